Source: an optimization exercise on an open RTL-to-GDS flow (aim: small area). Production flows keep margins and buffers that such runs may drop. At most, simulation tests tie the RTL to the original design; equivalence was not proved. Order is by start time. A run may have started before the one above it ended, and the first run may already hold edits. Some runs may be left out. An edit can pass the tests and still lose a function that they never use. The RTL of runs 1, 6, 7, 13, 24 to 26, 28, 31 and 40 was laid out without a check of its function.

### flow/run.sh
#!/bin/bash
# synth_recipe.tcl (not shown) runs the flow's synth.tcl, then flattens the netlist and writes it again
# the make line also repeats each setting of config.mk as NAME=value (left out here)
make -C /OpenROAD-flow-scripts/flow DESIGN_CONFIG=/design/flow/config.mk WORK_HOME=/design/flow/orfs CLKGATE_MAP_FILE= SYNTH_SCRIPT=/design/flow/synth_recipe.tcl finish
### flow/constraint.sdc
create_clock -name core_clock -period 15.0 [get_ports {clk}]
set_input_delay 3.0000 -clock core_clock [delete_from_list [all_inputs] [get_ports {clk}]]
set_output_delay 3.0000 -clock core_clock [all_outputs]
set_load 0.01 [all_outputs]
### flow/design.v
module uniformRV32 ( RST, CLK, Y );
  input   CLK;
  input   RST;
  parameter [31:0] SEED = 32'h0F0F0F0F;
  output reg [31:0]  Y;
  reg  [31:0] next;
  always@* begin
    next[31] = Y[30];
    next[30] = Y[29];
    next[29] = Y[28];
    next[28] = Y[27];
    next[27] = Y[26];
    next[26] = Y[25];
    next[25] = Y[24];
    next[24] = Y[23];
    next[23] = Y[22];
    next[22] = Y[21];
    next[21] = Y[20];
    next[20] = Y[19];
    next[19] = Y[18];
    next[18] = Y[17];
    next[17] = Y[16];
    next[16] = Y[15];
    next[15] = Y[14];
    next[14] = Y[13];
    next[13] = Y[12];
    next[12] = Y[11];
    next[11] = Y[10];
    next[10] = Y[9];
    next[9] = Y[8];
    next[8] = Y[7];
    next[7] = Y[6];
    next[6] = Y[5];
    next[5] = Y[4];
    next[4] = Y[3];
    next[3] = Y[2];
    next[2] = Y[1];
    next[1] = Y[0];
    next[0] = Y[31]^Y[21]^Y[1]^Y[0];
  end
  always@(posedge CLK or posedge RST) begin
    if (RST) begin
      Y <= SEED;
    end else begin
      Y <= next;
    end
  end
endmodule
module gaussian_noise_40db (Y, clk, Y_hat, noise, reset);
input	[31:0]	Y;	
input clk, reset;
output reg [31:0]  	Y_hat, noise;
wire [31:0] noise1,noise2, noise3,noise4,noise5, noise6;
localparam [31:0] seed = 32'h0F0F0F0F;
uniformRV32 #(.SEED(seed)) uniformRV32_1( .RST (reset), .CLK (clk), .Y (noise1));
uniformRV32 #(.SEED(seed+15)) uniformRV32_2( .RST (reset), .CLK (clk), .Y (noise2));
uniformRV32 #(.SEED(seed+8)) uniformRV32_3( .RST (reset), .CLK (clk), .Y (noise3));
uniformRV32 #(.SEED(seed+12)) uniformRV32_4( .RST (reset), .CLK (clk), .Y (noise4));
uniformRV32 #(.SEED(seed+50)) uniformRV32_5( .RST (reset), .CLK (clk), .Y (noise5));
uniformRV32 #(.SEED(seed+47)) uniformRV32_6( .RST (reset), .CLK (clk), .Y (noise6));
always@(*)	 begin
	 noise = (noise1+noise2+noise3+noise4+noise5+noise6);
	 Y_hat = {{10'h00000000}, {noise[31:10]}}+Y;  
end
endmodule
module gaussian_noise_30db (Y, clk, Y_hat, noise, reset);
input	[31:0]	Y;	
input clk, reset;
output reg [31:0]  	Y_hat, noise;
wire [31:0] noise1,noise2, noise3,noise4,noise5, noise6;
localparam [31:0] seed = 32'h0FEFBF0F;
uniformRV32 #(.SEED(seed)) uniformRV32_1( .RST (reset), .CLK (clk), .Y (noise1));
uniformRV32 #(.SEED(seed+15)) uniformRV32_2( .RST (reset), .CLK (clk), .Y (noise2));
uniformRV32 #(.SEED(seed+8)) uniformRV32_3( .RST (reset), .CLK (clk), .Y (noise3));
uniformRV32 #(.SEED(seed+12)) uniformRV32_4( .RST (reset), .CLK (clk), .Y (noise4));
uniformRV32 #(.SEED(seed+50)) uniformRV32_5( .RST (reset), .CLK (clk), .Y (noise5));
uniformRV32 #(.SEED(seed+47)) uniformRV32_6( .RST (reset), .CLK (clk), .Y (noise6));
always@(*)	 begin
	 noise = (noise1+noise2+noise3+noise4+noise5+noise6);
	 Y_hat = {{8'b00000000}, {noise[31:8]}}+Y;  
end
endmodule
module gaussian_noise_20db (Y, clk, Y_hat, noise, reset);
input	[31:0]	Y;	
input clk, reset;
output reg [31:0]  	Y_hat, noise;
wire [31:0] noise1,noise2, noise3,noise4,noise5, noise6;
localparam [31:0] seed = 32'h0AEFBA0F;
uniformRV32 #(.SEED(seed)) uniformRV32_1( .RST (reset), .CLK (clk), .Y (noise1));
uniformRV32 #(.SEED(seed+15)) uniformRV32_2( .RST (reset), .CLK (clk), .Y (noise2));
uniformRV32 #(.SEED(seed+8)) uniformRV32_3( .RST (reset), .CLK (clk), .Y (noise3));
uniformRV32 #(.SEED(seed+12)) uniformRV32_4( .RST (reset), .CLK (clk), .Y (noise4));
uniformRV32 #(.SEED(seed+50)) uniformRV32_5( .RST (reset), .CLK (clk), .Y (noise5));
uniformRV32 #(.SEED(seed+47)) uniformRV32_6( .RST (reset), .CLK (clk), .Y (noise6));
always@(*)	 begin
	 noise = (noise1+noise2+noise3+noise4+noise5+noise6);
	 Y_hat = {{6'h00000000}, {noise[31:6]}}+Y;  
end
endmodule
module gaussian_noise_10db (Y, clk, Y_hat, noise, reset);
input	[31:0]	Y;	
input clk, reset;
output reg [31:0]  	Y_hat, noise;
wire [31:0] noise1,noise2, noise3,noise4,noise5, noise6;
localparam [31:0] seed = 32'h0AEF6A04;
uniformRV32 #(.SEED(seed)) uniformRV32_1( .RST (reset), .CLK (clk), .Y (noise1));
uniformRV32 #(.SEED(seed+15)) uniformRV32_2( .RST (reset), .CLK (clk), .Y (noise2));
uniformRV32 #(.SEED(seed+8)) uniformRV32_3( .RST (reset), .CLK (clk), .Y (noise3));
uniformRV32 #(.SEED(seed+12)) uniformRV32_4( .RST (reset), .CLK (clk), .Y (noise4));
uniformRV32 #(.SEED(seed+50)) uniformRV32_5( .RST (reset), .CLK (clk), .Y (noise5));
uniformRV32 #(.SEED(seed+47)) uniformRV32_6( .RST (reset), .CLK (clk), .Y (noise6));
always@(*)	 begin
	 noise = (noise1+noise2+noise3+noise4+noise5+noise6);
	 Y_hat = {{4'h00000000}, {noise[31:4]}}+Y;  
end
endmodule
module gaussian_noise_0db (Y, clk, Y_hat, noise, reset);
input	[31:0]	Y;	
input clk, reset;
output reg [31:0]  	Y_hat, noise;
wire [31:0] noise1,noise2, noise3,noise4,noise5, noise6;
localparam [31:0] seed = 32'h0A2F6204;
uniformRV32 #(.SEED(seed)) uniformRV32_1( .RST (reset), .CLK (clk), .Y (noise1));
uniformRV32 #(.SEED(seed+15)) uniformRV32_2( .RST (reset), .CLK (clk), .Y (noise2));
uniformRV32 #(.SEED(seed+8)) uniformRV32_3( .RST (reset), .CLK (clk), .Y (noise3));
uniformRV32 #(.SEED(seed+12)) uniformRV32_4( .RST (reset), .CLK (clk), .Y (noise4));
uniformRV32 #(.SEED(seed+50)) uniformRV32_5( .RST (reset), .CLK (clk), .Y (noise5));
uniformRV32 #(.SEED(seed+47)) uniformRV32_6( .RST (reset), .CLK (clk), .Y (noise6));
always@(*)	 begin
	 noise = (noise1+noise2+noise3+noise4+noise5+noise6);
	 Y_hat = {{2'h00000000}, {noise[31:2]}}+Y;  
end
endmodule
module gaussian_noise_m10db (Y, clk, Y_hat, noise, reset);
input	[31:0]	Y;	
input clk, reset;
output reg [31:0]  	Y_hat, noise;
wire [31:0] noise1,noise2, noise3,noise4,noise5, noise6;
localparam [31:0] seed = 32'h112C6204;
uniformRV32 #(.SEED(seed)) uniformRV32_1( .RST (reset), .CLK (clk), .Y (noise1));
uniformRV32 #(.SEED(seed+15)) uniformRV32_2( .RST (reset), .CLK (clk), .Y (noise2));
uniformRV32 #(.SEED(seed+8)) uniformRV32_3( .RST (reset), .CLK (clk), .Y (noise3));
uniformRV32 #(.SEED(seed+12)) uniformRV32_4( .RST (reset), .CLK (clk), .Y (noise4));
uniformRV32 #(.SEED(seed+50)) uniformRV32_5( .RST (reset), .CLK (clk), .Y (noise5));
uniformRV32 #(.SEED(seed+47)) uniformRV32_6( .RST (reset), .CLK (clk), .Y (noise6));
always@(*)	 begin
	 noise = (noise1+noise2+noise3+noise4+noise5+noise6);
	 Y_hat = noise+Y;  
end
endmodule
module gaussian_noise (Y, select, clk, Y_hat, noise_debug, reset, state);
input [31:0] Y ;
input [2:0] select;
input reset;
input clk;
output reg [31:0] Y_hat, noise_debug;
output reg [2:0] state;
wire reset_0;
wire [31:0] Y_hat_40, Y_hat_30, Y_hat_20, Y_hat_10, Y_hat_0, Y_hat_m10;
wire [31:0] noise_debug_40, noise_debug_30, noise_debug_20, noise_debug_10, noise_debug_0, noise_debug_m10;
assign reset_0 = reset;
gaussian_noise_40db gaussian_noise_40db_1(.Y (Y), .clk (clk), .Y_hat (Y_hat_40), .noise (noise_debug_40), .reset(reset_0));
gaussian_noise_30db gaussian_noise_30db_1(.Y (Y), .clk (clk), .Y_hat (Y_hat_30), .noise (noise_debug_30), .reset(reset_0));
gaussian_noise_20db gaussian_noise_20db_1(.Y (Y), .clk (clk), .Y_hat (Y_hat_20), .noise (noise_debug_20), .reset(reset_0));
gaussian_noise_10db gaussian_noise_10db_1(.Y (Y), .clk (clk), .Y_hat (Y_hat_10), .noise (noise_debug_10), .reset(reset_0));
gaussian_noise_0db gaussian_noise_0db_1(.Y (Y), .clk (clk), .Y_hat (Y_hat_0), .noise (noise_debug_0), .reset(reset_0));
gaussian_noise_m10db gaussian_noise_m10db_1(.Y (Y), .clk (clk), .Y_hat (Y_hat_m10), .noise (noise_debug_m10), .reset(reset_0));
always@(*)	 begin
if(select == 3'b000) begin 
	Y_hat=Y_hat_40;
	noise_debug = noise_debug_40;
	state=select;	
end
else if(select == 3'b001) begin 
	Y_hat=Y_hat_30;
	noise_debug = noise_debug_30; 
	state=select;	
end
else if(select == 3'b010) begin 
	Y_hat=Y_hat_20;
	noise_debug = noise_debug_20; 
	state=select;	
end
else if(select == 3'b011) begin 
	Y_hat=Y_hat_10;
	noise_debug = noise_debug_10; 
	state=select;	
end
else if(select == 3'b100) begin 
	Y_hat=Y_hat_0;
	noise_debug = noise_debug_0; 
	state=select;	
end
else if(select == 3'b101) begin 
	Y_hat=Y_hat_m10;
	noise_debug = noise_debug_m10; 
	state=select;	
end
else begin 
	Y_hat=Y;
	noise_debug = 32'h00000000; 
	state=select;	
end
end
endmodule
### flow/config.mk
export PLATFORM = sky130hd
export DESIGN_NAME = gaussian_noise
export DESIGN_NICKNAME = gaussian_noise
export VERILOG_FILES = /design/flow/design.v
export SDC_FILE = /design/flow/constraint.sdc
export NUM_CORES = 4
export LEC_CHECK = 0
export CAP_MARGIN = 20
export CORE_MARGIN = 2
export CORE_UTILIZATION = 40
export SLEW_MARGIN = 20
==> metrics.cfg, run 1 <==
[die]
initial_core_util_pct = 40.3
die-height_um = 423
dieWidth_um = 423
rows = 153
core_um2 = 174000
io_pins = 104
die-area_um2 = 179000

[cts]
ctsHoldBuffers = 0
cts_tree = yes
cts_resized = 0
post_cts_buffers = 0
clock_latency_ps = 790
cts_buffers = 131
htreeDepth = 4
root_buffer = clkbuf_16
clk_path_buf_depth = 3
clk_pin_slew_ps = 60
clock-sinks = 1152

[cells_and_area]
mostFrequentLayoutCells = inv_1 (1,359), fa_1 (744), dfrtp_1 (588)
post-route-cell-area_um2 = 78500
syn_to_final_growth_pct = 11.9
post_route_cells_drive_above_1_share_pct = 13.7
layout_commonest_cell = inv_1
stdcell_count = 8743
fin_nets = 7426

[timing]
post-route-min-period_ps = 12690
skew_ps = 36.6
tightest_slew_ps = 1220
setup_viol = 0
min_period_over_period_pct = 84.6
slew_viol_final = 0
finalSetupTns_ps = 0
maxSlewHeadroom_pct = 18.2
fmax_mhz = 78.8
rsz0062_at_grt = no
hold_viol_final = 0
holdWs_ps = 350

[place]
io_buffers = 103
dpl_cell_area_um2 = 74000
dp.cells = 8491
hpwl_um = 150000
gp_congestion = 1.01

[worst_setup_path]
cp_max_fo = 4
r2r-end = gaussian_noise_0db_1.uniformRV32_2.Y[0]
startpoint_type = register
end_kind = primary output
cpPeakStageDelay_ps = 810
reg2reg_from = gaussian_noise_0db_1.uniformRV32_2.Y[21]
ff2ff_setup_slack_ps = 13950
required_ps = 12000
r2r_cells = 2
crit_slowest_cell = o21ai_0
cp.arrival_ps = 9690
crit_type = reg -> out

[routing]
drt-wirelength-per-cell_um = 21.6
postRouteAntennaNets = 0
vias = 44200
vias_per_cell = 5.05
drc = 0
wl_um = 189000
first_iter_violations = 3550
dr.pass1.iters = 6

[logic_synthesis]
async_reset_ff_share_pct = 100
synthCells = 6115
yosysSeqAreaShare_pct = 42.1
syn_area_um2 = 70100
synth_seq_cells = 1152
syn-num-nets = 7242
synth.distinct_cells = 99
synth_flop_cell = dfrtp_1
avgSynthCellArea_um2 = 11.5
synth_edf_count = 0
yosysWarningCount = 43

[grt]
grt_antenna_before_repair = 25
grt_start_max_net_pins = 184
track_usage_pct = 21.8
grt_pass1_wl_um = 294000
overflow = 0
grt_pass1_vias = 47300

[hold_path]
hold_end = gaussian_noise_20db_1.uniformRV32_6.Y[8]
min-delay-start = gaussian_noise_20db_1.uniformRV32_6.Y[7]
worstHoldPathType = reg -> reg
hold-path-cell-count = 0

[run]
cap_viol_max_count = 0

[outcome]
status = finished clean

## worst max-delay path, delay by kind of cell, from the launching register on
family                   cells  cell delay, ps
buffers and inverters        6             970
adder cells (fa/ha/maj)      6            2330
XOR/XNOR                     2             540
AO/OA/AOI/OAI               15            3590
AND/OR/NAND/NOR              4             900
flip-flops                   1             550
## layer usage
metal  part of all wire, %  track usage [%]  vias up  wire length (um)
met5                 0.014                0        -                27
met4                   6.0             11.7        4             11300
met3                   5.1             3.28      406              9710
met2                    46             33.8     1268             86700
met1                    43             29.6    22600             81300
li1                      -                -    19900                 -
## synthesized netlist by cell type, types with 15 or more instances
cell	number	share of area, %
inv_1	1362	7.3
fa_1	744	21
dfrtp_1	588	21
dfstp_2	564	21
ha_1	346	6.2
xnor2_1	306	3.8
a21oi_1	301	2.1
nand2_1	233	1.2
nor2_1	226	1.2
o21ai_0	209	1.5
xor2_1	154	1.9
a21o_1	148	1.6
nand3_1	69	0.49
clkbuf_1	64	0.34
a211oi_1	54	0.58
o21a_1	52	0.56
a31oi_1	51	0.45
nand2b_1	51	0.45
nor3_1	50	0.36
o211ai_1	47	0.50
o21bai_1	41	0.44
and3_1	32	0.29
nor2b_1	26	0.23
o22ai_1	24	0.21
mux2i_1	23	0.33
nand4_1	23	0.21
a211o_1	18	0.22
mux4_2	17	0.55
o31ai_1	17	0.18
a221oi_1	16	0.20
or3_1	16	0.14
a22oi_1	15	0.16
and2_1	15	0.13
## final cells by class
cell class	instances	area [um2]
Clock inverter	48	589
Antenna cell	8	20.0
Tap cell	2325	2910
Inverter	1363	5120
Timing Repair Buffer	132	1310
Fill cell	16000	95500
Clock buffer	196	3830
Sequential cell	1152	29500
Multi-Input combinational cell	3519	35200
## worst max-delay path by stage
stage               cells after the start                                      from  slack (ps)                                 endpoint
floorplan                               1                                     reset       -3440  gaussian_noise_0db_1.uniformRV32_1.Y[0]
global placement                       28  gaussian_noise_10db_1.uniformRV32_3.Y[2]        3460                                Y_hat[30]
detailed placement                     33  gaussian_noise_40db_1.uniformRV32_3.Y[1]        3330                                Y_hat[30]
CTS                                    33  gaussian_noise_40db_1.uniformRV32_3.Y[1]        2430                                Y_hat[30]
global route                           33  gaussian_noise_40db_1.uniformRV32_3.Y[1]        1880                                Y_hat[30]
finish                                 33  gaussian_noise_40db_1.uniformRV32_3.Y[1]        2310                                Y_hat[30]
## logic make-up (layout without fill, tap and decap cells)
family                   Yosys count  in the layout  synth area share, %
buffers and inverters           1444           1739                 7.75
flip-flops                      1152           1152                 42.1
AO/OA/AOI/OAI                   1142           1142                 10.8
adder cells (fa/ha/maj)         1091           1091                 27.4
AND/OR/NAND/NOR                  778            778                 5.17
XOR/XNOR                         460            460                 5.74
multiplexers                      48             48                 1.00
other                              0              8                    0
## through the flow
stage	setup WS [ps]	utilization [%]
2_1_floorplan	-3440	-
5_1_grt	1880	45.1
4_1_cts	2430	45.1
3_5_place_dp	3330	42.6
6_report	2310	45.1
3_3_place_gp	3460	42.6
Power of run 1 is not shown: the default activity estimate is doubtful for this run.
==> run 2: changes to the inputs <==
==> flow/design.v (replaced) <==
module gaussian_noise (Y, select, clk, Y_hat, noise_debug, reset, state);
input [31:0] Y;
input [2:0] select;
input reset;
input clk;
output [31:0] Y_hat, noise_debug;
output [2:0] state;
reg [31:0] g0;
reg [31:0] g1;
reg [31:0] g2;
reg [31:0] g3;
reg [31:0] g4;
reg [31:0] g5;
reg [37:0] ch;
always @(posedge clk or posedge reset) begin
  if (reset) begin
    g0 <= 32'h0f0f0f0f;
    g1 <= 32'h0fefbf0f;
    g2 <= 32'h0aefba0f;
    g3 <= 32'h0aef6a04;
    g4 <= 32'h0a2f6204;
    g5 <= 32'h112c6204;
    ch <= 38'h6d;
  end else begin
    g0 <= {g0[30:0], g0[31]^g0[21]^g0[1]^g0[0]};
    g1 <= {g1[30:0], g1[31]^g1[21]^g1[1]^g1[0]};
    g2 <= {g2[30:0], g2[31]^g2[21]^g2[1]^g2[0]};
    g3 <= {g3[30:0], g3[31]^g3[21]^g3[1]^g3[0]};
    g4 <= {g4[30:0], g4[31]^g4[21]^g4[1]^g4[0]};
    g5 <= {g5[30:0], g5[31]^g5[21]^g5[1]^g5[0]};
    ch <= {ch[36:0], ch[31]^ch[21]^ch[1]^ch[0]};
  end
end
wire valid = (select[2:1] != 2'b11);
wire setb = (select >= 3'd3);
reg [31:0] gs;
always @(*) begin
  case (select)
    3'd0: gs = g0;
    3'd1: gs = g1;
    3'd2: gs = g2;
    3'd3: gs = g3;
    3'd4: gs = g4;
    3'd5: gs = g5;
    default: gs = 32'd0;
  endcase
end
wire [31:0] v0, v1, v2;
genvar m;
generate for (m = 0; m < 32; m = m + 1) begin : col
  wire d00 = ch[m+6] ^ ch[m+4] ^ ch[m+3] ^ ch[m+2];
  wire d01 = ch[m+5] ^ ch[m+2];
  wire d02 = ch[m+6] ^ ch[m+5] ^ ch[m+3] ^ ch[m+2];
  wire d03 = ch[m+5] ^ ch[m+3] ^ ch[m+2] ^ ch[m+1] ^ ch[m+0];
  wire d04 = ch[m+6] ^ ch[m+4] ^ ch[m+1];
  wire [2:0] c0 = {2'b0,d00} + {2'b0,d01} + {2'b0,d02} + {2'b0,d03} + {2'b0,d04};
  wire d10 = ch[m+6] ^ ch[m+3] ^ ch[m+2];
  wire d11 = ch[m+5] ^ ch[m+4] ^ ch[m+3];
  wire d12 = ch[m+6] ^ ch[m+5] ^ ch[m+3] ^ ch[m+2];
  wire d13 = ch[m+6] ^ ch[m+5] ^ ch[m+4] ^ ch[m+1];
  wire d14 = ch[m+6] ^ ch[m+1];
  wire [2:0] c1 = {2'b0,d10} + {2'b0,d11} + {2'b0,d12} + {2'b0,d13} + {2'b0,d14};
  wire [2:0] c = valid ? (setb ? c1 : c0) : 3'd0;
  wire [2:0] v = gs[m] ? 3'd6 - c : c;
  assign v0[m] = v[0];
  assign v1[m] = v[1];
  assign v2[m] = v[2];
end endgenerate
wire [31:0] n = v0 + {v1[30:0], 1'b0} + {v2[29:0], 2'b0};
reg [31:0] ns;
always @(*) begin
  case (select)
    3'd0: ns = n >> 10;
    3'd1: ns = n >> 8;
    3'd2: ns = n >> 6;
    3'd3: ns = n >> 4;
    3'd4: ns = n >> 2;
    3'd5: ns = n >> 0;
    default: ns = n;
  endcase
end
assign noise_debug = n;
assign Y_hat = Y + ns;
assign state = select;
endmodule
==> metrics.cfg, run 2 <==
[grt]
track_usage_pct = 21.7  ; -0.073 points
grt_pass1_vias = 17000  ; -64%
grt_start_max_net_pins = 96  ; -48%
grt_pass1_wl_um = 96200  ; -67%
overflow = 0  ; unchanged
grt_antenna_before_repair = 1  ; -96%

[worst_setup_path]
cp_max_fo = 68  ; +64
startpoint_type = input pin
cpPeakStageDelay_ps = 550  ; -260 ps
required_ps = 12000  ; about the same
end_kind = primary output
cp.arrival_ps = 11420  ; +1730 ps
crit_slowest_cell = clkdlybuf4s50_1
cpMostUsedCell = a21oi_1
crit_type = in -> out

[timing]
setup_viol = 0  ; unchanged
maxSlewHeadroom_pct = 31.1  ; +13 points
tightest_slew_ps = 1030  ; -192 ps
finalWorstSetupSlack_ps = 576  ; -1740 ps
finalSetupTns_ps = 0  ; unchanged
skew_ps = 29.3  ; -7.39 ps
rsz0062_at_grt = no
fmax_mhz = 69.3  ; -12%
slew_viol_final = 0  ; unchanged
hold_viol_final = 0  ; unchanged
min_period_over_period_pct = 96.2  ; +12 points
post-route-min-period_ps = 14420  ; +1740 ps

[logic_synthesis]
synthTopCellsByArea = dfrtp_1 (16%), fa_1 (15%), xnor2_1 (12%)
yosysTopAreaCellShare_pct = 15.8  ; -5.4 points
synth_flop_cell = dfrtp_1
synthCells = 2269  ; -63%
synth_seq_cells = 230  ; -80%
avgSynthCellArea_um2 = 9.41  ; -18%
synth_edf_count = 0  ; unchanged
synth_top_area_cell = dfrtp_1
synth.distinct_cells = 83  ; -16%
netlist_top_cells_count = xnor2_1 (294), nand2_1 (218), inv_1 (210), a21oi_1 (177), fa_1 (155)
syn-num-nets = 2612  ; -64%
yosysWarningCount = 1  ; -98%
yosysSeqAreaShare_pct = 27.5  ; -15 points
yosysMostFrequentCell = xnor2_1
async_reset_ff_share_pct = 100  ; unchanged
syn_area_um2 = 21400  ; -70%

[place]
hpwl_um = 47700  ; -68%
gp_congestion = 0.928  ; -7.8%
dp_slack_ps = 438  ; -2900 ps
io_buffers = 103  ; unchanged

[cells_and_area]
largest_register_ffs = 38
post_route_cells_drive_above_1_share_pct = 11.0  ; -2.7 points
largest_register = ch
diodes = 0  ; -8
syn_to_final_growth_pct = 12.8
layout_commonest_cell = xnor2_1
fin_nets = 2669  ; -64%
mostFrequentLayoutCells = xnor2_1 (294), nand2_1 (217), inv_1 (209)

[outcome]
status = finished clean

[run]
cap_viol_max_count = 0  ; unchanged

[die]
dieWidth_um = 235  ; -44%
die-area_um2 = 55300  ; -69%
io_pins = 104  ; unchanged
rows = 84  ; -45%
core_um2 = 52700  ; -70%
initial_core_util_pct = 40.6  ; +0.26 points
die-height_um = 235  ; -44%

[cts]
htreeDepth = 1  ; -3
clk_pin_slew_ps = 60  ; about the same
ctsHoldBuffers = 0  ; unchanged
root_buffer = clkbuf_16
cts_tree = yes
clock-sinks = 230  ; -80%
clk_path_buf_depth = 3  ; unchanged
clock_latency_ps = 550  ; -240 ps
cts_buffers = 25  ; -81%

[routing]
wl_um = 60000  ; -68%
drt-wirelength-per-cell_um = 19.8  ; -8.5%
first_iter_violations = 1191  ; -66%
drc = 0  ; unchanged
dr.pass1.iters = 5  ; -1
postRouteAntennaNets = 0  ; unchanged
vias_per_cell = 5.44  ; +7.6%
vias = 16500  ; -63%

[hold_path]
worstHoldPathType = reg -> reg

[run 2: cell types whose count changed in the layout (fill, tap and decap cells not counted), moves of 109 or more]
cell / previous run / this run
inv_1: 1359 / 209
fa_1: 744 / 155
dfstp_2: 564 / 95
dfrtp_1: 588 / 135
ha_1: 346 / 151
o21ai_0: 209 / 53
a21oi_1: 301 / 176
a21o_1: 148 / 25
clkbuf_16: 134 / 25
[run 2: per-layer routing]
metal  track usage (%)  wire (um)
met5                 0         13
met4              4.32       1110
met3              2.53       3470
met2              36.9      28900
met1              30.0      26500
[run 2: worst paths after layout]
check / endpoint / cells past startpoint / slack, ps / start
max: Y_hat[31] / 35 / 580 / select[2]
min: g1[13] / 0 / 340 / g1[12]
max reg2reg: ch[0] / 2 / 13250 / ch[31]
min reg2reg: g1[13] / 0 / 340 / g1[12]
max in group asynchronous: ch[18] / 4 / 9910 / reset
min in group asynchronous: ch[4] / 2 / 2960 / reset
[run 2: worst max-delay path: cells and delay by family]
family | cells | cell delay, ps
buffers and inverters | 7 | 1730
xor gates and xnor gates | 3 | 830
adders and majority gates | 4 | 1530
AOI/OAI and AO/OA | 17 | 3360
and+or+nand+nor | 4 | 900
[run 2: area by class of cell]
type / count / area, um2
multi-input combinational: 1707 / 14300
tap: 688 / 861
clock buffer: 33 / 686
timing repair buffer: 151 / 1420
clock inverter: 13 / 188
inverter: 211 / 800
fill: 4981 / 28600
sequential: 230 / 5870
[run 2: metrics by stage]
stage	cells	utilization (%)	instance area [um2]	hold slack (ps)
finish	3033	45.8	24100	337
global route	3033	45.8	24100	333
CTS	3030	45.7	24000	330
detailed placement	2984	44.0	23200	356
global placement	2984	44.0	23200	356
floorplan	2269	-	21400	352
[run 2: kinds of logic after synthesis]
family,after synthesis,synth area share [%]
compound gates,505,15.9
xor+xnor,430,17.8
fa+ha+maj,306,23.4
simple gates,463,9.25
mux,3,0.141
buf+inv,332,6.00
flops,230,27.5
[run 2: repair_timing]
action / 4_1_cts / 5_1_grt
gates resized for setup: 0 / 5
setup endpoints to repair: 0 / 4
buffers inserted: 0 / 3
Power of run 2 is not shown: the default activity estimate is doubtful for this run.
==> run 3: changes to the inputs <==
--- a/flow/design.v
+++ b/flow/design.v
@@ -13,3 +13,16 @@
 reg [31:0] g5;
-reg [37:0] ch;
+reg [31:0] ch;   
+reg [31:1] ca0, ca1, ca2, cb0, cb1, cb2;   
+wire h00 = ch[6] ^ ch[4] ^ ch[3] ^ ch[2];
+wire h01 = ch[5] ^ ch[2];
+wire h02 = ch[6] ^ ch[5] ^ ch[3] ^ ch[2];
+wire h03 = ch[5] ^ ch[3] ^ ch[2] ^ ch[1] ^ ch[0];
+wire h04 = ch[6] ^ ch[4] ^ ch[1];
+wire [2:0] n0 = {2'b0,h00} + {2'b0,h01} + {2'b0,h02} + {2'b0,h03} + {2'b0,h04};
+wire h10 = ch[6] ^ ch[3] ^ ch[2];
+wire h11 = ch[5] ^ ch[4] ^ ch[3];
+wire h12 = ch[6] ^ ch[5] ^ ch[3] ^ ch[2];
+wire h13 = ch[6] ^ ch[5] ^ ch[4] ^ ch[1];
+wire h14 = ch[6] ^ ch[1];
+wire [2:0] n1 = {2'b0,h10} + {2'b0,h11} + {2'b0,h12} + {2'b0,h13} + {2'b0,h14};
 always @(posedge clk or posedge reset) begin
@@ -22,3 +35,9 @@
     g5 <= 32'h112c6204;
-    ch <= 38'h6d;
+    ch <= 32'h0000006d;
+    ca0 <= 31'h00000031;
+    ca1 <= 31'h00000006;
+    ca2 <= 31'h00000008;
+    cb0 <= 31'h00000007;
+    cb1 <= 31'h00000013;
+    cb2 <= 31'h00000008;
   end else begin
@@ -30,5 +49,13 @@
     g5 <= {g5[30:0], g5[31]^g5[21]^g5[1]^g5[0]};
-    ch <= {ch[36:0], ch[31]^ch[21]^ch[1]^ch[0]};
+    ch <= {ch[30:0], ch[31]^ch[21]^ch[1]^ch[0]};
+    ca0 <= {ca0[30:1], n0[0]};
+    ca1 <= {ca1[30:1], n0[1]};
+    ca2 <= {ca2[30:1], n0[2]};
+    cb0 <= {cb0[30:1], n1[0]};
+    cb1 <= {cb1[30:1], n1[1]};
+    cb2 <= {cb2[30:1], n1[2]};
   end
 end
+wire [31:0] a0 = {ca0, n0[0]}, a1 = {ca1, n0[1]}, a2 = {ca2, n0[2]};
+wire [31:0] b0 = {cb0, n1[0]}, b1 = {cb1, n1[1]}, b2 = {cb2, n1[2]};
 wire valid = (select[2:1] != 2'b11);
@@ -50,15 +77,3 @@
 generate for (m = 0; m < 32; m = m + 1) begin : col
-  wire d00 = ch[m+6] ^ ch[m+4] ^ ch[m+3] ^ ch[m+2];
-  wire d01 = ch[m+5] ^ ch[m+2];
-  wire d02 = ch[m+6] ^ ch[m+5] ^ ch[m+3] ^ ch[m+2];
-  wire d03 = ch[m+5] ^ ch[m+3] ^ ch[m+2] ^ ch[m+1] ^ ch[m+0];
-  wire d04 = ch[m+6] ^ ch[m+4] ^ ch[m+1];
-  wire [2:0] c0 = {2'b0,d00} + {2'b0,d01} + {2'b0,d02} + {2'b0,d03} + {2'b0,d04};
-  wire d10 = ch[m+6] ^ ch[m+3] ^ ch[m+2];
-  wire d11 = ch[m+5] ^ ch[m+4] ^ ch[m+3];
-  wire d12 = ch[m+6] ^ ch[m+5] ^ ch[m+3] ^ ch[m+2];
-  wire d13 = ch[m+6] ^ ch[m+5] ^ ch[m+4] ^ ch[m+1];
-  wire d14 = ch[m+6] ^ ch[m+1];
-  wire [2:0] c1 = {2'b0,d10} + {2'b0,d11} + {2'b0,d12} + {2'b0,d13} + {2'b0,d14};
-  wire [2:0] c = valid ? (setb ? c1 : c0) : 3'd0;
+  wire [2:0] c = valid ? (setb ? {b2[m], b1[m], b0[m]} : {a2[m], a1[m], a0[m]}) : 3'd0;
   wire [2:0] v = gs[m] ? 3'd6 - c : c;
==> metrics.cfg, run 3 <==
[place]
io_buffers = 103  ; unchanged
dp.cells = 2461  ; -18%
hpwl_um = 37800  ; -21%
gp_congestion = 0.914  ; -1.5%
dpl_cell_area_um2 = 21200  ; -8.6%

[timing]
slew_viol_final = 0  ; unchanged
skew_ps = 18.6  ; -10.7 ps
finalSetupTns_ps = 0  ; unchanged
hold_viol_final = 0  ; unchanged
tightest_slew_ps = 1040  ; +14.2 ps
setup_viol = 0  ; unchanged
holdWs_ps = 346  ; +9.56 ps
maxSlewHeadroom_pct = 30.2  ; -0.95 points
min_period_over_period_pct = 97.2  ; +1.1 points
post-route-min-period_ps = 14580  ; +161 ps
fmax_mhz = 68.6  ; -1.1%
rsz0062_at_grt = no

[worst_setup_path]
startpoint_type = input pin
crit_cells = 30  ; -14%
cpLargestDelayFamily = compound AO/OA/AOI/OAI gates
cp.arrival_ps = 11580  ; +160 ps
cp_max_fo = 26  ; -62%
required_ps = 12000  ; about the same
cpMostUsedCell = nor2_1
cp_num_buf_inv = 2  ; -5
cpPeakStageDelay_ps = 750  ; +200 ps
r2r_cells = 7  ; +5
crit_type = in -> out
end_kind = primary output
crit_slowest_cell = o31ai_1

[cells_and_area]
stdcell_count = 2538  ; -16%
syn_to_final_growth_pct = 17.2
fillers = 4373  ; -12%
fin_nets = 2055  ; -23%
layout_commonest_cell = dfrtp_1
post_route_cells_drive_above_1_share_pct = 13.8  ; +2.7 points
post-route-cell-area_um2 = 22600  ; -6.2%
mostFrequentLayoutCells = dfrtp_1 (296), nand2_1 (289), a21oi_1 (168)

[run]
cap_viol_max_count = 0  ; unchanged

[logic_synthesis]
yosysWarningCount = 1  ; unchanged
synthCells = 1778  ; -22%
synth_seq_cells = 404  ; +76%
synth.distinct_cells = 87  ; +4.8%
synth_flop_cell = dfrtp_1
syn_area_um2 = 19300  ; -9.7%
synthTopCellsByArea = dfrtp_1 (38%), dfstp_2 (15%), ha_1 (6.0%)
avgSynthCellArea_um2 = 10.8  ; +15%
syn-num-nets = 1943  ; -26%
yosysTopAreaCellShare_pct = 38.4  ; +23 points
async_reset_ff_share_pct = 100  ; unchanged
synth_top_area_cell = dfrtp_1
synth_edf_count = 0  ; unchanged
yosysSeqAreaShare_pct = 53.1  ; +26 points
yosysMostFrequentCell = dfrtp_1
netlist_top_cells_count = dfrtp_1 (296), nand2_1 (289), a21oi_1 (168), dfstp_2 (108), nor2_1 (96)

[die]
rows = 80  ; -4.8%
dieWidth_um = 224  ; -4.9%
die-height_um = 224  ; -4.9%
core_um2 = 47600  ; -9.5%
io_pins = 104  ; unchanged
initial_core_util_pct = 40.5  ; -0.099 points
die-area_um2 = 50000  ; -9.6%

[routing]
vias_per_cell = 5.50  ; +1.2%
postRouteAntennaNets = 0  ; unchanged
wl_um = 51200  ; -15%
drc = 0  ; unchanged
vias = 14000  ; -15%
dr.pass1.iters = 6  ; +1
first_iter_violations = 1370  ; +15%
drt-wirelength-per-cell_um = 20.2  ; +2.1%

[cts]
clock_latency_ps = 570  ; +20 ps
clk_path_buf_depth = 3  ; unchanged
ctsHoldBuffers = 0  ; unchanged
root_buffer = clkbuf_16
post_cts_buffers = 0  ; unchanged
cts_tree = yes
htreeDepth = 2  ; +1
cts_buffers = 41  ; +64%
clk_pin_slew_ps = 60  ; about the same
cts_resized = 0  ; unchanged
clock-sinks = 404  ; +76%

[grt]
grt_antenna_before_repair = 1  ; unchanged
grt_pass1_vias = 14000  ; -17%
track_usage_pct = 20.7  ; -1.1 points
grt_start_max_net_pins = 194  ; +100%
overflow = 0  ; unchanged
grt_pass1_wl_um = 79600  ; -17%

[outcome]
status = finished clean

[hold_path]
hold-path-cell-count = 0  ; unchanged
worstHoldPathType = reg -> reg

-- run 3: changes by cell type in the layout (fill, tap and decap cells not counted), sizes merged, moves of 19 or more --
| cell | change |
|---|---|
| xnor2 | -236 |
| inv | -187 |
| dfrtp | +161 |
| fa | -120 |
| xor2 | -80 |
| nand2 | +74 |
| ha | -58 |
| nor2 | -53 |
| o21ai | +36 |
| clkbuf | +32 |
| a22oi | -20 |
| or2 | -20 |
| mux2i | +19 |
-- run 3: layer usage --
metal | vias up | global-route usage, % | part of all wire (%) | routed length, um
met1 | 6950 | 28.1 | 44 | 22700
li1 | 6504 | - | - | -
met3 | 77 | 3.52 | 5.9 | 3020
met4 | 0 | 7.20 | 3.1 | 1570
met5 | - | 0 | 0 | 0
met2 | 435 | 33.6 | 47 | 24000
-- run 3: cells by family (layout without fill, tap and decap cells) --
family	Yosys count	after routing	synth area share [%]
compound gates	508	508	17.1
simple gates	481	481	10.7
flops	404	404	53.1
fa+ha+maj	128	128	9.67
xor+xnor	115	115	5.46
buf+inv	115	259	2.38
mux	27	27	1.49
other cells	0	1	0
-- run 3: metrics by stage --
| stage | util, % | setup WS [ps] |
|---|---|---|
| 3_3_place_gp | 44.5 | 614 |
| 5_1_grt | 47.4 | 85.5 |
| 6_report | 47.4 | 415 |
| 3_5_place_dp | 44.5 | 655 |
| 2_1_floorplan | - | 941 |
| 4_1_cts | 47.4 | 629 |
-- run 3: path summary, 6_finish.rpt --
path                            slack (ps)        end      start
worst max-delay path                   420  Y_hat[17]  select[1]
worst min register to register         350     ch[26]     ch[25]
worst min-delay path                   350     ch[26]     ch[25]
worst max register to register       12360     ca1[0]      ch[6]
max in group asynchronous            10350     g5[27]      reset
min in group asynchronous             3040    ca2[25]      reset
-- run 3: cell type report --
type | count | area, um2 | share of cell area (%)
inverters | 27 | 109 | 0.482
well taps | 615 | 769 | 3.40
flip-flops and latches | 404 | 10200 | 45.3
clock inverters | 9 | 159 | 0.703
multi-input cells | 1259 | 8600 | 38.1
clock buffers | 66 | 1230 | 5.44
diodes | 1 | 2.50 | 0.0111
repair buffers | 157 | 1490 | 6.57
Power of run 3 is not shown: the default activity estimate is doubtful for this run.
==> run 4: changes to the inputs <==
--- a/flow/config.mk
+++ b/flow/config.mk
@@ -7,5 +7,6 @@
 export LEC_CHECK = 0
-export CAP_MARGIN = 20
+export CAP_MARGIN = 5
 export CORE_MARGIN = 2
 export CORE_UTILIZATION = 40
-export SLEW_MARGIN = 20
+export CTS_BUF_LIST = sky130_fd_sc_hd__clkbuf_4
+export SLEW_MARGIN = 5
==> metrics.cfg, run 4 <==
[cells_and_area]
post_route_cells_drive_above_1_share_pct = 17.9  ; +4.2 points
fin_nets = 2114  ; +2.9%
layout_commonest_cell = dfrtp_1
mostFrequentLayoutCells = dfrtp_1 (296), nand2_1 (289), a21oi_1 (168)
syn_to_final_growth_pct = 16.9

[worst_setup_path]
startpoint_type = input pin
cpPeakStageDelay_ps = 730  ; -20 ps
crit_type = in -> out
cp_max_fo = 26  ; unchanged
cp.arrival_ps = 11570  ; about the same
required_ps = 12000  ; about the same
crit_slowest_cell = a222oi_1
cpMostUsedCell = nor2_1
end_kind = primary output

[routing]
drt-met1-wl_um = 22800  ; +0.78%
wl_um = 51500  ; +0.56%
wl_met3_um = 2830  ; -6.2%
first_iter_violations = 1197  ; -13%
dr.pass1.iters = 7  ; +1
vias = 14300  ; +2.6%
drt-wirelength-per-cell_um = 19.5  ; -3.6%
drc = 0  ; unchanged
top_layer = met4
postRouteAntennaNets = 0  ; unchanged
met2_wirelength_um = 24600  ; +2.6%
vias_per_cell = 5.41  ; -1.6%

[grt]
overflow = 0  ; unchanged
track_usage_pct = 20.9  ; +0.27 points
grt_start_max_net_pins = 194  ; unchanged
grt_pass1_wl_um = 80700  ; +1.3%
grt_pass1_vias = 14600  ; +3.7%
grt_antenna_before_repair = 2  ; +1

[cts]
post_cts_buffers = 0  ; unchanged
cts_buffers = 101  ; +150%
clk_path_buf_depth = 3  ; unchanged
clk_pin_slew_ps = 60  ; about the same
clock_latency_ps = 850  ; +280 ps
clock-sinks = 404  ; unchanged
root_buffer = clkbuf_4
htreeDepth = 3  ; +1
cts_resized = 0  ; unchanged
cts_tree = yes
ctsHoldBuffers = 0  ; unchanged

[logic_synthesis]
synthSimpleGateAreaFrac_pct = 10.7  ; unchanged
netlist_top_cells_count = dfrtp_1 (296), nand2_1 (289), a21oi_1 (168), dfstp_2 (108), nor2_1 (96)
synthCells = 1778  ; unchanged
yosysMostFrequentCell = dfrtp_1
synth_edf_count = 0  ; unchanged
synthTopCellsByArea = dfrtp_1 (38%), dfstp_2 (15%), ha_1 (6.0%)
avgSynthCellArea_um2 = 10.8  ; unchanged
synth_mux_area_share_pct = 1.49  ; unchanged
yosysTopAreaCellShare_pct = 38.4  ; unchanged
syn-num-nets = 1943  ; unchanged
synth_seq_cells = 404  ; unchanged
yosysSeqAreaShare_pct = 53.1  ; unchanged
syn_area_um2 = 19300  ; unchanged
synthAdderAreaFrac_pct = 9.67  ; unchanged
synth_compound_area_share_pct = 17.1  ; unchanged
synth_top_family_by_area = compound AO/OA/AOI/OAI gates
async_reset_ff_share_pct = 100  ; unchanged
synth_top_area_cell = dfrtp_1
synth.distinct_cells = 87  ; unchanged
yosysWarningCount = 1  ; unchanged
synth_flop_cell = dfrtp_1
synthXorXnorAreaFrac_pct = 5.46  ; unchanged

[outcome]
status = finished clean

[die]
die-area_um2 = 50000  ; unchanged
dieWidth_um = 224  ; unchanged
core_um2 = 47600  ; unchanged
rows = 80  ; unchanged
die-height_um = 224  ; unchanged
initial_core_util_pct = 40.5  ; unchanged
io_pins = 104  ; unchanged

[timing]
min_period_over_period_pct = 97.1  ; about the same
post-route-min-period_ps = 14570  ; -14.6 ps
finalSetupTns_ps = 0  ; unchanged
tightest_slew_ps = 1100  ; +61.7 ps
setup_viol = 0  ; unchanged
fmax_mhz = 68.6  ; about the same
finalWorstSetupSlack_ps = 430  ; +14.6 ps
rsz0062_at_grt = no
holdWs_ps = 336  ; -9.94 ps
hold_viol_final = 0  ; unchanged
maxSlewHeadroom_pct = 26.5  ; -3.6 points
slew_viol_final = 0  ; unchanged
skew_ps = 38.6  ; +20.0 ps

[place]
dp_slack_ps = 655  ; unchanged
hpwl_um = 37800  ; unchanged
io_buffers = 103  ; unchanged
gp_congestion = 0.914  ; unchanged

[hold_path]
worstHoldPathType = reg -> reg

[run]
cap_viol_max_count = 0  ; unchanged

-- run 4: cell counts after synthesis --
Identical to the previous run, type by type.
-- run 4: kinds of logic after synthesis --
| kind of cell | after synthesis |
|---|---|
| multiplexers | 27 |
| XOR/XNOR | 115 |
| flip-flops | 404 |
| AO/OA/AOI/OAI | 508 |
| adder cells (fa/ha/maj) | 128 |
| AND/OR/NAND/NOR | 481 |
| buffers and inverters | 115 |
-- run 4: layout make-up --
cell class / count / area [um2]
multi-input combinational: 1259 / 8600
fill: 4449 / 25100
inverter: 27 / 109
antenna: 4 / 10.0
clock inverter: 34 / 233
timing repair buffer: 156 / 1450
sequential: 404 / 10200
tap: 615 / 769
clock buffer: 148 / 1110
-- run 4: path summary, 6_finish.rpt --
kind	startpoint	to	slack [ps]	cells past startpoint
max	select[1]	Y_hat[17]	430	30
min	ch[29]	ch[30]	340	0
max reg2reg	ch[6]	ca1[0]	12370	7
min reg2reg	ch[29]	ch[30]	340	0
max in group asynchronous	reset	g0[29]	10600	3
min in group asynchronous	reset	cb2[23]	2780	2
-- run 4: layer usage --
metal | vias to the layer above | track usage [%]
li1 | 6710 | -
met1 | 7101 | 28.0
met2 | 452 | 34.2
met3 | 66 | 4.37
met4 | 0 | 6.82
met5 | - | 0
-- run 4: stage by stage --
| step | utilization, % | cells | cell area (um2) |
|---|---|---|---|
| after detailed placement | 44.5 | 2461 | 21200 |
| after global placement | 44.5 | 2461 | 21200 |
| after floorplan | - | 1778 | 19300 |
| after global routing | 47.3 | 2647 | 22500 |
| after CTS | 47.3 | 2643 | 22500 |
| final | 47.3 | 2647 | 22500 |
-- run 4: worst max-delay path: cells and delay by family --
kind,cells,cell delay (ps)
compound gates,13,3960
xor+xnor,3,670
simple gates,7,1120
fa+ha+maj,5,1750
buf+inv,2,1020
Power of run 4 is not shown: the default activity estimate is doubtful for this run.
==> run 5: changes to the inputs <==
--- a/flow/config.mk
+++ b/flow/config.mk
@@ -7,6 +7,6 @@
 export LEC_CHECK = 0
-export CAP_MARGIN = 5
+export CAP_MARGIN = 20
 export CORE_MARGIN = 2
 export CORE_UTILIZATION = 40
-export CTS_BUF_LIST = sky130_fd_sc_hd__clkbuf_4
-export SLEW_MARGIN = 5
+export CTS_BUF_LIST = sky130_fd_sc_hd__clkbuf_8
+export SLEW_MARGIN = 20
==> metrics.cfg, run 5 <==
[grt]
grt_antenna_before_repair = 2  ; unchanged
grt_start_max_net_pins = 194  ; unchanged
overflow = 0  ; unchanged
track_usage_pct = 20.8  ; -0.12 points
grt_pass1_vias = 14200  ; -2.3%
grt_pass1_wl_um = 80100  ; -0.72%

[cts]
root_buffer = clkbuf_8
ctsHoldBuffers = 0  ; unchanged
clk_pin_slew_ps = 50  ; about the same
post_cts_buffers = 0  ; unchanged
cts_tree = yes
clk_path_buf_depth = 3  ; unchanged
cts_resized = 0  ; unchanged
clock-sinks = 404  ; unchanged
cts_buffers = 67  ; -34%
clock_latency_ps = 630  ; -220 ps
htreeDepth = 3  ; unchanged

[logic_synthesis]
synth_top_area_cell = dfrtp_1
synthCells = 1778  ; unchanged
yosysSeqAreaShare_pct = 53.1  ; unchanged
async_reset_ff_share_pct = 100  ; unchanged
synth.distinct_cells = 87  ; unchanged
synth_flop_cell = dfrtp_1
synthTopCellsByArea = dfrtp_1 (38%), dfstp_2 (15%), ha_1 (6.0%)
syn-num-nets = 1943  ; unchanged
avgSynthCellArea_um2 = 10.8  ; unchanged
yosysWarningCount = 1  ; unchanged
syn_area_um2 = 19300  ; unchanged
netlist_top_cells_count = dfrtp_1 (296), nand2_1 (289), a21oi_1 (168), dfstp_2 (108), nor2_1 (96)
yosysMostFrequentCell = dfrtp_1
synth_edf_count = 0  ; unchanged
yosysTopAreaCellShare_pct = 38.4  ; unchanged
synth_seq_cells = 404  ; unchanged

[timing]
tightest_slew_ps = 1030  ; -67.3 ps
setup_viol = 0  ; unchanged
min_period_over_period_pct = 96.8  ; -0.31 points
hold_viol_final = 0  ; unchanged
post-route-min-period_ps = 14520  ; -46.7 ps
skew_ps = 23.7  ; -14.9 ps
finalSetupTns_ps = 0  ; unchanged
fmax_mhz = 68.9  ; +0.32%
rsz0062_at_grt = no
maxSlewHeadroom_pct = 30.5  ; +4.0 points
slew_viol_final = 0  ; unchanged

[outcome]
status = finished clean

[die]
dieWidth_um = 224  ; unchanged
die-area_um2 = 50000  ; unchanged
die-height_um = 224  ; unchanged
rows = 80  ; unchanged
initial_core_util_pct = 40.5  ; unchanged
io_pins = 104  ; unchanged
core_um2 = 47600  ; unchanged

[cells_and_area]
mostFrequentLayoutCells = dfrtp_1 (296), nand2_1 (289), a21oi_1 (168)
layout_commonest_cell = dfrtp_1
fin_nets = 2081  ; -1.6%
fillers = 4397  ; -1.2%
post_route_cells_drive_above_1_share_pct = 15.4  ; -2.5 points
syn_to_final_growth_pct = 17.3

[routing]
postRouteAntennaNets = 0  ; unchanged
drt-met1-wl_um = 22900  ; +0.47%
wl_um = 51300  ; -0.37%
vias = 14000  ; -2.0%
met2_wirelength_um = 24300  ; -1.2%
wl_met3_um = 2800  ; -0.88%
drc = 0  ; unchanged
vias_per_cell = 5.43  ; +0.35%
top_layer = met4
dr.pass1.iters = 7  ; unchanged
drt-wirelength-per-cell_um = 19.9  ; +2.1%
first_iter_violations = 1295  ; +8.2%

[run]
cap_viol_max_count = 0  ; unchanged

[worst_setup_path]
required_ps = 12000  ; about the same
startpoint_type = input pin
cpMostUsedCell = a21oi_1
cpLargestDelayFamily = compound AO/OA/AOI/OAI gates
cpPeakStageDelay_ps = 770  ; +40 ps
cp_max_fo = 40  ; +54%
cp_num_buf_inv = 2  ; unchanged
cp.arrival_ps = 11520  ; -50 ps
crit_type = in -> out
crit_slowest_cell = and2_2
end_kind = primary output

[place]
gp_congestion = 0.914  ; unchanged
io_buffers = 103  ; unchanged
hpwl_um = 37800  ; unchanged

[hold_path]
worstHoldPathType = reg -> reg

[run 5: cell types whose count changed in the layout (fill, tap and decap cells not counted), moves of 2 or more]
| cell | previous run | this run |
|---|---|---|
| clkbuf_4 | 148 | 0 |
| clkbuf_8 | 0 | 84 |
| clkinv_1 | 22 | 1 |
| inv_1 | 24 | 45 |
| clkinvlp_4 | 0 | 3 |
| diode_2 | 4 | 2 |
[run 5: area by class of cell]
class                           instances  area (um2)  area share [%]
Multi-Input combinational cell       1259        8600            38.0
Clock buffer                           84        1160            5.11
Timing Repair Buffer                  157        1490            6.56
Antenna cell                            2        5.00          0.0221
Inverter                               27         109           0.481
Clock inverter                         36         251            1.11
Sequential cell                       404       10200            45.3
Tap cell                              615         769            3.40
[run 5: worst paths after layout]
path	from	end	slack (ps)	cells after the start
max	select[1]	Y_hat[17]	480	28
max in group asynchronous	reset	g1[28]	10440	4
min in group asynchronous	reset	ca2[25]	2990	2
min	ch[25]	ch[26]	350	0
min reg2reg	ch[25]	ch[26]	350	0
max reg2reg	ch[6]	ca1[0]	12360	7
[run 5: per-stage QoR]
stage	instance area (um2)	instances	worst slack, ps	utilization (%)	hold slack [ps]
6_report	22600	2584	476	47.5	345
5_1_grt	22600	2583	105	47.5	356
4_1_cts	22600	2581	631	47.4	347
3_5_place_dp	21200	2461	655	44.5	336
3_3_place_gp	21200	2461	614	44.5	337
2_1_floorplan	19300	1778	941	-	331
[run 5: cells by family after synthesis]
family / Yosys count / synth area share (%)
buf+inv: 115 / 2.38
mux: 27 / 1.49
flops: 404 / 53.1
xor+xnor: 115 / 5.46
simple gates: 481 / 10.7
compound gates: 508 / 17.1
fa+ha+maj: 128 / 9.67
[run 5: worst reg2reg max path, stage by stage, from the launching register on]
cell and delay, ps:
dfstp_2 560, xor2_1 80, xnor2_1 360, xor2_1 160, fa_1 560, inv_1 60
fa_1 420, ha_1 320
[run 5: layer usage]
metal / vias up / global-route usage (%)
met2: 419 / 34.1
met4: 0 / 6.54
met1: 6969 / 28.0
met3: 70 / 4.01
li1: 6579 / -
met5: - / 0
Power of run 5 is not shown: the default activity estimate is doubtful for this run.
==> run 6: changes to the inputs <==
--- a/flow/design.v
+++ b/flow/design.v
@@ -60,25 +60,9 @@
 wire [31:0] b0 = {cb0, n1[0]}, b1 = {cb1, n1[1]}, b2 = {cb2, n1[2]};
-wire valid = (select[2:1] != 2'b11);
-wire setb = (select >= 3'd3);
-reg [31:0] gs;
-always @(*) begin
-  case (select)
-    3'd0: gs = g0;
-    3'd1: gs = g1;
-    3'd2: gs = g2;
-    3'd3: gs = g3;
-    3'd4: gs = g4;
-    3'd5: gs = g5;
-    default: gs = 32'd0;
-  endcase
-end
-wire [31:0] v0, v1, v2;
-genvar m;
-generate for (m = 0; m < 32; m = m + 1) begin : col
-  wire [2:0] c = valid ? (setb ? {b2[m], b1[m], b0[m]} : {a2[m], a1[m], a0[m]}) : 3'd0;
-  wire [2:0] v = gs[m] ? 3'd6 - c : c;
-  assign v0[m] = v[0];
-  assign v1[m] = v[1];
-  assign v2[m] = v[2];
-end endgenerate
+wire valid = ~(select[2] & select[1]);   
+wire setb = select[2] | (select[1] & select[0]);   
+wire [31:0] gs = select[2] ? (select[0] ? g5 : g4) : (select[1] ? (select[0] ? g3 : g2) : (select[0] ? g1 : g0));
+wire [31:0] c0 = setb ? b0 : a0, c1 = setb ? b1 : a1, c2 = setb ? b2 : a2;
+wire [31:0] v0 = c0;
+wire [31:0] v1 = c1 ^ (gs & ~c0);
+wire [31:0] v2 = c2 ^ (gs & ~(c1 & c0));
 wire [31:0] n = v0 + {v1[30:0], 1'b0} + {v2[29:0], 2'b0};
@@ -93,7 +77,7 @@
     3'd5: ns = n >> 0;
-    default: ns = n;
+    default: ns = 32'd0;
   endcase
 end
-assign noise_debug = n;
 assign Y_hat = Y + ns;
+assign noise_debug = valid ? n : 32'd0;
 assign state = select;
--- a/flow/config.mk
+++ b/flow/config.mk
@@ -10,3 +10,5 @@
 export CORE_UTILIZATION = 40
-export CTS_BUF_LIST = sky130_fd_sc_hd__clkbuf_8
+export CTS_BUF_LIST = sky130_fd_sc_hd__clkbuf_16
+export CTS_CLUSTER_DIAMETER = 100
+export CTS_CLUSTER_SIZE = 24
 export SLEW_MARGIN = 20
==> metrics.cfg, run 6 <==
[logic_synthesis]
synth_top_area_cell = dfrtp_1
synthCells = 1553  ; -13%
syn-num-nets = 1688  ; -13%
synth_flop_cell = dfrtp_1
syn_area_um2 = 19300  ; about the same
netlist_top_cells_count = dfrtp_1 (296), mux2i_1 (134), nand2_1 (109), dfstp_2 (108), xor2_1 (88)
synthAdderAreaFrac_pct = 7.73  ; -1.9 points
synthTopCellsByArea = dfrtp_1 (38%), dfstp_2 (15%), mux2i_1 (7.0%)
yosysSeqAreaShare_pct = 53.2  ; about the same
synth.distinct_cells = 92  ; +5.7%
synthXorXnorAreaFrac_pct = 6.80  ; +1.3 points
synth_edf_count = 0  ; unchanged
yosysMostFrequentCell = dfrtp_1
async_reset_ff_share_pct = 100  ; unchanged
synth_compound_area_share_pct = 10.4  ; -6.7 points
yosysWarningCount = 1  ; unchanged
synthSimpleGateAreaFrac_pct = 7.54  ; -3.2 points
synth_top_family_by_area = multiplexers
synth_mux_area_share_pct = 11.4  ; +9.9 points
yosysTopAreaCellShare_pct = 38.4  ; about the same
synth_seq_cells = 404  ; unchanged
avgSynthCellArea_um2 = 12.4  ; +14%

[routing]
vias = 11800  ; -16%
drt-wirelength-per-cell_um = 18.1  ; -9.0%
first_iter_violations = 677  ; -48%
drc = 0  ; unchanged
postRouteAntennaNets = 0  ; unchanged
dr.pass1.iters = 5  ; -2
vias_per_cell = 5.21  ; -4.1%
wl_um = 41100  ; -20%

[timing]
hold_viol_final = 0  ; unchanged
rsz0062_at_grt = no
skew_ps = 24.3  ; +0.527 ps
tightest_slew_ps = 958  ; -76.8 ps
maxSlewHeadroom_pct = 36.1  ; +5.6 points
post-route-min-period_ps = 14460  ; -60.9 ps
finalSetupTns_ps = 0  ; unchanged
setup_viol = 0  ; unchanged
slew_viol_final = 0  ; unchanged
min_period_over_period_pct = 96.4  ; -0.41 points
fmax_mhz = 69.1  ; +0.42%

[cells_and_area]
fin_nets = 1780  ; -14%
mostFrequentLayoutCells = dfrtp_1 (296), mux2i_1 (134), nand2_1 (109)
syn_to_final_growth_pct = 12.2
post_route_cells_drive_above_1_share_pct = 14.5  ; -0.87 points
stdcell_count = 2273  ; -12%
diodes = 0  ; -2
layout_commonest_cell = dfrtp_1

[hold_path]
worstHoldPathType = reg -> reg

[grt]
overflow = 0  ; unchanged
track_usage_pct = 16.5  ; -4.3 points
grt_util_met1_pct = 24.9  ; -3.1 points
grt_pass1_wl_um = 66700  ; -17%
grt_antenna_before_repair = 0  ; -2
grt_busiest_layer = met2
grt_start_max_net_pins = 159  ; -18%
grt_pass1_vias = 12200  ; -14%
use_met2_pct = 25.5  ; -8.6 points
met3_usage_pct = 1.91  ; -2.1 points

[worst_setup_path]
end_kind = primary output
startpoint_type = input pin
cp_max_fo = 27  ; -33%
crit_slowest_cell = clkdlybuf4s50_1
cp.arrival_ps = 11460  ; -60 ps
cpMostUsedCell = o21ai_0
cpPeakStageDelay_ps = 760  ; about the same
crit_type = in -> out
required_ps = 12000  ; about the same

[cts]
clock-sinks = 404  ; unchanged
clk_pin_slew_ps = 90  ; +40 ps
clock_latency_ps = 540  ; -90 ps
ctsHoldBuffers = 0  ; unchanged
htreeDepth = 1  ; -2
root_buffer = clkbuf_16
cts_buffers = 21  ; -69%
cts_tree = yes
clk_path_buf_depth = 3  ; unchanged

[die]
die-area_um2 = 50000  ; about the same
rows = 80  ; unchanged
die-height_um = 223  ; about the same
core_um2 = 47600  ; unchanged
dieWidth_um = 223  ; about the same
initial_core_util_pct = 40.4  ; about the same
io_pins = 104  ; unchanged

[place]
dp.cells = 2231  ; -9.3%
hpwl_um = 30300  ; -20%
io_buffers = 103  ; unchanged
gp_congestion = 0.889  ; -2.7%

[run]
cap_viol_max_count = 0  ; unchanged

[outcome]
status = finished clean

==> run 6: changes by cell type in the layout (fill, tap and decap cells not counted), sizes merged, moves of 26 or more <==
cell    before  now
a21oi      169   61
a22oi       62    2
buf         57   31
clkbuf      84   21
ha          93   63
mux2i       22  134
mux4         1   33
nand2      292  109
xor2        52   88
==> run 6: final cells by class <==
class / count / area, um2
clock buffers: 21 / 526
inverters: 60 / 233
clock inverters: 15 / 80.1
repair buffers: 132 / 1290
well taps: 615 / 769
fillers: 4231 / 26000
multi-input cells: 1026 / 8480
flip-flops and latches: 404 / 10200
==> run 6: metal layers <==
metal / routed length [um] / vias to the layer above
li1: - / 5654
met1: 20600 / 5887
met2: 18100 / 254
met3: 1570 / 50
met4: 812 / 0
met5: 0 / -
==> run 6: cells by family after synthesis <==
| family | after synthesis |
|---|---|
| AND/OR/NAND/NOR | 301 |
| buffers and inverters | 123 |
| XOR/XNOR | 148 |
| flip-flops | 404 |
| multiplexers | 177 |
| AO/OA/AOI/OAI | 302 |
| adder cells (fa/ha/maj) | 98 |
==> run 6: worst paths after layout <==
path | start | endpoint | slack (ps) | cells after the start
max | select[2] | Y_hat[20] | 540 | 33
min | ch[15] | ch[16] | 350 | 0
max reg2reg | ch[3] | cb1[0] | 12310 | 8
min reg2reg | ch[15] | ch[16] | 350 | 0
max in group asynchronous | reset | ch[28] | 9890 | 4
min in group asynchronous | reset | g1[28] | 2960 | 2
==> run 6: timing repair <==
item                                   4_1_cts  5_1_grt
buffers inserted                             0        6
gates resized for setup                      0        2
setup endpoints to repair                    0        4
endpoints found under the hold margin        0        0
==> run 6: through the flow <==
step | setup WS, ps | area, um2 | hold slack, ps | utilization (%)
2_1_floorplan | 941 | 19300 | 331 | -
3_3_place_gp | 422 | 20900 | 336 | 44.0
3_5_place_dp | 248 | 20900 | 337 | 44.0
4_1_cts | 241 | 21500 | 359 | 45.2
5_1_grt | 33.2 | 21600 | 365 | 45.4
6_report | 537 | 21600 | 355 | 45.4
==> run 6: worst max-delay path, delay by kind of cell <==
| family | cells | cell delay (ps) |
|---|---|---|
| AOI/OAI and AO/OA | 13 | 2580 |
| xor gates and xnor gates | 2 | 450 |
| adders and majority gates | 5 | 1870 |
| buffers and inverters | 6 | 1950 |
| muxes | 1 | 300 |
| and+or+nand+nor | 6 | 1310 |
Power of run 6 is not shown: the default activity estimate is doubtful for this run.
==> run 7: changes to the inputs <==
==> flow/flow/run.sh (new file) <==
#!/bin/bash
# Standard ORFS layout, with the port buffers inserted as the smallest buffer cell.
# Each tool's full log is kept by ORFS under orfs/logs/; make's own output goes to flow_make.log.
set -euo pipefail
bash standard.sh BUFFER_PORTS_ARGS="-buffer_cell sky130_fd_sc_hd__buf_1" finish > flow_make.log 2>&1
==> flow/standard.sh (new file) <==
#!/bin/bash
# synth_recipe.tcl (not shown) runs the flow's synth.tcl, then flattens the netlist and writes it again
# the make line also repeats each setting of config.mk as NAME=value (left out here)
make -C /OpenROAD-flow-scripts/flow DESIGN_CONFIG=/design/flow/config.mk WORK_HOME=/design/flow/orfs CLKGATE_MAP_FILE= SYNTH_SCRIPT=/design/flow/synth_recipe.tcl "${@:-finish}"
removed: flow/run.sh
==> metrics.cfg, run 7 <==
[outcome]
status = finished clean

[cells_and_area]
syn_to_final_growth_pct = 8.64
post_route_cells_drive_above_1_share_pct = 13.9  ; -0.63 points
multi_input_area_um2 = 8470  ; about the same
diodes = 0  ; unchanged
layout_commonest_cell = dfrtp_1
fin_nets = 1766  ; -0.79%
fillers = 4327  ; +2.3%
mostFrequentLayoutCells = dfrtp_1 (296), mux2i_1 (134), nand2_1 (109)
regArea_um2 = 10200  ; unchanged

[worst_setup_path]
end_kind = primary output
cp.arrival_ps = 10990  ; -470 ps
startpoint_type = input pin
crit_type = in -> out
cp_max_fo = 67  ; +150%
r2r_cells = 7  ; -1
ff2ff_setup_slack_ps = 12250  ; -60 ps
cpMostUsedCell = o21ai_0
required_ps = 12000  ; about the same
reg2reg_from = ch[6]
crit_end = Y_hat[20]
r2r-end = cb1[0]
startpoint = select[0]
crit_slowest_cell = or4b_2
cpPeakStageDelay_ps = 640  ; -120 ps

[logic_synthesis]
synth.distinct_cells = 92  ; unchanged
avgSynthCellArea_um2 = 12.4  ; unchanged
yosysMostFrequentCell = dfrtp_1
yosysWarningCount = 1  ; unchanged
synth_flop_cell = dfrtp_1
syn_area_um2 = 19300  ; unchanged
synthCells = 1553  ; unchanged
synthTopCellsByArea = dfrtp_1 (38%), dfstp_2 (15%), mux2i_1 (7.0%)
syn-num-nets = 1688  ; unchanged
async_reset_ff_share_pct = 100  ; unchanged
netlist_top_cells_count = dfrtp_1 (296), mux2i_1 (134), nand2_1 (109), dfstp_2 (108), xor2_1 (88)
yosysTopAreaCellShare_pct = 38.4  ; unchanged
synth_edf_count = 0  ; unchanged
synth_top_area_cell = dfrtp_1
synth_seq_cells = 404  ; unchanged
yosysSeqAreaShare_pct = 53.2  ; unchanged

[timing]
slew_viol_final = 0  ; unchanged
finalSetupTns_ps = 0  ; unchanged
setup_viol = 0  ; unchanged
min_period_over_period_pct = 93.3  ; -3.1 points
post-route-min-period_ps = 13990  ; -471 ps
rsz0062_at_grt = no
maxSlewHeadroom_pct = 35.8  ; -0.32 points
tightest_slew_ps = 938  ; -19.4 ps
hold_viol_final = 0  ; unchanged
fmax_mhz = 71.5  ; +3.4%
skew_ps = 18.2  ; -6.03 ps
holdWs_ps = 351  ; -4.05 ps

[die]
initial_core_util_pct = 40.4  ; unchanged
dieWidth_um = 223  ; unchanged
io_pins = 104  ; unchanged
rows = 80  ; unchanged
die-height_um = 223  ; unchanged
core_um2 = 47600  ; unchanged
die-area_um2 = 50000  ; unchanged

[run]
cap_viol_max_count = 0  ; unchanged

[routing]
vias_per_cell = 5.21  ; about the same
postRouteAntennaNets = 0  ; unchanged
wl_um = 40600  ; -1.3%
drc = 0  ; unchanged
dr.pass1.iters = 5  ; unchanged
drt-wirelength-per-cell_um = 17.9  ; -0.82%
first_iter_violations = 687  ; +1.5%
vias = 11800  ; -0.41%

[grt]
overflow = 0  ; unchanged
grt_start_max_net_pins = 159  ; unchanged
track_usage_pct = 16.3  ; -0.27 points
grt_antenna_before_repair = 0  ; unchanged
grt_pass1_vias = 12000  ; -1.1%
grt_pass1_wl_um = 65800  ; -1.4%

[cts]
root_buffer = clkbuf_16
clock-sinks = 404  ; unchanged
cts_tree = yes
clock_latency_ps = 550  ; about the same
ctsHoldBuffers = 0  ; unchanged
clk_pin_slew_ps = 90  ; about the same
clk_path_buf_depth = 3  ; unchanged
cts_resized = 0  ; unchanged
htreeDepth = 1  ; unchanged
post_cts_buffers = 0  ; unchanged
cts_buffers = 22  ; +4.8%

[hold_path]
worstHoldPathType = reg -> reg

[place]
hpwl_um = 30000  ; -0.80%
io_buffers = 103  ; unchanged
gp_congestion = 0.904  ; +1.7%

-- run 7: worst min path at each step --
| stage | cells past startpoint | end | start |
|---|---|---|---|
| after floorplan | 0 | ch[10] | ch[9] |
| after global placement | 0 | ch[8] | ch[7] |
| after detailed placement | 0 | ch[31] | ch[30] |
| after CTS | 0 | ch[28] | ch[27] |
| after global routing | 0 | ch[29] | ch[28] |
| final | 0 | g0[17] | g0[16] |
-- run 7: area by class of cell --
cell class / instances / area share (%)
sequential: 404 / 48.9
multi-input combinational: 1026 / 40.5
tap: 615 / 3.68
clock buffer: 23 / 2.75
timing repair buffer: 117 / 2.50
inverter: 60 / 1.11
clock inverter: 17 / 0.568
-- run 7: worst max-delay path, delay by kind of cell --
family                     cells  cell delay, ps
and+or+nand+nor                6            1170
xor gates and xnor gates       2             560
muxes                          1             340
AOI/OAI and AO/OA             13            3030
adders and majority gates      5            1840
buffers and inverters          5            1000
-- run 7: kinds of logic after synthesis --
family,after synthesis,synth area share (%)
DFF,404,53.2
AOI/OAI and AO/OA,302,10.4
and+or+nand+nor,301,7.54
muxes,177,11.4
xor gates and xnor gates,148,6.80
buffers and inverters,123,2.95
adders and majority gates,98,7.73
-- run 7: per-layer routing --
metal  global-route usage (%)  vias to the layer above  part of all wire (%)
li1                         -                     5624                     -
met4                     3.83                        0                   1.8
met5                        0                        -                     0
met1                     23.9                     5873                    48
met3                     1.84                       46                   4.3
met2                     25.9                      253                    46
-- run 7: through the flow --
stage               setup slack (ps)  utilization [%]  cells  area (um2)
CTS                             1040             43.9   2262       20900
global route                     532             43.9   2262       20900
global placement                1110             42.5   2222       20200
detailed placement              1060             42.5   2222       20200
floorplan                        941                -   1553       19300
finish                          1010             43.9   2262       20900
Power of run 7 is not shown: the default activity estimate is doubtful for this run.
==> run 8: changes to the inputs <==
--- a/flow/design.v
+++ b/flow/design.v
@@ -67,3 +67,170 @@
 wire [31:0] v2 = c2 ^ (gs & ~(c1 & c0));
-wire [31:0] n = v0 + {v1[30:0], 1'b0} + {v2[29:0], 2'b0};
+wire [31:0] ra = v0, rb = {v1[30:0], 1'b0}, rc = {v2[29:0], 2'b0};
+wire [31:0] cs = ra ^ rb ^ rc;
+wire [31:0] cc = (ra & rb) | (ra & rc) | (rb & rc);
+wire [31:0] n_p = cs ^ {cc[30:0], 1'b0};
+wire [31:0] n_g = cs & {cc[30:0], 1'b0};
+wire n_G1 = n_g[0] | (n_p[0] & 1'b0);
+wire n_P1 = n_p[0] & 1'b0;
+wire n_G2 = n_g[2] | (n_p[2] & n_g[1]);
+wire n_P2 = n_p[2] & n_p[1];
+wire n_G3 = n_g[4] | (n_p[4] & n_g[3]);
+wire n_P3 = n_p[4] & n_p[3];
+wire n_G4 = n_g[6] | (n_p[6] & n_g[5]);
+wire n_P4 = n_p[6] & n_p[5];
+wire n_G5 = n_g[8] | (n_p[8] & n_g[7]);
+wire n_P5 = n_p[8] & n_p[7];
+wire n_G6 = n_g[10] | (n_p[10] & n_g[9]);
+wire n_P6 = n_p[10] & n_p[9];
+wire n_G7 = n_g[12] | (n_p[12] & n_g[11]);
+wire n_P7 = n_p[12] & n_p[11];
+wire n_G8 = n_g[14] | (n_p[14] & n_g[13]);
+wire n_P8 = n_p[14] & n_p[13];
+wire n_G9 = n_g[16] | (n_p[16] & n_g[15]);
+wire n_P9 = n_p[16] & n_p[15];
+wire n_G10 = n_g[18] | (n_p[18] & n_g[17]);
+wire n_P10 = n_p[18] & n_p[17];
+wire n_G11 = n_g[20] | (n_p[20] & n_g[19]);
+wire n_P11 = n_p[20] & n_p[19];
+wire n_G12 = n_g[22] | (n_p[22] & n_g[21]);
+wire n_P12 = n_p[22] & n_p[21];
+wire n_G13 = n_g[24] | (n_p[24] & n_g[23]);
+wire n_P13 = n_p[24] & n_p[23];
+wire n_G14 = n_g[26] | (n_p[26] & n_g[25]);
+wire n_P14 = n_p[26] & n_p[25];
+wire n_G15 = n_g[28] | (n_p[28] & n_g[27]);
+wire n_P15 = n_p[28] & n_p[27];
+wire n_G16 = n_g[30] | (n_p[30] & n_g[29]);
+wire n_P16 = n_p[30] & n_p[29];
+wire n_G17 = n_g[1] | (n_p[1] & n_G1);
+wire n_P17 = n_p[1] & n_P1;
+wire n_G18 = n_G2 | (n_P2 & n_G1);
+wire n_P18 = n_P2 & n_P1;
+wire n_G19 = n_g[5] | (n_p[5] & n_G3);
+wire n_P19 = n_p[5] & n_P3;
+wire n_G20 = n_G4 | (n_P4 & n_G3);
+wire n_P20 = n_P4 & n_P3;
+wire n_G21 = n_g[9] | (n_p[9] & n_G5);
+wire n_P21 = n_p[9] & n_P5;
+wire n_G22 = n_G6 | (n_P6 & n_G5);
+wire n_P22 = n_P6 & n_P5;
+wire n_G23 = n_g[13] | (n_p[13] & n_G7);
+wire n_P23 = n_p[13] & n_P7;
+wire n_G24 = n_G8 | (n_P8 & n_G7);
+wire n_P24 = n_P8 & n_P7;
+wire n_G25 = n_g[17] | (n_p[17] & n_G9);
+wire n_P25 = n_p[17] & n_P9;
+wire n_G26 = n_G10 | (n_P10 & n_G9);
+wire n_P26 = n_P10 & n_P9;
+wire n_G27 = n_g[21] | (n_p[21] & n_G11);
+wire n_P27 = n_p[21] & n_P11;
+wire n_G28 = n_G12 | (n_P12 & n_G11);
+wire n_P28 = n_P12 & n_P11;
+wire n_G29 = n_g[25] | (n_p[25] & n_G13);
+wire n_P29 = n_p[25] & n_P13;
+wire n_G30 = n_G14 | (n_P14 & n_G13);
+wire n_P30 = n_P14 & n_P13;
+wire n_G31 = n_g[29] | (n_p[29] & n_G15);
+wire n_P31 = n_p[29] & n_P15;
+wire n_G32 = n_G16 | (n_P16 & n_G15);
+wire n_P32 = n_P16 & n_P15;
+wire n_G33 = n_g[3] | (n_p[3] & n_G18);
+wire n_P33 = n_p[3] & n_P18;
+wire n_G34 = n_G3 | (n_P3 & n_G18);
+wire n_P34 = n_P3 & n_P18;
+wire n_G35 = n_G19 | (n_P19 & n_G18);
+wire n_P35 = n_P19 & n_P18;
+wire n_G36 = n_G20 | (n_P20 & n_G18);
+wire n_P36 = n_P20 & n_P18;
+wire n_G37 = n_g[11] | (n_p[11] & n_G22);
+wire n_P37 = n_p[11] & n_P22;
+wire n_G38 = n_G7 | (n_P7 & n_G22);
+wire n_P38 = n_P7 & n_P22;
+wire n_G39 = n_G23 | (n_P23 & n_G22);
+wire n_P39 = n_P23 & n_P22;
+wire n_G40 = n_G24 | (n_P24 & n_G22);
+wire n_P40 = n_P24 & n_P22;
+wire n_G41 = n_g[19] | (n_p[19] & n_G26);
+wire n_P41 = n_p[19] & n_P26;
+wire n_G42 = n_G11 | (n_P11 & n_G26);
+wire n_P42 = n_P11 & n_P26;
+wire n_G43 = n_G27 | (n_P27 & n_G26);
+wire n_P43 = n_P27 & n_P26;
+wire n_G44 = n_G28 | (n_P28 & n_G26);
+wire n_P44 = n_P28 & n_P26;
+wire n_G45 = n_g[27] | (n_p[27] & n_G30);
+wire n_P45 = n_p[27] & n_P30;
+wire n_G46 = n_G15 | (n_P15 & n_G30);
+wire n_P46 = n_P15 & n_P30;
+wire n_G47 = n_G31 | (n_P31 & n_G30);
+wire n_P47 = n_P31 & n_P30;
+wire n_G48 = n_G32 | (n_P32 & n_G30);
+wire n_P48 = n_P32 & n_P30;
+wire n_G49 = n_g[7] | (n_p[7] & n_G36);
+wire n_P49 = n_p[7] & n_P36;
+wire n_G50 = n_G5 | (n_P5 & n_G36);
+wire n_P50 = n_P5 & n_P36;
+wire n_G51 = n_G21 | (n_P21 & n_G36);
+wire n_P51 = n_P21 & n_P36;
+wire n_G52 = n_G22 | (n_P22 & n_G36);
+wire n_P52 = n_P22 & n_P36;
+wire n_G53 = n_G37 | (n_P37 & n_G36);
+wire n_P53 = n_P37 & n_P36;
+wire n_G54 = n_G38 | (n_P38 & n_G36);
+wire n_P54 = n_P38 & n_P36;
+wire n_G55 = n_G39 | (n_P39 & n_G36);
+wire n_P55 = n_P39 & n_P36;
+wire n_G56 = n_G40 | (n_P40 & n_G36);
+wire n_P56 = n_P40 & n_P36;
+wire n_G57 = n_g[23] | (n_p[23] & n_G44);
+wire n_P57 = n_p[23] & n_P44;
+wire n_G58 = n_G13 | (n_P13 & n_G44);
+wire n_P58 = n_P13 & n_P44;
+wire n_G59 = n_G29 | (n_P29 & n_G44);
+wire n_P59 = n_P29 & n_P44;
+wire n_G60 = n_G30 | (n_P30 & n_G44);
+wire n_P60 = n_P30 & n_P44;
+wire n_G61 = n_G45 | (n_P45 & n_G44);
+wire n_P61 = n_P45 & n_P44;
+wire n_G62 = n_G46 | (n_P46 & n_G44);
+wire n_P62 = n_P46 & n_P44;
+wire n_G63 = n_G47 | (n_P47 & n_G44);
+wire n_P63 = n_P47 & n_P44;
+wire n_G64 = n_G48 | (n_P48 & n_G44);
+wire n_P64 = n_P48 & n_P44;
+wire n_G65 = n_g[15] | (n_p[15] & n_G56);
+wire n_P65 = n_p[15] & n_P56;
+wire n_G66 = n_G9 | (n_P9 & n_G56);
+wire n_P66 = n_P9 & n_P56;
+wire n_G67 = n_G25 | (n_P25 & n_G56);
+wire n_P67 = n_P25 & n_P56;
+wire n_G68 = n_G26 | (n_P26 & n_G56);
+wire n_P68 = n_P26 & n_P56;
+wire n_G69 = n_G41 | (n_P41 & n_G56);
+wire n_P69 = n_P41 & n_P56;
+wire n_G70 = n_G42 | (n_P42 & n_G56);
+wire n_P70 = n_P42 & n_P56;
+wire n_G71 = n_G43 | (n_P43 & n_G56);
+wire n_P71 = n_P43 & n_P56;
+wire n_G72 = n_G44 | (n_P44 & n_G56);
+wire n_P72 = n_P44 & n_P56;
+wire n_G73 = n_G57 | (n_P57 & n_G56);
+wire n_P73 = n_P57 & n_P56;
+wire n_G74 = n_G58 | (n_P58 & n_G56);
+wire n_P74 = n_P58 & n_P56;
+wire n_G75 = n_G59 | (n_P59 & n_G56);
+wire n_P75 = n_P59 & n_P56;
+wire n_G76 = n_G60 | (n_P60 & n_G56);
+wire n_P76 = n_P60 & n_P56;
+wire n_G77 = n_G61 | (n_P61 & n_G56);
+wire n_P77 = n_P61 & n_P56;
+wire n_G78 = n_G62 | (n_P62 & n_G56);
+wire n_P78 = n_P62 & n_P56;
+wire n_G79 = n_G63 | (n_P63 & n_G56);
+wire n_P79 = n_P63 & n_P56;
+wire n_G80 = n_G64 | (n_P64 & n_G56);
+wire n_P80 = n_P64 & n_P56;
+wire n_G81 = n_g[31] | (n_p[31] & n_G80);
+wire n_P81 = n_p[31] & n_P80;
+wire [31:0] n = n_p ^ {n_G80, n_G79, n_G78, n_G77, n_G76, n_G75, n_G74, n_G73, n_G72, n_G71, n_G70, n_G69, n_G68, n_G67, n_G66, n_G65, n_G56, n_G55, n_G54, n_G53, n_G52, n_G51, n_G50, n_G49, n_G36, n_G35, n_G34, n_G33, n_G18, n_G17, n_G1, 1'b0};
 reg [31:0] ns;
@@ -80,3 +247,168 @@
 end
-assign Y_hat = Y + ns;
+wire [31:0] yh_p = Y ^ ns;
+wire [31:0] yh_g = Y & ns;
+wire yh_G1 = yh_g[0] | (yh_p[0] & 1'b0);
+wire yh_P1 = yh_p[0] & 1'b0;
+wire yh_G2 = yh_g[2] | (yh_p[2] & yh_g[1]);
+wire yh_P2 = yh_p[2] & yh_p[1];
+wire yh_G3 = yh_g[4] | (yh_p[4] & yh_g[3]);
+wire yh_P3 = yh_p[4] & yh_p[3];
+wire yh_G4 = yh_g[6] | (yh_p[6] & yh_g[5]);
+wire yh_P4 = yh_p[6] & yh_p[5];
+wire yh_G5 = yh_g[8] | (yh_p[8] & yh_g[7]);
+wire yh_P5 = yh_p[8] & yh_p[7];
+wire yh_G6 = yh_g[10] | (yh_p[10] & yh_g[9]);
+wire yh_P6 = yh_p[10] & yh_p[9];
+wire yh_G7 = yh_g[12] | (yh_p[12] & yh_g[11]);
+wire yh_P7 = yh_p[12] & yh_p[11];
+wire yh_G8 = yh_g[14] | (yh_p[14] & yh_g[13]);
+wire yh_P8 = yh_p[14] & yh_p[13];
+wire yh_G9 = yh_g[16] | (yh_p[16] & yh_g[15]);
+wire yh_P9 = yh_p[16] & yh_p[15];
+wire yh_G10 = yh_g[18] | (yh_p[18] & yh_g[17]);
+wire yh_P10 = yh_p[18] & yh_p[17];
+wire yh_G11 = yh_g[20] | (yh_p[20] & yh_g[19]);
+wire yh_P11 = yh_p[20] & yh_p[19];
+wire yh_G12 = yh_g[22] | (yh_p[22] & yh_g[21]);
+wire yh_P12 = yh_p[22] & yh_p[21];
+wire yh_G13 = yh_g[24] | (yh_p[24] & yh_g[23]);
+wire yh_P13 = yh_p[24] & yh_p[23];
+wire yh_G14 = yh_g[26] | (yh_p[26] & yh_g[25]);
+wire yh_P14 = yh_p[26] & yh_p[25];
+wire yh_G15 = yh_g[28] | (yh_p[28] & yh_g[27]);
+wire yh_P15 = yh_p[28] & yh_p[27];
+wire yh_G16 = yh_g[30] | (yh_p[30] & yh_g[29]);
+wire yh_P16 = yh_p[30] & yh_p[29];
+wire yh_G17 = yh_g[1] | (yh_p[1] & yh_G1);
+wire yh_P17 = yh_p[1] & yh_P1;
+wire yh_G18 = yh_G2 | (yh_P2 & yh_G1);
+wire yh_P18 = yh_P2 & yh_P1;
+wire yh_G19 = yh_g[5] | (yh_p[5] & yh_G3);
+wire yh_P19 = yh_p[5] & yh_P3;
+wire yh_G20 = yh_G4 | (yh_P4 & yh_G3);
+wire yh_P20 = yh_P4 & yh_P3;
+wire yh_G21 = yh_g[9] | (yh_p[9] & yh_G5);
+wire yh_P21 = yh_p[9] & yh_P5;
+wire yh_G22 = yh_G6 | (yh_P6 & yh_G5);
+wire yh_P22 = yh_P6 & yh_P5;
+wire yh_G23 = yh_g[13] | (yh_p[13] & yh_G7);
+wire yh_P23 = yh_p[13] & yh_P7;
+wire yh_G24 = yh_G8 | (yh_P8 & yh_G7);
+wire yh_P24 = yh_P8 & yh_P7;
+wire yh_G25 = yh_g[17] | (yh_p[17] & yh_G9);
+wire yh_P25 = yh_p[17] & yh_P9;
+wire yh_G26 = yh_G10 | (yh_P10 & yh_G9);
+wire yh_P26 = yh_P10 & yh_P9;
+wire yh_G27 = yh_g[21] | (yh_p[21] & yh_G11);
+wire yh_P27 = yh_p[21] & yh_P11;
+wire yh_G28 = yh_G12 | (yh_P12 & yh_G11);
+wire yh_P28 = yh_P12 & yh_P11;
+wire yh_G29 = yh_g[25] | (yh_p[25] & yh_G13);
+wire yh_P29 = yh_p[25] & yh_P13;
+wire yh_G30 = yh_G14 | (yh_P14 & yh_G13);
+wire yh_P30 = yh_P14 & yh_P13;
+wire yh_G31 = yh_g[29] | (yh_p[29] & yh_G15);
+wire yh_P31 = yh_p[29] & yh_P15;
+wire yh_G32 = yh_G16 | (yh_P16 & yh_G15);
+wire yh_P32 = yh_P16 & yh_P15;
+wire yh_G33 = yh_g[3] | (yh_p[3] & yh_G18);
+wire yh_P33 = yh_p[3] & yh_P18;
+wire yh_G34 = yh_G3 | (yh_P3 & yh_G18);
+wire yh_P34 = yh_P3 & yh_P18;
+wire yh_G35 = yh_G19 | (yh_P19 & yh_G18);
+wire yh_P35 = yh_P19 & yh_P18;
+wire yh_G36 = yh_G20 | (yh_P20 & yh_G18);
+wire yh_P36 = yh_P20 & yh_P18;
+wire yh_G37 = yh_g[11] | (yh_p[11] & yh_G22);
+wire yh_P37 = yh_p[11] & yh_P22;
+wire yh_G38 = yh_G7 | (yh_P7 & yh_G22);
+wire yh_P38 = yh_P7 & yh_P22;
+wire yh_G39 = yh_G23 | (yh_P23 & yh_G22);
+wire yh_P39 = yh_P23 & yh_P22;
+wire yh_G40 = yh_G24 | (yh_P24 & yh_G22);
+wire yh_P40 = yh_P24 & yh_P22;
+wire yh_G41 = yh_g[19] | (yh_p[19] & yh_G26);
+wire yh_P41 = yh_p[19] & yh_P26;
+wire yh_G42 = yh_G11 | (yh_P11 & yh_G26);
+wire yh_P42 = yh_P11 & yh_P26;
+wire yh_G43 = yh_G27 | (yh_P27 & yh_G26);
+wire yh_P43 = yh_P27 & yh_P26;
+wire yh_G44 = yh_G28 | (yh_P28 & yh_G26);
+wire yh_P44 = yh_P28 & yh_P26;
+wire yh_G45 = yh_g[27] | (yh_p[27] & yh_G30);
+wire yh_P45 = yh_p[27] & yh_P30;
+wire yh_G46 = yh_G15 | (yh_P15 & yh_G30);
+wire yh_P46 = yh_P15 & yh_P30;
+wire yh_G47 = yh_G31 | (yh_P31 & yh_G30);
+wire yh_P47 = yh_P31 & yh_P30;
+wire yh_G48 = yh_G32 | (yh_P32 & yh_G30);
+wire yh_P48 = yh_P32 & yh_P30;
+wire yh_G49 = yh_g[7] | (yh_p[7] & yh_G36);
+wire yh_P49 = yh_p[7] & yh_P36;
+wire yh_G50 = yh_G5 | (yh_P5 & yh_G36);
+wire yh_P50 = yh_P5 & yh_P36;
+wire yh_G51 = yh_G21 | (yh_P21 & yh_G36);
+wire yh_P51 = yh_P21 & yh_P36;
+wire yh_G52 = yh_G22 | (yh_P22 & yh_G36);
+wire yh_P52 = yh_P22 & yh_P36;
+wire yh_G53 = yh_G37 | (yh_P37 & yh_G36);
+wire yh_P53 = yh_P37 & yh_P36;
+wire yh_G54 = yh_G38 | (yh_P38 & yh_G36);
+wire yh_P54 = yh_P38 & yh_P36;
+wire yh_G55 = yh_G39 | (yh_P39 & yh_G36);
+wire yh_P55 = yh_P39 & yh_P36;
+wire yh_G56 = yh_G40 | (yh_P40 & yh_G36);
+wire yh_P56 = yh_P40 & yh_P36;
+wire yh_G57 = yh_g[23] | (yh_p[23] & yh_G44);
+wire yh_P57 = yh_p[23] & yh_P44;
+wire yh_G58 = yh_G13 | (yh_P13 & yh_G44);
+wire yh_P58 = yh_P13 & yh_P44;
+wire yh_G59 = yh_G29 | (yh_P29 & yh_G44);
+wire yh_P59 = yh_P29 & yh_P44;
+wire yh_G60 = yh_G30 | (yh_P30 & yh_G44);
+wire yh_P60 = yh_P30 & yh_P44;
+wire yh_G61 = yh_G45 | (yh_P45 & yh_G44);
+wire yh_P61 = yh_P45 & yh_P44;
+wire yh_G62 = yh_G46 | (yh_P46 & yh_G44);
+wire yh_P62 = yh_P46 & yh_P44;
+wire yh_G63 = yh_G47 | (yh_P47 & yh_G44);
+wire yh_P63 = yh_P47 & yh_P44;
+wire yh_G64 = yh_G48 | (yh_P48 & yh_G44);
+wire yh_P64 = yh_P48 & yh_P44;
+wire yh_G65 = yh_g[15] | (yh_p[15] & yh_G56);
+wire yh_P65 = yh_p[15] & yh_P56;
+wire yh_G66 = yh_G9 | (yh_P9 & yh_G56);
+wire yh_P66 = yh_P9 & yh_P56;
+wire yh_G67 = yh_G25 | (yh_P25 & yh_G56);
+wire yh_P67 = yh_P25 & yh_P56;
+wire yh_G68 = yh_G26 | (yh_P26 & yh_G56);
+wire yh_P68 = yh_P26 & yh_P56;
+wire yh_G69 = yh_G41 | (yh_P41 & yh_G56);
+wire yh_P69 = yh_P41 & yh_P56;
+wire yh_G70 = yh_G42 | (yh_P42 & yh_G56);
+wire yh_P70 = yh_P42 & yh_P56;
+wire yh_G71 = yh_G43 | (yh_P43 & yh_G56);
+wire yh_P71 = yh_P43 & yh_P56;
+wire yh_G72 = yh_G44 | (yh_P44 & yh_G56);
+wire yh_P72 = yh_P44 & yh_P56;
+wire yh_G73 = yh_G57 | (yh_P57 & yh_G56);
+wire yh_P73 = yh_P57 & yh_P56;
+wire yh_G74 = yh_G58 | (yh_P58 & yh_G56);
+wire yh_P74 = yh_P58 & yh_P56;
+wire yh_G75 = yh_G59 | (yh_P59 & yh_G56);
+wire yh_P75 = yh_P59 & yh_P56;
+wire yh_G76 = yh_G60 | (yh_P60 & yh_G56);
+wire yh_P76 = yh_P60 & yh_P56;
+wire yh_G77 = yh_G61 | (yh_P61 & yh_G56);
+wire yh_P77 = yh_P61 & yh_P56;
+wire yh_G78 = yh_G62 | (yh_P62 & yh_G56);
+wire yh_P78 = yh_P62 & yh_P56;
+wire yh_G79 = yh_G63 | (yh_P63 & yh_G56);
+wire yh_P79 = yh_P63 & yh_P56;
+wire yh_G80 = yh_G64 | (yh_P64 & yh_G56);
+wire yh_P80 = yh_P64 & yh_P56;
+wire yh_G81 = yh_g[31] | (yh_p[31] & yh_G80);
+wire yh_P81 = yh_p[31] & yh_P80;
+wire [31:0] yh = yh_p ^ {yh_G80, yh_G79, yh_G78, yh_G77, yh_G76, yh_G75, yh_G74, yh_G73, yh_G72, yh_G71, yh_G70, yh_G69, yh_G68, yh_G67, yh_G66, yh_G65, yh_G56, yh_G55, yh_G54, yh_G53, yh_G52, yh_G51, yh_G50, yh_G49, yh_G36, yh_G35, yh_G34, yh_G33, yh_G18, yh_G17, yh_G1, 1'b0};
+assign Y_hat = yh;
 assign noise_debug = valid ? n : 32'd0;
==> flow/run.sh (new file) <==
#!/bin/bash
# synth_recipe.tcl (not shown) runs the flow's synth.tcl, then flattens the netlist and writes it again
# the make line also repeats each setting of config.mk as NAME=value (left out here)
make -C /OpenROAD-flow-scripts/flow DESIGN_CONFIG=/design/flow/config.mk WORK_HOME=/design/flow/orfs CLKGATE_MAP_FILE= SYNTH_SCRIPT=/design/flow/synth_recipe.tcl finish
removed: flow/flow/run.sh
removed: flow/standard.sh
==> metrics.cfg, run 8 <==
[logic_synthesis]
synth_seq_cells = 404  ; unchanged
yosysSeqAreaShare_pct = 56.1  ; +2.9 points
synth_flop_cell = dfrtp_1
async_reset_ff_share_pct = 100  ; unchanged
yosysMostFrequentCell = dfrtp_1
synthCells = 1381  ; -11%
syn_area_um2 = 18300  ; -5.2%
yosysTopAreaCellShare_pct = 40.5  ; +2.1 points
yosysWarningCount = 1  ; unchanged
syn-num-nets = 1521  ; -9.9%
netlist_top_cells_count = dfrtp_1 (296), mux2i_1 (111), dfstp_2 (108), nor2_1 (96), xor2_1 (83)
synth.distinct_cells = 68  ; -26%
avgSynthCellArea_um2 = 13.2  ; +6.7%
synth_edf_count = 0  ; unchanged
synthTopCellsByArea = dfrtp_1 (41%), dfstp_2 (16%), mux2i_1 (6.1%)
synth_top_area_cell = dfrtp_1

[die]
die-height_um = 218  ; -2.6%
core_um2 = 45300  ; -5.0%
io_pins = 104  ; unchanged
dieWidth_um = 218  ; -2.6%
initial_core_util_pct = 40.4  ; -0.087 points
die-area_um2 = 47400  ; -5.1%
rows = 78  ; -2.5%

[routing]
vias = 10500  ; -11%
wl_um = 38600  ; -4.8%
dr.pass1.iters = 5  ; unchanged
first_iter_violations = 446  ; -35%
vias_per_cell = 5.04  ; -3.3%
drt-wirelength-per-cell_um = 18.5  ; +3.3%
postRouteAntennaNets = 0  ; unchanged
drc = 0  ; unchanged

[timing]
min_period_over_period_pct = 95.7  ; +2.4 points
finalSetupTns_ps = 0  ; unchanged
setup_viol = 0  ; unchanged
fmax_mhz = 69.7  ; -2.5%
hold_viol_final = 0  ; unchanged
post-route-min-period_ps = 14350  ; +357 ps
slew_viol_final = 0  ; unchanged
maxSlewHeadroom_pct = 36.4  ; +0.54 points
finalWorstSetupSlack_ps = 652  ; -357 ps
skew_ps = 17.3  ; -0.918 ps
tightest_slew_ps = 954  ; +16.1 ps
rsz0062_at_grt = no

[cells_and_area]
mostFrequentLayoutCells = dfrtp_1 (296), mux2i_1 (111), dfstp_2 (108)
multi_input_area_um2 = 7630  ; -9.9%
fin_nets = 1611  ; -8.8%
fillers = 4068  ; -6.0%
diodes = 0  ; unchanged
syn_to_final_growth_pct = 12.6
layout_commonest_cell = dfrtp_1
regArea_um2 = 10200  ; unchanged
post_route_cells_drive_above_1_share_pct = 17.6  ; +3.7 points

[cts]
htreeDepth = 1  ; unchanged
cts_resized = 0  ; unchanged
cts_buffers = 20  ; -9.1%
clock-sinks = 404  ; unchanged
root_buffer = clkbuf_16
ctsHoldBuffers = 0  ; unchanged
clk_path_buf_depth = 3  ; unchanged
clock_latency_ps = 540  ; about the same
clk_pin_slew_ps = 90  ; about the same
post_cts_buffers = 0  ; unchanged
cts_tree = yes

[grt]
grt_antenna_before_repair = 0  ; unchanged
grt_pass1_wl_um = 62000  ; -5.7%
grt_start_max_net_pins = 123  ; -23%
grt_pass1_vias = 11300  ; -6.2%
overflow = 0  ; unchanged
track_usage_pct = 16.6  ; +0.31 points

[hold_path]
worstHoldPathType = reg -> reg
hold-path-cell-count = 0  ; unchanged

[worst_setup_path]
crit_slowest_cell = clkdlybuf4s50_1
ff2ff_setup_slack_ps = 12280  ; +30 ps
cp_num_buf_inv = 3  ; -2
cpLargestDelayFamily = compound AO/OA/AOI/OAI gates
crit_type = in -> out
startpoint = select[1]
startpoint_type = input pin
required_ps = 12000  ; about the same
end_kind = primary output
crit_end = Y_hat[31]
cp_max_fo = 40  ; -40%
crit_cells = 30  ; -6.3%
r2r-end = cb0[1]
reg2reg_from = ch[3]
r2r_cells = 5  ; -2
cpPeakStageDelay_ps = 550  ; -90 ps
cp.arrival_ps = 11350  ; +360 ps
cpMostUsedCell = a21oi_1

[place]
io_buffers = 103  ; unchanged
hpwl_um = 28600  ; -4.9%
dp_slack_ps = 659  ; -398 ps
gp_congestion = 0.852  ; -5.8%

[run]
cap_viol_max_count = 0  ; unchanged

[outcome]
status = finished clean

[run 8: changes by cell type in the layout (fill, tap and decap cells not counted), moves of 23 or more]
cell,change
buf_1,-100
clkdlybuf4s50_1,+100
mux2_2,+49
mux2i_1,-23
nand2_1,-54
nor2_1,+24
[run 8: worst min-delay path by stage]
stage,start,end,slack [ps]
global placement,ch[28],ch[29],330
CTS,ch[28],ch[29],360
global route,ch[25],ch[26],360
floorplan,ch[9],ch[10],330
finish,ch[17],ch[18],350
detailed placement,ch[7],ch[8],330
[run 8: cell type report]
cell class                      instances  share of cell area [%]
Tap cell                              600                    3.65
Clock buffer                           21                    2.55
Timing Repair Buffer                  118                    5.63
Inverter                               55                    1.04
Sequential cell                       404                    49.8
Clock inverter                         15                   0.280
Multi-Input combinational cell        872                    37.1
[run 8: through the flow]
| step | instance area (um2) | hold WS, ps | std cells | utilization [%] |
|---|---|---|---|---|
| floorplan | 18300 | 331 | 1381 | - |
| global placement | 20000 | 335 | 2049 | 44.2 |
| detailed placement | 20000 | 335 | 2049 | 44.2 |
| CTS | 20600 | 356 | 2085 | 45.5 |
| global route | 20600 | 365 | 2085 | 45.5 |
| finish | 20600 | 354 | 2085 | 45.5 |
[run 8: metal layers]
metal / global-route usage [%] / wire length, um
met2: 27.9 / 18200
met5: 0 / 0
met1: 22.3 / 17600
met3: 2.41 / 1750
met4: 5.08 / 1030
[run 8: kinds of logic after synthesis]
logic type,synth area share (%)
AOI/OAI and AO/OA,7.48
xor gates and xnor gates,6.88
adders and majority gates,8.69
buffers and inverters,2.24
DFF,56.1
muxes,13.4
and+or+nand+nor,5.24
[run 8: worst register-to-register path: cells and delay by family, from the launching register on]
kind | cells | cell delay (ps)
fa+ha+maj | 2 | 1270
xor+xnor | 3 | 730
flops | 1 | 570
Power of run 8 is not shown: the default activity estimate is doubtful for this run.
==> run 9: changes to the inputs <==
==> flow/flow/run.sh (new file) <==
#!/bin/bash
# Standard ORFS layout, with the port buffers inserted as the smallest buffer cell.
# Each tool's full log is kept by ORFS under orfs/logs/; make's own output goes to flow_make.log.
set -euo pipefail
bash standard.sh BUFFER_PORTS_ARGS="-buffer_cell sky130_fd_sc_hd__buf_1" finish > flow_make.log 2>&1
==> flow/standard.sh (new file) <==
#!/bin/bash
# synth_recipe.tcl (not shown) runs the flow's synth.tcl, then flattens the netlist and writes it again
# the make line also repeats each setting of config.mk as NAME=value (left out here)
make -C /OpenROAD-flow-scripts/flow DESIGN_CONFIG=/design/flow/config.mk WORK_HOME=/design/flow/orfs CLKGATE_MAP_FILE= SYNTH_SCRIPT=/design/flow/synth_recipe.tcl "${@:-finish}"
removed: flow/run.sh
==> metrics.cfg, run 9 <==
[outcome]
status = finished clean

[cts]
root_buffer = clkbuf_16
htreeDepth = 1  ; unchanged
clock_latency_ps = 540  ; about the same
clk_pin_slew_ps = 90  ; about the same
cts_buffers = 20  ; unchanged
post_cts_buffers = 0  ; unchanged
cts_tree = yes
clk_path_buf_depth = 3  ; unchanged
cts_resized = 0  ; unchanged
ctsHoldBuffers = 0  ; unchanged
clock-sinks = 404  ; unchanged

[timing]
post-route-min-period_ps = 14230  ; -119 ps
setup_viol = 0  ; unchanged
tightest_slew_ps = 955  ; +0.343 ps
hold_viol_final = 0  ; unchanged
rsz0062_at_grt = no
maxSlewHeadroom_pct = 36.3  ; about the same
fmax_mhz = 70.3  ; +0.84%
skew_ps = 18.3  ; +0.983 ps
slew_viol_final = 0  ; unchanged
min_period_over_period_pct = 94.9  ; -0.79 points
finalSetupTns_ps = 0  ; unchanged

[cells_and_area]
syn_to_final_growth_pct = 9.17
fillers = 4138  ; +1.7%
post_route_cells_drive_above_1_share_pct = 17.6  ; -0.067 points
mostFrequentLayoutCells = dfrtp_1 (296), mux2i_1 (111), dfstp_2 (108)
fin_nets = 1611  ; unchanged
layout_commonest_cell = dfrtp_1

[hold_path]
hold-path-cell-count = 0  ; unchanged
min-delay-start = ch[29]
worstHoldPathType = reg -> reg
hold_end = ch[30]

[place]
hpwl_um = 27900  ; -2.3%
gp_congestion = 0.930  ; +9.2%
io_buffers = 103  ; unchanged

[logic_synthesis]
synthSimpleGateAreaFrac_pct = 5.24  ; unchanged
synth_edf_count = 0  ; unchanged
syn_area_um2 = 18300  ; unchanged
synthXorXnorAreaFrac_pct = 6.88  ; unchanged
yosysWarningCount = 1  ; unchanged
syn-num-nets = 1521  ; unchanged
synthTopCellsByArea = dfrtp_1 (41%), dfstp_2 (16%), mux2i_1 (6.1%)
synth_top_area_cell = dfrtp_1
synth_compound_area_share_pct = 7.48  ; unchanged
avgSynthCellArea_um2 = 13.2  ; unchanged
netlist_top_cells_count = dfrtp_1 (296), mux2i_1 (111), dfstp_2 (108), nor2_1 (96), xor2_1 (83)
yosysSeqAreaShare_pct = 56.1  ; unchanged
synth_flop_cell = dfrtp_1
synth_seq_cells = 404  ; unchanged
synth_top_family_by_area = multiplexers
async_reset_ff_share_pct = 100  ; unchanged
yosysTopAreaCellShare_pct = 40.5  ; unchanged
synth_mux_area_share_pct = 13.4  ; unchanged
synthCells = 1381  ; unchanged
yosysMostFrequentCell = dfrtp_1
synthAdderAreaFrac_pct = 8.69  ; unchanged
synth.distinct_cells = 68  ; unchanged

[worst_setup_path]
reg2reg_from = ch[3]
crit_slowest_cell = buf_4
r2r-end = ca1[0]
required_ps = 12000  ; about the same
r2r_cells = 7  ; +2
cpPeakStageDelay_ps = 500  ; -50 ps
cp.arrival_ps = 11230  ; -120 ps
ff2ff_setup_slack_ps = 12350  ; +70 ps
crit_type = in -> out
cpMostUsedCell = xnor2_1
cp_max_fo = 27  ; -33%
end_kind = primary output
startpoint_type = input pin

[routing]
drc = 0  ; unchanged
vias_per_cell = 5.08  ; +0.78%
vias = 10600  ; +0.83%
wl_um = 37600  ; -2.5%
drt-wirelength-per-cell_um = 18.0  ; -2.5%
first_iter_violations = 632  ; +42%
dr.pass1.iters = 7  ; +2
postRouteAntennaNets = 0  ; unchanged

[grt]
grt_antenna_before_repair = 0  ; unchanged
grt_start_max_net_pins = 187  ; +52%
overflow = 0  ; unchanged
grt_pass1_wl_um = 60600  ; -2.2%
track_usage_pct = 16.2  ; -0.40 points
grt_pass1_vias = 11000  ; -2.2%

[die]
io_pins = 104  ; unchanged
rows = 78  ; unchanged
die-area_um2 = 47400  ; unchanged
core_um2 = 45300  ; unchanged
die-height_um = 218  ; unchanged
dieWidth_um = 218  ; unchanged
initial_core_util_pct = 40.4  ; unchanged

[run]
cap_viol_max_count = 0  ; unchanged

-- run 9: cell counts after synthesis --
No cell type changed its count.
-- run 9: cell families after synthesis --
kind of cell / count (synthesis)
adders and majority gates: 103
muxes: 200
and+or+nand+nor: 216
DFF: 404
xor gates and xnor gates: 141
AOI/OAI and AO/OA: 212
buffers and inverters: 105
-- run 9: final cells by class --
type | count | area, um2 | share of cell area (%)
Antenna cell | 1 | 2.50 | 0.0125
Sequential cell | 404 | 10200 | 51.3
Inverter | 55 | 214 | 1.07
Timing Repair Buffer | 118 | 520 | 2.61
Multi-Input combinational cell | 872 | 7640 | 38.3
Tap cell | 600 | 751 | 3.76
Clock inverter | 15 | 56.3 | 0.282
Clock buffer | 21 | 526 | 2.63
-- run 9: worst max-delay path: cells and delay by family --
| family | cells | cell delay, ps |
|---|---|---|
| compound gates | 13 | 3660 |
| fa+ha+maj | 4 | 1630 |
| buf+inv | 3 | 940 |
| simple gates | 4 | 890 |
| xor+xnor | 4 | 810 |
| mux | 2 | 280 |
-- run 9: worst max path at each step --
stage                    from         to
floorplan               reset    ca0[10]
global placement    select[1]  Y_hat[31]
detailed placement  select[1]  Y_hat[31]
CTS                 select[1]  Y_hat[31]
global route        select[1]  Y_hat[31]
finish              select[1]  Y_hat[31]
-- run 9: layer usage --
layer  up-vias  wire, um  track usage, %
li1       4942         -               -
met1      5394     17600            23.2
met2       215     17400            25.8
met3        51      1820            2.43
met4         0       802            4.44
met5         -         0               0
-- run 9: per-stage QoR --
stage                     hold WS, ps  instances  utilization [%]  cell area (um2)  worst slack, ps
final                             350       2086             44.1            20000              770
after global placement            333       2049             42.8            19400             1010
after global routing              363       2085             44.1            19900              158
after floorplan                   331       1381                -            18300              941
after detailed placement          336       2049             42.8            19400              807
after CTS                         354       2085             44.1            19900              768
Power of run 9 is not shown: the default activity estimate is doubtful for this run.
==> run 10: changes to the inputs <==
--- a/flow/config.mk
+++ b/flow/config.mk
@@ -9,6 +9,6 @@
 export CORE_MARGIN = 2
-export CORE_UTILIZATION = 40
+export CORE_UTILIZATION = 55
 export CTS_BUF_LIST = sky130_fd_sc_hd__clkbuf_16
-export CTS_CLUSTER_DIAMETER = 100
-export CTS_CLUSTER_SIZE = 24
+export CTS_CLUSTER_DIAMETER = 80
+export CTS_CLUSTER_SIZE = 30
 export SLEW_MARGIN = 20
==> metrics.cfg, run 10 <==
[outcome]
status = finished clean

[cts]
clock_latency_ps = 550  ; about the same
htreeDepth = 1  ; unchanged
post_cts_buffers = 0  ; unchanged
clk_path_buf_depth = 3  ; unchanged
root_buffer = clkbuf_16
cts_tree = yes
cts_buffers = 20  ; unchanged
cts_resized = 0  ; unchanged
clock-sinks = 404  ; unchanged
ctsHoldBuffers = 0  ; unchanged
clk_pin_slew_ps = 110  ; +20 ps

[timing]
slew_viol_final = 0  ; unchanged
fmax_mhz = 70.7  ; +0.62%
skew_ps = 28.5  ; +10.2 ps
maxSlewHeadroom_pct = 33.6  ; -2.7 points
setup_viol = 0  ; unchanged
hold_viol_final = 0  ; unchanged
post-route-min-period_ps = 14140  ; -87.6 ps
tightest_slew_ps = 988  ; +33.4 ps
rsz0062_at_grt = no
finalSetupTns_ps = 0  ; unchanged
holdWs_ps = 347  ; -2.88 ps
finalWorstSetupSlack_ps = 858  ; +87.6 ps
min_period_over_period_pct = 94.3  ; -0.58 points

[cells_and_area]
post_route_cells_drive_above_1_share_pct = 18.3  ; +0.72 points
post-route-cell-area_um2 = 19900  ; -0.21%
diodes = 0  ; -1
syn_to_final_growth_pct = 8.94
mostFrequentLayoutCells = dfrtp_1 (296), mux2i_1 (111), dfstp_2 (108)
layout_commonest_cell = dfrtp_1
fin_nets = 1613  ; +0.12%

[logic_synthesis]
avgSynthCellArea_um2 = 13.2  ; unchanged
async_reset_ff_share_pct = 100  ; unchanged
synth.distinct_cells = 68  ; unchanged
synth_edf_count = 0  ; unchanged
synth_flop_cell = dfrtp_1
yosysTopAreaCellShare_pct = 40.5  ; unchanged
yosysWarningCount = 1  ; unchanged
syn-num-nets = 1521  ; unchanged
synth_seq_cells = 404  ; unchanged
synthCells = 1381  ; unchanged
synthTopCellsByArea = dfrtp_1 (41%), dfstp_2 (16%), mux2i_1 (6.1%)
syn_area_um2 = 18300  ; unchanged
netlist_top_cells_count = dfrtp_1 (296), mux2i_1 (111), dfstp_2 (108), nor2_1 (96), xor2_1 (83)
yosysMostFrequentCell = dfrtp_1
synth_top_area_cell = dfrtp_1
yosysSeqAreaShare_pct = 56.1  ; unchanged

[worst_setup_path]
startpoint_type = input pin
cpPeakStageDelay_ps = 670  ; +170 ps
r2r_cells = 7  ; unchanged
crit_type = in -> out
end_kind = primary output
cp_max_fo = 35  ; +30%
cp_num_buf_inv = 4  ; +1
crit_cells = 31  ; +3.3%
cpMostUsedCell = a21oi_1
crit_slowest_cell = a21oi_4
cpLargestDelayFamily = compound AO/OA/AOI/OAI gates
required_ps = 12000  ; about the same
cp.arrival_ps = 11140  ; -90 ps

[die]
core_um2 = 32600  ; -28%
io_pins = 104  ; unchanged
die-height_um = 186  ; -14%
dieWidth_um = 186  ; -14%
die-area_um2 = 34700  ; -27%
initial_core_util_pct = 56.0  ; +16 points
rows = 66  ; -15%

[grt]
overflow = 0  ; unchanged
track_usage_pct = 21.7  ; +5.5 points
grt_antenna_before_repair = 0  ; unchanged
use_met2_pct = 34.5  ; +8.7 points
grt_busiest_layer = met2
met3_usage_pct = 3.27  ; +0.84 points
grt_pass1_vias = 10700  ; -3.4%
grt_pass1_wl_um = 58200  ; -4.1%
grt_util_met1_pct = 31.9  ; +8.7 points
grt_start_max_net_pins = 211  ; +13%

[routing]
first_iter_violations = 531  ; -16%
drt-wirelength-per-cell_um = 18.9  ; +4.9%
vias = 10400  ; -1.9%
vias_per_cell = 5.39  ; +6.1%
wl_um = 36500  ; -3.0%
dr.pass1.iters = 5  ; -2
drc = 0  ; unchanged
postRouteAntennaNets = 0  ; unchanged

[hold_path]
hold-path-cell-count = 0  ; unchanged
worstHoldPathType = reg -> reg

[place]
io_buffers = 103  ; unchanged
hpwl_um = 26700  ; -4.5%
dp_slack_ps = 848  ; +41.1 ps
gp_congestion = 0.850  ; -8.6%
dpl_cell_area_um2 = 19200  ; -0.94%

[run]
cap_viol_max_count = 0  ; unchanged

==> run 10: cell types whose count changed in the layout (fill, tap and decap cells not counted), sizes merged <==
cell / before / now
clkinv: 2 / 5
inv: 68 / 65
buf: 115 / 117
diode: 1 / 0
==> run 10: worst paths after layout <==
| check | start | end | slack [ps] |
|---|---|---|---|
| max | select[1] | Y_hat[31] | 860 |
| min | cb2[14] | cb2[15] | 350 |
| max reg2reg | ch[2] | ca1[0] | 12340 |
| min reg2reg | cb2[14] | cb2[15] | 350 |
| max in group asynchronous | reset | ca2[14] | 10210 |
| min in group asynchronous | reset | ch[12] | 2590 |
==> run 10: logic make-up (layout without fill, tap and decap cells) <==
kind of cell	Yosys count	after routing	share of synthesized area, %
AOI/OAI and AO/OA	212	212	7.48
xor gates and xnor gates	141	141	6.88
adders and majority gates	103	103	8.69
buffers and inverters	105	211	2.24
DFF	404	404	56.1
muxes	200	200	13.4
and+or+nand+nor	216	216	5.24
==> run 10: area by class of cell <==
type / instances / area [um2]
inverter: 55 / 214
sequential: 404 / 10200
multi-input combinational: 872 / 7630
timing repair buffer: 120 / 572
tap: 442 / 553
clock inverter: 15 / 169
clock buffer: 21 / 526
fill: 2566 / 12700
==> run 10: layer usage <==
metal	up-vias	routed length [um]
li1	4960	-
met1	5187	17400
met2	198	16800
met3	56	1570
met4	0	762
met5	-	0
==> run 10: metrics by stage <==
| step | utilization, % | std cells |
|---|---|---|
| 5_1_grt | 61.0 | 1929 |
| 3_3_place_gp | 58.8 | 1892 |
| 3_5_place_dp | 58.8 | 1892 |
| 2_1_floorplan | - | 1381 |
| 6_report | 61.0 | 1929 |
| 4_1_cts | 60.9 | 1928 |
Power of run 10 is not shown: the default activity estimate is doubtful for this run.
==> run 11: changes to the inputs <==
--- a/flow/design.v
+++ b/flow/design.v
@@ -7,10 +7,10 @@
 output [2:0] state;
-reg [31:0] g0;
-reg [31:0] g1;
-reg [31:0] g2;
-reg [31:0] g3;
-reg [31:0] g4;
-reg [31:0] g5;
-reg [31:0] ch;   
-reg [31:1] ca0, ca1, ca2, cb0, cb1, cb2;   
+reg [31:0] g0;   
+reg [31:0] g1;   
+reg [31:0] g2;   
+reg [31:0] g3;   
+reg [31:0] g4;   
+reg [31:0] g5;   
+reg [37:0] ch;   
+reg [31:1] ca1, ca2, cb1, cb2;   
 wire h00 = ch[6] ^ ch[4] ^ ch[3] ^ ch[2];
@@ -35,7 +35,5 @@
     g5 <= 32'h112c6204;
-    ch <= 32'h0000006d;
-    ca0 <= 31'h00000031;
+    ch <= 38'h6d;
     ca1 <= 31'h00000006;
     ca2 <= 31'h00000008;
-    cb0 <= 31'h00000007;
     cb1 <= 31'h00000013;
@@ -49,7 +47,5 @@
     g5 <= {g5[30:0], g5[31]^g5[21]^g5[1]^g5[0]};
-    ch <= {ch[30:0], ch[31]^ch[21]^ch[1]^ch[0]};
-    ca0 <= {ca0[30:1], n0[0]};
+    ch <= {ch[36:0], ch[31]^ch[21]^ch[1]^ch[0]};
     ca1 <= {ca1[30:1], n0[1]};
     ca2 <= {ca2[30:1], n0[2]};
-    cb0 <= {cb0[30:1], n1[0]};
     cb1 <= {cb1[30:1], n1[1]};
@@ -58,4 +54,14 @@
 end
-wire [31:0] a0 = {ca0, n0[0]}, a1 = {ca1, n0[1]}, a2 = {ca2, n0[2]};
-wire [31:0] b0 = {cb0, n1[0]}, b1 = {cb1, n1[1]}, b2 = {cb2, n1[2]};
+wire [31:0] a1 = {ca1, n0[1]}, a2 = {ca2, n0[2]};
+wire [31:0] b1 = {cb1, n1[1]}, b2 = {cb2, n1[2]};
+wire [31:0] a0;
+genvar ia;
+generate for (ia = 0; ia < 32; ia = ia + 1) begin : para
+  assign a0[ia] = ch[ia+6] ^ ch[ia+5] ^ ch[ia+3] ^ ch[ia+0];
+end endgenerate
+wire [31:0] b0;
+genvar ib;
+generate for (ib = 0; ib < 32; ib = ib + 1) begin : parb
+  assign b0[ib] = ch[ib+5] ^ ch[ib+3];
+end endgenerate
 wire valid = ~(select[2] & select[1]);   
==> flow/flow/run.sh (replaced) <==
#!/bin/bash
# Standard ORFS layout with two changes:
#  - synthesis maps with flow/abc_map.script (ORFS's speed script without ABC's own
#    buffering and sizing; OpenROAD repairs and sizes later); everything else in the
#    synthesis, including register mapping and naming, is the standard script;
#  - the port buffers are the smallest buffer cell.
# ORFS keeps each tool's full log under orfs/logs/; make's own output is in flow_make.log.
set -euo pipefail
here=$(pwd)
{
  echo "proc abc {args} { set i [lsearch \$args -script]; if {\$i >= 0} { lset args [expr {\$i+1}] $here/flow/abc_map.script }; yosys abc {*}\$args }"
  cat synth_recipe.tcl
} > my_synth.tcl
bash standard.sh SYNTH_SCRIPT=$here/my_synth.tcl BUFFER_PORTS_ARGS="-buffer_cell sky130_fd_sc_hd__buf_1" finish > flow_make.log 2>&1
==> flow/flow/abc_map.script (new file) <==
&get -n
&st
&dch
&nf
&st
&syn2
&if -g -K 6
&synch2
&nf
&st
&syn2
&if -g -K 6
&synch2
&nf
&st
&syn2
&if -g -K 6
&synch2
&nf
&st
&syn2
&if -g -K 6
&synch2
&nf
&st
&syn2
&if -g -K 6
&synch2
&nf
&put
topo
--- a/flow/config.mk
+++ b/flow/config.mk
@@ -9,6 +9,6 @@
 export CORE_MARGIN = 2
-export CORE_UTILIZATION = 55
+export CORE_UTILIZATION = 40
 export CTS_BUF_LIST = sky130_fd_sc_hd__clkbuf_16
-export CTS_CLUSTER_DIAMETER = 80
-export CTS_CLUSTER_SIZE = 30
+export CTS_CLUSTER_DIAMETER = 100
+export CTS_CLUSTER_SIZE = 24
 export SLEW_MARGIN = 20
==> metrics.cfg, run 11 <==
[timing]
slew_viol_final = 0  ; unchanged
finalSetupTns_ps = 0  ; unchanged
skew_ps = 28.4  ; -0.107 ps
maxSlewHeadroom_pct = 46.3  ; +13 points
hold_viol_final = 0  ; unchanged
post-route-min-period_ps = 14180  ; +36.1 ps
rsz0062_at_grt = no
setup_viol = 0  ; unchanged
min_period_over_period_pct = 94.5  ; +0.24 points
tightest_slew_ps = 806  ; -182 ps
fmax_mhz = 70.5  ; -0.25%

[run]
cap_viol_max_count = 0  ; unchanged

[logic_synthesis]
syn-num-nets = 1516  ; -0.33%
synthCells = 1376  ; -0.36%
synth_seq_cells = 348  ; -14%
yosysWarningCount = 1  ; unchanged
synth_flop_cell = dfrtp_1
netlist_top_cells_count = dfrtp_1 (246), xnor2_1 (173), dfstp_2 (102), nand2_1 (91)
synth_top_area_cell = dfrtp_1
async_reset_ff_share_pct = 100  ; unchanged
syn_area_um2 = 17300  ; -5.3%
synth_top_family_by_area = multiplexers
yosysSeqAreaShare_pct = 51.1  ; -5.0 points
synthSimpleGateAreaFrac_pct = 5.92  ; +0.69 points
yosysTopAreaCellShare_pct = 35.6  ; -5.0 points
synthAdderAreaFrac_pct = 9.10  ; +0.40 points
synthTopCellsByArea = dfrtp_1 (36%), dfstp_2 (15%), xnor2_1 (8.8%)
yosysMostFrequentCell = dfrtp_1
synth_edf_count = 0  ; unchanged
synth_compound_area_share_pct = 7.41  ; -0.071 points
synthXorXnorAreaFrac_pct = 12.2  ; +5.3 points
synth.distinct_cells = 50  ; -26%
avgSynthCellArea_um2 = 12.6  ; -5.0%
synth_mux_area_share_pct = 12.6  ; -0.82 points

[cts]
clk_path_buf_depth = 3  ; unchanged
root_buffer = clkbuf_16
cts_buffers = 19  ; -5.0%
clock-sinks = 348  ; -14%
clk_pin_slew_ps = 90  ; -20 ps
cts_tree = yes
ctsHoldBuffers = 0  ; unchanged
post_cts_buffers = 0  ; unchanged
cts_resized = 0  ; unchanged
clock_latency_ps = 530  ; -20 ps
htreeDepth = 1  ; unchanged

[cells_and_area]
mostFrequentLayoutCells = dfrtp_1 (246), xnor2_1 (173), dfstp_2 (102)
post_route_cells_drive_above_1_share_pct = 12.0  ; -6.3 points
syn_to_final_growth_pct = 10.9
diodes = 0  ; unchanged
largest_register = ch
layout_commonest_cell = dfrtp_1
fin_nets = 1658  ; +2.8%
largest_register_ffs = 38

[grt]
grt_antenna_before_repair = 0  ; unchanged
grt_pass1_vias = 11100  ; +4.4%
grt_start_max_net_pins = 112  ; -47%
grt_util_met1_pct = 24.7  ; -7.2 points
grt_pass1_wl_um = 61200  ; +5.2%
overflow = 0  ; unchanged
grt_busiest_layer = met2
track_usage_pct = 17.4  ; -4.4 points
use_met2_pct = 28.2  ; -6.4 points
met3_usage_pct = 2.13  ; -1.1 points

[die]
die-height_um = 212  ; +14%
initial_core_util_pct = 40.3  ; -16 points
dieWidth_um = 212  ; +14%
die-area_um2 = 44900  ; +29%
rows = 76  ; +15%
io_pins = 104  ; unchanged
core_um2 = 42900  ; +31%

[worst_setup_path]
cp_num_buf_inv = 5  ; +1
required_ps = 12000  ; about the same
crit_slowest_cell = a21oi_4
cpPeakStageDelay_ps = 600  ; -70 ps
end_kind = primary output
startpoint_type = input pin
crit_type = in -> out
cp_max_fo = 28  ; -20%
cpLargestDelayFamily = compound AO/OA/AOI/OAI gates
cp.arrival_ps = 11180  ; +40 ps

[routing]
first_iter_violations = 542  ; +2.1%
dr.pass1.iters = 5  ; unchanged
drt-wirelength-per-cell_um = 18.0  ; -4.9%
vias_per_cell = 5.03  ; -6.7%
postRouteAntennaNets = 0  ; unchanged
wl_um = 38100  ; +4.3%
drc = 0  ; unchanged
vias = 10600  ; +2.3%

[place]
gp_congestion = 0.799  ; -6.0%
io_buffers = 103  ; unchanged
hpwl_um = 28800  ; +8.0%

[outcome]
status = finished clean

[hold_path]
worstHoldPathType = reg -> reg

[run 11: worst register-to-register path: stages (launching register included)]
cell	delay, ps
dfstp_2	670
xor2_1	110
xnor2_1	400
xor2_1	150
fa_1	520
clkinv_1	60
ha_1	260
a21o_1	160
ha_1	310
[run 11: layout make-up]
| class | instances | area [um2] |
|---|---|---|
| Tap cell | 585 | 732 |
| Sequential cell | 348 | 8840 |
| Fill cell | 3938 | 23700 |
| Clock inverter | 15 | 91.3 |
| Timing Repair Buffer | 124 | 586 |
| Inverter | 74 | 285 |
| Multi-Input combinational cell | 951 | 8180 |
| Clock buffer | 19 | 475 |
[run 11: through the flow]
stage          worst slack (ps)  instance area [um2]  hold WS, ps  instances  utilization, %
6_report                    822                19200          347       2116            44.7
5_1_grt                     129                19200          344       2116            44.7
3_5_place_dp                801                18600          353       2082            43.4
4_1_cts                     786                19200          348       2116            44.7
3_3_place_gp                942                18600          351       2082            43.4
2_1_floorplan              1250                17300          347       1376               -
[run 11: worst paths after layout]
check	cells after the start	end	slack [ps]	startpoint
hold / removal	0	g2[23]	350	g2[22]
setup / recovery	28	Y_hat[31]	820	select[1]
min in group asynchronous	2	g4[3]	2650	reset
max in group asynchronous	3	g5[20]	11040	reset
hold reg to reg	0	g2[23]	350	g2[22]
setup reg to reg	8	ca1[0]	12260	ch[6]
[run 11: metal layers]
metal / part of all wire [%] / up-vias
met2: 46 / 205
met1: 48 / 5361
li1: - / 5031
met5: 0 / -
met4: 2.6 / 0
met3: 3.6 / 46
[run 11: cells by family (layout without fill, tap and decap cells)]
family          Yosys count  after routing
simple gates            235            235
flops                   348            348
buf+inv                  77            232
xor+xnor                239            239
fa+ha+maj               103            103
compound gates          203            203
mux                     171            171
Power of run 11 is not shown: the default activity estimate is doubtful for this run.
==> run 12: changes to the inputs <==
==> flow/flow/run.sh (replaced) <==
#!/bin/bash
# Standard ORFS layout, with the port buffers inserted as the smallest buffer cell.
# Each tool's full log is kept by ORFS under orfs/logs/; make's own output goes to flow_make.log.
set -euo pipefail
bash standard.sh BUFFER_PORTS_ARGS="-buffer_cell sky130_fd_sc_hd__buf_1" finish > flow_make.log 2>&1
removed: flow/flow/abc_map.script
==> metrics.cfg, run 12 <==
[grt]
grt_pass1_vias = 11000  ; -0.84%
track_usage_pct = 16.5  ; -0.91 points
overflow = 0  ; unchanged
grt_start_max_net_pins = 114  ; +1.8%
grt_pass1_wl_um = 58900  ; -3.8%
grt_antenna_before_repair = 1  ; +1

[cts]
root_buffer = clkbuf_16
cts_resized = 0  ; unchanged
ctsHoldBuffers = 0  ; unchanged
clk_pin_slew_ps = 90  ; about the same
clock-sinks = 348  ; unchanged
clock_latency_ps = 510  ; -20 ps
clk_path_buf_depth = 3  ; unchanged
cts_buffers = 18  ; -1
cts_tree = yes
htreeDepth = 1  ; unchanged
post_cts_buffers = 0  ; unchanged

[routing]
first_iter_violations = 623  ; +15%
drt-wirelength-per-cell_um = 17.4  ; -3.5%
dr.pass1.iters = 5  ; unchanged
postRouteAntennaNets = 0  ; unchanged
vias = 10500  ; -1.4%
vias_per_cell = 4.98  ; -0.93%
wl_um = 36600  ; -3.9%
drc = 0  ; unchanged

[logic_synthesis]
yosysTopAreaCellShare_pct = 35.0  ; -0.59 points
synth_flop_cell = dfrtp_1
yosysWarningCount = 1  ; unchanged
yosysSeqAreaShare_pct = 50.2  ; -0.85 points
synth_edf_count = 0  ; unchanged
syn-num-nets = 1564  ; +3.2%
avgSynthCellArea_um2 = 12.4  ; -1.7%
synthTopCellsByArea = dfrtp_1 (35%), dfstp_2 (15%), xnor2_1 (8.5%)
syn_area_um2 = 17600  ; +1.7%
async_reset_ff_share_pct = 100  ; unchanged
yosysMostFrequentCell = dfrtp_1
netlist_top_cells_count = dfrtp_1 (246), xnor2_1 (170), dfstp_2 (102), nand2_1 (91)
synthCells = 1424  ; +3.5%
synth_seq_cells = 348  ; unchanged
synth.distinct_cells = 61  ; +22%
synth_top_area_cell = dfrtp_1

[timing]
hold_viol_final = 0  ; unchanged
skew_ps = 9.67  ; -18.7 ps
fmax_mhz = 72.7  ; +3.0%
finalSetupTns_ps = 0  ; unchanged
rsz0062_at_grt = no
slew_viol_final = 0  ; unchanged
tightest_slew_ps = 964  ; +159 ps
setup_viol = 0  ; unchanged
post-route-min-period_ps = 13760  ; -417 ps
maxSlewHeadroom_pct = 35.7  ; -11 points
min_period_over_period_pct = 91.7  ; -2.8 points

[place]
dpl_cell_area_um2 = 18600  ; +0.20%
hpwl_um = 27900  ; -3.1%
gp_congestion = 0.825  ; +3.2%
io_buffers = 103  ; unchanged

[die]
core_um2 = 43300  ; +0.89%
initial_core_util_pct = 40.7  ; +0.32 points
io_pins = 104  ; unchanged
die-area_um2 = 45700  ; +1.7%
die-height_um = 214  ; +0.82%
dieWidth_um = 214  ; +0.82%
rows = 76  ; unchanged

[cells_and_area]
diodes = 0  ; unchanged
largest_register_ffs = 38  ; unchanged
post-route-cell-area_um2 = 19200  ; about the same
multi_input_area_um2 = 8280  ; +1.2%
post_route_cells_drive_above_1_share_pct = 16.9  ; +4.9 points
layout_commonest_cell = dfrtp_1
mostFrequentLayoutCells = dfrtp_1 (246), xnor2_1 (170), dfstp_2 (102)
regArea_um2 = 8840  ; unchanged
fillers = 3994  ; +1.4%
fin_nets = 1650  ; -0.48%
syn_to_final_growth_pct = 9.06
largest_register = ch

[worst_setup_path]
startpoint = select[2]
startpoint_type = input pin
end_kind = primary output
cpMostUsedCell = a21o_1
crit_type = in -> out
crit_slowest_cell = fa_1
cp.arrival_ps = 10760  ; -420 ps
cpPeakStageDelay_ps = 560  ; -40 ps
reg2reg_from = ch[5]
cp_max_fo = 62  ; +120%
required_ps = 12000  ; about the same

[outcome]
status = finished clean

[hold_path]
worstHoldPathType = reg -> reg
min-delay-start = g0[24]

[run]
cap_viol_max_count = 0  ; unchanged

==> run 12: area by class of cell <==
class | count | share of cell area [%]
Sequential cell | 348 | 46.0
Multi-Input combinational cell | 951 | 43.2
Tap cell | 585 | 3.81
Timing Repair Buffer | 117 | 2.69
Clock buffer | 19 | 2.48
Inverter | 74 | 1.49
Clock inverter | 13 | 0.320
==> run 12: logic make-up after synthesis <==
family | after synthesis | share of synthesized area (%)
mux | 171 | 12.4
simple gates | 235 | 5.83
compound gates | 203 | 7.73
fa+ha+maj | 103 | 8.95
xor+xnor | 239 | 12.1
buf+inv | 125 | 2.79
flops | 348 | 50.2
==> run 12: metal layers <==
layer / GRT usage, % / up-vias / part of all wire (%)
met5: 0 / - / 0
met4: 2.42 / 0 / 1.2
met3: 2.18 / 26 / 3.5
met2: 29.4 / 168 / 51
met1: 21.8 / 5280 / 44
li1: - / 5025 / -
==> run 12: path summary, 6_finish.rpt <==
path	end	slack, ps	depth (start not counted)
worst max-delay path	Y_hat[31]	1240	29
worst min-delay path	g0[25]	360	0
worst max register to register	ca1[0]	12390	8
worst min register to register	g0[25]	360	0
max in group asynchronous	ca1[27]	10020	4
min in group asynchronous	g2[7]	2650	2
==> run 12: worst max-delay path: cells and delay by family <==
kind                       cells  cell delay [ps]
muxes                          2              260
adders and majority gates      3             1220
and+or+nand+nor                3              550
xor gates and xnor gates       4             1480
AOI/OAI and AO/OA             13             3140
buffers and inverters          4             1030
==> run 12: per-stage QoR <==
step,hold slack (ps),utilization [%],cells,worst slack (ps)
finish,363,44.3,2107,1240
global route,369,44.3,2107,634
CTS,366,44.3,2107,1270
detailed placement,355,43.1,2075,1290
global placement,352,43.1,2075,1420
floorplan,349,-,1424,2470
Power of run 12 is not shown: the default activity estimate is doubtful for this run.
==> run 13: changes to the inputs <==
--- a/flow/design.v
+++ b/flow/design.v
@@ -110,133 +110,87 @@
 wire n_P16 = n_p[30] & n_p[29];
-wire n_G17 = n_g[1] | (n_p[1] & n_G1);
-wire n_P17 = n_p[1] & n_P1;
-wire n_G18 = n_G2 | (n_P2 & n_G1);
-wire n_P18 = n_P2 & n_P1;
-wire n_G19 = n_g[5] | (n_p[5] & n_G3);
-wire n_P19 = n_p[5] & n_P3;
-wire n_G20 = n_G4 | (n_P4 & n_G3);
-wire n_P20 = n_P4 & n_P3;
-wire n_G21 = n_g[9] | (n_p[9] & n_G5);
-wire n_P21 = n_p[9] & n_P5;
-wire n_G22 = n_G6 | (n_P6 & n_G5);
-wire n_P22 = n_P6 & n_P5;
-wire n_G23 = n_g[13] | (n_p[13] & n_G7);
-wire n_P23 = n_p[13] & n_P7;
-wire n_G24 = n_G8 | (n_P8 & n_G7);
-wire n_P24 = n_P8 & n_P7;
-wire n_G25 = n_g[17] | (n_p[17] & n_G9);
-wire n_P25 = n_p[17] & n_P9;
-wire n_G26 = n_G10 | (n_P10 & n_G9);
-wire n_P26 = n_P10 & n_P9;
-wire n_G27 = n_g[21] | (n_p[21] & n_G11);
-wire n_P27 = n_p[21] & n_P11;
-wire n_G28 = n_G12 | (n_P12 & n_G11);
-wire n_P28 = n_P12 & n_P11;
-wire n_G29 = n_g[25] | (n_p[25] & n_G13);
-wire n_P29 = n_p[25] & n_P13;
-wire n_G30 = n_G14 | (n_P14 & n_G13);
-wire n_P30 = n_P14 & n_P13;
-wire n_G31 = n_g[29] | (n_p[29] & n_G15);
-wire n_P31 = n_p[29] & n_P15;
-wire n_G32 = n_G16 | (n_P16 & n_G15);
-wire n_P32 = n_P16 & n_P15;
-wire n_G33 = n_g[3] | (n_p[3] & n_G18);
-wire n_P33 = n_p[3] & n_P18;
-wire n_G34 = n_G3 | (n_P3 & n_G18);
-wire n_P34 = n_P3 & n_P18;
-wire n_G35 = n_G19 | (n_P19 & n_G18);
-wire n_P35 = n_P19 & n_P18;
-wire n_G36 = n_G20 | (n_P20 & n_G18);
-wire n_P36 = n_P20 & n_P18;
-wire n_G37 = n_g[11] | (n_p[11] & n_G22);
-wire n_P37 = n_p[11] & n_P22;
-wire n_G38 = n_G7 | (n_P7 & n_G22);
-wire n_P38 = n_P7 & n_P22;
-wire n_G39 = n_G23 | (n_P23 & n_G22);
-wire n_P39 = n_P23 & n_P22;
-wire n_G40 = n_G24 | (n_P24 & n_G22);
-wire n_P40 = n_P24 & n_P22;
-wire n_G41 = n_g[19] | (n_p[19] & n_G26);
-wire n_P41 = n_p[19] & n_P26;
-wire n_G42 = n_G11 | (n_P11 & n_G26);
-wire n_P42 = n_P11 & n_P26;
-wire n_G43 = n_G27 | (n_P27 & n_G26);
-wire n_P43 = n_P27 & n_P26;
-wire n_G44 = n_G28 | (n_P28 & n_G26);
-wire n_P44 = n_P28 & n_P26;
-wire n_G45 = n_g[27] | (n_p[27] & n_G30);
-wire n_P45 = n_p[27] & n_P30;
-wire n_G46 = n_G15 | (n_P15 & n_G30);
-wire n_P46 = n_P15 & n_P30;
-wire n_G47 = n_G31 | (n_P31 & n_G30);
-wire n_P47 = n_P31 & n_P30;
-wire n_G48 = n_G32 | (n_P32 & n_G30);
-wire n_P48 = n_P32 & n_P30;
-wire n_G49 = n_g[7] | (n_p[7] & n_G36);
-wire n_P49 = n_p[7] & n_P36;
-wire n_G50 = n_G5 | (n_P5 & n_G36);
-wire n_P50 = n_P5 & n_P36;
-wire n_G51 = n_G21 | (n_P21 & n_G36);
-wire n_P51 = n_P21 & n_P36;
-wire n_G52 = n_G22 | (n_P22 & n_G36);
-wire n_P52 = n_P22 & n_P36;
-wire n_G53 = n_G37 | (n_P37 & n_G36);
-wire n_P53 = n_P37 & n_P36;
-wire n_G54 = n_G38 | (n_P38 & n_G36);
-wire n_P54 = n_P38 & n_P36;
-wire n_G55 = n_G39 | (n_P39 & n_G36);
-wire n_P55 = n_P39 & n_P36;
-wire n_G56 = n_G40 | (n_P40 & n_G36);
-wire n_P56 = n_P40 & n_P36;
-wire n_G57 = n_g[23] | (n_p[23] & n_G44);
-wire n_P57 = n_p[23] & n_P44;
-wire n_G58 = n_G13 | (n_P13 & n_G44);
-wire n_P58 = n_P13 & n_P44;
-wire n_G59 = n_G29 | (n_P29 & n_G44);
-wire n_P59 = n_P29 & n_P44;
-wire n_G60 = n_G30 | (n_P30 & n_G44);
-wire n_P60 = n_P30 & n_P44;
-wire n_G61 = n_G45 | (n_P45 & n_G44);
-wire n_P61 = n_P45 & n_P44;
-wire n_G62 = n_G46 | (n_P46 & n_G44);
-wire n_P62 = n_P46 & n_P44;
-wire n_G63 = n_G47 | (n_P47 & n_G44);
-wire n_P63 = n_P47 & n_P44;
-wire n_G64 = n_G48 | (n_P48 & n_G44);
-wire n_P64 = n_P48 & n_P44;
-wire n_G65 = n_g[15] | (n_p[15] & n_G56);
-wire n_P65 = n_p[15] & n_P56;
-wire n_G66 = n_G9 | (n_P9 & n_G56);
-wire n_P66 = n_P9 & n_P56;
-wire n_G67 = n_G25 | (n_P25 & n_G56);
-wire n_P67 = n_P25 & n_P56;
-wire n_G68 = n_G26 | (n_P26 & n_G56);
-wire n_P68 = n_P26 & n_P56;
-wire n_G69 = n_G41 | (n_P41 & n_G56);
-wire n_P69 = n_P41 & n_P56;
-wire n_G70 = n_G42 | (n_P42 & n_G56);
-wire n_P70 = n_P42 & n_P56;
-wire n_G71 = n_G43 | (n_P43 & n_G56);
-wire n_P71 = n_P43 & n_P56;
-wire n_G72 = n_G44 | (n_P44 & n_G56);
-wire n_P72 = n_P44 & n_P56;
-wire n_G73 = n_G57 | (n_P57 & n_G56);
-wire n_P73 = n_P57 & n_P56;
-wire n_G74 = n_G58 | (n_P58 & n_G56);
-wire n_P74 = n_P58 & n_P56;
-wire n_G75 = n_G59 | (n_P59 & n_G56);
-wire n_P75 = n_P59 & n_P56;
-wire n_G76 = n_G60 | (n_P60 & n_G56);
-wire n_P76 = n_P60 & n_P56;
-wire n_G77 = n_G61 | (n_P61 & n_G56);
-wire n_P77 = n_P61 & n_P56;
-wire n_G78 = n_G62 | (n_P62 & n_G56);
-wire n_P78 = n_P62 & n_P56;
-wire n_G79 = n_G63 | (n_P63 & n_G56);
-wire n_P79 = n_P63 & n_P56;
-wire n_G80 = n_G64 | (n_P64 & n_G56);
-wire n_P80 = n_P64 & n_P56;
-wire n_G81 = n_g[31] | (n_p[31] & n_G80);
-wire n_P81 = n_p[31] & n_P80;
-wire [31:0] n = n_p ^ {n_G80, n_G79, n_G78, n_G77, n_G76, n_G75, n_G74, n_G73, n_G72, n_G71, n_G70, n_G69, n_G68, n_G67, n_G66, n_G65, n_G56, n_G55, n_G54, n_G53, n_G52, n_G51, n_G50, n_G49, n_G36, n_G35, n_G34, n_G33, n_G18, n_G17, n_G1, 1'b0};
+wire n_G17 = n_G2 | (n_P2 & n_G1);
+wire n_P17 = n_P2 & n_P1;
+wire n_G18 = n_G4 | (n_P4 & n_G3);
+wire n_P18 = n_P4 & n_P3;
+wire n_G19 = n_G6 | (n_P6 & n_G5);
+wire n_P19 = n_P6 & n_P5;
+wire n_G20 = n_G8 | (n_P8 & n_G7);
+wire n_P20 = n_P8 & n_P7;
+wire n_G21 = n_G10 | (n_P10 & n_G9);
+wire n_P21 = n_P10 & n_P9;
+wire n_G22 = n_G12 | (n_P12 & n_G11);
+wire n_P22 = n_P12 & n_P11;
+wire n_G23 = n_G14 | (n_P14 & n_G13);
+wire n_P23 = n_P14 & n_P13;
+wire n_G24 = n_G16 | (n_P16 & n_G15);
+wire n_P24 = n_P16 & n_P15;
+wire n_G25 = n_G18 | (n_P18 & n_G17);
+wire n_P25 = n_P18 & n_P17;
+wire n_G26 = n_G20 | (n_P20 & n_G19);
+wire n_P26 = n_P20 & n_P19;
+wire n_G27 = n_G22 | (n_P22 & n_G21);
+wire n_P27 = n_P22 & n_P21;
+wire n_G28 = n_G24 | (n_P24 & n_G23);
+wire n_P28 = n_P24 & n_P23;
+wire n_G29 = n_G26 | (n_P26 & n_G25);
+wire n_P29 = n_P26 & n_P25;
+wire n_G30 = n_G28 | (n_P28 & n_G27);
+wire n_P30 = n_P28 & n_P27;
+wire n_G31 = n_G30 | (n_P30 & n_G29);
+wire n_P31 = n_P30 & n_P29;
+wire n_G32 = n_G27 | (n_P27 & n_G29);
+wire n_P32 = n_P27 & n_P29;
+wire n_G33 = n_G19 | (n_P19 & n_G25);
+wire n_P33 = n_P19 & n_P25;
+wire n_G34 = n_G21 | (n_P21 & n_G29);
+wire n_P34 = n_P21 & n_P29;
+wire n_G35 = n_G23 | (n_P23 & n_G32);
+wire n_P35 = n_P23 & n_P32;
+wire n_G36 = n_G3 | (n_P3 & n_G17);
+wire n_P36 = n_P3 & n_P17;
+wire n_G37 = n_G5 | (n_P5 & n_G25);
+wire n_P37 = n_P5 & n_P25;
+wire n_G38 = n_G7 | (n_P7 & n_G33);
+wire n_P38 = n_P7 & n_P33;
+wire n_G39 = n_G9 | (n_P9 & n_G29);
+wire n_P39 = n_P9 & n_P29;
+wire n_G40 = n_G11 | (n_P11 & n_G34);
+wire n_P40 = n_P11 & n_P34;
+wire n_G41 = n_G13 | (n_P13 & n_G32);
+wire n_P41 = n_P13 & n_P32;
+wire n_G42 = n_G15 | (n_P15 & n_G35);
+wire n_P42 = n_P15 & n_P35;
+wire n_G43 = n_g[1] | (n_p[1] & n_G1);
+wire n_P43 = n_p[1] & n_P1;
+wire n_G44 = n_g[3] | (n_p[3] & n_G17);
+wire n_P44 = n_p[3] & n_P17;
+wire n_G45 = n_g[5] | (n_p[5] & n_G36);
+wire n_P45 = n_p[5] & n_P36;
+wire n_G46 = n_g[7] | (n_p[7] & n_G25);
+wire n_P46 = n_p[7] & n_P25;
+wire n_G47 = n_g[9] | (n_p[9] & n_G37);
+wire n_P47 = n_p[9] & n_P37;
+wire n_G48 = n_g[11] | (n_p[11] & n_G33);
+wire n_P48 = n_p[11] & n_P33;
+wire n_G49 = n_g[13] | (n_p[13] & n_G38);
+wire n_P49 = n_p[13] & n_P38;
+wire n_G50 = n_g[15] | (n_p[15] & n_G29);
+wire n_P50 = n_p[15] & n_P29;
+wire n_G51 = n_g[17] | (n_p[17] & n_G39);
+wire n_P51 = n_p[17] & n_P39;
+wire n_G52 = n_g[19] | (n_p[19] & n_G34);
+wire n_P52 = n_p[19] & n_P34;
+wire n_G53 = n_g[21] | (n_p[21] & n_G40);
+wire n_P53 = n_p[21] & n_P40;
+wire n_G54 = n_g[23] | (n_p[23] & n_G32);
+wire n_P54 = n_p[23] & n_P32;
+wire n_G55 = n_g[25] | (n_p[25] & n_G41);
+wire n_P55 = n_p[25] & n_P41;
+wire n_G56 = n_g[27] | (n_p[27] & n_G35);
+wire n_P56 = n_p[27] & n_P35;
+wire n_G57 = n_g[29] | (n_p[29] & n_G42);
+wire n_P57 = n_p[29] & n_P42;
+wire n_G58 = n_g[31] | (n_p[31] & n_G31);
+wire n_P58 = n_p[31] & n_P31;
+wire [31:0] n = n_p ^ {n_G31, n_G57, n_G42, n_G56, n_G35, n_G55, n_G41, n_G54, n_G32, n_G53, n_G40, n_G52, n_G34, n_G51, n_G39, n_G50, n_G29, n_G49, n_G38, n_G48, n_G33, n_G47, n_G37, n_G46, n_G25, n_G45, n_G36, n_G44, n_G17, n_G43, n_G1, 1'b0};
 reg [31:0] ns;
==> metrics.cfg, run 13 <==
[outcome]
status = finished clean

[die]
die-height_um = 213  ; -0.51%
dieWidth_um = 213  ; -0.51%
io_pins = 104  ; unchanged
initial_core_util_pct = 40.5  ; -0.16 points
rows = 76  ; unchanged
die-area_um2 = 45200  ; -1.0%
core_um2 = 43000  ; -0.66%

[worst_setup_path]
end_kind = primary output
cpLargestDelayFamily = compound AO/OA/AOI/OAI gates
crit_slowest_cell = fa_1
crit_type = in -> out
startpoint_type = input pin
cpMostUsedCell = a21o_1
required_ps = 12000  ; about the same
cp_num_buf_inv = 5  ; +1
cp_max_fo = 26  ; -58%
cp.arrival_ps = 11200  ; +440 ps
cpPeakStageDelay_ps = 560  ; about the same

[cts]
post_cts_buffers = 0  ; unchanged
clk_pin_slew_ps = 90  ; about the same
clock-sinks = 348  ; unchanged
ctsHoldBuffers = 0  ; unchanged
root_buffer = clkbuf_16
clock_latency_ps = 530  ; +20 ps
cts_tree = yes
cts_resized = 0  ; unchanged
htreeDepth = 1  ; unchanged
cts_buffers = 18  ; unchanged
clk_path_buf_depth = 3  ; unchanged

[grt]
grt_start_max_net_pins = 201  ; +76%
overflow = 0  ; unchanged
grt_pass1_wl_um = 59100  ; +0.43%
grt_pass1_vias = 11100  ; +0.41%
grt_antenna_before_repair = 0  ; -1
track_usage_pct = 16.5  ; +0.039 points

[cells_and_area]
largest_register = ch
largest_register_ffs = 38  ; unchanged
layout_commonest_cell = dfrtp_1
mostFrequentLayoutCells = dfrtp_1 (246), xnor2_1 (160), dfstp_2 (102)
diodes = 0  ; unchanged
post_route_cells_drive_above_1_share_pct = 12.3  ; -4.5 points
fin_nets = 1654  ; +0.24%
syn_to_final_growth_pct = 9.37
fillers = 4042  ; +1.2%

[logic_synthesis]
synthTopCellsByArea = dfrtp_1 (35%), dfstp_2 (15%), xnor2_1 (8.0%)
netlist_top_cells_count = dfrtp_1 (246), xnor2_1 (160), dfstp_2 (102), nor2_1 (96), mux2i_1 (95)
avgSynthCellArea_um2 = 12.3  ; -0.63%
async_reset_ff_share_pct = 100  ; unchanged
synth.distinct_cells = 56  ; -8.2%
yosysSeqAreaShare_pct = 50.8  ; +0.53 points
syn-num-nets = 1569  ; +0.32%
yosysTopAreaCellShare_pct = 35.4  ; +0.37 points
yosysMostFrequentCell = dfrtp_1
synth_flop_cell = dfrtp_1
synthCells = 1418  ; -0.42%
synth_top_area_cell = dfrtp_1
yosysWarningCount = 1  ; unchanged
synth_seq_cells = 348  ; unchanged
syn_area_um2 = 17400  ; -1.0%
synth_edf_count = 0  ; unchanged

[routing]
drt-wirelength-per-cell_um = 17.3  ; -0.53%
dr.pass1.iters = 5  ; unchanged
drc = 0  ; unchanged
first_iter_violations = 669  ; +7.4%
postRouteAntennaNets = 0  ; unchanged
vias_per_cell = 5.07  ; +1.8%
vias = 10700  ; +1.5%
wl_um = 36300  ; -0.86%

[timing]
tightest_slew_ps = 1010  ; +41.5 ps
slew_viol_final = 0  ; unchanged
fmax_mhz = 70.4  ; -3.1%
finalSetupTns_ps = 0  ; unchanged
skew_ps = 20.5  ; +10.8 ps
maxSlewHeadroom_pct = 32.4  ; -3.3 points
hold_viol_final = 0  ; unchanged
post-route-min-period_ps = 14200  ; +435 ps
setup_viol = 0  ; unchanged
rsz0062_at_grt = no
min_period_over_period_pct = 94.6  ; +2.9 points

[hold_path]
worstHoldPathType = reg -> reg

[place]
gp_congestion = 0.872  ; +5.7%
hpwl_um = 27200  ; -2.3%
io_buffers = 103  ; unchanged

[run]
cap_viol_max_count = 0  ; unchanged

## run 13: cell types whose count changed after synthesis, sizes merged, moves of 13 or more
| cell | before | now |
|---|---|---|
| mux2 | 63 | 1 |
| mux2i | 77 | 95 |
| o21ai | 58 | 44 |
| a21oi | 48 | 63 |
| nor2 | 77 | 96 |
| nor3 | 19 | 3 |
| o22ai | 10 | 26 |
| xnor2 | 173 | 160 |
## run 13: area by class of cell
class	count	area (um2)	share of cell area [%]
well taps	585	732	3.84
clock inverters	13	61.3	0.322
clock buffers	19	475	2.50
inverters	76	293	1.54
flip-flops and latches	348	8840	46.4
multi-input cells	940	8070	42.4
repair buffers	119	578	3.04
## run 13: cell families after synthesis
group | after synthesis | share of synthesized area, %
buffers and inverters | 130 | 2.96
AND/OR/NAND/NOR | 232 | 5.71
adder cells (fa/ha/maj) | 114 | 10.3
AO/OA/AOI/OAI | 234 | 8.94
flip-flops | 348 | 50.8
XOR/XNOR | 233 | 11.8
multiplexers | 127 | 9.54
## run 13: per-stage QoR
stage                     std cells  cell area, um2  utilization (%)  setup slack (ps)  hold slack (ps)
after floorplan                1418           17400                -              1720              349
after global placement         2066           18500             42.9               886              351
after detailed placement       2066           18500             42.9               862              355
after CTS                      2098           19000             44.2               827              366
after global routing           2100           19000             44.3               229              371
final                          2100           19000             44.3               804              364
## run 13: per-layer routing
layer / global-route usage, % / vias to the layer above / routed length (um)
met5: 0 / - / 0
met2: 27.5 / 182 / 17900
li1: - / 5035 / -
met1: 23.4 / 5391 / 16600
met3: 1.88 / 44 / 1120
met4: 3.21 / 0 / 700
## run 13: worst paths after layout
| kind | startpoint | endpoint | slack (ps) | depth (start not counted) |
|---|---|---|---|---|
| worst max-delay path | select[1] | Y_hat[31] | 800 | 32 |
| worst min-delay path | g5[13] | g5[14] | 360 | 0 |
| worst max register to register | ch[5] | ca1[0] | 12130 | 8 |
| worst min register to register | g5[13] | g5[14] | 360 | 0 |
| max in group asynchronous | reset | cb2[23] | 10670 | 5 |
| min in group asynchronous | reset | g3[6] | 2540 | 2 |
Power of run 13 is not shown: the default activity estimate is doubtful for this run.
==> run 14: changes to the inputs <==
--- a/flow/design.v
+++ b/flow/design.v
@@ -195,14 +195,4 @@
 wire [31:0] n = n_p ^ {n_G31, n_G57, n_G42, n_G56, n_G35, n_G55, n_G41, n_G54, n_G32, n_G53, n_G40, n_G52, n_G34, n_G51, n_G39, n_G50, n_G29, n_G49, n_G38, n_G48, n_G33, n_G47, n_G37, n_G46, n_G25, n_G45, n_G36, n_G44, n_G17, n_G43, n_G1, 1'b0};
-reg [31:0] ns;
-always @(*) begin
-  case (select)
-    3'd0: ns = n >> 10;
-    3'd1: ns = n >> 8;
-    3'd2: ns = n >> 6;
-    3'd3: ns = n >> 4;
-    3'd4: ns = n >> 2;
-    3'd5: ns = n >> 0;
-    default: ns = 32'd0;
-  endcase
-end
+wire [31:0] ng = valid ? n : 32'd0;   
+wire [31:0] ns = select[2] ? (select[0] ? ng : ng >> 2) : (select[1] ? (select[0] ? ng >> 4 : ng >> 6) : (select[0] ? ng >> 8 : ng >> 10));
 wire [31:0] yh_p = Y ^ ns;
@@ -373,3 +363,3 @@
 assign Y_hat = yh;
-assign noise_debug = valid ? n : 32'd0;
+assign noise_debug = ng;
 assign state = select;
==> metrics.cfg, run 14 <==
[outcome]
status = finished clean

[cells_and_area]
syn_to_final_growth_pct = 9.23
largest_register_ffs = 38  ; unchanged
fillers = 4034  ; -0.20%
mostFrequentLayoutCells = dfrtp_1 (246), xnor2_1 (170), nand2_1 (119)
post_route_cells_drive_above_1_share_pct = 12.4  ; about the same
largest_register = ch
layout_commonest_cell = dfrtp_1
fin_nets = 1661  ; +0.42%
diodes = 0  ; unchanged

[logic_synthesis]
synth_seq_cells = 348  ; unchanged
synth.distinct_cells = 46  ; -18%
synthAdderAreaFrac_pct = 10.3  ; +0.022 points
yosysMostFrequentCell = dfrtp_1
syn-num-nets = 1574  ; +0.32%
synth_top_family_by_area = XOR/XNOR gates
yosysTopAreaCellShare_pct = 35.4  ; +0.074 points
synth_flop_cell = dfrtp_1
synth_edf_count = 0  ; unchanged
yosysWarningCount = 1  ; unchanged
synthTopCellsByArea = dfrtp_1 (35%), dfstp_2 (15%), xnor2_1 (8.6%)
synth_compound_area_share_pct = 7.02  ; -1.9 points
avgSynthCellArea_um2 = 12.2  ; -0.56%
synthCells = 1423  ; +0.35%
synth_mux_area_share_pct = 11.2  ; +1.7 points
synthSimpleGateAreaFrac_pct = 5.94  ; +0.24 points
netlist_top_cells_count = dfrtp_1 (246), xnor2_1 (170), nand2_1 (119), mux2i_1 (113), dfstp_2 (102)
synth_top_area_cell = dfrtp_1
async_reset_ff_share_pct = 100  ; unchanged
yosysSeqAreaShare_pct = 50.9  ; +0.11 points
synthXorXnorAreaFrac_pct = 11.7  ; -0.076 points
syn_area_um2 = 17400  ; -0.21%

[die]
die-area_um2 = 45100  ; -0.21%
core_um2 = 43000  ; unchanged
die-height_um = 212  ; -0.10%
io_pins = 104  ; unchanged
rows = 76  ; unchanged
dieWidth_um = 212  ; -0.10%
initial_core_util_pct = 40.4  ; -0.084 points

[grt]
grt_start_max_net_pins = 122  ; -39%
track_usage_pct = 15.9  ; -0.63 points
grt_antenna_before_repair = 0  ; unchanged
overflow = 0  ; unchanged
grt_pass1_wl_um = 57200  ; -3.3%
grt_pass1_vias = 10500  ; -5.0%

[hold_path]
worstHoldPathType = reg -> reg
min-delay-start = g0[24]
hold_end = g0[25]
hold-path-cell-count = 0  ; unchanged

[worst_setup_path]
crit_type = in -> out
cp_max_fo = 20  ; -23%
cpPeakStageDelay_ps = 570  ; about the same
cp.arrival_ps = 11320  ; +120 ps
reg2reg_from = ch[6]
cpMostUsedCell = a21oi_1
crit_slowest_cell = fa_1
end_kind = primary output
startpoint_type = input pin
ff2ff_setup_slack_ps = 12170  ; +40 ps
r2r_cells = 8  ; unchanged
required_ps = 12000  ; about the same
r2r-end = cb1[0]

[timing]
min_period_over_period_pct = 95.5  ; +0.82 points
tightest_slew_ps = 961  ; -44.4 ps
hold_viol_final = 0  ; unchanged
setup_viol = 0  ; unchanged
rsz0062_at_grt = no
finalSetupTns_ps = 0  ; unchanged
fmax_mhz = 69.8  ; -0.86%
skew_ps = 19.3  ; -1.20 ps
post-route-min-period_ps = 14320  ; +124 ps
slew_viol_final = 0  ; unchanged
maxSlewHeadroom_pct = 35.9  ; +3.5 points

[cts]
clk_pin_slew_ps = 90  ; about the same
clock-sinks = 348  ; unchanged
clk_path_buf_depth = 3  ; unchanged
clock_latency_ps = 510  ; -20 ps
root_buffer = clkbuf_16
ctsHoldBuffers = 0  ; unchanged
cts_tree = yes
cts_buffers = 18  ; unchanged
htreeDepth = 1  ; unchanged

[routing]
first_iter_violations = 640  ; -4.3%
dr.pass1.iters = 4  ; -1
postRouteAntennaNets = 0  ; unchanged
vias = 10300  ; -3.5%
drc = 0  ; unchanged
vias_per_cell = 4.88  ; -3.8%
wl_um = 35400  ; -2.4%
drt-wirelength-per-cell_um = 16.8  ; -2.7%

[place]
hpwl_um = 26700  ; -2.1%
io_buffers = 103  ; unchanged
gp_congestion = 0.847  ; -2.9%

[run]
cap_viol_max_count = 0  ; unchanged

## run 14: changes by cell type in the layout (fill, tap and decap cells not counted), sizes merged, moves of 10 or more
cell,delta
and2,+16
mux2i,+18
nand2,+29
nor2,-35
nor3,+18
o21ai,+33
o221ai,-14
o22ai,-26
xnor2,+10
xor2,-12
## run 14: critical path: cells and delay by family
family | cells | cell delay, ps
compound gates | 17 | 3930
buf+inv | 4 | 860
xor+xnor | 3 | 580
fa+ha+maj | 4 | 1640
simple gates | 5 | 640
mux | 2 | 640
## run 14: cell type report
cell class	instances	area (um2)	area share [%]
Clock buffer	19	475	2.51
Clock inverter	13	61.3	0.323
Inverter	74	285	1.50
Multi-Input combinational cell	947	8040	42.4
Sequential cell	348	8840	46.6
Tap cell	585	732	3.86
Timing Repair Buffer	121	543	2.86
## run 14: repair_timing
item	in CTS	in global routing
setup buffers	0	3
resized for setup	0	0
endpoints found under the setup margin	0	1
## run 14: layer usage
metal / up-vias / wire length [um] / track usage, %
li1: 4948 / - / -
met1: 5126 / 17800 / 24.3
met3: 28 / 1450 / 1.43
met2: 177 / 15800 / 24.9
met5: - / 0 / 0
met4: 0 / 444 / 2.65
## run 14: how the worst max path moves through the flow
| stage | start | to | slack [ps] | depth (start not counted) |
|---|---|---|---|---|
| after detailed placement | select[0] | Y_hat[31] | 660 | 37 |
| after global placement | select[0] | Y_hat[31] | 820 | 37 |
| final | select[0] | Y_hat[31] | 680 | 35 |
| after floorplan | select[0] | Y_hat[31] | 1390 | 36 |
| after CTS | select[0] | Y_hat[31] | 600 | 37 |
| after global routing | select[0] | Y_hat[31] | 50 | 35 |
## run 14: cells by family (layout without fill, tap and decap cells)
group / Yosys count / after routing
XOR/XNOR: 231 / 231
multiplexers: 154 / 154
buffers and inverters: 128 / 227
flip-flops: 348 / 348
adder cells (fa/ha/maj): 114 / 114
AO/OA/AOI/OAI: 207 / 207
AND/OR/NAND/NOR: 241 / 241
## run 14: stage by stage
stage,std cells,util (%),setup WS (ps),hold slack [ps],area [um2]
2_1_floorplan,1423,-,1390,349,17400
3_3_place_gp,2072,42.9,818,355,18400
3_5_place_dp,2072,42.9,660,355,18400
4_1_cts,2104,44.1,603,340,19000
5_1_grt,2107,44.2,52.3,342,19000
6_report,2107,44.2,681,342,19000
Power of run 14 is not shown: the default activity estimate is doubtful for this run.
==> run 15: changes to the inputs <==
--- a/flow/config.mk
+++ b/flow/config.mk
@@ -12,3 +12,3 @@
 export CTS_CLUSTER_DIAMETER = 100
-export CTS_CLUSTER_SIZE = 24
+export CTS_CLUSTER_SIZE = 30
 export SLEW_MARGIN = 20
==> metrics.cfg, run 15 <==
[logic_synthesis]
synth.distinct_cells = 46  ; unchanged
synthTopCellsByArea = dfrtp_1 (35%), dfstp_2 (15%), xnor2_1 (8.6%)
synthAdderAreaFrac_pct = 10.3  ; unchanged
synth_edf_count = 0  ; unchanged
synthXorXnorAreaFrac_pct = 11.7  ; unchanged
netlist_top_cells_count = dfrtp_1 (246), xnor2_1 (170), nand2_1 (119), mux2i_1 (113), dfstp_2 (102)
synthSimpleGateAreaFrac_pct = 5.94  ; unchanged
synth_seq_cells = 348  ; unchanged
synthCells = 1423  ; unchanged
synth_flop_cell = dfrtp_1
yosysWarningCount = 1  ; unchanged
yosysMostFrequentCell = dfrtp_1
syn_area_um2 = 17400  ; unchanged
yosysSeqAreaShare_pct = 50.9  ; unchanged
synth_top_family_by_area = XOR/XNOR gates
synth_mux_area_share_pct = 11.2  ; unchanged
syn-num-nets = 1574  ; unchanged
yosysTopAreaCellShare_pct = 35.4  ; unchanged
avgSynthCellArea_um2 = 12.2  ; unchanged
async_reset_ff_share_pct = 100  ; unchanged
synth_compound_area_share_pct = 7.02  ; unchanged
synth_top_area_cell = dfrtp_1

[place]
hpwl_um = 26700  ; unchanged
io_buffers = 103  ; unchanged
dp.cells = 2072  ; unchanged
gp_congestion = 0.847  ; unchanged

[timing]
finalSetupTns_ps = 0  ; unchanged
post-route-min-period_ps = 14280  ; -34.5 ps
min_period_over_period_pct = 95.2  ; -0.23 points
setup_viol = 0  ; unchanged
skew_ps = 19.1  ; -0.148 ps
tightest_slew_ps = 963  ; +1.68 ps
hold_viol_final = 0  ; unchanged
rsz0062_at_grt = no
slew_viol_final = 0  ; unchanged
maxSlewHeadroom_pct = 35.8  ; -0.11 points
fmax_mhz = 70.0  ; +0.24%

[worst_setup_path]
cp_num_buf_inv = 6  ; +2
cpPeakStageDelay_ps = 540  ; -30 ps
cpMostUsedCell = a21oi_1
r2r-end = cb1[0]
reg2reg_from = ch[6]
cp.arrival_ps = 11280  ; -40 ps
r2r_cells = 8  ; unchanged
startpoint_type = input pin
required_ps = 12000  ; about the same
ff2ff_setup_slack_ps = 12170  ; about the same
crit_slowest_cell = fa_1
end_kind = primary output
cpLargestDelayFamily = compound AO/OA/AOI/OAI gates
crit_type = in -> out
cp_max_fo = 56  ; +180%

[cts]
cts_tree = yes
clk_path_buf_depth = 3  ; unchanged
clk_pin_slew_ps = 110  ; +20 ps
ctsHoldBuffers = 0  ; unchanged
clock-sinks = 348  ; unchanged
clock_latency_ps = 520  ; about the same
root_buffer = clkbuf_16
htreeDepth = 1  ; unchanged
cts_buffers = 15  ; -3

[cells_and_area]
fillers = 4035  ; +0.025%
regArea_um2 = 8840  ; unchanged
fin_nets = 1658  ; -0.18%
diodes = 0  ; unchanged
largest_register = ch
stdcell_count = 2101  ; -0.28%
layout_commonest_cell = dfrtp_1
syn_to_final_growth_pct = 8.61
multi_input_area_um2 = 8040  ; unchanged
finalCoreUtilization_pct = 43.9  ; -0.25 points
largest_register_ffs = 38  ; unchanged
post_route_cells_drive_above_1_share_pct = 12.3  ; -0.083 points
mostFrequentLayoutCells = dfrtp_1 (246), xnor2_1 (170), nand2_1 (119)

[die]
io_pins = 104  ; unchanged
die-height_um = 212  ; unchanged
initial_core_util_pct = 40.4  ; unchanged
die-area_um2 = 45100  ; unchanged
dieWidth_um = 212  ; unchanged
core_um2 = 43000  ; unchanged
rows = 76  ; unchanged

[grt]
track_usage_pct = 15.8  ; -0.073 points
grt_pass1_vias = 10500  ; -0.42%
overflow = 0  ; unchanged
grt_pass1_wl_um = 56800  ; -0.54%
grt_start_max_net_pins = 122  ; unchanged
grt_antenna_before_repair = 0  ; unchanged

[routing]
dr.pass1.iters = 6  ; +2
drt-wirelength-per-cell_um = 16.8  ; -0.26%
drc = 0  ; unchanged
vias = 10300  ; -0.11%
vias_per_cell = 4.89  ; +0.18%
first_iter_violations = 604  ; -5.6%
wl_um = 35200  ; -0.55%
postRouteAntennaNets = 0  ; unchanged

[hold_path]
hold_end = g3[17]
worstHoldPathType = reg -> reg
hold-path-cell-count = 0  ; unchanged
min-delay-start = g3[16]

[run]
cap_viol_max_count = 0  ; unchanged

[outcome]
status = finished clean

[run 15: cell counts after synthesis]
No cell type changed its count.
[run 15: cell type report]
cell class / instances / share of cell area [%]
Clock inverter: 11 / 0.292
Tap cell: 585 / 3.88
Multi-Input combinational cell: 947 / 42.6
Sequential cell: 348 / 46.8
Inverter: 74 / 1.51
Timing Repair Buffer: 121 / 2.88
Clock buffer: 15 / 1.99
[run 15: through the flow]
step	hold slack (ps)	area [um2]	setup slack, ps
finish	362	18900	715
global route	369	18900	50.4
CTS	367	18800	653
detailed placement	355	18400	660
global placement	355	18400	818
floorplan	349	17400	1390
[run 15: kinds of logic after synthesis]
| kind of cell | Yosys count |
|---|---|
| AO/OA/AOI/OAI | 207 |
| XOR/XNOR | 231 |
| adder cells (fa/ha/maj) | 114 |
| buffers and inverters | 128 |
| flip-flops | 348 |
| multiplexers | 154 |
| AND/OR/NAND/NOR | 241 |
[run 15: worst max-delay path by stage]
stage / from / endpoint / slack [ps] / cells after the start
after floorplan: select[0] / Y_hat[31] / 1390 / 36
final: select[0] / Y_hat[31] / 720 / 36
after detailed placement: select[0] / Y_hat[31] / 660 / 37
after global routing: select[0] / Y_hat[31] / 50 / 35
after global placement: select[0] / Y_hat[31] / 820 / 37
after CTS: select[0] / Y_hat[31] / 650 / 37
[run 15: repair_timing]
item | 4_1_cts | 5_1_grt
setup buffers | 0 | 3
endpoints found under the setup margin | 0 | 1
hold endpoints to repair | 0 | 0
gates resized for setup | 0 | 0
[run 15: metal layers]
metal | vias to the layer above | routed length [um] | GRT usage (%)
met2 | 182 | 15700 | 24.9
met1 | 5110 | 17400 | 24.0
met5 | - | 0 | 0
met4 | 0 | 501 | 2.89
met3 | 30 | 1660 | 1.30
li1 | 4946 | - | -
[run 15: worst register-to-register path, stage by stage (launching register included)]
cell     delay, ps
dfstp_2        660
xor2_1         390
xor2_1         270
xnor2_1        130
fa_1           540
inv_1           50
ha_1           270
a21o_1         160
ha_1           300
Power of run 15 is not shown: the default activity estimate is doubtful for this run.
==> run 16: changes to the inputs <==
--- a/flow/config.mk
+++ b/flow/config.mk
@@ -10,5 +10,5 @@
 export CORE_UTILIZATION = 40
-export CTS_BUF_LIST = sky130_fd_sc_hd__clkbuf_16
-export CTS_CLUSTER_DIAMETER = 100
-export CTS_CLUSTER_SIZE = 30
+export CTS_BUF_LIST = sky130_fd_sc_hd__clkbuf_8
+export CTS_CLUSTER_DIAMETER = 60
+export CTS_CLUSTER_SIZE = 16
 export SLEW_MARGIN = 20
==> metrics.cfg, run 16 <==
[worst_setup_path]
end_kind = primary output
startpoint = select[0]
crit_slowest_cell = fa_1
required_ps = 12000  ; about the same
crit_type = in -> out
startpoint_type = input pin
cpMostUsedCell = a21oi_1
cp_max_fo = 56  ; unchanged
cpPeakStageDelay_ps = 540  ; about the same
cp.arrival_ps = 11270  ; about the same
reg2reg_from = ch[6]

[die]
die-area_um2 = 45100  ; unchanged
dieWidth_um = 212  ; unchanged
core_um2 = 43000  ; unchanged
rows = 76  ; unchanged
initial_core_util_pct = 40.4  ; unchanged
io_pins = 104  ; unchanged
die-height_um = 212  ; unchanged

[routing]
postRouteAntennaNets = 0  ; unchanged
first_iter_violations = 639  ; +5.8%
vias_per_cell = 4.85  ; -0.77%
wl_um = 35600  ; +0.93%
dr.pass1.iters = 4  ; -2
drc = 0  ; unchanged
vias = 10300  ; +0.36%
drt-wirelength-per-cell_um = 16.7  ; -0.21%

[cells_and_area]
syn_to_final_growth_pct = 8.92
fillers = 4055  ; +0.50%
post-route-cell-area_um2 = 18900  ; +0.29%
largest_register_ffs = 38  ; unchanged
fin_nets = 1670  ; +0.72%
finalCoreUtilization_pct = 44.0  ; +0.13 points
post_route_cells_drive_above_1_share_pct = 13.0  ; +0.72 points
largest_register = ch
mostFrequentLayoutCells = dfrtp_1 (246), xnor2_1 (170), nand2_1 (119)
layout_commonest_cell = dfrtp_1
diodes = 0  ; unchanged

[hold_path]
worstHoldPathType = reg -> reg
min-delay-start = g0[24]

[place]
io_buffers = 103  ; unchanged
dpl_cell_area_um2 = 18400  ; unchanged
gp_congestion = 0.847  ; unchanged
hpwl_um = 26700  ; unchanged

[cts]
clk_pin_slew_ps = 110  ; about the same
post_cts_buffers = 0  ; unchanged
cts_tree = yes
cts_buffers = 27  ; +12
clk_path_buf_depth = 3  ; unchanged
htreeDepth = 1  ; unchanged
ctsHoldBuffers = 0  ; unchanged
root_buffer = clkbuf_8
clock-sinks = 348  ; unchanged
clock_latency_ps = 600  ; +80 ps
cts_resized = 0  ; unchanged

[timing]
slew_viol_final = 0  ; unchanged
skew_ps = 22.2  ; +3.11 ps
maxSlewHeadroom_pct = 34.9  ; -0.86 points
setup_viol = 0  ; unchanged
rsz0062_at_grt = no
holdWs_ps = 342  ; -20.6 ps
fmax_mhz = 70.1  ; about the same
post-route-min-period_ps = 14270  ; -9.99 ps
min_period_over_period_pct = 95.2  ; about the same
hold_viol_final = 0  ; unchanged
finalSetupTns_ps = 0  ; unchanged
tightest_slew_ps = 976  ; +12.9 ps

[logic_synthesis]
async_reset_ff_share_pct = 100  ; unchanged
synth_flop_cell = dfrtp_1
yosysSeqAreaShare_pct = 50.9  ; unchanged
synth_edf_count = 0  ; unchanged
synth_top_area_cell = dfrtp_1
avgSynthCellArea_um2 = 12.2  ; unchanged
synth.distinct_cells = 46  ; unchanged
syn_area_um2 = 17400  ; unchanged
yosysTopAreaCellShare_pct = 35.4  ; unchanged
synthCells = 1423  ; unchanged
syn-num-nets = 1574  ; unchanged
synthTopCellsByArea = dfrtp_1 (35%), dfstp_2 (15%), xnor2_1 (8.6%)
synth_seq_cells = 348  ; unchanged
yosysMostFrequentCell = dfrtp_1
netlist_top_cells_count = dfrtp_1 (246), xnor2_1 (170), nand2_1 (119), mux2i_1 (113), dfstp_2 (102)
yosysWarningCount = 1  ; unchanged

[run]
cap_viol_max_count = 0  ; unchanged

[grt]
track_usage_pct = 16.0  ; +0.19 points
grt_antenna_before_repair = 0  ; unchanged
overflow = 0  ; unchanged
grt_start_max_net_pins = 122  ; unchanged
grt_pass1_vias = 10600  ; +1.1%
grt_pass1_wl_um = 57500  ; +1.1%

[outcome]
status = finished clean

-- run 16: cell types whose count changed in the layout (fill, tap and decap cells not counted), sizes merged --
cell,change
clkinvlp,+1
clkbuf,+12
inv,+12
clkinv,-1
-- run 16: worst paths after layout --
path | endpoint | slack [ps] | cells after the start
min in group asynchronous | g3[26] | 2550 | 2
min reg2reg | g0[25] | 340 | 0
max reg2reg | cb1[0] | 12170 | 8
min | g0[25] | 340 | 0
max in group asynchronous | ca1[7] | 10920 | 3
max | Y_hat[31] | 730 | 36
-- run 16: area by class of cell --
cell class              count  area (um2)  share of cell area, %
clock buffers              27         372                   1.96
clock inverters            23         113                  0.595
inverters                  74         285                   1.51
multi-input cells         947        8040                   42.5
flip-flops and latches    348        8840                   46.7
well taps                 585         732                   3.87
repair buffers            121         543                   2.87
-- run 16: critical path: cells and delay by family --
kind                       cells  cell delay [ps]
AOI/OAI and AO/OA             15             3320
muxes                          1              340
xor gates and xnor gates       4              930
and+or+nand+nor                6              740
adders and majority gates      4             1660
buffers and inverters          6             1210
-- run 16: through the flow --
| step | setup WS [ps] | cells |
|---|---|---|
| 6_report | 725 | 2125 |
| 5_1_grt | 50.4 | 2125 |
| 4_1_cts | 653 | 2122 |
| 3_5_place_dp | 660 | 2072 |
| 3_3_place_gp | 818 | 2072 |
| 2_1_floorplan | 1390 | 1423 |
-- run 16: metal layers --
layer  GRT usage, %  wire length [um]  up-vias
met2           24.9             15600      192
li1               -                 -     4971
met4           3.38               573        0
met1           24.2             17700     5101
met3           1.65              1630       41
met5              0                 0        -
-- run 16: logic make-up (layout without fill, tap and decap cells) --
group                      after synthesis  after routing  synth area share (%)
muxes                                  154            154                  11.2
AOI/OAI and AO/OA                      207            207                  7.02
adders and majority gates              114            114                  10.3
buffers and inverters                  128            245                  2.91
xor gates and xnor gates               231            231                  11.7
and+or+nand+nor                        241            241                  5.94
DFF                                    348            348                  50.9
Power of run 16 is not shown: the default activity estimate is doubtful for this run.
==> run 17: changes to the inputs <==
--- a/flow/config.mk
+++ b/flow/config.mk
@@ -7,3 +7,3 @@
 export LEC_CHECK = 0
-export CAP_MARGIN = 20
+export CAP_MARGIN = 5
 export CORE_MARGIN = 2
@@ -13,2 +13,2 @@
 export CTS_CLUSTER_SIZE = 16
-export SLEW_MARGIN = 20
+export SLEW_MARGIN = 5
==> metrics.cfg, run 17 <==
[logic_synthesis]
syn_area_um2 = 17400  ; unchanged
synth_edf_count = 0  ; unchanged
synth.distinct_cells = 46  ; unchanged
yosysMostFrequentCell = dfrtp_1
synthTopCellsByArea = dfrtp_1 (35%), dfstp_2 (15%), xnor2_1 (8.6%)
async_reset_ff_share_pct = 100  ; unchanged
netlist_top_cells_count = dfrtp_1 (246), xnor2_1 (170), nand2_1 (119), mux2i_1 (113), dfstp_2 (102)
syn-num-nets = 1574  ; unchanged
yosysTopAreaCellShare_pct = 35.4  ; unchanged
yosysSeqAreaShare_pct = 50.9  ; unchanged
yosysWarningCount = 1  ; unchanged
synth_flop_cell = dfrtp_1
synth_seq_cells = 348  ; unchanged
synth_top_area_cell = dfrtp_1
avgSynthCellArea_um2 = 12.2  ; unchanged
synthCells = 1423  ; unchanged

[place]
dp.cells = 2072  ; unchanged
dpl_cell_area_um2 = 18400  ; unchanged
hpwl_um = 26700  ; unchanged
dp_slack_ps = 660  ; unchanged
io_buffers = 103  ; unchanged
gp_congestion = 0.847  ; unchanged

[cells_and_area]
fillers = 4055  ; unchanged
stdcell_count = 2125  ; unchanged
syn_to_final_growth_pct = 8.92  ; unchanged
post-route-cell-area_um2 = 18900  ; unchanged
largest_register = ch
mostFrequentLayoutCells = dfrtp_1 (246), xnor2_1 (170), nand2_1 (119)
layout_commonest_cell = dfrtp_1
fin_nets = 1670  ; unchanged
post_route_cells_drive_above_1_share_pct = 13.0  ; unchanged
diodes = 0  ; unchanged
largest_register_ffs = 38  ; unchanged
multi_input_area_um2 = 8040  ; unchanged
regArea_um2 = 8840  ; unchanged

[routing]
dr.pass1.iters = 4  ; unchanged
top_layer = met4
vias_per_cell = 4.85  ; unchanged
drc = 0  ; unchanged
drt-wirelength-per-cell_um = 16.7  ; unchanged
postRouteAntennaNets = 0  ; unchanged
wl_um = 35600  ; unchanged
met2_wirelength_um = 15600  ; unchanged
wl_met3_um = 1630  ; unchanged
drt-met1-wl_um = 17700  ; unchanged
vias = 10300  ; unchanged
first_iter_violations = 639  ; unchanged

[worst_setup_path]
crit_cells = 36  ; unchanged
cp_max_fo = 56  ; unchanged
crit_type = in -> out
startpoint_type = input pin
crit_slowest_cell = fa_1
cpPeakStageDelay_ps = 540  ; about the same
r2r_cells = 8  ; unchanged
reg2reg_from = ch[6]
required_ps = 12000  ; about the same
r2r-end = cb1[0]
cpMostUsedCell = a21oi_1
cp.arrival_ps = 11270  ; about the same
cp_num_buf_inv = 6  ; unchanged
ff2ff_setup_slack_ps = 12170  ; about the same
cpLargestDelayFamily = compound AO/OA/AOI/OAI gates
end_kind = primary output

[timing]
skew_ps = 22.2  ; unchanged
min_period_over_period_pct = 95.2  ; unchanged
slew_viol_final = 0  ; unchanged
finalWorstSetupSlack_ps = 725  ; unchanged
tightest_slew_ps = 976  ; unchanged
setup_viol = 0  ; unchanged
finalSetupTns_ps = 0  ; unchanged
post-route-min-period_ps = 14270  ; unchanged
rsz0062_at_grt = no
fmax_mhz = 70.1  ; unchanged
maxSlewHeadroom_pct = 34.9  ; unchanged
hold_viol_final = 0  ; unchanged

[die]
rows = 76  ; unchanged
dieWidth_um = 212  ; unchanged
die-area_um2 = 45100  ; unchanged
initial_core_util_pct = 40.4  ; unchanged
core_um2 = 43000  ; unchanged
die-height_um = 212  ; unchanged
io_pins = 104  ; unchanged

[cts]
cts_tree = yes
clk_pin_slew_ps = 110  ; about the same
htreeDepth = 1  ; unchanged
clock_latency_ps = 600  ; about the same
root_buffer = clkbuf_8
ctsHoldBuffers = 0  ; unchanged
clock-sinks = 348  ; unchanged
clk_path_buf_depth = 3  ; unchanged
cts_buffers = 27  ; unchanged

[run]
cap_viol_max_count = 0  ; unchanged

[grt]
grt_antenna_before_repair = 0  ; unchanged
grt_start_max_net_pins = 122  ; unchanged
overflow = 0  ; unchanged
grt_pass1_wl_um = 57500  ; unchanged
grt_pass1_vias = 10600  ; unchanged
track_usage_pct = 16.0  ; unchanged

[hold_path]
hold-path-cell-count = 0  ; unchanged
min-delay-start = g0[24]
worstHoldPathType = reg -> reg
hold_end = g0[25]

[outcome]
status = finished clean

## run 17: cell counts in the layout (fill, tap and decap cells not counted)
Identical to the previous run, type by type.
## run 17: worst max path at each step
stage / start / to
CTS: select[0] / Y_hat[31]
global route: select[0] / Y_hat[31]
detailed placement: select[0] / Y_hat[31]
floorplan: select[0] / Y_hat[31]
global placement: select[0] / Y_hat[31]
finish: select[0] / Y_hat[31]
## run 17: per-stage QoR
step / utilization, % / hold WS, ps
floorplan: - / 349
global placement: 42.9 / 355
detailed placement: 42.9 / 355
CTS: 44.0 / 343
global route: 44.0 / 344
finish: 44.0 / 342
## run 17: what timing repair did
item / CTS / global route
buffers inserted: 0 / 3
resized for setup: 0 / 0
setup endpoints to repair: 0 / 1
hold endpoints to repair: 0 / 0
## run 17: kinds of logic after synthesis
kind of cell | synth area share (%)
compound gates | 7.02
xor+xnor | 11.7
fa+ha+maj | 10.3
buf+inv | 2.91
flops | 50.9
mux | 11.2
simple gates | 5.94
## run 17: final cells by class
class / count / share of cell area (%)
flip-flops and latches: 348 / 46.7
repair buffers: 121 / 2.87
well taps: 585 / 3.87
multi-input cells: 947 / 42.5
clock inverters: 23 / 0.595
clock buffers: 27 / 1.96
inverters: 74 / 1.51
## run 17: routing by layer
metal / vias up / global-route usage (%)
li1: 4971 / -
met1: 5101 / 24.2
met2: 192 / 24.9
met3: 41 / 1.65
met4: 0 / 3.38
met5: - / 0
Power of run 17 is not shown: the default activity estimate is doubtful for this run.
==> run 18: changes to the inputs <==
--- a/flow/config.mk
+++ b/flow/config.mk
@@ -7,5 +7,5 @@
 export LEC_CHECK = 0
-export CAP_MARGIN = 5
+export CAP_MARGIN = 20
 export CORE_MARGIN = 2
-export CORE_UTILIZATION = 40
+export CORE_UTILIZATION = 50
 export CTS_BUF_LIST = sky130_fd_sc_hd__clkbuf_8
@@ -13,2 +13,2 @@
 export CTS_CLUSTER_SIZE = 16
-export SLEW_MARGIN = 5
+export SLEW_MARGIN = 20
==> metrics.cfg, run 18 <==
[logic_synthesis]
synthTopCellsByArea = dfrtp_1 (35%), dfstp_2 (15%), xnor2_1 (8.6%)
yosysTopAreaCellShare_pct = 35.4  ; unchanged
synthXorXnorAreaFrac_pct = 11.7  ; unchanged
synth_top_family_by_area = XOR/XNOR gates
synth.distinct_cells = 46  ; unchanged
synth_seq_cells = 348  ; unchanged
synthCells = 1423  ; unchanged
avgSynthCellArea_um2 = 12.2  ; unchanged
netlist_top_cells_count = dfrtp_1 (246), xnor2_1 (170), nand2_1 (119), mux2i_1 (113), dfstp_2 (102)
synth_mux_area_share_pct = 11.2  ; unchanged
synth_compound_area_share_pct = 7.02  ; unchanged
synth_edf_count = 0  ; unchanged
syn_area_um2 = 17400  ; unchanged
synthAdderAreaFrac_pct = 10.3  ; unchanged
yosysSeqAreaShare_pct = 50.9  ; unchanged
yosysMostFrequentCell = dfrtp_1
synth_top_area_cell = dfrtp_1
yosysWarningCount = 1  ; unchanged
synth_flop_cell = dfrtp_1
async_reset_ff_share_pct = 100  ; unchanged
syn-num-nets = 1574  ; unchanged
synthSimpleGateAreaFrac_pct = 5.94  ; unchanged

[worst_setup_path]
r2r_cells = 8  ; unchanged
crit_type = in -> out
crit_slowest_cell = mux4_2
end_kind = primary output
cp.arrival_ps = 11220  ; -50 ps
startpoint_type = input pin
crit_cells = 34  ; -5.6%
cp_max_fo = 21  ; -63%
required_ps = 12000  ; about the same
cpPeakStageDelay_ps = 570  ; +30 ps
cp_num_buf_inv = 3  ; -3
cpMostUsedCell = a21oi_1
cpLargestDelayFamily = compound AO/OA/AOI/OAI gates

[timing]
fmax_mhz = 70.3  ; +0.37%
skew_ps = 32.3  ; +10.1 ps
finalSetupTns_ps = 0  ; unchanged
maxSlewHeadroom_pct = 34.2  ; -0.73 points
min_period_over_period_pct = 94.8  ; -0.35 points
hold_viol_final = 0  ; unchanged
post-route-min-period_ps = 14220  ; -53.0 ps
tightest_slew_ps = 987  ; +10.9 ps
rsz0062_at_grt = no
slew_viol_final = 0  ; unchanged
setup_viol = 0  ; unchanged

[cells_and_area]
largest_register = ch
layout_commonest_cell = dfrtp_1
syn_to_final_growth_pct = 8.29
largest_register_ffs = 38  ; unchanged
stdcell_count = 1993  ; -6.2%
mostFrequentLayoutCells = dfrtp_1 (246), xnor2_1 (170), nand2_1 (119)
diodes = 0  ; unchanged
fin_nets = 1668  ; -0.12%
post_route_cells_drive_above_1_share_pct = 13.1  ; +0.15 points
fillers = 2986  ; -26%

[place]
dp.cells = 1937  ; -6.5%
hpwl_um = 26400  ; -1.1%
io_buffers = 103  ; unchanged
gp_congestion = 0.895  ; +5.7%

[die]
core_um2 = 34400  ; -20%
die-height_um = 190  ; -10%
initial_core_util_pct = 50.5  ; +10 points
rows = 68  ; -11%
io_pins = 104  ; unchanged
dieWidth_um = 190  ; -10%
die-area_um2 = 36300  ; -20%

[routing]
drt-met1-wl_um = 17700  ; -0.50%
vias = 10300  ; +0.049%
vias_per_cell = 5.17  ; +6.7%
wl_um = 35400  ; -0.53%
dr.pass1.iters = 4  ; unchanged
met2_wirelength_um = 15100  ; -3.4%
top_layer = met4
wl_met3_um = 1990  ; +22%
drt-wirelength-per-cell_um = 17.7  ; +6.1%
first_iter_violations = 431  ; -33%
postRouteAntennaNets = 0  ; unchanged
drc = 0  ; unchanged

[cts]
cts_tree = yes
clock-sinks = 348  ; unchanged
cts_buffers = 27  ; unchanged
clk_path_buf_depth = 3  ; unchanged
clock_latency_ps = 600  ; about the same
htreeDepth = 1  ; unchanged
clk_pin_slew_ps = 100  ; about the same
root_buffer = clkbuf_8
ctsHoldBuffers = 0  ; unchanged

[grt]
overflow = 0  ; unchanged
grt_pass1_wl_um = 57300  ; -0.31%
grt_pass1_vias = 10500  ; -0.75%
grt_antenna_before_repair = 0  ; unchanged
grt_start_max_net_pins = 178  ; +46%
track_usage_pct = 20.1  ; +4.1 points

[hold_path]
worstHoldPathType = reg -> reg
hold-path-cell-count = 0  ; unchanged

[outcome]
status = finished clean

[run]
cap_viol_max_count = 0  ; unchanged

==> run 18: changes by cell type in the layout (fill, tap and decap cells not counted), sizes merged <==
cell	before	now
clkinv	0	1
clkbuf	30	32
buf	118	116
bufinv	0	1
inv	96	91
clkinvlp	1	2
==> run 18: layer usage <==
metal | up-vias | GRT usage, %
met3 | 44 | 2.58
li1 | 4946 | -
met4 | 0 | 3.94
met2 | 192 | 29.6
met1 | 5128 | 31.9
met5 | - | 0
==> run 18: kinds of logic after synthesis <==
logic type | after synthesis
AO/OA/AOI/OAI | 207
XOR/XNOR | 231
flip-flops | 348
buffers and inverters | 128
multiplexers | 154
AND/OR/NAND/NOR | 241
adder cells (fa/ha/maj) | 114
==> run 18: cell type report <==
type / instances / area, um2 / area share [%]
Inverter: 74 / 285 / 1.52
Clock buffer: 29 / 399 / 2.12
Tap cell: 455 / 569 / 3.03
Sequential cell: 348 / 8840 / 47.0
Multi-Input combinational cell: 947 / 8050 / 42.8
Timing Repair Buffer: 119 / 553 / 2.94
Clock inverter: 21 / 126 / 0.672
==> run 18: metrics by stage <==
step                      hold WS [ps]  cell area (um2)  util [%]  setup WS (ps)
final                              354            18800      54.7            778
after global routing               354            18800      54.7           44.7
after CTS                          357            18800      54.6            625
after detailed placement           356            18200      53.1            666
after global placement             354            18200      53.1            832
after floorplan                    349            17400         -           1390
==> run 18: path summary, 6_finish.rpt <==
check / startpoint / endpoint / slack [ps]
min in group asynchronous: reset / g3[24] / 2510
hold reg to reg: g0[26] / g0[27] / 350
hold / removal: g0[26] / g0[27] / 350
setup / recovery: select[0] / Y_hat[31] / 780
setup reg to reg: ch[6] / cb1[0] / 12220
max in group asynchronous: reset / cb2[20] / 10460
==> run 18: timing repair <==
item                       CTS  global route
buffers inserted             0             6
gates resized for setup      0             0
setup endpoints to repair    0             2
Power of run 18 is not shown: the default activity estimate is doubtful for this run.
==> run 19: changes to the inputs <==
--- a/flow/config.mk
+++ b/flow/config.mk
@@ -9,6 +9,6 @@
 export CORE_MARGIN = 2
-export CORE_UTILIZATION = 50
+export CORE_UTILIZATION = 40
 export CTS_BUF_LIST = sky130_fd_sc_hd__clkbuf_8
-export CTS_CLUSTER_DIAMETER = 60
-export CTS_CLUSTER_SIZE = 16
+export CTS_CLUSTER_DIAMETER = 50
+export CTS_CLUSTER_SIZE = 14
 export SLEW_MARGIN = 20
==> metrics.cfg, run 19 <==
[worst_setup_path]
r2r_cells = 8  ; unchanged
startpoint = select[0]
required_ps = 12000  ; about the same
cp_num_buf_inv = 6  ; +3
cpPeakStageDelay_ps = 540  ; -30 ps
reg2reg_from = ch[6]
crit_type = in -> out
crit_cells = 36  ; +5.9%
cpMostUsedCell = a21oi_1
cp.arrival_ps = 11300  ; +80 ps
startpoint_type = input pin
r2r-end = cb1[0]
end_kind = primary output
crit_end = Y_hat[31]
cp_max_fo = 56  ; +170%
cpLargestDelayFamily = compound AO/OA/AOI/OAI gates
crit_slowest_cell = fa_1
ff2ff_setup_slack_ps = 12170  ; -50 ps

[logic_synthesis]
yosysWarningCount = 1  ; unchanged
syn-num-nets = 1574  ; unchanged
synthCells = 1423  ; unchanged
synth.distinct_cells = 46  ; unchanged
yosysTopAreaCellShare_pct = 35.4  ; unchanged
async_reset_ff_share_pct = 100  ; unchanged
netlist_top_cells_count = dfrtp_1 (246), xnor2_1 (170), nand2_1 (119), mux2i_1 (113), dfstp_2 (102)
yosysMostFrequentCell = dfrtp_1
yosysSeqAreaShare_pct = 50.9  ; unchanged
synth_seq_cells = 348  ; unchanged
synth_top_area_cell = dfrtp_1
synth_flop_cell = dfrtp_1
syn_area_um2 = 17400  ; unchanged
avgSynthCellArea_um2 = 12.2  ; unchanged
synthTopCellsByArea = dfrtp_1 (35%), dfstp_2 (15%), xnor2_1 (8.6%)
synth_edf_count = 0  ; unchanged

[cts]
htreeDepth = 1  ; unchanged
clock_latency_ps = 620  ; +20 ps
cts_resized = 0  ; unchanged
clk_pin_slew_ps = 90  ; about the same
clock-sinks = 348  ; unchanged
root_buffer = clkbuf_8
clk_path_buf_depth = 3  ; unchanged
cts_buffers = 30  ; +11%
cts_tree = yes

[place]
io_buffers = 103  ; unchanged
dp_slack_ps = 660  ; -6.04 ps
gp_congestion = 0.847  ; -5.4%
dpl_cell_area_um2 = 18400  ; +0.96%
hpwl_um = 26700  ; +1.1%

[grt]
overflow = 0  ; unchanged
track_usage_pct = 16.0  ; -4.1 points
grt_pass1_vias = 10700  ; +1.6%
grt_antenna_before_repair = 0  ; unchanged
grt_start_max_net_pins = 122  ; -31%
grt_pass1_wl_um = 57400  ; +0.17%

[die]
die-area_um2 = 45100  ; +24%
initial_core_util_pct = 40.4  ; -10 points
die-height_um = 212  ; +12%
dieWidth_um = 212  ; +12%
rows = 76  ; +12%
io_pins = 104  ; unchanged
core_um2 = 43000  ; +25%

[timing]
slew_viol_final = 0  ; unchanged
fmax_mhz = 69.9  ; -0.58%
finalWorstSetupSlack_ps = 696  ; -82.5 ps
finalSetupTns_ps = 0  ; unchanged
hold_viol_final = 0  ; unchanged
setup_viol = 0  ; unchanged
tightest_slew_ps = 961  ; -25.6 ps
rsz0062_at_grt = no
maxSlewHeadroom_pct = 35.9  ; +1.7 points
skew_ps = 13.5  ; -18.8 ps
min_period_over_period_pct = 95.4  ; +0.55 points
post-route-min-period_ps = 14300  ; +82.5 ps

[cells_and_area]
multi_input_area_um2 = 8040  ; about the same
regArea_um2 = 8840  ; unchanged
fillers = 4018  ; +35%
diodes = 0  ; unchanged
finalCoreUtilization_pct = 44.2  ; -11 points
fin_nets = 1673  ; +0.30%
mostFrequentLayoutCells = dfrtp_1 (246), xnor2_1 (170), nand2_1 (119)
syn_to_final_growth_pct = 9.33
post-route-cell-area_um2 = 19000  ; +0.96%
layout_commonest_cell = dfrtp_1
post_route_cells_drive_above_1_share_pct = 13.3  ; +0.20 points
largest_register_ffs = 38  ; unchanged
largest_register = ch

[routing]
drt-wirelength-per-cell_um = 16.7  ; -5.9%
vias_per_cell = 4.87  ; -5.9%
wl_um = 35600  ; +0.59%
dr.pass1.iters = 5  ; +1
first_iter_violations = 571  ; +32%
postRouteAntennaNets = 0  ; unchanged
vias = 10400  ; +0.60%
drc = 0  ; unchanged

[outcome]
status = finished clean

[hold_path]
worstHoldPathType = reg -> reg

[run]
cap_viol_max_count = 0  ; unchanged

run 19: timing repair:
action                     CTS  global route
setup endpoints to repair    0             1
hold buffers                 0             0
setup buffers                0             3
run 19: worst min path at each step:
| stage | from | to | slack, ps | cells after the start |
|---|---|---|---|---|
| 2_1_floorplan | g2[28] | g2[29] | 350 | 0 |
| 3_3_place_gp | g1[8] | g1[9] | 350 | 0 |
| 3_5_place_dp | g2[16] | g2[17] | 350 | 0 |
| 4_1_cts | g0[10] | g0[11] | 360 | 0 |
| 5_1_grt | g0[10] | g0[11] | 360 | 0 |
| 6_report | g0[10] | g0[11] | 360 | 0 |
run 19: routing by layer:
| layer | GRT usage (%) | part of all wire, % | wire length [um] |
|---|---|---|---|
| met1 | 24.1 | 50 | 17900 |
| met2 | 24.7 | 43 | 15500 |
| met3 | 1.65 | 3.9 | 1400 |
| met4 | 4.20 | 2.1 | 761 |
| met5 | 0 | 0 | 0 |
run 19: area by class of cell:
| class | count | area share [%] |
|---|---|---|
| Inverter | 74 | 1.50 |
| Clock buffer | 33 | 2.39 |
| Multi-Input combinational cell | 947 | 42.3 |
| Tap cell | 585 | 3.85 |
| Timing Repair Buffer | 121 | 2.86 |
| Sequential cell | 348 | 46.5 |
| Clock inverter | 22 | 0.534 |
run 19: cell families after synthesis:
logic type      share of synthesized area [%]
compound gates                           7.02
xor+xnor                                 11.7
fa+ha+maj                                10.3
buf+inv                                  2.91
flops                                    50.9
mux                                      11.2
simple gates                             5.94
run 19: through the flow:
step / hold WS, ps / instances
after floorplan: 349 / 1423
after CTS: 357 / 2127
final: 360 / 2130
after global placement: 355 / 2072
after detailed placement: 355 / 2072
after global routing: 363 / 2130
Power of run 19 is not shown: the default activity estimate is doubtful for this run.
==> run 20: changes to the inputs <==
--- a/flow/config.mk
+++ b/flow/config.mk
@@ -10,5 +10,5 @@
 export CORE_UTILIZATION = 40
-export CTS_BUF_LIST = sky130_fd_sc_hd__clkbuf_8
-export CTS_CLUSTER_DIAMETER = 50
-export CTS_CLUSTER_SIZE = 14
+export CTS_BUF_LIST = sky130_fd_sc_hd__clkbuf_16
+export CTS_CLUSTER_DIAMETER = 100
+export CTS_CLUSTER_SIZE = 28
 export SLEW_MARGIN = 20
==> metrics.cfg, run 20 <==
[worst_setup_path]
cp_num_buf_inv = 4  ; -2
cp_max_fo = 20  ; -64%
cpPeakStageDelay_ps = 530  ; about the same
cpLargestDelayFamily = compound AO/OA/AOI/OAI gates
crit_type = in -> out
startpoint_type = input pin
end_kind = primary output
cp.arrival_ps = 11270  ; -30 ps
cpMostUsedCell = a21oi_1
required_ps = 12000  ; about the same
crit_slowest_cell = fa_1

[routing]
postRouteAntennaNets = 0  ; unchanged
drc = 0  ; unchanged
vias_per_cell = 4.87  ; about the same
dr.pass1.iters = 6  ; +1
vias = 10200  ; -1.3%
drt-wirelength-per-cell_um = 16.8  ; +0.65%
first_iter_violations = 614  ; +7.5%
wl_um = 35400  ; -0.62%

[die]
initial_core_util_pct = 40.4  ; unchanged
die-area_um2 = 45100  ; unchanged
die-height_um = 212  ; unchanged
dieWidth_um = 212  ; unchanged
rows = 76  ; unchanged
io_pins = 104  ; unchanged
core_um2 = 43000  ; unchanged

[logic_synthesis]
yosysSeqAreaShare_pct = 50.9  ; unchanged
synth_top_area_cell = dfrtp_1
syn_area_um2 = 17400  ; unchanged
yosysMostFrequentCell = dfrtp_1
synthCells = 1423  ; unchanged
synth_edf_count = 0  ; unchanged
synth_seq_cells = 348  ; unchanged
async_reset_ff_share_pct = 100  ; unchanged
netlist_top_cells_count = dfrtp_1 (246), xnor2_1 (170), nand2_1 (119), mux2i_1 (113), dfstp_2 (102)
syn-num-nets = 1574  ; unchanged
synth.distinct_cells = 46  ; unchanged
yosysWarningCount = 1  ; unchanged
yosysTopAreaCellShare_pct = 35.4  ; unchanged
synthTopCellsByArea = dfrtp_1 (35%), dfstp_2 (15%), xnor2_1 (8.6%)
synth_flop_cell = dfrtp_1
avgSynthCellArea_um2 = 12.2  ; unchanged

[place]
gp_congestion = 0.847  ; unchanged
hpwl_um = 26700  ; unchanged
io_buffers = 103  ; unchanged

[run]
cap_viol_max_count = 0  ; unchanged

[cells_and_area]
largest_register_ffs = 38  ; unchanged
fin_nets = 1659  ; -0.84%
post_route_cells_drive_above_1_share_pct = 12.3  ; -1.1 points
largest_register = ch
mostFrequentLayoutCells = dfrtp_1 (246), xnor2_1 (170), nand2_1 (119)
syn_to_final_growth_pct = 8.89
diodes = 0  ; unchanged
layout_commonest_cell = dfrtp_1

[timing]
skew_ps = 18.3  ; +4.78 ps
fmax_mhz = 70.1  ; +0.22%
hold_viol_final = 0  ; unchanged
finalSetupTns_ps = 0  ; unchanged
tightest_slew_ps = 965  ; +3.44 ps
setup_viol = 0  ; unchanged
maxSlewHeadroom_pct = 35.7  ; -0.23 points
min_period_over_period_pct = 95.1  ; -0.21 points
post-route-min-period_ps = 14270  ; -32.0 ps
slew_viol_final = 0  ; unchanged
rsz0062_at_grt = no

[cts]
clk_pin_slew_ps = 100  ; about the same
cts_tree = yes
cts_buffers = 16  ; -47%
htreeDepth = 1  ; unchanged
root_buffer = clkbuf_16
clock-sinks = 348  ; unchanged
cts_resized = 0  ; unchanged
clock_latency_ps = 520  ; -100 ps
clk_path_buf_depth = 3  ; unchanged

[grt]
grt_pass1_vias = 10500  ; -1.4%
track_usage_pct = 15.9  ; -0.082 points
overflow = 0  ; unchanged
grt_start_max_net_pins = 122  ; unchanged
grt_antenna_before_repair = 0  ; unchanged
grt_pass1_wl_um = 57000  ; -0.63%

[outcome]
status = finished clean

[hold_path]
worstHoldPathType = reg -> reg

-- run 20: worst register-to-register path: stages (launching register included) --
cell and delay [ps]:
dfstp_2 650, xor2_1 390, xor2_1 270, xnor2_1 130
fa_1 540, inv_1 50, ha_1 270, a21o_1 160
ha_1 300
-- run 20: worst paths after layout --
| path | startpoint | to | slack [ps] | cells past startpoint |
|---|---|---|---|---|
| worst max-delay path | select[0] | Y_hat[31] | 730 | 35 |
| worst min-delay path | g1[24] | g1[25] | 350 | 0 |
| worst max register to register | ch[6] | cb1[0] | 12170 | 8 |
| worst min register to register | g1[24] | g1[25] | 350 | 0 |
| max in group asynchronous | reset | ca2[5] | 10870 | 3 |
| min in group asynchronous | reset | g2[26] | 2650 | 2 |
-- run 20: cells by family after synthesis --
kind of cell / after synthesis / share of synthesized area (%)
xor+xnor: 231 / 11.7
compound gates: 207 / 7.02
mux: 154 / 11.2
flops: 348 / 50.9
buf+inv: 128 / 2.91
fa+ha+maj: 114 / 10.3
simple gates: 241 / 5.94
-- run 20: through the flow --
stage | setup slack (ps) | instance area (um2) | cells | utilization [%] | hold WS [ps]
after global routing | 46.8 | 18900 | 2103 | 44.0 | 348
after global placement | 818 | 18400 | 2072 | 42.9 | 355
after detailed placement | 660 | 18400 | 2072 | 42.9 | 355
after floorplan | 1390 | 17400 | 1423 | - | 349
after CTS | 653 | 18900 | 2100 | 44.0 | 352
final | 728 | 18900 | 2103 | 44.0 | 350
-- run 20: layout make-up --
cell class	instances	area [um2]
repair buffers	121	543
fillers	4019	24100
clock inverters	11	53.8
well taps	585	732
inverters	74	285
clock buffers	17	425
multi-input cells	947	8040
flip-flops and latches	348	8840
-- run 20: routing by layer --
metal  up-vias  GRT usage, %  wire length (um)
met5         -             0                 0
met4         0          3.52               574
met3        33          1.42              1320
met2       174          24.9             15500
met1      5096          24.1             17900
li1       4936             -                 -
-- run 20: repair_timing --
item / in CTS / in global routing
endpoints found under the setup margin: 0 / 1
endpoints found under the hold margin: 0 / 0
hold buffers: 0 / 0
buffers inserted: 0 / 3
Power of run 20 is not shown: the default activity estimate is doubtful for this run.
==> run 21: changes to the inputs <==
--- a/flow/config.mk
+++ b/flow/config.mk
@@ -9,6 +9,6 @@
 export CORE_MARGIN = 2
-export CORE_UTILIZATION = 40
-export CTS_BUF_LIST = sky130_fd_sc_hd__clkbuf_16
-export CTS_CLUSTER_DIAMETER = 100
-export CTS_CLUSTER_SIZE = 28
+export CORE_UTILIZATION = 30
+export CTS_BUF_LIST = sky130_fd_sc_hd__clkbuf_8
+export CTS_CLUSTER_DIAMETER = 60
+export CTS_CLUSTER_SIZE = 16
 export SLEW_MARGIN = 20
==> metrics.cfg, run 21 <==
[worst_setup_path]
reg2reg_from = ch[6]
cpMostUsedCell = a21oi_1
cpPeakStageDelay_ps = 560  ; +30 ps
crit_type = in -> out
cp.arrival_ps = 11280  ; about the same
cp_max_fo = 23  ; +15%
startpoint = select[0]
crit_slowest_cell = mux4_2
startpoint_type = input pin
required_ps = 12000  ; about the same
end_kind = primary output

[logic_synthesis]
avgSynthCellArea_um2 = 12.2  ; unchanged
synth_compound_area_share_pct = 7.02  ; unchanged
synth_edf_count = 0  ; unchanged
yosysMostFrequentCell = dfrtp_1
synth_mux_area_share_pct = 11.2  ; unchanged
synthXorXnorAreaFrac_pct = 11.7  ; unchanged
synthCells = 1423  ; unchanged
yosysTopAreaCellShare_pct = 35.4  ; unchanged
async_reset_ff_share_pct = 100  ; unchanged
synth.distinct_cells = 46  ; unchanged
syn_area_um2 = 17400  ; unchanged
synthAdderAreaFrac_pct = 10.3  ; unchanged
synth_top_family_by_area = XOR/XNOR gates
synthSimpleGateAreaFrac_pct = 5.94  ; unchanged
syn-num-nets = 1574  ; unchanged
yosysSeqAreaShare_pct = 50.9  ; unchanged
netlist_top_cells_count = dfrtp_1 (246), xnor2_1 (170), nand2_1 (119), mux2i_1 (113), dfstp_2 (102)
synth_flop_cell = dfrtp_1
synth_seq_cells = 348  ; unchanged
synthTopCellsByArea = dfrtp_1 (35%), dfstp_2 (15%), xnor2_1 (8.6%)
yosysWarningCount = 1  ; unchanged
synth_top_area_cell = dfrtp_1

[cells_and_area]
layout_commonest_cell = dfrtp_1
fin_nets = 1667  ; +0.48%
mostFrequentLayoutCells = dfrtp_1 (246), xnor2_1 (170), nand2_1 (119)
syn_to_final_growth_pct = 10.5
post_route_cells_drive_above_1_share_pct = 13.0  ; +0.77 points
largest_register_ffs = 38  ; unchanged
largest_register = ch

[timing]
fmax_mhz = 70.0  ; about the same
slew_viol_final = 0  ; unchanged
skew_ps = 18.0  ; -0.301 ps
maxSlewHeadroom_pct = 29.3  ; -6.4 points
finalSetupTns_ps = 0  ; unchanged
min_period_over_period_pct = 95.2  ; about the same
hold_viol_final = 0  ; unchanged
tightest_slew_ps = 1060  ; +95.4 ps
rsz0062_at_grt = no
setup_viol = 0  ; unchanged
post-route-min-period_ps = 14280  ; +11.4 ps

[die]
die-height_um = 245  ; +15%
io_pins = 104  ; unchanged
initial_core_util_pct = 30.2  ; -10 points
dieWidth_um = 245  ; +15%
core_um2 = 57500  ; +34%
die-area_um2 = 59900  ; +33%
rows = 88  ; +16%

[routing]
drt-wirelength-per-cell_um = 16.3  ; -3.2%
wl_um = 37500  ; +5.9%
first_iter_violations = 513  ; -16%
drc = 0  ; unchanged
dr.pass1.iters = 5  ; -1
vias_per_cell = 4.56  ; -6.4%
vias = 10500  ; +2.5%
postRouteAntennaNets = 0  ; unchanged

[run]
cap_viol_max_count = 0  ; unchanged

[grt]
grt_pass1_wl_um = 60900  ; +6.8%
overflow = 0  ; unchanged
grt_start_max_net_pins = 169  ; +39%
grt_antenna_before_repair = 1  ; +1
track_usage_pct = 12.5  ; -3.4 points
grt_pass1_vias = 11100  ; +5.4%

[place]
io_buffers = 103  ; unchanged
gp_congestion = 0.857  ; +1.2%
hpwl_um = 28200  ; +5.7%

[cts]
htreeDepth = 1  ; unchanged
cts_resized = 0  ; unchanged
clock_latency_ps = 590  ; +70 ps
cts_buffers = 27  ; +11
ctsHoldBuffers = 0  ; unchanged
clk_pin_slew_ps = 100  ; about the same
post_cts_buffers = 0  ; unchanged
root_buffer = clkbuf_8
clk_path_buf_depth = 3  ; unchanged
cts_tree = yes
clock-sinks = 348  ; unchanged

[outcome]
status = finished clean

[hold_path]
min-delay-start = g1[24]
worstHoldPathType = reg -> reg

[run 21: area by class of cell]
type	count	area (um2)
Antenna cell	1	2.50
Multi-Input combinational cell	947	8040
Sequential cell	348	8840
Inverter	74	285
Clock buffer	31	427
Clock inverter	18	111
Timing Repair Buffer	118	533
Tap cell	765	957
Fill cell	5726	38300
[run 21: metal layers]
layer  part of all wire, %  GRT usage, %
met1                    50          18.5
met2                    45          19.9
met3                   4.2          1.31
met4                   1.5          2.65
met5                     0             0
[run 21: critical path, delay by kind of cell]
family,cells,cell delay [ps]
mux,2,900
xor+xnor,3,590
fa+ha+maj,4,1710
buf+inv,6,1450
simple gates,7,580
compound gates,16,3030
[run 21: cells by family after synthesis]
logic type,count (synthesis)
flip-flops,348
AND/OR/NAND/NOR,241
XOR/XNOR,231
AO/OA/AOI/OAI,207
multiplexers,154
buffers and inverters,128
adder cells (fa/ha/maj),114
[run 21: final timing paths]
path	to	slack [ps]	cells past startpoint
max	Y_hat[31]	720	38
min	g1[25]	350	0
max in group asynchronous	g2[14]	10270	4
max reg2reg	cb1[0]	12190	8
min in group asynchronous	g2[29]	2560	2
min reg2reg	g1[25]	350	0
[run 21: stage by stage]
step	area [um2]	setup WS, ps	hold slack, ps	std cells	utilization (%)
floorplan	17400	1390	349	1423	-
global placement	18700	872	354	2252	32.5
detailed placement	18700	709	355	2252	32.5
CTS	19200	694	351	2301	33.4
global route	19200	25.7	356	2302	33.4
finish	19200	716	351	2302	33.4
Power of run 21 is not shown: the default activity estimate is doubtful for this run.
==> run 22: changes to the inputs <==
--- a/flow/config.mk
+++ b/flow/config.mk
@@ -9,6 +9,6 @@
 export CORE_MARGIN = 2
-export CORE_UTILIZATION = 30
-export CTS_BUF_LIST = sky130_fd_sc_hd__clkbuf_8
-export CTS_CLUSTER_DIAMETER = 60
-export CTS_CLUSTER_SIZE = 16
+export CORE_UTILIZATION = 40
+export CTS_BUF_LIST = sky130_fd_sc_hd__clkbuf_8 sky130_fd_sc_hd__clkbuf_16
+export CTS_CLUSTER_DIAMETER = 80
+export CTS_CLUSTER_SIZE = 20
 export SLEW_MARGIN = 20
==> metrics.cfg, run 22 <==
[timing]
skew_ps = 11.9  ; -6.03 ps
finalSetupTns_ps = 0  ; unchanged
slew_viol_final = 0  ; unchanged
rsz0062_at_grt = no
maxSlewHeadroom_pct = 36.0  ; +6.7 points
finalWorstSetupSlack_ps = 689  ; -26.9 ps
tightest_slew_ps = 960  ; -100 ps
min_period_over_period_pct = 95.4  ; +0.18 points
hold_viol_final = 0  ; unchanged
fmax_mhz = 69.9  ; -0.19%
setup_viol = 0  ; unchanged
post-route-min-period_ps = 14310  ; +26.9 ps

[place]
hpwl_um = 26700  ; -5.4%
dpl_cell_area_um2 = 18400  ; -1.3%
io_buffers = 103  ; unchanged
dp.cells = 2072  ; -8.0%
dp_slack_ps = 660  ; -48.8 ps
gp_congestion = 0.847  ; -1.2%

[cells_and_area]
largest_register = ch
layout_commonest_cell = dfrtp_1
fillers = 4011  ; -30%
largest_register_ffs = 38  ; unchanged
post_route_cells_drive_above_1_share_pct = 12.6  ; -0.45 points
syn_to_final_growth_pct = 9.66
stdcell_count = 2112  ; -8.3%
post-route-cell-area_um2 = 19100  ; -0.75%
mostFrequentLayoutCells = dfrtp_1 (246), xnor2_1 (170), nand2_1 (119)
diodes = 0  ; -1
fin_nets = 1664  ; -0.18%

[logic_synthesis]
synth_seq_cells = 348  ; unchanged
synthCells = 1423  ; unchanged
avgSynthCellArea_um2 = 12.2  ; unchanged
netlist_top_cells_count = dfrtp_1 (246), xnor2_1 (170), nand2_1 (119), mux2i_1 (113), dfstp_2 (102)
synth_flop_cell = dfrtp_1
yosysSeqAreaShare_pct = 50.9  ; unchanged
syn_area_um2 = 17400  ; unchanged
synth.distinct_cells = 46  ; unchanged
syn-num-nets = 1574  ; unchanged
yosysTopAreaCellShare_pct = 35.4  ; unchanged
synth_edf_count = 0  ; unchanged
synthTopCellsByArea = dfrtp_1 (35%), dfstp_2 (15%), xnor2_1 (8.6%)
synth_top_area_cell = dfrtp_1
yosysWarningCount = 1  ; unchanged
async_reset_ff_share_pct = 100  ; unchanged
yosysMostFrequentCell = dfrtp_1

[die]
dieWidth_um = 212  ; -13%
core_um2 = 43000  ; -25%
die-area_um2 = 45100  ; -25%
io_pins = 104  ; unchanged
die-height_um = 212  ; -13%
initial_core_util_pct = 40.4  ; +10 points
rows = 76  ; -14%

[run]
cap_viol_max_count = 0  ; unchanged

[worst_setup_path]
end_kind = primary output
required_ps = 12000  ; about the same
crit_slowest_cell = fa_1
cp.arrival_ps = 11310  ; +30 ps
startpoint = select[0]
startpoint_type = input pin
cp_max_fo = 20  ; -13%
crit_type = in -> out
reg2reg_from = ch[6]
cpPeakStageDelay_ps = 560  ; about the same
cpMostUsedCell = a21oi_1

[routing]
drt-wirelength-per-cell_um = 16.8  ; +3.2%
vias_per_cell = 4.85  ; +6.4%
drc = 0  ; unchanged
postRouteAntennaNets = 0  ; unchanged
dr.pass1.iters = 5  ; unchanged
first_iter_violations = 635  ; +24%
vias = 10200  ; -2.4%
wl_um = 35500  ; -5.3%

[cts]
clk_pin_slew_ps = 80  ; -20 ps
post_cts_buffers = 0  ; unchanged
clock_latency_ps = 520  ; -70 ps
cts_buffers = 21  ; -22%
cts_tree = yes
htreeDepth = 1  ; unchanged
cts_resized = 0  ; unchanged
clock-sinks = 348  ; unchanged
ctsHoldBuffers = 0  ; unchanged
root_buffer = clkbuf_16
clk_path_buf_depth = 3  ; unchanged

[outcome]
status = finished clean

[grt]
grt_pass1_vias = 10600  ; -4.3%
track_usage_pct = 15.9  ; +3.4 points
grt_start_max_net_pins = 122  ; -28%
grt_pass1_wl_um = 57500  ; -5.6%
overflow = 0  ; unchanged
grt_antenna_before_repair = 0  ; -1

[hold_path]
worstHoldPathType = reg -> reg
min-delay-start = g0[24]

## run 22: path summary, 6_finish.rpt
kind / endpoint / slack (ps) / cells after the start
setup / recovery: Y_hat[31] / 690 / 35
hold / removal: g0[25] / 350 / 0
setup reg to reg: cb1[0] / 12170 / 8
hold reg to reg: g0[25] / 350 / 0
max in group asynchronous: ca2[5] / 10850 / 3
min in group asynchronous: g3[26] / 2660 / 2
## run 22: metal layers
metal | track usage (%) | share of wire (%) | vias to the layer above | wire length [um]
met4 | 2.72 | 1.3 | 0 | 461
met2 | 25.2 | 44 | 171 | 15700
met5 | 0 | 0 | - | 0
li1 | - | - | 4950 | -
met3 | 1.55 | 4.0 | 37 | 1410
met1 | 24.1 | 50 | 5088 | 17900
## run 22: area by class of cell
cell class	count	area, um2	share of cell area [%]
sequential	348	8840	46.4
multi-input combinational	947	8040	42.2
tap	585	732	3.84
clock buffer	22	551	2.89
timing repair buffer	121	543	2.85
inverter	74	285	1.50
clock inverter	15	61.3	0.322
## run 22: worst max-delay path, delay by kind of cell
kind	cells	cell delay [ps]
muxes	2	640
xor gates and xnor gates	3	580
adders and majority gates	4	1630
buffers and inverters	4	870
and+or+nand+nor	5	640
AOI/OAI and AO/OA	17	3930
## run 22: kinds of logic (layout without fill, tap and decap cells)
kind of cell,count (synthesis),after routing,share of synthesized area [%]
AOI/OAI and AO/OA,207,207,7.02
xor gates and xnor gates,231,231,11.7
adders and majority gates,114,114,10.3
buffers and inverters,128,232,2.91
DFF,348,348,50.9
muxes,154,154,11.2
and+or+nand+nor,241,241,5.94
## run 22: per-stage QoR
step	hold slack [ps]	util (%)
2_1_floorplan	349	-
3_3_place_gp	355	42.9
3_5_place_dp	355	42.9
4_1_cts	355	44.3
5_1_grt	360	44.3
6_report	355	44.3
Power of run 22 is not shown: the default activity estimate is doubtful for this run.
==> run 23: changes to the inputs <==
--- a/flow/config.mk
+++ b/flow/config.mk
@@ -10,5 +10,6 @@
 export CORE_UTILIZATION = 40
-export CTS_BUF_LIST = sky130_fd_sc_hd__clkbuf_8 sky130_fd_sc_hd__clkbuf_16
-export CTS_CLUSTER_DIAMETER = 80
-export CTS_CLUSTER_SIZE = 20
+export CTS_BUF_LIST = sky130_fd_sc_hd__clkbuf_8
+export CTS_CLUSTER_DIAMETER = 60
+export CTS_CLUSTER_SIZE = 16
+export GPL_TIMING_DRIVEN = 0
 export SLEW_MARGIN = 20
==> metrics.cfg, run 23 <==
[timing]
tightest_slew_ps = 815  ; -145 ps
setup_viol = 0  ; unchanged
skew_ps = 36.3  ; +24.4 ps
fmax_mhz = 69.4  ; -0.62%
slew_viol_final = 0  ; unchanged
post-route-min-period_ps = 14400  ; +89.5 ps
min_period_over_period_pct = 96.0  ; +0.60 points
hold_viol_final = 0  ; unchanged
maxSlewHeadroom_pct = 45.7  ; +9.7 points
rsz0062_at_grt = no

[logic_synthesis]
synth_edf_count = 0  ; unchanged
synthCells = 1423  ; unchanged
yosysWarningCount = 1  ; unchanged
synth_seq_cells = 348  ; unchanged
synth.distinct_cells = 46  ; unchanged
yosysMostFrequentCell = dfrtp_1
synth_top_area_cell = dfrtp_1
yosysTopAreaCellShare_pct = 35.4  ; unchanged
synthTopCellsByArea = dfrtp_1 (35%), dfstp_2 (15%), xnor2_1 (8.6%)
yosysSeqAreaShare_pct = 50.9  ; unchanged
synth_flop_cell = dfrtp_1
syn-num-nets = 1574  ; unchanged
netlist_top_cells_count = dfrtp_1 (246), xnor2_1 (170), nand2_1 (119), mux2i_1 (113), dfstp_2 (102)
syn_area_um2 = 17400  ; unchanged
avgSynthCellArea_um2 = 12.2  ; unchanged
async_reset_ff_share_pct = 100  ; unchanged

[grt]
overflow = 0  ; unchanged
grt_antenna_before_repair = 0  ; unchanged
track_usage_pct = 17.4  ; +1.5 points
grt_util_met1_pct = 25.2  ; +1.1 points
met3_usage_pct = 1.79  ; +0.24 points
grt_busiest_layer = met2
use_met2_pct = 28.0  ; +2.7 points
grt_pass1_vias = 11200  ; +5.2%
grt_pass1_wl_um = 61700  ; +7.4%
grt_start_max_net_pins = 112  ; -8.2%

[routing]
dr.pass1.iters = 5  ; unchanged
vias_per_cell = 4.91  ; +1.1%
drt-wirelength-per-cell_um = 17.6  ; +5.0%
vias = 10600  ; +3.5%
wl_um = 38100  ; +7.4%
drc = 0  ; unchanged
first_iter_violations = 508  ; -20%
postRouteAntennaNets = 0  ; unchanged

[cells_and_area]
layout_commonest_cell = dfrtp_1
post_route_cells_drive_above_1_share_pct = 13.3  ; +0.75 points
largest_register = ch
mostFrequentLayoutCells = dfrtp_1 (246), xnor2_1 (169), nand2_1 (119)
post-route-cell-area_um2 = 19200  ; +0.69%
largest_register_ffs = 38  ; unchanged
syn_to_final_growth_pct = 10.4
fin_nets = 1706  ; +2.5%

[run]
cap_viol_max_count = 0  ; unchanged

[worst_setup_path]
required_ps = 12000  ; about the same
r2r-end = cb1[0]
cpPeakStageDelay_ps = 740  ; +180 ps
r2r_cells = 9  ; +1
cp_max_fo = 10  ; -50%
ff2ff_setup_slack_ps = 11880  ; -290 ps
crit_slowest_cell = clkdlybuf4s15_1
cp.arrival_ps = 11400  ; +90 ps
end_kind = primary output
crit_type = in -> out
startpoint_type = input pin
reg2reg_from = ch[6]

[cts]
htreeDepth = 1  ; unchanged
root_buffer = clkbuf_8
post_cts_buffers = 0  ; unchanged
ctsHoldBuffers = 0  ; unchanged
cts_buffers = 28  ; +33%
clock-sinks = 348  ; unchanged
clk_path_buf_depth = 3  ; unchanged
clk_pin_slew_ps = 110  ; +30 ps
clock_latency_ps = 610  ; +90 ps
cts_tree = yes

[hold_path]
min-delay-start = g0[10]
hold_end = g0[11]
worstHoldPathType = reg -> reg
hold-path-cell-count = 0  ; unchanged

[outcome]
status = finished clean

[die]
dieWidth_um = 212  ; unchanged
rows = 76  ; unchanged
io_pins = 104  ; unchanged
die-area_um2 = 45100  ; unchanged
core_um2 = 43000  ; unchanged
die-height_um = 212  ; unchanged
initial_core_util_pct = 40.4  ; unchanged

[place]
dpl_cell_area_um2 = 18600  ; +0.84%
io_buffers = 100  ; -2.9%
gp_congestion = 0.879  ; +3.8%
hpwl_um = 29800  ; +12%

==> run 23: cell count changes in the layout (fill, tap and decap cells not counted), moves of 7 or more <==
cell	previous run	this run
buf_1	100	111
buf_4	17	6
clkbuf_1	0	21
clkbuf_16	22	0
clkbuf_2	1	8
clkbuf_8	0	29
==> run 23: area by class of cell <==
type                            count  area, um2
Antenna cell                        1       2.50
Buffer                             53        256
Clock buffer                       29        399
Clock inverter                     22        166
Fill cell                        4063      23800
Inverter                           74        285
Multi-Input combinational cell    947       8050
Sequential cell                   348       8840
Tap cell                          585        732
Timing Repair Buffer              103        458
==> run 23: metal layers <==
metal	wire, um	share of wire (%)	vias up
li1	-	-	5051
met1	18500	49	5260
met2	17200	45	237
met3	1440	3.8	59
met4	939	2.5	0
met5	0	0	-
==> run 23: worst max path at each step <==
| stage | cells past startpoint | slack [ps] | end | startpoint |
|---|---|---|---|---|
| 2_1_floorplan | 36 | 1390 | Y_hat[31] | select[0] |
| 6_report | 34 | 600 | Y_hat[31] | select[2] |
| 3_3_place_gp | 37 | -640 | Y_hat[31] | select[2] |
| 3_5_place_dp | 37 | -720 | Y_hat[31] | select[2] |
| 5_1_grt | 36 | 3 | Y_hat[31] | select[2] |
| 4_1_cts | 37 | 8 | Y_hat[31] | select[0] |
==> run 23: cells by family after synthesis <==
group           share of synthesized area, %
buf+inv                                 2.91
flops                                   50.9
mux                                     11.2
xor+xnor                                11.7
compound gates                          7.02
simple gates                            5.94
fa+ha+maj                               10.3
==> run 23: what timing repair did <==
item | CTS | global route
endpoints found under the setup margin | 11 | 8
cloned | 0 | 0
resized for setup | 10 | 26
pin swaps | 0 | 0
==> run 23: through the flow <==
stage	utilization (%)	TNS, ps	hold WS (ps)	instances	setup slack, ps
6_report	44.6	0	348	2162	600
5_1_grt	44.6	0	356	2161	2.84
4_1_cts	44.6	0	349	2161	8.05
3_5_place_dp	43.2	-4210	355	2111	-723
3_3_place_gp	43.0	-139690	354	2108	-638
2_1_floorplan	-	0	349	1423	1390
==> run 23: worst max-delay path: cells and delay by family <==
| kind | cells | cell delay, ps |
|---|---|---|
| adders and majority gates | 4 | 1610 |
| muxes | 1 | 310 |
| AOI/OAI and AO/OA | 17 | 3860 |
| and+or+nand+nor | 5 | 650 |
| buffers and inverters | 4 | 1350 |
| xor gates and xnor gates | 3 | 610 |
Power of run 23 is not shown: the default activity estimate is doubtful for this run.
==> run 24: changes to the inputs <==
--- a/flow/design.v
+++ b/flow/design.v
@@ -68,3 +68,4 @@
 wire setb = select[2] | (select[1] & select[0]);   
-wire [31:0] gs = select[2] ? (select[0] ? g5 : g4) : (select[1] ? (select[0] ? g3 : g2) : (select[0] ? g1 : g0));
+wire [5:0] sel1h = {select == 3'd5, select == 3'd4, select == 3'd3, select == 3'd2, select == 3'd1, select == 3'd0};
+wire [31:0] gs = ({32{sel1h[0]}} & g0) | ({32{sel1h[1]}} & g1) | ({32{sel1h[2]}} & g2) | ({32{sel1h[3]}} & g3) | ({32{sel1h[4]}} & g4) | ({32{sel1h[5]}} & g5);
 wire [31:0] c0 = setb ? b0 : a0, c1 = setb ? b1 : a1, c2 = setb ? b2 : a2;
--- a/flow/config.mk
+++ b/flow/config.mk
@@ -13,3 +13,2 @@
 export CTS_CLUSTER_SIZE = 16
-export GPL_TIMING_DRIVEN = 0
 export SLEW_MARGIN = 20
==> metrics.cfg, run 24 <==
[worst_setup_path]
reg2reg_from = ch[2]
end_kind = primary output
cpPeakStageDelay_ps = 690  ; -50 ps
startpoint = select[2]
startpoint_type = input pin
crit_type = in -> out
cpMostUsedCell = o21ai_0
cp.arrival_ps = 11210  ; -190 ps
cpLargestDelayFamily = compound AO/OA/AOI/OAI gates
required_ps = 12000  ; about the same
cp_max_fo = 10  ; unchanged
cp_num_buf_inv = 4  ; unchanged
crit_slowest_cell = and3_1

[cts]
clk_pin_slew_ps = 100  ; about the same
root_buffer = clkbuf_8
cts_tree = yes
clock-sinks = 348  ; unchanged
clock_latency_ps = 600  ; about the same
clk_path_buf_depth = 3  ; unchanged
post_cts_buffers = 0  ; unchanged
cts_buffers = 27  ; -3.6%
htreeDepth = 1  ; unchanged
cts_resized = 0  ; -10
ctsHoldBuffers = 0  ; unchanged

[die]
die-height_um = 210  ; -1.0%
core_um2 = 41900  ; -2.4%
rows = 75  ; -1.3%
initial_core_util_pct = 40.6  ; +0.14 points
io_pins = 104  ; unchanged
die-area_um2 = 44200  ; -2.0%
dieWidth_um = 210  ; -1.0%

[logic_synthesis]
synthTopCellsByArea = dfrtp_1 (36%), dfstp_2 (16%), xnor2_1 (8.8%)
yosysSeqAreaShare_pct = 51.9  ; +1.1 points
synthCells = 1442  ; +1.3%
synth_top_area_cell = dfrtp_1
yosysWarningCount = 1  ; unchanged
synth_flop_cell = dfrtp_1
avgSynthCellArea_um2 = 11.8  ; -3.4%
yosysTopAreaCellShare_pct = 36.2  ; +0.75 points
synth_seq_cells = 348  ; unchanged
async_reset_ff_share_pct = 100  ; unchanged
syn-num-nets = 1593  ; +1.2%
synth.distinct_cells = 54  ; +17%
syn_area_um2 = 17000  ; -2.1%
synth_edf_count = 0  ; unchanged
yosysMostFrequentCell = dfrtp_1
netlist_top_cells_count = dfrtp_1 (246), xnor2_1 (170), dfstp_2 (102), a22oi_1 (89)

[routing]
vias_per_cell = 5.13  ; +4.5%
first_iter_violations = 721  ; +42%
postRouteAntennaNets = 0  ; unchanged
drc = 0  ; unchanged
wl_um = 38200  ; +0.21%
vias = 10800  ; +1.5%
drt-wirelength-per-cell_um = 18.2  ; +3.2%
dr.pass1.iters = 8  ; +3

[timing]
fmax_mhz = 70.4  ; +1.4%
min_period_over_period_pct = 94.7  ; -1.3 points
setup_viol = 0  ; unchanged
slew_viol_final = 0  ; unchanged
skew_ps = 19.4  ; -16.9 ps
post-route-min-period_ps = 14210  ; -195 ps
finalSetupTns_ps = 0  ; unchanged
tightest_slew_ps = 968  ; +153 ps
hold_viol_final = 0  ; unchanged
maxSlewHeadroom_pct = 35.5  ; -10 points
rsz0062_at_grt = no

[grt]
grt_pass1_vias = 11600  ; +3.5%
grt_start_max_net_pins = 210  ; +88%
grt_antenna_before_repair = 0  ; unchanged
grt_pass1_wl_um = 62200  ; +0.72%
track_usage_pct = 17.9  ; +0.45 points
overflow = 0  ; unchanged

[cells_and_area]
syn_to_final_growth_pct = 9.47
mostFrequentLayoutCells = dfrtp_1 (246), xnor2_1 (170), dfstp_2 (102)
post-route-cell-area_um2 = 18600  ; -2.9%
largest_register_ffs = 38  ; unchanged
layout_commonest_cell = dfrtp_1
fin_nets = 1690  ; -0.94%
diodes = 0  ; -1
post_route_cells_drive_above_1_share_pct = 11.9  ; -1.5 points
largest_register = ch

[place]
gp_congestion = 0.879  ; about the same
io_buffers = 103  ; +3.0%
dpl_cell_area_um2 = 18100  ; -2.6%
hpwl_um = 29400  ; -1.4%

[run]
cap_viol_max_count = 0  ; unchanged

[outcome]
status = finished clean

[hold_path]
min-delay-start = g1[9]
worstHoldPathType = reg -> reg

==> run 24: changes by cell type in the layout (fill, tap and decap cells not counted), sizes merged, moves of 13 or more <==
cell and delta:
inv +13, mux2i -34, mux4 -31, nand3 +29, nand2 -35, clkbuf -30, a22oi +89, o21ai -25
==> run 24: layout make-up <==
class | count | area, um2
clock inverter | 23 | 141
timing repair buffer | 127 | 628
sequential | 348 | 8840
inverter | 85 | 327
clock buffer | 27 | 372
fill | 3944 | 23300
multi-input combinational | 950 | 7650
tap | 539 | 674
==> run 24: kinds of logic after synthesis <==
family                   share of synthesized area [%]
multiplexers                                      5.11
adder cells (fa/ha/maj)                           10.5
AO/OA/AOI/OAI                                     10.7
flip-flops                                        51.9
AND/OR/NAND/NOR                                   6.25
XOR/XNOR                                          12.2
buffers and inverters                             3.30
==> run 24: path summary, 6_finish.rpt <==
| path | to | slack, ps | cells after the start |
|---|---|---|---|
| worst max-delay path | Y_hat[31] | 790 | 34 |
| worst min-delay path | g1[10] | 360 | 0 |
| worst max register to register | cb1[0] | 12360 | 8 |
| worst min register to register | g1[10] | 360 | 0 |
| max in group asynchronous | cb2[25] | 10850 | 4 |
| min in group asynchronous | g4[5] | 2620 | 2 |
==> run 24: per-layer routing <==
metal  track usage (%)  wire, um
met2              31.1     19100
met4              4.38       921
met1              23.5     16600
met5                 0         0
met3              2.68      1580
==> run 24: per-stage QoR <==
stage | hold slack [ps] | cells | utilization, % | worst slack (ps)
2_1_floorplan | 347 | 1442 | - | 1950
3_3_place_gp | 354 | 2048 | 43.1 | 976
3_5_place_dp | 357 | 2048 | 43.1 | 848
4_1_cts | 355 | 2098 | 44.3 | 808
5_1_grt | 363 | 2099 | 44.4 | 187
6_report | 362 | 2099 | 44.4 | 795
Power of run 24 is not shown: the default activity estimate is doubtful for this run.
==> run 25: changes to the inputs <==
--- a/flow/config.mk
+++ b/flow/config.mk
@@ -10,5 +10,5 @@
 export CORE_UTILIZATION = 40
-export CTS_BUF_LIST = sky130_fd_sc_hd__clkbuf_8
-export CTS_CLUSTER_DIAMETER = 60
-export CTS_CLUSTER_SIZE = 16
+export CTS_BUF_LIST = sky130_fd_sc_hd__clkbuf_16
+export CTS_CLUSTER_DIAMETER = 100
+export CTS_CLUSTER_SIZE = 30
 export SLEW_MARGIN = 20
==> metrics.cfg, run 25 <==
[timing]
min_period_over_period_pct = 94.7  ; about the same
hold_viol_final = 0  ; unchanged
fmax_mhz = 70.4  ; about the same
post-route-min-period_ps = 14210  ; +4.33 ps
rsz0062_at_grt = no
maxSlewHeadroom_pct = 35.6  ; +0.15 points
finalSetupTns_ps = 0  ; unchanged
tightest_slew_ps = 965  ; -2.32 ps
slew_viol_final = 0  ; unchanged
skew_ps = 21.9  ; +2.50 ps
setup_viol = 0  ; unchanged

[cts]
root_buffer = clkbuf_16
clk_pin_slew_ps = 110  ; about the same
post_cts_buffers = 0  ; unchanged
cts_resized = 0  ; unchanged
cts_buffers = 15  ; -44%
clock-sinks = 348  ; unchanged
ctsHoldBuffers = 0  ; unchanged
htreeDepth = 1  ; unchanged
cts_tree = yes
clk_path_buf_depth = 3  ; unchanged
clock_latency_ps = 510  ; -90 ps

[grt]
grt_antenna_before_repair = 0  ; unchanged
grt_start_max_net_pins = 210  ; unchanged
grt_pass1_wl_um = 61600  ; -0.94%
grt_pass1_vias = 11400  ; -1.6%
track_usage_pct = 17.7  ; -0.21 points
overflow = 0  ; unchanged

[logic_synthesis]
synth_flop_cell = dfrtp_1
yosysSeqAreaShare_pct = 51.9  ; unchanged
yosysTopAreaCellShare_pct = 36.2  ; unchanged
synthTopCellsByArea = dfrtp_1 (36%), dfstp_2 (16%), xnor2_1 (8.8%)
synth_compound_area_share_pct = 10.7  ; unchanged
yosysMostFrequentCell = dfrtp_1
synth.distinct_cells = 54  ; unchanged
synthSimpleGateAreaFrac_pct = 6.25  ; unchanged
synth_top_area_cell = dfrtp_1
async_reset_ff_share_pct = 100  ; unchanged
synthXorXnorAreaFrac_pct = 12.2  ; unchanged
synth_top_family_by_area = XOR/XNOR gates
netlist_top_cells_count = dfrtp_1 (246), xnor2_1 (170), dfstp_2 (102), a22oi_1 (89)
avgSynthCellArea_um2 = 11.8  ; unchanged
synth_mux_area_share_pct = 5.11  ; unchanged
synth_seq_cells = 348  ; unchanged
yosysWarningCount = 1  ; unchanged
synthAdderAreaFrac_pct = 10.5  ; unchanged
syn-num-nets = 1593  ; unchanged
synthCells = 1442  ; unchanged
syn_area_um2 = 17000  ; unchanged
synth_edf_count = 0  ; unchanged

[routing]
dr.pass1.iters = 5  ; -3
drt-wirelength-per-cell_um = 18.3  ; +0.57%
vias_per_cell = 5.16  ; +0.65%
drc = 0  ; unchanged
postRouteAntennaNets = 0  ; unchanged
first_iter_violations = 676  ; -6.2%
wl_um = 37900  ; -0.63%
vias = 10700  ; -0.55%

[worst_setup_path]
cp.arrival_ps = 11210  ; about the same
cpPeakStageDelay_ps = 520  ; -170 ps
ff2ff_setup_slack_ps = 12350  ; about the same
end_kind = primary output
cpMostUsedCell = o21ai_0
startpoint_type = input pin
cp_max_fo = 19  ; +9
crit_type = in -> out
required_ps = 12000  ; about the same
crit_slowest_cell = a21oi_4

[die]
die-height_um = 210  ; unchanged
core_um2 = 41900  ; unchanged
io_pins = 104  ; unchanged
die-area_um2 = 44200  ; unchanged
initial_core_util_pct = 40.6  ; unchanged
rows = 75  ; unchanged
dieWidth_um = 210  ; unchanged

[cells_and_area]
finalCoreUtilization_pct = 44.2  ; -0.21 points
fin_nets = 1678  ; -0.71%
mostFrequentLayoutCells = dfrtp_1 (246), xnor2_1 (170), dfstp_2 (102)
layout_commonest_cell = dfrtp_1
diodes = 0  ; unchanged
post_route_cells_drive_above_1_share_pct = 10.9  ; -0.98 points
largest_register = ch
largest_register_ffs = 38  ; unchanged
syn_to_final_growth_pct = 8.96

[outcome]
status = finished clean

[run]
cap_viol_max_count = 0  ; unchanged

[place]
hpwl_um = 29400  ; unchanged
io_buffers = 103  ; unchanged
gp_congestion = 0.879  ; unchanged

[hold_path]
worstHoldPathType = reg -> reg

## run 25: worst max-delay path: cells and delay by family
family                   cells  cell delay [ps]
XOR/XNOR                     4             1240
buffers and inverters        4              710
multiplexers                 1              300
AND/OR/NAND/NOR              3              320
AO/OA/AOI/OAI               18             4050
adder cells (fa/ha/maj)      4             1520
## run 25: kinds of logic (layout without fill, tap and decap cells)
group,Yosys count,after routing
xor+xnor,233,233
simple gates,237,237
flops,348,348
compound gates,280,280
buf+inv,144,237
mux,86,86
fa+ha+maj,114,114
## run 25: final timing paths
| check | startpoint | end | cells past startpoint |
|---|---|---|---|
| max in group asynchronous | reset | ch[37] | 4 |
| hold reg to reg | g0[24] | g0[25] | 0 |
| setup reg to reg | ch[2] | cb1[0] | 8 |
| min in group asynchronous | reset | g0[7] | 2 |
| hold / removal | g0[24] | g0[25] | 0 |
| setup / recovery | select[1] | Y_hat[31] | 34 |
## run 25: final cells by class
| cell class | count | area (um2) |
|---|---|---|
| inverter | 85 | 327 |
| sequential | 348 | 8840 |
| timing repair buffer | 127 | 628 |
| clock buffer | 15 | 375 |
| fill | 3931 | 23400 |
| multi-input combinational | 950 | 7650 |
| tap | 539 | 674 |
| clock inverter | 10 | 50.0 |
## run 25: metrics by stage
stage	worst slack, ps	hold slack (ps)	instance area (um2)	instances
detailed placement	848	357	18100	2048
CTS	806	372	18500	2073
finish	791	371	18500	2074
global route	191	377	18500	2074
floorplan	1950	347	17000	1442
global placement	976	354	18100	2048
## run 25: layer usage
| metal | vias to the layer above | global-route usage [%] | wire length [um] |
|---|---|---|---|
| li1 | 5073 | - | - |
| met1 | 5432 | 23.4 | 16800 |
| met2 | 155 | 31.3 | 19200 |
| met3 | 44 | 2.13 | 1190 |
| met4 | 0 | 3.62 | 755 |
| met5 | - | 0 | 0 |
Power of run 25 is not shown: the default activity estimate is doubtful for this run.
==> run 26: changes to the inputs <==
--- a/flow/config.mk
+++ b/flow/config.mk
@@ -12,3 +12,3 @@
 export CTS_CLUSTER_DIAMETER = 100
-export CTS_CLUSTER_SIZE = 30
+export CTS_CLUSTER_SIZE = 26
 export SLEW_MARGIN = 20
==> metrics.cfg, run 26 <==
[cells_and_area]
regArea_um2 = 8840  ; unchanged
largest_register_ffs = 38  ; unchanged
largest_register = ch
finalCoreUtilization_pct = 44.3  ; +0.14 points
diodes = 0  ; unchanged
fin_nets = 1680  ; +0.12%
stdcell_count = 2078  ; +0.19%
multi_input_area_um2 = 7650  ; unchanged
syn_to_final_growth_pct = 9.30
fillers = 3918  ; -0.33%
layout_commonest_cell = dfrtp_1
post_route_cells_drive_above_1_share_pct = 11.0  ; +0.17 points
mostFrequentLayoutCells = dfrtp_1 (246), xnor2_1 (170), dfstp_2 (102)

[logic_synthesis]
yosysMostFrequentCell = dfrtp_1
synth_top_family_by_area = XOR/XNOR gates
synth_flop_cell = dfrtp_1
yosysTopAreaCellShare_pct = 36.2  ; unchanged
yosysWarningCount = 1  ; unchanged
synth_compound_area_share_pct = 10.7  ; unchanged
synthSimpleGateAreaFrac_pct = 6.25  ; unchanged
syn_area_um2 = 17000  ; unchanged
synth_mux_area_share_pct = 5.11  ; unchanged
yosysSeqAreaShare_pct = 51.9  ; unchanged
avgSynthCellArea_um2 = 11.8  ; unchanged
async_reset_ff_share_pct = 100  ; unchanged
synth_seq_cells = 348  ; unchanged
synthAdderAreaFrac_pct = 10.5  ; unchanged
synthCells = 1442  ; unchanged
syn-num-nets = 1593  ; unchanged
synth_edf_count = 0  ; unchanged
synthTopCellsByArea = dfrtp_1 (36%), dfstp_2 (16%), xnor2_1 (8.8%)
netlist_top_cells_count = dfrtp_1 (246), xnor2_1 (170), dfstp_2 (102), a22oi_1 (89)
synth.distinct_cells = 54  ; unchanged
synthXorXnorAreaFrac_pct = 12.2  ; unchanged
synth_top_area_cell = dfrtp_1

[outcome]
status = finished clean

[timing]
maxSlewHeadroom_pct = 35.6  ; about the same
post-route-min-period_ps = 14210  ; +2.89 ps
min_period_over_period_pct = 94.7  ; about the same
skew_ps = 16.5  ; -5.44 ps
setup_viol = 0  ; unchanged
rsz0062_at_grt = no
holdWs_ps = 359  ; -11.1 ps
slew_viol_final = 0  ; unchanged
hold_viol_final = 0  ; unchanged
tightest_slew_ps = 965  ; -0.0798 ps
finalSetupTns_ps = 0  ; unchanged
fmax_mhz = 70.4  ; about the same

[die]
dieWidth_um = 210  ; unchanged
core_um2 = 41900  ; unchanged
rows = 75  ; unchanged
initial_core_util_pct = 40.6  ; unchanged
die-height_um = 210  ; unchanged
die-area_um2 = 44200  ; unchanged
io_pins = 104  ; unchanged

[cts]
cts_resized = 0  ; unchanged
cts_tree = yes
clk_path_buf_depth = 3  ; unchanged
clk_pin_slew_ps = 100  ; about the same
clock_latency_ps = 500  ; about the same
cts_buffers = 17  ; +2
ctsHoldBuffers = 0  ; unchanged
root_buffer = clkbuf_16
clock-sinks = 348  ; unchanged
post_cts_buffers = 0  ; unchanged
htreeDepth = 1  ; unchanged

[place]
io_buffers = 103  ; unchanged
dp.cells = 2048  ; unchanged
hpwl_um = 29400  ; unchanged
gp_congestion = 0.879  ; unchanged

[worst_setup_path]
end_kind = primary output
crit_slowest_cell = a21oi_4
cpPeakStageDelay_ps = 520  ; about the same
cp.arrival_ps = 11210  ; about the same
cpMostUsedCell = o21ai_0
startpoint_type = input pin
required_ps = 12000  ; about the same
cp_max_fo = 19  ; unchanged
crit_type = in -> out

[routing]
first_iter_violations = 647  ; -4.3%
vias_per_cell = 5.19  ; +0.52%
wl_um = 37900  ; about the same
drt-wirelength-per-cell_um = 18.2  ; -0.26%
postRouteAntennaNets = 0  ; unchanged
dr.pass1.iters = 5  ; unchanged
drc = 0  ; unchanged
vias = 10800  ; +0.71%

[grt]
grt_pass1_vias = 11500  ; +0.60%
track_usage_pct = 17.8  ; +0.070 points
overflow = 0  ; unchanged
grt_start_max_net_pins = 210  ; unchanged
grt_antenna_before_repair = 0  ; unchanged
grt_pass1_wl_um = 61800  ; +0.32%

[hold_path]
worstHoldPathType = reg -> reg

[run]
cap_viol_max_count = 0  ; unchanged

-- run 26: cell count changes in the layout (fill, tap and decap cells not counted) --
cell       previous run  this run
inv_1                92        93
clkinv_2              0         1
clkbuf_16            15        17
-- run 26: worst max-delay path, delay by kind of cell --
kind                       cells  cell delay, ps
AOI/OAI and AO/OA             18            4050
xor gates and xnor gates       4            1240
adders and majority gates      4            1520
buffers and inverters          4             710
muxes                          1             300
and+or+nand+nor                3             320
-- run 26: routing by layer --
metal  GRT usage, %  wire (um)  share of wire [%]  vias to the layer above
met5              0          0                  0                        -
met4           3.60        780                2.1                        0
met3           2.28       1400                3.7                       50
met2           31.4      19100                 50                      189
met1           23.4      16600                 44                     5456
li1               -          -                  -                     5085
-- run 26: path summary, 6_finish.rpt --
kind	from	endpoint	slack [ps]	cells after the start
setup reg to reg	ch[3]	cb1[0]	12350	8
setup / recovery	select[1]	Y_hat[31]	790	34
max in group asynchronous	reset	ca2[22]	10730	4
hold / removal	g0[16]	g0[17]	360	0
hold reg to reg	g0[16]	g0[17]	360	0
min in group asynchronous	reset	g3[5]	2710	2
-- run 26: cell families (layout without fill, tap and decap cells) --
kind of cell / count (synthesis) / in the layout
adder cells (fa/ha/maj): 114 / 114
XOR/XNOR: 233 / 233
AO/OA/AOI/OAI: 280 / 280
AND/OR/NAND/NOR: 237 / 237
multiplexers: 86 / 86
buffers and inverters: 144 / 241
flip-flops: 348 / 348
-- run 26: layout make-up --
cell class	count	area share [%]
sequential	348	47.5
multi-input combinational	950	41.1
tap	539	3.63
timing repair buffer	127	3.38
inverter	85	1.76
clock inverter	12	0.316
clock buffer	17	2.29
-- run 26: through the flow --
stage,area [um2],worst slack (ps)
2_1_floorplan,17000,1950
4_1_cts,18600,808
6_report,18600,788
5_1_grt,18600,193
3_3_place_gp,18100,976
3_5_place_dp,18100,848
Power of run 26 is not shown: the default activity estimate is doubtful for this run.
==> run 27: changes to the inputs <==
--- a/flow/design.v
+++ b/flow/design.v
@@ -70,3 +70,4 @@
 wire [31:0] gs = ({32{sel1h[0]}} & g0) | ({32{sel1h[1]}} & g1) | ({32{sel1h[2]}} & g2) | ({32{sel1h[3]}} & g3) | ({32{sel1h[4]}} & g4) | ({32{sel1h[5]}} & g5);
-wire [31:0] c0 = setb ? b0 : a0, c1 = setb ? b1 : a1, c2 = setb ? b2 : a2;
+wire [31:0] c0 = setb ? b0 : a0;
+wire [31:0] c1 = setb ? b1 : a1, c2 = setb ? b2 : a2;
 wire [31:0] v0 = c0;
--- a/flow/config.mk
+++ b/flow/config.mk
@@ -10,5 +10,5 @@
 export CORE_UTILIZATION = 40
-export CTS_BUF_LIST = sky130_fd_sc_hd__clkbuf_16
-export CTS_CLUSTER_DIAMETER = 100
-export CTS_CLUSTER_SIZE = 26
+export CTS_BUF_LIST = sky130_fd_sc_hd__clkbuf_8
+export CTS_CLUSTER_DIAMETER = 60
+export CTS_CLUSTER_SIZE = 16
 export SLEW_MARGIN = 20
==> metrics.cfg, run 27 <==
[routing]
postRouteAntennaNets = 0  ; unchanged
drt-wirelength-per-cell_um = 18.2  ; -0.30%
drc = 0  ; unchanged
wl_um = 38200  ; +0.71%
vias_per_cell = 5.13  ; -1.2%
first_iter_violations = 721  ; +11%
dr.pass1.iters = 8  ; +3
vias = 10800  ; -0.16%

[place]
hpwl_um = 29400  ; unchanged
dp_slack_ps = 848  ; unchanged
gp_congestion = 0.879  ; unchanged
io_buffers = 103  ; unchanged
dp.cells = 2048  ; unchanged

[worst_setup_path]
cp_max_fo = 10  ; -9
r2r_cells = 8  ; unchanged
cpPeakStageDelay_ps = 690  ; +170 ps
cpMostUsedCell = o21ai_0
required_ps = 12000  ; about the same
crit_type = in -> out
end_kind = primary output
cp.arrival_ps = 11210  ; about the same
startpoint_type = input pin
crit_slowest_cell = and3_1

[cells_and_area]
mostFrequentLayoutCells = dfrtp_1 (246), xnor2_1 (170), dfstp_2 (102)
stdcell_count = 2099  ; +1.0%
fillers = 3944  ; +0.66%
layout_commonest_cell = dfrtp_1
largest_register_ffs = 38  ; unchanged
fin_nets = 1690  ; +0.60%
largest_register = ch
diodes = 0  ; unchanged
syn_to_final_growth_pct = 9.47
post_route_cells_drive_above_1_share_pct = 11.9  ; +0.81 points

[logic_synthesis]
async_reset_ff_share_pct = 100  ; unchanged
synthCells = 1442  ; unchanged
synth.distinct_cells = 54  ; unchanged
yosysWarningCount = 1  ; unchanged
syn-num-nets = 1593  ; unchanged
avgSynthCellArea_um2 = 11.8  ; unchanged
synth_flop_cell = dfrtp_1
yosysSeqAreaShare_pct = 51.9  ; unchanged
synthTopCellsByArea = dfrtp_1 (36%), dfstp_2 (16%), xnor2_1 (8.8%)
synth_seq_cells = 348  ; unchanged
netlist_top_cells_count = dfrtp_1 (246), xnor2_1 (170), dfstp_2 (102), a22oi_1 (89)
synth_top_area_cell = dfrtp_1
synth_edf_count = 0  ; unchanged
yosysTopAreaCellShare_pct = 36.2  ; unchanged
yosysMostFrequentCell = dfrtp_1
syn_area_um2 = 17000  ; unchanged

[cts]
clk_pin_slew_ps = 100  ; about the same
clk_path_buf_depth = 3  ; unchanged
root_buffer = clkbuf_8
cts_resized = 0  ; unchanged
clock-sinks = 348  ; unchanged
clock_latency_ps = 600  ; +100 ps
htreeDepth = 1  ; unchanged
cts_tree = yes
post_cts_buffers = 0  ; unchanged
cts_buffers = 27  ; +10
ctsHoldBuffers = 0  ; unchanged

[die]
initial_core_util_pct = 40.6  ; unchanged
rows = 75  ; unchanged
dieWidth_um = 210  ; unchanged
core_um2 = 41900  ; unchanged
io_pins = 104  ; unchanged
die-area_um2 = 44200  ; unchanged
die-height_um = 210  ; unchanged

[run]
cap_viol_max_count = 0  ; unchanged

[hold_path]
hold-path-cell-count = 0  ; unchanged
worstHoldPathType = reg -> reg

[grt]
grt_pass1_vias = 11600  ; +0.98%
grt_start_max_net_pins = 210  ; unchanged
track_usage_pct = 17.9  ; +0.14 points
grt_antenna_before_repair = 0  ; unchanged
overflow = 0  ; unchanged
grt_pass1_wl_um = 62200  ; +0.63%

[timing]
setup_viol = 0  ; unchanged
min_period_over_period_pct = 94.7  ; about the same
tightest_slew_ps = 968  ; +2.40 ps
maxSlewHeadroom_pct = 35.5  ; -0.16 points
finalWorstSetupSlack_ps = 795  ; +7.22 ps
rsz0062_at_grt = no
holdWs_ps = 362  ; +2.04 ps
fmax_mhz = 70.4  ; about the same
post-route-min-period_ps = 14210  ; -7.22 ps
slew_viol_final = 0  ; unchanged
skew_ps = 19.4  ; +2.94 ps
finalSetupTns_ps = 0  ; unchanged
hold_viol_final = 0  ; unchanged

[outcome]
status = finished clean

==> run 27: cell counts after synthesis <==
No cell type changed its count.
==> run 27: worst max-delay path: cells and delay by family <==
kind / cells / cell delay, ps
xor gates and xnor gates: 3 / 780
AOI/OAI and AO/OA: 18 / 3530
adders and majority gates: 4 / 1680
buffers and inverters: 4 / 730
muxes: 1 / 300
and+or+nand+nor: 4 / 1140
==> run 27: final timing paths <==
check / slack, ps / end / start
worst max-delay path: 790 / Y_hat[31] / select[2]
worst min-delay path: 360 / g1[10] / g1[9]
worst max register to register: 12360 / cb1[0] / ch[2]
worst min register to register: 360 / g1[10] / g1[9]
max in group asynchronous: 10850 / cb2[25] / reset
min in group asynchronous: 2620 / g4[5] / reset
==> run 27: metal layers <==
metal / wire (um) / GRT usage, % / share of wire, %
met1: 16600 / 23.5 / 43
met3: 1580 / 2.68 / 4.1
met2: 19100 / 31.1 / 50
met4: 921 / 4.38 / 2.4
met5: 0 / 0 / 0
==> run 27: logic make-up after synthesis <==
family	count (synthesis)	synth area share [%]
DFF	348	51.9
AOI/OAI and AO/OA	280	10.7
and+or+nand+nor	237	6.25
xor gates and xnor gates	233	12.2
buffers and inverters	144	3.30
adders and majority gates	114	10.5
muxes	86	5.11
==> run 27: per-stage QoR <==
stage | cell area [um2] | utilization [%]
after global routing | 18600 | 44.4
after floorplan | 17000 | -
after detailed placement | 18100 | 43.1
final | 18600 | 44.4
after global placement | 18100 | 43.1
after CTS | 18600 | 44.3
==> run 27: final cells by class <==
type,count,area [um2],area share [%]
timing repair buffer,127,628,3.37
sequential,348,8840,47.4
clock buffer,27,372,2.00
tap,539,674,3.62
clock inverter,23,141,0.759
inverter,85,327,1.75
multi-input combinational,950,7650,41.1
Power of run 27 is not shown: the default activity estimate is doubtful for this run.
==> run 28: changes to the inputs <==
--- a/flow/design.v
+++ b/flow/design.v
@@ -70,4 +70,3 @@
 wire [31:0] gs = ({32{sel1h[0]}} & g0) | ({32{sel1h[1]}} & g1) | ({32{sel1h[2]}} & g2) | ({32{sel1h[3]}} & g3) | ({32{sel1h[4]}} & g4) | ({32{sel1h[5]}} & g5);
-wire [31:0] c0 = setb ? b0 : a0;
-wire [31:0] c1 = setb ? b1 : a1, c2 = setb ? b2 : a2;
+wire [31:0] c0 = setb ? b0 : a0, c1 = setb ? b1 : a1, c2 = setb ? b2 : a2;
 wire [31:0] v0 = c0;
--- a/flow/config.mk
+++ b/flow/config.mk
@@ -10,5 +10,5 @@
 export CORE_UTILIZATION = 40
-export CTS_BUF_LIST = sky130_fd_sc_hd__clkbuf_8
-export CTS_CLUSTER_DIAMETER = 60
-export CTS_CLUSTER_SIZE = 16
+export CTS_BUF_LIST = sky130_fd_sc_hd__clkbuf_16
+export CTS_CLUSTER_DIAMETER = 80
+export CTS_CLUSTER_SIZE = 28
 export SLEW_MARGIN = 20
==> metrics.cfg, run 28 <==
[logic_synthesis]
async_reset_ff_share_pct = 100  ; unchanged
synth_edf_count = 0  ; unchanged
yosysTopAreaCellShare_pct = 36.2  ; unchanged
avgSynthCellArea_um2 = 11.8  ; unchanged
syn-num-nets = 1593  ; unchanged
yosysSeqAreaShare_pct = 51.9  ; unchanged
yosysWarningCount = 1  ; unchanged
synth_seq_cells = 348  ; unchanged
syn_area_um2 = 17000  ; unchanged
synth_flop_cell = dfrtp_1
synth.distinct_cells = 54  ; unchanged
netlist_top_cells_count = dfrtp_1 (246), xnor2_1 (170), dfstp_2 (102), a22oi_1 (89)
synth_top_area_cell = dfrtp_1
synthTopCellsByArea = dfrtp_1 (36%), dfstp_2 (16%), xnor2_1 (8.8%)
synthCells = 1442  ; unchanged
yosysMostFrequentCell = dfrtp_1

[die]
io_pins = 104  ; unchanged
core_um2 = 41900  ; unchanged
die-height_um = 210  ; unchanged
initial_core_util_pct = 40.6  ; unchanged
die-area_um2 = 44200  ; unchanged
rows = 75  ; unchanged
dieWidth_um = 210  ; unchanged

[worst_setup_path]
r2r-end = cb1[0]
startpoint = select[1]
cp_num_buf_inv = 4  ; unchanged
crit_slowest_cell = a21oi_4
cpMostUsedCell = o21ai_0
cp.arrival_ps = 11250  ; +40 ps
reg2reg_from = ch[3]
r2r_cells = 8  ; unchanged
cpLargestDelayFamily = compound AO/OA/AOI/OAI gates
required_ps = 12000  ; about the same
crit_end = Y_hat[31]
crit_cells = 34  ; unchanged
crit_type = in -> out
ff2ff_setup_slack_ps = 12350  ; about the same
cp_max_fo = 19  ; +9
end_kind = primary output
startpoint_type = input pin
cpPeakStageDelay_ps = 520  ; -170 ps

[grt]
overflow = 0  ; unchanged
use_met2_pct = 31.2  ; +0.091 points
grt_busiest_layer = met2
grt_start_max_net_pins = 210  ; unchanged
grt_antenna_before_repair = 0  ; unchanged
met3_usage_pct = 2.32  ; -0.36 points
grt_pass1_wl_um = 61900  ; -0.38%
grt_pass1_vias = 11500  ; -0.99%
track_usage_pct = 17.8  ; -0.11 points
grt_util_met1_pct = 23.5  ; -0.034 points

[timing]
rsz0062_at_grt = no
tightest_slew_ps = 984  ; +16.6 ps
setup_viol = 0  ; unchanged
hold_viol_final = 0  ; unchanged
finalSetupTns_ps = 0  ; unchanged
skew_ps = 18.0  ; -1.46 ps
slew_viol_final = 0  ; unchanged
min_period_over_period_pct = 95.0  ; +0.29 points
fmax_mhz = 70.2  ; -0.30%
maxSlewHeadroom_pct = 34.4  ; -1.1 points
post-route-min-period_ps = 14250  ; +42.8 ps

[cells_and_area]
diodes = 0  ; unchanged
fillers = 3919  ; -0.63%
layout_commonest_cell = dfrtp_1
stdcell_count = 2078  ; -1.0%
fin_nets = 1680  ; -0.59%
post_route_cells_drive_above_1_share_pct = 11.2  ; -0.62 points
syn_to_final_growth_pct = 9.53  ; about the same
regArea_um2 = 8840  ; unchanged
mostFrequentLayoutCells = dfrtp_1 (246), xnor2_1 (170), dfstp_2 (102)
finalCoreUtilization_pct = 44.4  ; about the same
largest_register = ch
multi_input_area_um2 = 7650  ; unchanged
largest_register_ffs = 38  ; unchanged

[place]
gp_congestion = 0.879  ; unchanged
io_buffers = 103  ; unchanged
hpwl_um = 29400  ; unchanged
dp.cells = 2048  ; unchanged

[run]
cap_viol_max_count = 0  ; unchanged

[cts]
htreeDepth = 1  ; unchanged
clk_path_buf_depth = 3  ; unchanged
cts_buffers = 17  ; -37%
clock_latency_ps = 510  ; -90 ps
cts_resized = 0  ; unchanged
root_buffer = clkbuf_16
post_cts_buffers = 0  ; unchanged
clock-sinks = 348  ; unchanged
clk_pin_slew_ps = 100  ; about the same
cts_tree = yes
ctsHoldBuffers = 0  ; unchanged

[routing]
drc = 0  ; unchanged
vias_per_cell = 5.17  ; +0.84%
postRouteAntennaNets = 0  ; unchanged
dr.pass1.iters = 5  ; -3
drt-wirelength-per-cell_um = 18.3  ; +0.51%
wl_um = 38000  ; -0.50%
first_iter_violations = 724  ; +0.42%
vias = 10700  ; -0.17%

[hold_path]
hold-path-cell-count = 0  ; unchanged
worstHoldPathType = reg -> reg

[outcome]
status = finished clean

[run 28: cell counts after synthesis]
Identical to the previous run, type by type.
[run 28: metrics by stage]
| step | setup slack, ps | hold WS, ps | cell area (um2) |
|---|---|---|---|
| 2_1_floorplan | 1950 | 347 | 17000 |
| 3_3_place_gp | 976 | 354 | 18100 |
| 3_5_place_dp | 848 | 357 | 18100 |
| 4_1_cts | 808 | 361 | 18600 |
| 5_1_grt | 193 | 360 | 18600 |
| 6_report | 752 | 360 | 18600 |
[run 28: cells by family after synthesis]
| kind of cell | after synthesis | synth area share (%) |
|---|---|---|
| mux | 86 | 5.11 |
| compound gates | 280 | 10.7 |
| simple gates | 237 | 6.25 |
| xor+xnor | 233 | 12.2 |
| fa+ha+maj | 114 | 10.5 |
| buf+inv | 144 | 3.30 |
| flops | 348 | 51.9 |
[run 28: area by class of cell]
type / count / share of cell area [%]
flip-flops and latches: 348 / 47.4
well taps: 539 / 3.62
inverters: 85 / 1.75
clock buffers: 18 / 2.42
clock inverters: 11 / 0.389
multi-input cells: 950 / 41.0
repair buffers: 127 / 3.37
[run 28: worst min path at each step]
stage               endpoint  slack, ps  startpoint
floorplan             g3[31]        350      g3[30]
global placement     cb2[15]        350     cb2[14]
detailed placement    g1[12]        360      g1[11]
CTS                    g5[9]        360       g5[8]
global route           g5[9]        360       g5[8]
finish                g0[11]        360      g0[10]
[run 28: routing by layer]
metal	wire length (um)	part of all wire (%)
met1	16700	44
met2	19100	50
met3	1240	3.3
met4	867	2.3
met5	0	0
[run 28: worst reg2reg max path, cell delays in order (launching register included)]
cell and delay, ps:
dfstp_2 590, xnor2_1 240, xor2_1 300, xor2_1 250, fa_1 440, inv_1 60, ha_1 220, a21o_1 160
ha_1 310
Power of run 28 is not shown: the default activity estimate is doubtful for this run.
==> run 29: changes to the inputs <==
==> flow/design.v (replaced) <==
module gaussian_noise (Y, select, clk, Y_hat, noise_debug, reset, state);
input [31:0] Y;
input [2:0] select;
input reset;
input clk;
output [31:0] Y_hat, noise_debug;
output [2:0] state;
reg [31:0] ch;   
reg [31:0] n0;   
reg [31:0] n1;   
reg [31:0] n2;   
reg [31:0] n3;   
reg [31:0] n4;   
reg [31:0] n5;   
wire chfb = ch[31] ^ ch[21] ^ ch[1] ^ ch[0];
wire [6:0] cw = {ch[5:0], chfb};   
wire h00 = cw[6] ^ cw[4] ^ cw[3] ^ cw[2];
wire h01 = cw[5] ^ cw[2];
wire h02 = cw[6] ^ cw[5] ^ cw[3] ^ cw[2];
wire h03 = cw[5] ^ cw[3] ^ cw[2] ^ cw[1] ^ cw[0];
wire h04 = cw[6] ^ cw[4] ^ cw[1];
wire [2:0] c0 = {2'b0,h00} + {2'b0,h01} + {2'b0,h02} + {2'b0,h03} + {2'b0,h04};   
wire h10 = cw[6] ^ cw[3] ^ cw[2];
wire h11 = cw[5] ^ cw[4] ^ cw[3];
wire h12 = cw[6] ^ cw[5] ^ cw[3] ^ cw[2];
wire h13 = cw[6] ^ cw[5] ^ cw[4] ^ cw[1];
wire h14 = cw[6] ^ cw[1];
wire [2:0] c1 = {2'b0,h10} + {2'b0,h11} + {2'b0,h12} + {2'b0,h13} + {2'b0,h14};   
wire b0 = ^(ch & 32'h3c333334);   
wire [2:0] w0 = b0 ? 3'd6 - c0 : c0;   
wire [31:0] u0;   
wire [31:3] k0;   
assign u0[0] = w0[0];
assign u0[1] = n0[0] ^ w0[1];
assign u0[2] = n0[1] ^ w0[2] ^ (n0[0] & w0[1]);
assign k0[3] = (n0[1] & w0[2]) | ((n0[1] ^ w0[2]) & n0[0] & w0[1]);
genvar i0;
generate for (i0 = 3; i0 < 32; i0 = i0 + 1) begin : inc0
  assign u0[i0] = n0[i0-1] ^ k0[i0];
  if (i0 < 31) begin : cy
    assign k0[i0+1] = n0[i0-1] & k0[i0];
  end
end endgenerate
wire b1 = ^(ch & 32'h3f722374);   
wire [2:0] w1 = b1 ? 3'd6 - c0 : c0;   
wire [31:0] u1;   
wire [31:3] k1;   
assign u1[0] = w1[0];
assign u1[1] = n1[0] ^ w1[1];
assign u1[2] = n1[1] ^ w1[2] ^ (n1[0] & w1[1]);
assign k1[3] = (n1[1] & w1[2]) | ((n1[1] ^ w1[2]) & n1[0] & w1[1]);
genvar i1;
generate for (i1 = 3; i1 < 32; i1 = i1 + 1) begin : inc1
  assign u1[i1] = n1[i1-1] ^ k1[i1];
  if (i1 < 31) begin : cy
    assign k1[i1+1] = n1[i1-1] & k1[i1];
  end
end endgenerate
wire b2 = ^(ch & 32'h17780b74);   
wire [2:0] w2 = b2 ? 3'd6 - c0 : c0;   
wire [31:0] u2;   
wire [31:3] k2;   
assign u2[0] = w2[0];
assign u2[1] = n2[0] ^ w2[1];
assign u2[2] = n2[1] ^ w2[2] ^ (n2[0] & w2[1]);
assign k2[3] = (n2[1] & w2[2]) | ((n2[1] ^ w2[2]) & n2[0] & w2[1]);
genvar i2;
generate for (i2 = 3; i2 < 32; i2 = i2 + 1) begin : inc2
  assign u2[i2] = n2[i2-1] ^ k2[i2];
  if (i2 < 31) begin : cy
    assign k2[i2+1] = n2[i2-1] & k2[i2];
  end
end endgenerate
wire b3 = ^(ch & 32'h15b8bb78);   
wire [2:0] w3 = b3 ? 3'd6 - c1 : c1;   
wire [31:0] u3;   
wire [31:3] k3;   
assign u3[0] = w3[0];
assign u3[1] = n3[0] ^ w3[1];
assign u3[2] = n3[1] ^ w3[2] ^ (n3[0] & w3[1]);
assign k3[3] = (n3[1] & w3[2]) | ((n3[1] ^ w3[2]) & n3[0] & w3[1]);
genvar i3;
generate for (i3 = 3; i3 < 32; i3 = i3 + 1) begin : inc3
  assign u3[i3] = n3[i3-1] ^ k3[i3];
  if (i3 < 31) begin : cy
    assign k3[i3+1] = n3[i3-1] & k3[i3];
  end
end endgenerate
wire b4 = ^(ch & 32'h11b97b78);   
wire [2:0] w4 = b4 ? 3'd6 - c1 : c1;   
wire [31:0] u4;   
wire [31:3] k4;   
assign u4[0] = w4[0];
assign u4[1] = n4[0] ^ w4[1];
assign u4[2] = n4[1] ^ w4[2] ^ (n4[0] & w4[1]);
assign k4[3] = (n4[1] & w4[2]) | ((n4[1] ^ w4[2]) & n4[0] & w4[1]);
genvar i4;
generate for (i4 = 3; i4 < 32; i4 = i4 + 1) begin : inc4
  assign u4[i4] = n4[i4-1] ^ k4[i4];
  if (i4 < 31) begin : cy
    assign k4[i4+1] = n4[i4-1] & k4[i4];
  end
end endgenerate
wire b5 = ^(ch & 32'h11894178);   
wire [2:0] w5 = b5 ? 3'd6 - c1 : c1;   
wire [31:0] u5;   
wire [31:3] k5;   
assign u5[0] = w5[0];
assign u5[1] = n5[0] ^ w5[1];
assign u5[2] = n5[1] ^ w5[2] ^ (n5[0] & w5[1]);
assign k5[3] = (n5[1] & w5[2]) | ((n5[1] ^ w5[2]) & n5[0] & w5[1]);
genvar i5;
generate for (i5 = 3; i5 < 32; i5 = i5 + 1) begin : inc5
  assign u5[i5] = n5[i5-1] ^ k5[i5];
  if (i5 < 31) begin : cy
    assign k5[i5+1] = n5[i5-1] & k5[i5];
  end
end endgenerate
always @(posedge clk or posedge reset) begin
  if (reset) begin
    ch <= 32'h0000006d;
    n0 <= 32'h5a5a5ade;
    n1 <= 32'h5f9e7ade;
    n2 <= 32'h419e5cde;
    n3 <= 32'h419c7c9c;
    n4 <= 32'h3d1c4c9c;
    n5 <= 32'h670a4c9c;
  end else begin
    ch <= {ch[30:0], chfb};
    n0 <= u0;
    n1 <= u1;
    n2 <= u2;
    n3 <= u3;
    n4 <= u4;
    n5 <= u5;
  end
end
wire [5:0] sel1h = {select == 3'd5, select == 3'd4, select == 3'd3, select == 3'd2, select == 3'd1, select == 3'd0};
wire [31:0] ng = ({32{sel1h[0]}} & n0) | ({32{sel1h[1]}} & n1) | ({32{sel1h[2]}} & n2) | ({32{sel1h[3]}} & n3) | ({32{sel1h[4]}} & n4) | ({32{sel1h[5]}} & n5);
wire [31:0] ns = select[2] ? (select[0] ? ng : ng >> 2) : (select[1] ? (select[0] ? ng >> 4 : ng >> 6) : (select[0] ? ng >> 8 : ng >> 10));
wire [31:0] yh_p = Y ^ ns;
wire [31:0] yh_g = Y & ns;
wire yh_G1 = yh_g[0] | (yh_p[0] & 1'b0);
wire yh_P1 = yh_p[0] & 1'b0;
wire yh_G2 = yh_g[2] | (yh_p[2] & yh_g[1]);
wire yh_P2 = yh_p[2] & yh_p[1];
wire yh_G3 = yh_g[4] | (yh_p[4] & yh_g[3]);
wire yh_P3 = yh_p[4] & yh_p[3];
wire yh_G4 = yh_g[6] | (yh_p[6] & yh_g[5]);
wire yh_P4 = yh_p[6] & yh_p[5];
wire yh_G5 = yh_g[8] | (yh_p[8] & yh_g[7]);
wire yh_P5 = yh_p[8] & yh_p[7];
wire yh_G6 = yh_g[10] | (yh_p[10] & yh_g[9]);
wire yh_P6 = yh_p[10] & yh_p[9];
wire yh_G7 = yh_g[12] | (yh_p[12] & yh_g[11]);
wire yh_P7 = yh_p[12] & yh_p[11];
wire yh_G8 = yh_g[14] | (yh_p[14] & yh_g[13]);
wire yh_P8 = yh_p[14] & yh_p[13];
wire yh_G9 = yh_g[16] | (yh_p[16] & yh_g[15]);
wire yh_P9 = yh_p[16] & yh_p[15];
wire yh_G10 = yh_g[18] | (yh_p[18] & yh_g[17]);
wire yh_P10 = yh_p[18] & yh_p[17];
wire yh_G11 = yh_g[20] | (yh_p[20] & yh_g[19]);
wire yh_P11 = yh_p[20] & yh_p[19];
wire yh_G12 = yh_g[22] | (yh_p[22] & yh_g[21]);
wire yh_P12 = yh_p[22] & yh_p[21];
wire yh_G13 = yh_g[24] | (yh_p[24] & yh_g[23]);
wire yh_P13 = yh_p[24] & yh_p[23];
wire yh_G14 = yh_g[26] | (yh_p[26] & yh_g[25]);
wire yh_P14 = yh_p[26] & yh_p[25];
wire yh_G15 = yh_g[28] | (yh_p[28] & yh_g[27]);
wire yh_P15 = yh_p[28] & yh_p[27];
wire yh_G16 = yh_g[30] | (yh_p[30] & yh_g[29]);
wire yh_P16 = yh_p[30] & yh_p[29];
wire yh_G17 = yh_G2 | (yh_P2 & yh_G1);
wire yh_P17 = yh_P2 & yh_P1;
wire yh_G18 = yh_G4 | (yh_P4 & yh_G3);
wire yh_P18 = yh_P4 & yh_P3;
wire yh_G19 = yh_G6 | (yh_P6 & yh_G5);
wire yh_P19 = yh_P6 & yh_P5;
wire yh_G20 = yh_G8 | (yh_P8 & yh_G7);
wire yh_P20 = yh_P8 & yh_P7;
wire yh_G21 = yh_G10 | (yh_P10 & yh_G9);
wire yh_P21 = yh_P10 & yh_P9;
wire yh_G22 = yh_G12 | (yh_P12 & yh_G11);
wire yh_P22 = yh_P12 & yh_P11;
wire yh_G23 = yh_G14 | (yh_P14 & yh_G13);
wire yh_P23 = yh_P14 & yh_P13;
wire yh_G24 = yh_G16 | (yh_P16 & yh_G15);
wire yh_P24 = yh_P16 & yh_P15;
wire yh_G25 = yh_G18 | (yh_P18 & yh_G17);
wire yh_P25 = yh_P18 & yh_P17;
wire yh_G26 = yh_G20 | (yh_P20 & yh_G19);
wire yh_P26 = yh_P20 & yh_P19;
wire yh_G27 = yh_G22 | (yh_P22 & yh_G21);
wire yh_P27 = yh_P22 & yh_P21;
wire yh_G28 = yh_G24 | (yh_P24 & yh_G23);
wire yh_P28 = yh_P24 & yh_P23;
wire yh_G29 = yh_G26 | (yh_P26 & yh_G25);
wire yh_P29 = yh_P26 & yh_P25;
wire yh_G30 = yh_G28 | (yh_P28 & yh_G27);
wire yh_P30 = yh_P28 & yh_P27;
wire yh_G31 = yh_G30 | (yh_P30 & yh_G29);
wire yh_P31 = yh_P30 & yh_P29;
wire yh_G32 = yh_G27 | (yh_P27 & yh_G29);
wire yh_P32 = yh_P27 & yh_P29;
wire yh_G33 = yh_G19 | (yh_P19 & yh_G25);
wire yh_P33 = yh_P19 & yh_P25;
wire yh_G34 = yh_G21 | (yh_P21 & yh_G29);
wire yh_P34 = yh_P21 & yh_P29;
wire yh_G35 = yh_G23 | (yh_P23 & yh_G32);
wire yh_P35 = yh_P23 & yh_P32;
wire yh_G36 = yh_G3 | (yh_P3 & yh_G17);
wire yh_P36 = yh_P3 & yh_P17;
wire yh_G37 = yh_G5 | (yh_P5 & yh_G25);
wire yh_P37 = yh_P5 & yh_P25;
wire yh_G38 = yh_G7 | (yh_P7 & yh_G33);
wire yh_P38 = yh_P7 & yh_P33;
wire yh_G39 = yh_G9 | (yh_P9 & yh_G29);
wire yh_P39 = yh_P9 & yh_P29;
wire yh_G40 = yh_G11 | (yh_P11 & yh_G34);
wire yh_P40 = yh_P11 & yh_P34;
wire yh_G41 = yh_G13 | (yh_P13 & yh_G32);
wire yh_P41 = yh_P13 & yh_P32;
wire yh_G42 = yh_G15 | (yh_P15 & yh_G35);
wire yh_P42 = yh_P15 & yh_P35;
wire yh_G43 = yh_g[1] | (yh_p[1] & yh_G1);
wire yh_P43 = yh_p[1] & yh_P1;
wire yh_G44 = yh_g[3] | (yh_p[3] & yh_G17);
wire yh_P44 = yh_p[3] & yh_P17;
wire yh_G45 = yh_g[5] | (yh_p[5] & yh_G36);
wire yh_P45 = yh_p[5] & yh_P36;
wire yh_G46 = yh_g[7] | (yh_p[7] & yh_G25);
wire yh_P46 = yh_p[7] & yh_P25;
wire yh_G47 = yh_g[9] | (yh_p[9] & yh_G37);
wire yh_P47 = yh_p[9] & yh_P37;
wire yh_G48 = yh_g[11] | (yh_p[11] & yh_G33);
wire yh_P48 = yh_p[11] & yh_P33;
wire yh_G49 = yh_g[13] | (yh_p[13] & yh_G38);
wire yh_P49 = yh_p[13] & yh_P38;
wire yh_G50 = yh_g[15] | (yh_p[15] & yh_G29);
wire yh_P50 = yh_p[15] & yh_P29;
wire yh_G51 = yh_g[17] | (yh_p[17] & yh_G39);
wire yh_P51 = yh_p[17] & yh_P39;
wire yh_G52 = yh_g[19] | (yh_p[19] & yh_G34);
wire yh_P52 = yh_p[19] & yh_P34;
wire yh_G53 = yh_g[21] | (yh_p[21] & yh_G40);
wire yh_P53 = yh_p[21] & yh_P40;
wire yh_G54 = yh_g[23] | (yh_p[23] & yh_G32);
wire yh_P54 = yh_p[23] & yh_P32;
wire yh_G55 = yh_g[25] | (yh_p[25] & yh_G41);
wire yh_P55 = yh_p[25] & yh_P41;
wire yh_G56 = yh_g[27] | (yh_p[27] & yh_G35);
wire yh_P56 = yh_p[27] & yh_P35;
wire yh_G57 = yh_g[29] | (yh_p[29] & yh_G42);
wire yh_P57 = yh_p[29] & yh_P42;
wire yh_G58 = yh_g[31] | (yh_p[31] & yh_G31);
wire yh_P58 = yh_p[31] & yh_P31;
wire [31:0] yh = yh_p ^ {yh_G31, yh_G57, yh_G42, yh_G56, yh_G35, yh_G55, yh_G41, yh_G54, yh_G32, yh_G53, yh_G40, yh_G52, yh_G34, yh_G51, yh_G39, yh_G50, yh_G29, yh_G49, yh_G38, yh_G48, yh_G33, yh_G47, yh_G37, yh_G46, yh_G25, yh_G45, yh_G36, yh_G44, yh_G17, yh_G43, yh_G1, 1'b0};
assign Y_hat = yh;
assign noise_debug = ng;
assign state = select;
endmodule
--- a/flow/config.mk
+++ b/flow/config.mk
@@ -11,4 +11,4 @@
 export CTS_BUF_LIST = sky130_fd_sc_hd__clkbuf_16
-export CTS_CLUSTER_DIAMETER = 80
-export CTS_CLUSTER_SIZE = 28
+export CTS_CLUSTER_DIAMETER = 100
+export CTS_CLUSTER_SIZE = 30
 export SLEW_MARGIN = 20
==> metrics.cfg, run 29 <==
[outcome]
status = finished clean

[worst_setup_path]
cp.arrival_ps = 9680  ; -1570 ps
crit_type = in -> out
r2r_cells = 40  ; +32
startpoint_type = input pin
cp_num_buf_inv = 3  ; -1
cpPeakStageDelay_ps = 1070  ; +550 ps
cp_max_fo = 29  ; +10
cpMostUsedCell = o21ai_0
ff2ff_setup_slack_ps = 5930  ; -6420 ps
cpLargestDelayFamily = compound AO/OA/AOI/OAI gates
reg2reg_from = ch[5]
r2r-end = n3[31]
required_ps = 12000  ; about the same
cp_cell_sequence = clkbuf_4 > clkinv_1 > nor2_1 > a21oi_1 > o21ai_0 > o21ai_0 > mux2_2 > o21ai_0 > ha_1 > a21o_1 > a21o_1 > o311ai_0 > a21oi_1 > o41a_1 > fa_1 > xor2_1 > buf_1
end_kind = primary output
crit_slowest_cell = nor2_1

[cells_and_area]
post_route_cells_drive_above_1_share_pct = 16.3  ; +5.1 points
fin_nets = 1397  ; -17%
layout_commonest_cell = ha_1
diodes = 0  ; unchanged
syn_to_final_growth_pct = 8.99
biggestRegsByFlops = ch (32), n2 (32), n3 (32)
mostFrequentLayoutCells = ha_1 (213), dfrtp_1 (114), dfstp_2 (106)

[grt]
overflow = 0  ; unchanged
grt_pass1_wl_um = 46000  ; -26%
grt_pass1_vias = 8571  ; -25%
grt_start_max_net_pins = 99  ; -53%
track_usage_pct = 17.7  ; -0.042 points
grt_antenna_before_repair = 0  ; unchanged

[die]
dieWidth_um = 183  ; -13%
io_pins = 104  ; unchanged
rows = 65  ; -13%
die-area_um2 = 33400  ; -25%
initial_core_util_pct = 40.6  ; about the same
die-height_um = 183  ; -13%
core_um2 = 31500  ; -25%

[logic_synthesis]
synth_top_family_by_area = adder cells
netlist_top_cells_count = ha_1 (213), dfrtp_1 (114), dfstp_2 (106), nor2_1 (78), inv_1 (70)
syn_area_um2 = 12800  ; -25%
synthTopCellsByArea = dfrtp_1 (22%), dfstp_2 (22%), ha_1 (21%)
synthAdderAreaFrac_pct = 24.2  ; +14 points
synth.distinct_cells = 53  ; -1.9%
yosysMostFrequentCell = ha_1
syn-num-nets = 1311  ; -18%
synthCells = 1040  ; -28%
synth_seq_cells = 220  ; -37%
avgSynthCellArea_um2 = 12.3  ; +4.0%
synth_mux_area_share_pct = 9.35  ; +4.2 points
yosysWarningCount = 1  ; unchanged
synthXorXnorAreaFrac_pct = 6.02  ; -6.1 points
synth_compound_area_share_pct = 7.81  ; -2.9 points
synth_top_area_cell = dfrtp_1
yosysSeqAreaShare_pct = 44.2  ; -7.8 points
synth_edf_count = 0  ; unchanged
synth_flop_cell = dfrtp_1
async_reset_ff_share_pct = 100  ; unchanged
yosysTopAreaCellShare_pct = 22.4  ; -14 points
synthSimpleGateAreaFrac_pct = 4.69  ; -1.6 points

[routing]
dr.pass1.iters = 5  ; unchanged
drt-wirelength-per-cell_um = 18.8  ; +2.8%
postRouteAntennaNets = 0  ; unchanged
wl_um = 28800  ; -24%
first_iter_violations = 370  ; -49%
drc = 0  ; unchanged
vias_per_cell = 5.22  ; +1.0%
vias = 8012  ; -25%

[timing]
slew_viol_final = 0  ; unchanged
maxSlewHeadroom_pct = 23.7  ; -11 points
fmax_mhz = 78.9  ; +12%
tightest_slew_ps = 1140  ; +155 ps
rsz0062_at_grt = no
setup_viol = 0  ; unchanged
min_period_over_period_pct = 84.5  ; -10 points
skew_ps = 30.5  ; +12.5 ps
finalSetupTns_ps = 0  ; unchanged
post-route-min-period_ps = 12680  ; -1570 ps
hold_viol_final = 0  ; unchanged

[cts]
post_cts_buffers = 0  ; unchanged
ctsHoldBuffers = 0  ; unchanged
clk_path_buf_depth = 3  ; unchanged
cts_tree = yes
clock_latency_ps = 490  ; -20 ps
cts_resized = 0  ; unchanged
clk_pin_slew_ps = 110  ; about the same
root_buffer = clkbuf_16
htreeDepth = 1  ; unchanged
clock-sinks = 220  ; -37%
cts_buffers = 12  ; -5

[hold_path]
min-delay-start = ch[10]
hold_end = ch[11]
worstHoldPathType = reg -> reg
hold-path-cell-count = 0  ; unchanged

[place]
io_buffers = 103  ; unchanged
hpwl_um = 22200  ; -24%
gp_congestion = 0.866  ; -1.4%

[run]
cap_viol_max_count = 0  ; unchanged

[run 29: changes by cell type after synthesis, sizes merged, moves of 26 or more]
cell	previous run	this run
ha	65	213
dfrtp	246	114
xnor2	170	53
a22oi	89	12
nand2	84	31
xor2	61	30
fa	49	21
mux2i	79	51
nand3	33	6
a21oi	71	45
[run 29: cell type report]
type / count / area [um2]
Clock buffer: 13 / 325
Clock inverter: 7 / 72.6
Fill cell: 2966 / 17600
Inverter: 71 / 274
Multi-Input combinational cell: 710 / 6640
Sequential cell: 220 / 5640
Tap cell: 402 / 503
Timing Repair Buffer: 111 / 455
[run 29: logic make-up (layout without fill, tap and decap cells)]
family,after synthesis,after routing
AO/OA/AOI/OAI,158,158
XOR/XNOR,83,83
adder cells (fa/ha/maj),234,234
buffers and inverters,110,202
flip-flops,220,220
multiplexers,94,94
AND/OR/NAND/NOR,141,141
[run 29: worst max-delay path by stage]
stage                    from   endpoint  slack, ps  cells past startpoint
finish              select[0]  Y_hat[30]       2320                     17
global route        select[0]  Y_hat[30]       1880                     17
CTS                 select[0]  Y_hat[30]       2320                     17
detailed placement  select[0]  Y_hat[30]       2340                     17
global placement    select[0]  Y_hat[30]       2330                     17
floorplan           select[0]  Y_hat[22]       5010                     19
[run 29: per-layer routing]
layer  track usage [%]  wire (um)  part of all wire [%]
met5                 0          0                     0
met4              4.71        784                   2.7
met3              3.01       1280                   4.4
met2              32.9      15000                    52
met1              21.2      11800                    41
[run 29: stage by stage]
step / hold WS [ps] / instances / cell area (um2) / utilization (%) / worst slack (ps)
2_1_floorplan: 331 / 1040 / 12800 / - / 5010
3_3_place_gp: 331 / 1514 / 13500 / 42.9 / 2330
3_5_place_dp: 337 / 1514 / 13500 / 42.9 / 2340
4_1_cts: 364 / 1534 / 13900 / 44.2 / 2320
5_1_grt: 371 / 1534 / 13900 / 44.2 / 1880
6_report: 360 / 1534 / 13900 / 44.2 / 2320
Power of run 29 is not shown: the default activity estimate is doubtful for this run.
==> run 30: changes to the inputs <==
--- a/flow/config.mk
+++ b/flow/config.mk
@@ -10,5 +10,5 @@
 export CORE_UTILIZATION = 40
-export CTS_BUF_LIST = sky130_fd_sc_hd__clkbuf_16
-export CTS_CLUSTER_DIAMETER = 100
-export CTS_CLUSTER_SIZE = 30
+export CTS_BUF_LIST = sky130_fd_sc_hd__clkbuf_8
+export CTS_CLUSTER_DIAMETER = 60
+export CTS_CLUSTER_SIZE = 16
 export SLEW_MARGIN = 20
==> metrics.cfg, run 30 <==
[worst_setup_path]
crit_end = Y_hat[30]
cpPeakStageDelay_ps = 1040  ; -30 ps
cp_cell_sequence = clkbuf_4 > clkinv_1 > nor2_1 > a21oi_1 > o21ai_0 > o21ai_0 > mux2_2 > o21ai_0 > ha_1 > a21o_1 > a21o_1 > o311ai_0 > a21oi_1 > o41a_1 > fa_1 > xor2_1 > buf_1
ff2ff_setup_slack_ps = 5940  ; about the same
startpoint_type = input pin
required_ps = 12000  ; about the same
end_kind = primary output
crit_slowest_cell = nor2_1
startpoint = select[0]
cp_max_fo = 29  ; unchanged
cp_num_buf_inv = 3  ; unchanged
cpLargestDelayFamily = compound AO/OA/AOI/OAI gates
crit_cells = 17  ; unchanged
reg2reg_from = ch[5]
crit_type = in -> out
cpMostUsedCell = o21ai_0
r2r-end = n4[31]
cp.arrival_ps = 9670  ; about the same
r2r_cells = 40  ; unchanged

[timing]
min_period_over_period_pct = 84.4  ; about the same
rsz0062_at_grt = no
fmax_mhz = 79.0  ; about the same
slew_viol_final = 0  ; unchanged
tightest_slew_ps = 1140  ; -0.773 ps
skew_ps = 27.8  ; -2.62 ps
setup_viol = 0  ; unchanged
hold_viol_final = 0  ; unchanged
finalSetupTns_ps = 0  ; unchanged
maxSlewHeadroom_pct = 23.8  ; +0.052 points
holdWs_ps = 357  ; -3.47 ps
post-route-min-period_ps = 12670  ; -12.6 ps

[routing]
vias = 7999  ; -0.16%
wl_um = 28900  ; +0.23%
dr.pass1.iters = 5  ; unchanged
vias_per_cell = 5.16  ; -1.3%
drc = 0  ; unchanged
first_iter_violations = 320  ; -14%
postRouteAntennaNets = 0  ; unchanged
drt-wirelength-per-cell_um = 18.6  ; -0.87%

[cts]
cts_tree = yes
clock-sinks = 220  ; unchanged
clk_pin_slew_ps = 100  ; about the same
clock_latency_ps = 540  ; +50 ps
clk_path_buf_depth = 3  ; unchanged
cts_resized = 0  ; unchanged
ctsHoldBuffers = 0  ; unchanged
htreeDepth = 1  ; unchanged
post_cts_buffers = 0  ; unchanged
cts_buffers = 21  ; +9
root_buffer = clkbuf_8

[die]
die-area_um2 = 33400  ; unchanged
die-height_um = 183  ; unchanged
rows = 65  ; unchanged
initial_core_util_pct = 40.6  ; unchanged
io_pins = 104  ; unchanged
dieWidth_um = 183  ; unchanged
core_um2 = 31500  ; unchanged

[grt]
grt_pass1_wl_um = 46400  ; +0.72%
grt_antenna_before_repair = 0  ; unchanged
track_usage_pct = 17.9  ; +0.11 points
grt_start_max_net_pins = 99  ; unchanged
overflow = 0  ; unchanged
grt_pass1_vias = 8662  ; +1.1%

[logic_synthesis]
yosysWarningCount = 1  ; unchanged
synth_edf_count = 0  ; unchanged
syn_area_um2 = 12800  ; unchanged
yosysSeqAreaShare_pct = 44.2  ; unchanged
synth.distinct_cells = 53  ; unchanged
synthTopCellsByArea = dfrtp_1 (22%), dfstp_2 (22%), ha_1 (21%)
async_reset_ff_share_pct = 100  ; unchanged
synth_flop_cell = dfrtp_1
synth_seq_cells = 220  ; unchanged
synth_top_area_cell = dfrtp_1
synthCells = 1040  ; unchanged
syn-num-nets = 1311  ; unchanged
avgSynthCellArea_um2 = 12.3  ; unchanged
yosysTopAreaCellShare_pct = 22.4  ; unchanged
yosysMostFrequentCell = ha_1
netlist_top_cells_count = ha_1 (213), dfrtp_1 (114), dfstp_2 (106), nor2_1 (78), inv_1 (70)

[cells_and_area]
fillers = 2968  ; +0.067%
layout_commonest_cell = ha_1
regArea_um2 = 5640  ; unchanged
syn_to_final_growth_pct = 9.35
multi_input_area_um2 = 6640  ; unchanged
diodes = 0  ; unchanged
fin_nets = 1406  ; +0.64%
mostFrequentLayoutCells = ha_1 (213), dfrtp_1 (114), dfstp_2 (106)
biggestRegsByFlops = ch (32), n2 (32), n3 (32)
post_route_cells_drive_above_1_share_pct = 17.5  ; +1.2 points

[run]
cap_viol_max_count = 0  ; unchanged

[place]
io_buffers = 103  ; unchanged
hpwl_um = 22200  ; unchanged
gp_congestion = 0.866  ; unchanged

[hold_path]
worstHoldPathType = reg -> reg

[outcome]
status = finished clean

## run 30: final cells by class
class | instances | share of cell area (%)
Clock inverter | 14 | 0.914
Timing Repair Buffer | 111 | 3.26
Clock buffer | 23 | 2.27
Multi-Input combinational cell | 710 | 47.6
Sequential cell | 220 | 40.4
Inverter | 71 | 1.96
Tap cell | 402 | 3.60
## run 30: worst min-delay path by stage
stage	endpoint	cells after the start	startpoint	slack (ps)
after floorplan	ch[11]	0	ch[10]	330
after global placement	ch[8]	0	ch[7]	330
after detailed placement	ch[31]	0	ch[30]	340
after CTS	ch[11]	0	ch[10]	360
after global routing	ch[19]	0	ch[18]	370
final	ch[11]	0	ch[10]	360
## run 30: cell families after synthesis
kind of cell	after synthesis	synth area share, %
adders and majority gates	234	24.2
DFF	220	44.2
AOI/OAI and AO/OA	158	7.81
and+or+nand+nor	141	4.69
buffers and inverters	110	3.78
muxes	94	9.35
xor gates and xnor gates	83	6.02
## run 30: worst register-to-register path, delay by kind of cell, from the launching register on
| kind | cells | cell delay (ps) |
|---|---|---|
| DFF | 1 | 620 |
| buffers and inverters | 2 | 120 |
| muxes | 1 | 290 |
| AOI/OAI and AO/OA | 1 | 240 |
| adders and majority gates | 32 | 6970 |
| xor gates and xnor gates | 4 | 760 |
## run 30: per-layer routing
layer / GRT usage [%] / part of all wire (%)
met1: 21.5 / 41
met2: 32.5 / 52
met4: 5.29 / 2.9
met5: 0 / 0
met3: 3.17 / 4.0
## run 30: stage by stage
stage | utilization (%) | cell area, um2 | worst slack, ps | cells
after floorplan | - | 12800 | 5010 | 1040
after global placement | 42.9 | 13500 | 2330 | 1514
after detailed placement | 42.9 | 13500 | 2340 | 1514
after CTS | 44.3 | 14000 | 2320 | 1551
after global routing | 44.3 | 14000 | 1880 | 1551
final | 44.3 | 14000 | 2330 | 1551
Power of run 30 is not shown: the default activity estimate is doubtful for this run.
==> run 31: changes to the inputs <==
--- a/flow/design.v
+++ b/flow/design.v
@@ -139,3 +139,3 @@
 wire [31:0] ng = ({32{sel1h[0]}} & n0) | ({32{sel1h[1]}} & n1) | ({32{sel1h[2]}} & n2) | ({32{sel1h[3]}} & n3) | ({32{sel1h[4]}} & n4) | ({32{sel1h[5]}} & n5);
-wire [31:0] ns = select[2] ? (select[0] ? ng : ng >> 2) : (select[1] ? (select[0] ? ng >> 4 : ng >> 6) : (select[0] ? ng >> 8 : ng >> 10));
+wire [31:0] ns = ({32{sel1h[0]}} & (n0 >> 10)) | ({32{sel1h[1]}} & (n1 >> 8)) | ({32{sel1h[2]}} & (n2 >> 6)) | ({32{sel1h[3]}} & (n3 >> 4)) | ({32{sel1h[4]}} & (n4 >> 2)) | ({32{sel1h[5]}} & (n5 >> 0));
 wire [31:0] yh_p = Y ^ ns;
@@ -174,87 +174,133 @@
 wire yh_P16 = yh_p[30] & yh_p[29];
-wire yh_G17 = yh_G2 | (yh_P2 & yh_G1);
-wire yh_P17 = yh_P2 & yh_P1;
-wire yh_G18 = yh_G4 | (yh_P4 & yh_G3);
-wire yh_P18 = yh_P4 & yh_P3;
-wire yh_G19 = yh_G6 | (yh_P6 & yh_G5);
-wire yh_P19 = yh_P6 & yh_P5;
-wire yh_G20 = yh_G8 | (yh_P8 & yh_G7);
-wire yh_P20 = yh_P8 & yh_P7;
-wire yh_G21 = yh_G10 | (yh_P10 & yh_G9);
-wire yh_P21 = yh_P10 & yh_P9;
-wire yh_G22 = yh_G12 | (yh_P12 & yh_G11);
-wire yh_P22 = yh_P12 & yh_P11;
-wire yh_G23 = yh_G14 | (yh_P14 & yh_G13);
-wire yh_P23 = yh_P14 & yh_P13;
-wire yh_G24 = yh_G16 | (yh_P16 & yh_G15);
-wire yh_P24 = yh_P16 & yh_P15;
-wire yh_G25 = yh_G18 | (yh_P18 & yh_G17);
-wire yh_P25 = yh_P18 & yh_P17;
-wire yh_G26 = yh_G20 | (yh_P20 & yh_G19);
-wire yh_P26 = yh_P20 & yh_P19;
-wire yh_G27 = yh_G22 | (yh_P22 & yh_G21);
-wire yh_P27 = yh_P22 & yh_P21;
-wire yh_G28 = yh_G24 | (yh_P24 & yh_G23);
-wire yh_P28 = yh_P24 & yh_P23;
-wire yh_G29 = yh_G26 | (yh_P26 & yh_G25);
-wire yh_P29 = yh_P26 & yh_P25;
-wire yh_G30 = yh_G28 | (yh_P28 & yh_G27);
-wire yh_P30 = yh_P28 & yh_P27;
-wire yh_G31 = yh_G30 | (yh_P30 & yh_G29);
-wire yh_P31 = yh_P30 & yh_P29;
-wire yh_G32 = yh_G27 | (yh_P27 & yh_G29);
-wire yh_P32 = yh_P27 & yh_P29;
-wire yh_G33 = yh_G19 | (yh_P19 & yh_G25);
-wire yh_P33 = yh_P19 & yh_P25;
-wire yh_G34 = yh_G21 | (yh_P21 & yh_G29);
-wire yh_P34 = yh_P21 & yh_P29;
-wire yh_G35 = yh_G23 | (yh_P23 & yh_G32);
-wire yh_P35 = yh_P23 & yh_P32;
-wire yh_G36 = yh_G3 | (yh_P3 & yh_G17);
-wire yh_P36 = yh_P3 & yh_P17;
-wire yh_G37 = yh_G5 | (yh_P5 & yh_G25);
-wire yh_P37 = yh_P5 & yh_P25;
-wire yh_G38 = yh_G7 | (yh_P7 & yh_G33);
-wire yh_P38 = yh_P7 & yh_P33;
-wire yh_G39 = yh_G9 | (yh_P9 & yh_G29);
-wire yh_P39 = yh_P9 & yh_P29;
-wire yh_G40 = yh_G11 | (yh_P11 & yh_G34);
-wire yh_P40 = yh_P11 & yh_P34;
-wire yh_G41 = yh_G13 | (yh_P13 & yh_G32);
-wire yh_P41 = yh_P13 & yh_P32;
-wire yh_G42 = yh_G15 | (yh_P15 & yh_G35);
-wire yh_P42 = yh_P15 & yh_P35;
-wire yh_G43 = yh_g[1] | (yh_p[1] & yh_G1);
-wire yh_P43 = yh_p[1] & yh_P1;
-wire yh_G44 = yh_g[3] | (yh_p[3] & yh_G17);
-wire yh_P44 = yh_p[3] & yh_P17;
-wire yh_G45 = yh_g[5] | (yh_p[5] & yh_G36);
-wire yh_P45 = yh_p[5] & yh_P36;
-wire yh_G46 = yh_g[7] | (yh_p[7] & yh_G25);
-wire yh_P46 = yh_p[7] & yh_P25;
-wire yh_G47 = yh_g[9] | (yh_p[9] & yh_G37);
-wire yh_P47 = yh_p[9] & yh_P37;
-wire yh_G48 = yh_g[11] | (yh_p[11] & yh_G33);
-wire yh_P48 = yh_p[11] & yh_P33;
-wire yh_G49 = yh_g[13] | (yh_p[13] & yh_G38);
-wire yh_P49 = yh_p[13] & yh_P38;
-wire yh_G50 = yh_g[15] | (yh_p[15] & yh_G29);
-wire yh_P50 = yh_p[15] & yh_P29;
-wire yh_G51 = yh_g[17] | (yh_p[17] & yh_G39);
-wire yh_P51 = yh_p[17] & yh_P39;
-wire yh_G52 = yh_g[19] | (yh_p[19] & yh_G34);
-wire yh_P52 = yh_p[19] & yh_P34;
-wire yh_G53 = yh_g[21] | (yh_p[21] & yh_G40);
-wire yh_P53 = yh_p[21] & yh_P40;
-wire yh_G54 = yh_g[23] | (yh_p[23] & yh_G32);
-wire yh_P54 = yh_p[23] & yh_P32;
-wire yh_G55 = yh_g[25] | (yh_p[25] & yh_G41);
-wire yh_P55 = yh_p[25] & yh_P41;
-wire yh_G56 = yh_g[27] | (yh_p[27] & yh_G35);
-wire yh_P56 = yh_p[27] & yh_P35;
-wire yh_G57 = yh_g[29] | (yh_p[29] & yh_G42);
-wire yh_P57 = yh_p[29] & yh_P42;
-wire yh_G58 = yh_g[31] | (yh_p[31] & yh_G31);
-wire yh_P58 = yh_p[31] & yh_P31;
-wire [31:0] yh = yh_p ^ {yh_G31, yh_G57, yh_G42, yh_G56, yh_G35, yh_G55, yh_G41, yh_G54, yh_G32, yh_G53, yh_G40, yh_G52, yh_G34, yh_G51, yh_G39, yh_G50, yh_G29, yh_G49, yh_G38, yh_G48, yh_G33, yh_G47, yh_G37, yh_G46, yh_G25, yh_G45, yh_G36, yh_G44, yh_G17, yh_G43, yh_G1, 1'b0};
+wire yh_G17 = yh_g[1] | (yh_p[1] & yh_G1);
+wire yh_P17 = yh_p[1] & yh_P1;
+wire yh_G18 = yh_G2 | (yh_P2 & yh_G1);
+wire yh_P18 = yh_P2 & yh_P1;
+wire yh_G19 = yh_g[5] | (yh_p[5] & yh_G3);
+wire yh_P19 = yh_p[5] & yh_P3;
+wire yh_G20 = yh_G4 | (yh_P4 & yh_G3);
+wire yh_P20 = yh_P4 & yh_P3;
+wire yh_G21 = yh_g[9] | (yh_p[9] & yh_G5);
+wire yh_P21 = yh_p[9] & yh_P5;
+wire yh_G22 = yh_G6 | (yh_P6 & yh_G5);
+wire yh_P22 = yh_P6 & yh_P5;
+wire yh_G23 = yh_g[13] | (yh_p[13] & yh_G7);
+wire yh_P23 = yh_p[13] & yh_P7;
+wire yh_G24 = yh_G8 | (yh_P8 & yh_G7);
+wire yh_P24 = yh_P8 & yh_P7;
+wire yh_G25 = yh_g[17] | (yh_p[17] & yh_G9);
+wire yh_P25 = yh_p[17] & yh_P9;
+wire yh_G26 = yh_G10 | (yh_P10 & yh_G9);
+wire yh_P26 = yh_P10 & yh_P9;
+wire yh_G27 = yh_g[21] | (yh_p[21] & yh_G11);
+wire yh_P27 = yh_p[21] & yh_P11;
+wire yh_G28 = yh_G12 | (yh_P12 & yh_G11);
+wire yh_P28 = yh_P12 & yh_P11;
+wire yh_G29 = yh_g[25] | (yh_p[25] & yh_G13);
+wire yh_P29 = yh_p[25] & yh_P13;
+wire yh_G30 = yh_G14 | (yh_P14 & yh_G13);
+wire yh_P30 = yh_P14 & yh_P13;
+wire yh_G31 = yh_g[29] | (yh_p[29] & yh_G15);
+wire yh_P31 = yh_p[29] & yh_P15;
+wire yh_G32 = yh_G16 | (yh_P16 & yh_G15);
+wire yh_P32 = yh_P16 & yh_P15;
+wire yh_G33 = yh_g[3] | (yh_p[3] & yh_G18);
+wire yh_P33 = yh_p[3] & yh_P18;
+wire yh_G34 = yh_G3 | (yh_P3 & yh_G18);
+wire yh_P34 = yh_P3 & yh_P18;
+wire yh_G35 = yh_G19 | (yh_P19 & yh_G18);
+wire yh_P35 = yh_P19 & yh_P18;
+wire yh_G36 = yh_G20 | (yh_P20 & yh_G18);
+wire yh_P36 = yh_P20 & yh_P18;
+wire yh_G37 = yh_g[11] | (yh_p[11] & yh_G22);
+wire yh_P37 = yh_p[11] & yh_P22;
+wire yh_G38 = yh_G7 | (yh_P7 & yh_G22);
+wire yh_P38 = yh_P7 & yh_P22;
+wire yh_G39 = yh_G23 | (yh_P23 & yh_G22);
+wire yh_P39 = yh_P23 & yh_P22;
+wire yh_G40 = yh_G24 | (yh_P24 & yh_G22);
+wire yh_P40 = yh_P24 & yh_P22;
+wire yh_G41 = yh_g[19] | (yh_p[19] & yh_G26);
+wire yh_P41 = yh_p[19] & yh_P26;
+wire yh_G42 = yh_G11 | (yh_P11 & yh_G26);
+wire yh_P42 = yh_P11 & yh_P26;
+wire yh_G43 = yh_G27 | (yh_P27 & yh_G26);
+wire yh_P43 = yh_P27 & yh_P26;
+wire yh_G44 = yh_G28 | (yh_P28 & yh_G26);
+wire yh_P44 = yh_P28 & yh_P26;
+wire yh_G45 = yh_g[27] | (yh_p[27] & yh_G30);
+wire yh_P45 = yh_p[27] & yh_P30;
+wire yh_G46 = yh_G15 | (yh_P15 & yh_G30);
+wire yh_P46 = yh_P15 & yh_P30;
+wire yh_G47 = yh_G31 | (yh_P31 & yh_G30);
+wire yh_P47 = yh_P31 & yh_P30;
+wire yh_G48 = yh_G32 | (yh_P32 & yh_G30);
+wire yh_P48 = yh_P32 & yh_P30;
+wire yh_G49 = yh_g[7] | (yh_p[7] & yh_G36);
+wire yh_P49 = yh_p[7] & yh_P36;
+wire yh_G50 = yh_G5 | (yh_P5 & yh_G36);
+wire yh_P50 = yh_P5 & yh_P36;
+wire yh_G51 = yh_G21 | (yh_P21 & yh_G36);
+wire yh_P51 = yh_P21 & yh_P36;
+wire yh_G52 = yh_G22 | (yh_P22 & yh_G36);
+wire yh_P52 = yh_P22 & yh_P36;
+wire yh_G53 = yh_G37 | (yh_P37 & yh_G36);
+wire yh_P53 = yh_P37 & yh_P36;
+wire yh_G54 = yh_G38 | (yh_P38 & yh_G36);
+wire yh_P54 = yh_P38 & yh_P36;
+wire yh_G55 = yh_G39 | (yh_P39 & yh_G36);
+wire yh_P55 = yh_P39 & yh_P36;
+wire yh_G56 = yh_G40 | (yh_P40 & yh_G36);
+wire yh_P56 = yh_P40 & yh_P36;
+wire yh_G57 = yh_g[23] | (yh_p[23] & yh_G44);
+wire yh_P57 = yh_p[23] & yh_P44;
+wire yh_G58 = yh_G13 | (yh_P13 & yh_G44);
+wire yh_P58 = yh_P13 & yh_P44;
+wire yh_G59 = yh_G29 | (yh_P29 & yh_G44);
+wire yh_P59 = yh_P29 & yh_P44;
+wire yh_G60 = yh_G30 | (yh_P30 & yh_G44);
+wire yh_P60 = yh_P30 & yh_P44;
+wire yh_G61 = yh_G45 | (yh_P45 & yh_G44);
+wire yh_P61 = yh_P45 & yh_P44;
+wire yh_G62 = yh_G46 | (yh_P46 & yh_G44);
+wire yh_P62 = yh_P46 & yh_P44;
+wire yh_G63 = yh_G47 | (yh_P47 & yh_G44);
+wire yh_P63 = yh_P47 & yh_P44;
+wire yh_G64 = yh_G48 | (yh_P48 & yh_G44);
+wire yh_P64 = yh_P48 & yh_P44;
+wire yh_G65 = yh_g[15] | (yh_p[15] & yh_G56);
+wire yh_P65 = yh_p[15] & yh_P56;
+wire yh_G66 = yh_G9 | (yh_P9 & yh_G56);
+wire yh_P66 = yh_P9 & yh_P56;
+wire yh_G67 = yh_G25 | (yh_P25 & yh_G56);
+wire yh_P67 = yh_P25 & yh_P56;
+wire yh_G68 = yh_G26 | (yh_P26 & yh_G56);
+wire yh_P68 = yh_P26 & yh_P56;
+wire yh_G69 = yh_G41 | (yh_P41 & yh_G56);
+wire yh_P69 = yh_P41 & yh_P56;
+wire yh_G70 = yh_G42 | (yh_P42 & yh_G56);
+wire yh_P70 = yh_P42 & yh_P56;
+wire yh_G71 = yh_G43 | (yh_P43 & yh_G56);
+wire yh_P71 = yh_P43 & yh_P56;
+wire yh_G72 = yh_G44 | (yh_P44 & yh_G56);
+wire yh_P72 = yh_P44 & yh_P56;
+wire yh_G73 = yh_G57 | (yh_P57 & yh_G56);
+wire yh_P73 = yh_P57 & yh_P56;
+wire yh_G74 = yh_G58 | (yh_P58 & yh_G56);
+wire yh_P74 = yh_P58 & yh_P56;
+wire yh_G75 = yh_G59 | (yh_P59 & yh_G56);
+wire yh_P75 = yh_P59 & yh_P56;
+wire yh_G76 = yh_G60 | (yh_P60 & yh_G56);
+wire yh_P76 = yh_P60 & yh_P56;
+wire yh_G77 = yh_G61 | (yh_P61 & yh_G56);
+wire yh_P77 = yh_P61 & yh_P56;
+wire yh_G78 = yh_G62 | (yh_P62 & yh_G56);
+wire yh_P78 = yh_P62 & yh_P56;
+wire yh_G79 = yh_G63 | (yh_P63 & yh_G56);
+wire yh_P79 = yh_P63 & yh_P56;
+wire yh_G80 = yh_G64 | (yh_P64 & yh_G56);
+wire yh_P80 = yh_P64 & yh_P56;
+wire yh_G81 = yh_g[31] | (yh_p[31] & yh_G80);
+wire yh_P81 = yh_p[31] & yh_P80;
+wire [31:0] yh = yh_p ^ {yh_G80, yh_G79, yh_G78, yh_G77, yh_G76, yh_G75, yh_G74, yh_G73, yh_G72, yh_G71, yh_G70, yh_G69, yh_G68, yh_G67, yh_G66, yh_G65, yh_G56, yh_G55, yh_G54, yh_G53, yh_G52, yh_G51, yh_G50, yh_G49, yh_G36, yh_G35, yh_G34, yh_G33, yh_G18, yh_G17, yh_G1, 1'b0};
 assign Y_hat = yh;
==> metrics.cfg, run 31 <==
[logic_synthesis]
synthXorXnorAreaFrac_pct = 6.81  ; +0.79 points
synthAdderAreaFrac_pct = 24.0  ; -0.20 points
yosysTopAreaCellShare_pct = 23.9  ; +1.5 points
yosysMostFrequentCell = ha_1
synth.distinct_cells = 44  ; -17%
synth_edf_count = 0  ; unchanged
yosysSeqAreaShare_pct = 47.2  ; +3.0 points
syn_area_um2 = 11900  ; -6.4%
avgSynthCellArea_um2 = 12.5  ; +1.6%
synth_compound_area_share_pct = 12.2  ; +4.4 points
yosysWarningCount = 1  ; unchanged
synth_top_area_cell = dfrtp_1
synthCells = 958  ; -7.9%
synthTopCellsByArea = dfrtp_1 (24%), dfstp_2 (23%), ha_1 (22%)
syn-num-nets = 1218  ; -7.1%
synth_seq_cells = 220  ; unchanged
synthSimpleGateAreaFrac_pct = 5.81  ; +1.1 points
netlist_top_cells_count = ha_1 (213), a22oi_1 (130), dfrtp_1 (114), dfstp_2 (106), nand2_1 (52)
async_reset_ff_share_pct = 100  ; unchanged
synth_mux_area_share_pct = 1.93  ; -7.4 points
synth_top_family_by_area = adder cells
synth_flop_cell = dfrtp_1

[worst_setup_path]
r2r_cells = 40  ; unchanged
end_kind = primary output
cp_max_fo = 49  ; +69%
startpoint = select[0]
startpoint_type = input pin
ff2ff_setup_slack_ps = 5880  ; -60 ps
crit_end = Y_hat[27]
reg2reg_from = ch[5]
crit_type = in -> out
required_ps = 12000  ; about the same
cp.arrival_ps = 7560  ; -2110 ps
r2r-end = n3[31]

[cells_and_area]
layout_commonest_cell = ha_1
mostFrequentLayoutCells = ha_1 (213), a22oi_1 (130), dfrtp_1 (114)
syn_to_final_growth_pct = 10.5
post_route_cells_drive_above_1_share_pct = 16.3  ; -1.2 points
fin_nets = 1312  ; -6.7%
fillers = 2828  ; -4.7%
multi_input_area_um2 = 6100  ; -8.2%
diodes = 0  ; unchanged
biggestRegsByFlops = ch (32), n2 (32), n3 (32)
regArea_um2 = 5640  ; unchanged

[place]
hpwl_um = 20800  ; -6.3%
io_buffers = 103  ; unchanged
gp_congestion = 0.814  ; -6.0%

[grt]
met3_usage_pct = 2.56  ; -0.62 points
overflow = 0  ; unchanged
grt_util_met1_pct = 25.7  ; +4.2 points
use_met2_pct = 29.0  ; -3.5 points
grt_busiest_layer = met2
grt_pass1_vias = 8340  ; -3.7%
grt_antenna_before_repair = 0  ; unchanged
track_usage_pct = 18.1  ; +0.24 points
grt_pass1_wl_um = 44600  ; -3.8%
grt_start_max_net_pins = 140  ; +41%

[timing]
hold_viol_final = 0  ; unchanged
fmax_mhz = 94.7  ; +20%
rsz0062_at_grt = no
slew_viol_final = 0  ; unchanged
skew_ps = 27.4  ; -0.483 ps
maxSlewHeadroom_pct = 35.2  ; +11 points
min_period_over_period_pct = 70.4  ; -14 points
finalSetupTns_ps = 0  ; unchanged
post-route-min-period_ps = 10560  ; -2110 ps
tightest_slew_ps = 972  ; -167 ps
setup_viol = 0  ; unchanged

[cts]
clock-sinks = 220  ; unchanged
clk_path_buf_depth = 3  ; unchanged
cts_resized = 0  ; unchanged
post_cts_buffers = 0  ; unchanged
cts_buffers = 20  ; -4.8%
clk_pin_slew_ps = 100  ; about the same
cts_tree = yes
clock_latency_ps = 540  ; about the same
root_buffer = clkbuf_8
ctsHoldBuffers = 0  ; unchanged
htreeDepth = 1  ; unchanged

[routing]
postRouteAntennaNets = 0  ; unchanged
first_iter_violations = 561  ; +75%
vias = 8041  ; +0.53%
wl_um = 27600  ; -4.6%
vias_per_cell = 5.52  ; +7.1%
drc = 0  ; unchanged
dr.pass1.iters = 6  ; +1
drt-wirelength-per-cell_um = 18.9  ; +1.7%

[outcome]
status = finished clean

[die]
core_um2 = 29600  ; -6.1%
io_pins = 104  ; unchanged
rows = 63  ; -3.1%
initial_core_util_pct = 40.4  ; -0.13 points
dieWidth_um = 177  ; -3.2%
die-area_um2 = 31300  ; -6.2%
die-height_um = 177  ; -3.2%

[hold_path]
worstHoldPathType = reg -> reg

[run]
cap_viol_max_count = 0  ; unchanged

## run 31: cell types whose count changed after synthesis, moves of 21 or more
cell | before | now
a21oi_1 | 45 | 19
inv_1 | 70 | 25
nand4_1 | 3 | 28
mux2i_1 | 51 | 5
nand3_1 | 6 | 34
nand2_1 | 31 | 52
a22oi_1 | 12 | 130
nor2_1 | 78 | 18
## run 31: cell type report
| cell class | count | area share [%] |
|---|---|---|
| clock buffer | 25 | 2.61 |
| clock inverter | 11 | 0.701 |
| inverter | 25 | 0.768 |
| multi-input combinational | 675 | 46.2 |
| sequential | 220 | 42.7 |
| tap | 390 | 3.70 |
| timing repair buffer | 110 | 3.35 |
## run 31: cells by family (layout without fill, tap and decap cells)
logic type / Yosys count / in the layout
and+or+nand+nor: 146 / 146
DFF: 220 / 220
xor gates and xnor gates: 86 / 86
muxes: 19 / 19
adders and majority gates: 223 / 223
AOI/OAI and AO/OA: 201 / 201
buffers and inverters: 63 / 171
## run 31: metal layers
metal	vias up	part of all wire (%)
met4	0	2.3
met3	47	5.7
li1	3745	-
met1	3993	46
met2	256	46
met5	-	0
## run 31: critical path, stage by stage
cell and delay, ps:
buf_1 580, inv_1 230, nor3_2 200, buf_4 490
a22oi_1 140, nand4_1 180, ha_1 210, o211ai_1 120
o211ai_1 420, nand4_1 340, a211oi_1 560, o21ai_0 260
o21ai_0 320, a21oi_1 130, xnor2_1 150, buf_1 160
## run 31: how the worst min path moves through the flow
stage | from | end | cells past startpoint
floorplan | ch[10] | ch[11] | 0
global placement | ch[7] | ch[8] | 0
detailed placement | ch[18] | ch[19] | 0
CTS | ch[18] | ch[19] | 0
global route | ch[30] | ch[31] | 0
finish | ch[7] | ch[8] | 0
## run 31: per-stage QoR
stage	utilization, %	cell area (um2)	setup slack, ps	instances	hold WS, ps
2_1_floorplan	-	11900	5750	958	331
3_3_place_gp	43.2	12800	4610	1420	334
3_5_place_dp	43.2	12800	4540	1420	336
4_1_cts	44.7	13200	4550	1456	361
5_1_grt	44.7	13200	4160	1456	373
6_report	44.7	13200	4440	1456	359
Power of run 31 is not shown: the default activity estimate is doubtful for this run.
==> run 32: changes to the inputs <==
--- a/flow/design.v
+++ b/flow/design.v
@@ -14,17 +14,47 @@
 reg [31:0] n5;   
-wire chfb = ch[31] ^ ch[21] ^ ch[1] ^ ch[0];
-wire [6:0] cw = {ch[5:0], chfb};   
-wire h00 = cw[6] ^ cw[4] ^ cw[3] ^ cw[2];
-wire h01 = cw[5] ^ cw[2];
-wire h02 = cw[6] ^ cw[5] ^ cw[3] ^ cw[2];
-wire h03 = cw[5] ^ cw[3] ^ cw[2] ^ cw[1] ^ cw[0];
-wire h04 = cw[6] ^ cw[4] ^ cw[1];
+wire x0 = ch[4] ^ ch[5];
+wire x1 = ch[28] ^ ch[8];
+wire x2 = x0 ^ x1;
+wire x3 = ch[20] ^ ch[21];
+wire x4 = ch[24] ^ ch[6];
+wire x5 = ch[9] ^ x2;
+wire x6 = x3 ^ x5;
+wire x7 = ch[13] ^ x6;
+wire x8 = ch[19] ^ x4;
+wire x9 = ch[1] ^ ch[2];
+wire x10 = ch[11] ^ x8;
+wire x11 = ch[12] ^ x7;
+wire x12 = ch[23] ^ ch[3];
+wire x13 = ch[26] ^ ch[2];
+wire x14 = ch[0] ^ ch[3];
+wire x15 = ch[14] ^ ch[16];
+wire x16 = ch[17] ^ ch[27];
+wire x17 = ch[21] ^ ch[31];
+wire x18 = ch[22] ^ ch[25];
+wire x19 = ch[29] ^ x13;
+wire x20 = ch[2] ^ ch[4];
+wire x21 = ch[5] ^ x9;
+wire x22 = x0 ^ x9;
+wire x23 = x10 ^ x11;
+wire x24 = x12 ^ x15;
+wire x25 = x16 ^ x19;
+wire chfb = ch[0] ^ ch[1] ^ x17;
+wire h00 = ch[3] ^ x21;
+wire h01 = ch[1] ^ ch[4];
+wire h02 = x22;
+wire h03 = x17 ^ x20;
+wire h04 = ch[5] ^ x14;
+wire h10 = x21;
+wire h11 = ch[3] ^ x20;
+wire h12 = x22;
+wire h13 = x0 ^ x14;
+wire h14 = ch[0] ^ ch[5];
+wire b0 = ch[16] ^ x11 ^ x25;
+wire b1 = x18 ^ x25 ^ x4 ^ x7;
+wire b2 = x10 ^ x13 ^ x18 ^ x6;
+wire b3 = ch[15] ^ ch[26] ^ x12 ^ x23;
+wire b4 = x23 ^ x24;
+wire b5 = x2 ^ x24 ^ x8;
 wire [2:0] c0 = {2'b0,h00} + {2'b0,h01} + {2'b0,h02} + {2'b0,h03} + {2'b0,h04};   
-wire h10 = cw[6] ^ cw[3] ^ cw[2];
-wire h11 = cw[5] ^ cw[4] ^ cw[3];
-wire h12 = cw[6] ^ cw[5] ^ cw[3] ^ cw[2];
-wire h13 = cw[6] ^ cw[5] ^ cw[4] ^ cw[1];
-wire h14 = cw[6] ^ cw[1];
 wire [2:0] c1 = {2'b0,h10} + {2'b0,h11} + {2'b0,h12} + {2'b0,h13} + {2'b0,h14};   
-wire b0 = ^(ch & 32'h3c333334);   
 wire [2:0] w0 = b0 ? 3'd6 - c0 : c0;   
@@ -43,3 +73,2 @@
 end endgenerate
-wire b1 = ^(ch & 32'h3f722374);   
 wire [2:0] w1 = b1 ? 3'd6 - c0 : c0;   
@@ -58,3 +87,2 @@
 end endgenerate
-wire b2 = ^(ch & 32'h17780b74);   
 wire [2:0] w2 = b2 ? 3'd6 - c0 : c0;   
@@ -73,3 +101,2 @@
 end endgenerate
-wire b3 = ^(ch & 32'h15b8bb78);   
 wire [2:0] w3 = b3 ? 3'd6 - c1 : c1;   
@@ -88,3 +115,2 @@
 end endgenerate
-wire b4 = ^(ch & 32'h11b97b78);   
 wire [2:0] w4 = b4 ? 3'd6 - c1 : c1;   
@@ -103,3 +129,2 @@
 end endgenerate
-wire b5 = ^(ch & 32'h11894178);   
 wire [2:0] w5 = b5 ? 3'd6 - c1 : c1;   
==> metrics.cfg, run 32 <==
[outcome]
status = finished clean

[worst_setup_path]
crit_end = Y_hat[30]
cp_cell_sequence = buf_1 > nand2b_1 > nor2_4 > buf_4 > nand2_1 > nand4_1 > ha_1 > a211oi_1 > o211ai_1 > nand4_1 > nand2_1 > a21oi_1 > o21ai_0 > a21o_1 > a21oi_1 > xnor2_1 > buf_1
startpoint_type = input pin
reg2reg_from = ch[4]
startpoint = select[2]
crit_slowest_cell = buf_4
ff2ff_setup_slack_ps = 5990  ; +110 ps
r2r_cells = 39  ; -2.5%
cpPeakStageDelay_ps = 510  ; -70 ps
cp_max_fo = 53  ; +8.2%
cpLargestDelayFamily = compound AO/OA/AOI/OAI gates
required_ps = 12000  ; about the same
end_kind = primary output
crit_cells = 17  ; +1
r2r-end = n1[31]
crit_type = in -> out
cp.arrival_ps = 7260  ; -300 ps
cp_num_buf_inv = 3  ; -1

[grt]
grt_antenna_before_repair = 0  ; unchanged
overflow = 0  ; unchanged
grt_pass1_vias = 8103  ; -2.8%
grt_start_max_net_pins = 92  ; -34%
grt_util_met1_pct = 25.0  ; -0.71 points
track_usage_pct = 17.6  ; -0.48 points
met3_usage_pct = 2.26  ; -0.29 points
grt_pass1_wl_um = 43200  ; -3.2%
use_met2_pct = 28.4  ; -0.62 points
grt_busiest_layer = met2

[timing]
rsz0062_at_grt = no
fmax_mhz = 97.5  ; +2.9%
finalSetupTns_ps = 0  ; unchanged
tightest_slew_ps = 1010  ; +33.2 ps
min_period_over_period_pct = 68.4  ; -2.0 points
slew_viol_final = 0  ; unchanged
skew_ps = 34.5  ; +7.14 ps
post-route-min-period_ps = 10260  ; -300 ps
setup_viol = 0  ; unchanged
hold_viol_final = 0  ; unchanged
maxSlewHeadroom_pct = 33.0  ; -2.2 points

[cells_and_area]
layout_commonest_cell = ha_1
syn_to_final_growth_pct = 10.8
fillers = 2752  ; -2.7%
biggestRegsByFlops = ch (32), n2 (32), n5 (32)
diodes = 0  ; unchanged
fin_nets = 1299  ; -0.99%
mostFrequentLayoutCells = ha_1 (213), a22oi_1 (127), dfrtp_1 (114)
stdcell_count = 1443  ; -0.89%
post_route_cells_drive_above_1_share_pct = 16.5  ; +0.20 points
finalCoreUtilization_pct = 44.7  ; about the same

[logic_synthesis]
yosysTopAreaCellShare_pct = 24.1  ; +0.18 points
netlist_top_cells_count = ha_1 (213), a22oi_1 (127), dfrtp_1 (114), dfstp_2 (106), nand2_1 (52)
synth_edf_count = 0  ; unchanged
yosysMostFrequentCell = ha_1
synth_top_area_cell = dfrtp_1
synth_seq_cells = 220  ; unchanged
avgSynthCellArea_um2 = 12.6  ; +0.92%
synthTopCellsByArea = dfrtp_1 (24%), dfstp_2 (23%), ha_1 (22%)
yosysWarningCount = 1  ; unchanged
synth_flop_cell = dfrtp_1
syn_area_um2 = 11900  ; -0.76%
synth.distinct_cells = 49  ; +11%
async_reset_ff_share_pct = 100  ; unchanged
yosysSeqAreaShare_pct = 47.5  ; +0.36 points
syn-num-nets = 1202  ; -1.3%
synthCells = 942  ; -1.7%

[cts]
clk_path_buf_depth = 3  ; unchanged
post_cts_buffers = 0  ; unchanged
clock_latency_ps = 540  ; about the same
cts_tree = yes
ctsHoldBuffers = 0  ; unchanged
root_buffer = clkbuf_8
clk_pin_slew_ps = 100  ; about the same
htreeDepth = 1  ; unchanged
clock-sinks = 220  ; unchanged
cts_buffers = 21  ; +5.0%
cts_resized = 0  ; unchanged

[place]
io_buffers = 103  ; unchanged
hpwl_um = 20100  ; -3.4%
gp_congestion = 0.869  ; +6.8%
dp.cells = 1406  ; -0.99%

[routing]
vias_per_cell = 5.44  ; -1.5%
drt-wirelength-per-cell_um = 18.5  ; -2.2%
dr.pass1.iters = 6  ; unchanged
vias = 7851  ; -2.4%
drc = 0  ; unchanged
wl_um = 26800  ; -3.0%
first_iter_violations = 537  ; -4.3%
postRouteAntennaNets = 0  ; unchanged

[die]
rows = 63  ; unchanged
initial_core_util_pct = 40.3  ; -0.094 points
dieWidth_um = 176  ; -0.37%
die-height_um = 176  ; -0.37%
io_pins = 104  ; unchanged
die-area_um2 = 31000  ; -0.75%
core_um2 = 29400  ; -0.53%

[hold_path]
worstHoldPathType = reg -> reg

[run]
cap_viol_max_count = 0  ; unchanged

-- run 32: cell types whose count changed after synthesis, sizes merged, moves of 3 or more --
cell,before,now
inv,25,14
mux2,14,8
and3,4,0
o211ai,5,2
mux2i,5,8
and4,1,4
xor2,35,38
a22oi,130,127
-- run 32: through the flow --
step	instance area [um2]	hold slack, ps	setup WS, ps
after CTS	13100	357	4670
after floorplan	11900	331	5790
after global routing	13100	377	4350
final	13100	357	4740
after detailed placement	12700	340	4680
after global placement	12700	334	4780
-- run 32: worst min-delay path by stage --
stage               startpoint  endpoint  slack [ps]  cells after the start
floorplan               ch[10]    ch[11]         330                      0
detailed placement      ch[18]    ch[19]         340                      0
CTS                     ch[10]    ch[11]         360                      0
finish                  ch[10]    ch[11]         360                      0
global placement        ch[18]    ch[19]         330                      0
global route            ch[18]    ch[19]         380                      0
-- run 32: metal layers --
layer | wire, um | vias up
li1 | - | 3687
met1 | 12400 | 3890
met2 | 12200 | 228
met3 | 1400 | 46
met4 | 782 | 0
met5 | 0 | -
-- run 32: area by class of cell --
class	count	area, um2	area share (%)
Timing Repair Buffer	112	454	3.46
Clock inverter	14	144	1.10
Sequential cell	220	5640	42.9
Tap cell	390	488	3.72
Multi-Input combinational cell	670	6030	45.9
Clock buffer	23	317	2.41
Inverter	14	60.1	0.457
-- run 32: cells by family after synthesis --
family,after synthesis,share of synthesized area [%]
fa+ha+maj,223,24.2
compound gates,192,11.7
mux,16,1.44
buf+inv,52,1.90
simple gates,151,6.28
flops,220,47.5
xor+xnor,88,7.01
Power of run 32 is not shown: the default activity estimate is doubtful for this run.
==> run 33: changes to the inputs <==
--- a/flow/config.mk
+++ b/flow/config.mk
@@ -10,5 +10,5 @@
 export CORE_UTILIZATION = 40
-export CTS_BUF_LIST = sky130_fd_sc_hd__clkbuf_8
-export CTS_CLUSTER_DIAMETER = 60
-export CTS_CLUSTER_SIZE = 16
+export CTS_BUF_LIST = sky130_fd_sc_hd__clkbuf_16
+export CTS_CLUSTER_DIAMETER = 100
+export CTS_CLUSTER_SIZE = 30
 export SLEW_MARGIN = 20
==> metrics.cfg, run 33 <==
[logic_synthesis]
syn-num-nets = 1202  ; unchanged
synthCells = 942  ; unchanged
yosysSeqAreaShare_pct = 47.5  ; unchanged
netlist_top_cells_count = ha_1 (213), a22oi_1 (127), dfrtp_1 (114), dfstp_2 (106), nand2_1 (52)
yosysWarningCount = 1  ; unchanged
synth_flop_cell = dfrtp_1
syn_area_um2 = 11900  ; unchanged
synth_edf_count = 0  ; unchanged
synth.distinct_cells = 49  ; unchanged
yosysMostFrequentCell = ha_1
synth_top_area_cell = dfrtp_1
synthTopCellsByArea = dfrtp_1 (24%), dfstp_2 (23%), ha_1 (22%)
yosysTopAreaCellShare_pct = 24.1  ; unchanged
async_reset_ff_share_pct = 100  ; unchanged
avgSynthCellArea_um2 = 12.6  ; unchanged
synth_seq_cells = 220  ; unchanged

[timing]
min_period_over_period_pct = 68.2  ; -0.17 points
finalSetupTns_ps = 0  ; unchanged
post-route-min-period_ps = 10230  ; -25.3 ps
skew_ps = 15.0  ; -19.5 ps
finalWorstSetupSlack_ps = 4770  ; +25.3 ps
hold_viol_final = 0  ; unchanged
setup_viol = 0  ; unchanged
tightest_slew_ps = 1000  ; -2.57 ps
holdWs_ps = 352  ; -5.03 ps
fmax_mhz = 97.8  ; +0.25%
slew_viol_final = 0  ; unchanged
rsz0062_at_grt = no
maxSlewHeadroom_pct = 33.2  ; +0.17 points

[cts]
cts_buffers = 11  ; -48%
ctsHoldBuffers = 0  ; unchanged
post_cts_buffers = 0  ; unchanged
root_buffer = clkbuf_16
cts_tree = yes
clk_path_buf_depth = 3  ; unchanged
clock_latency_ps = 480  ; -60 ps
cts_resized = 0  ; unchanged
htreeDepth = 1  ; unchanged
clk_pin_slew_ps = 110  ; about the same
clock-sinks = 220  ; unchanged

[run]
cap_viol_max_count = 0  ; unchanged

[place]
io_buffers = 103  ; unchanged
dp.cells = 1406  ; unchanged
dp_slack_ps = 4680  ; unchanged
gp_congestion = 0.869  ; unchanged
hpwl_um = 20100  ; unchanged

[cells_and_area]
stdcell_count = 1423  ; -1.4%
post_route_cells_drive_above_1_share_pct = 15.0  ; -1.5 points
syn_to_final_growth_pct = 9.71
diodes = 0  ; unchanged
mostFrequentLayoutCells = ha_1 (213), a22oi_1 (127), dfrtp_1 (114)
fin_nets = 1289  ; -0.77%
layout_commonest_cell = ha_1
biggestRegsByFlops = ch (32), n2 (32), n5 (32)

[grt]
grt_pass1_wl_um = 42900  ; -0.65%
grt_start_max_net_pins = 92  ; unchanged
grt_pass1_vias = 8022  ; -1.0%
overflow = 0  ; unchanged
grt_antenna_before_repair = 0  ; unchanged
track_usage_pct = 17.5  ; -0.084 points

[die]
io_pins = 104  ; unchanged
dieWidth_um = 176  ; unchanged
initial_core_util_pct = 40.3  ; unchanged
die-area_um2 = 31000  ; unchanged
core_um2 = 29400  ; unchanged
rows = 63  ; unchanged
die-height_um = 176  ; unchanged

[worst_setup_path]
cpLargestDelayFamily = compound AO/OA/AOI/OAI gates
ff2ff_setup_slack_ps = 6020  ; +30 ps
required_ps = 12000  ; about the same
crit_slowest_cell = buf_4
cp_num_buf_inv = 3  ; unchanged
r2r_cells = 39  ; unchanged
cpPeakStageDelay_ps = 500  ; about the same
startpoint_type = input pin
startpoint = select[2]
crit_type = in -> out
cp.arrival_ps = 7230  ; -30 ps
r2r-end = n1[31]
reg2reg_from = ch[4]
cp_max_fo = 53  ; unchanged
cp_cell_sequence = buf_1 > nand2b_1 > nor2_4 > buf_4 > nand2_1 > nand4_1 > ha_1 > a211oi_1 > o211ai_1 > nand4_1 > nand2_1 > a21oi_1 > o21ai_0 > a21o_1 > a21oi_1 > xnor2_1 > buf_1
end_kind = primary output

[routing]
first_iter_violations = 629  ; +17%
dr.pass1.iters = 6  ; unchanged
wl_um = 26700  ; -0.17%
drc = 0  ; unchanged
postRouteAntennaNets = 0  ; unchanged
vias_per_cell = 5.50  ; +1.1%
vias = 7831  ; -0.25%
drt-wirelength-per-cell_um = 18.8  ; +1.2%

[hold_path]
hold-path-cell-count = 0  ; unchanged
min-delay-start = ch[10]
worstHoldPathType = reg -> reg
hold_end = ch[11]

[outcome]
status = finished clean

-- run 33: cell counts after synthesis --
No cell type changed its count.
-- run 33: per-stage QoR --
step	area, um2	utilization (%)
finish	13000	44.2
global route	13000	44.2
CTS	13000	44.2
detailed placement	12700	43.1
global placement	12700	43.1
floorplan	11900	-
-- run 33: worst max path at each step --
stage / to / slack, ps / cells after the start
6_report: Y_hat[30] / 4770 / 17
5_1_grt: Y_hat[27] / 4360 / 17
4_1_cts: Y_hat[30] / 4670 / 17
3_5_place_dp: Y_hat[30] / 4680 / 17
3_3_place_gp: Y_hat[30] / 4780 / 17
2_1_floorplan: Y_hat[16] / 5790 / 15
-- run 33: kinds of logic after synthesis --
family	share of synthesized area [%]
AOI/OAI and AO/OA	11.7
xor gates and xnor gates	7.01
adders and majority gates	24.2
buffers and inverters	1.90
DFF	47.5
muxes	1.44
and+or+nand+nor	6.28
-- run 33: area by class of cell --
cell class | count | area (um2)
Clock buffer | 11 | 275
Clock inverter | 6 | 61.3
Fill cell | 2758 | 16400
Inverter | 14 | 60.1
Multi-Input combinational cell | 670 | 6030
Sequential cell | 220 | 5640
Tap cell | 390 | 488
Timing Repair Buffer | 112 | 454
-- run 33: worst reg2reg max path: cells and delay by family (launching register included) --
kind	cells	cell delay, ps
buf+inv	2	110
mux	1	280
xor+xnor	3	720
compound gates	1	230
fa+ha+maj	32	7030
flops	1	530
-- run 33: routing by layer --
| layer | part of all wire [%] | global-route usage, % | vias up | routed length [um] |
|---|---|---|---|---|
| li1 | - | - | 3661 | - |
| met1 | 46 | 24.9 | 3882 | 12200 |
| met2 | 46 | 28.4 | 249 | 12300 |
| met3 | 5.9 | 2.09 | 39 | 1580 |
| met4 | 2.5 | 4.86 | 0 | 666 |
| met5 | 0 | 0 | - | 0 |
Power of run 33 is not shown: the default activity estimate is doubtful for this run.
==> run 34: changes to the inputs <==
--- a/flow/config.mk
+++ b/flow/config.mk
@@ -10,5 +10,5 @@
 export CORE_UTILIZATION = 40
-export CTS_BUF_LIST = sky130_fd_sc_hd__clkbuf_16
-export CTS_CLUSTER_DIAMETER = 100
-export CTS_CLUSTER_SIZE = 30
+export CTS_BUF_LIST = sky130_fd_sc_hd__clkbuf_4
+export CTS_CLUSTER_DIAMETER = 40
+export CTS_CLUSTER_SIZE = 10
 export SLEW_MARGIN = 20
==> metrics.cfg, run 34 <==
[logic_synthesis]
avgSynthCellArea_um2 = 12.6  ; unchanged
yosysWarningCount = 1  ; unchanged
async_reset_ff_share_pct = 100  ; unchanged
synthCells = 942  ; unchanged
yosysTopAreaCellShare_pct = 24.1  ; unchanged
synth_flop_cell = dfrtp_1
synth_seq_cells = 220  ; unchanged
netlist_top_cells_count = ha_1 (213), a22oi_1 (127), dfrtp_1 (114), dfstp_2 (106), nand2_1 (52)
syn-num-nets = 1202  ; unchanged
synth.distinct_cells = 49  ; unchanged
synthTopCellsByArea = dfrtp_1 (24%), dfstp_2 (23%), ha_1 (22%)
yosysSeqAreaShare_pct = 47.5  ; unchanged
yosysMostFrequentCell = ha_1
syn_area_um2 = 11900  ; unchanged
synth_top_area_cell = dfrtp_1
synth_edf_count = 0  ; unchanged

[worst_setup_path]
cp_cell_sequence = buf_1 > nand2b_1 > nor2_4 > buf_4 > nand2_1 > nand4_1 > ha_1 > a211oi_1 > o211ai_1 > nand4_1 > nand2_1 > a21oi_1 > o21ai_0 > a21o_1 > a21oi_1 > xnor2_1 > buf_1
cp_max_fo = 53  ; unchanged
cpPeakStageDelay_ps = 500  ; about the same
crit_type = in -> out
crit_slowest_cell = buf_4
cp.arrival_ps = 7250  ; +20 ps
r2r_cells = 39  ; unchanged
required_ps = 12000  ; about the same
startpoint_type = input pin
end_kind = primary output

[grt]
track_usage_pct = 18.1  ; +0.55 points
use_met2_pct = 28.6  ; +0.20 points
overflow = 0  ; unchanged
grt_util_met1_pct = 25.0  ; +0.12 points
grt_busiest_layer = met2
grt_antenna_before_repair = 1  ; +1
met3_usage_pct = 2.89  ; +0.80 points
grt_pass1_vias = 8302  ; +3.5%
grt_pass1_wl_um = 43900  ; +2.2%
grt_start_max_net_pins = 92  ; unchanged

[place]
hpwl_um = 20100  ; unchanged
gp_congestion = 0.869  ; unchanged
io_buffers = 103  ; unchanged

[cells_and_area]
fillers = 2761  ; +0.11%
mostFrequentLayoutCells = ha_1 (213), a22oi_1 (127), dfrtp_1 (114)
biggestRegsByFlops = ch (32), n2 (32), n5 (32)
post_route_cells_drive_above_1_share_pct = 18.6  ; +3.6 points
multi_input_area_um2 = 6030  ; unchanged
fin_nets = 1313  ; +1.9%
syn_to_final_growth_pct = 10.5
layout_commonest_cell = ha_1
regArea_um2 = 5640  ; unchanged

[routing]
postRouteAntennaNets = 0  ; unchanged
dr.pass1.iters = 5  ; -1
first_iter_violations = 552  ; -12%
wl_um = 27200  ; +1.9%
drt-wirelength-per-cell_um = 18.5  ; -1.4%
vias = 8004  ; +2.2%
drc = 0  ; unchanged
vias_per_cell = 5.44  ; -1.1%

[die]
die-area_um2 = 31000  ; unchanged
initial_core_util_pct = 40.3  ; unchanged
die-height_um = 176  ; unchanged
rows = 63  ; unchanged
io_pins = 104  ; unchanged
dieWidth_um = 176  ; unchanged
core_um2 = 29400  ; unchanged

[timing]
rsz0062_at_grt = no
post-route-min-period_ps = 10250  ; +21.0 ps
hold_viol_final = 0  ; unchanged
min_period_over_period_pct = 68.3  ; +0.14 points
skew_ps = 64.8  ; +49.8 ps
tightest_slew_ps = 997  ; -5.66 ps
setup_viol = 0  ; unchanged
slew_viol_final = 0  ; unchanged
maxSlewHeadroom_pct = 33.5  ; +0.38 points
fmax_mhz = 97.6  ; -0.20%
finalSetupTns_ps = 0  ; unchanged

[cts]
cts_resized = 0  ; unchanged
clk_pin_slew_ps = 90  ; -20 ps
post_cts_buffers = 0  ; unchanged
clock_latency_ps = 670  ; +190 ps
root_buffer = clkbuf_4
htreeDepth = 2  ; +1
clock-sinks = 220  ; unchanged
ctsHoldBuffers = 0  ; unchanged
cts_tree = yes
clk_path_buf_depth = 3  ; unchanged
cts_buffers = 35  ; +24

[run]
cap_viol_max_count = 0  ; unchanged

[hold_path]
worstHoldPathType = reg -> reg
hold-path-cell-count = 0  ; unchanged

[outcome]
status = finished clean

[run 34: cell counts after synthesis]
No cell type changed its count.
[run 34: kinds of logic (layout without fill, tap and decap cells)]
group | after synthesis | in the layout | share of synthesized area (%)
mux | 16 | 16 | 1.44
other cells | 0 | 1 | 0
compound gates | 192 | 192 | 11.7
xor+xnor | 88 | 88 | 7.01
flops | 220 | 220 | 47.5
buf+inv | 52 | 190 | 1.90
fa+ha+maj | 223 | 223 | 24.2
simple gates | 151 | 151 | 6.28
[run 34: layout make-up]
type	count	share of cell area, %
sequential	220	43.0
clock buffer	40	2.29
multi-input combinational	670	46.0
inverter	14	0.458
antenna	1	0.0191
tap	390	3.72
clock inverter	24	0.993
timing repair buffer	112	3.47
[run 34: worst paths after layout]
path,from,endpoint,slack [ps]
max,select[2],Y_hat[30],4750
min,ch[30],ch[31],360
max reg2reg,ch[4],n1[31],5980
min reg2reg,ch[30],ch[31],360
max in group asynchronous,reset,n5[18],10460
min in group asynchronous,reset,ch[10],2460
[run 34: critical path: cells and delay by family]
kind                     cells  cell delay [ps]
AO/OA/AOI/OAI                6             1470
AND/OR/NAND/NOR              6             1190
adder cells (fa/ha/maj)      1              280
XOR/XNOR                     1              140
buffers and inverters        3             1150
[run 34: per-layer routing]
| layer | routed length, um | share of wire [%] |
|---|---|---|
| met1 | 12400 | 46 |
| met2 | 12500 | 46 |
| met3 | 1440 | 5.3 |
| met4 | 926 | 3.4 |
| met5 | 0 | 0 |
[run 34: stage by stage]
stage | instance area (um2) | cells | hold slack [ps] | setup WS, ps | util, %
after global routing | 13100 | 1471 | 391 | 4350 | 44.6
after detailed placement | 12700 | 1406 | 340 | 4680 | 43.1
after global placement | 12700 | 1406 | 334 | 4780 | 43.1
final | 13100 | 1471 | 358 | 4750 | 44.6
after floorplan | 11900 | 942 | 331 | 5790 | -
after CTS | 13100 | 1470 | 363 | 4670 | 44.6
Power of run 34 is not shown: the default activity estimate is doubtful for this run.
==> run 35: changes to the inputs <==
--- a/flow/config.mk
+++ b/flow/config.mk
@@ -10,5 +10,5 @@
 export CORE_UTILIZATION = 40
-export CTS_BUF_LIST = sky130_fd_sc_hd__clkbuf_4
-export CTS_CLUSTER_DIAMETER = 40
-export CTS_CLUSTER_SIZE = 10
+export CTS_BUF_LIST = sky130_fd_sc_hd__clkbuf_8
+export CTS_CLUSTER_DIAMETER = 60
+export CTS_CLUSTER_SIZE = 18
 export SLEW_MARGIN = 20
==> metrics.cfg, run 35 <==
[outcome]
status = finished clean

[worst_setup_path]
startpoint_type = input pin
end_kind = primary output
required_ps = 12000  ; about the same
ff2ff_setup_slack_ps = 5980  ; about the same
cp_max_fo = 53  ; unchanged
cp_cell_sequence = buf_1 > nand2b_1 > nor2_4 > buf_4 > nand2_1 > nand4_1 > ha_1 > a211oi_1 > o211ai_1 > nand4_1 > nand2_1 > a21oi_1 > o21ai_0 > a21o_1 > a21oi_1 > xnor2_1 > buf_1
cp.arrival_ps = 7270  ; +20 ps
cp_num_buf_inv = 3  ; unchanged
cpLargestDelayFamily = compound AO/OA/AOI/OAI gates
reg2reg_from = ch[4]
crit_slowest_cell = buf_4
crit_type = in -> out
cpPeakStageDelay_ps = 510  ; about the same
r2r-end = n1[31]
r2r_cells = 39  ; unchanged

[timing]
finalSetupTns_ps = 0  ; unchanged
fmax_mhz = 97.4  ; -0.15%
setup_viol = 0  ; unchanged
rsz0062_at_grt = no
tightest_slew_ps = 1010  ; +12.8 ps
min_period_over_period_pct = 68.4  ; +0.10 points
slew_viol_final = 0  ; unchanged
maxSlewHeadroom_pct = 32.7  ; -0.86 points
skew_ps = 46.7  ; -18.1 ps
holdWs_ps = 358  ; +0.333 ps
post-route-min-period_ps = 10270  ; +15.1 ps
hold_viol_final = 0  ; unchanged

[cts]
clk_path_buf_depth = 3  ; unchanged
cts_buffers = 21  ; -40%
root_buffer = clkbuf_8
cts_resized = 0  ; unchanged
cts_tree = yes
clk_pin_slew_ps = 100  ; about the same
post_cts_buffers = 0  ; unchanged
clock_latency_ps = 550  ; -120 ps
ctsHoldBuffers = 0  ; unchanged
htreeDepth = 1  ; -1
clock-sinks = 220  ; unchanged

[die]
die-area_um2 = 31000  ; unchanged
io_pins = 104  ; unchanged
die-height_um = 176  ; unchanged
rows = 63  ; unchanged
initial_core_util_pct = 40.3  ; unchanged
core_um2 = 29400  ; unchanged
dieWidth_um = 176  ; unchanged

[routing]
first_iter_violations = 561  ; +1.6%
drc = 0  ; unchanged
wl_um = 27000  ; -0.89%
vias = 7837  ; -2.1%
postRouteAntennaNets = 0  ; unchanged
dr.pass1.iters = 6  ; +1
vias_per_cell = 5.43  ; -0.19%
drt-wirelength-per-cell_um = 18.7  ; +1.0%

[logic_synthesis]
syn_area_um2 = 11900  ; unchanged
synth_flop_cell = dfrtp_1
synth_seq_cells = 220  ; unchanged
yosysSeqAreaShare_pct = 47.5  ; unchanged
yosysWarningCount = 1  ; unchanged
synthCells = 942  ; unchanged
synth.distinct_cells = 49  ; unchanged
async_reset_ff_share_pct = 100  ; unchanged
yosysTopAreaCellShare_pct = 24.1  ; unchanged
synthTopCellsByArea = dfrtp_1 (24%), dfstp_2 (23%), ha_1 (22%)
netlist_top_cells_count = ha_1 (213), a22oi_1 (127), dfrtp_1 (114), dfstp_2 (106), nand2_1 (52)
yosysMostFrequentCell = ha_1
synth_top_area_cell = dfrtp_1
avgSynthCellArea_um2 = 12.6  ; unchanged
syn-num-nets = 1202  ; unchanged
synth_edf_count = 0  ; unchanged

[hold_path]
worstHoldPathType = reg -> reg
min-delay-start = ch[10]
hold-path-cell-count = 0  ; unchanged
hold_end = ch[11]

[cells_and_area]
diodes = 0  ; -1
fin_nets = 1299  ; -1.1%
mostFrequentLayoutCells = ha_1 (213), a22oi_1 (127), dfrtp_1 (114)
fillers = 2742  ; -0.69%
layout_commonest_cell = ha_1
biggestRegsByFlops = ch (32), n2 (32), n5 (32)
post_route_cells_drive_above_1_share_pct = 16.9  ; -1.7 points
syn_to_final_growth_pct = 11.3

[grt]
grt_start_max_net_pins = 92  ; unchanged
grt_pass1_vias = 8123  ; -2.2%
track_usage_pct = 17.7  ; -0.35 points
grt_antenna_before_repair = 0  ; -1
overflow = 0  ; unchanged
grt_pass1_wl_um = 43400  ; -1.0%

[place]
gp_congestion = 0.869  ; unchanged
io_buffers = 103  ; unchanged
hpwl_um = 20100  ; unchanged

[run]
cap_viol_max_count = 0  ; unchanged

## run 35: cell families (layout without fill, tap and decap cells)
group / after synthesis / in the layout / synth area share, %
XOR/XNOR: 88 / 88 / 7.01
flip-flops: 220 / 220 / 47.5
buffers and inverters: 52 / 163 / 1.90
AND/OR/NAND/NOR: 151 / 151 / 6.28
adder cells (fa/ha/maj): 223 / 223 / 24.2
multiplexers: 16 / 16 / 1.44
AO/OA/AOI/OAI: 192 / 192 / 11.7
## run 35: area by class of cell
cell class / count / area, um2 / area share (%)
well taps: 390 / 488 / 3.70
clock buffers: 24 / 330 / 2.50
inverters: 14 / 60.1 / 0.455
repair buffers: 112 / 454 / 3.44
multi-input cells: 670 / 6030 / 45.7
flip-flops and latches: 220 / 5640 / 42.7
clock inverters: 13 / 194 / 1.47
## run 35: layer usage
layer,up-vias,routed length (um),global-route usage (%)
met5,-,0,0
met4,0,667,4.79
met3,44,1410,2.39
met2,206,12400,28.7
met1,3903,12500,25.0
li1,3684,-,-
## run 35: worst max path at each step
stage | startpoint | endpoint | slack [ps] | depth (start not counted)
finish | select[2] | Y_hat[30] | 4730 | 17
global route | select[2] | Y_hat[27] | 4350 | 17
CTS | select[2] | Y_hat[30] | 4670 | 17
detailed placement | select[2] | Y_hat[30] | 4680 | 17
global placement | select[2] | Y_hat[30] | 4780 | 17
floorplan | select[1] | Y_hat[16] | 5790 | 15
## run 35: per-stage QoR
stage                     instance area (um2)  setup slack (ps)  instances  utilization [%]
after global placement                  12700              4780       1406             43.1
after global routing                    13200              4350       1443             44.9
after CTS                               13200              4670       1443             44.9
after floorplan                         11900              5790        942                -
after detailed placement                12700              4680       1406             43.1
final                                   13200              4730       1443             44.9
Power of run 35 is not shown: the default activity estimate is doubtful for this run.
==> run 36: changes to the inputs <==
--- a/flow/config.mk
+++ b/flow/config.mk
@@ -10,5 +10,5 @@
 export CORE_UTILIZATION = 40
-export CTS_BUF_LIST = sky130_fd_sc_hd__clkbuf_8
-export CTS_CLUSTER_DIAMETER = 60
-export CTS_CLUSTER_SIZE = 18
+export CTS_BUF_LIST = sky130_fd_sc_hd__clkbuf_16
+export CTS_CLUSTER_DIAMETER = 100
+export CTS_CLUSTER_SIZE = 24
 export SLEW_MARGIN = 20
==> metrics.cfg, run 36 <==
[routing]
postRouteAntennaNets = 0  ; unchanged
vias_per_cell = 5.48  ; +0.84%
first_iter_violations = 621  ; +11%
dr.pass1.iters = 5  ; -1
drc = 0  ; unchanged
vias = 7815  ; -0.28%
drt-wirelength-per-cell_um = 18.9  ; +0.87%
wl_um = 26900  ; -0.25%

[cts]
cts_buffers = 13  ; -38%
clock_latency_ps = 480  ; -70 ps
post_cts_buffers = 0  ; unchanged
cts_tree = yes
htreeDepth = 1  ; unchanged
clock-sinks = 220  ; unchanged
ctsHoldBuffers = 0  ; unchanged
cts_resized = 0  ; unchanged
clk_path_buf_depth = 3  ; unchanged
root_buffer = clkbuf_16
clk_pin_slew_ps = 100  ; about the same

[timing]
setup_viol = 0  ; unchanged
skew_ps = 20.1  ; -26.6 ps
post-route-min-period_ps = 10270  ; +5.38 ps
tightest_slew_ps = 1000  ; -9.52 ps
slew_viol_final = 0  ; unchanged
hold_viol_final = 0  ; unchanged
maxSlewHeadroom_pct = 33.3  ; +0.63 points
rsz0062_at_grt = no
fmax_mhz = 97.4  ; about the same
finalSetupTns_ps = 0  ; unchanged
min_period_over_period_pct = 68.5  ; about the same

[logic_synthesis]
synth_seq_cells = 220  ; unchanged
synthCells = 942  ; unchanged
synth_top_area_cell = dfrtp_1
synth_flop_cell = dfrtp_1
synthTopCellsByArea = dfrtp_1 (24%), dfstp_2 (23%), ha_1 (22%)
netlist_top_cells_count = ha_1 (213), a22oi_1 (127), dfrtp_1 (114), dfstp_2 (106), nand2_1 (52)
synth.distinct_cells = 49  ; unchanged
avgSynthCellArea_um2 = 12.6  ; unchanged
async_reset_ff_share_pct = 100  ; unchanged
syn-num-nets = 1202  ; unchanged
yosysTopAreaCellShare_pct = 24.1  ; unchanged
syn_area_um2 = 11900  ; unchanged
synth_edf_count = 0  ; unchanged
yosysSeqAreaShare_pct = 47.5  ; unchanged
yosysWarningCount = 1  ; unchanged
yosysMostFrequentCell = ha_1

[die]
rows = 63  ; unchanged
io_pins = 104  ; unchanged
die-area_um2 = 31000  ; unchanged
core_um2 = 29400  ; unchanged
die-height_um = 176  ; unchanged
initial_core_util_pct = 40.3  ; unchanged
dieWidth_um = 176  ; unchanged

[grt]
grt_pass1_wl_um = 43300  ; -0.35%
grt_start_max_net_pins = 92  ; unchanged
grt_antenna_before_repair = 0  ; unchanged
overflow = 0  ; unchanged
track_usage_pct = 17.7  ; -0.041 points
grt_pass1_vias = 8074  ; -0.60%

[hold_path]
worstHoldPathType = reg -> reg

[worst_setup_path]
cp.arrival_ps = 7270  ; about the same
end_kind = primary output
crit_type = in -> out
startpoint_type = input pin
required_ps = 12000  ; about the same
cp_max_fo = 53  ; unchanged

[cells_and_area]
layout_commonest_cell = ha_1
syn_to_final_growth_pct = 10.0
mostFrequentLayoutCells = ha_1 (213), a22oi_1 (127), dfrtp_1 (114)
fillers = 2758  ; +0.58%
fin_nets = 1291  ; -0.62%
post_route_cells_drive_above_1_share_pct = 15.1  ; -1.8 points
diodes = 0  ; unchanged
biggestRegsByFlops = ch (32), n2 (32), n5 (32)

[place]
hpwl_um = 20100  ; unchanged
gp_congestion = 0.869  ; unchanged
io_buffers = 103  ; unchanged

[outcome]
status = finished clean

[run]
cap_viol_max_count = 0  ; unchanged

## run 36: cell types whose count changed in the layout (fill, tap and decap cells not counted)
cell        previous run  this run
inv_1                 13        18
inv_8                  4         1
bufinv_16              3         0
clkbuf_8              24         0
clkinvlp_4             2         0
clkbuf_16              0        13
clkinv_4               2         1
clkinv_8               2         1
## run 36: final timing paths
kind / slack [ps] / from / endpoint / depth (start not counted)
min in group asynchronous: 2630 / reset / ch[11] / 2
hold reg to reg: 340 / ch[10] / ch[11] / 0
setup / recovery: 4730 / select[2] / Y_hat[30] / 17
max in group asynchronous: 10310 / reset / n5[8] / 4
setup reg to reg: 6000 / ch[4] / n1[31] / 39
hold / removal: 340 / ch[10] / ch[11] / 0
## run 36: final cells by class
type	instances	area, um2	area share [%]
Clock buffer	13	325	2.49
Clock inverter	8	48.8	0.374
Inverter	14	60.1	0.460
Multi-Input combinational cell	670	6030	46.2
Sequential cell	220	5640	43.2
Tap cell	390	488	3.74
Timing Repair Buffer	112	454	3.48
## run 36: per-layer routing
layer	global-route usage (%)	part of all wire [%]	up-vias
li1	-	-	3662
met1	25.0	47	3917
met2	28.9	46	197
met3	2.17	4.9	39
met4	4.68	2.3	0
met5	0	0	-
## run 36: logic make-up (layout without fill, tap and decap cells)
family                     Yosys count  in the layout  synth area share (%)
AOI/OAI and AO/OA                  192            192                  11.7
buffers and inverters               52            147                  1.90
xor gates and xnor gates            88             88                  7.01
and+or+nand+nor                    151            151                  6.28
muxes                               16             16                  1.44
adders and majority gates          223            223                  24.2
DFF                                220            220                  47.5
## run 36: through the flow
step / utilization, % / std cells / hold slack (ps) / setup WS [ps] / cell area [um2]
after global routing: 44.4 / 1427 / 370 / 4360 / 13000
after detailed placement: 43.1 / 1406 / 340 / 4680 / 12700
after floorplan: - / 942 / 331 / 5790 / 11900
after global placement: 43.1 / 1406 / 334 / 4780 / 12700
after CTS: 44.4 / 1427 / 348 / 4670 / 13000
final: 44.4 / 1427 / 339 / 4730 / 13000
## run 36: worst max-delay path, stage by stage
cell and delay [ps]:
buf_1 480, nand2b_1 330, nor2_4 140, buf_4 500
nand2_1 180, nand4_1 240, ha_1 290, a211oi_1 300
o211ai_1 180, nand4_1 120, nand2_1 170, a21oi_1 360
o21ai_0 240, a21o_1 240, a21oi_1 170, xnor2_1 140
buf_1 170
Power of run 36 is not shown: the default activity estimate is doubtful for this run.
==> run 37: changes to the inputs <==
==> flow/flow/run.sh (replaced) <==
#!/bin/bash
# Standard ORFS layout with two changes:
#  - synthesis maps with flow/abc_map.script (an area-oriented ABC mapping);
#    everything else in the
#    synthesis, including register mapping and naming, is the standard script;
#  - the port buffers are the smallest buffer cell.
# ORFS keeps each tool's full log under orfs/logs/; make's own output is in flow_make.log.
set -euo pipefail
here=$(pwd)
{
  echo "proc abc {args} { set i [lsearch \$args -script]; if {\$i >= 0} { lset args [expr {\$i+1}] $here/flow/abc_map.script }; yosys abc {*}\$args }"
  cat synth_recipe.tcl
} > my_synth.tcl
bash standard.sh SYNTH_SCRIPT=$here/my_synth.tcl BUFFER_PORTS_ARGS="-buffer_cell sky130_fd_sc_hd__buf_1" finish > flow_make.log 2>&1
==> flow/flow/abc_map.script (new file) <==
strash
dch
map -a
topo
==> metrics.cfg, run 37 <==
[cells_and_area]
post_route_cells_drive_above_1_share_pct = 12.0  ; -3.1 points
post-route-cell-area_um2 = 13100  ; about the same
regArea_um2 = 5640  ; unchanged
fillers = 2808  ; +1.8%
mostFrequentLayoutCells = ha_1 (213), clkinv_1 (130), nand2_1 (120)
biggestRegsByFlops = ch (32), n2 (32), n5 (32)
diodes = 0  ; unchanged
layout_commonest_cell = ha_1
syn_to_final_growth_pct = 11.1
stdcell_count = 1592  ; +12%
multi_input_area_um2 = 5630  ; -6.7%
fin_nets = 1462  ; +13%

[cts]
cts_resized = 0  ; unchanged
cts_buffers = 13  ; unchanged
clock_latency_ps = 470  ; about the same
ctsHoldBuffers = 0  ; unchanged
root_buffer = clkbuf_16
post_cts_buffers = 0  ; unchanged
htreeDepth = 1  ; unchanged
clock-sinks = 220  ; unchanged
clk_path_buf_depth = 3  ; unchanged
clk_pin_slew_ps = 90  ; about the same
cts_tree = yes

[routing]
vias = 8031  ; +2.8%
vias_per_cell = 5.04  ; -7.9%
drt-wirelength-per-cell_um = 16.5  ; -12%
first_iter_violations = 425  ; -32%
wl_um = 26300  ; -2.3%
postRouteAntennaNets = 0  ; unchanged
drc = 0  ; unchanged
dr.pass1.iters = 5  ; unchanged

[logic_synthesis]
synth_flop_cell = dfrtp_1
yosysWarningCount = 1  ; unchanged
avgSynthCellArea_um2 = 10.9  ; -14%
synth.distinct_cells = 31  ; -37%
synthTopCellsByArea = dfrtp_1 (24%), dfstp_2 (24%), ha_1 (23%)
synth_seq_cells = 220  ; unchanged
syn_area_um2 = 11800  ; -0.84%
synthCells = 1080  ; +15%
yosysSeqAreaShare_pct = 48.0  ; +0.40 points
yosysTopAreaCellShare_pct = 24.3  ; +0.20 points
async_reset_ff_share_pct = 100  ; unchanged
synth_top_area_cell = dfrtp_1
synth_edf_count = 0  ; unchanged
netlist_top_cells_count = ha_1 (213), clkinv_1 (131), nand2_1 (120), dfrtp_1 (114), nor2_1 (109)
yosysMostFrequentCell = ha_1
syn-num-nets = 1340  ; +11%

[timing]
setup_viol = 0  ; unchanged
skew_ps = 19.5  ; -0.649 ps
finalSetupTns_ps = 0  ; unchanged
fmax_mhz = 85.7  ; -12%
tightest_slew_ps = 809  ; -191 ps
post-route-min-period_ps = 11660  ; +1390 ps
finalWorstSetupSlack_ps = 3340  ; -1390 ps
maxSlewHeadroom_pct = 46.1  ; +13 points
hold_viol_final = 0  ; unchanged
min_period_over_period_pct = 77.8  ; +9.3 points
rsz0062_at_grt = no
slew_viol_final = 0  ; unchanged

[grt]
grt_pass1_vias = 8474  ; +5.0%
grt_antenna_before_repair = 0  ; unchanged
track_usage_pct = 17.7  ; -0.025 points
overflow = 0  ; unchanged
grt_pass1_wl_um = 43000  ; -0.56%
grt_start_max_net_pins = 102  ; +11%

[worst_setup_path]
end_kind = primary output
crit_slowest_cell = o21ai_0
cp_cell_sequence = buf_1 > clkinv_1 > nand2_1 > clkinv_1 > nand2_1 > nand2_1 > nor4_1 > clkinv_1 > ha_1 > nand2_1 > nor2_1 > a211oi_1 > o21ai_0 > nand3_1 > nand2_1 > clkinv_1 > o21ai_0 > clkinv_1 > nor4_1 > nor3_1 > xor2_1 > buf_1
cpPeakStageDelay_ps = 610  ; +110 ps
required_ps = 12000  ; about the same
cp_max_fo = 19  ; -64%
startpoint_type = input pin
crit_type = in -> out
cp.arrival_ps = 8660  ; +1390 ps

[die]
io_pins = 104  ; unchanged
core_um2 = 28900  ; -1.9%
rows = 62  ; -1.6%
initial_core_util_pct = 40.7  ; +0.41 points
die-height_um = 175  ; -0.41%
dieWidth_um = 175  ; -0.41%
die-area_um2 = 30800  ; -0.83%

[outcome]
status = finished clean

[place]
dp.cells = 1571  ; +12%
gp_congestion = 0.828  ; -4.8%
io_buffers = 103  ; unchanged
hpwl_um = 20700  ; +3.1%
dpl_cell_area_um2 = 12700  ; about the same
dp_slack_ps = 3290  ; -1390 ps

[run]
cap_viol_max_count = 0  ; unchanged

[hold_path]
worstHoldPathType = reg -> reg

run 37: cell type report:
type,count,share of cell area [%]
repair buffers,110,3.36
inverters,131,3.82
clock buffers,13,2.49
well taps,384,3.68
flip-flops and latches,220,43.2
clock inverters,8,0.364
multi-input cells,726,43.1
run 37: layer usage:
layer / routed length (um) / GRT usage, %
met5: 0 / 0
met4: 359 / 3.06
met3: 993 / 1.97
met2: 12900 / 31.3
met1: 12100 / 23.7
run 37: cell families (layout without fill, tap and decap cells):
logic type / Yosys count / count (layout) / share of synthesized area (%)
buffers and inverters: 134 / 262 / 4.37
DFF: 220 / 220 / 48.0
and+or+nand+nor: 323 / 323 / 12.0
xor gates and xnor gates: 83 / 83 / 6.18
AOI/OAI and AO/OA: 97 / 97 / 5.17
adders and majority gates: 223 / 223 / 24.4
run 37: path summary, 6_finish.rpt:
kind / startpoint / end / slack (ps) / cells after the start
min in group asynchronous: reset / n1[29] / 2650 / 2
worst max register to register: ch[5] / n4[31] / 5970 / 38
worst max-delay path: select[2] / Y_hat[31] / 3340 / 22
worst min-delay path: ch[10] / ch[11] / 360 / 0
worst min register to register: ch[10] / ch[11] / 360 / 0
max in group asynchronous: reset / n5[16] / 11080 / 3
run 37: worst max-delay path, delay by kind of cell:
| kind | cells | cell delay [ps] |
|---|---|---|
| buf+inv | 7 | 1790 |
| compound gates | 3 | 1180 |
| fa+ha+maj | 1 | 290 |
| xor+xnor | 1 | 140 |
| simple gates | 10 | 2230 |
run 37: metrics by stage:
| stage | hold slack (ps) | utilization [%] |
|---|---|---|
| 3_5_place_dp | 335 | 43.9 |
| 6_report | 355 | 45.3 |
| 5_1_grt | 367 | 45.3 |
| 2_1_floorplan | 331 | - |
| 3_3_place_gp | 334 | 43.9 |
| 4_1_cts | 351 | 45.2 |
Power of run 37 is not shown: the default activity estimate is doubtful for this run.
==> run 38: changes to the inputs <==
==> flow/flow/run.sh (replaced) <==
#!/bin/bash
# Standard ORFS layout, with the port buffers inserted as the smallest buffer cell.
# Each tool's full log is kept by ORFS under orfs/logs/; make's own output goes to flow_make.log.
set -euo pipefail
bash standard.sh BUFFER_PORTS_ARGS="-buffer_cell sky130_fd_sc_hd__buf_1" finish > flow_make.log 2>&1
--- a/flow/config.mk
+++ b/flow/config.mk
@@ -9,3 +9,3 @@
 export CORE_MARGIN = 2
-export CORE_UTILIZATION = 40
+export CORE_UTILIZATION = 50
 export CTS_BUF_LIST = sky130_fd_sc_hd__clkbuf_16
removed: flow/flow/abc_map.script
==> metrics.cfg, run 38 <==
[outcome]
status = finished clean

[worst_setup_path]
cp.arrival_ps = 7400  ; -1260 ps
end_kind = primary output
crit_type = in -> out
required_ps = 12000  ; about the same
r2r-end = n2[31]
r2r_cells = 39  ; +2.6%
ff2ff_setup_slack_ps = 5970  ; about the same
cp_max_fo = 38  ; +19
startpoint_type = input pin
reg2reg_from = ch[4]

[place]
hpwl_um = 20300  ; -2.1%
dp_slack_ps = 4580  ; +1300 ps
io_buffers = 103  ; unchanged
gp_congestion = 0.868  ; +4.8%

[cts]
cts_buffers = 13  ; unchanged
cts_resized = 0  ; unchanged
clock-sinks = 220  ; unchanged
post_cts_buffers = 0  ; unchanged
ctsHoldBuffers = 0  ; unchanged
clock_latency_ps = 470  ; about the same
root_buffer = clkbuf_16
htreeDepth = 1  ; unchanged
clk_pin_slew_ps = 90  ; about the same
cts_tree = yes
clk_path_buf_depth = 3  ; unchanged

[logic_synthesis]
synth_flop_cell = dfrtp_1
yosysTopAreaCellShare_pct = 24.1  ; -0.20 points
synth_top_area_cell = dfrtp_1
yosysMostFrequentCell = ha_1
synthTopCellsByArea = dfrtp_1 (24%), dfstp_2 (23%), ha_1 (22%)
syn_area_um2 = 11900  ; +0.85%
synthCells = 942  ; -13%
avgSynthCellArea_um2 = 12.6  ; +16%
synth.distinct_cells = 49  ; +58%
syn-num-nets = 1202  ; -10%
synth_seq_cells = 220  ; unchanged
synth_edf_count = 0  ; unchanged
netlist_top_cells_count = ha_1 (213), a22oi_1 (127), dfrtp_1 (114), dfstp_2 (106), nand2_1 (52)
yosysSeqAreaShare_pct = 47.5  ; -0.40 points
yosysWarningCount = 1  ; unchanged
async_reset_ff_share_pct = 100  ; unchanged

[grt]
grt_antenna_before_repair = 0  ; unchanged
grt_pass1_wl_um = 43000  ; about the same
grt_start_max_net_pins = 148  ; +45%
overflow = 0  ; unchanged
grt_pass1_vias = 7968  ; -6.0%
track_usage_pct = 22.2  ; +4.5 points

[timing]
rsz0062_at_grt = no
finalWorstSetupSlack_ps = 4600  ; +1270 ps
holdWs_ps = 357  ; +1.40 ps
tightest_slew_ps = 912  ; +103 ps
min_period_over_period_pct = 69.3  ; -8.4 points
post-route-min-period_ps = 10400  ; -1270 ps
setup_viol = 0  ; unchanged
slew_viol_final = 0  ; unchanged
finalSetupTns_ps = 0  ; unchanged
hold_viol_final = 0  ; unchanged
fmax_mhz = 96.2  ; +12%
maxSlewHeadroom_pct = 39.2  ; -6.9 points
skew_ps = 27.6  ; +8.12 ps

[die]
dieWidth_um = 158  ; -9.9%
die-area_um2 = 25000  ; -19%
rows = 56  ; -9.7%
die-height_um = 158  ; -9.9%
initial_core_util_pct = 50.7  ; +9.9 points
io_pins = 104  ; unchanged
core_um2 = 23400  ; -19%

[cells_and_area]
syn_to_final_growth_pct = 9.26
post_route_cells_drive_above_1_share_pct = 15.1  ; +3.1 points
mostFrequentLayoutCells = ha_1 (213), a22oi_1 (127), dfrtp_1 (114)
diodes = 0  ; unchanged
fin_nets = 1291  ; -12%
layout_commonest_cell = ha_1
biggestRegsByFlops = ch (32), n2 (32), n5 (32)

[hold_path]
min-delay-start = ch[18]
hold-path-cell-count = 0  ; unchanged
worstHoldPathType = reg -> reg
hold_end = ch[19]

[routing]
postRouteAntennaNets = 0  ; unchanged
first_iter_violations = 639  ; +50%
vias = 7769  ; -3.3%
dr.pass1.iters = 5  ; unchanged
vias_per_cell = 5.73  ; +14%
wl_um = 26800  ; +1.9%
drc = 0  ; unchanged
drt-wirelength-per-cell_um = 19.8  ; +20%

[run]
cap_viol_max_count = 0  ; unchanged

-- run 38: cell types whose count changed in the layout (fill, tap and decap cells not counted), moves of 15 or more --
cell      delta
a21oi_1     -19
a22oi_1    +119
clkinv_1   -129
nand2_1     -68
nand3_1     +15
nor2_1      -94
nor3_1      -17
xnor2_1     +18
xor2_1      -18
-- run 38: final cells by class --
cell class,instances,area [um2]
inverters,14,65.1
clock buffers,13,325
repair buffers,112,454
well taps,319,399
clock inverters,7,42.5
fillers,2054,10400
flip-flops and latches,220,5640
multi-input cells,670,6030
-- run 38: critical path: stages --
cell	delay, ps
buf_1	500
nand2b_1	360
nor2_4	450
buf_4	480
a22oi_1	140
nand3_1	120
ha_1	290
and4_1	260
and4_1	220
nand4_1	90
nand2_1	160
a21oi_1	330
o21ai_0	230
a21o_1	240
a21oi_1	170
xnor2_1	140
buf_1	170
-- run 38: how the worst max path moves through the flow --
stage	cells past startpoint	from	end	slack (ps)
CTS	17	select[2]	Y_hat[30]	4570
finish	17	select[2]	Y_hat[30]	4600
floorplan	15	select[1]	Y_hat[16]	5790
detailed placement	17	select[2]	Y_hat[30]	4580
global route	17	select[2]	Y_hat[30]	4290
global placement	17	select[2]	Y_hat[30]	4710
-- run 38: logic make-up after synthesis --
logic type | Yosys count | share of synthesized area, %
xor gates and xnor gates | 88 | 7.01
DFF | 220 | 47.5
AOI/OAI and AO/OA | 192 | 11.7
muxes | 16 | 1.44
and+or+nand+nor | 151 | 6.28
adders and majority gates | 223 | 24.2
buffers and inverters | 52 | 1.90
-- run 38: routing by layer --
| metal | GRT usage [%] | vias to the layer above | routed length, um |
|---|---|---|---|
| li1 | - | 3676 | - |
| met1 | 32.8 | 3828 | 12700 |
| met2 | 34.7 | 227 | 12100 |
| met3 | 3.12 | 38 | 1450 |
| met4 | 4.93 | 0 | 544 |
| met5 | 0 | - | 0 |
-- run 38: per-stage QoR --
stage | utilization (%) | instances | instance area (um2)
after floorplan | - | 942 | 11900
after global placement | 53.8 | 1335 | 12600
after detailed placement | 53.8 | 1335 | 12600
after CTS | 55.3 | 1355 | 13000
after global routing | 55.4 | 1355 | 13000
final | 55.4 | 1355 | 13000
Power of run 38 is not shown: the default activity estimate is doubtful for this run.
==> run 39: changes to the inputs <==
--- a/flow/config.mk
+++ b/flow/config.mk
@@ -9,6 +9,6 @@
 export CORE_MARGIN = 2
-export CORE_UTILIZATION = 50
+export CORE_UTILIZATION = 40
 export CTS_BUF_LIST = sky130_fd_sc_hd__clkbuf_16
 export CTS_CLUSTER_DIAMETER = 100
-export CTS_CLUSTER_SIZE = 24
+export CTS_CLUSTER_SIZE = 27
 export SLEW_MARGIN = 20
==> metrics.cfg, run 39 <==
[worst_setup_path]
cpPeakStageDelay_ps = 500  ; about the same
cp.arrival_ps = 7260  ; -140 ps
required_ps = 12000  ; about the same
cp_max_fo = 53  ; +39%
cp_num_buf_inv = 3  ; unchanged
cp_cell_sequence = buf_1 > nand2b_1 > nor2_4 > buf_4 > nand2_1 > nand4_1 > ha_1 > a211oi_1 > o211ai_1 > nand4_1 > nand2_1 > a21oi_1 > o21ai_0 > a21o_1 > a21oi_1 > xnor2_1 > buf_1
startpoint_type = input pin
crit_type = in -> out
cpLargestDelayFamily = compound AO/OA/AOI/OAI gates
end_kind = primary output
crit_slowest_cell = buf_4

[logic_synthesis]
synthAdderAreaFrac_pct = 24.2  ; unchanged
synthTopCellsByArea = dfrtp_1 (24%), dfstp_2 (23%), ha_1 (22%)
yosysTopAreaCellShare_pct = 24.1  ; unchanged
syn_area_um2 = 11900  ; unchanged
synthXorXnorAreaFrac_pct = 7.01  ; unchanged
syn-num-nets = 1202  ; unchanged
avgSynthCellArea_um2 = 12.6  ; unchanged
synth_flop_cell = dfrtp_1
yosysSeqAreaShare_pct = 47.5  ; unchanged
synth_compound_area_share_pct = 11.7  ; unchanged
synth_top_area_cell = dfrtp_1
netlist_top_cells_count = ha_1 (213), a22oi_1 (127), dfrtp_1 (114), dfstp_2 (106), nand2_1 (52)
yosysWarningCount = 1  ; unchanged
async_reset_ff_share_pct = 100  ; unchanged
synth_seq_cells = 220  ; unchanged
synth.distinct_cells = 49  ; unchanged
synth_mux_area_share_pct = 1.44  ; unchanged
synthCells = 942  ; unchanged
synth_edf_count = 0  ; unchanged
synth_top_family_by_area = adder cells
synthSimpleGateAreaFrac_pct = 6.28  ; unchanged
yosysMostFrequentCell = ha_1

[cts]
clock-sinks = 220  ; unchanged
clk_pin_slew_ps = 110  ; +20 ps
cts_resized = 0  ; unchanged
cts_tree = yes
root_buffer = clkbuf_16
ctsHoldBuffers = 0  ; unchanged
clock_latency_ps = 490  ; +20 ps
post_cts_buffers = 0  ; unchanged
clk_path_buf_depth = 3  ; unchanged
htreeDepth = 1  ; unchanged
cts_buffers = 12  ; -1

[die]
initial_core_util_pct = 40.3  ; -10 points
rows = 63  ; +13%
die-height_um = 176  ; +12%
die-area_um2 = 31000  ; +24%
core_um2 = 29400  ; +26%
dieWidth_um = 176  ; +12%
io_pins = 104  ; unchanged

[routing]
vias = 7814  ; +0.58%
drc = 0  ; unchanged
first_iter_violations = 548  ; -14%
dr.pass1.iters = 8  ; +3
drt-wirelength-per-cell_um = 18.7  ; -5.3%
vias_per_cell = 5.48  ; -4.4%
wl_um = 26700  ; -0.37%
postRouteAntennaNets = 0  ; unchanged

[hold_path]
worstHoldPathType = reg -> reg

[cells_and_area]
fin_nets = 1290  ; -0.077%
diodes = 0  ; unchanged
biggestRegsByFlops = ch (32), n2 (32), n5 (32)
layout_commonest_cell = ha_1
mostFrequentLayoutCells = ha_1 (213), a22oi_1 (127), dfrtp_1 (114)
syn_to_final_growth_pct = 9.99
post_route_cells_drive_above_1_share_pct = 15.2  ; +0.097 points

[grt]
grt_pass1_vias = 8051  ; +1.0%
track_usage_pct = 17.6  ; -4.6 points
overflow = 0  ; unchanged
grt_start_max_net_pins = 92  ; -38%
grt_pass1_wl_um = 43100  ; +0.21%
grt_antenna_before_repair = 0  ; unchanged

[place]
dp_slack_ps = 4680  ; +97.4 ps
io_buffers = 103  ; unchanged
hpwl_um = 20100  ; -0.91%
gp_congestion = 0.869  ; +0.20%

[timing]
maxSlewHeadroom_pct = 33.2  ; -6.0 points
setup_viol = 0  ; unchanged
post-route-min-period_ps = 10260  ; -138 ps
rsz0062_at_grt = no
finalSetupTns_ps = 0  ; unchanged
skew_ps = 22.5  ; -5.13 ps
slew_viol_final = 0  ; unchanged
finalWorstSetupSlack_ps = 4740  ; +138 ps
fmax_mhz = 97.5  ; +1.3%
hold_viol_final = 0  ; unchanged
tightest_slew_ps = 1000  ; +89.6 ps
min_period_over_period_pct = 68.4  ; -0.92 points

[outcome]
status = finished clean

[run]
cap_viol_max_count = 0  ; unchanged

[run 39: cell counts after synthesis]
Identical to the previous run, type by type.
[run 39: cell families after synthesis]
kind of cell    count (synthesis)
mux                            16
buf+inv                        52
xor+xnor                       88
fa+ha+maj                     223
flops                         220
simple gates                  151
compound gates                192
[run 39: worst paths after layout]
| check | from | end | slack (ps) | cells past startpoint |
|---|---|---|---|---|
| max | select[2] | Y_hat[30] | 4740 | 17 |
| min | ch[10] | ch[11] | 350 | 0 |
| max reg2reg | ch[4] | n1[31] | 5990 | 39 |
| min reg2reg | ch[10] | ch[11] | 350 | 0 |
| max in group asynchronous | reset | n5[18] | 10310 | 4 |
| min in group asynchronous | reset | ch[11] | 2620 | 2 |
[run 39: cell type report]
cell class                      instances  area, um2
Fill cell                            2755      16400
Multi-Input combinational cell        670       6030
Sequential cell                       220       5640
Tap cell                              390        488
Timing Repair Buffer                  112        454
Clock buffer                           13        325
Inverter                               14       60.1
Clock inverter                          7       45.0
[run 39: routing by layer]
metal / vias up / GRT usage (%) / routed length, um
met1: 3892 / 25.0 / 12500
met5: - / 0 / 0
li1: 3664 / - / -
met2: 218 / 28.4 / 12200
met4: 0 / 4.79 / 596
met3: 40 / 2.37 / 1440
[run 39: stage by stage]
step | hold WS (ps) | util, % | cell area, um2 | cells
final | 347 | 44.4 | 13000 | 1426
after global routing | 377 | 44.4 | 13000 | 1426
after CTS | 357 | 44.4 | 13000 | 1426
after detailed placement | 340 | 43.1 | 12700 | 1406
after global placement | 334 | 43.1 | 12700 | 1406
after floorplan | 331 | - | 11900 | 942
Power of run 39 is not shown: the default activity estimate is doubtful for this run.
==> run 40: changes to the inputs <==
==> flow/design.v (replaced) <==
module gaussian_noise (Y, select, clk, Y_hat, noise_debug, reset, state);
input [31:0] Y;
input [2:0] select;
input reset;
input clk;
output [31:0] Y_hat, noise_debug;
output [2:0] state;
reg [31:0] ch;   
reg [31:0] n0;   
reg [31:0] n1;   
reg [31:0] n2;   
reg [31:0] n3;   
reg [31:0] n4;   
reg [31:0] n5;   
wire x0 = ch[4] ^ ch[5];
wire x1 = ch[28] ^ ch[8];
wire x2 = x0 ^ x1;
wire x3 = ch[20] ^ ch[21];
wire x4 = ch[24] ^ ch[6];
wire x5 = ch[9] ^ x2;
wire x6 = x3 ^ x5;
wire x7 = ch[13] ^ x6;
wire x8 = ch[19] ^ x4;
wire x9 = ch[1] ^ ch[2];
wire x10 = ch[11] ^ x8;
wire x11 = ch[12] ^ x7;
wire x12 = ch[23] ^ ch[3];
wire x13 = ch[26] ^ ch[2];
wire x14 = ch[0] ^ ch[3];
wire x15 = ch[14] ^ ch[16];
wire x16 = ch[17] ^ ch[27];
wire x17 = ch[21] ^ ch[31];
wire x18 = ch[22] ^ ch[25];
wire x19 = ch[29] ^ x13;
wire x20 = ch[2] ^ ch[4];
wire x21 = ch[5] ^ x9;
wire x22 = x0 ^ x9;
wire x23 = x10 ^ x11;
wire x24 = x12 ^ x15;
wire x25 = x16 ^ x19;
wire chfb = ch[0] ^ ch[1] ^ x17;
wire h00 = ch[3] ^ x21;
wire h01 = ch[1] ^ ch[4];
wire h02 = x22;
wire h03 = x17 ^ x20;
wire h04 = ch[5] ^ x14;
wire h10 = x21;
wire h11 = ch[3] ^ x20;
wire h12 = x22;
wire h13 = x0 ^ x14;
wire h14 = ch[0] ^ ch[5];
wire b0 = ch[16] ^ x11 ^ x25;
wire b1 = x18 ^ x25 ^ x4 ^ x7;
wire b2 = x10 ^ x13 ^ x18 ^ x6;
wire b3 = ch[15] ^ ch[26] ^ x12 ^ x23;
wire b4 = x23 ^ x24;
wire b5 = x2 ^ x24 ^ x8;
wire [2:0] c0 = {2'b0,h00} + {2'b0,h01} + {2'b0,h02} + {2'b0,h03} + {2'b0,h04};   
wire [2:0] c1 = {2'b0,h10} + {2'b0,h11} + {2'b0,h12} + {2'b0,h13} + {2'b0,h14};   
wire [2:0] w0 = b0 ? 3'd6 - c0 : c0;   
wire [31:0] u0;   
wire [31:3] k0;   
assign u0[0] = w0[0];
assign u0[1] = n0[0] ^ w0[1];
assign u0[2] = n0[1] ^ w0[2] ^ (n0[0] & w0[1]);
assign k0[3] = (n0[1] & w0[2]) | ((n0[1] ^ w0[2]) & n0[0] & w0[1]);
genvar i0;
generate for (i0 = 3; i0 < 32; i0 = i0 + 1) begin : inc0
  assign u0[i0] = n0[i0-1] ^ k0[i0];
  if (i0 < 31) begin : cy
    assign k0[i0+1] = n0[i0-1] & k0[i0];
  end
end endgenerate
wire [2:0] w1 = b1 ? 3'd6 - c0 : c0;   
wire [31:0] u1;   
wire [31:3] k1;   
assign u1[0] = w1[0];
assign u1[1] = n1[0] ^ w1[1];
assign u1[2] = n1[1] ^ w1[2] ^ (n1[0] & w1[1]);
assign k1[3] = (n1[1] & w1[2]) | ((n1[1] ^ w1[2]) & n1[0] & w1[1]);
genvar i1;
generate for (i1 = 3; i1 < 32; i1 = i1 + 1) begin : inc1
  assign u1[i1] = n1[i1-1] ^ k1[i1];
  if (i1 < 31) begin : cy
    assign k1[i1+1] = n1[i1-1] & k1[i1];
  end
end endgenerate
wire [2:0] w2 = b2 ? 3'd6 - c0 : c0;   
wire [31:0] u2;   
wire [31:3] k2;   
assign u2[0] = w2[0];
assign u2[1] = n2[0] ^ w2[1];
assign u2[2] = n2[1] ^ w2[2] ^ (n2[0] & w2[1]);
assign k2[3] = (n2[1] & w2[2]) | ((n2[1] ^ w2[2]) & n2[0] & w2[1]);
genvar i2;
generate for (i2 = 3; i2 < 32; i2 = i2 + 1) begin : inc2
  assign u2[i2] = n2[i2-1] ^ k2[i2];
  if (i2 < 31) begin : cy
    assign k2[i2+1] = n2[i2-1] & k2[i2];
  end
end endgenerate
wire [2:0] w3 = b3 ? 3'd6 - c1 : c1;   
wire [31:0] u3;   
wire [31:3] k3;   
assign u3[0] = w3[0];
assign u3[1] = n3[0] ^ w3[1];
assign u3[2] = n3[1] ^ w3[2] ^ (n3[0] & w3[1]);
assign k3[3] = (n3[1] & w3[2]) | ((n3[1] ^ w3[2]) & n3[0] & w3[1]);
genvar i3;
generate for (i3 = 3; i3 < 32; i3 = i3 + 1) begin : inc3
  assign u3[i3] = n3[i3-1] ^ k3[i3];
  if (i3 < 31) begin : cy
    assign k3[i3+1] = n3[i3-1] & k3[i3];
  end
end endgenerate
wire [2:0] w4 = b4 ? 3'd6 - c1 : c1;   
wire [31:0] u4;   
wire [31:3] k4;   
assign u4[0] = w4[0];
assign u4[1] = n4[0] ^ w4[1];
assign u4[2] = n4[1] ^ w4[2] ^ (n4[0] & w4[1]);
assign k4[3] = (n4[1] & w4[2]) | ((n4[1] ^ w4[2]) & n4[0] & w4[1]);
genvar i4;
generate for (i4 = 3; i4 < 32; i4 = i4 + 1) begin : inc4
  assign u4[i4] = n4[i4-1] ^ k4[i4];
  if (i4 < 31) begin : cy
    assign k4[i4+1] = n4[i4-1] & k4[i4];
  end
end endgenerate
wire [2:0] w5 = b5 ? 3'd6 - c1 : c1;   
wire [31:0] u5;   
wire [31:3] k5;   
assign u5[0] = w5[0];
assign u5[1] = n5[0] ^ w5[1];
assign u5[2] = n5[1] ^ w5[2] ^ (n5[0] & w5[1]);
assign k5[3] = (n5[1] & w5[2]) | ((n5[1] ^ w5[2]) & n5[0] & w5[1]);
genvar i5;
generate for (i5 = 3; i5 < 32; i5 = i5 + 1) begin : inc5
  assign u5[i5] = n5[i5-1] ^ k5[i5];
  if (i5 < 31) begin : cy
    assign k5[i5+1] = n5[i5-1] & k5[i5];
  end
end endgenerate
always @(posedge clk or posedge reset) begin
  if (reset) begin
    ch <= 32'h0000006d;
    n0 <= 32'h5a5a5ade;
    n1 <= 32'h5f9e7ade;
    n2 <= 32'h419e5cde;
    n3 <= 32'h419c7c9c;
    n4 <= 32'h3d1c4c9c;
    n5 <= 32'h670a4c9c;
  end else begin
    ch <= {ch[30:0], chfb};
    n0 <= u0;
    n1 <= u1;
    n2 <= u2;
    n3 <= u3;
    n4 <= u4;
    n5 <= u5;
  end
end
wire [5:0] sel1h = {select == 3'd5, select == 3'd4, select == 3'd3, select == 3'd2, select == 3'd1, select == 3'd0};
wire [31:0] ng = ({32{sel1h[0]}} & n0) | ({32{sel1h[1]}} & n1) | ({32{sel1h[2]}} & n2) | ({32{sel1h[3]}} & n3) | ({32{sel1h[4]}} & n4) | ({32{sel1h[5]}} & n5);
wire [31:0] ns = ({32{sel1h[0]}} & (n0 >> 10)) | ({32{sel1h[1]}} & (n1 >> 8)) | ({32{sel1h[2]}} & (n2 >> 6)) | ({32{sel1h[3]}} & (n3 >> 4)) | ({32{sel1h[4]}} & (n4 >> 2)) | ({32{sel1h[5]}} & (n5 >> 0));
wire [31:0] yh_p = Y ^ ns;
wire [31:0] yh_g = Y & ns;
wire [32:0] yh_c;   
assign yh_c[0] = 1'b0;
wire [8:0] yh_r0;
assign yh_r0[0] = 1'b0;
assign yh_r0[1] = yh_g[0] | (yh_p[0] & yh_r0[0]);
assign yh_r0[2] = yh_g[1] | (yh_p[1] & yh_r0[1]);
assign yh_r0[3] = yh_g[2] | (yh_p[2] & yh_r0[2]);
assign yh_r0[4] = yh_g[3] | (yh_p[3] & yh_r0[3]);
assign yh_r0[5] = yh_g[4] | (yh_p[4] & yh_r0[4]);
assign yh_r0[6] = yh_g[5] | (yh_p[5] & yh_r0[5]);
assign yh_r0[7] = yh_g[6] | (yh_p[6] & yh_r0[6]);
assign yh_r0[8] = yh_g[7] | (yh_p[7] & yh_r0[7]);
wire [7:0] yh_s0 = yh_p[7:0] ^ yh_r0[7:0];
assign yh_c[8] = yh_r0[8];
wire [8:0] yh_r1_0;
assign yh_r1_0[0] = 1'b0;
assign yh_r1_0[1] = yh_g[8] | (yh_p[8] & yh_r1_0[0]);
assign yh_r1_0[2] = yh_g[9] | (yh_p[9] & yh_r1_0[1]);
assign yh_r1_0[3] = yh_g[10] | (yh_p[10] & yh_r1_0[2]);
assign yh_r1_0[4] = yh_g[11] | (yh_p[11] & yh_r1_0[3]);
assign yh_r1_0[5] = yh_g[12] | (yh_p[12] & yh_r1_0[4]);
assign yh_r1_0[6] = yh_g[13] | (yh_p[13] & yh_r1_0[5]);
assign yh_r1_0[7] = yh_g[14] | (yh_p[14] & yh_r1_0[6]);
assign yh_r1_0[8] = yh_g[15] | (yh_p[15] & yh_r1_0[7]);
wire [8:0] yh_r1_1;
assign yh_r1_1[0] = 1'b1;
assign yh_r1_1[1] = yh_g[8] | (yh_p[8] & yh_r1_1[0]);
assign yh_r1_1[2] = yh_g[9] | (yh_p[9] & yh_r1_1[1]);
assign yh_r1_1[3] = yh_g[10] | (yh_p[10] & yh_r1_1[2]);
assign yh_r1_1[4] = yh_g[11] | (yh_p[11] & yh_r1_1[3]);
assign yh_r1_1[5] = yh_g[12] | (yh_p[12] & yh_r1_1[4]);
assign yh_r1_1[6] = yh_g[13] | (yh_p[13] & yh_r1_1[5]);
assign yh_r1_1[7] = yh_g[14] | (yh_p[14] & yh_r1_1[6]);
assign yh_r1_1[8] = yh_g[15] | (yh_p[15] & yh_r1_1[7]);
wire [15:8] yh_s1 = yh_p[15:8] ^ (yh_c[8] ? yh_r1_1[7:0] : yh_r1_0[7:0]);
assign yh_c[16] = yh_c[8] ? yh_r1_1[8] : yh_r1_0[8];
wire [8:0] yh_r2_0;
assign yh_r2_0[0] = 1'b0;
assign yh_r2_0[1] = yh_g[16] | (yh_p[16] & yh_r2_0[0]);
assign yh_r2_0[2] = yh_g[17] | (yh_p[17] & yh_r2_0[1]);
assign yh_r2_0[3] = yh_g[18] | (yh_p[18] & yh_r2_0[2]);
assign yh_r2_0[4] = yh_g[19] | (yh_p[19] & yh_r2_0[3]);
assign yh_r2_0[5] = yh_g[20] | (yh_p[20] & yh_r2_0[4]);
assign yh_r2_0[6] = yh_g[21] | (yh_p[21] & yh_r2_0[5]);
assign yh_r2_0[7] = yh_g[22] | (yh_p[22] & yh_r2_0[6]);
assign yh_r2_0[8] = yh_g[23] | (yh_p[23] & yh_r2_0[7]);
wire [8:0] yh_r2_1;
assign yh_r2_1[0] = 1'b1;
assign yh_r2_1[1] = yh_g[16] | (yh_p[16] & yh_r2_1[0]);
assign yh_r2_1[2] = yh_g[17] | (yh_p[17] & yh_r2_1[1]);
assign yh_r2_1[3] = yh_g[18] | (yh_p[18] & yh_r2_1[2]);
assign yh_r2_1[4] = yh_g[19] | (yh_p[19] & yh_r2_1[3]);
assign yh_r2_1[5] = yh_g[20] | (yh_p[20] & yh_r2_1[4]);
assign yh_r2_1[6] = yh_g[21] | (yh_p[21] & yh_r2_1[5]);
assign yh_r2_1[7] = yh_g[22] | (yh_p[22] & yh_r2_1[6]);
assign yh_r2_1[8] = yh_g[23] | (yh_p[23] & yh_r2_1[7]);
wire [23:16] yh_s2 = yh_p[23:16] ^ (yh_c[16] ? yh_r2_1[7:0] : yh_r2_0[7:0]);
assign yh_c[24] = yh_c[16] ? yh_r2_1[8] : yh_r2_0[8];
wire [8:0] yh_r3_0;
assign yh_r3_0[0] = 1'b0;
assign yh_r3_0[1] = yh_g[24] | (yh_p[24] & yh_r3_0[0]);
assign yh_r3_0[2] = yh_g[25] | (yh_p[25] & yh_r3_0[1]);
assign yh_r3_0[3] = yh_g[26] | (yh_p[26] & yh_r3_0[2]);
assign yh_r3_0[4] = yh_g[27] | (yh_p[27] & yh_r3_0[3]);
assign yh_r3_0[5] = yh_g[28] | (yh_p[28] & yh_r3_0[4]);
assign yh_r3_0[6] = yh_g[29] | (yh_p[29] & yh_r3_0[5]);
assign yh_r3_0[7] = yh_g[30] | (yh_p[30] & yh_r3_0[6]);
assign yh_r3_0[8] = yh_g[31] | (yh_p[31] & yh_r3_0[7]);
wire [8:0] yh_r3_1;
assign yh_r3_1[0] = 1'b1;
assign yh_r3_1[1] = yh_g[24] | (yh_p[24] & yh_r3_1[0]);
assign yh_r3_1[2] = yh_g[25] | (yh_p[25] & yh_r3_1[1]);
assign yh_r3_1[3] = yh_g[26] | (yh_p[26] & yh_r3_1[2]);
assign yh_r3_1[4] = yh_g[27] | (yh_p[27] & yh_r3_1[3]);
assign yh_r3_1[5] = yh_g[28] | (yh_p[28] & yh_r3_1[4]);
assign yh_r3_1[6] = yh_g[29] | (yh_p[29] & yh_r3_1[5]);
assign yh_r3_1[7] = yh_g[30] | (yh_p[30] & yh_r3_1[6]);
assign yh_r3_1[8] = yh_g[31] | (yh_p[31] & yh_r3_1[7]);
wire [31:24] yh_s3 = yh_p[31:24] ^ (yh_c[24] ? yh_r3_1[7:0] : yh_r3_0[7:0]);
assign yh_c[32] = yh_c[24] ? yh_r3_1[8] : yh_r3_0[8];
wire [31:0] yh = {yh_s3, yh_s2, yh_s1, yh_s0};
assign Y_hat = yh;
assign noise_debug = ng;
assign state = select;
endmodule
--- a/flow/config.mk
+++ b/flow/config.mk
@@ -12,3 +12,3 @@
 export CTS_CLUSTER_DIAMETER = 100
-export CTS_CLUSTER_SIZE = 27
+export CTS_CLUSTER_SIZE = 24
 export SLEW_MARGIN = 20
==> metrics.cfg, run 40 <==
[place]
hpwl_um = 21300  ; +6.1%
dp_slack_ps = -22.7  ; -4700 ps
io_buffers = 103  ; unchanged
gp_congestion = 0.924  ; +6.3%
dp.cells = 1391  ; -1.1%

[routing]
drc = 0  ; unchanged
postRouteAntennaNets = 0  ; unchanged
vias_per_cell = 5.32  ; -2.9%
first_iter_violations = 522  ; -4.7%
drt-wirelength-per-cell_um = 19.5  ; +4.0%
wl_um = 27500  ; +3.0%
dr.pass1.iters = 6  ; -2
vias = 7522  ; -3.7%

[worst_setup_path]
crit_slowest_cell = fa_1
ff2ff_setup_slack_ps = 6010  ; +20 ps
cpPeakStageDelay_ps = 430  ; -70 ps
r2r_cells = 38  ; -2.6%
cpMostUsedCell = fa_2
r2r-end = n4[31]
reg2reg_from = ch[5]
cp_num_buf_inv = 3  ; unchanged
crit_type = in -> out
cp_max_fo = 7  ; -87%
crit_cells = 42  ; +25
end_kind = primary output
cp.arrival_ps = 11450  ; +4190 ps
startpoint_type = input pin
required_ps = 12000  ; about the same
cpLargestDelayFamily = adder cells

[logic_synthesis]
synth_top_area_cell = dfrtp_1
synthCells = 908  ; -3.6%
syn_area_um2 = 11600  ; -2.3%
synth_flop_cell = dfrtp_1
synthTopCellsByArea = dfrtp_1 (25%), dfstp_2 (24%), ha_1 (22%)
yosysWarningCount = 1  ; unchanged
yosysTopAreaCellShare_pct = 24.6  ; +0.56 points
synth_seq_cells = 220  ; unchanged
yosysSeqAreaShare_pct = 48.7  ; +1.1 points
yosysMostFrequentCell = ha_1
avgSynthCellArea_um2 = 12.8  ; +1.4%
synth.distinct_cells = 45  ; -8.2%
async_reset_ff_share_pct = 100  ; unchanged
netlist_top_cells_count = ha_1 (206), dfrtp_1 (114), dfstp_2 (106), a22oi_1 (98), nand2_1 (69)
syn-num-nets = 1167  ; -2.9%
synth_edf_count = 0  ; unchanged

[grt]
track_usage_pct = 18.5  ; +0.87 points
grt_start_max_net_pins = 142  ; +54%
grt_antenna_before_repair = 0  ; unchanged
overflow = 0  ; unchanged
grt_pass1_vias = 7746  ; -3.8%
grt_pass1_wl_um = 43900  ; +1.9%

[timing]
maxSlewHeadroom_pct = 34.3  ; +1.1 points
fmax_mhz = 69.2  ; -29%
min_period_over_period_pct = 96.4  ; +28 points
setup_viol = 0  ; unchanged
skew_ps = 32.8  ; +10.4 ps
slew_viol_final = 0  ; unchanged
finalSetupTns_ps = 0  ; unchanged
hold_viol_final = 0  ; unchanged
finalWorstSetupSlack_ps = 547  ; -4190 ps
tightest_slew_ps = 986  ; -15.9 ps
post-route-min-period_ps = 14450  ; +4190 ps

[run]
cap_viol_max_count = 0  ; unchanged

[outcome]
status = finished clean

[cells_and_area]
stdcell_count = 1413  ; -0.91%
biggestRegsByFlops = ch (32), n2 (32), n5 (32)
diodes = 0  ; unchanged
post_route_cells_drive_above_1_share_pct = 19.0  ; +3.8 points
multi_input_area_um2 = 5740  ; -4.8%
regArea_um2 = 5640  ; unchanged
fin_nets = 1282  ; -0.62%
fillers = 2645  ; -4.0%
layout_commonest_cell = ha_1
mostFrequentLayoutCells = ha_1 (206), dfrtp_1 (114), dfstp_2 (106)
finalCoreUtilization_pct = 45.5  ; +1.1 points
syn_to_final_growth_pct = 12.3

[die]
initial_core_util_pct = 40.5  ; +0.15 points
core_um2 = 28600  ; -2.6%
dieWidth_um = 174  ; -1.1%
rows = 62  ; -1.6%
die-height_um = 174  ; -1.1%
die-area_um2 = 30300  ; -2.2%
io_pins = 104  ; unchanged

[cts]
clk_pin_slew_ps = 100  ; about the same
clk_path_buf_depth = 3  ; unchanged
clock-sinks = 220  ; unchanged
clock_latency_ps = 490  ; about the same
root_buffer = clkbuf_16
ctsHoldBuffers = 0  ; unchanged
cts_buffers = 13  ; +1
htreeDepth = 1  ; unchanged
cts_tree = yes

[hold_path]
hold_end = ch[11]
hold-path-cell-count = 0  ; unchanged
min-delay-start = ch[10]
worstHoldPathType = reg -> reg

## run 40: changes by cell type after synthesis, sizes merged, moves of 4 or more
cell    change
a21oi      -14
a221oi      +9
a21o        -8
nand3      -10
inv        +22
fa          +6
nor2       -10
xor2        -7
a22oi      -29
ha          -7
nand2      +17
o21ai       -5
o21bai      +4
## run 40: metal layers
metal  GRT usage (%)  up-vias  part of all wire, %
met5               0        -                    0
met4            4.10        0                  2.0
met3            2.23       32                  4.8
met2            28.4      210                   45
met1            28.0     3751                   49
li1                -     3529                    -
## run 40: worst max path at each step
stage | slack [ps] | start | to
6_report | 550 | select[0] | Y_hat[31]
5_1_grt | -10 | select[1] | Y_hat[31]
4_1_cts | 30 | select[1] | Y_hat[31]
3_5_place_dp | -20 | select[0] | Y_hat[31]
3_3_place_gp | 80 | select[0] | Y_hat[31]
2_1_floorplan | 70 | select[0] | Y_hat[31]
## run 40: per-stage QoR
stage                     hold WS, ps  cell area, um2
after floorplan                   331           11600
after global placement            333           12600
after detailed placement          337           12600
after CTS                         358           13000
after global routing              369           13000
final                             356           13000
## run 40: kinds of logic (layout without fill, tap and decap cells)
kind of cell	Yosys count	after routing	synth area share, %
adder cells (fa/ha/maj)	222	222	25.0
flip-flops	220	220	48.7
AO/OA/AOI/OAI	150	150	9.71
AND/OR/NAND/NOR	148	148	6.12
XOR/XNOR	80	80	6.60
buffers and inverters	73	194	2.47
multiplexers	15	15	1.45
## run 40: worst reg2reg max path: cells and delay by family (launching register included)
family	cells	cell delay (ps)
adder cells (fa/ha/maj)	32	7060
flip-flops	1	580
AO/OA/AOI/OAI	2	430
XOR/XNOR	4	830
## run 40: final cells by class
class	count	share of cell area [%]
multi-input cells	615	44.1
inverters	36	1.10
repair buffers	137	4.97
well taps	384	3.69
clock buffers	13	2.50
clock inverters	8	0.336
flip-flops and latches	220	43.3
## run 40: repair_timing
action / 4_1_cts / 5_1_grt
endpoints found under the setup margin: 1 / 2
resized for setup: 3 / 14
pin swaps: 0 / 9
setup buffers: 0 / 1
Power of run 40 is not shown: the default activity estimate is doubtful for this run.

separate check: timing with driven ports:
No port has a modelled driver above. Below, the same layouts with a new extraction and two added sets of constraints.
Step 1, drivers: a clkbuf_16 drives clk and a buf_2 each remaining input, both assumed.
Step 2 also shifts input and output timing later by t, the mid clock arrival at the registers, as if the neighbouring blocks saw the same clock.
a / b / c = ideal ports / drivers / drivers and shift; a / b = the first two.
| run | shift t [ns] | setup WS [ns] | worst setup path at the end | pins driven straight from the clock port |
|---|---|---|---|---|
| run 1 | 0.869 | 2.312 / 2.221 / 3.090 | register to output | 1 |
| run 2 | 0.599 | 0.576 / 0.533 / 0.533 | input to output | 1 |
| run 3 | 0.611 | 0.415 / 0.393 / 0.393 | input to output | 1 |
| run 4 | 0.875 | 0.430 / 0.408 / 0.408 | input to output | 1 |
| run 5 | 0.669 | 0.476 / 0.454 / 0.454 | input to output | 1 |
| run 6 | 0.579 | 0.537 / 0.510 / 0.510 | input to output | 1 |
| run 7 | 0.605 | 1.008 / 0.989 / 0.989 | input to output | 1 |
| run 8 | 0.582 | 0.652 / 0.626 / 0.626 | input to output | 1 |
| run 9 | 0.587 | 0.770 / 0.751 / 0.751 | input to output | 1 |
| run 10 | 0.593 | 0.858 / 0.838 / 0.838 | input to output | 1 |
| run 11 | 0.576 | 0.822 / 0.801 / 0.801 | input to output | 1 |
| run 12 | 0.561 | 1.239 / 1.218 / 1.218 | input to output | 1 |
| run 13 | 0.565 | 0.804 / 0.779 / 0.779 | input to output | 1 |
| run 14 | 0.551 | 0.681 / 0.661 / 0.661 | input to output | 1 |
| run 15 | 0.557 | 0.715 / 0.695 / 0.695 | input to output | 1 |
| run 16 | 0.628 | 0.725 / 0.705 / 0.705 | input to output | 1 |
| run 17 | 0.628 | 0.725 / 0.705 / 0.705 | input to output | 1 |
| run 18 | 0.631 | 0.778 / 0.754 / 0.754 | input to output | 1 |
| run 19 | 0.651 | 0.696 / 0.676 / 0.676 | input to output | 1 |
| run 20 | 0.559 | 0.728 / 0.708 / 0.708 | input to output | 1 |
| run 21 | 0.624 | 0.716 / 0.694 / 0.694 | input to output | 1 |
| run 22 | 0.561 | 0.689 / 0.669 / 0.669 | input to output | 1 |
| run 23 | 0.643 | 0.600 / 0.558 / 0.558 | input to output | 1 |
| run 24 | 0.637 | 0.795 / 0.773 / 0.773 | input to output | 1 |
| run 25 | 0.549 | 0.791 / 0.769 / 0.769 | input to output | 1 |
| run 26 | 0.550 | 0.788 / 0.766 / 0.766 | input to output | 1 |
| run 27 | 0.637 | 0.795 / 0.773 / 0.773 | input to output | 1 |
| run 28 | 0.554 | 0.752 / 0.730 / 0.730 | input to output | 1 |
| run 29 | 0.528 | 2.322 / 2.296 / 2.296 | input to output | 1 |
| run 30 | 0.574 | 2.334 / 2.308 / 2.308 | input to output | 1 |
| run 31 | 0.575 | 4.445 / 4.418 / 4.418 | input to output | 1 |
| run 32 | 0.562 | 4.745 / 4.718 / 4.718 | input to output | 1 |
| run 33 | 0.516 | 4.770 / 4.743 / 4.743 | input to output | 1 |
| run 34 | 0.679 | 4.749 / 4.722 / 4.722 | input to output | 1 |
| run 35 | 0.569 | 4.734 / 4.707 / 4.707 | input to output | 1 |
| run 36 | 0.516 | 4.729 / 4.701 / 4.701 | input to output | 1 |
| run 37 | 0.510 | 3.336 / 3.313 / 3.313 | input to output | 1 |
| run 38 | 0.499 | 4.602 / 4.578 / 4.578 | input to output | 1 |
| run 39 | 0.526 | 4.740 / 4.713 / 4.713 | input to output | 1 |
| run 40 | 0.516 | 0.547 / 0.524 / 0.524 | input to output | 1 |
After both steps setup and hold are still met in every run listed. For run 2, which loses most, drivers alone change the setup slack by -0.043 ns; drivers and shift together by -0.043 ns.
